This is an optimization exercise on Yosys and OpenROAD, whose aim is small area, a short achievable clock period and few clock cycles, not a production implementation. RTL that was checked went through simulation tests only; none was proved equivalent to the original. Runs are listed by start time; runs that overlapped did not see each other's results, and the first one shown may already differ from the original design. The series may have gaps, and a smaller design here may also do less where the tests do not look. Only the layout flow was run in runs 2, 3, 5, 8 to 10, 21 and 22; the RTL was not checked for function there. Power and IR drop assume default switching activity.

### flow/config.mk
export PLATFORM = sky130hd
export DESIGN_NAME = Top
export DESIGN_NICKNAME = Top
export VERILOG_FILES = /design/flow/design.v
export SDC_FILE = /design/flow/constraint.sdc
export NUM_CORES = 4
export LEC_CHECK = 0
export ABC_AREA = 1
export CAP_MARGIN = 20
export CORE_MARGIN = 2
export CORE_UTILIZATION = 40
export SLEW_MARGIN = 20
export SYNTH_MEMORY_MAX_BITS = 32768
### flow/constraint.sdc
create_clock -name core_clock -period 10.0 [get_ports {sys_clk}]
set_input_delay 2.0000 -clock core_clock [delete_from_list [all_inputs] [get_ports {sys_clk}]]
set_output_delay 2.0000 -clock core_clock [all_outputs]
set_load 0.01 [all_outputs]
### flow/design.v
module Top(
    input                           sys_clk     ,
    input                           sys_rst_n   ,
    input                           trig        ,
    output  reg                     vld         ,
    input                   [9:0]   data_in     ,
    output  wire    signed  [12:0]  sin_out     ,
    output  wire    signed  [12:0]  cos_out
);
wire [7:0] r = data_in[7:0];
reg  [7:0] w;        
reg        sw;       
reg        s_neg;
reg        c_neg;
reg        busy;
always @(posedge sys_clk) begin
    w     <= r[7] ? (8'd0 - r) : r;
    sw    <= data_in[8] ^ data_in[7];
    s_neg <= data_in[9];
    c_neg <= data_in[9] ^ data_in[8];
end
always @(posedge sys_clk or negedge sys_rst_n) begin
    if (~sys_rst_n) begin
        busy <= 1'b0;
        vld  <= 1'b0;
    end
    else begin
        busy <= trig;
        vld  <= busy;
    end
end
wire [10:0] s_t;
wire [11:0] c_t;
sc_tab tab (.a(w[6:0]), .s(s_t), .c(c_t));
wire [10:0] s_w = w[7] ? 11'd1448 : s_t;
wire [11:0] c_w = w[7] ? 12'd1448 : c_t;
wire        fix = sw && (w == 8'd108);
wire [11:0] s_mag = sw ? c_w : {1'b0, s_w};
wire [11:0] c_mag = sw ? (fix ? 12'd1259 : {1'b0, s_w}) : c_w;
reg [11:0] s_r, c_r;
reg        sn_r, cn_r;
always @(posedge sys_clk) begin
    s_r  <= s_mag;
    c_r  <= c_mag;
    sn_r <= s_neg;
    cn_r <= c_neg;
end
assign sin_out = sn_r ? -{1'b0, s_r} : {1'b0, s_r};
assign cos_out = cn_r ? -{1'b0, c_r} : {1'b0, c_r};
endmodule
module sc_tab(
    input  [6:0] a,
    output [10:0] s,
    output [11:0] c
);
wire new_n31;
wire new_n32;
wire new_n33;
wire new_n34;
wire new_n35;
wire new_n37;
wire new_n38;
wire new_n39;
wire new_n40;
wire new_n41;
wire new_n42;
wire new_n43;
wire new_n45;
wire new_n46;
wire new_n47;
wire new_n48;
wire new_n49;
wire new_n50;
wire new_n51;
wire new_n52;
wire new_n53;
wire new_n54;
wire new_n55;
wire new_n56;
wire new_n57;
wire new_n58;
wire new_n59;
wire new_n60;
wire new_n61;
wire new_n62;
wire new_n63;
wire new_n64;
wire new_n65;
wire new_n66;
wire new_n67;
wire new_n68;
wire new_n69;
wire new_n70;
wire new_n71;
wire new_n72;
wire new_n73;
wire new_n74;
wire new_n75;
wire new_n76;
wire new_n77;
wire new_n78;
wire new_n79;
wire new_n80;
wire new_n81;
wire new_n82;
wire new_n83;
wire new_n84;
wire new_n85;
wire new_n86;
wire new_n87;
wire new_n88;
wire new_n89;
wire new_n90;
wire new_n91;
wire new_n92;
wire new_n93;
wire new_n94;
wire new_n95;
wire new_n96;
wire new_n97;
wire new_n98;
wire new_n100;
wire new_n101;
wire new_n102;
wire new_n103;
wire new_n104;
wire new_n105;
wire new_n106;
wire new_n107;
wire new_n108;
wire new_n109;
wire new_n110;
wire new_n111;
wire new_n112;
wire new_n113;
wire new_n114;
wire new_n116;
wire new_n117;
wire new_n118;
wire new_n119;
wire new_n120;
wire new_n121;
wire new_n122;
wire new_n123;
wire new_n124;
wire new_n125;
wire new_n126;
wire new_n127;
wire new_n128;
wire new_n129;
wire new_n130;
wire new_n131;
wire new_n132;
wire new_n133;
wire new_n134;
wire new_n135;
wire new_n136;
wire new_n137;
wire new_n138;
wire new_n139;
wire new_n140;
wire new_n141;
wire new_n142;
wire new_n143;
wire new_n144;
wire new_n145;
wire new_n146;
wire new_n147;
wire new_n148;
wire new_n149;
wire new_n150;
wire new_n151;
wire new_n152;
wire new_n153;
wire new_n154;
wire new_n155;
wire new_n156;
wire new_n157;
wire new_n158;
wire new_n159;
wire new_n160;
wire new_n161;
wire new_n162;
wire new_n163;
wire new_n164;
wire new_n165;
wire new_n166;
wire new_n167;
wire new_n168;
wire new_n169;
wire new_n170;
wire new_n171;
wire new_n172;
wire new_n173;
wire new_n174;
wire new_n175;
wire new_n176;
wire new_n177;
wire new_n178;
wire new_n179;
wire new_n180;
wire new_n181;
wire new_n182;
wire new_n183;
wire new_n185;
wire new_n187;
wire new_n188;
wire new_n189;
wire new_n190;
wire new_n191;
wire new_n192;
wire new_n193;
wire new_n194;
wire new_n195;
wire new_n196;
wire new_n197;
wire new_n198;
wire new_n199;
wire new_n200;
wire new_n201;
wire new_n202;
wire new_n203;
wire new_n204;
wire new_n205;
wire new_n206;
wire new_n207;
wire new_n208;
wire new_n209;
wire new_n210;
wire new_n211;
wire new_n212;
wire new_n213;
wire new_n214;
wire new_n215;
wire new_n216;
wire new_n217;
wire new_n218;
wire new_n219;
wire new_n220;
wire new_n221;
wire new_n222;
wire new_n223;
wire new_n224;
wire new_n225;
wire new_n226;
wire new_n227;
wire new_n228;
wire new_n229;
wire new_n230;
wire new_n231;
wire new_n232;
wire new_n233;
wire new_n234;
wire new_n235;
wire new_n236;
wire new_n237;
wire new_n238;
wire new_n239;
wire new_n240;
wire new_n241;
wire new_n242;
wire new_n243;
wire new_n244;
wire new_n245;
wire new_n247;
wire new_n248;
wire new_n249;
wire new_n250;
wire new_n251;
wire new_n252;
wire new_n253;
wire new_n254;
wire new_n255;
wire new_n256;
wire new_n257;
wire new_n258;
wire new_n259;
wire new_n260;
wire new_n261;
wire new_n262;
wire new_n263;
wire new_n264;
wire new_n265;
wire new_n266;
wire new_n267;
wire new_n268;
wire new_n269;
wire new_n270;
wire new_n271;
wire new_n272;
wire new_n273;
wire new_n274;
wire new_n275;
wire new_n276;
wire new_n277;
wire new_n278;
wire new_n279;
wire new_n280;
wire new_n281;
wire new_n282;
wire new_n283;
wire new_n284;
wire new_n285;
wire new_n287;
wire new_n288;
wire new_n289;
wire new_n290;
wire new_n291;
wire new_n292;
wire new_n293;
wire new_n294;
wire new_n295;
wire new_n296;
wire new_n297;
wire new_n298;
wire new_n299;
wire new_n300;
wire new_n301;
wire new_n302;
wire new_n303;
wire new_n304;
wire new_n305;
wire new_n306;
wire new_n307;
wire new_n308;
wire new_n309;
wire new_n310;
wire new_n311;
wire new_n312;
wire new_n313;
wire new_n314;
wire new_n315;
wire new_n316;
wire new_n317;
wire new_n318;
wire new_n319;
wire new_n320;
wire new_n321;
wire new_n322;
wire new_n323;
wire new_n324;
wire new_n325;
wire new_n327;
wire new_n328;
wire new_n329;
wire new_n330;
wire new_n331;
wire new_n332;
wire new_n333;
wire new_n334;
wire new_n335;
wire new_n336;
wire new_n337;
wire new_n338;
wire new_n339;
wire new_n340;
wire new_n341;
wire new_n342;
wire new_n343;
wire new_n344;
wire new_n345;
wire new_n346;
wire new_n347;
wire new_n348;
wire new_n349;
wire new_n350;
wire new_n351;
wire new_n352;
wire new_n353;
wire new_n354;
wire new_n355;
wire new_n356;
wire new_n357;
wire new_n358;
wire new_n359;
wire new_n360;
wire new_n361;
wire new_n362;
wire new_n363;
wire new_n364;
wire new_n365;
wire new_n366;
wire new_n367;
wire new_n369;
wire new_n370;
wire new_n371;
wire new_n372;
wire new_n373;
wire new_n374;
wire new_n375;
wire new_n376;
wire new_n377;
wire new_n378;
wire new_n379;
wire new_n380;
wire new_n381;
wire new_n382;
wire new_n383;
wire new_n384;
wire new_n385;
wire new_n386;
wire new_n387;
wire new_n388;
wire new_n389;
wire new_n390;
wire new_n391;
wire new_n392;
wire new_n393;
wire new_n394;
wire new_n395;
wire new_n396;
wire new_n397;
wire new_n398;
wire new_n399;
wire new_n400;
wire new_n401;
wire new_n402;
wire new_n403;
wire new_n405;
wire new_n406;
wire new_n408;
wire new_n409;
wire new_n411;
wire new_n412;
wire new_n413;
wire new_n415;
wire new_n416;
wire new_n417;
wire new_n418;
wire new_n419;
wire new_n420;
wire new_n421;
wire new_n422;
wire new_n423;
wire new_n424;
wire new_n425;
wire new_n426;
wire new_n427;
wire new_n429;
wire new_n430;
wire new_n432;
wire new_n433;
wire new_n434;
wire new_n435;
wire new_n436;
wire new_n437;
wire new_n438;
wire new_n439;
wire new_n440;
wire new_n441;
wire new_n442;
wire new_n443;
wire new_n444;
wire new_n445;
wire new_n446;
wire new_n447;
wire new_n448;
wire new_n449;
wire new_n450;
wire new_n452;
wire new_n453;
wire new_n454;
wire new_n455;
wire new_n456;
wire new_n457;
wire new_n458;
wire new_n459;
wire new_n460;
wire new_n461;
wire new_n462;
wire new_n463;
wire new_n464;
wire new_n465;
wire new_n466;
wire new_n467;
wire new_n468;
wire new_n469;
wire new_n470;
wire new_n471;
wire new_n472;
wire new_n473;
wire new_n474;
wire new_n475;
wire new_n476;
wire new_n478;
wire new_n479;
wire new_n480;
wire new_n481;
wire new_n482;
wire new_n483;
wire new_n484;
wire new_n485;
wire new_n486;
wire new_n487;
wire new_n488;
wire new_n489;
wire new_n490;
wire new_n491;
wire new_n492;
wire new_n493;
wire new_n494;
wire new_n495;
wire new_n496;
wire new_n497;
wire new_n498;
wire new_n499;
wire new_n500;
wire new_n501;
wire new_n502;
wire new_n503;
wire new_n504;
wire new_n505;
wire new_n506;
wire new_n508;
wire new_n509;
wire new_n510;
wire new_n511;
wire new_n512;
wire new_n513;
wire new_n514;
wire new_n515;
wire new_n516;
wire new_n517;
wire new_n518;
wire new_n519;
wire new_n520;
wire new_n521;
wire new_n522;
wire new_n523;
wire new_n524;
wire new_n525;
wire new_n526;
wire new_n527;
wire new_n528;
wire new_n529;
wire new_n530;
wire new_n531;
wire new_n532;
wire new_n533;
wire new_n534;
wire new_n535;
wire new_n536;
wire new_n537;
wire new_n538;
wire new_n540;
wire new_n541;
wire new_n542;
wire new_n543;
wire new_n544;
wire new_n545;
wire new_n546;
wire new_n547;
wire new_n548;
wire new_n549;
wire new_n550;
wire new_n551;
wire new_n552;
wire new_n553;
wire new_n554;
wire new_n555;
wire new_n556;
wire new_n557;
wire new_n558;
wire new_n559;
wire new_n560;
wire new_n561;
wire new_n562;
wire new_n563;
wire new_n564;
wire new_n565;
wire new_n566;
wire new_n567;
wire new_n568;
wire new_n569;
wire new_n570;
wire new_n571;
wire new_n573;
wire new_n574;
wire new_n575;
wire new_n576;
wire new_n577;
wire new_n578;
wire new_n579;
wire new_n580;
wire new_n581;
wire new_n582;
wire new_n583;
wire new_n584;
wire new_n585;
wire new_n586;
wire new_n587;
wire new_n588;
wire new_n589;
wire new_n590;
wire new_n591;
wire new_n592;
wire new_n593;
wire new_n594;
wire new_n595;
wire new_n596;
wire new_n597;
wire new_n598;
wire new_n599;
wire new_n600;
wire new_n601;
wire new_n602;
wire new_n603;
wire new_n604;
wire new_n605;
wire new_n606;
wire new_n607;
wire new_n608;
wire new_n609;
wire new_n610;
assign new_n31 = a[6] & a[5];
assign new_n32 = a[6] & a[4];
assign new_n33 = a[2] & a[1];
assign new_n34 = ~a[3] & ~new_n33;
assign new_n35 = new_n32 & ~new_n34;
assign s[10] = ~(~new_n31 & ~new_n35);
assign new_n37 = ~a[2] & ~a[1];
assign new_n38 = ~a[4] & new_n37;
assign new_n39 = a[5] & ~new_n38;
assign new_n40 = ~a[6] & ~new_n39;
assign new_n41 = ~s[10] & ~new_n40;
assign new_n42 = ~a[4] & ~a[3];
assign new_n43 = ~a[6] & new_n42;
assign s[9] = new_n41 & ~new_n43;
assign new_n45 = ~a[4] & a[1];
assign new_n46 = a[6] & new_n45;
assign new_n47 = a[2] & ~a[1];
assign new_n48 = a[4] & ~a[0];
assign new_n49 = new_n47 & new_n48;
assign new_n50 = ~new_n41 & new_n49;
assign new_n51 = ~a[6] & a[1];
assign new_n52 = a[4] & ~a[2];
assign new_n53 = new_n51 & new_n52;
assign new_n54 = a[6] & ~a[5];
assign new_n55 = new_n47 & new_n54;
assign new_n56 = ~new_n53 & ~new_n55;
assign new_n57 = a[1] & a[0];
assign new_n58 = a[6] & a[2];
assign new_n59 = new_n57 & ~new_n58;
assign new_n60 = a[4] & ~a[3];
assign new_n61 = ~a[5] & a[2];
assign new_n62 = ~new_n60 & new_n61;
assign new_n63 = ~new_n59 & ~new_n62;
assign new_n64 = new_n56 & new_n63;
assign new_n65 = ~new_n50 & new_n64;
assign new_n66 = ~new_n46 & new_n65;
assign new_n67 = ~a[5] & new_n66;
assign new_n68 = a[6] & ~a[4];
assign new_n69 = a[3] & ~a[2];
assign new_n70 = new_n68 & new_n69;
assign new_n71 = ~a[5] & a[4];
assign new_n72 = ~a[6] & new_n71;
assign new_n73 = ~new_n60 & ~new_n72;
assign new_n74 = ~a[6] & ~a[2];
assign new_n75 = ~new_n45 & new_n74;
assign new_n76 = new_n73 & new_n75;
assign new_n77 = a[5] & new_n37;
assign new_n78 = ~a[5] & ~a[3];
assign new_n79 = a[5] & a[3];
assign new_n80 = ~new_n78 & ~new_n79;
assign new_n81 = ~a[4] & new_n80;
assign new_n82 = ~new_n77 & new_n81;
assign new_n83 = ~new_n76 & ~new_n82;
assign new_n84 = ~new_n70 & new_n83;
assign new_n85 = ~a[5] & a[0];
assign new_n86 = new_n51 & new_n85;
assign new_n87 = new_n57 & new_n68;
assign new_n88 = new_n31 & ~new_n87;
assign new_n89 = ~new_n86 & ~new_n88;
assign new_n90 = a[3] & ~new_n65;
assign new_n91 = a[4] & ~new_n90;
assign new_n92 = new_n89 & ~new_n91;
assign new_n93 = ~a[3] & ~new_n89;
assign new_n94 = a[2] & ~new_n93;
assign new_n95 = ~new_n92 & new_n94;
assign new_n96 = new_n84 & ~new_n95;
assign new_n97 = ~new_n67 & ~new_n96;
assign new_n98 = new_n52 & new_n78;
assign s[7] = ~(~new_n97 & ~new_n98);
assign new_n100 = ~a[6] & a[4];
assign new_n101 = ~new_n68 & ~new_n100;
assign new_n102 = ~a[5] & a[3];
assign new_n103 = ~new_n101 & ~new_n102;
assign new_n104 = s[7] & new_n103;
assign new_n105 = a[5] & new_n42;
assign new_n106 = a[5] & ~a[3];
assign new_n107 = ~new_n101 & ~new_n106;
assign new_n108 = ~new_n31 & ~new_n107;
assign new_n109 = ~new_n105 & ~new_n108;
assign new_n110 = ~s[7] & ~new_n109;
assign new_n111 = ~a[6] & a[3];
assign new_n112 = ~a[5] & ~a[4];
assign new_n113 = new_n111 & new_n112;
assign new_n114 = ~new_n110 & ~new_n113;
assign s[8] = ~new_n104 & new_n114;
assign new_n116 = a[3] & ~a[0];
assign new_n117 = ~a[6] & new_n116;
assign new_n118 = ~a[6] & ~a[1];
assign new_n119 = ~new_n106 & new_n118;
assign new_n120 = ~a[4] & ~new_n119;
assign new_n121 = ~new_n117 & new_n120;
assign new_n122 = a[3] & ~new_n57;
assign new_n123 = new_n31 & ~new_n122;
assign new_n124 = ~a[1] & ~a[0];
assign new_n125 = ~a[3] & ~new_n124;
assign new_n126 = ~a[5] & ~new_n125;
assign new_n127 = ~new_n123 & ~new_n126;
assign new_n128 = new_n121 & new_n127;
assign new_n129 = a[6] & new_n125;
assign new_n130 = a[5] & ~new_n111;
assign new_n131 = ~new_n129 & new_n130;
assign new_n132 = a[3] & ~a[1];
assign new_n133 = ~a[6] & a[0];
assign new_n134 = ~new_n132 & new_n133;
assign new_n135 = a[1] & new_n78;
assign new_n136 = a[4] & ~new_n135;
assign new_n137 = ~new_n134 & new_n136;
assign new_n138 = ~new_n131 & new_n137;
assign new_n139 = ~new_n128 & ~new_n138;
assign new_n140 = a[5] & ~a[2];
assign new_n141 = a[1] & new_n140;
assign new_n142 = a[2] & ~a[0];
assign new_n143 = a[5] & ~a[4];
assign new_n144 = a[6] & new_n143;
assign new_n145 = ~new_n142 & new_n144;
assign new_n146 = new_n66 & ~new_n145;
assign new_n147 = ~new_n141 & new_n146;
assign new_n148 = new_n139 & ~new_n141;
assign new_n149 = ~new_n61 & ~new_n139;
assign new_n150 = new_n42 & ~new_n149;
assign new_n151 = ~new_n148 & new_n150;
assign new_n152 = ~new_n147 & ~new_n151;
assign new_n153 = ~a[3] & new_n152;
assign new_n154 = ~a[4] & ~new_n152;
assign new_n155 = ~a[4] & a[2];
assign new_n156 = a[4] & ~new_n58;
assign new_n157 = ~new_n57 & ~new_n156;
assign new_n158 = new_n51 & ~new_n142;
assign new_n159 = ~new_n157 & ~new_n158;
assign new_n160 = ~new_n155 & ~new_n159;
assign new_n161 = ~a[6] & a[5];
assign new_n162 = new_n124 & ~new_n161;
assign new_n163 = ~new_n74 & new_n162;
assign new_n164 = ~a[5] & ~a[2];
assign new_n165 = a[5] & a[2];
assign new_n166 = ~new_n164 & ~new_n165;
assign new_n167 = new_n57 & ~new_n71;
assign new_n168 = ~new_n166 & new_n167;
assign new_n169 = ~new_n163 & ~new_n168;
assign new_n170 = ~new_n160 & new_n169;
assign new_n171 = ~new_n154 & ~new_n170;
assign new_n172 = a[3] & ~new_n171;
assign new_n173 = ~new_n153 & ~new_n172;
assign new_n174 = new_n139 & ~new_n173;
assign new_n175 = a[6] & a[3];
assign new_n176 = ~new_n31 & ~new_n175;
assign new_n177 = a[4] & new_n176;
assign new_n178 = new_n173 & new_n177;
assign new_n179 = ~new_n174 & ~new_n178;
assign new_n180 = a[3] & new_n31;
assign new_n181 = new_n179 & ~new_n180;
assign new_n182 = ~a[2] & ~new_n181;
assign new_n183 = a[2] & ~new_n139;
assign s[6] = ~(~new_n182 & ~new_n183);
assign new_n185 = new_n61 & new_n87;
assign s[5] = ~(new_n173 & ~new_n185);
assign new_n187 = ~a[2] & a[0];
assign new_n188 = ~new_n142 & ~new_n187;
assign new_n189 = a[1] & new_n188;
assign new_n190 = new_n152 & new_n189;
assign new_n191 = ~a[0] & new_n140;
assign new_n192 = new_n58 & new_n85;
assign new_n193 = ~a[1] & ~new_n192;
assign new_n194 = ~new_n191 & new_n193;
assign new_n195 = ~a[3] & ~new_n188;
assign new_n196 = a[4] & ~new_n195;
assign new_n197 = ~new_n194 & new_n196;
assign new_n198 = ~new_n190 & new_n197;
assign new_n199 = a[3] & a[0];
assign new_n200 = ~a[3] & ~a[0];
assign new_n201 = ~new_n199 & ~new_n200;
assign new_n202 = a[6] & ~a[2];
assign new_n203 = a[4] & a[3];
assign new_n204 = ~new_n42 & ~new_n203;
assign new_n205 = new_n202 & ~new_n204;
assign new_n206 = new_n201 & new_n205;
assign new_n207 = ~new_n57 & ~new_n124;
assign new_n208 = a[3] & ~new_n37;
assign new_n209 = new_n207 & new_n208;
assign new_n210 = new_n57 & ~new_n199;
assign new_n211 = ~new_n209 & ~new_n210;
assign new_n212 = new_n31 & ~new_n211;
assign new_n213 = ~a[1] & a[0];
assign new_n214 = a[3] & new_n213;
assign new_n215 = ~new_n142 & ~new_n214;
assign new_n216 = a[3] & a[2];
assign new_n217 = new_n54 & ~new_n216;
assign new_n218 = ~new_n215 & new_n217;
assign new_n219 = ~a[6] & new_n79;
assign new_n220 = new_n37 & new_n219;
assign new_n221 = new_n134 & new_n166;
assign new_n222 = ~new_n220 & ~new_n221;
assign new_n223 = ~new_n218 & new_n222;
assign new_n224 = new_n61 & ~new_n201;
assign new_n225 = new_n57 & new_n224;
assign new_n226 = a[1] & new_n166;
assign new_n227 = ~new_n51 & ~new_n61;
assign new_n228 = ~a[0] & ~new_n227;
assign new_n229 = ~new_n226 & new_n228;
assign new_n230 = ~new_n225 & ~new_n229;
assign new_n231 = new_n223 & new_n230;
assign new_n232 = ~new_n212 & new_n231;
assign new_n233 = ~a[4] & ~new_n232;
assign new_n234 = ~new_n206 & ~new_n233;
assign new_n235 = ~new_n198 & new_n234;
assign new_n236 = a[5] & a[0];
assign new_n237 = ~new_n213 & ~new_n236;
assign new_n238 = ~a[2] & ~new_n42;
assign new_n239 = ~new_n237 & new_n238;
assign new_n240 = new_n162 & ~new_n164;
assign new_n241 = ~new_n239 & ~new_n240;
assign new_n242 = ~new_n175 & ~new_n241;
assign new_n243 = a[1] & new_n142;
assign new_n244 = new_n100 & new_n243;
assign new_n245 = ~new_n242 & ~new_n244;
assign s[4] = ~(new_n235 & new_n245);
assign new_n247 = ~a[6] & ~a[0];
assign new_n248 = ~new_n199 & ~new_n247;
assign new_n249 = new_n112 & ~new_n248;
assign new_n250 = ~a[0] & ~new_n61;
assign new_n251 = a[4] & new_n250;
assign new_n252 = ~new_n175 & ~new_n251;
assign new_n253 = new_n175 & new_n251;
assign new_n254 = ~new_n252 & ~new_n253;
assign new_n255 = ~new_n235 & new_n254;
assign new_n256 = new_n155 & ~new_n176;
assign new_n257 = new_n98 & new_n133;
assign new_n258 = a[1] & ~new_n257;
assign new_n259 = ~new_n256 & new_n258;
assign new_n260 = ~new_n255 & new_n259;
assign new_n261 = ~new_n249 & new_n260;
assign new_n262 = a[6] & ~a[0];
assign new_n263 = ~new_n155 & ~new_n206;
assign new_n264 = new_n262 & ~new_n263;
assign new_n265 = a[0] & ~new_n54;
assign new_n266 = new_n43 & new_n140;
assign new_n267 = ~new_n265 & ~new_n266;
assign new_n268 = ~new_n161 & ~new_n203;
assign new_n269 = ~new_n267 & ~new_n268;
assign new_n270 = ~a[3] & ~new_n156;
assign new_n271 = a[0] & ~new_n270;
assign new_n272 = ~a[0] & new_n101;
assign new_n273 = ~a[5] & ~new_n272;
assign new_n274 = ~new_n271 & new_n273;
assign new_n275 = ~a[1] & ~new_n274;
assign new_n276 = ~new_n269 & new_n275;
assign new_n277 = ~new_n264 & new_n276;
assign new_n278 = ~new_n261 & ~new_n277;
assign new_n279 = ~a[2] & new_n213;
assign new_n280 = a[5] & new_n279;
assign new_n281 = a[5] & ~a[0];
assign new_n282 = ~a[3] & new_n58;
assign new_n283 = ~new_n51 & ~new_n282;
assign new_n284 = new_n281 & ~new_n283;
assign new_n285 = ~new_n280 & ~new_n284;
assign s[3] = ~(~new_n278 & new_n285);
assign new_n287 = ~new_n203 & new_n213;
assign new_n288 = new_n152 & new_n287;
assign new_n289 = ~new_n112 & new_n232;
assign new_n290 = a[3] & new_n187;
assign new_n291 = ~new_n289 & new_n290;
assign new_n292 = ~a[3] & a[2];
assign new_n293 = ~a[5] & ~new_n292;
assign new_n294 = ~new_n207 & new_n293;
assign new_n295 = ~a[3] & ~a[1];
assign new_n296 = ~new_n124 & ~new_n165;
assign new_n297 = ~new_n295 & ~new_n296;
assign new_n298 = ~new_n294 & ~new_n297;
assign new_n299 = a[4] & ~new_n298;
assign new_n300 = ~a[3] & new_n280;
assign new_n301 = ~a[4] & ~a[0];
assign new_n302 = a[6] & ~new_n301;
assign new_n303 = new_n176 & ~new_n302;
assign new_n304 = ~new_n69 & new_n281;
assign new_n305 = ~new_n295 & new_n304;
assign new_n306 = ~new_n243 & ~new_n305;
assign new_n307 = ~new_n303 & new_n306;
assign new_n308 = ~new_n300 & new_n307;
assign new_n309 = ~new_n299 & new_n308;
assign new_n310 = ~new_n291 & new_n309;
assign new_n311 = ~new_n288 & new_n310;
assign new_n312 = a[4] & a[1];
assign new_n313 = a[2] & new_n312;
assign new_n314 = new_n85 & ~new_n313;
assign new_n315 = new_n38 & new_n281;
assign new_n316 = ~new_n314 & ~new_n315;
assign new_n317 = ~a[3] & ~new_n316;
assign new_n318 = ~a[3] & ~new_n39;
assign new_n319 = ~new_n85 & ~new_n281;
assign new_n320 = ~a[4] & a[0];
assign new_n321 = new_n33 & new_n320;
assign new_n322 = ~new_n319 & ~new_n321;
assign new_n323 = ~new_n318 & ~new_n322;
assign new_n324 = ~a[6] & ~new_n323;
assign new_n325 = ~new_n317 & new_n324;
assign s[2] = ~new_n311 & ~new_n325;
assign new_n327 = a[6] & new_n204;
assign new_n328 = ~a[1] & ~new_n327;
assign new_n329 = new_n208 & ~new_n328;
assign new_n330 = ~new_n282 & ~new_n312;
assign new_n331 = ~new_n236 & ~new_n330;
assign new_n332 = a[0] & new_n175;
assign new_n333 = ~a[2] & ~new_n68;
assign new_n334 = ~new_n332 & new_n333;
assign new_n335 = ~new_n331 & ~new_n334;
assign new_n336 = ~new_n329 & new_n335;
assign new_n337 = ~new_n188 & new_n302;
assign new_n338 = a[4] & new_n74;
assign new_n339 = ~new_n337 & ~new_n338;
assign new_n340 = a[3] & ~new_n339;
assign new_n341 = ~a[6] & ~new_n216;
assign new_n342 = new_n188 & new_n341;
assign new_n343 = new_n133 & new_n155;
assign new_n344 = a[1] & ~new_n31;
assign new_n345 = ~new_n42 & new_n344;
assign new_n346 = ~new_n343 & new_n345;
assign new_n347 = ~new_n342 & new_n346;
assign new_n348 = ~new_n340 & new_n347;
assign new_n349 = ~new_n336 & ~new_n348;
assign new_n350 = ~new_n143 & ~new_n349;
assign new_n351 = ~new_n52 & ~new_n68;
assign new_n352 = ~a[0] & ~new_n351;
assign new_n353 = new_n39 & new_n352;
assign new_n354 = ~a[6] & new_n77;
assign new_n355 = ~a[3] & ~new_n354;
assign new_n356 = ~new_n353 & new_n355;
assign new_n357 = ~new_n350 & new_n356;
assign new_n358 = a[5] & a[4];
assign new_n359 = ~new_n349 & ~new_n358;
assign new_n360 = ~new_n33 & new_n207;
assign new_n361 = a[6] & ~new_n47;
assign new_n362 = ~new_n321 & new_n361;
assign new_n363 = ~new_n360 & new_n362;
assign new_n364 = ~new_n343 & ~new_n363;
assign new_n365 = a[5] & ~new_n364;
assign new_n366 = a[3] & ~new_n365;
assign new_n367 = ~new_n359 & new_n366;
assign s[1] = ~new_n357 & ~new_n367;
assign new_n369 = ~new_n54 & ~new_n219;
assign new_n370 = new_n124 & ~new_n369;
assign new_n371 = s[6] & new_n370;
assign new_n372 = ~new_n38 & new_n202;
assign new_n373 = ~new_n312 & ~new_n372;
assign new_n374 = a[3] & ~new_n373;
assign new_n375 = new_n100 & new_n295;
assign new_n376 = ~new_n374 & ~new_n375;
assign new_n377 = a[0] & ~new_n376;
assign new_n378 = a[1] & ~a[0];
assign new_n379 = ~new_n179 & new_n378;
assign new_n380 = ~new_n377 & ~new_n379;
assign new_n381 = ~a[5] & ~new_n380;
assign new_n382 = a[5] & ~new_n173;
assign new_n383 = a[1] & ~new_n199;
assign new_n384 = ~a[6] & ~new_n214;
assign new_n385 = ~new_n383 & new_n384;
assign new_n386 = new_n68 & ~new_n295;
assign new_n387 = ~a[4] & ~new_n386;
assign new_n388 = ~new_n385 & new_n387;
assign new_n389 = ~new_n382 & new_n388;
assign new_n390 = a[6] & ~new_n132;
assign new_n391 = ~new_n312 & new_n390;
assign new_n392 = a[1] & new_n42;
assign new_n393 = ~a[2] & ~new_n60;
assign new_n394 = ~new_n332 & ~new_n393;
assign new_n395 = ~new_n392 & new_n394;
assign new_n396 = ~new_n391 & new_n395;
assign new_n397 = new_n202 & new_n213;
assign new_n398 = a[5] & ~new_n397;
assign new_n399 = ~a[2] & new_n45;
assign new_n400 = new_n398 & ~new_n399;
assign new_n401 = ~new_n396 & new_n400;
assign new_n402 = ~new_n389 & ~new_n401;
assign new_n403 = ~new_n381 & new_n402;
assign s[0] = ~(~new_n371 & new_n403);
assign new_n405 = new_n37 & new_n42;
assign new_n406 = ~a[0] & new_n405;
assign c[11] = new_n249 & new_n406;
assign new_n408 = ~new_n34 & new_n358;
assign new_n409 = a[6] & new_n408;
assign c[9] = ~c[11] & ~new_n409;
assign new_n411 = new_n32 & ~new_n65;
assign new_n412 = ~s[10] & ~new_n411;
assign new_n413 = ~new_n408 & ~new_n412;
assign c[8] = ~c[11] & ~new_n413;
assign new_n415 = a[5] & new_n242;
assign new_n416 = ~a[1] & ~new_n85;
assign new_n417 = new_n216 & ~new_n416;
assign new_n418 = ~new_n34 & ~new_n417;
assign new_n419 = a[6] & ~new_n418;
assign new_n420 = ~c[11] & ~new_n419;
assign new_n421 = ~new_n415 & new_n420;
assign new_n422 = ~new_n41 & ~new_n421;
assign new_n423 = new_n41 & ~new_n42;
assign new_n424 = ~new_n413 & new_n423;
assign new_n425 = ~new_n422 & ~new_n424;
assign new_n426 = ~new_n68 & new_n425;
assign new_n427 = new_n100 & new_n208;
assign c[6] = ~(~new_n425 & ~new_n427);
assign new_n429 = ~new_n43 & ~new_n327;
assign new_n430 = ~c[6] & new_n429;
assign c[7] = ~(~new_n426 & ~new_n430);
assign new_n432 = ~a[1] & ~new_n320;
assign new_n433 = ~new_n84 & new_n432;
assign new_n434 = a[6] & ~new_n77;
assign new_n435 = ~new_n57 & new_n238;
assign new_n436 = new_n80 & ~new_n435;
assign new_n437 = ~new_n434 & ~new_n436;
assign new_n438 = ~new_n433 & new_n437;
assign new_n439 = ~a[5] & new_n204;
assign new_n440 = ~new_n72 & ~new_n439;
assign new_n441 = ~a[4] & ~new_n58;
assign new_n442 = ~new_n33 & ~new_n37;
assign new_n443 = ~new_n207 & new_n442;
assign new_n444 = ~new_n441 & ~new_n443;
assign new_n445 = ~new_n440 & ~new_n444;
assign new_n446 = new_n38 & new_n262;
assign new_n447 = new_n58 & ~new_n112;
assign new_n448 = ~new_n416 & new_n447;
assign new_n449 = ~new_n446 & ~new_n448;
assign new_n450 = ~new_n445 & new_n449;
assign c[5] = ~(~new_n438 & new_n450);
assign new_n452 = new_n132 & new_n217;
assign new_n453 = ~new_n224 & ~new_n452;
assign new_n454 = ~new_n260 & ~new_n453;
assign new_n455 = ~a[6] & new_n83;
assign new_n456 = ~a[3] & ~new_n140;
assign new_n457 = ~new_n455 & new_n456;
assign new_n458 = ~new_n57 & ~new_n166;
assign new_n459 = new_n60 & ~new_n458;
assign new_n460 = new_n132 & new_n191;
assign new_n461 = new_n33 & new_n79;
assign new_n462 = new_n52 & new_n132;
assign new_n463 = ~new_n461 & ~new_n462;
assign new_n464 = a[6] & ~new_n378;
assign new_n465 = new_n52 & new_n102;
assign new_n466 = ~new_n464 & ~new_n465;
assign new_n467 = new_n463 & new_n466;
assign new_n468 = ~new_n460 & new_n467;
assign new_n469 = ~new_n459 & new_n468;
assign new_n470 = ~new_n50 & new_n469;
assign new_n471 = ~new_n457 & new_n470;
assign new_n472 = a[1] & new_n31;
assign new_n473 = ~a[2] & new_n125;
assign new_n474 = ~new_n435 & new_n473;
assign new_n475 = ~new_n472 & ~new_n474;
assign new_n476 = ~new_n471 & new_n475;
assign c[4] = ~(~new_n454 & new_n476);
assign new_n478 = new_n165 & new_n295;
assign new_n479 = ~new_n45 & new_n142;
assign new_n480 = new_n126 & new_n479;
assign new_n481 = ~new_n250 & new_n392;
assign new_n482 = a[6] & ~new_n214;
assign new_n483 = ~new_n61 & ~new_n482;
assign new_n484 = ~new_n481 & ~new_n483;
assign new_n485 = ~new_n480 & new_n484;
assign new_n486 = ~new_n478 & ~new_n485;
assign new_n487 = new_n189 & new_n439;
assign new_n488 = ~new_n38 & new_n236;
assign new_n489 = ~new_n406 & ~new_n488;
assign new_n490 = ~new_n487 & new_n489;
assign new_n491 = ~new_n486 & new_n490;
assign new_n492 = a[1] & ~new_n142;
assign new_n493 = new_n105 & new_n492;
assign new_n494 = new_n47 & new_n79;
assign new_n495 = ~a[6] & ~new_n49;
assign new_n496 = ~new_n494 & new_n495;
assign new_n497 = ~new_n493 & new_n496;
assign new_n498 = ~new_n225 & ~new_n300;
assign new_n499 = a[1] & new_n164;
assign new_n500 = ~new_n200 & ~new_n213;
assign new_n501 = ~new_n499 & new_n500;
assign new_n502 = a[4] & ~new_n501;
assign new_n503 = ~c[11] & ~new_n502;
assign new_n504 = new_n498 & new_n503;
assign new_n505 = new_n497 & new_n504;
assign new_n506 = ~new_n371 & new_n505;
assign c[3] = ~(~new_n491 & ~new_n506);
assign new_n508 = new_n165 & new_n173;
assign new_n509 = new_n112 & new_n152;
assign new_n510 = ~new_n32 & new_n61;
assign new_n511 = ~a[3] & ~new_n510;
assign new_n512 = new_n378 & ~new_n511;
assign new_n513 = ~new_n509 & new_n512;
assign new_n514 = ~new_n78 & new_n393;
assign new_n515 = new_n57 & ~new_n72;
assign new_n516 = ~new_n514 & new_n515;
assign new_n517 = new_n152 & new_n516;
assign new_n518 = ~new_n513 & ~new_n517;
assign new_n519 = ~new_n508 & ~new_n518;
assign new_n520 = ~new_n179 & new_n311;
assign new_n521 = ~a[1] & ~new_n520;
assign new_n522 = new_n54 & ~new_n521;
assign new_n523 = a[3] & new_n166;
assign new_n524 = ~new_n405 & ~new_n523;
assign new_n525 = new_n247 & ~new_n524;
assign new_n526 = new_n111 & new_n188;
assign new_n527 = a[2] & ~new_n111;
assign new_n528 = ~a[1] & ~new_n527;
assign new_n529 = ~new_n526 & new_n528;
assign new_n530 = ~new_n73 & new_n213;
assign new_n531 = ~new_n78 & ~new_n124;
assign new_n532 = ~a[6] & ~a[4];
assign new_n533 = ~new_n531 & new_n532;
assign new_n534 = ~new_n327 & ~new_n533;
assign new_n535 = ~new_n530 & new_n534;
assign new_n536 = ~new_n529 & new_n535;
assign new_n537 = ~new_n525 & ~new_n536;
assign new_n538 = ~new_n522 & new_n537;
assign c[2] = ~(~new_n519 & ~new_n538);
assign new_n540 = ~new_n45 & ~new_n48;
assign new_n541 = new_n146 & ~new_n540;
assign new_n542 = ~new_n71 & ~new_n541;
assign new_n543 = ~a[3] & new_n188;
assign new_n544 = ~new_n542 & new_n543;
assign new_n545 = new_n118 & new_n233;
assign new_n546 = ~a[4] & new_n201;
assign new_n547 = a[4] & a[0];
assign new_n548 = ~new_n140 & new_n547;
assign new_n549 = ~new_n191 & ~new_n548;
assign new_n550 = ~new_n546 & new_n549;
assign new_n551 = a[1] & ~new_n550;
assign new_n552 = ~new_n390 & ~new_n434;
assign new_n553 = ~new_n279 & ~new_n295;
assign new_n554 = ~a[5] & ~new_n553;
assign new_n555 = ~a[1] & ~new_n301;
assign new_n556 = new_n61 & ~new_n555;
assign new_n557 = new_n463 & ~new_n556;
assign new_n558 = ~new_n554 & new_n557;
assign new_n559 = ~new_n552 & new_n558;
assign new_n560 = ~new_n551 & new_n559;
assign new_n561 = ~new_n124 & new_n155;
assign new_n562 = ~new_n53 & ~new_n561;
assign new_n563 = ~new_n54 & ~new_n80;
assign new_n564 = ~new_n562 & new_n563;
assign new_n565 = ~new_n85 & ~new_n165;
assign new_n566 = ~a[1] & ~new_n204;
assign new_n567 = ~new_n565 & new_n566;
assign new_n568 = ~new_n86 & ~new_n567;
assign new_n569 = ~new_n564 & new_n568;
assign new_n570 = ~new_n560 & new_n569;
assign new_n571 = ~new_n545 & new_n570;
assign c[1] = ~(~new_n544 & new_n571);
assign new_n573 = ~new_n117 & new_n198;
assign new_n574 = ~new_n117 & ~new_n215;
assign new_n575 = new_n47 & ~new_n574;
assign new_n576 = ~new_n69 & ~new_n292;
assign new_n577 = new_n57 & ~new_n74;
assign new_n578 = new_n576 & new_n577;
assign new_n579 = ~new_n247 & ~new_n464;
assign new_n580 = ~new_n576 & new_n579;
assign new_n581 = ~new_n578 & ~new_n580;
assign new_n582 = ~new_n575 & new_n581;
assign new_n583 = ~a[4] & ~new_n582;
assign new_n584 = new_n48 & ~new_n74;
assign new_n585 = ~new_n118 & new_n584;
assign new_n586 = new_n576 & new_n585;
assign new_n587 = new_n398 & ~new_n586;
assign new_n588 = ~new_n583 & new_n587;
assign new_n589 = ~new_n573 & new_n588;
assign new_n590 = a[0] & ~new_n175;
assign new_n591 = ~new_n204 & new_n378;
assign new_n592 = new_n175 & new_n591;
assign new_n593 = ~new_n590 & ~new_n592;
assign new_n594 = ~s[6] & ~new_n593;
assign new_n595 = s[6] & new_n332;
assign new_n596 = ~a[0] & ~new_n43;
assign new_n597 = new_n47 & ~new_n596;
assign new_n598 = ~new_n293 & ~new_n510;
assign new_n599 = new_n386 & ~new_n492;
assign new_n600 = ~new_n598 & ~new_n599;
assign new_n601 = new_n38 & new_n116;
assign new_n602 = ~a[3] & ~new_n378;
assign new_n603 = new_n100 & ~new_n602;
assign new_n604 = ~new_n601 & ~new_n603;
assign new_n605 = new_n600 & new_n604;
assign new_n606 = ~new_n597 & new_n605;
assign new_n607 = ~new_n595 & new_n606;
assign new_n608 = ~new_n594 & new_n607;
assign new_n609 = ~new_n589 & ~new_n608;
assign new_n610 = new_n74 & new_n591;
assign c[0] = ~(~new_n609 & ~new_n610);
assign c[10] = ~c[11];
endmodule
### flow/run.sh
#!/bin/bash
# synth_recipe.tcl (not shown) runs the flow's synth.tcl, then flattens the netlist and writes it again
# the make line also repeats each setting of config.mk as NAME=value (left out here)
make -C /OpenROAD-flow-scripts/flow DESIGN_CONFIG=/design/flow/config.mk WORK_HOME=/design/flow/orfs CLKGATE_MAP_FILE= SYNTH_SCRIPT=/design/flow/synth_recipe.tcl finish
==> key figures, run 1 <==
Clock tree
  – Cell at the root of the clock tree: clkbuf_8
  – CTS Hold Bufs: 0
  – CTS clk-pin slew, worst paths: about 80 ps
  – CTS sink count: 39
  – # resized after CTS: 0
  – H-Tree Depth: 2
  – Total CTS buffers: 5
  – CTS tree: built
  – Setup bufs post-CTS: 0
  – Worst-Skew Late Latency: slightly below 300 ps
  – Clk buf depth: 2

Final layout
  – Area added between synthesis and finish: 13.4%
  – Non-Filler Instances: 839
  – Most common library cell in the layout ignoring fill and taps: nand2_1
  – Nets: between 700 and 800
  – Multi-input combinational cell area: around 2900 um2
  – # fillers: ~1100
  – Register area: slightly below 800 um2
  – Most frequent cells in the layout: nand2_1 (133), inv_1 (91), nor2_1 (75)
  – N_diodes: 0
  – Fraction of layout cells with a size suffix above 1: about 6.0%

Route
  – Pre-Repair DR Iteration Count: 5
  – Post-Route WL: ~17000 um
  – Via count: 4975
  – Antenna Violating Nets Remaining: 0
  – DR DRC count: 0
  – Drt via density: ~5.9
  – Violation count after the first detailed-routing iteration: around 640
  – Avg WL per Cell: approximately 21 um

STA
  – Setup TNS: 0 ps
  – Final period util: between 40% and 50%
  – Fmax achieved: approximately 0.24 GHz
  – Slew margin rel.: between 40% and 50%
  – Final-report setup violation count: 0
  – Final min period: between 4000 and 5000 ps
  – Final hold vios: 0
  – Slew Viols, Final: 0
  – Clock Skew: ~5.0 ps
  – Slew @ Worst Pin: between 800 and 900 ps
  – Unrepaired setup endpoints after global routing: no

Worst setup path
  – Worst path arrival time: 2240 ps
  – CP max FO: 3
  – Worst reg-to-reg path cell count: 14
  – CP Cell Sequence: inv_1, ha_1, inv_1, nor3_1, nor3b_1, inv_1, nor2_1, a21oi_1, xor2_1, clkdlybuf4s50_1
  – Setup crit start kind: flop
  – CP dominant cell by count: inv_1
  – Reg2reg start: w[2]
  – Worst R2R Setup Slack: ~6100 ps
  – Crit path capture type: output pin
  – Slowest-stage cell, CP: clkdlybuf4s50_1
  – Crit path required time: about 8000 ps
  – CP peak stage delay: around 550 ps
  – Kind of critical path: flop to output pin
  – Reg2reg end: s_r[5]

Synthesis
  – Net count after synthesis: just over 700
  – Syn. warnings: 1
  – Area leader, netlist: dfxtp_1
  – Largest cells by area after synthesis: dfxtp_1 (17%), nand2_1 (12%), ha_1 (10%)
  – Sequential area share after synthesis: between 10% and 20%
  – Mapped cell area: between 4000 and 5000 um2
  – Number of flops mapped to enable cells by yosys: 0
  – Post-synth cell types: 50
  – Gate Count Post-Synth: between 600 and 700
  – Synth top area share: between 10% and 20%
  – Ys async rst share: a little over 5%
  – Predominant post-synthesis flop cell: dfxtp_1
  – #FFs+latches synth: 39
  – Synthesized area per cell: 6.27 um2

GRT
  – First-pass GRT wire length: 26700 um
  – Gr usage total: between 30% and 40%
  – Vias in the first global route: ~4700
  – Initial antenna violation count: 0
  – GR Overflow Total: 0
  – Largest net degree at the start of global routing: 30

Run status
  – Status: timing/DRC/antenna clean

Die
  – Core Box Area: approximately 10000 um2
  – # rows: 37
  – Die Width: ~110 um
  – Io pins: 40
  – Die area: 11500 um2
  – Die height: roughly 110 um
  – Starting Density: between 40% and 50%

Placed design
  – Hpwl dp: 13000 um
  – RD Place Congestion: approximately 1.1
  – DP Cell Count: 831
  – Number of port buffers: 39

Power
  – Peak supply drop: approximately 99 uV
  – Cell leakage power: around 2.3 nW
  – Power per cell area: between 150 and 200 nW/um2

Min path
  – Cells on Worst Hold Path: 0
  – Worst Hold Launch: c_neg
  – Worst Hold End: cn_r
  – HP Class: flop to flop

Run
  – Max cap viols: 0
layer usage:
layer	wire [um]	GRT usage, %	vias to the layer above
li1	-	-	2311
met1	7140	40.9	2257
met2	7350	46.6	353
met3	2200	9.30	54
met4	614	10.0	0
met5	0	0	-
where the power goes:
group	leakage [nW]	internal (W)	switching (W)
combinational	1.89	0.000190	0.000311
clock	0.0581	0.0000742	0.0000549
sequential	0.334	0.000188	0.0000304
total	2.29	0.000452	0.000396
through the flow:
stage	area [um2]	setup WS, ps	hold slack, ps	util, %	total power [W]
3_3_place_gp	4710	6070	310	45.7	0.000711
4_1_cts	4830	5750	331	46.7	0.000836
5_1_grt	4830	5510	341	46.7	0.000904
2_1_floorplan	4260	6620	310	-	0.000515
6_report	4830	5760	330	46.7	0.000848
3_5_place_dp	4710	6090	313	45.7	0.000706
cells in the mapped netlist, types with 7 or more instances:
cell      instances
a21oi_1          28
a31oi_1           8
buf_2             8
clkbuf_1         14
dfxtp_1          37
ha_1             35
inv_1            91
nand2_1         133
nand2_2           7
nand3_1          42
nand4_1           9
nor2_1           75
nor3_1           15
o211ai_1          8
o21ai_0          57
o22ai_1          10
xor2_1           23
sequential cells by signal, indices dropped and copies added, names as in the netlist:
name and count:
busy 1, c_neg 1, c_r 12, cn_r 1
s_neg 1, s_r 12, sn_r 1, sw 1
vld 1, w 8
how the worst max path moves through the flow:
stage | to | slack [ps] | startpoint | cells past startpoint
global placement | cos_out[10] | 6070 | c_r[0] | 10
global route | cos_out[10] | 5510 | c_r[1] | 10
finish | cos_out[10] | 5760 | c_r[0] | 10
CTS | cos_out[10] | 5750 | c_r[0] | 10
detailed placement | cos_out[10] | 6090 | c_r[0] | 10
floorplan | cos_out[10] | 6620 | c_r[0] | 9
critical path: cells and delay by family, from the launching register on:
kind,cells,cell delay (ps)
XOR/XNOR,1,130
buffers and inverters,4,730
AND/OR/NAND/NOR,3,540
adder cells (fa/ha/maj),1,130
AO/OA/AOI/OAI,1,100
flip-flops,1,330
cells by family (layout without fill, tap and decap cells):
kind of cell,count (synthesis),count (layout),synth area share (%)
and+or+nand+nor,299,299,31.5
adders and majority gates,35,35,10.3
DFF,39,39,18.6
buffers and inverters,129,153,12.5
xor gates and xnor gates,28,28,5.76
AOI/OAI and AO/OA,149,149,21.4
cell type report:
| type | count | share of cell area [%] |
|---|---|---|
| sequential | 39 | 16.4 |
| multi-input combinational | 511 | 60.8 |
| timing repair buffer | 46 | 9.18 |
| inverter | 99 | 7.75 |
| clock buffer | 5 | 1.43 |
| tap | 136 | 3.53 |
| clock inverter | 3 | 0.907 |
Testbench counts, summed over its fixed seeds: cycles 4,800.
==> inputs of run 2 (changes only) <==
--- a/flow/design.v
+++ b/flow/design.v
@@ -38,14 +38,11 @@
 wire [11:0] s_mag = sw ? c_w : {1'b0, s_w};
 wire [11:0] c_mag = sw ? (fix ? 12'd1259 : {1'b0, s_w}) : c_w;
-reg [11:0] s_r, c_r;
-reg        sn_r, cn_r;
+reg [12:0] s_r, c_r;
 always @(posedge sys_clk) begin
-    s_r  <= s_mag;
-    c_r  <= c_mag;
-    sn_r <= s_neg;
-    cn_r <= c_neg;
+    s_r <= s_neg ? -{1'b0, s_mag} : {1'b0, s_mag};
+    c_r <= c_neg ? -{1'b0, c_mag} : {1'b0, c_mag};
 end
-assign sin_out = sn_r ? -{1'b0, s_r} : {1'b0, s_r};
-assign cos_out = cn_r ? -{1'b0, c_r} : {1'b0, c_r};
+assign sin_out = s_r;
+assign cos_out = c_r;
 endmodule
 module sc_tab(
==> run 2 against run 1 <==
  * Still clean
  * Setup slack got worse by 170 ps
  * Critical path depth up 15
  * Synthesized area rose by 9.3%
  * Clock skew about the same
  * Cell count rose by 9.8%
  * Utilization is 0.43 points lower
  * Count of clock-buffer cells in the layout is 1 higher
  * Die area rose by 8.9%
  * Via count rose by 9.8%
  * Synthesized cell count increased by 11%
  * Highest routed layer unchanged
==> key figures, run 2 <==
Run status
  – Status: timing/DRC/antenna clean

Power
  – Power per cell area: between 150 and 200 nW/um2
  – Sw Pwr: 0.000455 W
  – Reg power frac: between 20 and 25%
  – Clock share of power: between 10% and 20%
  – Cell leakage power: roughly 2.6 nW
  – Peak supply drop: between 100 and 150 uV
  – Combinational power share: a little under 60%
  – Net Sw Frac: 46.3%
  – Internal Power: about 0.00053 W

STA
  – Post-layout worst setup margin: ~5600 ps
  – Final period util: 44.2%
  – Unrepaired setup endpoints after global routing: no
  – Setup TNS: 0 ps
  – Slew margin rel.: between 40% and 50%
  – Clock Skew: slightly above 5 ps
  – Fmax achieved: 0.226 GHz
  – Slew Viols, Final: 0
  – Final hold vios: 0
  – Final-report setup violation count: 0
  – Slew @ Worst Pin: between 800 and 900 ps
  – Final min period: approximately 4400 ps

Worst setup path
  – CP max FO: 18
  – Crit path required time: a little over 10000 ps
  – Critical path buffer and inverter count: 2
  – Crit path capture type: flop
  – Kind of critical path: flop to flop
  – CP dominant cell by count: nand2_4
  – Slowest-stage cell, CP: dfxtp_1
  – Crit-path leading delay family: simple AND/OR/NAND/NOR gates
  – Setup crit start kind: flop
  – CP peak stage delay: about 860 ps
  – Worst path arrival time: ~4600 ps

Clock tree
  – # resized after CTS: 0
  – CTS clk-pin slew, worst paths: approximately 60 ps
  – CTS sink count: 39
  – Total CTS buffers: 5
  – Clk buf depth: 2
  – CTS tree: built
  – Setup bufs post-CTS: 0
  – CTS Hold Bufs: 0
  – H-Tree Depth: 2
  – Cell at the root of the clock tree: clkbuf_16
  – Worst-Skew Late Latency: 290 ps

Route
  – DR DRC count: 0
  – Via count: ~5500
  – Violation count after the first detailed-routing iteration: 555
  – Avg WL per Cell: 21.0 um
  – Post-Route WL: 19400 um
  – Drt via density: 5.93
  – Pre-Repair DR Iteration Count: 5
  – Antenna Violating Nets Remaining: 0

Min path
  – HP Class: flop to flop

Synthesis
  – Syn. warnings: 1
  – Synth top area share: ~16%
  – Net count after synthesis: approximately 800
  – Predominant post-synthesis flop cell: dfxtp_1
  – Largest cells by area after synthesis: dfxtp_1 (16%), nand2_1 (15%), ha_1 (9.4%)
  – Most common cell in the netlist: nand2_1
  – Post-synth cell types: 53
  – Mapped cell area: ~4700 um2
  – Commonest cells post-synth: nand2_1 (191), inv_1 (90), nor2_1 (72)
  – Sequential area share after synthesis: 17.0%
  – Synthesized area per cell: about 6 um2
  – Gate Count Post-Synth: about 750
  – Ys async rst share: 5.13%
  – #FFs+latches synth: 39
  – Number of flops mapped to enable cells by yosys: 0
  – Area leader, netlist: dfxtp_1

GRT
  – First-pass GRT wire length: about 30000 um
  – Vias in the first global route: 5210
  – Gr usage total: ~31%
  – GR Overflow Total: 0
  – Initial antenna violation count: 0
  – Largest net degree at the start of global routing: 30

Die
  – Io pins: 40
  – Die height: 112 um
  – Core Box Area: approximately 11000 um2
  – Starting Density: 40.9%
  – # rows: 39
  – Die Width: about 110 um
  – Die area: 12500 um2

Final layout
  – # fillers: 1228
  – Design Area, Final: 5270 um2
  – N_diodes: 0
  – Most common library cell in the layout ignoring fill and taps: nand2_1
  – Area added between synthesis and finish: 13.2%
  – Fraction of layout cells with a size suffix above 1: a little over a tenth
  – Top flop regs: c_r (13), s_r (13), w (8)
  – Most frequent cells in the layout: nand2_1 (191), inv_1 (90), nor2_1 (72)
  – Nets: slightly above 800

Placed design
  – Hpwl dp: approximately 15000 um
  – RD Place Congestion: between 1 and 1.5
  – Placed Area: about 5100 um2
  – Number of port buffers: 39
  – Place WS: about 5800 ps

Run
  – Max cap viols: 0
==> run 2: kinds of logic (layout without fill, tap and decap cells) <==
family | count (synthesis) | after routing | share of synthesized area (%)
buffers and inverters | 131 | 155 | 12.1
AOI/OAI and AO/OA | 136 | 136 | 18.1
DFF | 39 | 39 | 17.0
adders and majority gates | 35 | 35 | 9.42
xor gates and xnor gates | 21 | 21 | 3.95
and+or+nand+nor | 392 | 392 | 39.4
==> run 2: path summary, 6_finish.rpt <==
| kind | startpoint | end | slack [ps] | depth (start not counted) |
|---|---|---|---|---|
| hold / removal | busy | vld | 350 | 0 |
| setup reg to reg | w[0] | s_r[6] | 5580 | 25 |
| hold reg to reg | busy | vld | 350 | 0 |
| setup / recovery | w[0] | s_r[6] | 5580 | 25 |
| min in group asynchronous | sys_rst_n | busy | 1870 | 1 |
| max in group asynchronous | sys_rst_n | vld | 8010 | 1 |
==> run 2: final cells by class <==
class                           instances  area, um2  area share (%)
Inverter                              101        384            7.29
Multi-Input combinational cell        584       3300            62.6
Sequential cell                        39        791            15.0
Clock buffer                            6        139            2.64
Timing Repair Buffer                   46        443            8.41
Clock inverter                          2       35.0           0.665
Tap cell                              143        179            3.40
==> run 2: routing by layer <==
metal	global-route usage (%)	share of wire (%)
met1	43.3	42
met2	46.5	43
met3	6.26	11
met4	11.4	4.0
met5	0	0
==> run 2: power groups by stage <==
| stage | combinational [W] | sequential [W] | clock (W) |
|---|---|---|---|
| final | 0.000581 | 0.000215 | 0.000186 |
| after global routing | 0.000626 | 0.000220 | 0.000197 |
| after CTS | 0.000566 | 0.000216 | 0.000189 |
| after detailed placement | 0.000563 | 0.000219 | 0 |
| after global placement | 0.000570 | 0.000219 | 0 |
| after floorplan | 0.000337 | 0.000239 | 0 |
==> run 2: stage by stage <==
stage / power, W / utilization (%) / cells / hold slack, ps
after floorplan: 0.000575 / - / 754 / 331
after global placement: 0.000789 / 44.8 / 913 / 337
after detailed placement: 0.000783 / 44.8 / 913 / 339
after CTS: 0.000972 / 46.3 / 921 / 352
after global routing: 0.00104 / 46.3 / 921 / 353
final: 0.000983 / 46.3 / 921 / 349
==> inputs of run 3 (changes only) <==
--- a/flow/config.mk
+++ b/flow/config.mk
@@ -6,5 +6,4 @@
 export NUM_CORES = 4
 export LEC_CHECK = 0
-export ABC_AREA = 1
 export CAP_MARGIN = 20
 export CORE_MARGIN = 2
==> run 3 against run 2 <==
  * Still clean on timing, DRC and antenna
  * Sequential cell count did not move
  * Synthesized cell count fell by 16%
  * Die area rose by 0.45%
  * Critical path depth fell by 8
  * Combinational power fell by 0.9%
  * Critical path type unchanged
  * Largest power group unchanged
==> key figures, run 3 <==
GRT
  – Gr usage total: 28.8%
  – Initial antenna violation count: 0
  – First-pass GRT wire length: 28800 um
  – Vias in the first global route: about 5100
  – Largest net degree at the start of global routing: between 50 and 60
  – GR Overflow Total: 0

Synthesis
  – Largest cells by area after synthesis: dfxtp_1 (16%), ha_1 (9.4%), nor2_1 (4.4%)
  – Syn. warnings: 1
  – Area leader, netlist: dfxtp_1
  – Gate Count Post-Synth: around 640
  – Synth top area share: roughly 16%
  – Post-synth cell types: between 80 and 90
  – Commonest cells post-synth: nor2_1 (55), nand2_1 (53), a21oi_1 (38)
  – Mapped cell area: ~4700 um2
  – Net count after synthesis: 683
  – Predominant post-synthesis flop cell: dfxtp_1
  – Most common cell in the netlist: nor2_1
  – Number of flops mapped to enable cells by yosys: 0
  – Synthesized area per cell: roughly 7.4 um2
  – Ys async rst share: 5.13%
  – Sequential area share after synthesis: ~17%
  – #FFs+latches synth: 39

STA
  – Unrepaired setup endpoints after global routing: no
  – Final min period: about 5100 ps
  – Clock Skew: ~6.1 ps
  – Fmax achieved: 0.197 GHz
  – Slew margin rel.: between 30% and 40%
  – Final period util: about half
  – Final hold vios: 0
  – Slew Viols, Final: 0
  – Setup TNS: 0 ps
  – Slew @ Worst Pin: around 900 ps
  – Final-report setup violation count: 0

Final layout
  – Most frequent cells in the layout: nor2_1 (55), nand2_1 (53), clkdlybuf4s50_1 (39)
  – Most common library cell in the layout ignoring fill and taps: nor2_1
  – Fraction of layout cells with a size suffix above 1: 6.82%
  – Top flop regs: c_r (13), s_r (13), w (8)
  – Area added between synthesis and finish: 12.5%
  – Register area: 791 um2
  – Multi-input combinational cell area: 3590 um2
  – N_diodes: 0
  – Nets: roughly 690
  – # fillers: between 1000 and 1500
  – Non-Filler Instances: slightly below 800

Clock tree
  – Worst-Skew Late Latency: around 280 ps
  – # resized after CTS: 0
  – CTS Hold Bufs: 0
  – Total CTS buffers: 5
  – CTS clk-pin slew, worst paths: 60 ps
  – Clk buf depth: 2
  – Setup bufs post-CTS: 0
  – H-Tree Depth: 2
  – CTS tree: built
  – Cell at the root of the clock tree: clkbuf_16
  – CTS sink count: 39

Worst setup path
  – Crit path required time: about 10000 ps
  – Kind of critical path: flop to flop
  – Worst path arrival time: ~5300 ps
  – CP max FO: 38
  – Crit path capture type: flop
  – Setup crit start kind: flop

Die
  – # rows: 39
  – Die Width: approximately 110 um
  – Die area: around 13000 um2
  – Starting Density: 40.9%
  – Core Box Area: 11400 um2
  – Die height: roughly 110 um
  – Io pins: 40

Run status
  – Status: timing/DRC/antenna clean

Min path
  – HP Class: flop to flop

Route
  – Avg WL per Cell: roughly 24 um
  – Antenna Violating Nets Remaining: 0
  – Violation count after the first detailed-routing iteration: a little under 1000
  – Pre-Repair DR Iteration Count: 8
  – DR DRC count: 0
  – Drt via density: around 6.9
  – Via count: 5413
  – Post-Route WL: 18600 um

Power
  – Net Sw Frac: 43.4%
  – Clock share of power: between 15 and 20%
  – Combinational power share: between 50% and 60%
  – Cell leakage power: 2.02 nW
  – Power per cell area: about 180 nW/um2
  – Reg power frac: between 20% and 30%
  – Sw Pwr: about 0.00042 W
  – Peak supply drop: approximately 120 uV
  – Internal Power: ~0.00055 W

Placed design
  – DP Cell Count: 780
  – Number of port buffers: 39
  – RD Place Congestion: ~1.1
  – Hpwl dp: about 13000 um

Run
  – Max cap viols: 0
## run 3: area by class of cell
type / instances / share of cell area (%)
multi-input combinational: 529 / 68.2
sequential: 39 / 15.0
timing repair buffer: 47 / 8.57
tap: 143 / 3.40
clock buffer: 5 / 2.38
inverter: 22 / 1.57
clock inverter: 3 / 0.833
## run 3: worst paths after layout
kind / slack, ps / endpoint / startpoint / cells past startpoint
worst max register to register: 4920 / c_r[10] / w[1] / 17
worst min-delay path: 350 / vld / busy / 0
max in group asynchronous: 8010 / vld / sys_rst_n / 1
worst min register to register: 350 / vld / busy / 0
worst max-delay path: 4920 / c_r[10] / w[1] / 17
min in group asynchronous: 1880 / busy / sys_rst_n / 1
## run 3: kinds of logic (layout without fill, tap and decap cells)
group | count (synthesis) | after routing | synth area share [%]
adders and majority gates | 35 | 35 | 9.37
DFF | 39 | 39 | 16.9
and+or+nand+nor | 243 | 243 | 26.7
muxes | 8 | 8 | 1.77
AOI/OAI and AO/OA | 217 | 217 | 34.1
buffers and inverters | 67 | 77 | 6.32
xor gates and xnor gates | 26 | 26 | 4.87
## run 3: per-stage QoR
stage	setup slack, ps	total power (W)	util (%)	area (um2)	hold slack [ps]
final	4920	0.000967	46.0	5260	354
after global routing	4690	0.00102	46.0	5260	368
after CTS	5080	0.000954	46.0	5260	357
after detailed placement	5060	0.000773	44.6	5090	344
after global placement	5040	0.000779	44.6	5090	340
after floorplan	6000	0.000577	-	4670	331
## run 3: power by group through the flow
stage / sequential, W / clock [W] / combinational [W]
floorplan: 0.000239 / 0 / 0.000338
global placement: 0.000216 / 0 / 0.000563
detailed placement: 0.000217 / 0 / 0.000556
CTS: 0.000214 / 0.000182 / 0.000558
global route: 0.000217 / 0.000189 / 0.000610
finish: 0.000213 / 0.000179 / 0.000576
## run 3: routing by layer
layer  up-vias  track usage (%)  part of all wire [%]
met3       104             6.26                    12
met5         -                0                     0
met2       436             43.2                    42
met1      2483             39.1                    39
li1       2390                -                     -
met4         0             14.1                   6.2
## run 3: critical path, cell delays in order (launching register included)
cell	delay [ps]
dfxtp_1	300
buf_4	370
clkinv_1	540
ha_1	590
nor2b_1	290
a221o_1	350
a2111oi_0	740
o311ai_0	290
o22ai_1	240
a211o_1	200
a22o_1	160
nor2_1	40
inv_1	90
ha_1	130
inv_1	40
or2_1	280
o21ai_1	190
xor2_1	160
==> inputs of run 4 (changes only) <==
--- a/flow/design.v
+++ b/flow/design.v
@@ -38,11 +38,14 @@
 wire [11:0] s_mag = sw ? c_w : {1'b0, s_w};
 wire [11:0] c_mag = sw ? (fix ? 12'd1259 : {1'b0, s_w}) : c_w;
-reg [12:0] s_r, c_r;
+reg [11:0] s_r, c_r;
+reg        sn_r, cn_r;
 always @(posedge sys_clk) begin
-    s_r <= s_neg ? -{1'b0, s_mag} : {1'b0, s_mag};
-    c_r <= c_neg ? -{1'b0, c_mag} : {1'b0, c_mag};
+    s_r  <= s_mag;
+    c_r  <= c_mag;
+    sn_r <= s_neg;
+    cn_r <= c_neg;
 end
-assign sin_out = s_r;
-assign cos_out = c_r;
+assign sin_out = sn_r ? -{1'b0, s_r} : {1'b0, s_r};
+assign cos_out = cn_r ? -{1'b0, c_r} : {1'b0, c_r};
 endmodule
 module sc_tab(
==> flow/flow/run.sh (new file) <==
#!/bin/bash
# The standard layout, with faster port buffers and timing repair aimed 6.5 ns below the clock period.
set -euo pipefail
bash standard.sh "BUFFER_PORTS_ARGS=-buffer_cell sky130_fd_sc_hd__buf_2" SETUP_SLACK_MARGIN=6.5 finish > standard_flow.log 2>&1
==> flow/standard.sh (new file) <==
#!/bin/bash
# synth_recipe.tcl (not shown) runs the flow's synth.tcl, then flattens the netlist and writes it again
# the make line also repeats each setting of config.mk as NAME=value (left out here)
make -C /OpenROAD-flow-scripts/flow DESIGN_CONFIG=/design/flow/config.mk WORK_HOME=/design/flow/orfs CLKGATE_MAP_FILE= SYNTH_SCRIPT=/design/flow/synth_recipe.tcl "${@:-finish}"
--- a/flow/config.mk
+++ b/flow/config.mk
@@ -6,4 +6,5 @@
 export NUM_CORES = 4
 export LEC_CHECK = 0
+export ABC_AREA = 1
 export CAP_MARGIN = 20
 export CORE_MARGIN = 2
removed: flow/run.sh
==> run 4 against run 3 <==
  * Cell area fell by 8.7%
  * Critical endpoint is now cos_out[10]
  * Synthesized area fell by 8.9%
  * Maximum frequency is 36% higher
  * Combinational power down 14%
  * Critical path depth decreased by 7
  * Cell count increased by 7.4%
  * Clock skew grew 3.2 ps
  * First-iteration DRC count decreased by 23%
==> key figures, run 4 <==
Clock tree
  – Clk buf depth: 2
  – H-Tree Depth: 2
  – Total CTS buffers: 5
  – CTS Hold Bufs: 0
  – CTS clk-pin slew, worst paths: ~80 ps
  – CTS sink count: 39
  – Worst-Skew Late Latency: roughly 300 ps
  – CTS tree: built
  – Cell at the root of the clock tree: clkbuf_8

Final layout
  – N_diodes: 0
  – Most frequent cells in the layout: nand2_1 (129), inv_1 (84), nor2_1 (70)
  – Top flop regs: c_r (12), s_r (12), w (8)
  – Area added between synthesis and finish: 12.8%
  – Nets: 757
  – Most common library cell in the layout ignoring fill and taps: nand2_1
  – Fraction of layout cells with a size suffix above 1: approximately 17%
  – Non-Filler Instances: 846

Synthesis
  – Largest cells by area after synthesis: dfxtp_1 (17%), nand2_1 (12%), ha_1 (10%)
  – Post-synth cell types: 50
  – Synthesized area per cell: ~6.3 um2
  – Most common cell in the netlist: nand2_1
  – #FFs+latches synth: 39
  – Commonest cells post-synth: nand2_1 (133), inv_1 (91), nor2_1 (75)
  – Area leader, netlist: dfxtp_1
  – Syn. warnings: 1
  – Synth top area share: between 10% and 20%
  – Sequential area share after synthesis: between 10% and 20%
  – Ys async rst share: 5.13%
  – Number of flops mapped to enable cells by yosys: 0
  – Gate Count Post-Synth: around 680
  – Mapped cell area: around 4300 um2
  – Predominant post-synthesis flop cell: dfxtp_1
  – Net count after synthesis: ~730

Worst setup path
  – CP Cell Sequence: inv_4, ha_4, inv_2, nor3_2, nor3b_2, inv_2, nor2_4, a21oi_2, xor2_1, buf_2
  – Crit path capture type: output pin
  – Worst path arrival time: around 1700 ps
  – Setup crit start kind: flop
  – Reg2reg start: w[5]
  – CP peak stage delay: 370 ps
  – Worst R2R Setup Slack: approximately 6700 ps
  – Reg2reg end: c_r[2]
  – Slowest-stage cell, CP: dfxtp_4
  – Crit path required time: 8000 ps
  – Worst reg-to-reg path cell count: 15
  – Kind of critical path: flop to output pin
  – CP dominant cell by count: inv_2
  – CP max FO: 3

Placed design
  – RD Place Congestion: 1.07
  – Number of port buffers: 39
  – Hpwl dp: roughly 14000 um
  – DP Cell Count: between 800 and 900

Die
  – Die height: around 110 um
  – Die Width: ~110 um
  – Starting Density: 41.2%
  – Io pins: 40
  – Core Box Area: about 10000 um2
  – Die area: between 10000 and 15000 um2
  – # rows: 37

Power
  – Power per cell area: about 170 nW/um2
  – Cell leakage power: around 2.3 nW
  – Peak supply drop: just over 100 uV

Route
  – Violation count after the first detailed-routing iteration: about 740
  – Via count: roughly 5100
  – Antenna Violating Nets Remaining: 0
  – Drt via density: 6.05
  – Avg WL per Cell: around 22 um
  – Post-Route WL: 18600 um
  – DR DRC count: 0
  – Pre-Repair DR Iteration Count: 6

STA
  – Fmax achieved: between 0.2 and 0.3 GHz
  – Final min period: between 3000 and 4000 ps
  – Final-report setup violation count: 0
  – Clock Skew: around 9 ps
  – Slew Viols, Final: 0
  – Slew margin rel.: a little over half
  – Setup TNS: 0 ps
  – Slew @ Worst Pin: between 700 and 800 ps
  – Final hold vios: 0
  – Unrepaired setup endpoints after global routing: yes
  – Final period util: a little under two fifths

GRT
  – GR Overflow Total: 0
  – Largest net degree at the start of global routing: 30
  – Gr usage total: between 30% and 40%
  – First-pass GRT wire length: around 28000 um
  – Vias in the first global route: roughly 5000
  – Initial antenna violation count: 0

Run
  – Max cap viols: 0

Min path
  – Worst Hold End: sn_r
  – Worst Hold Launch: s_neg
  – Cells on Worst Hold Path: 0
  – HP Class: flop to flop

Run status
  – Status: timing/DRC/antenna clean
## run 4: power breakdown
group / total, W / switching, W / internal [W] / leakage (nW)
Clock: 0.000103 / 0.0000537 / 0.0000489 / 0.0422
Combinational: 0.000493 / 0.000327 / 0.000166 / 1.95
Sequential: 0.000232 / 0.0000406 / 0.000191 / 0.335
## run 4: layout make-up
type	count	area, um2
multi-input combinational	511	3060
fill	1070	5520
tap	136	170
sequential	39	805
timing repair buffer	53	304
clock buffer	7	76.3
inverter	99	377
clock inverter	1	5.00
## run 4: kinds of logic after synthesis
group	count (synthesis)	synth area share, %
AND/OR/NAND/NOR	299	31.5
AO/OA/AOI/OAI	149	21.4
buffers and inverters	129	12.5
flip-flops	39	18.6
adder cells (fa/ha/maj)	35	10.3
XOR/XNOR	28	5.76
## run 4: how the worst max path moves through the flow
stage	startpoint	to	cells past startpoint
global route	c_r[0]	cos_out[10]	10
detailed placement	c_r[0]	cos_out[10]	10
CTS	c_r[0]	cos_out[8]	10
floorplan	c_r[0]	cos_out[10]	9
finish	c_r[0]	cos_out[10]	10
global placement	c_r[0]	cos_out[10]	10
## run 4: stage by stage
step / util [%] / worst slack [ps] / hold slack (ps) / total power, W / cell area, um2
detailed placement: 43.8 / 6440 / 312 / 0.000669 / 4520
global placement: 43.8 / 6430 / 311 / 0.000679 / 4520
global route: 46.5 / 6170 / 336 / 0.000877 / 4800
floorplan: - / 6620 / 310 / 0.000515 / 4260
CTS: 45.6 / 6270 / 328 / 0.000789 / 4710
finish: 46.5 / 6270 / 328 / 0.000827 / 4800
## run 4: worst max-delay path, delay by kind of cell (launching register included)
family                   cells  cell delay (ps)
AND/OR/NAND/NOR              3              420
flip-flops                   1              370
buffers and inverters        4              310
XOR/XNOR                     1              160
adder cells (fa/ha/maj)      1              120
AO/OA/AOI/OAI                1               60
## run 4: layer usage
metal  wire length, um  GRT usage, %  share of wire (%)  vias to the layer above
met5                 0             0                  0                        -
met4              1080          16.0                5.8                        0
met3              2210          9.91                 12                       79
met2              7860          49.0                 42                      379
met1              7480          42.6                 40                     2333
li1                  -             -                  -                     2324
## run 4: what timing repair did
action / in CTS / in global routing
buffers inserted: 4 / 3
endpoints found under the setup margin: 13 / 18
gates resized for setup: 29 / 20
pin swaps: 3 / 9
Testbench counts for the RTL of run 4, summed over its fixed seeds: cycles 4,800.
==> inputs of run 5 (changes only) <==
--- a/flow/design.v
+++ b/flow/design.v
@@ -38,14 +38,11 @@
 wire [11:0] s_mag = sw ? c_w : {1'b0, s_w};
 wire [11:0] c_mag = sw ? (fix ? 12'd1259 : {1'b0, s_w}) : c_w;
-reg [11:0] s_r, c_r;
-reg        sn_r, cn_r;
+reg [12:0] s_r, c_r;
 always @(posedge sys_clk) begin
-    s_r  <= s_mag;
-    c_r  <= c_mag;
-    sn_r <= s_neg;
-    cn_r <= c_neg;
+    s_r <= s_neg ? -{1'b0, s_mag} : {1'b0, s_mag};
+    c_r <= c_neg ? -{1'b0, c_mag} : {1'b0, c_mag};
 end
-assign sin_out = sn_r ? -{1'b0, s_r} : {1'b0, s_r};
-assign cos_out = cn_r ? -{1'b0, c_r} : {1'b0, c_r};
+assign sin_out = s_r;
+assign cos_out = c_r;
 endmodule
 module sc_tab(
==> run 5 against run 4 <==
  * Clock skew fell by 4.6 ps
  * Sequential cell count unchanged
  * Hold slack better by 19 ps
  * Clock power increased by 82%
==> key figures, run 5 <==
GRT
  – Vias in the first global route: ~5400
  – Largest net degree at the start of global routing: 30
  – GR Overflow Total: 0
  – Initial antenna violation count: 0
  – Gr usage total: roughly 32%
  – First-pass GRT wire length: approximately 31000 um

STA
  – Final hold vios: 0
  – Fmax achieved: 0.293 GHz
  – Slew @ Worst Pin: approximately 740 ps
  – Slew Viols, Final: 0
  – Setup TNS: 0 ps
  – Unrepaired setup endpoints after global routing: yes
  – Final period util: between 30% and 40%
  – Final hold slack: between 300 and 400 ps
  – Final min period: between 3000 and 4000 ps
  – Clock Skew: between 4 and 5 ps
  – Slew margin rel.: approximately 50%
  – Final-report setup violation count: 0

Clock tree
  – CTS clk-pin slew, worst paths: 60 ps
  – CTS sink count: 39
  – Cell at the root of the clock tree: clkbuf_16
  – Clk buf depth: 2
  – Worst-Skew Late Latency: roughly 280 ps
  – Total CTS buffers: 5
  – H-Tree Depth: 2
  – CTS Hold Bufs: 0
  – CTS tree: built

Final layout
  – Fraction of layout cells with a size suffix above 1: 28.0%
  – Most frequent cells in the layout: nand2_1 (176), inv_1 (83), nor2_1 (65)
  – Nets: 876
  – Most common library cell in the layout ignoring fill and taps: nand2_1
  – Top flop regs: c_r (13), s_r (13), w (8)
  – # fillers: 1153
  – N_diodes: 0
  – Area added between synthesis and finish: 30.5%

Die
  – Die area: 12500 um2
  – Die Width: 112 um
  – Core Box Area: around 11000 um2
  – Io pins: 40
  – Die height: approximately 110 um
  – # rows: 39
  – Starting Density: between 40% and 50%

Synthesis
  – Most common cell in the netlist: nand2_1
  – Predominant post-synthesis flop cell: dfxtp_1
  – Post-synth cell types: between 50 and 60
  – Mapped cell area: around 4700 um2
  – #FFs+latches synth: 39
  – Synth top area share: 15.9%
  – Largest cells by area after synthesis: dfxtp_1 (16%), nand2_1 (15%), ha_1 (9.4%)
  – Area leader, netlist: dfxtp_1
  – Synthesized area per cell: 6.17 um2
  – Net count after synthesis: 802
  – Syn. warnings: 1
  – Ys async rst share: just over 5%
  – Gate Count Post-Synth: 754
  – Sequential area share after synthesis: between 10% and 20%
  – Number of flops mapped to enable cells by yosys: 0
  – Commonest cells post-synth: nand2_1 (191), inv_1 (90), nor2_1 (72)

Worst setup path
  – Crit path capture type: flop
  – Setup crit start kind: flop
  – CP max FO: 6
  – Crit path required time: between 10000 and 15000 ps
  – Worst path arrival time: about 3600 ps
  – Kind of critical path: flop to flop

Power
  – Cell leakage power: a little under 3 nW
  – Overall Power: 0.00107 W
  – Peak supply drop: between 100 and 150 uV
  – Power per cell area: 176 nW/um2

Run status
  – Status: timing/DRC/antenna clean

Route
  – Pre-Repair DR Iteration Count: 8
  – DR DRC count: 0
  – Violation count after the first detailed-routing iteration: roughly 840
  – Avg WL per Cell: 21.5 um
  – Post-Route WL: around 21000 um
  – Antenna Violating Nets Remaining: 0
  – Via count: between 5000 and 6000
  – Drt via density: 6.00

Placed design
  – RD Place Congestion: between 1 and 1.5
  – Hpwl dp: ~15000 um
  – Number of port buffers: 39

Min path
  – HP Class: flop to flop

Run
  – Max cap viols: 0
run 5: changes by cell type after synthesis, sizes merged, moves of 5 or more:
cell   previous run  this run
nor3             15        20
o21ai            62        70
nand3            45        51
nand2           144       224
a21oi            28        19
run 5: kinds of logic (layout without fill, tap and decap cells):
group | after synthesis | after routing | synth area share [%]
and+or+nand+nor | 392 | 392 | 39.4
AOI/OAI and AO/OA | 136 | 136 | 18.1
buffers and inverters | 131 | 206 | 12.1
DFF | 39 | 39 | 17.0
adders and majority gates | 35 | 35 | 9.42
xor gates and xnor gates | 21 | 21 | 3.95
run 5: worst max-delay path, cell delays in order, from the launching register on:
cell and delay (ps):
dfxtp_4 350, buf_12 110, clkinvlp_4 210, ha_4 260
buf_4 150, o21ai_0 230, nand2_1 100, nor2_1 180
a21oi_1 130, nor2_1 230, nand2_1 100, nand2_1 70
nand2_1 70, nand2_1 70, nand2_1 110, nand2_1 90
nand2_1 70, nand2_1 130, inv_1 110, nor3_2 140
inv_2 60, o21ai_4 170, nand2_1 70, nand2_1 50
nand2_1 40
run 5: per-stage QoR:
step                      utilization [%]  cell area, um2  setup WS, ps  instances
final                                53.4            6070          6580        972
after global routing                 53.4            6070          6390        972
after CTS                            47.9            5440          6490        938
after detailed placement             43.1            4900          5900        913
after global placement               43.1            4900          5950        913
after floorplan                         -            4650          6570        754
run 5: what timing repair did:
item | CTS | global route
pin swaps | 3 | 25
resized for setup | 46 | 82
endpoints found under the setup margin | 24 | 22
setup buffers | 14 | 33
cloned | 3 | 1
run 5: report_power, final:
group	switching [W]	total (W)	internal, W
sequential	0.0000161	0.000215	0.000199
clock	0.0000631	0.000187	0.000124
combinational	0.000426	0.000667	0.000241
total	0.000505	0.00107	0.000564
run 5: layer usage:
metal | track usage (%) | up-vias | wire length (um)
li1 | - | 2615 | -
met5 | 0 | - | 0
met3 | 9.47 | 95 | 2780
met2 | 47.6 | 438 | 8680
met4 | 14.2 | 0 | 1220
met1 | 43.6 | 2685 | 8260
run 5: path summary, 6_finish.rpt:
kind / start / endpoint / slack [ps] / cells after the start
max: w[5] / s_r[10] / 6580 / 24
min: busy / vld / 350 / 0
max reg2reg: w[5] / s_r[10] / 6580 / 24
min reg2reg: busy / vld / 350 / 0
max in group asynchronous: sys_rst_n / vld / 8420 / 1
min in group asynchronous: sys_rst_n / busy / 1490 / 1
run 5: layout make-up:
class / instances / area (um2) / share of cell area (%)
clock inverter: 2 / 35.0 / 0.577
multi-input combinational: 584 / 3670 / 60.4
timing repair buffer: 97 / 830 / 13.7
clock buffer: 6 / 139 / 2.29
sequential: 39 / 806 / 13.3
inverter: 101 / 414 / 6.82
tap: 143 / 179 / 2.95
==> inputs of run 6 (changes only) <==
--- a/flow/design.v
+++ b/flow/design.v
@@ -38,11 +38,14 @@
 wire [11:0] s_mag = sw ? c_w : {1'b0, s_w};
 wire [11:0] c_mag = sw ? (fix ? 12'd1259 : {1'b0, s_w}) : c_w;
-reg [12:0] s_r, c_r;
+reg [11:0] s_r, c_r;
+reg        sn_r, cn_r;
 always @(posedge sys_clk) begin
-    s_r <= s_neg ? -{1'b0, s_mag} : {1'b0, s_mag};
-    c_r <= c_neg ? -{1'b0, c_mag} : {1'b0, c_mag};
+    s_r  <= s_mag;
+    c_r  <= c_mag;
+    sn_r <= s_neg;
+    cn_r <= c_neg;
 end
-assign sin_out = s_r;
-assign cos_out = c_r;
+assign sin_out = sn_r ? -{1'b0, s_r} : {1'b0, s_r};
+assign cos_out = cn_r ? -{1'b0, c_r} : {1'b0, c_r};
 endmodule
 module sc_tab(
==> flow/flow/run.sh (replaced) <==
#!/bin/bash
# The standard layout, without adder cells in synthesis, with faster port buffers,
# and with timing repair aimed 6.5 ns below the clock period.
set -euo pipefail
bash standard.sh ADDER_MAP_FILE= "BUFFER_PORTS_ARGS=-buffer_cell sky130_fd_sc_hd__buf_2" SETUP_SLACK_MARGIN=6.5  finish > standard_flow.log 2>&1
==> run 6 against run 5 <==
  * Synthesized cell count down 12%
  * Sequential power increased by 6%
  * Synthesized area down 17%
  * Register-to-register slack better by 120 ps
  * Cell count fell by 13%
  * Combinational power down 32%
  * Critical path depth decreased by 11
==> key figures, run 6 <==
Synthesis
  – Gate Count Post-Synth: 667
  – Post-synth cell types: 40
  – Commonest cells post-synth: nand2_1 (147), nor2_1 (92), inv_1 (72)
  – Area leader, netlist: dfxtp_1
  – Mapped cell area: between 3000 and 4000 um2
  – Synthesized area per cell: between 5 and 6 um2
  – Number of flops mapped to enable cells by yosys: 0
  – Most common cell in the netlist: nand2_1
  – Synth top area share: around 19%
  – Predominant post-synthesis flop cell: dfxtp_1
  – Sequential area share after synthesis: approximately a fifth
  – Largest cells by area after synthesis: dfxtp_1 (19%), nand2_1 (14%), nor2_1 (9.0%)
  – Net count after synthesis: slightly below 700
  – #FFs+latches synth: 39
  – Ys async rst share: 5.13%
  – Syn. warnings: 1

Power
  – Internal Power: approximately 0.00044 W
  – Clock share of power: between 10% and 20%
  – Net Sw Frac: a little under half
  – Cell leakage power: 2.16 nW
  – Combinational power share: 54.3%
  – Sw Pwr: 0.000394 W
  – Overall Power: about 0.00084 W
  – Power per cell area: 184 nW/um2
  – Peak supply drop: around 120 uV
  – Reg power frac: 27.2%

STA
  – Fmax achieved: around 0.24 GHz
  – Final period util: approximately two fifths
  – Slew @ Worst Pin: about 830 ps
  – Final min period: about 4000 ps
  – Final-report setup violation count: 0
  – Final hold vios: 0
  – Setup TNS: 0 ps
  – Post-layout worst setup margin: 5900 ps
  – Slew margin rel.: 43.0%
  – Clock Skew: 12.2 ps
  – Unrepaired setup endpoints after global routing: yes
  – Slew Viols, Final: 0

Route
  – Via count: between 5000 and 6000
  – Antenna Violating Nets Remaining: 0
  – Violation count after the first detailed-routing iteration: between 800 and 900
  – Post-Route WL: about 18000 um
  – DR DRC count: 0
  – Drt via density: 6.18
  – Avg WL per Cell: ~21 um
  – Pre-Repair DR Iteration Count: 6

Clock tree
  – Cell at the root of the clock tree: clkbuf_8
  – H-Tree Depth: 2
  – CTS tree: built
  – CTS sink count: 39
  – Total CTS buffers: 5
  – Worst-Skew Late Latency: between 200 and 300 ps
  – Clk buf depth: 2
  – CTS clk-pin slew, worst paths: about 80 ps

Placed design
  – Hpwl dp: 13000 um
  – RD Place Congestion: around 1.0
  – Placed Area: between 4000 and 5000 um2
  – Number of port buffers: 39
  – Place WS: just over 6000 ps

Worst setup path
  – Crit path required time: roughly 8000 ps
  – Reg2reg end: s_r[4]
  – Worst R2R Setup Slack: around 6700 ps
  – Setup crit start kind: flop
  – Crit path capture type: output pin
  – Reg2reg start: w[3]
  – Worst path arrival time: 2100 ps
  – Kind of critical path: flop to output pin
  – CP max FO: 3
  – Worst reg-to-reg path cell count: 19

GRT
  – GR Overflow Total: 0
  – First-pass GRT wire length: 26600 um
  – Vias in the first global route: 4870
  – Largest net degree at the start of global routing: 26
  – Initial antenna violation count: 0
  – Gr usage total: around 34%

Die
  – Die Width: between 100 and 150 um
  – Die height: between 100 and 150 um
  – # rows: 35
  – Core Box Area: 9280 um2
  – Starting Density: 41.5%
  – Io pins: 40
  – Die area: ~10000 um2

Final layout
  – N_diodes: 0
  – Nets: 724
  – Top flop regs: c_r (12), s_r (12), w (8)
  – Most common library cell in the layout ignoring fill and taps: nand2_1
  – Area added between synthesis and finish: 18.1%
  – Layout Utilization: around half
  – Most frequent cells in the layout: nand2_1 (141), nor2_1 (85), inv_1 (67)
  – Design Area, Final: 4550 um2
  – Fraction of layout cells with a size suffix above 1: ~20%

Min path
  – Cells on Worst Hold Path: 0
  – Worst Hold Launch: c_neg
  – HP Class: flop to flop
  – Worst Hold End: cn_r

Run
  – Max cap viols: 0

Run status
  – Status: timing/DRC/antenna clean
## run 6: changes by cell type in the layout (fill, tap and decap cells not counted), moves of 13 or more
cell	previous run	this run
inv_1	83	67
nand2_1	176	141
a21oi_1	18	32
nand2_4	14	1
nor2_1	65	85
buf_4	43	20
ha_1	19	0
## run 6: power groups by stage
| stage | Sequential [W] | Clock, W | Combinational [W] |
|---|---|---|---|
| after floorplan | 0.000212 | 0 | 0.000273 |
| after global placement | 0.000218 | 0 | 0.000410 |
| after detailed placement | 0.000222 | 0 | 0.000402 |
| after CTS | 0.000222 | 0.000155 | 0.000419 |
| after global routing | 0.000230 | 0.000162 | 0.000483 |
| final | 0.000227 | 0.000155 | 0.000454 |
## run 6: routing by layer
metal	routed length, um	track usage, %	vias up
li1	-	-	2313
met1	6700	43.4	2338
met2	7550	49.5	451
met3	2650	11.6	97
met4	1100	20.1	2
met5	35	2.88	-
## run 6: worst max-delay path by stage
stage	startpoint	end	slack [ps]	depth (start not counted)
after detailed placement	c_r[1]	cos_out[11]	6170	13
after global routing	s_r[0]	sin_out[11]	5760	13
after CTS	c_r[0]	cos_out[11]	5890	13
after global placement	s_r[1]	sin_out[11]	6290	13
after floorplan	c_r[1]	cos_out[11]	6420	12
final	c_r[1]	cos_out[11]	5900	13
## run 6: critical path, cell delays in order, from the launching register on
cell and delay [ps]:
dfxtp_2 340, nor2_2 130, inv_1 60, nor2_2 120
inv_2 60, nor3_2 100, inv_1 80, nor2_2 130
inv_2 60, nor3_4 140, nand2_2 100, o21ai_2 160
xor2_1 170, buf_2 160
## run 6: timing repair
action,in CTS,in global routing
hold buffers,0,0
setup buffers,12,10
pin swaps,13,20
resized for setup,25,25
setup endpoints to repair,18,36
## run 6: area by class of cell
type                       instances  area [um2]
sequential                        39         802
clock inverter                     2        60.1
tap                              129         161
inverter                          81         308
timing repair buffer              68         447
clock buffer                       6        72.6
fill                             976        4730
multi-input combinational        516        2700
## run 6: cell families after synthesis
group                     Yosys count  synth area share (%)
DFF                                39                  20.5
and+or+nand+nor                   335                  37.1
xor gates and xnor gates           28                  6.36
buffers and inverters             112                  12.1
AOI/OAI and AO/OA                 153                  23.9
## run 6: metrics by stage
stage | std cells | hold WS [ps]
after floorplan | 667 | 310
after global placement | 811 | 311
after detailed placement | 811 | 312
after CTS | 831 | 330
after global routing | 841 | 331
final | 841 | 327
Testbench counts for the RTL of run 6, summed over its fixed seeds: cycles 4,800.
==> inputs of run 7 (changes only) <==
==> flow/flow/run.sh (replaced) <==
#!/bin/bash
# The standard layout, without adder cells in synthesis, with faster port buffers,
# and with timing repair aimed 6.0 ns below the clock period.
set -euo pipefail
bash standard.sh ADDER_MAP_FILE= "BUFFER_PORTS_ARGS=-buffer_cell sky130_fd_sc_hd__buf_2" SETUP_SLACK_MARGIN=6.0  finish > standard_flow.log 2>&1
==> run 7 against run 6 <==
  * Still clean
  * Global-route usage fell by 2.2 points
  * Register-to-register slack worse by 250 ps
  * Wire length shrank 7.4%
  * Critical path depth unchanged
  * Sequential cell count unchanged
  * Synthesized cell count stayed put
  * Combinational power shrank 5.1%
  * Non-clock buffer count decreased by 18
  * Utilization decreased by 2.1 points
  * Count of clock-buffer cells in the layout unchanged
==> key figures, run 7 <==
STA
  – Final min period: just over 4000 ps
  – Fmax achieved: approximately 0.25 GHz
  – Unrepaired setup endpoints after global routing: yes
  – Slew Viols, Final: 0
  – Final period util: about two fifths
  – Slew margin rel.: 46.7%
  – Final hold vios: 0
  – Final-report setup violation count: 0
  – Clock Skew: between 6 and 7 ps
  – Setup TNS: 0 ps
  – Slew @ Worst Pin: between 700 and 800 ps

Min path
  – HP Class: flop to flop

Worst setup path
  – CP max FO: 3
  – CP dominant cell by count: inv_2
  – Slowest-stage cell, CP: dfxtp_4
  – Setup crit start kind: flop
  – Worst path arrival time: 2050 ps
  – Crit path capture type: output pin
  – Crit-path leading delay family: simple AND/OR/NAND/NOR gates
  – Crit path required time: approximately 8000 ps
  – CP Cell Sequence: nor2_4, inv_2, nor2_4, inv_2, nor3_2, inv_1, nor2_2, inv_2, nor3_4, nand2_2, o21ai_2, xor2_1, buf_2
  – Critical path buffer and inverter count: 5
  – CP peak stage delay: 360 ps
  – Kind of critical path: flop to output pin
  – Worst R2R Setup Slack: around 6500 ps

Placed design
  – Hpwl dp: roughly 12000 um
  – RD Place Congestion: 1.11
  – DP Cell Count: between 800 and 900
  – Number of port buffers: 39
  – Placed Area: just over 4000 um2

Power
  – Peak supply drop: approximately 85 uV
  – Cell leakage power: about 2.1 nW
  – Power per cell area: roughly 180 nW/um2

Clock tree
  – Clk buf depth: 2
  – CTS clk-pin slew, worst paths: 70 ps
  – CTS sink count: 39
  – CTS Hold Bufs: 0
  – CTS tree: built
  – Worst-Skew Late Latency: 280 ps
  – H-Tree Depth: 2
  – Cell at the root of the clock tree: clkbuf_8
  – Total CTS buffers: 5

Route
  – Via count: between 5000 and 6000
  – Pre-Repair DR Iteration Count: 7
  – DR DRC count: 0
  – Avg WL per Cell: just over 20 um
  – Violation count after the first detailed-routing iteration: approximately 890
  – Post-Route WL: 16700 um
  – Drt via density: approximately 6.2
  – Antenna Violating Nets Remaining: 0

Final layout
  – Nets: between 700 and 800
  – N_diodes: 0
  – Multi-input combinational cell area: roughly 2700 um2
  – Top flop regs: c_r (12), s_r (12), w (8)
  – Most frequent cells in the layout: nand2_1 (144), nor2_1 (85), inv_1 (67)
  – Area added between synthesis and finish: 13.1%
  – Non-Filler Instances: approximately 820
  – # fillers: roughly 1000
  – Most common library cell in the layout ignoring fill and taps: nand2_1
  – Layout Utilization: a little under half
  – Register area: around 800 um2
  – Fraction of layout cells with a size suffix above 1: between 15 and 20%
  – Design Area, Final: about 4400 um2

Synthesis
  – Syn. warnings: 1
  – Ys async rst share: 5.13%
  – Predominant post-synthesis flop cell: dfxtp_1
  – Number of flops mapped to enable cells by yosys: 0
  – #FFs+latches synth: 39
  – Most common cell in the netlist: nand2_1
  – Gate Count Post-Synth: ~670
  – Post-synth cell types: 40
  – Net count after synthesis: roughly 700
  – Mapped cell area: roughly 3900 um2
  – Synth top area share: about a fifth
  – Area leader, netlist: dfxtp_1
  – Sequential area share after synthesis: around a fifth
  – Synthesized area per cell: between 5 and 6 um2
  – Commonest cells post-synth: nand2_1 (147), nor2_1 (92), inv_1 (72)
  – Largest cells by area after synthesis: dfxtp_1 (19%), nand2_1 (14%), nor2_1 (9.0%)

Die
  – Core Box Area: slightly above 9000 um2
  – Die Width: roughly 100 um
  – Io pins: 40
  – Starting Density: 41.5%
  – Die height: a little over 100 um
  – Die area: around 10000 um2
  – # rows: 35

GRT
  – Gr usage total: 31.8%
  – First-pass GRT wire length: 25300 um
  – GR peak layer: met2
  – Grt met1 use: between 40% and 50%
  – GR Overflow Total: 0
  – Vias in the first global route: ~4700
  – Largest net degree at the start of global routing: 26
  – Initial antenna violation count: 0
  – Met3 GRT Util: between 10% and 20%
  – GRT met2 Usage: 46.5%

Run
  – Max cap viols: 0

Run status
  – Status: timing/DRC/antenna clean
## run 7: changes by cell type in the layout (fill, tap and decap cells not counted), sizes merged
cell      delta
buf         -18
clkinvlp     -1
inv          +1
## run 7: worst paths after layout
| kind | start | cells after the start | end |
|---|---|---|---|
| worst max-delay path | c_r[0] | 13 | cos_out[11] |
| min in group asynchronous | sys_rst_n | 1 | busy |
| worst max register to register | w[0] | 15 | s_r[4] |
| max in group asynchronous | sys_rst_n | 1 | vld |
| worst min register to register | c_neg | 0 | cn_r |
| worst min-delay path | c_neg | 0 | cn_r |
## run 7: per-layer routing
layer	wire length [um]	vias to the layer above	part of all wire, %
met1	6230	2255	37
met3	2610	120	16
met2	6790	504	41
met5	0	-	0
met4	1070	0	6.4
li1	-	2263	-
## run 7: metrics by stage
stage	total power [W]	worst slack, ps	hold slack [ps]
finish	0.000802	5950	331
global route	0.000848	5720	342
CTS	0.000769	5930	332
detailed placement	0.000615	6030	314
global placement	0.000621	6080	312
floorplan	0.000483	6250	310
## run 7: what timing repair did
item / CTS / global route
pin swaps: 0 / 9
endpoints found under the setup margin: 8 / 13
resized for setup: 6 / 27
buffers inserted: 1 / 2
## run 7: cell families (layout without fill, tap and decap cells)
family / count (synthesis) / after routing / share of synthesized area [%]
simple gates: 335 / 335 / 37.1
compound gates: 153 / 153 / 23.9
buf+inv: 112 / 139 / 12.1
flops: 39 / 39 / 20.5
xor+xnor: 28 / 28 / 6.36
## run 7: report_power, final
| part | internal [W] | switching, W |
|---|---|---|
| clock network | 0.0000997 | 0.0000504 |
| logic | 0.000137 | 0.000293 |
| registers | 0.000189 | 0.0000327 |
## run 7: layout make-up
type                    count  share of cell area (%)
clock buffers               6                    1.67
clock inverters             2                    1.38
inverters                  81                    6.98
multi-input cells         516                    61.6
flip-flops and latches     39                    18.3
well taps                 129                    3.70
repair buffers             50                    6.46
==> inputs of run 8 (changes only) <==
==> flow/design.v (replaced) <==
module Top(
    input                           sys_clk     ,
    input                           sys_rst_n   ,
    input                           trig        ,
    output  reg                     vld         ,
    input                   [9:0]   data_in     ,
    output  wire    signed  [12:0]  sin_out     ,
    output  wire    signed  [12:0]  cos_out
);
wire [7:0] r = data_in[7:0];
reg  [7:0] w;        
reg        sw;       
reg        s_neg;
reg        c_neg;
reg        busy;
always @(posedge sys_clk) begin
    w     <= r[7] ? (8'd0 - r) : r;
    sw    <= data_in[8] ^ data_in[7];
    s_neg <= data_in[9];
    c_neg <= data_in[9] ^ data_in[8];
end
always @(posedge sys_clk or negedge sys_rst_n) begin
    if (~sys_rst_n) begin
        busy <= 1'b0;
        vld  <= 1'b0;
    end
    else begin
        busy <= trig;
        vld  <= busy;
    end
end
wire [10:0] s_t;
wire [11:0] c_t;
sc_tab tab (.a(w), .s(s_t), .c(c_t));
wire        fix = sw && (w == 8'd108);
wire        w0  = (w == 8'd0);
wire [11:0] s_mag = sw ? c_t : {1'b0, s_t};
wire [11:0] c_mag = sw ? (fix ? 12'd1259 : {1'b0, s_t}) : c_t;
wire        s_n = s_neg & ~(w0 & ~sw);
wire        c_n = c_neg & ~(w0 & sw);
function [11:0] lowzero;
    input [11:0] m;
    reg   [11:0] n;
    reg          a01, a23, a45, a67, a89, p4, p8;
    begin
        n   = ~m;
        a01 = n[0] & n[1];
        a23 = n[2] & n[3];
        a45 = n[4] & n[5];
        a67 = n[6] & n[7];
        a89 = n[8] & n[9];
        p4  = a01 & a23;
        p8  = p4 & (a45 & a67);
        lowzero[0]  = 1'b1;
        lowzero[1]  = n[0];
        lowzero[2]  = a01;
        lowzero[3]  = a01 & n[2];
        lowzero[4]  = p4;
        lowzero[5]  = p4 & n[4];
        lowzero[6]  = p4 & a45;
        lowzero[7]  = p4 & (a45 & n[6]);
        lowzero[8]  = p8;
        lowzero[9]  = p8 & n[8];
        lowzero[10] = p8 & a89;
        lowzero[11] = p8 & (a89 & n[10]);
    end
endfunction
wire [11:0] s_z = lowzero(s_mag);
wire [11:0] c_z = lowzero(c_mag);
reg  [11:0] s_r, c_r;
reg         sn_r, cn_r;
always @(posedge sys_clk) begin
    s_r  <= s_mag ^ ({12{s_n}} & s_z);
    c_r  <= c_mag ^ ({12{c_n}} & c_z);
    sn_r <= s_n;
    cn_r <= c_n;
end
assign sin_out = {sn_r, s_r ^ {12{sn_r}}};
assign cos_out = {cn_r, c_r ^ {12{cn_r}}};
endmodule
module sc_tab(
    input  [7:0] a,
    output [10:0] s,
    output [11:0] c
);
wire new_n32;
wire new_n33;
wire new_n34;
wire new_n35;
wire new_n36;
wire new_n37;
wire new_n38;
wire new_n40;
wire new_n41;
wire new_n42;
wire new_n43;
wire new_n44;
wire new_n45;
wire new_n46;
wire new_n48;
wire new_n49;
wire new_n50;
wire new_n51;
wire new_n52;
wire new_n53;
wire new_n54;
wire new_n55;
wire new_n56;
wire new_n57;
wire new_n58;
wire new_n59;
wire new_n60;
wire new_n61;
wire new_n62;
wire new_n63;
wire new_n64;
wire new_n65;
wire new_n66;
wire new_n67;
wire new_n68;
wire new_n69;
wire new_n70;
wire new_n71;
wire new_n72;
wire new_n73;
wire new_n74;
wire new_n75;
wire new_n76;
wire new_n77;
wire new_n78;
wire new_n79;
wire new_n80;
wire new_n81;
wire new_n82;
wire new_n83;
wire new_n84;
wire new_n85;
wire new_n86;
wire new_n87;
wire new_n88;
wire new_n89;
wire new_n90;
wire new_n91;
wire new_n92;
wire new_n93;
wire new_n94;
wire new_n95;
wire new_n96;
wire new_n97;
wire new_n98;
wire new_n99;
wire new_n100;
wire new_n101;
wire new_n102;
wire new_n103;
wire new_n104;
wire new_n105;
wire new_n106;
wire new_n107;
wire new_n108;
wire new_n109;
wire new_n110;
wire new_n111;
wire new_n112;
wire new_n113;
wire new_n114;
wire new_n115;
wire new_n116;
wire new_n117;
wire new_n118;
wire new_n119;
wire new_n120;
wire new_n121;
wire new_n122;
wire new_n123;
wire new_n124;
wire new_n125;
wire new_n126;
wire new_n127;
wire new_n128;
wire new_n129;
wire new_n130;
wire new_n131;
wire new_n132;
wire new_n133;
wire new_n134;
wire new_n135;
wire new_n136;
wire new_n137;
wire new_n138;
wire new_n139;
wire new_n140;
wire new_n141;
wire new_n142;
wire new_n143;
wire new_n144;
wire new_n145;
wire new_n146;
wire new_n147;
wire new_n148;
wire new_n149;
wire new_n150;
wire new_n151;
wire new_n152;
wire new_n153;
wire new_n154;
wire new_n155;
wire new_n156;
wire new_n157;
wire new_n158;
wire new_n159;
wire new_n160;
wire new_n161;
wire new_n162;
wire new_n163;
wire new_n164;
wire new_n165;
wire new_n166;
wire new_n167;
wire new_n168;
wire new_n169;
wire new_n170;
wire new_n171;
wire new_n172;
wire new_n173;
wire new_n174;
wire new_n175;
wire new_n176;
wire new_n177;
wire new_n178;
wire new_n179;
wire new_n180;
wire new_n181;
wire new_n182;
wire new_n183;
wire new_n184;
wire new_n185;
wire new_n186;
wire new_n187;
wire new_n188;
wire new_n189;
wire new_n190;
wire new_n191;
wire new_n192;
wire new_n193;
wire new_n194;
wire new_n195;
wire new_n196;
wire new_n197;
wire new_n198;
wire new_n200;
wire new_n201;
wire new_n202;
wire new_n203;
wire new_n204;
wire new_n205;
wire new_n207;
wire new_n210;
wire new_n211;
wire new_n213;
wire new_n215;
wire new_n216;
wire new_n217;
wire new_n218;
wire new_n219;
wire new_n220;
wire new_n222;
wire new_n223;
wire new_n224;
wire new_n225;
wire new_n226;
wire new_n227;
wire new_n228;
wire new_n229;
wire new_n230;
wire new_n232;
wire new_n233;
wire new_n234;
wire new_n235;
wire new_n236;
wire new_n237;
wire new_n238;
wire new_n239;
wire new_n240;
wire new_n241;
wire new_n242;
wire new_n243;
wire new_n244;
wire new_n245;
wire new_n246;
wire new_n247;
wire new_n248;
wire new_n249;
wire new_n250;
wire new_n251;
wire new_n252;
wire new_n253;
wire new_n254;
wire new_n255;
wire new_n256;
wire new_n257;
wire new_n258;
wire new_n259;
wire new_n260;
wire new_n261;
wire new_n262;
wire new_n263;
wire new_n265;
wire new_n266;
wire new_n267;
wire new_n268;
wire new_n269;
wire new_n270;
wire new_n271;
wire new_n272;
wire new_n273;
wire new_n274;
wire new_n275;
wire new_n276;
wire new_n277;
wire new_n278;
wire new_n279;
wire new_n280;
wire new_n281;
wire new_n282;
wire new_n283;
wire new_n284;
wire new_n285;
wire new_n286;
wire new_n287;
wire new_n288;
wire new_n289;
wire new_n290;
wire new_n291;
wire new_n292;
wire new_n293;
wire new_n294;
wire new_n295;
wire new_n296;
wire new_n297;
wire new_n299;
wire new_n300;
wire new_n301;
wire new_n302;
wire new_n303;
wire new_n304;
wire new_n305;
wire new_n306;
wire new_n307;
wire new_n308;
wire new_n309;
wire new_n310;
wire new_n311;
wire new_n312;
wire new_n313;
wire new_n314;
wire new_n315;
wire new_n316;
wire new_n317;
wire new_n318;
wire new_n319;
wire new_n320;
wire new_n321;
wire new_n322;
wire new_n323;
wire new_n324;
wire new_n325;
wire new_n326;
wire new_n327;
wire new_n328;
wire new_n329;
wire new_n330;
wire new_n332;
wire new_n333;
wire new_n334;
wire new_n335;
wire new_n336;
wire new_n337;
wire new_n338;
wire new_n339;
wire new_n340;
wire new_n341;
wire new_n342;
wire new_n343;
wire new_n344;
wire new_n345;
wire new_n346;
wire new_n347;
wire new_n348;
wire new_n349;
wire new_n350;
wire new_n351;
wire new_n352;
wire new_n353;
wire new_n354;
wire new_n355;
wire new_n356;
wire new_n357;
wire new_n358;
wire new_n359;
wire new_n360;
wire new_n362;
wire new_n363;
wire new_n364;
wire new_n365;
wire new_n366;
wire new_n367;
wire new_n368;
wire new_n369;
wire new_n370;
wire new_n371;
wire new_n372;
wire new_n373;
wire new_n374;
wire new_n376;
wire new_n377;
wire new_n378;
wire new_n379;
wire new_n380;
wire new_n381;
wire new_n382;
wire new_n383;
wire new_n384;
wire new_n385;
wire new_n386;
wire new_n387;
wire new_n388;
wire new_n389;
wire new_n391;
wire new_n392;
wire new_n393;
wire new_n394;
wire new_n395;
wire new_n396;
wire new_n397;
wire new_n398;
wire new_n399;
wire new_n400;
wire new_n401;
wire new_n402;
wire new_n403;
wire new_n404;
wire new_n405;
wire new_n406;
wire new_n407;
wire new_n408;
wire new_n409;
wire new_n410;
wire new_n411;
wire new_n412;
wire new_n414;
wire new_n415;
wire new_n416;
wire new_n417;
wire new_n418;
wire new_n419;
wire new_n420;
wire new_n421;
wire new_n422;
wire new_n423;
wire new_n424;
wire new_n425;
wire new_n426;
wire new_n427;
wire new_n428;
wire new_n429;
wire new_n430;
wire new_n431;
wire new_n432;
wire new_n433;
wire new_n434;
wire new_n435;
wire new_n436;
wire new_n437;
wire new_n438;
wire new_n439;
wire new_n440;
wire new_n441;
wire new_n443;
wire new_n444;
wire new_n445;
wire new_n446;
wire new_n447;
wire new_n448;
wire new_n449;
wire new_n450;
wire new_n451;
wire new_n452;
wire new_n453;
wire new_n454;
wire new_n455;
wire new_n456;
wire new_n457;
wire new_n458;
wire new_n459;
wire new_n460;
wire new_n461;
wire new_n462;
wire new_n463;
wire new_n464;
wire new_n465;
wire new_n466;
wire new_n467;
wire new_n468;
wire new_n469;
wire new_n470;
wire new_n471;
wire new_n472;
wire new_n473;
wire new_n475;
wire new_n476;
wire new_n477;
wire new_n478;
wire new_n479;
wire new_n480;
wire new_n481;
wire new_n482;
wire new_n483;
wire new_n484;
wire new_n485;
wire new_n486;
wire new_n487;
wire new_n488;
wire new_n489;
wire new_n490;
wire new_n491;
wire new_n492;
wire new_n493;
wire new_n494;
wire new_n495;
wire new_n496;
wire new_n497;
wire new_n498;
wire new_n499;
wire new_n500;
wire new_n501;
wire new_n502;
wire new_n503;
wire new_n504;
wire new_n505;
wire new_n506;
wire new_n507;
wire new_n508;
wire new_n510;
wire new_n511;
wire new_n512;
wire new_n513;
wire new_n514;
wire new_n515;
wire new_n516;
wire new_n517;
wire new_n518;
wire new_n519;
wire new_n520;
wire new_n521;
wire new_n522;
wire new_n523;
wire new_n524;
wire new_n525;
wire new_n526;
wire new_n527;
wire new_n528;
wire new_n529;
wire new_n530;
wire new_n531;
wire new_n532;
wire new_n533;
wire new_n534;
wire new_n535;
wire new_n536;
wire new_n537;
wire new_n538;
wire new_n539;
wire new_n540;
wire new_n541;
wire new_n542;
wire new_n543;
wire new_n544;
wire new_n546;
wire new_n547;
wire new_n548;
wire new_n549;
wire new_n550;
wire new_n551;
wire new_n552;
wire new_n553;
wire new_n554;
wire new_n555;
wire new_n556;
wire new_n557;
wire new_n558;
wire new_n559;
wire new_n560;
wire new_n561;
wire new_n562;
wire new_n563;
wire new_n564;
wire new_n565;
wire new_n566;
wire new_n567;
wire new_n568;
wire new_n569;
wire new_n570;
wire new_n571;
wire new_n572;
wire new_n573;
wire new_n574;
wire new_n575;
assign new_n32 = ~a[3] & ~a[1];
assign new_n33 = a[6] & ~new_n32;
assign new_n34 = ~a[3] & ~a[2];
assign new_n35 = a[4] & ~new_n34;
assign new_n36 = new_n33 & new_n35;
assign new_n37 = a[6] & a[5];
assign new_n38 = ~a[7] & ~new_n37;
assign s[10] = ~(~new_n36 & new_n38);
assign new_n40 = a[5] & a[3];
assign new_n41 = a[5] & a[4];
assign new_n42 = ~new_n40 & ~new_n41;
assign new_n43 = ~a[4] & ~a[1];
assign new_n44 = ~a[2] & new_n43;
assign new_n45 = ~new_n42 & ~new_n44;
assign new_n46 = ~a[6] & ~new_n45;
assign s[9] = ~s[10] & ~new_n46;
assign new_n48 = a[5] & ~a[3];
assign new_n49 = ~a[5] & a[4];
assign new_n50 = ~a[3] & new_n49;
assign new_n51 = ~a[6] & ~a[4];
assign new_n52 = ~a[4] & a[3];
assign new_n53 = a[6] & ~new_n52;
assign new_n54 = ~new_n51 & ~new_n53;
assign new_n55 = a[5] & new_n43;
assign new_n56 = ~new_n54 & ~new_n55;
assign new_n57 = new_n40 & ~new_n56;
assign new_n58 = ~new_n50 & ~new_n57;
assign new_n59 = a[1] & a[0];
assign new_n60 = a[4] & a[3];
assign new_n61 = ~a[3] & ~a[0];
assign new_n62 = a[6] & ~new_n61;
assign new_n63 = ~new_n60 & ~new_n62;
assign new_n64 = ~new_n59 & ~new_n63;
assign new_n65 = a[6] & a[4];
assign new_n66 = ~a[5] & a[3];
assign new_n67 = ~new_n48 & ~new_n66;
assign new_n68 = new_n65 & ~new_n67;
assign new_n69 = a[2] & ~new_n68;
assign new_n70 = a[3] & ~a[1];
assign new_n71 = a[4] & ~new_n70;
assign new_n72 = ~a[4] & new_n66;
assign new_n73 = ~a[0] & new_n72;
assign new_n74 = ~new_n71 & ~new_n73;
assign new_n75 = ~a[6] & ~new_n74;
assign new_n76 = ~a[2] & ~new_n50;
assign new_n77 = ~new_n75 & new_n76;
assign new_n78 = ~a[3] & ~new_n37;
assign new_n79 = new_n43 & ~new_n78;
assign new_n80 = a[3] & new_n37;
assign new_n81 = ~new_n79 & ~new_n80;
assign new_n82 = new_n77 & new_n81;
assign new_n83 = ~new_n69 & ~new_n82;
assign new_n84 = a[3] & ~new_n59;
assign new_n85 = ~new_n67 & ~new_n84;
assign new_n86 = ~a[6] & new_n85;
assign new_n87 = a[4] & ~a[3];
assign new_n88 = ~new_n52 & ~new_n87;
assign new_n89 = new_n37 & new_n88;
assign new_n90 = ~new_n72 & ~new_n89;
assign new_n91 = ~new_n86 & new_n90;
assign new_n92 = ~new_n83 & ~new_n91;
assign new_n93 = new_n64 & ~new_n92;
assign new_n94 = ~a[4] & ~a[3];
assign new_n95 = a[1] & ~new_n94;
assign new_n96 = ~a[0] & ~new_n95;
assign new_n97 = new_n49 & new_n96;
assign new_n98 = ~a[5] & a[1];
assign new_n99 = new_n94 & new_n98;
assign new_n100 = a[2] & ~new_n99;
assign new_n101 = ~new_n97 & new_n100;
assign new_n102 = ~new_n93 & new_n101;
assign new_n103 = ~new_n58 & ~new_n102;
assign new_n104 = ~new_n48 & ~new_n103;
assign new_n105 = a[4] & ~new_n104;
assign new_n106 = ~a[4] & new_n104;
assign new_n107 = ~new_n105 & ~new_n106;
assign new_n108 = ~a[3] & a[2];
assign new_n109 = ~a[6] & ~a[5];
assign new_n110 = new_n94 & new_n109;
assign new_n111 = ~new_n65 & ~new_n110;
assign new_n112 = ~a[2] & ~a[1];
assign new_n113 = ~new_n49 & ~new_n112;
assign new_n114 = ~a[6] & a[5];
assign new_n115 = ~new_n94 & new_n114;
assign new_n116 = ~new_n113 & new_n115;
assign new_n117 = ~a[2] & a[0];
assign new_n118 = a[2] & ~a[0];
assign new_n119 = ~new_n117 & ~new_n118;
assign new_n120 = a[5] & ~a[1];
assign new_n121 = ~new_n37 & ~new_n98;
assign new_n122 = ~new_n120 & new_n121;
assign new_n123 = ~new_n119 & new_n122;
assign new_n124 = ~new_n116 & ~new_n123;
assign new_n125 = new_n111 & ~new_n124;
assign new_n126 = ~a[1] & ~a[0];
assign new_n127 = ~new_n59 & ~new_n126;
assign new_n128 = new_n49 & ~new_n127;
assign new_n129 = a[6] & ~new_n128;
assign new_n130 = new_n83 & ~new_n129;
assign new_n131 = a[1] & ~a[0];
assign new_n132 = a[6] & ~new_n94;
assign new_n133 = ~new_n51 & ~new_n132;
assign new_n134 = ~new_n131 & ~new_n133;
assign new_n135 = new_n65 & new_n108;
assign new_n136 = a[1] & ~new_n51;
assign new_n137 = ~a[0] & new_n136;
assign new_n138 = ~new_n135 & new_n137;
assign new_n139 = ~new_n134 & ~new_n138;
assign new_n140 = ~a[4] & ~a[2];
assign new_n141 = ~a[5] & ~new_n117;
assign new_n142 = ~new_n140 & new_n141;
assign new_n143 = a[4] & ~new_n98;
assign new_n144 = ~new_n127 & new_n143;
assign new_n145 = ~new_n142 & ~new_n144;
assign new_n146 = ~new_n139 & ~new_n145;
assign new_n147 = ~new_n130 & new_n146;
assign new_n148 = ~new_n59 & new_n92;
assign new_n149 = new_n147 & ~new_n148;
assign new_n150 = ~a[6] & ~new_n107;
assign new_n151 = ~new_n33 & new_n117;
assign new_n152 = ~new_n150 & new_n151;
assign new_n153 = ~new_n149 & ~new_n152;
assign new_n154 = ~new_n125 & new_n153;
assign new_n155 = new_n108 & ~new_n154;
assign new_n156 = ~a[2] & ~new_n32;
assign new_n157 = new_n65 & new_n156;
assign new_n158 = new_n37 & new_n156;
assign new_n159 = ~new_n78 & ~new_n118;
assign new_n160 = ~a[1] & ~new_n40;
assign new_n161 = ~new_n159 & new_n160;
assign new_n162 = a[3] & a[1];
assign new_n163 = ~new_n118 & new_n162;
assign new_n164 = new_n111 & ~new_n163;
assign new_n165 = ~new_n161 & new_n164;
assign new_n166 = ~new_n158 & new_n165;
assign new_n167 = ~new_n157 & ~new_n166;
assign new_n168 = ~a[3] & a[0];
assign new_n169 = ~new_n156 & ~new_n168;
assign new_n170 = ~new_n59 & ~new_n162;
assign new_n171 = ~new_n169 & new_n170;
assign new_n172 = new_n147 & new_n171;
assign new_n173 = ~new_n167 & ~new_n172;
assign new_n174 = ~new_n155 & new_n173;
assign new_n175 = ~a[1] & new_n155;
assign new_n176 = ~a[7] & ~new_n175;
assign new_n177 = ~new_n174 & new_n176;
assign new_n178 = a[6] & ~new_n141;
assign new_n179 = new_n59 & ~new_n88;
assign new_n180 = a[3] & a[2];
assign new_n181 = ~new_n126 & new_n180;
assign new_n182 = ~a[4] & new_n181;
assign new_n183 = ~new_n162 & ~new_n182;
assign new_n184 = ~new_n179 & ~new_n183;
assign new_n185 = new_n94 & ~new_n127;
assign new_n186 = ~new_n184 & ~new_n185;
assign new_n187 = new_n178 & ~new_n186;
assign new_n188 = new_n154 & ~new_n187;
assign new_n189 = a[1] & new_n117;
assign new_n190 = new_n188 & new_n189;
assign new_n191 = ~a[5] & ~a[3];
assign new_n192 = ~a[6] & a[4];
assign new_n193 = ~new_n191 & ~new_n192;
assign new_n194 = new_n98 & new_n193;
assign new_n195 = ~new_n64 & new_n194;
assign new_n196 = ~new_n190 & new_n195;
assign new_n197 = new_n190 & ~new_n195;
assign new_n198 = ~new_n196 & ~new_n197;
assign s[5] = ~(new_n177 & new_n198);
assign new_n200 = new_n65 & s[5];
assign new_n201 = ~s[10] & ~new_n200;
assign new_n202 = ~a[2] & new_n126;
assign new_n203 = new_n110 & new_n202;
assign new_n204 = ~a[7] & ~new_n203;
assign new_n205 = a[5] & new_n36;
assign c[9] = new_n204 & ~new_n205;
assign new_n207 = ~new_n201 & c[9];
assign c[11] = new_n201 & ~c[9];
assign c[8] = ~new_n207 & ~c[11];
assign new_n210 = new_n107 & ~c[8];
assign new_n211 = ~a[7] & new_n150;
assign s[8] = ~new_n210 & ~new_n211;
assign new_n213 = ~a[7] & ~new_n92;
assign s[7] = ~(~new_n103 & new_n213);
assign new_n215 = a[1] & new_n83;
assign new_n216 = a[5] & new_n51;
assign new_n217 = ~new_n84 & new_n216;
assign new_n218 = ~new_n215 & ~new_n217;
assign new_n219 = new_n102 & new_n218;
assign new_n220 = ~a[7] & ~new_n82;
assign s[6] = ~new_n219 & new_n220;
assign new_n222 = ~a[5] & ~new_n126;
assign new_n223 = a[4] & a[2];
assign new_n224 = ~new_n140 & ~new_n223;
assign new_n225 = new_n222 & ~new_n224;
assign new_n226 = ~a[4] & a[0];
assign new_n227 = ~a[6] & ~a[2];
assign new_n228 = ~new_n226 & new_n227;
assign new_n229 = new_n225 & new_n228;
assign new_n230 = new_n188 & ~new_n229;
assign s[4] = ~a[7] & ~new_n230;
assign new_n232 = new_n190 & new_n192;
assign new_n233 = ~a[0] & new_n104;
assign new_n234 = ~new_n104 & ~new_n118;
assign new_n235 = new_n37 & ~new_n234;
assign new_n236 = ~new_n233 & new_n235;
assign new_n237 = new_n92 & new_n112;
assign new_n238 = a[6] & a[2];
assign new_n239 = ~a[6] & new_n60;
assign new_n240 = ~a[5] & ~new_n239;
assign new_n241 = ~new_n238 & ~new_n240;
assign new_n242 = new_n59 & ~new_n191;
assign new_n243 = ~new_n241 & new_n242;
assign new_n244 = ~new_n83 & new_n243;
assign new_n245 = ~a[5] & ~new_n51;
assign new_n246 = ~new_n53 & ~new_n245;
assign new_n247 = new_n66 & new_n238;
assign new_n248 = ~new_n246 & ~new_n247;
assign new_n249 = a[1] & ~new_n248;
assign new_n250 = ~a[1] & ~new_n65;
assign new_n251 = new_n245 & new_n250;
assign new_n252 = ~new_n249 & ~new_n251;
assign new_n253 = ~a[0] & ~new_n252;
assign new_n254 = ~a[1] & a[0];
assign new_n255 = ~a[4] & new_n191;
assign new_n256 = ~new_n241 & ~new_n255;
assign new_n257 = new_n254 & ~new_n256;
assign new_n258 = ~a[7] & ~new_n257;
assign new_n259 = ~new_n253 & new_n258;
assign new_n260 = ~new_n244 & new_n259;
assign new_n261 = ~new_n237 & new_n260;
assign new_n262 = ~new_n172 & new_n261;
assign new_n263 = ~new_n236 & new_n262;
assign s[3] = ~(~new_n232 & new_n263);
assign new_n265 = a[2] & a[1];
assign new_n266 = ~new_n255 & ~new_n265;
assign new_n267 = a[4] & new_n59;
assign new_n268 = ~a[6] & ~new_n267;
assign new_n269 = ~new_n130 & ~new_n268;
assign new_n270 = a[2] & ~a[1];
assign new_n271 = new_n40 & new_n270;
assign new_n272 = new_n48 & new_n131;
assign new_n273 = new_n60 & new_n126;
assign new_n274 = ~new_n272 & ~new_n273;
assign new_n275 = ~new_n271 & new_n274;
assign new_n276 = new_n269 & new_n275;
assign new_n277 = new_n266 & new_n276;
assign new_n278 = ~a[6] & ~new_n66;
assign new_n279 = ~new_n277 & ~new_n278;
assign new_n280 = ~new_n237 & ~new_n279;
assign new_n281 = ~a[0] & ~new_n280;
assign new_n282 = ~new_n34 & ~new_n180;
assign new_n283 = ~a[5] & new_n282;
assign new_n284 = new_n266 & new_n283;
assign new_n285 = a[5] & new_n265;
assign new_n286 = a[4] & new_n285;
assign new_n287 = ~a[1] & ~new_n191;
assign new_n288 = ~new_n35 & new_n287;
assign new_n289 = ~new_n286 & ~new_n288;
assign new_n290 = ~new_n284 & new_n289;
assign new_n291 = new_n276 & new_n290;
assign new_n292 = a[3] & new_n109;
assign new_n293 = ~new_n265 & new_n292;
assign new_n294 = a[0] & ~new_n293;
assign new_n295 = ~new_n237 & new_n294;
assign new_n296 = ~new_n291 & new_n295;
assign new_n297 = ~new_n281 & ~new_n296;
assign s[2] = ~a[7] & ~new_n297;
assign new_n299 = a[3] & ~new_n270;
assign new_n300 = ~new_n127 & new_n299;
assign new_n301 = ~new_n218 & new_n300;
assign new_n302 = new_n131 & new_n218;
assign new_n303 = a[4] & ~a[0];
assign new_n304 = new_n238 & ~new_n303;
assign new_n305 = ~a[2] & ~new_n62;
assign new_n306 = ~new_n304 & ~new_n305;
assign new_n307 = ~new_n165 & ~new_n306;
assign new_n308 = new_n193 & ~new_n307;
assign new_n309 = ~new_n70 & new_n308;
assign new_n310 = ~new_n302 & new_n309;
assign new_n311 = ~new_n301 & new_n310;
assign new_n312 = ~new_n140 & ~new_n226;
assign new_n313 = ~new_n303 & new_n312;
assign new_n314 = ~new_n228 & ~new_n313;
assign new_n315 = new_n162 & ~new_n314;
assign new_n316 = new_n269 & ~new_n315;
assign new_n317 = ~a[2] & ~new_n179;
assign new_n318 = ~new_n41 & ~new_n317;
assign new_n319 = ~new_n316 & new_n318;
assign new_n320 = ~a[0] & new_n49;
assign new_n321 = ~new_n113 & ~new_n320;
assign new_n322 = ~a[1] & ~new_n321;
assign new_n323 = a[4] & ~new_n254;
assign new_n324 = ~new_n66 & ~new_n140;
assign new_n325 = ~new_n323 & new_n324;
assign new_n326 = a[6] & ~new_n325;
assign new_n327 = ~new_n322 & new_n326;
assign new_n328 = ~new_n48 & ~new_n327;
assign new_n329 = ~new_n319 & new_n328;
assign new_n330 = ~a[7] & ~new_n329;
assign s[1] = ~new_n311 & new_n330;
assign new_n332 = ~new_n33 & ~new_n65;
assign new_n333 = new_n117 & new_n162;
assign new_n334 = ~new_n332 & ~new_n333;
assign new_n335 = new_n126 & ~new_n224;
assign new_n336 = a[3] & ~new_n117;
assign new_n337 = a[4] & ~new_n168;
assign new_n338 = ~new_n336 & new_n337;
assign new_n339 = ~new_n335 & ~new_n338;
assign new_n340 = new_n334 & new_n339;
assign new_n341 = ~new_n88 & new_n127;
assign new_n342 = ~a[6] & ~new_n99;
assign new_n343 = ~new_n341 & new_n342;
assign new_n344 = ~new_n37 & ~new_n343;
assign new_n345 = ~new_n340 & new_n344;
assign new_n346 = new_n62 & ~new_n119;
assign new_n347 = ~new_n87 & ~new_n140;
assign new_n348 = a[1] & ~new_n347;
assign new_n349 = a[5] & ~new_n348;
assign new_n350 = ~new_n346 & new_n349;
assign new_n351 = ~new_n315 & ~new_n350;
assign new_n352 = ~new_n345 & new_n351;
assign new_n353 = a[3] & ~a[2];
assign new_n354 = new_n114 & ~new_n140;
assign new_n355 = ~new_n353 & new_n354;
assign new_n356 = ~a[4] & a[1];
assign new_n357 = new_n108 & new_n356;
assign new_n358 = ~new_n273 & ~new_n357;
assign new_n359 = new_n355 & new_n358;
assign new_n360 = ~a[7] & ~new_n359;
assign s[0] = ~new_n352 & new_n360;
assign new_n362 = ~a[6] & c[9];
assign new_n363 = new_n201 & ~new_n362;
assign new_n364 = a[4] & ~a[1];
assign new_n365 = ~a[4] & ~new_n282;
assign new_n366 = ~new_n35 & new_n136;
assign new_n367 = ~new_n365 & new_n366;
assign new_n368 = ~new_n364 & ~new_n367;
assign new_n369 = new_n33 & ~new_n368;
assign new_n370 = new_n60 & ~new_n112;
assign new_n371 = ~new_n132 & ~new_n370;
assign new_n372 = ~new_n369 & new_n371;
assign new_n373 = a[5] & c[9];
assign new_n374 = ~new_n372 & new_n373;
assign c[7] = ~new_n363 & ~new_n374;
assign new_n376 = a[4] & ~new_n48;
assign new_n377 = ~new_n112 & new_n376;
assign new_n378 = ~new_n44 & ~new_n377;
assign new_n379 = new_n153 & ~new_n378;
assign new_n380 = a[6] & ~a[5];
assign new_n381 = new_n83 & new_n380;
assign new_n382 = ~new_n115 & ~new_n381;
assign new_n383 = ~new_n379 & ~new_n382;
assign new_n384 = a[1] & new_n180;
assign new_n385 = new_n48 & ~new_n265;
assign new_n386 = ~new_n72 & ~new_n385;
assign new_n387 = ~new_n384 & new_n386;
assign new_n388 = a[6] & ~new_n387;
assign new_n389 = new_n204 & ~new_n388;
assign c[6] = ~new_n383 & new_n389;
assign new_n391 = ~a[3] & ~new_n59;
assign new_n392 = new_n222 & ~new_n391;
assign new_n393 = ~new_n272 & ~new_n392;
assign new_n394 = new_n83 & ~new_n393;
assign new_n395 = ~a[4] & new_n202;
assign new_n396 = ~new_n285 & ~new_n395;
assign new_n397 = a[6] & ~new_n396;
assign new_n398 = ~a[5] & ~new_n53;
assign new_n399 = ~a[6] & a[3];
assign new_n400 = new_n112 & ~new_n399;
assign new_n401 = ~new_n42 & new_n400;
assign new_n402 = ~new_n398 & ~new_n401;
assign new_n403 = new_n44 & new_n61;
assign new_n404 = ~new_n181 & ~new_n403;
assign new_n405 = ~new_n402 & new_n404;
assign new_n406 = ~new_n113 & ~new_n226;
assign new_n407 = new_n399 & ~new_n406;
assign new_n408 = a[2] & new_n50;
assign new_n409 = ~a[7] & ~new_n408;
assign new_n410 = ~new_n407 & new_n409;
assign new_n411 = ~new_n405 & new_n410;
assign new_n412 = ~new_n397 & new_n411;
assign c[5] = ~(~new_n394 & new_n412);
assign new_n414 = a[6] & ~new_n154;
assign new_n415 = new_n191 & ~new_n414;
assign new_n416 = new_n48 & new_n95;
assign new_n417 = ~new_n43 & ~new_n416;
assign new_n418 = ~new_n154 & ~new_n417;
assign new_n419 = ~new_n180 & new_n224;
assign new_n420 = ~new_n65 & ~new_n178;
assign new_n421 = ~new_n419 & new_n420;
assign new_n422 = ~new_n285 & new_n421;
assign new_n423 = a[3] & ~new_n98;
assign new_n424 = ~new_n109 & new_n423;
assign new_n425 = ~a[5] & new_n118;
assign new_n426 = ~new_n37 & ~new_n425;
assign new_n427 = ~new_n424 & new_n426;
assign new_n428 = ~new_n120 & ~new_n427;
assign new_n429 = ~new_n421 & new_n428;
assign new_n430 = ~new_n422 & ~new_n429;
assign new_n431 = ~new_n418 & new_n430;
assign new_n432 = ~new_n415 & new_n431;
assign new_n433 = new_n67 & ~new_n109;
assign new_n434 = new_n202 & new_n433;
assign new_n435 = a[2] & new_n245;
assign new_n436 = a[3] & ~new_n126;
assign new_n437 = ~a[0] & new_n32;
assign new_n438 = ~new_n436 & ~new_n437;
assign new_n439 = new_n435 & new_n438;
assign new_n440 = new_n204 & ~new_n439;
assign new_n441 = ~new_n434 & new_n440;
assign c[4] = ~new_n432 & new_n441;
assign new_n443 = ~new_n44 & ~new_n425;
assign new_n444 = a[6] & new_n88;
assign new_n445 = ~new_n443 & new_n444;
assign new_n446 = new_n92 & new_n335;
assign new_n447 = a[0] & new_n37;
assign new_n448 = ~new_n109 & ~new_n391;
assign new_n449 = ~a[4] & ~new_n242;
assign new_n450 = ~new_n448 & new_n449;
assign new_n451 = ~new_n42 & new_n59;
assign new_n452 = ~new_n68 & ~new_n178;
assign new_n453 = ~new_n451 & new_n452;
assign new_n454 = ~new_n450 & new_n453;
assign new_n455 = ~new_n77 & ~new_n454;
assign new_n456 = ~new_n179 & ~new_n323;
assign new_n457 = ~new_n407 & new_n456;
assign new_n458 = new_n77 & ~new_n457;
assign new_n459 = ~new_n455 & ~new_n458;
assign new_n460 = ~new_n447 & ~new_n459;
assign new_n461 = ~a[2] & new_n96;
assign new_n462 = a[2] & new_n127;
assign new_n463 = ~new_n461 & ~new_n462;
assign new_n464 = new_n326 & ~new_n463;
assign new_n465 = new_n225 & ~new_n326;
assign new_n466 = new_n40 & new_n131;
assign new_n467 = ~new_n465 & ~new_n466;
assign new_n468 = ~new_n464 & new_n467;
assign new_n469 = ~new_n460 & new_n468;
assign new_n470 = ~new_n446 & new_n469;
assign new_n471 = new_n445 & new_n470;
assign new_n472 = ~new_n445 & ~new_n470;
assign new_n473 = ~a[7] & ~new_n472;
assign c[3] = ~(~new_n471 & new_n473);
assign new_n475 = ~a[0] & ~new_n83;
assign new_n476 = a[0] & new_n83;
assign new_n477 = new_n364 & ~new_n476;
assign new_n478 = ~new_n475 & new_n477;
assign new_n479 = ~new_n52 & new_n98;
assign new_n480 = ~new_n424 & ~new_n479;
assign new_n481 = ~new_n65 & ~new_n480;
assign new_n482 = ~new_n37 & ~new_n118;
assign new_n483 = ~new_n147 & new_n482;
assign new_n484 = ~new_n481 & new_n483;
assign new_n485 = new_n478 & new_n484;
assign new_n486 = new_n481 & ~new_n483;
assign new_n487 = new_n308 & new_n437;
assign new_n488 = ~a[4] & ~new_n265;
assign new_n489 = a[0] & ~new_n488;
assign new_n490 = new_n111 & ~new_n489;
assign new_n491 = ~new_n423 & ~new_n490;
assign new_n492 = ~new_n487 & ~new_n491;
assign new_n493 = ~a[5] & ~new_n270;
assign new_n494 = new_n252 & new_n493;
assign new_n495 = ~new_n492 & ~new_n494;
assign new_n496 = ~a[0] & ~new_n71;
assign new_n497 = ~new_n56 & new_n496;
assign new_n498 = ~new_n51 & ~new_n127;
assign new_n499 = ~a[3] & ~new_n226;
assign new_n500 = ~new_n498 & new_n499;
assign new_n501 = ~a[6] & new_n59;
assign new_n502 = ~a[2] & ~new_n242;
assign new_n503 = ~new_n501 & new_n502;
assign new_n504 = ~new_n500 & new_n503;
assign new_n505 = ~new_n497 & new_n504;
assign new_n506 = ~new_n495 & ~new_n505;
assign new_n507 = ~new_n486 & new_n506;
assign new_n508 = ~new_n485 & new_n507;
assign c[2] = ~a[7] & ~new_n508;
assign new_n510 = ~new_n32 & ~new_n270;
assign new_n511 = ~new_n85 & ~new_n423;
assign new_n512 = a[5] & new_n189;
assign new_n513 = a[4] & ~new_n61;
assign new_n514 = ~new_n512 & new_n513;
assign new_n515 = ~new_n511 & new_n514;
assign new_n516 = ~a[5] & new_n126;
assign new_n517 = ~new_n312 & ~new_n333;
assign new_n518 = ~new_n516 & new_n517;
assign new_n519 = ~new_n515 & ~new_n518;
assign new_n520 = new_n510 & ~new_n519;
assign new_n521 = a[2] & a[0];
assign new_n522 = ~a[5] & ~new_n353;
assign new_n523 = ~new_n521 & new_n522;
assign new_n524 = a[6] & ~new_n523;
assign new_n525 = ~a[6] & a[2];
assign new_n526 = ~new_n254 & ~new_n525;
assign new_n527 = ~a[4] & ~new_n526;
assign new_n528 = ~new_n165 & new_n527;
assign new_n529 = ~new_n524 & ~new_n528;
assign new_n530 = ~new_n520 & ~new_n529;
assign new_n531 = new_n34 & new_n131;
assign new_n532 = ~new_n40 & ~new_n501;
assign new_n533 = ~new_n531 & new_n532;
assign new_n534 = ~new_n478 & new_n533;
assign new_n535 = a[1] & new_n88;
assign new_n536 = new_n228 & new_n535;
assign new_n537 = a[5] & ~new_n536;
assign new_n538 = ~new_n60 & ~new_n227;
assign new_n539 = ~new_n43 & new_n510;
assign new_n540 = ~new_n538 & ~new_n539;
assign new_n541 = ~new_n182 & ~new_n540;
assign new_n542 = new_n537 & new_n541;
assign new_n543 = ~new_n534 & ~new_n542;
assign new_n544 = ~new_n530 & ~new_n543;
assign c[1] = ~a[7] & ~new_n544;
assign new_n546 = ~new_n32 & ~new_n173;
assign new_n547 = new_n147 & ~new_n546;
assign new_n548 = new_n132 & ~new_n162;
assign new_n549 = new_n368 & new_n548;
assign new_n550 = ~new_n60 & ~new_n531;
assign new_n551 = ~new_n300 & new_n550;
assign new_n552 = ~a[6] & ~new_n551;
assign new_n553 = new_n94 & new_n117;
assign new_n554 = ~new_n356 & new_n521;
assign new_n555 = ~a[5] & ~new_n554;
assign new_n556 = ~new_n553 & new_n555;
assign new_n557 = ~new_n552 & new_n556;
assign new_n558 = ~new_n549 & new_n557;
assign new_n559 = ~new_n547 & new_n558;
assign new_n560 = ~a[1] & ~new_n51;
assign new_n561 = new_n180 & ~new_n356;
assign new_n562 = ~new_n560 & new_n561;
assign new_n563 = ~new_n369 & ~new_n562;
assign new_n564 = ~a[0] & ~new_n563;
assign new_n565 = ~a[4] & ~new_n34;
assign new_n566 = ~a[6] & ~new_n565;
assign new_n567 = ~new_n94 & new_n270;
assign new_n568 = a[0] & ~new_n567;
assign new_n569 = ~new_n566 & new_n568;
assign new_n570 = ~new_n367 & new_n569;
assign new_n571 = new_n87 & new_n202;
assign new_n572 = new_n537 & ~new_n571;
assign new_n573 = ~new_n570 & new_n572;
assign new_n574 = ~new_n564 & new_n573;
assign new_n575 = ~a[7] & ~new_n574;
assign c[0] = ~new_n559 & new_n575;
assign c[10] = ~c[11];
endmodule
==> flow/flow/run.sh (replaced) <==
#!/bin/bash
# The standard layout (standard.sh), with three changes: synthesis maps no adder
# cells (ADDER_MAP_FILE empty, so ABC maps that logic with the rest), port buffers are
# buf_2 instead of the delay buffer buffer_ports picks by default, and timing repair
# aims for 6.0 ns of setup slack. The clock period and constraints are the standard flow's.
set -euo pipefail
bash standard.sh ADDER_MAP_FILE= "BUFFER_PORTS_ARGS=-buffer_cell sky130_fd_sc_hd__buf_2" SETUP_SLACK_MARGIN=6.0  finish > standard_flow.log 2>&1
==> run 8 against run 7 <==
  * Still clean
  * Synthesized area up 1.2%
  * Synthesized cell count is 6.3% lower
  * Power decreased by 1.4%
  * Largest power group unchanged
==> key figures, run 8 <==
Run status
  – Status: timing/DRC/antenna clean

Synthesis
  – Number of flops mapped to enable cells by yosys: 0
  – Ys async rst share: around 5.1%
  – Predominant post-synthesis flop cell: dfxtp_1
  – Synthesized area per cell: 6.24 um2
  – Largest cells by area after synthesis: dfxtp_1 (19%), nand2_1 (12%), xor2_1 (7.4%)
  – Commonest cells post-synth: nand2_1 (125), nor2_1 (71), inv_1 (53), nand3_1 (53), dfxtp_1 (37)
  – Net count after synthesis: around 640
  – Gate Count Post-Synth: approximately 630
  – Post-synth cell types: 52
  – Sequential area share after synthesis: between 20 and 25%
  – Area leader, netlist: dfxtp_1
  – Most common cell in the netlist: nand2_1
  – #FFs+latches synth: 39
  – Synth top area share: 19.0%
  – Mapped cell area: 3900 um2
  – Syn. warnings: 1

Clock tree
  – CTS tree: built
  – # resized after CTS: 0
  – Cell at the root of the clock tree: clkbuf_8
  – CTS sink count: 39
  – Clk buf depth: 2
  – Total CTS buffers: 5
  – Worst-Skew Late Latency: around 300 ps
  – CTS clk-pin slew, worst paths: approximately 90 ps
  – H-Tree Depth: 2
  – Setup bufs post-CTS: 0
  – CTS Hold Bufs: 0

Route
  – DR DRC count: 0
  – Drt via density: slightly above 6
  – Pre-Repair DR Iteration Count: 8
  – Antenna Violating Nets Remaining: 0
  – Post-Route WL: 15800 um
  – Violation count after the first detailed-routing iteration: between 700 and 800
  – Via count: around 4700
  – Avg WL per Cell: slightly above 20 um

Worst setup path
  – CP peak stage delay: between 800 and 900 ps
  – Worst R2R Setup Slack: ~6300 ps
  – Worst path arrival time: 3910 ps
  – Reg2reg start: w[0]
  – CP dominant cell by count: nand2_1
  – Crit path capture type: flop
  – CP Cell Sequence: nor2_1, inv_1, nand2_1, nand3_1, nand2_1, nand2_1, nand3_1, a21oi_1, o211ai_1, nand3_1, nand2_1, nand2_1, inv_2, nor2_4, nand2_2, a21oi_4, nand3b_1, nand2_1, nand2_1
  – Slowest-stage cell, CP: dfxtp_1
  – Crit path required time: 10190 ps
  – Setup crit start kind: flop
  – Worst reg-to-reg path cell count: 19
  – Kind of critical path: flop to flop
  – Reg2reg end: s_r[6]
  – CP max FO: 16

Die
  – Die Width: a little over 100 um
  – # rows: 36
  – Io pins: 40
  – Starting Density: about two fifths
  – Core Box Area: between 9000 and 10000 um2
  – Die area: between 10000 and 15000 um2
  – Die height: between 100 and 150 um

STA
  – Clock Skew: between 9 and 10 ps
  – Final-report setup violation count: 0
  – Slew Viols, Final: 0
  – Fmax achieved: around 0.27 GHz
  – Final period util: 37.2%
  – Setup TNS: 0 ps
  – Unrepaired setup endpoints after global routing: no
  – Slew @ Worst Pin: ~1000 ps
  – Slew margin rel.: 31.4%
  – Final min period: between 3000 and 4000 ps
  – Final hold vios: 0

Final layout
  – Most common library cell in the layout ignoring fill and taps: nand2_1
  – # fillers: 1086
  – N_diodes: 0
  – Register area: ~800 um2
  – Fraction of layout cells with a size suffix above 1: approximately a fifth
  – Multi-input combinational cell area: between 2000 and 3000 um2
  – Nets: approximately 660
  – Non-Filler Instances: 779
  – Area added between synthesis and finish: 8.28%
  – Design Area, Final: 4220 um2
  – Layout Utilization: between 40% and 50%
  – Top flop regs: c_r (12), s_r (12), w (8)
  – Most frequent cells in the layout: nand2_1 (125), nor2_1 (71), inv_1 (53), nand3_1 (53), buf_2 (39)

GRT
  – Vias in the first global route: roughly 4400
  – First-pass GRT wire length: between 20000 and 25000 um
  – GR Overflow Total: 0
  – Initial antenna violation count: 0
  – Largest net degree at the start of global routing: 29
  – Gr usage total: 30.2%

Placed design
  – RD Place Congestion: 1.03
  – Placed Area: around 4100 um2
  – DP Cell Count: slightly below 800
  – Number of port buffers: 39
  – Hpwl dp: ~12000 um

Min path
  – Cells on Worst Hold Path: 0
  – HP Class: flop to flop
  – Worst Hold End: vld
  – Worst Hold Launch: busy

Power
  – Cell leakage power: 2.00 nW
  – Power per cell area: roughly 190 nW/um2
  – Peak supply drop: between 80 and 90 uV

Run
  – Max cap viols: 0
==> run 8: changes by cell type in the layout (fill, tap and decap cells not counted), sizes merged, moves of 5 or more <==
cell	change
o21ai	-18
o211ai	+6
a21oi	-14
nand2	-10
inv	-9
a211oi	-6
xnor2	-5
nor2	-17
buf	-5
xor2	+15
nor3	+5
nand3	+8
==> run 8: per-stage QoR <==
stage               power [W]  setup WS [ps]  hold WS (ps)
floorplan            0.000515           6920           331
finish               0.000791           6280           359
detailed placement   0.000643           6550           344
global placement     0.000657           6420           341
global route         0.000843           6090           376
CTS                  0.000781           6470           364
==> run 8: power breakdown <==
part | internal, W | leakage [nW] | total (W) | switching [W]
logic | 0.000143 | 1.61 | 0.000441 | 0.000298
clock network | 0.0000752 | 0.0548 | 0.000136 | 0.0000613
registers | 0.000192 | 0.334 | 0.000213 | 0.0000217
total | 0.000410 | 2.00 | 0.000791 | 0.000381
==> run 8: cell families (layout without fill, tap and decap cells) <==
kind of cell,after synthesis,after routing,share of synthesized area [%]
buffers and inverters,104,125,12.2
AND/OR/NAND/NOR,322,322,38.5
AO/OA/AOI/OAI,122,122,20.5
XOR/XNOR,38,38,8.53
flip-flops,39,39,20.3
==> run 8: layout make-up <==
cell class                      count  share of cell area (%)
Multi-Input combinational cell    482                    62.4
Clock inverter                      3                    1.10
Clock buffer                        5                    1.63
Tap cell                          133                    3.94
Sequential cell                    39                    18.7
Inverter                           72                    6.52
Timing Repair Buffer               45                    5.69
==> run 8: metal layers <==
metal,vias up,wire (um),global-route usage (%)
met4,0,1050,15.5
li1,2125,-,-
met3,89,2110,6.58
met5,-,0,0
met2,404,6540,45.3
met1,2107,6070,40.6
==> run 8: how the worst max path moves through the flow <==
stage	from	to	slack (ps)	depth (start not counted)
2_1_floorplan	cn_r	cos_out[10]	6920	2
3_3_place_gp	w[2]	s_r[6]	6420	20
3_5_place_dp	w[2]	s_r[6]	6550	20
4_1_cts	cn_r	cos_out[11]	6470	2
5_1_grt	w[5]	s_r[8]	6090	25
6_report	w[0]	s_r[6]	6280	19
==> run 8: worst max-delay path: cells and delay by family (launching register included) <==
kind	cells	cell delay [ps]
and+or+nand+nor	14	1800
buffers and inverters	2	370
AOI/OAI and AO/OA	3	550
DFF	1	880
==> inputs of run 9 (changes only) <==
==> flow/flow/run.sh (replaced) <==
#!/bin/bash
# The standard layout (standard.sh), with three changes: synthesis maps no adder
# cells (ADDER_MAP_FILE empty, so ABC maps that logic with the rest), port buffers are
# buf_2 instead of the delay buffer buffer_ports picks by default, and timing repair
# aims for 6.6 ns of setup slack. The clock period and constraints are the standard flow's.
set -euo pipefail
bash standard.sh ADDER_MAP_FILE= "BUFFER_PORTS_ARGS=-buffer_cell sky130_fd_sc_hd__buf_2" SETUP_SLACK_MARGIN=6.6  finish > standard_flow.log 2>&1
==> run 9 against run 8 <==
  * Still clean
  * Wire length up 0.95%
  * Die area stayed put
  * Register-to-register slack better by 470 ps
  * Via count is 1.9% higher
  * Power grew 1.8%
  * Synthesized cell count did not move
  * First-iteration DRC count decreased by 0.14%
  * Sequential cell count is the same
  * Maximum frequency increased by 14%
==> key figures, run 9 <==
Die
  – Die Width: 103 um
  – Core Box Area: around 9600 um2
  – # rows: 36
  – Die area: about 11000 um2
  – Starting Density: 40.5%
  – Io pins: 40
  – Die height: roughly 100 um

Power
  – Cell leakage power: roughly 2.0 nW
  – Net Sw Frac: 48.0%
  – Peak supply drop: a little under 90 uV
  – Clock share of power: between 15 and 20%
  – Combinational power share: about 56%
  – Power per cell area: between 150 and 200 nW/um2
  – Sw Pwr: around 0.00039 W
  – Overall Power: 0.000805 W
  – Reg power frac: between 20% and 30%
  – Internal Power: about 0.00042 W

Worst setup path
  – CP Cell Sequence: xor2_1, buf_2
  – Slowest-stage cell, CP: dfxtp_2
  – CP peak stage delay: slightly below 600 ps
  – Worst path arrival time: about 1300 ps
  – Crit path required time: about 8000 ps
  – Kind of critical path: flop to output pin
  – Critical path buffer and inverter count: 1
  – Crit path capture type: output pin
  – CP max FO: 13
  – Setup crit start kind: flop
  – Crit-path leading delay family: flip-flops

Route
  – Post-Route WL: 15900 um
  – Pre-Repair DR Iteration Count: 6
  – Violation count after the first detailed-routing iteration: 734
  – Via count: ~4800
  – DR DRC count: 0
  – Drt via density: approximately 6
  – Antenna Violating Nets Remaining: 0
  – Avg WL per Cell: ~20 um

Final layout
  – Most frequent cells in the layout: nand2_1 (125), nor2_1 (69), nand3_1 (53)
  – Fraction of layout cells with a size suffix above 1: between 20% and 30%
  – Top flop regs: c_r (12), s_r (12), w (8)
  – Most common library cell in the layout ignoring fill and taps: nand2_1
  – Area added between synthesis and finish: 11.8%
  – N_diodes: 0
  – Nets: about 670

Synthesis
  – Number of flops mapped to enable cells by yosys: 0
  – Syn. warnings: 1
  – Area leader, netlist: dfxtp_1
  – Post-synth cell types: 52
  – Synth top area share: 19.0%
  – Synthesized area per cell: a little over 6 um2
  – #FFs+latches synth: 39
  – Predominant post-synthesis flop cell: dfxtp_1
  – Commonest cells post-synth: nand2_1 (125), nor2_1 (71), inv_1 (53), nand3_1 (53), dfxtp_1 (37)
  – Gate Count Post-Synth: about 630
  – Most common cell in the netlist: nand2_1
  – Net count after synthesis: approximately 640
  – Ys async rst share: about 5%
  – Mapped cell area: a little under 4000 um2
  – Largest cells by area after synthesis: dfxtp_1 (19%), nand2_1 (12%), xor2_1 (7.4%)
  – Sequential area share after synthesis: 20.3%

STA
  – Final hold vios: 0
  – Setup TNS: 0 ps
  – Final-report setup violation count: 0
  – Final period util: roughly 33%
  – Final min period: between 3000 and 4000 ps
  – Fmax achieved: between 0.3 and 0.4 GHz
  – Unrepaired setup endpoints after global routing: yes
  – Final hold slack: 359 ps
  – Slew Viols, Final: 0
  – Slew margin rel.: 30.5%
  – Slew @ Worst Pin: between 1000 and 1500 ps
  – Clock Skew: between 10 and 15 ps

Placed design
  – Hpwl dp: between 10000 and 15000 um
  – RD Place Congestion: between 1 and 1.5
  – Number of port buffers: 39

GRT
  – GR Overflow Total: 0
  – Gr usage total: between 30% and 40%
  – Largest net degree at the start of global routing: 29
  – Vias in the first global route: between 4000 and 5000
  – Initial antenna violation count: 0
  – First-pass GRT wire length: approximately 24000 um

Clock tree
  – Cell at the root of the clock tree: clkbuf_8
  – H-Tree Depth: 2
  – CTS tree: built
  – Worst-Skew Late Latency: approximately 300 ps
  – Total CTS buffers: 5
  – CTS clk-pin slew, worst paths: 90 ps
  – CTS sink count: 39
  – Clk buf depth: 2

Run
  – Max cap viols: 0

Run status
  – Status: timing/DRC/antenna clean

Min path
  – HP Class: flop to flop
## run 9: cell count changes in the layout (fill, tap and decap cells not counted), sizes merged
cell | before | now
buf | 45 | 53
inv | 72 | 69
clkinvlp | 1 | 3
clkinv | 1 | 2
## run 9: cell type report
class	instances	area, um2
Inverter	72	300
Sequential cell	39	801
Timing Repair Buffer	53	319
Fill cell	1083	5280
Clock inverter	3	46.3
Clock buffer	5	68.8
Tap cell	133	166
Multi-Input combinational cell	482	2660
## run 9: repair_timing
action	4_1_cts	5_1_grt
resized for setup	5	22
endpoints found under the setup margin	27	12
pin swaps	0	1
hold buffers	0	0
setup buffers	0	8
## run 9: stage by stage
stage	setup WS (ps)	instance area (um2)	std cells	util [%]
finish	6740	4360	787	45.2
CTS	6680	4230	779	43.9
global placement	6420	4110	771	42.6
detailed placement	6550	4110	771	42.6
floorplan	6920	3900	625	-
global route	6560	4360	787	45.2
## run 9: power groups by stage
stage	registers, W	clock network [W]	logic, W
2_1_floorplan	0.000209	0	0.000306
3_3_place_gp	0.000216	0	0.000441
3_5_place_dp	0.000217	0	0.000426
4_1_cts	0.000214	0.000139	0.000428
5_1_grt	0.000218	0.000146	0.000493
6_report	0.000214	0.000137	0.000454
## run 9: path summary, 6_finish.rpt
check	start	to	slack [ps]	depth (start not counted)
max in group asynchronous	sys_rst_n	vld	8440	1
setup / recovery	cn_r	cos_out[11]	6740	2
setup reg to reg	w[2]	s_r[6]	6750	21
min in group asynchronous	sys_rst_n	busy	1470	1
hold / removal	busy	vld	360	0
hold reg to reg	busy	vld	360	0
## run 9: per-layer routing
layer | wire length (um) | vias up | share of wire, % | global-route usage [%]
met2 | 6600 | 418 | 41 | 45.3
met4 | 1070 | 0 | 6.7 | 15.7
li1 | - | 2148 | - | -
met3 | 2130 | 105 | 13 | 6.71
met1 | 6120 | 2143 | 38 | 40.9
met5 | 0 | - | 0 | 0
## run 9: kinds of logic after synthesis
kind of cell,count (synthesis),share of synthesized area (%)
AOI/OAI and AO/OA,122,20.5
DFF,39,20.3
xor gates and xnor gates,38,8.53
buffers and inverters,104,12.2
and+or+nand+nor,322,38.5
==> inputs of run 10 (changes only) <==
==> flow/flow/run.sh (replaced) <==
#!/bin/bash
# The standard layout (standard.sh), with three changes: synthesis maps no adder
# cells (ADDER_MAP_FILE empty, so ABC maps that logic with the rest), port buffers are
# buf_2 instead of the delay buffer buffer_ports picks by default, and timing repair
# aims for 7.4 ns of setup slack. The clock period and constraints are the standard flow's.
set -euo pipefail
bash standard.sh ADDER_MAP_FILE= "BUFFER_PORTS_ARGS=-buffer_cell sky130_fd_sc_hd__buf_2" SETUP_SLACK_MARGIN=7.4  finish > standard_flow.log 2>&1
==> run 10 against run 9 <==
  * First-iteration DRC count up 60%
  * Utilization up 23 points
  * Wire length up 34%
  * Non-clock buffer count up 106
  * Power up 44%
  * Critical path depth up 1
  * Register-to-register slack better by 110 ps
  * Count of clock-buffer cells in the layout unchanged
  * Global-route usage up 6.8 points
  * Critical endpoint is now cos_out[10]
  * Highest routed layer unchanged
==> key figures, run 10 <==
Placed design
  – Number of port buffers: 39
  – Place WS: between 6000 and 7000 ps
  – Placed Area: 4460 um2
  – RD Place Congestion: around 1.1
  – Hpwl dp: roughly 12000 um

Worst setup path
  – Setup crit start kind: flop
  – Reg2reg end: s_r[6]
  – CP peak stage delay: around 400 ps
  – Worst R2R Setup Slack: 6860 ps
  – Reg2reg start: w[5]
  – Worst reg-to-reg path cell count: 25
  – Crit path capture type: output pin
  – CP Cell Sequence: buf_12, xor2_1, buf_2
  – Slowest-stage cell, CP: dfxtp_4
  – Kind of critical path: flop to output pin
  – Worst path arrival time: 1160 ps
  – Crit path required time: 8000 ps
  – CP max FO: 6

Synthesis
  – Most common cell in the netlist: nand2_1
  – Mapped cell area: just under 4000 um2
  – Net count after synthesis: ~640
  – Post-synth cell types: 52
  – Gate Count Post-Synth: between 600 and 700
  – Ys async rst share: between 5 and 6%
  – Number of flops mapped to enable cells by yosys: 0
  – #FFs+latches synth: 39
  – Largest cells by area after synthesis: dfxtp_1 (19%), nand2_1 (12%), xor2_1 (7.4%)
  – Commonest cells post-synth: nand2_1 (125), nor2_1 (71), inv_1 (53), nand3_1 (53), dfxtp_1 (37)
  – Sequential area share after synthesis: 20.3%
  – Synth top area share: a little under a fifth
  – Area leader, netlist: dfxtp_1
  – Predominant post-synthesis flop cell: dfxtp_1
  – Syn. warnings: 1
  – Synthesized area per cell: between 6 and 7 um2

Route
  – Via count: about 5800
  – DR DRC count: 0
  – Violation count after the first detailed-routing iteration: ~1200
  – Pre-Repair DR Iteration Count: 17
  – Drt via density: approximately 6.5
  – Avg WL per Cell: approximately 24 um
  – Post-Route WL: 21300 um
  – Antenna Violating Nets Remaining: 0

Final layout
  – Top flop regs: c_r (12), s_r (12), w (8)
  – Most frequent cells in the layout: nand2_1 (94), buf_4 (85), nor2_1 (52)
  – Fraction of layout cells with a size suffix above 1: approximately half
  – Most common library cell in the layout ignoring fill and taps: nand2_1
  – # fillers: 740
  – N_diodes: 0
  – Area added between synthesis and finish: 67.5%
  – Nets: 773
  – Design Area, Final: between 6000 and 7000 um2

Clock tree
  – H-Tree Depth: 2
  – CTS clk-pin slew, worst paths: roughly 80 ps
  – Cell at the root of the clock tree: clkbuf_8
  – CTS tree: built
  – Total CTS buffers: 5
  – CTS sink count: 39
  – Worst-Skew Late Latency: 290 ps
  – Clk buf depth: 2

STA
  – Slew margin rel.: a little over 50%
  – Unrepaired setup endpoints after global routing: yes
  – Slew @ Worst Pin: about 740 ps
  – Final min period: between 3000 and 4000 ps
  – Final period util: 31.6%
  – Final hold vios: 0
  – Slew Viols, Final: 0
  – Fmax achieved: ~0.32 GHz
  – Clock Skew: ~6.3 ps
  – Final hold slack: about 370 ps
  – Post-layout worst setup margin: around 6800 ps
  – Final-report setup violation count: 0
  – Setup TNS: 0 ps

Die
  – # rows: 36
  – Io pins: 40
  – Starting Density: between 40 and 50%
  – Die height: ~100 um
  – Die Width: roughly 100 um
  – Die area: 10600 um2
  – Core Box Area: 9640 um2

Min path
  – HP Class: flop to flop
  – Worst Hold End: vld
  – Cells on Worst Hold Path: 0
  – Worst Hold Launch: busy

Run
  – Max cap viols: 0

GRT
  – Largest net degree at the start of global routing: 23
  – Initial antenna violation count: 0
  – First-pass GRT wire length: approximately 29000 um
  – GR Overflow Total: 0
  – Vias in the first global route: ~5200
  – Gr usage total: roughly 37%

Power
  – Power per cell area: between 150 and 200 nW/um2
  – Cell leakage power: around 3.0 nW
  – Peak supply drop: around 120 uV

Run status
  – Status: timing/DRC/antenna clean
==> run 10: kinds of logic (layout without fill, tap and decap cells) <==
logic type,after synthesis,count (layout),share of synthesized area [%]
AOI/OAI and AO/OA,122,122,20.5
and+or+nand+nor,322,322,38.5
DFF,39,39,20.3
buffers and inverters,104,240,12.2
xor gates and xnor gates,38,38,8.53
==> run 10: through the flow <==
step	std cells	utilization, %	power (W)
detailed placement	772	46.3	0.000705
floorplan	625	-	0.000574
CTS	857	60.7	0.00101
global placement	772	46.3	0.000714
finish	894	67.8	0.00116
global route	894	67.8	0.00120
==> run 10: worst max-delay path by stage <==
stage | slack, ps | startpoint | cells after the start | endpoint
after detailed placement | 6330 | w[3] | 23 | s_r[5]
after CTS | 6860 | cn_r | 3 | cos_out[10]
after floorplan | 7180 | cn_r | 2 | cos_out[10]
after global routing | 6810 | cn_r | 3 | cos_out[10]
after global placement | 6340 | w[3] | 23 | s_r[5]
final | 6840 | cn_r | 3 | cos_out[10]
==> run 10: timing repair <==
action                                  in CTS  in global routing
resized for setup                          133                 96
setup buffers                               72                 37
hold buffers                                 0                  0
pin swaps                                   45                 56
endpoints found under the setup margin      55                 55
gates cloned                                 5                  0
==> run 10: final cells by class <==
class,count,area [um2],area share [%]
Clock buffer,5,68.8,1.05
Timing Repair inverter,1,8.76,0.134
Sequential cell,39,816,12.5
Inverter,72,328,5.02
Clock inverter,3,67.6,1.03
Multi-Input combinational cell,482,3520,53.9
Timing Repair Buffer,159,1550,23.8
Tap cell,133,166,2.55
==> run 10: where the power goes <==
part | switching [W] | internal [W]
registers | 0.0000502 | 0.000193
clock network | 0.0000581 | 0.0000995
logic | 0.000424 | 0.000334
total | 0.000532 | 0.000626
==> run 10: per-layer routing <==
layer | global-route usage, % | vias up | share of wire [%]
met5 | 0 | - | 0
met4 | 24.3 | 0 | 10
met3 | 14.7 | 246 | 16
met2 | 54.6 | 614 | 41
met1 | 44.8 | 2581 | 33
li1 | - | 2346 | -
==> run 10: worst max-delay path: cells and delay by family (launching register included) <==
kind / cells / cell delay (ps)
xor+xnor: 1 / 150
buf+inv: 2 / 320
flops: 1 / 400
==> inputs of run 11 (changes only) <==
==> flow/design.v (replaced) <==
module Top(
    input                           sys_clk     ,
    input                           sys_rst_n   ,
    input                           trig        ,
    output  reg                     vld         ,
    input                   [9:0]   data_in     ,
    output  wire    signed  [12:0]  sin_out     ,
    output  wire    signed  [12:0]  cos_out
);
wire [7:0] r = data_in[7:0];
reg  [7:0] w;        
reg        sw;       
reg        s_neg;
reg        c_neg;
reg        busy;
always @(posedge sys_clk) begin
    w     <= r[7] ? (8'd0 - r) : r;
    sw    <= data_in[8] ^ data_in[7];
    s_neg <= data_in[9];
    c_neg <= data_in[9] ^ data_in[8];
end
always @(posedge sys_clk or negedge sys_rst_n) begin
    if (~sys_rst_n) begin
        busy <= 1'b0;
        vld  <= 1'b0;
    end
    else begin
        busy <= trig;
        vld  <= busy;
    end
end
wire [10:0] s_t;
wire [11:0] c_t;
sc_tab tab (.a(w), .s(s_t), .c(c_t));
wire        fix = sw && (w == 8'd108);
wire        w0  = (w == 8'd0);
wire [11:0] s_mag = sw ? c_t : {1'b0, s_t};
wire [11:0] c_mag = sw ? (fix ? 12'd1259 : {1'b0, s_t}) : c_t;
wire        s_n = s_neg & ~(w0 & ~sw);
wire        c_n = c_neg & ~(w0 & sw);
function [11:0] lowzero;
    input [11:0] m;
    reg   [11:0] n;
    reg          a01, a23, a45, a67, a89, p4, p8;
    begin
        n   = ~m;
        a01 = n[0] & n[1];
        a23 = n[2] & n[3];
        a45 = n[4] & n[5];
        a67 = n[6] & n[7];
        a89 = n[8] & n[9];
        p4  = a01 & a23;
        p8  = p4 & (a45 & a67);
        lowzero[0]  = 1'b1;
        lowzero[1]  = n[0];
        lowzero[2]  = a01;
        lowzero[3]  = a01 & n[2];
        lowzero[4]  = p4;
        lowzero[5]  = p4 & n[4];
        lowzero[6]  = p4 & a45;
        lowzero[7]  = p4 & (a45 & n[6]);
        lowzero[8]  = p8;
        lowzero[9]  = p8 & n[8];
        lowzero[10] = p8 & a89;
        lowzero[11] = p8 & (a89 & n[10]);
    end
endfunction
wire [11:0] s_z = lowzero(s_mag);
wire [11:0] c_z = lowzero(c_mag);
reg  [12:0] s_r, c_r;
always @(posedge sys_clk) begin
    s_r <= {s_n, s_mag ^ ({12{s_n}} & ~s_z)};
    c_r <= {c_n, c_mag ^ ({12{c_n}} & ~c_z)};
end
assign sin_out = s_r;
assign cos_out = c_r;
endmodule
module sc_tab(
    input  [7:0] a,
    output [10:0] s,
    output [11:0] c
);
wire new_n32;
wire new_n33;
wire new_n34;
wire new_n35;
wire new_n36;
wire new_n37;
wire new_n38;
wire new_n40;
wire new_n41;
wire new_n42;
wire new_n43;
wire new_n44;
wire new_n45;
wire new_n47;
wire new_n48;
wire new_n49;
wire new_n50;
wire new_n51;
wire new_n52;
wire new_n53;
wire new_n54;
wire new_n55;
wire new_n56;
wire new_n57;
wire new_n58;
wire new_n59;
wire new_n60;
wire new_n61;
wire new_n62;
wire new_n63;
wire new_n64;
wire new_n65;
wire new_n66;
wire new_n67;
wire new_n68;
wire new_n69;
wire new_n70;
wire new_n71;
wire new_n72;
wire new_n73;
wire new_n74;
wire new_n75;
wire new_n76;
wire new_n77;
wire new_n78;
wire new_n79;
wire new_n80;
wire new_n81;
wire new_n82;
wire new_n83;
wire new_n84;
wire new_n85;
wire new_n86;
wire new_n87;
wire new_n88;
wire new_n89;
wire new_n90;
wire new_n91;
wire new_n92;
wire new_n93;
wire new_n94;
wire new_n95;
wire new_n96;
wire new_n97;
wire new_n98;
wire new_n99;
wire new_n100;
wire new_n101;
wire new_n102;
wire new_n103;
wire new_n104;
wire new_n105;
wire new_n106;
wire new_n107;
wire new_n108;
wire new_n109;
wire new_n110;
wire new_n111;
wire new_n112;
wire new_n113;
wire new_n114;
wire new_n115;
wire new_n116;
wire new_n117;
wire new_n118;
wire new_n119;
wire new_n120;
wire new_n121;
wire new_n122;
wire new_n123;
wire new_n124;
wire new_n125;
wire new_n126;
wire new_n127;
wire new_n128;
wire new_n129;
wire new_n130;
wire new_n131;
wire new_n132;
wire new_n133;
wire new_n134;
wire new_n135;
wire new_n136;
wire new_n137;
wire new_n138;
wire new_n139;
wire new_n140;
wire new_n141;
wire new_n142;
wire new_n143;
wire new_n144;
wire new_n145;
wire new_n146;
wire new_n147;
wire new_n148;
wire new_n149;
wire new_n150;
wire new_n151;
wire new_n152;
wire new_n153;
wire new_n154;
wire new_n155;
wire new_n156;
wire new_n157;
wire new_n158;
wire new_n159;
wire new_n160;
wire new_n161;
wire new_n162;
wire new_n163;
wire new_n164;
wire new_n165;
wire new_n166;
wire new_n167;
wire new_n168;
wire new_n169;
wire new_n170;
wire new_n171;
wire new_n172;
wire new_n173;
wire new_n174;
wire new_n175;
wire new_n176;
wire new_n177;
wire new_n178;
wire new_n179;
wire new_n180;
wire new_n181;
wire new_n182;
wire new_n183;
wire new_n184;
wire new_n185;
wire new_n186;
wire new_n187;
wire new_n188;
wire new_n189;
wire new_n190;
wire new_n191;
wire new_n192;
wire new_n193;
wire new_n194;
wire new_n195;
wire new_n196;
wire new_n197;
wire new_n198;
wire new_n199;
wire new_n200;
wire new_n201;
wire new_n202;
wire new_n203;
wire new_n205;
wire new_n206;
wire new_n207;
wire new_n208;
wire new_n210;
wire new_n211;
wire new_n212;
wire new_n213;
wire new_n214;
wire new_n215;
wire new_n218;
wire new_n219;
wire new_n221;
wire new_n222;
wire new_n223;
wire new_n225;
wire new_n226;
wire new_n227;
wire new_n228;
wire new_n229;
wire new_n230;
wire new_n232;
wire new_n233;
wire new_n234;
wire new_n235;
wire new_n236;
wire new_n237;
wire new_n238;
wire new_n239;
wire new_n240;
wire new_n241;
wire new_n243;
wire new_n244;
wire new_n245;
wire new_n246;
wire new_n247;
wire new_n248;
wire new_n249;
wire new_n250;
wire new_n251;
wire new_n252;
wire new_n253;
wire new_n254;
wire new_n255;
wire new_n256;
wire new_n257;
wire new_n258;
wire new_n259;
wire new_n260;
wire new_n261;
wire new_n262;
wire new_n263;
wire new_n264;
wire new_n265;
wire new_n266;
wire new_n267;
wire new_n268;
wire new_n269;
wire new_n270;
wire new_n271;
wire new_n272;
wire new_n274;
wire new_n275;
wire new_n276;
wire new_n277;
wire new_n278;
wire new_n279;
wire new_n280;
wire new_n281;
wire new_n282;
wire new_n283;
wire new_n284;
wire new_n285;
wire new_n286;
wire new_n287;
wire new_n288;
wire new_n289;
wire new_n290;
wire new_n291;
wire new_n292;
wire new_n293;
wire new_n294;
wire new_n295;
wire new_n296;
wire new_n297;
wire new_n298;
wire new_n299;
wire new_n300;
wire new_n301;
wire new_n302;
wire new_n303;
wire new_n304;
wire new_n305;
wire new_n306;
wire new_n307;
wire new_n309;
wire new_n310;
wire new_n311;
wire new_n312;
wire new_n313;
wire new_n314;
wire new_n315;
wire new_n316;
wire new_n317;
wire new_n318;
wire new_n319;
wire new_n320;
wire new_n321;
wire new_n322;
wire new_n323;
wire new_n324;
wire new_n325;
wire new_n326;
wire new_n327;
wire new_n328;
wire new_n329;
wire new_n330;
wire new_n331;
wire new_n332;
wire new_n333;
wire new_n334;
wire new_n335;
wire new_n336;
wire new_n337;
wire new_n338;
wire new_n339;
wire new_n340;
wire new_n341;
wire new_n342;
wire new_n344;
wire new_n345;
wire new_n346;
wire new_n347;
wire new_n348;
wire new_n349;
wire new_n350;
wire new_n351;
wire new_n352;
wire new_n353;
wire new_n354;
wire new_n355;
wire new_n356;
wire new_n357;
wire new_n358;
wire new_n359;
wire new_n360;
wire new_n361;
wire new_n362;
wire new_n363;
wire new_n364;
wire new_n365;
wire new_n366;
wire new_n367;
wire new_n368;
wire new_n369;
wire new_n370;
wire new_n371;
wire new_n372;
wire new_n374;
wire new_n375;
wire new_n376;
wire new_n377;
wire new_n378;
wire new_n379;
wire new_n380;
wire new_n381;
wire new_n382;
wire new_n383;
wire new_n384;
wire new_n385;
wire new_n386;
wire new_n387;
wire new_n388;
wire new_n390;
wire new_n391;
wire new_n392;
wire new_n393;
wire new_n394;
wire new_n395;
wire new_n396;
wire new_n397;
wire new_n398;
wire new_n399;
wire new_n400;
wire new_n401;
wire new_n402;
wire new_n403;
wire new_n404;
wire new_n406;
wire new_n407;
wire new_n408;
wire new_n409;
wire new_n410;
wire new_n411;
wire new_n412;
wire new_n413;
wire new_n414;
wire new_n415;
wire new_n416;
wire new_n417;
wire new_n418;
wire new_n419;
wire new_n420;
wire new_n421;
wire new_n422;
wire new_n423;
wire new_n424;
wire new_n425;
wire new_n426;
wire new_n427;
wire new_n428;
wire new_n430;
wire new_n431;
wire new_n432;
wire new_n433;
wire new_n434;
wire new_n435;
wire new_n436;
wire new_n437;
wire new_n438;
wire new_n439;
wire new_n440;
wire new_n441;
wire new_n442;
wire new_n443;
wire new_n444;
wire new_n445;
wire new_n446;
wire new_n447;
wire new_n448;
wire new_n449;
wire new_n450;
wire new_n451;
wire new_n452;
wire new_n453;
wire new_n454;
wire new_n455;
wire new_n456;
wire new_n458;
wire new_n459;
wire new_n460;
wire new_n461;
wire new_n462;
wire new_n463;
wire new_n464;
wire new_n465;
wire new_n466;
wire new_n467;
wire new_n468;
wire new_n469;
wire new_n470;
wire new_n471;
wire new_n472;
wire new_n473;
wire new_n474;
wire new_n475;
wire new_n476;
wire new_n477;
wire new_n478;
wire new_n479;
wire new_n480;
wire new_n481;
wire new_n482;
wire new_n483;
wire new_n484;
wire new_n485;
wire new_n486;
wire new_n487;
wire new_n488;
wire new_n490;
wire new_n491;
wire new_n492;
wire new_n493;
wire new_n494;
wire new_n495;
wire new_n496;
wire new_n497;
wire new_n498;
wire new_n499;
wire new_n500;
wire new_n501;
wire new_n502;
wire new_n503;
wire new_n504;
wire new_n505;
wire new_n506;
wire new_n507;
wire new_n508;
wire new_n509;
wire new_n510;
wire new_n511;
wire new_n512;
wire new_n513;
wire new_n514;
wire new_n515;
wire new_n516;
wire new_n517;
wire new_n518;
wire new_n519;
wire new_n520;
wire new_n521;
wire new_n522;
wire new_n523;
wire new_n525;
wire new_n526;
wire new_n527;
wire new_n528;
wire new_n529;
wire new_n530;
wire new_n531;
wire new_n532;
wire new_n533;
wire new_n534;
wire new_n535;
wire new_n536;
wire new_n537;
wire new_n538;
wire new_n539;
wire new_n540;
wire new_n541;
wire new_n542;
wire new_n543;
wire new_n544;
wire new_n545;
wire new_n546;
wire new_n547;
wire new_n548;
wire new_n549;
wire new_n550;
wire new_n551;
wire new_n552;
wire new_n553;
wire new_n554;
wire new_n555;
wire new_n556;
wire new_n557;
wire new_n558;
wire new_n559;
wire new_n561;
wire new_n562;
wire new_n563;
wire new_n564;
wire new_n565;
wire new_n566;
wire new_n567;
wire new_n568;
wire new_n569;
wire new_n570;
wire new_n571;
wire new_n572;
wire new_n573;
wire new_n574;
wire new_n575;
wire new_n576;
wire new_n577;
wire new_n578;
wire new_n579;
wire new_n580;
wire new_n581;
wire new_n582;
wire new_n583;
wire new_n584;
wire new_n585;
wire new_n586;
wire new_n587;
wire new_n588;
wire new_n589;
wire new_n590;
wire new_n591;
assign new_n32 = ~a[3] & ~a[1];
assign new_n33 = a[6] & ~new_n32;
assign new_n34 = ~a[3] & ~a[2];
assign new_n35 = a[4] & ~new_n34;
assign new_n36 = new_n33 & new_n35;
assign new_n37 = a[6] & a[5];
assign new_n38 = ~a[7] & ~new_n37;
assign s[10] = ~(~new_n36 & new_n38);
assign new_n40 = ~a[4] & ~a[2];
assign new_n41 = ~a[1] & new_n40;
assign new_n42 = ~a[4] & ~a[3];
assign new_n43 = a[5] & ~new_n42;
assign new_n44 = ~new_n41 & new_n43;
assign new_n45 = ~a[6] & ~new_n44;
assign s[9] = ~s[10] & ~new_n45;
assign new_n47 = a[5] & ~a[3];
assign new_n48 = ~a[5] & a[3];
assign new_n49 = ~new_n47 & ~new_n48;
assign new_n50 = a[1] & a[0];
assign new_n51 = a[3] & ~new_n50;
assign new_n52 = ~new_n49 & ~new_n51;
assign new_n53 = ~a[6] & new_n52;
assign new_n54 = ~a[4] & new_n48;
assign new_n55 = a[4] & ~a[3];
assign new_n56 = ~a[4] & a[3];
assign new_n57 = ~new_n55 & ~new_n56;
assign new_n58 = new_n37 & new_n57;
assign new_n59 = ~new_n54 & ~new_n58;
assign new_n60 = ~new_n53 & new_n59;
assign new_n61 = a[4] & a[3];
assign new_n62 = ~a[3] & ~a[0];
assign new_n63 = a[6] & ~new_n62;
assign new_n64 = ~new_n61 & ~new_n63;
assign new_n65 = ~new_n50 & ~new_n64;
assign new_n66 = new_n60 & new_n65;
assign new_n67 = ~a[5] & a[4];
assign new_n68 = ~a[3] & new_n67;
assign new_n69 = ~a[2] & ~new_n68;
assign new_n70 = a[3] & ~a[1];
assign new_n71 = a[4] & ~new_n70;
assign new_n72 = ~a[4] & ~a[0];
assign new_n73 = new_n48 & new_n72;
assign new_n74 = ~new_n71 & ~new_n73;
assign new_n75 = ~a[6] & ~new_n74;
assign new_n76 = new_n69 & ~new_n75;
assign new_n77 = ~a[3] & ~new_n37;
assign new_n78 = ~a[4] & ~a[1];
assign new_n79 = a[3] & new_n37;
assign new_n80 = ~new_n78 & ~new_n79;
assign new_n81 = ~new_n77 & ~new_n80;
assign new_n82 = new_n76 & ~new_n81;
assign new_n83 = a[6] & a[4];
assign new_n84 = ~new_n49 & new_n83;
assign new_n85 = a[2] & ~new_n84;
assign new_n86 = new_n65 & ~new_n85;
assign new_n87 = ~new_n82 & new_n86;
assign new_n88 = ~new_n66 & ~new_n87;
assign new_n89 = ~a[5] & a[1];
assign new_n90 = new_n42 & new_n89;
assign new_n91 = a[1] & ~new_n42;
assign new_n92 = ~a[0] & ~new_n91;
assign new_n93 = new_n67 & new_n92;
assign new_n94 = ~new_n90 & ~new_n93;
assign new_n95 = a[2] & new_n94;
assign new_n96 = ~new_n47 & new_n95;
assign new_n97 = new_n88 & new_n96;
assign new_n98 = a[5] & a[3];
assign new_n99 = ~a[6] & ~a[4];
assign new_n100 = a[6] & ~new_n56;
assign new_n101 = ~new_n99 & ~new_n100;
assign new_n102 = a[5] & new_n78;
assign new_n103 = ~new_n101 & ~new_n102;
assign new_n104 = new_n98 & ~new_n103;
assign new_n105 = ~new_n68 & ~new_n104;
assign new_n106 = ~new_n47 & new_n105;
assign new_n107 = ~new_n97 & ~new_n106;
assign new_n108 = a[4] & new_n107;
assign new_n109 = ~a[4] & ~new_n107;
assign new_n110 = ~new_n108 & ~new_n109;
assign new_n111 = ~a[6] & a[4];
assign new_n112 = new_n107 & new_n111;
assign new_n113 = new_n99 & ~new_n107;
assign new_n114 = ~new_n112 & ~new_n113;
assign new_n115 = ~a[2] & a[0];
assign new_n116 = ~new_n33 & new_n115;
assign new_n117 = new_n114 & new_n116;
assign new_n118 = ~a[5] & ~a[3];
assign new_n119 = new_n99 & new_n118;
assign new_n120 = ~new_n83 & ~new_n119;
assign new_n121 = a[5] & ~a[1];
assign new_n122 = a[2] & ~a[0];
assign new_n123 = ~new_n115 & ~new_n122;
assign new_n124 = ~new_n37 & ~new_n89;
assign new_n125 = ~new_n123 & new_n124;
assign new_n126 = ~new_n121 & new_n125;
assign new_n127 = ~a[2] & ~a[1];
assign new_n128 = ~new_n67 & ~new_n127;
assign new_n129 = ~a[6] & new_n43;
assign new_n130 = ~new_n128 & new_n129;
assign new_n131 = ~new_n126 & ~new_n130;
assign new_n132 = new_n120 & ~new_n131;
assign new_n133 = ~new_n82 & ~new_n85;
assign new_n134 = ~a[1] & ~a[0];
assign new_n135 = ~new_n50 & ~new_n134;
assign new_n136 = new_n67 & ~new_n135;
assign new_n137 = a[6] & ~new_n136;
assign new_n138 = new_n133 & ~new_n137;
assign new_n139 = a[4] & ~new_n89;
assign new_n140 = ~new_n135 & new_n139;
assign new_n141 = ~a[5] & ~new_n115;
assign new_n142 = ~new_n40 & new_n141;
assign new_n143 = ~new_n140 & ~new_n142;
assign new_n144 = a[1] & ~a[0];
assign new_n145 = a[6] & ~new_n42;
assign new_n146 = ~new_n99 & ~new_n145;
assign new_n147 = ~new_n144 & ~new_n146;
assign new_n148 = a[6] & a[2];
assign new_n149 = new_n55 & new_n148;
assign new_n150 = ~new_n99 & new_n144;
assign new_n151 = ~new_n149 & new_n150;
assign new_n152 = ~new_n147 & ~new_n151;
assign new_n153 = ~new_n143 & ~new_n152;
assign new_n154 = ~new_n138 & new_n153;
assign new_n155 = ~new_n60 & ~new_n133;
assign new_n156 = ~new_n50 & new_n155;
assign new_n157 = new_n154 & ~new_n156;
assign new_n158 = ~new_n132 & ~new_n157;
assign new_n159 = ~new_n117 & new_n158;
assign new_n160 = a[6] & ~new_n141;
assign new_n161 = new_n50 & ~new_n57;
assign new_n162 = a[3] & a[1];
assign new_n163 = a[3] & a[2];
assign new_n164 = ~new_n134 & new_n163;
assign new_n165 = ~a[4] & new_n164;
assign new_n166 = ~new_n162 & ~new_n165;
assign new_n167 = ~new_n161 & ~new_n166;
assign new_n168 = new_n42 & ~new_n135;
assign new_n169 = ~new_n167 & ~new_n168;
assign new_n170 = new_n160 & ~new_n169;
assign new_n171 = ~a[2] & new_n50;
assign new_n172 = ~new_n170 & new_n171;
assign new_n173 = new_n159 & new_n172;
assign new_n174 = ~a[5] & ~new_n111;
assign new_n175 = new_n162 & new_n174;
assign new_n176 = ~new_n65 & new_n175;
assign new_n177 = new_n173 & ~new_n176;
assign new_n178 = ~new_n173 & new_n176;
assign new_n179 = ~new_n177 & ~new_n178;
assign new_n180 = ~new_n122 & new_n162;
assign new_n181 = new_n120 & ~new_n180;
assign new_n182 = ~new_n98 & new_n122;
assign new_n183 = ~new_n77 & ~new_n182;
assign new_n184 = ~a[1] & ~new_n183;
assign new_n185 = new_n181 & ~new_n184;
assign new_n186 = ~a[2] & ~new_n32;
assign new_n187 = new_n37 & new_n186;
assign new_n188 = new_n185 & ~new_n187;
assign new_n189 = new_n83 & new_n186;
assign new_n190 = ~new_n188 & ~new_n189;
assign new_n191 = ~new_n162 & new_n186;
assign new_n192 = ~a[3] & a[0];
assign new_n193 = ~new_n191 & ~new_n192;
assign new_n194 = ~new_n50 & ~new_n193;
assign new_n195 = new_n154 & new_n194;
assign new_n196 = ~new_n190 & ~new_n195;
assign new_n197 = ~a[3] & a[2];
assign new_n198 = ~new_n159 & new_n197;
assign new_n199 = new_n196 & ~new_n198;
assign new_n200 = ~a[1] & new_n197;
assign new_n201 = ~new_n159 & new_n200;
assign new_n202 = ~a[7] & ~new_n201;
assign new_n203 = ~new_n199 & new_n202;
assign s[5] = ~(new_n179 & new_n203);
assign new_n205 = ~a[2] & new_n134;
assign new_n206 = new_n119 & new_n205;
assign new_n207 = ~a[7] & ~new_n206;
assign new_n208 = a[5] & new_n36;
assign c[9] = new_n207 & ~new_n208;
assign new_n210 = new_n83 & c[9];
assign new_n211 = s[5] & new_n210;
assign new_n212 = s[10] & c[9];
assign new_n213 = ~new_n211 & ~new_n212;
assign new_n214 = new_n83 & s[5];
assign new_n215 = ~s[10] & ~c[9];
assign c[11] = ~new_n214 & new_n215;
assign c[8] = new_n213 & ~c[11];
assign new_n218 = new_n110 & ~c[8];
assign new_n219 = ~a[7] & ~new_n114;
assign s[8] = ~new_n218 & ~new_n219;
assign new_n221 = new_n88 & new_n95;
assign new_n222 = ~new_n105 & ~new_n221;
assign new_n223 = ~a[7] & ~new_n222;
assign s[7] = ~(~new_n155 & new_n223);
assign new_n225 = a[5] & new_n99;
assign new_n226 = ~new_n51 & new_n225;
assign new_n227 = a[1] & new_n133;
assign new_n228 = ~new_n226 & ~new_n227;
assign new_n229 = new_n221 & new_n228;
assign new_n230 = ~a[7] & ~new_n229;
assign s[6] = ~new_n82 & new_n230;
assign new_n232 = ~a[5] & ~new_n134;
assign new_n233 = a[4] & a[2];
assign new_n234 = ~new_n40 & ~new_n233;
assign new_n235 = new_n232 & ~new_n234;
assign new_n236 = ~a[4] & a[0];
assign new_n237 = ~a[6] & ~a[2];
assign new_n238 = ~new_n236 & new_n237;
assign new_n239 = new_n235 & new_n238;
assign new_n240 = ~new_n170 & ~new_n239;
assign new_n241 = new_n159 & new_n240;
assign s[4] = ~a[7] & ~new_n241;
assign new_n243 = ~a[1] & a[0];
assign new_n244 = ~new_n118 & ~new_n148;
assign new_n245 = ~new_n174 & new_n244;
assign new_n246 = ~a[5] & new_n42;
assign new_n247 = ~new_n245 & ~new_n246;
assign new_n248 = new_n243 & ~new_n247;
assign new_n249 = new_n127 & new_n155;
assign new_n250 = ~a[5] & ~new_n99;
assign new_n251 = ~new_n100 & ~new_n250;
assign new_n252 = new_n48 & new_n148;
assign new_n253 = ~new_n251 & ~new_n252;
assign new_n254 = a[1] & ~new_n253;
assign new_n255 = ~a[1] & ~new_n83;
assign new_n256 = new_n250 & new_n255;
assign new_n257 = ~new_n254 & ~new_n256;
assign new_n258 = ~a[0] & ~new_n257;
assign new_n259 = ~a[7] & ~new_n258;
assign new_n260 = new_n50 & ~new_n118;
assign new_n261 = ~new_n245 & new_n260;
assign new_n262 = ~new_n133 & new_n261;
assign new_n263 = new_n259 & ~new_n262;
assign new_n264 = ~new_n249 & new_n263;
assign new_n265 = ~new_n248 & new_n264;
assign new_n266 = ~new_n195 & new_n265;
assign new_n267 = new_n107 & new_n122;
assign new_n268 = a[0] & ~new_n107;
assign new_n269 = ~new_n267 & ~new_n268;
assign new_n270 = new_n37 & ~new_n269;
assign new_n271 = new_n266 & ~new_n270;
assign new_n272 = new_n111 & new_n173;
assign s[3] = ~(new_n271 & ~new_n272);
assign new_n274 = a[2] & a[1];
assign new_n275 = ~new_n246 & ~new_n274;
assign new_n276 = a[4] & new_n50;
assign new_n277 = ~a[6] & ~new_n276;
assign new_n278 = ~new_n138 & ~new_n277;
assign new_n279 = new_n61 & new_n134;
assign new_n280 = new_n47 & new_n144;
assign new_n281 = a[2] & ~a[1];
assign new_n282 = new_n98 & new_n281;
assign new_n283 = ~new_n280 & ~new_n282;
assign new_n284 = ~new_n279 & new_n283;
assign new_n285 = new_n278 & new_n284;
assign new_n286 = new_n275 & new_n285;
assign new_n287 = ~a[6] & ~new_n48;
assign new_n288 = ~new_n286 & ~new_n287;
assign new_n289 = ~new_n249 & ~new_n288;
assign new_n290 = ~a[0] & ~new_n289;
assign new_n291 = ~new_n34 & ~new_n163;
assign new_n292 = ~a[5] & new_n291;
assign new_n293 = new_n275 & new_n292;
assign new_n294 = ~a[1] & ~new_n118;
assign new_n295 = ~new_n35 & new_n294;
assign new_n296 = a[5] & new_n274;
assign new_n297 = a[4] & new_n296;
assign new_n298 = ~new_n295 & ~new_n297;
assign new_n299 = ~new_n293 & new_n298;
assign new_n300 = new_n285 & new_n299;
assign new_n301 = ~a[6] & ~a[5];
assign new_n302 = ~new_n274 & new_n301;
assign new_n303 = a[3] & new_n302;
assign new_n304 = a[0] & ~new_n303;
assign new_n305 = ~new_n249 & new_n304;
assign new_n306 = ~new_n300 & new_n305;
assign new_n307 = ~new_n290 & ~new_n306;
assign s[2] = ~a[7] & ~new_n307;
assign new_n309 = ~a[0] & new_n67;
assign new_n310 = ~new_n128 & ~new_n309;
assign new_n311 = ~a[1] & ~new_n310;
assign new_n312 = a[4] & ~new_n243;
assign new_n313 = ~new_n40 & ~new_n48;
assign new_n314 = ~new_n312 & new_n313;
assign new_n315 = a[6] & ~new_n314;
assign new_n316 = ~new_n311 & new_n315;
assign new_n317 = ~new_n47 & ~new_n316;
assign new_n318 = a[4] & ~a[0];
assign new_n319 = ~a[4] & ~new_n122;
assign new_n320 = ~new_n318 & ~new_n319;
assign new_n321 = ~new_n238 & ~new_n320;
assign new_n322 = new_n162 & ~new_n321;
assign new_n323 = new_n278 & ~new_n322;
assign new_n324 = a[5] & a[4];
assign new_n325 = ~a[2] & ~new_n161;
assign new_n326 = ~new_n324 & ~new_n325;
assign new_n327 = ~new_n323 & new_n326;
assign new_n328 = new_n317 & ~new_n327;
assign new_n329 = ~new_n111 & ~new_n118;
assign new_n330 = new_n148 & ~new_n318;
assign new_n331 = ~a[2] & ~new_n63;
assign new_n332 = ~new_n330 & ~new_n331;
assign new_n333 = ~new_n185 & ~new_n332;
assign new_n334 = new_n329 & ~new_n333;
assign new_n335 = ~new_n70 & new_n334;
assign new_n336 = a[3] & ~new_n281;
assign new_n337 = ~new_n135 & new_n336;
assign new_n338 = ~new_n228 & new_n337;
assign new_n339 = new_n335 & ~new_n338;
assign new_n340 = new_n144 & new_n228;
assign new_n341 = new_n339 & ~new_n340;
assign new_n342 = ~new_n328 & ~new_n341;
assign s[1] = ~a[7] & new_n342;
assign new_n344 = new_n63 & ~new_n123;
assign new_n345 = ~new_n40 & ~new_n55;
assign new_n346 = a[1] & ~new_n345;
assign new_n347 = ~new_n344 & ~new_n346;
assign new_n348 = a[5] & new_n347;
assign new_n349 = ~new_n322 & ~new_n348;
assign new_n350 = new_n115 & new_n162;
assign new_n351 = a[4] & new_n62;
assign new_n352 = ~new_n350 & ~new_n351;
assign new_n353 = new_n61 & new_n115;
assign new_n354 = new_n352 & ~new_n353;
assign new_n355 = new_n134 & ~new_n234;
assign new_n356 = ~new_n33 & ~new_n83;
assign new_n357 = ~new_n355 & ~new_n356;
assign new_n358 = new_n354 & new_n357;
assign new_n359 = ~new_n57 & new_n135;
assign new_n360 = ~a[6] & ~new_n90;
assign new_n361 = ~new_n359 & new_n360;
assign new_n362 = ~new_n37 & ~new_n361;
assign new_n363 = ~new_n358 & new_n362;
assign new_n364 = new_n349 & ~new_n363;
assign new_n365 = new_n42 & new_n274;
assign new_n366 = ~new_n279 & ~new_n365;
assign new_n367 = a[3] & ~a[2];
assign new_n368 = ~a[6] & a[5];
assign new_n369 = ~new_n40 & new_n368;
assign new_n370 = ~new_n367 & new_n369;
assign new_n371 = new_n366 & new_n370;
assign new_n372 = ~a[7] & ~new_n371;
assign s[0] = ~new_n364 & new_n372;
assign new_n374 = ~s[10] & ~new_n214;
assign new_n375 = ~a[6] & c[9];
assign new_n376 = new_n374 & ~new_n375;
assign new_n377 = a[4] & ~a[1];
assign new_n378 = a[1] & ~new_n99;
assign new_n379 = ~new_n35 & new_n378;
assign new_n380 = ~a[4] & ~new_n291;
assign new_n381 = new_n379 & ~new_n380;
assign new_n382 = ~new_n377 & ~new_n381;
assign new_n383 = new_n33 & ~new_n382;
assign new_n384 = new_n61 & ~new_n127;
assign new_n385 = ~new_n145 & ~new_n384;
assign new_n386 = ~new_n383 & new_n385;
assign new_n387 = a[5] & c[9];
assign new_n388 = ~new_n386 & new_n387;
assign c[7] = ~new_n376 & ~new_n388;
assign new_n390 = a[6] & ~a[5];
assign new_n391 = new_n133 & new_n390;
assign new_n392 = ~new_n129 & ~new_n391;
assign new_n393 = ~new_n47 & ~new_n127;
assign new_n394 = a[4] & new_n393;
assign new_n395 = ~new_n41 & ~new_n394;
assign new_n396 = ~new_n157 & ~new_n395;
assign new_n397 = ~new_n117 & new_n396;
assign new_n398 = ~new_n392 & ~new_n397;
assign new_n399 = new_n47 & ~new_n274;
assign new_n400 = a[2] & new_n162;
assign new_n401 = ~new_n54 & ~new_n400;
assign new_n402 = ~new_n399 & new_n401;
assign new_n403 = a[6] & ~new_n402;
assign new_n404 = new_n207 & ~new_n403;
assign c[6] = ~new_n398 & new_n404;
assign new_n406 = ~a[6] & a[3];
assign new_n407 = new_n127 & ~new_n406;
assign new_n408 = new_n43 & new_n407;
assign new_n409 = ~new_n54 & ~new_n301;
assign new_n410 = ~new_n408 & new_n409;
assign new_n411 = ~new_n164 & ~new_n410;
assign new_n412 = ~a[1] & new_n62;
assign new_n413 = new_n40 & new_n412;
assign new_n414 = new_n411 & ~new_n413;
assign new_n415 = ~new_n128 & ~new_n236;
assign new_n416 = new_n406 & ~new_n415;
assign new_n417 = a[2] & new_n68;
assign new_n418 = ~a[7] & ~new_n417;
assign new_n419 = ~new_n416 & new_n418;
assign new_n420 = ~new_n414 & new_n419;
assign new_n421 = ~a[3] & ~new_n50;
assign new_n422 = new_n232 & ~new_n421;
assign new_n423 = ~new_n280 & ~new_n422;
assign new_n424 = new_n133 & ~new_n423;
assign new_n425 = new_n420 & ~new_n424;
assign new_n426 = ~a[0] & new_n41;
assign new_n427 = ~new_n296 & ~new_n426;
assign new_n428 = a[6] & ~new_n427;
assign c[5] = ~(new_n425 & ~new_n428);
assign new_n430 = a[3] & ~new_n134;
assign new_n431 = a[2] & ~new_n430;
assign new_n432 = new_n250 & ~new_n412;
assign new_n433 = new_n431 & new_n432;
assign new_n434 = new_n207 & ~new_n433;
assign new_n435 = new_n49 & new_n205;
assign new_n436 = ~new_n301 & new_n435;
assign new_n437 = new_n434 & ~new_n436;
assign new_n438 = a[6] & ~new_n159;
assign new_n439 = new_n118 & ~new_n438;
assign new_n440 = new_n47 & new_n91;
assign new_n441 = ~new_n78 & ~new_n440;
assign new_n442 = ~new_n159 & ~new_n441;
assign new_n443 = ~new_n163 & new_n234;
assign new_n444 = ~new_n83 & ~new_n443;
assign new_n445 = ~new_n160 & new_n444;
assign new_n446 = a[3] & ~new_n89;
assign new_n447 = ~new_n301 & new_n446;
assign new_n448 = ~a[5] & new_n122;
assign new_n449 = ~new_n37 & ~new_n448;
assign new_n450 = ~new_n447 & new_n449;
assign new_n451 = ~new_n121 & ~new_n450;
assign new_n452 = ~new_n445 & new_n451;
assign new_n453 = ~new_n296 & new_n445;
assign new_n454 = ~new_n452 & ~new_n453;
assign new_n455 = ~new_n442 & new_n454;
assign new_n456 = ~new_n439 & new_n455;
assign c[4] = new_n437 & ~new_n456;
assign new_n458 = a[6] & new_n57;
assign new_n459 = ~new_n41 & ~new_n448;
assign new_n460 = new_n458 & ~new_n459;
assign new_n461 = new_n43 & new_n50;
assign new_n462 = ~new_n301 & ~new_n421;
assign new_n463 = ~a[4] & ~new_n260;
assign new_n464 = ~new_n462 & new_n463;
assign new_n465 = ~new_n84 & ~new_n160;
assign new_n466 = ~new_n464 & new_n465;
assign new_n467 = ~new_n461 & new_n466;
assign new_n468 = ~new_n76 & new_n467;
assign new_n469 = ~new_n161 & ~new_n312;
assign new_n470 = ~new_n416 & new_n469;
assign new_n471 = new_n76 & new_n470;
assign new_n472 = ~new_n468 & ~new_n471;
assign new_n473 = a[0] & new_n37;
assign new_n474 = new_n472 & ~new_n473;
assign new_n475 = new_n235 & ~new_n315;
assign new_n476 = new_n98 & new_n144;
assign new_n477 = ~new_n475 & ~new_n476;
assign new_n478 = a[2] & new_n135;
assign new_n479 = ~a[2] & new_n92;
assign new_n480 = ~new_n478 & ~new_n479;
assign new_n481 = new_n315 & ~new_n480;
assign new_n482 = new_n477 & ~new_n481;
assign new_n483 = new_n155 & new_n355;
assign new_n484 = new_n482 & ~new_n483;
assign new_n485 = ~new_n474 & new_n484;
assign new_n486 = new_n460 & new_n485;
assign new_n487 = ~a[7] & ~new_n486;
assign new_n488 = ~new_n460 & ~new_n485;
assign c[3] = ~(new_n487 & ~new_n488);
assign new_n490 = ~a[4] & ~new_n274;
assign new_n491 = a[0] & ~new_n490;
assign new_n492 = new_n120 & ~new_n491;
assign new_n493 = ~new_n446 & ~new_n492;
assign new_n494 = new_n334 & new_n412;
assign new_n495 = ~new_n493 & ~new_n494;
assign new_n496 = ~a[5] & ~new_n281;
assign new_n497 = new_n257 & new_n496;
assign new_n498 = ~new_n495 & ~new_n497;
assign new_n499 = ~new_n56 & new_n89;
assign new_n500 = ~new_n447 & ~new_n499;
assign new_n501 = ~new_n83 & ~new_n500;
assign new_n502 = a[0] & ~new_n133;
assign new_n503 = ~a[0] & new_n133;
assign new_n504 = ~new_n502 & ~new_n503;
assign new_n505 = new_n377 & ~new_n504;
assign new_n506 = ~new_n37 & ~new_n122;
assign new_n507 = ~new_n154 & new_n506;
assign new_n508 = new_n505 & new_n507;
assign new_n509 = ~new_n501 & new_n508;
assign new_n510 = ~a[3] & ~new_n236;
assign new_n511 = ~new_n99 & ~new_n135;
assign new_n512 = new_n510 & ~new_n511;
assign new_n513 = ~a[6] & new_n50;
assign new_n514 = ~new_n260 & ~new_n513;
assign new_n515 = ~a[2] & new_n514;
assign new_n516 = ~new_n512 & new_n515;
assign new_n517 = ~a[0] & ~new_n71;
assign new_n518 = ~new_n103 & new_n517;
assign new_n519 = new_n516 & ~new_n518;
assign new_n520 = new_n501 & ~new_n507;
assign new_n521 = ~new_n519 & ~new_n520;
assign new_n522 = ~new_n509 & new_n521;
assign new_n523 = ~new_n498 & new_n522;
assign c[2] = ~a[7] & ~new_n523;
assign new_n525 = a[2] & a[0];
assign new_n526 = ~new_n367 & ~new_n525;
assign new_n527 = ~a[5] & new_n526;
assign new_n528 = a[6] & ~new_n527;
assign new_n529 = ~a[6] & a[2];
assign new_n530 = ~new_n243 & ~new_n529;
assign new_n531 = ~a[4] & ~new_n530;
assign new_n532 = ~new_n185 & new_n531;
assign new_n533 = ~new_n528 & ~new_n532;
assign new_n534 = a[4] & ~new_n62;
assign new_n535 = a[5] & new_n171;
assign new_n536 = new_n534 & ~new_n535;
assign new_n537 = ~new_n52 & ~new_n446;
assign new_n538 = new_n536 & ~new_n537;
assign new_n539 = ~a[5] & new_n134;
assign new_n540 = new_n319 & ~new_n350;
assign new_n541 = ~new_n539 & new_n540;
assign new_n542 = ~new_n538 & ~new_n541;
assign new_n543 = ~a[1] & ~new_n367;
assign new_n544 = ~new_n542 & ~new_n543;
assign new_n545 = ~new_n533 & ~new_n544;
assign new_n546 = new_n34 & new_n144;
assign new_n547 = ~new_n513 & ~new_n546;
assign new_n548 = ~new_n98 & new_n547;
assign new_n549 = ~new_n505 & new_n548;
assign new_n550 = new_n57 & new_n238;
assign new_n551 = a[1] & new_n550;
assign new_n552 = a[5] & ~new_n551;
assign new_n553 = ~new_n78 & ~new_n543;
assign new_n554 = ~new_n61 & ~new_n237;
assign new_n555 = ~new_n553 & ~new_n554;
assign new_n556 = ~new_n165 & ~new_n555;
assign new_n557 = new_n552 & new_n556;
assign new_n558 = ~new_n549 & ~new_n557;
assign new_n559 = ~new_n545 & ~new_n558;
assign c[1] = ~a[7] & ~new_n559;
assign new_n561 = ~a[1] & ~new_n99;
assign new_n562 = ~a[4] & a[1];
assign new_n563 = new_n163 & ~new_n562;
assign new_n564 = ~new_n561 & new_n563;
assign new_n565 = ~new_n383 & ~new_n564;
assign new_n566 = ~a[0] & ~new_n565;
assign new_n567 = ~a[4] & ~new_n34;
assign new_n568 = ~a[6] & ~new_n567;
assign new_n569 = ~new_n42 & new_n281;
assign new_n570 = a[0] & ~new_n569;
assign new_n571 = ~new_n568 & new_n570;
assign new_n572 = ~new_n381 & new_n571;
assign new_n573 = new_n55 & new_n205;
assign new_n574 = ~new_n572 & ~new_n573;
assign new_n575 = new_n552 & new_n574;
assign new_n576 = ~new_n566 & new_n575;
assign new_n577 = ~a[7] & ~new_n576;
assign new_n578 = ~new_n32 & ~new_n196;
assign new_n579 = new_n154 & ~new_n578;
assign new_n580 = ~new_n61 & ~new_n546;
assign new_n581 = ~new_n337 & new_n580;
assign new_n582 = ~a[6] & ~new_n581;
assign new_n583 = new_n42 & new_n115;
assign new_n584 = new_n525 & ~new_n562;
assign new_n585 = ~new_n583 & ~new_n584;
assign new_n586 = ~a[5] & new_n585;
assign new_n587 = ~new_n582 & new_n586;
assign new_n588 = new_n145 & ~new_n162;
assign new_n589 = new_n382 & new_n588;
assign new_n590 = new_n587 & ~new_n589;
assign new_n591 = ~new_n579 & new_n590;
assign c[0] = new_n577 & ~new_n591;
assign c[10] = ~c[11];
endmodule
==> flow/flow/run.sh (replaced) <==
#!/bin/bash
# The standard layout (standard.sh), with three changes: synthesis maps no adder
# cells (ADDER_MAP_FILE empty, so ABC maps that logic with the rest), port buffers are
# buf_2 instead of the delay buffer buffer_ports picks by default, and timing repair
# aims for 6.8 ns of setup slack. The clock period and constraints are the standard flow's.
set -euo pipefail
bash standard.sh ADDER_MAP_FILE= "BUFFER_PORTS_ARGS=-buffer_cell sky130_fd_sc_hd__buf_2" SETUP_SLACK_MARGIN=6.8  finish > standard_flow.log 2>&1
==> run 11 against run 10 <==
  * Clock power decreased by 15%
  * Count of clock-buffer cells in the layout unchanged
  * Die area decreased by 3.1%
  * Combinational power decreased by 43%
  * Critical path type is now flop to flop
  * Largest power group unchanged
  * Still clean on timing, DRC and antenna
  * Hold slack improved by 1.1 ps
  * Non-clock buffer count decreased by 111
  * Setup slack improved by 170 ps
  * Critical endpoint is now c_r[5]
  * Critical path depth increased by 18
  * Highest routed layer unchanged
==> key figures, run 11 <==
STA
  – Final hold vios: 0
  – Slew Viols, Final: 0
  – Final hold slack: 369 ps
  – Final-report setup violation count: 0
  – Final period util: 30.0%
  – Final min period: 3000 ps
  – Clock Skew: between 7 and 8 ps
  – Unrepaired setup endpoints after global routing: no
  – Fmax achieved: 0.334 GHz
  – Setup TNS: 0 ps
  – Slew margin rel.: 40.7%
  – Slew @ Worst Pin: around 900 ps

Final layout
  – N_diodes: 0
  – Most frequent cells in the layout: nand2_1 (197), nor2_1 (77), nand3_1 (65)
  – # fillers: 977
  – Most common library cell in the layout ignoring fill and taps: nand2_1
  – Area added between synthesis and finish: 11.4%
  – Top flop regs: c_r (13), s_r (13), w (8)
  – Fraction of layout cells with a size suffix above 1: 15.8%
  – Design Area, Final: 4210 um2
  – Nets: 710

Synthesis
  – #FFs+latches synth: 39
  – Largest cells by area after synthesis: nand2_1 (20%), dfxtp_1 (20%), nand3_1 (8.6%)
  – Post-synth cell types: approximately 50
  – Commonest cells post-synth: nand2_1 (200), nor2_1 (78), nand3_1 (65)
  – Predominant post-synthesis flop cell: dfxtp_1
  – Mapped cell area: 3770 um2
  – Net count after synthesis: 680
  – Ys async rst share: just over 5%
  – Number of flops mapped to enable cells by yosys: 0
  – Synthesized area per cell: ~5.7 um2
  – Most common cell in the netlist: nand2_1
  – Gate Count Post-Synth: approximately 670
  – Synth top area share: roughly a fifth
  – Syn. warnings: 1
  – Area leader, netlist: nand2_1
  – Sequential area share after synthesis: about a fifth

Power
  – Overall Power: approximately 0.0008 W
  – Cell leakage power: roughly 2.1 nW
  – Reg power frac: 27.9%
  – Sw Pwr: roughly 0.00038 W
  – Combinational power share: 55.2%
  – Clock share of power: about 17%
  – Internal Power: just over 0.0004 W
  – Peak supply drop: roughly 88 uV
  – Power per cell area: around 190 nW/um2
  – Net Sw Frac: roughly 48%

Route
  – Post-Route WL: around 15000 um
  – Drt via density: between 6 and 7
  – Avg WL per Cell: between 15 and 20 um
  – Via count: 4985
  – Antenna Violating Nets Remaining: 0
  – Violation count after the first detailed-routing iteration: between 800 and 900
  – Pre-Repair DR Iteration Count: 8
  – DR DRC count: 0

Placed design
  – Placed Area: between 3000 and 4000 um2
  – RD Place Congestion: about 1.2
  – Number of port buffers: 39
  – Hpwl dp: ~12000 um

Run status
  – Status: timing/DRC/antenna clean

Clock tree
  – Clk buf depth: 2
  – H-Tree Depth: 2
  – Cell at the root of the clock tree: clkbuf_8
  – CTS tree: built
  – CTS sink count: 39
  – Worst-Skew Late Latency: 300 ps
  – Total CTS buffers: 5
  – CTS clk-pin slew, worst paths: ~80 ps

Min path
  – Worst Hold Launch: busy
  – Worst Hold End: vld
  – Cells on Worst Hold Path: 0
  – HP Class: flop to flop

Die
  – # rows: 35
  – Io pins: 40
  – Die height: 101 um
  – Starting Density: 41.0%
  – Die Width: about 100 um
  – Core Box Area: around 9200 um2
  – Die area: 10200 um2

GRT
  – Gr usage total: between 30% and 40%
  – Vias in the first global route: about 4500
  – GR Overflow Total: 0
  – Largest net degree at the start of global routing: 27
  – Initial antenna violation count: 0
  – First-pass GRT wire length: roughly 24000 um

Worst setup path
  – Crit path required time: roughly 10000 ps
  – Crit path capture type: flop
  – Kind of critical path: flop to flop
  – Reg2reg start: w[3]
  – CP max FO: 10
  – Worst path arrival time: 3190 ps
  – Worst R2R Setup Slack: approximately 7000 ps
  – Setup crit start kind: flop
  – Worst reg-to-reg path cell count: 21
  – Reg2reg end: c_r[5]

Run
  – Max cap viols: 0
[run 11: cell count changes after synthesis, sizes merged, moves of 4 or more]
cell | before | now
buf | 25 | 21
xor2 | 33 | 14
o221ai | 5 | 1
nor2 | 79 | 85
a21oi | 21 | 26
nand2 | 153 | 211
nand3 | 60 | 68
nand4 | 5 | 9
a31oi | 8 | 2
inv | 71 | 78
o21ai | 45 | 52
nor3 | 20 | 16
[run 11: area by class of cell]
type,count,area (um2),share of cell area [%]
Multi-Input combinational cell,522,2550,60.7
Timing Repair inverter,1,5.00,0.119
Tap cell,111,139,3.30
Clock buffer,5,68.8,1.64
Clock inverter,3,43.8,1.04
Timing Repair Buffer,48,274,6.51
Inverter,80,314,7.47
Sequential cell,39,810,19.2
[run 11: per-stage QoR]
step,instances,worst slack [ps],utilization [%]
2_1_floorplan,667,7150,-
3_3_place_gp,793,6450,43.2
3_5_place_dp,793,6530,43.2
4_1_cts,801,6880,44.5
5_1_grt,809,6800,45.7
6_report,809,7000,45.7
[run 11: worst max-delay path, cell delays in order, from the launching register on]
cell and delay (ps):
dfxtp_4 380, buf_4 190, nor2_1 370, nand2_1 140, nand2_1 190, a21oi_1 60, nand2_1 110, nand2_1 80
nand3_1 80, nand2_1 40, o21ai_0 120, nand2_1 100, nor2_1 120, nand2_1 130, nand3_1 100, nand2_1 90
nor2_1 160, nand2_1 100, nor2_1 130, nor2_1 60, nand2_1 70, nand2_1 50
[run 11: worst max-delay path by stage]
stage / from / end / slack (ps) / cells after the start
finish: w[3] / c_r[5] / 7000 / 21
CTS: w[3] / s_r[6] / 6880 / 17
floorplan: data_in[1] / w[5] / 7150 / 8
global route: w[4] / c_r[6] / 6800 / 20
global placement: w[4] / c_r[5] / 6450 / 15
detailed placement: w[4] / c_r[6] / 6530 / 22
[run 11: cell families (layout without fill, tap and decap cells)]
group | count (synthesis) | count (layout) | share of synthesized area [%]
and+or+nand+nor | 393 | 393 | 45.0
buffers and inverters | 106 | 137 | 12.1
xor gates and xnor gates | 22 | 22 | 5.10
DFF | 39 | 39 | 20.9
AOI/OAI and AO/OA | 107 | 107 | 16.9
[run 11: power groups by stage]
stage | Combinational [W] | Sequential (W) | Clock (W)
6_report | 0.000435 | 0.000219 | 0.000134
3_5_place_dp | 0.000403 | 0.000225 | 0
5_1_grt | 0.000471 | 0.000224 | 0.000144
2_1_floorplan | 0.000271 | 0.000233 | 0
4_1_cts | 0.000405 | 0.000222 | 0.000138
3_3_place_gp | 0.000413 | 0.000225 | 0
[run 11: per-layer routing]
layer,GRT usage (%),vias up,routed length (um)
met5,0,-,0
met4,19.5,0,1330
met3,8.90,143,2210
met2,45.4,486,6130
met1,39.2,2133,5780
li1,-,2223,-
[run 11: repair_timing]
| action | CTS | global route |
|---|---|---|
| cloned | 0 | 1 |
| setup buffers | 0 | 7 |
| gates resized for setup | 6 | 21 |
| endpoints found under the setup margin | 14 | 12 |
| hold buffers | 0 | 0 |
Testbench counts for the RTL of run 11, summed over its fixed seeds: cycles 4,800.
==> inputs of run 12 (changes only) <==
==> flow/design.v (replaced) <==
module Top(
    input                           sys_clk     ,
    input                           sys_rst_n   ,
    input                           trig        ,
    output  reg                     vld         ,
    input                   [9:0]   data_in     ,
    output  wire    signed  [12:0]  sin_out     ,
    output  wire    signed  [12:0]  cos_out
);
wire [7:0] r = data_in[7:0];
reg  [7:0] w;        
reg        sw;       
reg        s_neg;
reg        c_neg;
reg        busy;
always @(posedge sys_clk) begin
    w     <= r[7] ? (8'd0 - r) : r;
    sw    <= data_in[8] ^ data_in[7];
    s_neg <= data_in[9];
    c_neg <= data_in[9] ^ data_in[8];
end
always @(posedge sys_clk or negedge sys_rst_n) begin
    if (~sys_rst_n) begin
        busy <= 1'b0;
        vld  <= 1'b0;
    end
    else begin
        busy <= trig;
        vld  <= busy;
    end
end
wire [10:0] s_t;
wire [11:0] c_t;
sc_tab tab (.a(w), .s(s_t), .c(c_t));
wire        fix = sw && (w == 8'd108);
wire        w0  = (w == 8'd0);
wire [11:0] s_mag = sw ? c_t : {1'b0, s_t};
wire [11:0] c_mag = sw ? (fix ? 12'd1259 : {1'b0, s_t}) : c_t;
wire        s_n = s_neg & ~(w0 & ~sw);
wire        c_n = c_neg & ~(w0 & sw);
function [11:0] lowzero;
    input [11:0] m;
    reg   [11:0] n;
    reg          a01, a23, a45, a67, a89, p4, p8;
    begin
        n   = ~m;
        a01 = n[0] & n[1];
        a23 = n[2] & n[3];
        a45 = n[4] & n[5];
        a67 = n[6] & n[7];
        a89 = n[8] & n[9];
        p4  = a01 & a23;
        p8  = p4 & (a45 & a67);
        lowzero[0]  = 1'b1;
        lowzero[1]  = n[0];
        lowzero[2]  = a01;
        lowzero[3]  = a01 & n[2];
        lowzero[4]  = p4;
        lowzero[5]  = p4 & n[4];
        lowzero[6]  = p4 & a45;
        lowzero[7]  = p4 & (a45 & n[6]);
        lowzero[8]  = p8;
        lowzero[9]  = p8 & n[8];
        lowzero[10] = p8 & a89;
        lowzero[11] = p8 & (a89 & n[10]);
    end
endfunction
wire [11:0] s_z = lowzero(s_mag);
wire [11:0] c_z = lowzero(c_mag);
reg  [12:0] s_r, c_r;
always @(posedge sys_clk) begin
    s_r <= {s_n, s_mag ^ ({12{s_n}} & ~s_z)};
    c_r <= {c_n, c_mag ^ ({12{c_n}} & ~c_z)};
end
assign sin_out = s_r;
assign cos_out = c_r;
endmodule
module sc_tab(
    input  [7:0] a,
    output [10:0] s,
    output [11:0] c
);
wire new_n32;
wire new_n33;
wire new_n34;
wire new_n35;
wire new_n36;
wire new_n37;
wire new_n39;
wire new_n40;
wire new_n41;
wire new_n42;
wire new_n43;
wire new_n44;
wire new_n45;
wire new_n47;
wire new_n48;
wire new_n49;
wire new_n50;
wire new_n51;
wire new_n52;
wire new_n53;
wire new_n54;
wire new_n55;
wire new_n56;
wire new_n57;
wire new_n58;
wire new_n59;
wire new_n60;
wire new_n61;
wire new_n62;
wire new_n63;
wire new_n64;
wire new_n65;
wire new_n66;
wire new_n67;
wire new_n68;
wire new_n69;
wire new_n70;
wire new_n71;
wire new_n72;
wire new_n73;
wire new_n74;
wire new_n75;
wire new_n76;
wire new_n77;
wire new_n78;
wire new_n79;
wire new_n80;
wire new_n81;
wire new_n82;
wire new_n83;
wire new_n84;
wire new_n85;
wire new_n86;
wire new_n87;
wire new_n88;
wire new_n89;
wire new_n90;
wire new_n91;
wire new_n92;
wire new_n93;
wire new_n94;
wire new_n95;
wire new_n96;
wire new_n97;
wire new_n98;
wire new_n99;
wire new_n100;
wire new_n101;
wire new_n102;
wire new_n103;
wire new_n104;
wire new_n106;
wire new_n107;
wire new_n108;
wire new_n109;
wire new_n110;
wire new_n111;
wire new_n113;
wire new_n114;
wire new_n115;
wire new_n116;
wire new_n117;
wire new_n118;
wire new_n119;
wire new_n120;
wire new_n121;
wire new_n122;
wire new_n123;
wire new_n124;
wire new_n125;
wire new_n126;
wire new_n127;
wire new_n128;
wire new_n129;
wire new_n130;
wire new_n131;
wire new_n132;
wire new_n133;
wire new_n134;
wire new_n135;
wire new_n136;
wire new_n137;
wire new_n138;
wire new_n139;
wire new_n140;
wire new_n141;
wire new_n142;
wire new_n143;
wire new_n144;
wire new_n145;
wire new_n146;
wire new_n147;
wire new_n148;
wire new_n149;
wire new_n150;
wire new_n151;
wire new_n152;
wire new_n153;
wire new_n154;
wire new_n155;
wire new_n156;
wire new_n157;
wire new_n158;
wire new_n159;
wire new_n160;
wire new_n161;
wire new_n162;
wire new_n163;
wire new_n164;
wire new_n165;
wire new_n166;
wire new_n167;
wire new_n168;
wire new_n169;
wire new_n170;
wire new_n171;
wire new_n172;
wire new_n173;
wire new_n175;
wire new_n176;
wire new_n177;
wire new_n178;
wire new_n179;
wire new_n180;
wire new_n181;
wire new_n182;
wire new_n183;
wire new_n184;
wire new_n185;
wire new_n186;
wire new_n187;
wire new_n188;
wire new_n189;
wire new_n190;
wire new_n191;
wire new_n192;
wire new_n193;
wire new_n194;
wire new_n195;
wire new_n196;
wire new_n197;
wire new_n198;
wire new_n199;
wire new_n200;
wire new_n201;
wire new_n202;
wire new_n203;
wire new_n204;
wire new_n205;
wire new_n206;
wire new_n207;
wire new_n208;
wire new_n209;
wire new_n210;
wire new_n211;
wire new_n212;
wire new_n213;
wire new_n214;
wire new_n215;
wire new_n216;
wire new_n217;
wire new_n218;
wire new_n219;
wire new_n220;
wire new_n221;
wire new_n222;
wire new_n223;
wire new_n224;
wire new_n225;
wire new_n226;
wire new_n227;
wire new_n228;
wire new_n229;
wire new_n230;
wire new_n231;
wire new_n232;
wire new_n233;
wire new_n234;
wire new_n235;
wire new_n236;
wire new_n237;
wire new_n238;
wire new_n240;
wire new_n241;
wire new_n242;
wire new_n243;
wire new_n244;
wire new_n246;
wire new_n247;
wire new_n248;
wire new_n249;
wire new_n250;
wire new_n251;
wire new_n252;
wire new_n253;
wire new_n254;
wire new_n255;
wire new_n256;
wire new_n257;
wire new_n258;
wire new_n259;
wire new_n260;
wire new_n261;
wire new_n262;
wire new_n263;
wire new_n264;
wire new_n265;
wire new_n266;
wire new_n267;
wire new_n268;
wire new_n269;
wire new_n270;
wire new_n271;
wire new_n272;
wire new_n273;
wire new_n274;
wire new_n275;
wire new_n276;
wire new_n277;
wire new_n278;
wire new_n279;
wire new_n281;
wire new_n282;
wire new_n283;
wire new_n284;
wire new_n285;
wire new_n286;
wire new_n287;
wire new_n288;
wire new_n289;
wire new_n290;
wire new_n291;
wire new_n292;
wire new_n293;
wire new_n294;
wire new_n295;
wire new_n296;
wire new_n297;
wire new_n298;
wire new_n299;
wire new_n300;
wire new_n301;
wire new_n302;
wire new_n303;
wire new_n304;
wire new_n305;
wire new_n306;
wire new_n307;
wire new_n308;
wire new_n309;
wire new_n311;
wire new_n312;
wire new_n313;
wire new_n314;
wire new_n315;
wire new_n316;
wire new_n317;
wire new_n318;
wire new_n319;
wire new_n320;
wire new_n321;
wire new_n322;
wire new_n323;
wire new_n324;
wire new_n325;
wire new_n326;
wire new_n327;
wire new_n328;
wire new_n329;
wire new_n330;
wire new_n331;
wire new_n332;
wire new_n333;
wire new_n334;
wire new_n335;
wire new_n336;
wire new_n337;
wire new_n338;
wire new_n339;
wire new_n340;
wire new_n341;
wire new_n342;
wire new_n344;
wire new_n345;
wire new_n346;
wire new_n347;
wire new_n348;
wire new_n349;
wire new_n350;
wire new_n351;
wire new_n352;
wire new_n353;
wire new_n354;
wire new_n355;
wire new_n356;
wire new_n357;
wire new_n358;
wire new_n359;
wire new_n360;
wire new_n361;
wire new_n362;
wire new_n363;
wire new_n364;
wire new_n365;
wire new_n366;
wire new_n367;
wire new_n368;
wire new_n369;
wire new_n370;
wire new_n371;
wire new_n372;
wire new_n374;
wire new_n375;
wire new_n377;
wire new_n379;
wire new_n380;
wire new_n382;
wire new_n383;
wire new_n384;
wire new_n385;
wire new_n386;
wire new_n387;
wire new_n388;
wire new_n390;
wire new_n391;
wire new_n392;
wire new_n393;
wire new_n394;
wire new_n395;
wire new_n396;
wire new_n397;
wire new_n398;
wire new_n399;
wire new_n400;
wire new_n401;
wire new_n402;
wire new_n403;
wire new_n404;
wire new_n405;
wire new_n407;
wire new_n408;
wire new_n409;
wire new_n410;
wire new_n411;
wire new_n412;
wire new_n413;
wire new_n414;
wire new_n415;
wire new_n416;
wire new_n417;
wire new_n418;
wire new_n420;
wire new_n421;
wire new_n422;
wire new_n423;
wire new_n424;
wire new_n425;
wire new_n426;
wire new_n427;
wire new_n428;
wire new_n429;
wire new_n430;
wire new_n431;
wire new_n432;
wire new_n433;
wire new_n434;
wire new_n435;
wire new_n436;
wire new_n437;
wire new_n438;
wire new_n439;
wire new_n440;
wire new_n441;
wire new_n442;
wire new_n444;
wire new_n445;
wire new_n446;
wire new_n447;
wire new_n448;
wire new_n449;
wire new_n450;
wire new_n451;
wire new_n452;
wire new_n453;
wire new_n454;
wire new_n455;
wire new_n456;
wire new_n457;
wire new_n458;
wire new_n459;
wire new_n460;
wire new_n461;
wire new_n462;
wire new_n463;
wire new_n464;
wire new_n465;
wire new_n466;
wire new_n467;
wire new_n468;
wire new_n470;
wire new_n471;
wire new_n472;
wire new_n473;
wire new_n474;
wire new_n475;
wire new_n476;
wire new_n477;
wire new_n478;
wire new_n479;
wire new_n480;
wire new_n481;
wire new_n482;
wire new_n483;
wire new_n484;
wire new_n485;
wire new_n486;
wire new_n487;
wire new_n488;
wire new_n489;
wire new_n490;
wire new_n491;
wire new_n492;
wire new_n493;
wire new_n494;
wire new_n496;
wire new_n497;
wire new_n498;
wire new_n499;
wire new_n500;
wire new_n501;
wire new_n502;
wire new_n503;
wire new_n504;
wire new_n505;
wire new_n506;
wire new_n507;
wire new_n508;
wire new_n509;
wire new_n510;
wire new_n511;
wire new_n512;
wire new_n513;
wire new_n514;
wire new_n515;
wire new_n516;
wire new_n517;
wire new_n518;
wire new_n519;
wire new_n520;
wire new_n521;
wire new_n522;
wire new_n523;
wire new_n524;
wire new_n525;
wire new_n526;
wire new_n527;
wire new_n529;
wire new_n530;
wire new_n531;
wire new_n532;
wire new_n533;
wire new_n534;
wire new_n535;
wire new_n536;
wire new_n537;
wire new_n538;
wire new_n539;
wire new_n540;
wire new_n541;
wire new_n542;
wire new_n543;
wire new_n544;
wire new_n545;
wire new_n546;
wire new_n547;
wire new_n548;
wire new_n549;
wire new_n550;
wire new_n551;
wire new_n552;
wire new_n553;
wire new_n554;
wire new_n555;
wire new_n556;
wire new_n557;
wire new_n558;
wire new_n559;
wire new_n560;
assign new_n32 = a[2] & a[1];
assign new_n33 = ~a[3] & ~new_n32;
assign new_n34 = a[6] & a[4];
assign new_n35 = ~new_n33 & new_n34;
assign new_n36 = ~a[7] & ~new_n35;
assign new_n37 = a[6] & a[5];
assign s[10] = ~(new_n36 & ~new_n37);
assign new_n39 = ~a[4] & ~a[3];
assign new_n40 = ~a[2] & ~a[1];
assign new_n41 = ~a[4] & new_n40;
assign new_n42 = ~a[6] & a[5];
assign new_n43 = ~new_n41 & new_n42;
assign new_n44 = ~new_n39 & new_n43;
assign new_n45 = ~a[6] & ~new_n44;
assign s[9] = ~s[10] & ~new_n45;
assign new_n47 = ~a[5] & a[4];
assign new_n48 = a[1] & a[0];
assign new_n49 = ~a[4] & ~new_n48;
assign new_n50 = a[6] & a[3];
assign new_n51 = new_n49 & new_n50;
assign new_n52 = ~a[6] & new_n48;
assign new_n53 = ~a[4] & a[3];
assign new_n54 = new_n52 & new_n53;
assign new_n55 = ~a[6] & new_n39;
assign new_n56 = ~new_n54 & ~new_n55;
assign new_n57 = ~new_n51 & new_n56;
assign new_n58 = a[5] & ~new_n57;
assign new_n59 = a[4] & a[3];
assign new_n60 = ~new_n52 & new_n59;
assign new_n61 = ~a[5] & ~a[1];
assign new_n62 = new_n39 & ~new_n61;
assign new_n63 = ~new_n60 & ~new_n62;
assign new_n64 = ~new_n37 & ~new_n63;
assign new_n65 = ~a[1] & ~a[0];
assign new_n66 = new_n47 & new_n65;
assign new_n67 = a[5] & ~a[4];
assign new_n68 = ~a[3] & ~new_n67;
assign new_n69 = ~a[5] & a[1];
assign new_n70 = a[6] & ~new_n65;
assign new_n71 = ~new_n69 & new_n70;
assign new_n72 = new_n68 & new_n71;
assign new_n73 = ~new_n66 & ~new_n72;
assign new_n74 = ~new_n64 & new_n73;
assign new_n75 = ~new_n58 & new_n74;
assign new_n76 = a[2] & new_n75;
assign new_n77 = a[6] & ~a[4];
assign new_n78 = a[5] & a[3];
assign new_n79 = ~a[6] & ~a[5];
assign new_n80 = a[1] & ~new_n79;
assign new_n81 = ~new_n78 & ~new_n80;
assign new_n82 = new_n77 & ~new_n81;
assign new_n83 = a[4] & ~a[3];
assign new_n84 = ~a[5] & new_n83;
assign new_n85 = ~a[4] & a[1];
assign new_n86 = a[3] & new_n42;
assign new_n87 = ~new_n85 & new_n86;
assign new_n88 = ~new_n84 & ~new_n87;
assign new_n89 = ~new_n82 & new_n88;
assign new_n90 = ~new_n76 & ~new_n89;
assign new_n91 = ~new_n42 & new_n68;
assign new_n92 = ~new_n34 & new_n78;
assign new_n93 = ~new_n91 & ~new_n92;
assign new_n94 = new_n76 & new_n93;
assign new_n95 = ~new_n90 & ~new_n94;
assign new_n96 = new_n47 & new_n95;
assign new_n97 = a[3] & new_n95;
assign new_n98 = new_n67 & ~new_n97;
assign new_n99 = ~new_n96 & ~new_n98;
assign new_n100 = ~a[6] & ~new_n99;
assign new_n101 = new_n59 & new_n76;
assign new_n102 = ~a[6] & ~new_n101;
assign new_n103 = new_n99 & ~new_n102;
assign new_n104 = ~a[7] & ~new_n103;
assign s[8] = ~(~new_n100 & new_n104);
assign new_n106 = ~new_n55 & new_n95;
assign new_n107 = ~a[5] & ~a[4];
assign new_n108 = new_n48 & new_n107;
assign new_n109 = new_n106 & ~new_n108;
assign new_n110 = ~a[3] & new_n107;
assign new_n111 = ~new_n109 & ~new_n110;
assign s[7] = ~(~a[7] & ~new_n111);
assign new_n113 = ~a[6] & ~a[3];
assign new_n114 = ~a[1] & a[0];
assign new_n115 = ~a[4] & a[2];
assign new_n116 = a[4] & ~a[2];
assign new_n117 = ~new_n115 & ~new_n116;
assign new_n118 = new_n114 & ~new_n117;
assign new_n119 = ~a[2] & ~a[0];
assign new_n120 = ~new_n32 & ~new_n40;
assign new_n121 = ~new_n119 & new_n120;
assign new_n122 = new_n107 & ~new_n121;
assign new_n123 = a[2] & ~a[0];
assign new_n124 = ~a[6] & a[1];
assign new_n125 = ~new_n107 & ~new_n124;
assign new_n126 = ~new_n123 & ~new_n125;
assign new_n127 = a[6] & ~a[1];
assign new_n128 = new_n61 & new_n123;
assign new_n129 = ~new_n127 & ~new_n128;
assign new_n130 = ~new_n126 & new_n129;
assign new_n131 = ~new_n122 & ~new_n130;
assign new_n132 = ~new_n118 & new_n131;
assign new_n133 = new_n50 & new_n123;
assign new_n134 = ~a[2] & a[0];
assign new_n135 = a[6] & a[1];
assign new_n136 = ~new_n47 & new_n135;
assign new_n137 = ~new_n134 & new_n136;
assign new_n138 = ~new_n133 & ~new_n137;
assign new_n139 = ~new_n132 & new_n138;
assign new_n140 = ~new_n113 & ~new_n139;
assign new_n141 = a[1] & ~a[0];
assign new_n142 = ~new_n114 & ~new_n141;
assign new_n143 = a[6] & new_n142;
assign new_n144 = ~new_n40 & ~new_n143;
assign new_n145 = ~a[3] & ~new_n144;
assign new_n146 = a[6] & ~new_n123;
assign new_n147 = ~new_n32 & ~new_n146;
assign new_n148 = ~a[5] & ~new_n48;
assign new_n149 = ~new_n134 & new_n148;
assign new_n150 = ~new_n147 & new_n149;
assign new_n151 = ~new_n145 & ~new_n150;
assign new_n152 = new_n131 & new_n151;
assign new_n153 = ~a[3] & ~new_n152;
assign new_n154 = ~new_n140 & ~new_n153;
assign new_n155 = a[3] & a[2];
assign new_n156 = ~a[3] & ~a[2];
assign new_n157 = ~new_n155 & ~new_n156;
assign new_n158 = a[5] & ~a[1];
assign new_n159 = ~new_n69 & ~new_n158;
assign new_n160 = new_n77 & ~new_n159;
assign new_n161 = ~new_n157 & new_n160;
assign new_n162 = ~a[7] & ~new_n161;
assign new_n163 = ~new_n154 & new_n162;
assign new_n164 = new_n75 & ~new_n163;
assign new_n165 = ~a[6] & a[4];
assign new_n166 = ~a[5] & a[3];
assign new_n167 = ~new_n47 & ~new_n50;
assign new_n168 = ~new_n166 & ~new_n167;
assign new_n169 = ~new_n165 & ~new_n168;
assign new_n170 = new_n163 & ~new_n169;
assign new_n171 = ~a[2] & ~new_n170;
assign new_n172 = ~new_n164 & new_n171;
assign new_n173 = ~a[7] & ~new_n76;
assign s[6] = ~new_n172 & new_n173;
assign new_n175 = ~a[6] & new_n40;
assign new_n176 = ~a[4] & new_n142;
assign new_n177 = a[4] & ~a[1];
assign new_n178 = ~new_n119 & new_n177;
assign new_n179 = a[6] & ~new_n178;
assign new_n180 = ~new_n176 & new_n179;
assign new_n181 = ~new_n175 & ~new_n180;
assign new_n182 = new_n78 & ~new_n181;
assign new_n183 = a[1] & new_n134;
assign new_n184 = new_n151 & ~new_n183;
assign new_n185 = ~new_n182 & new_n184;
assign new_n186 = new_n77 & new_n134;
assign new_n187 = ~new_n55 & ~new_n107;
assign new_n188 = ~new_n186 & new_n187;
assign new_n189 = ~new_n185 & new_n188;
assign new_n190 = ~a[3] & a[0];
assign new_n191 = ~a[2] & ~new_n79;
assign new_n192 = new_n190 & new_n191;
assign new_n193 = ~a[3] & ~a[0];
assign new_n194 = ~a[2] & ~new_n166;
assign new_n195 = ~new_n193 & new_n194;
assign new_n196 = ~new_n37 & ~new_n195;
assign new_n197 = ~new_n123 & ~new_n134;
assign new_n198 = ~new_n158 & ~new_n197;
assign new_n199 = new_n196 & new_n198;
assign new_n200 = ~new_n192 & ~new_n199;
assign new_n201 = ~new_n189 & ~new_n200;
assign new_n202 = a[2] & a[0];
assign new_n203 = a[4] & new_n202;
assign new_n204 = a[3] & a[0];
assign new_n205 = a[6] & ~new_n204;
assign new_n206 = new_n165 & ~new_n190;
assign new_n207 = a[6] & a[2];
assign new_n208 = a[4] & ~new_n207;
assign new_n209 = new_n190 & ~new_n208;
assign new_n210 = ~new_n206 & ~new_n209;
assign new_n211 = ~new_n205 & new_n210;
assign new_n212 = ~new_n133 & ~new_n211;
assign new_n213 = ~new_n203 & ~new_n212;
assign new_n214 = ~new_n47 & ~new_n69;
assign new_n215 = new_n213 & ~new_n214;
assign new_n216 = new_n201 & ~new_n215;
assign new_n217 = ~new_n32 & ~new_n110;
assign new_n218 = ~a[0] & ~new_n217;
assign new_n219 = ~a[5] & ~new_n115;
assign new_n220 = ~a[6] & ~new_n219;
assign new_n221 = new_n116 & new_n142;
assign new_n222 = ~a[5] & new_n221;
assign new_n223 = ~new_n220 & ~new_n222;
assign new_n224 = ~new_n218 & new_n223;
assign new_n225 = ~a[6] & a[2];
assign new_n226 = ~a[5] & ~a[3];
assign new_n227 = ~new_n225 & new_n226;
assign new_n228 = ~new_n224 & new_n227;
assign new_n229 = new_n189 & ~new_n228;
assign new_n230 = ~new_n216 & ~new_n229;
assign new_n231 = a[2] & ~a[1];
assign new_n232 = new_n68 & new_n231;
assign new_n233 = ~new_n230 & new_n232;
assign new_n234 = a[5] & a[1];
assign new_n235 = ~new_n48 & ~new_n234;
assign new_n236 = new_n205 & ~new_n235;
assign new_n237 = ~new_n117 & new_n236;
assign new_n238 = new_n163 & ~new_n237;
assign s[5] = ~(~new_n233 & new_n238);
assign new_n240 = ~new_n53 & ~new_n83;
assign new_n241 = ~a[1] & ~new_n240;
assign new_n242 = new_n107 & ~new_n241;
assign new_n243 = new_n184 & new_n242;
assign new_n244 = new_n230 & ~new_n243;
assign s[4] = ~a[7] & ~new_n244;
assign new_n246 = ~new_n53 & ~new_n114;
assign new_n247 = ~new_n204 & new_n246;
assign new_n248 = ~a[4] & ~new_n119;
assign new_n249 = ~a[2] & a[1];
assign new_n250 = ~new_n248 & new_n249;
assign new_n251 = ~new_n247 & new_n250;
assign new_n252 = ~new_n221 & ~new_n251;
assign new_n253 = new_n50 & ~new_n252;
assign new_n254 = ~a[0] & new_n77;
assign new_n255 = new_n210 & ~new_n254;
assign new_n256 = new_n61 & new_n255;
assign new_n257 = ~a[3] & new_n41;
assign new_n258 = ~new_n141 & ~new_n257;
assign new_n259 = ~a[6] & ~new_n258;
assign new_n260 = a[4] & new_n204;
assign new_n261 = ~new_n85 & ~new_n260;
assign new_n262 = new_n207 & ~new_n261;
assign new_n263 = a[6] & ~new_n59;
assign new_n264 = new_n123 & new_n263;
assign new_n265 = new_n114 & ~new_n207;
assign new_n266 = a[5] & ~new_n265;
assign new_n267 = ~new_n264 & new_n266;
assign new_n268 = ~new_n262 & new_n267;
assign new_n269 = ~new_n259 & new_n268;
assign new_n270 = ~new_n256 & ~new_n269;
assign new_n271 = ~new_n253 & ~new_n270;
assign new_n272 = ~new_n207 & ~new_n236;
assign new_n273 = new_n47 & ~new_n272;
assign new_n274 = a[6] & ~new_n107;
assign new_n275 = new_n33 & new_n274;
assign new_n276 = ~new_n273 & new_n275;
assign new_n277 = new_n69 & ~new_n276;
assign new_n278 = ~new_n213 & new_n277;
assign new_n279 = ~new_n271 & ~new_n278;
assign s[3] = ~(~a[7] & ~new_n279);
assign new_n281 = a[4] & ~new_n156;
assign new_n282 = ~new_n226 & new_n281;
assign new_n283 = new_n226 & ~new_n281;
assign new_n284 = new_n114 & ~new_n283;
assign new_n285 = ~new_n282 & new_n284;
assign new_n286 = a[6] & ~new_n285;
assign new_n287 = ~new_n32 & ~new_n286;
assign new_n288 = a[3] & ~new_n114;
assign new_n289 = ~new_n234 & ~new_n288;
assign new_n290 = a[4] & ~new_n249;
assign new_n291 = ~new_n289 & new_n290;
assign new_n292 = ~new_n78 & ~new_n234;
assign new_n293 = ~new_n193 & ~new_n231;
assign new_n294 = ~new_n292 & ~new_n293;
assign new_n295 = new_n134 & new_n166;
assign new_n296 = ~new_n294 & ~new_n295;
assign new_n297 = ~new_n291 & new_n296;
assign new_n298 = new_n224 & new_n297;
assign new_n299 = ~new_n287 & new_n298;
assign new_n300 = new_n155 & new_n242;
assign new_n301 = ~a[6] & ~new_n300;
assign new_n302 = a[5] & ~a[3];
assign new_n303 = new_n41 & new_n302;
assign new_n304 = ~new_n166 & ~new_n303;
assign new_n305 = ~a[0] & ~new_n304;
assign new_n306 = a[0] & new_n304;
assign new_n307 = ~new_n305 & ~new_n306;
assign new_n308 = new_n301 & new_n307;
assign new_n309 = ~a[7] & ~new_n308;
assign s[2] = ~new_n299 & new_n309;
assign new_n311 = a[1] & new_n119;
assign new_n312 = ~new_n175 & ~new_n178;
assign new_n313 = ~new_n311 & new_n312;
assign new_n314 = a[3] & ~new_n313;
assign new_n315 = new_n162 & ~new_n314;
assign new_n316 = ~new_n40 & new_n240;
assign new_n317 = new_n42 & ~new_n316;
assign new_n318 = ~a[4] & ~a[0];
assign new_n319 = ~a[3] & ~new_n197;
assign new_n320 = ~new_n115 & ~new_n319;
assign new_n321 = ~new_n318 & ~new_n320;
assign new_n322 = new_n37 & ~new_n321;
assign new_n323 = ~new_n317 & ~new_n322;
assign new_n324 = new_n315 & ~new_n323;
assign new_n325 = new_n48 & new_n210;
assign new_n326 = ~a[6] & ~new_n325;
assign new_n327 = a[6] & new_n213;
assign new_n328 = new_n59 & ~new_n135;
assign new_n329 = ~new_n327 & ~new_n328;
assign new_n330 = ~new_n114 & ~new_n329;
assign new_n331 = ~new_n326 & ~new_n330;
assign new_n332 = ~a[2] & ~new_n331;
assign new_n333 = ~new_n138 & new_n315;
assign new_n334 = new_n225 & new_n325;
assign new_n335 = new_n231 & new_n263;
assign new_n336 = ~a[7] & ~a[5];
assign new_n337 = new_n83 & new_n127;
assign new_n338 = new_n336 & ~new_n337;
assign new_n339 = ~new_n335 & new_n338;
assign new_n340 = ~new_n334 & new_n339;
assign new_n341 = ~new_n333 & new_n340;
assign new_n342 = ~new_n332 & new_n341;
assign s[1] = ~(~new_n324 & ~new_n342);
assign new_n344 = new_n65 & ~new_n155;
assign new_n345 = new_n263 & new_n344;
assign new_n346 = ~new_n127 & ~new_n142;
assign new_n347 = ~new_n47 & ~new_n79;
assign new_n348 = ~new_n123 & new_n347;
assign new_n349 = ~new_n240 & ~new_n348;
assign new_n350 = ~new_n346 & new_n349;
assign new_n351 = new_n68 & ~new_n281;
assign new_n352 = ~new_n148 & ~new_n351;
assign new_n353 = ~new_n122 & new_n352;
assign new_n354 = ~new_n349 & ~new_n353;
assign new_n355 = ~new_n350 & ~new_n354;
assign new_n356 = ~new_n124 & ~new_n127;
assign new_n357 = new_n240 & ~new_n356;
assign new_n358 = ~new_n189 & new_n357;
assign new_n359 = ~new_n355 & ~new_n358;
assign new_n360 = new_n207 & ~new_n247;
assign new_n361 = a[1] & ~new_n155;
assign new_n362 = ~new_n117 & new_n361;
assign new_n363 = ~a[6] & a[3];
assign new_n364 = ~new_n40 & ~new_n363;
assign new_n365 = ~a[0] & ~new_n32;
assign new_n366 = ~new_n364 & new_n365;
assign new_n367 = a[5] & ~new_n175;
assign new_n368 = ~new_n366 & new_n367;
assign new_n369 = ~new_n362 & new_n368;
assign new_n370 = ~new_n360 & new_n369;
assign new_n371 = ~new_n359 & ~new_n370;
assign new_n372 = ~new_n345 & ~new_n371;
assign s[0] = ~a[7] & ~new_n372;
assign new_n374 = new_n68 & new_n175;
assign new_n375 = new_n318 & new_n374;
assign c[11] = ~a[7] & new_n375;
assign new_n377 = ~new_n36 & ~new_n336;
assign c[9] = ~new_n375 & ~new_n377;
assign new_n379 = ~s[10] & ~new_n375;
assign new_n380 = ~new_n273 & new_n379;
assign c[8] = ~(~new_n377 & ~new_n380);
assign new_n382 = new_n33 & new_n67;
assign new_n383 = a[6] & ~new_n382;
assign new_n384 = a[5] & ~new_n40;
assign new_n385 = new_n59 & new_n384;
assign new_n386 = ~new_n375 & ~new_n385;
assign new_n387 = ~new_n383 & new_n386;
assign new_n388 = new_n36 & ~new_n273;
assign c[7] = ~(~new_n387 & new_n388);
assign new_n390 = ~a[2] & new_n158;
assign new_n391 = ~new_n48 & new_n116;
assign new_n392 = new_n302 & ~new_n391;
assign new_n393 = ~a[0] & new_n41;
assign new_n394 = ~a[6] & ~new_n393;
assign new_n395 = ~new_n392 & new_n394;
assign new_n396 = new_n390 & new_n395;
assign new_n397 = ~a[7] & ~new_n375;
assign new_n398 = new_n43 & ~new_n240;
assign new_n399 = ~new_n32 & ~new_n107;
assign new_n400 = ~new_n202 & new_n399;
assign new_n401 = new_n50 & ~new_n158;
assign new_n402 = ~new_n400 & new_n401;
assign new_n403 = ~new_n398 & ~new_n402;
assign new_n404 = new_n397 & new_n403;
assign new_n405 = ~new_n276 & new_n404;
assign c[6] = ~new_n396 & new_n405;
assign new_n407 = a[6] & ~new_n120;
assign new_n408 = new_n214 & new_n407;
assign new_n409 = ~new_n273 & ~new_n408;
assign new_n410 = ~new_n201 & ~new_n409;
assign new_n411 = ~a[5] & ~new_n202;
assign new_n412 = ~new_n32 & new_n411;
assign new_n413 = new_n59 & ~new_n384;
assign new_n414 = ~new_n412 & new_n413;
assign new_n415 = new_n395 & ~new_n414;
assign new_n416 = new_n53 & new_n412;
assign new_n417 = ~a[7] & ~new_n416;
assign new_n418 = ~new_n415 & new_n417;
assign c[5] = ~(~new_n410 & new_n418);
assign new_n420 = ~new_n49 & new_n191;
assign new_n421 = a[2] & ~new_n166;
assign new_n422 = ~new_n65 & ~new_n421;
assign new_n423 = new_n223 & ~new_n422;
assign new_n424 = ~new_n420 & ~new_n423;
assign new_n425 = new_n61 & ~new_n202;
assign new_n426 = new_n157 & new_n425;
assign new_n427 = ~new_n424 & new_n426;
assign new_n428 = a[1] & ~new_n196;
assign new_n429 = ~a[4] & new_n157;
assign new_n430 = new_n158 & ~new_n429;
assign new_n431 = ~new_n115 & new_n193;
assign new_n432 = ~new_n430 & ~new_n431;
assign new_n433 = ~a[6] & new_n134;
assign new_n434 = a[5] & ~new_n433;
assign new_n435 = new_n432 & new_n434;
assign new_n436 = a[3] & ~a[2];
assign new_n437 = ~new_n143 & ~new_n436;
assign new_n438 = a[4] & ~new_n437;
assign new_n439 = ~new_n435 & ~new_n438;
assign new_n440 = new_n424 & new_n439;
assign new_n441 = ~new_n428 & ~new_n440;
assign new_n442 = ~new_n427 & new_n441;
assign c[4] = ~a[7] & ~new_n442;
assign new_n444 = ~new_n207 & ~new_n390;
assign new_n445 = ~a[0] & ~new_n444;
assign new_n446 = new_n80 & ~new_n363;
assign new_n447 = ~new_n255 & new_n446;
assign new_n448 = ~new_n445 & ~new_n447;
assign new_n449 = new_n165 & new_n411;
assign new_n450 = ~a[2] & new_n127;
assign new_n451 = a[3] & new_n450;
assign new_n452 = ~new_n37 & ~new_n451;
assign new_n453 = ~new_n449 & new_n452;
assign new_n454 = ~new_n300 & new_n453;
assign new_n455 = new_n432 & new_n454;
assign new_n456 = ~new_n448 & new_n455;
assign new_n457 = new_n47 & new_n120;
assign new_n458 = a[6] & new_n257;
assign new_n459 = ~new_n457 & ~new_n458;
assign new_n460 = ~a[0] & ~new_n42;
assign new_n461 = ~new_n344 & ~new_n460;
assign new_n462 = ~new_n374 & ~new_n461;
assign new_n463 = new_n459 & new_n462;
assign new_n464 = a[6] & a[0];
assign new_n465 = ~new_n459 & new_n464;
assign new_n466 = ~new_n463 & ~new_n465;
assign new_n467 = ~new_n455 & new_n466;
assign new_n468 = ~new_n456 & ~new_n467;
assign c[3] = ~(~a[7] & ~new_n468);
assign new_n470 = a[0] & new_n177;
assign new_n471 = ~new_n318 & ~new_n470;
assign new_n472 = ~a[6] & ~new_n471;
assign new_n473 = new_n106 & new_n472;
assign new_n474 = ~new_n110 & ~new_n158;
assign new_n475 = ~new_n197 & ~new_n474;
assign new_n476 = new_n59 & new_n141;
assign new_n477 = ~new_n475 & ~new_n476;
assign new_n478 = ~new_n76 & ~new_n477;
assign new_n479 = ~new_n151 & new_n165;
assign new_n480 = ~new_n37 & ~new_n335;
assign new_n481 = ~new_n316 & ~new_n480;
assign new_n482 = ~new_n224 & new_n450;
assign new_n483 = ~new_n481 & ~new_n482;
assign new_n484 = ~new_n479 & new_n483;
assign new_n485 = ~new_n131 & ~new_n421;
assign new_n486 = ~new_n302 & ~new_n436;
assign new_n487 = ~new_n485 & new_n486;
assign new_n488 = ~new_n83 & new_n120;
assign new_n489 = a[0] & ~new_n488;
assign new_n490 = ~new_n487 & new_n489;
assign new_n491 = ~new_n243 & ~new_n490;
assign new_n492 = new_n484 & new_n491;
assign new_n493 = ~new_n478 & new_n492;
assign new_n494 = ~new_n473 & new_n493;
assign c[2] = ~a[7] & ~new_n494;
assign new_n496 = a[5] & ~new_n201;
assign new_n497 = new_n201 & new_n255;
assign new_n498 = ~new_n127 & ~new_n190;
assign new_n499 = new_n240 & ~new_n498;
assign new_n500 = ~new_n240 & new_n498;
assign new_n501 = new_n197 & ~new_n500;
assign new_n502 = ~new_n499 & new_n501;
assign new_n503 = ~new_n497 & ~new_n502;
assign new_n504 = ~new_n496 & new_n503;
assign new_n505 = new_n205 & new_n292;
assign new_n506 = ~new_n121 & ~new_n264;
assign new_n507 = ~new_n505 & new_n506;
assign new_n508 = ~new_n317 & ~new_n507;
assign new_n509 = ~new_n504 & new_n508;
assign new_n510 = ~a[6] & new_n311;
assign new_n511 = ~new_n106 & new_n510;
assign new_n512 = a[0] & ~new_n241;
assign new_n513 = ~a[3] & new_n85;
assign new_n514 = ~new_n512 & ~new_n513;
assign new_n515 = new_n81 & ~new_n514;
assign new_n516 = new_n116 & ~new_n124;
assign new_n517 = new_n193 & new_n516;
assign new_n518 = ~new_n114 & new_n120;
assign new_n519 = ~a[4] & new_n127;
assign new_n520 = a[3] & ~new_n165;
assign new_n521 = ~new_n519 & new_n520;
assign new_n522 = new_n67 & new_n521;
assign new_n523 = ~new_n518 & new_n522;
assign new_n524 = ~new_n517 & ~new_n523;
assign new_n525 = ~new_n515 & new_n524;
assign new_n526 = ~new_n511 & new_n525;
assign new_n527 = ~new_n509 & new_n526;
assign c[1] = ~a[7] & ~new_n527;
assign new_n529 = ~new_n85 & new_n119;
assign new_n530 = ~new_n177 & new_n529;
assign new_n531 = new_n521 & ~new_n530;
assign new_n532 = ~a[3] & ~new_n510;
assign new_n533 = ~new_n32 & ~new_n207;
assign new_n534 = new_n248 & new_n533;
assign new_n535 = a[4] & ~new_n533;
assign new_n536 = ~new_n534 & ~new_n535;
assign new_n537 = new_n532 & new_n536;
assign new_n538 = ~new_n531 & ~new_n537;
assign new_n539 = ~new_n202 & ~new_n262;
assign new_n540 = ~new_n176 & ~new_n539;
assign new_n541 = ~a[6] & ~new_n141;
assign new_n542 = ~new_n50 & ~new_n83;
assign new_n543 = ~new_n541 & new_n542;
assign new_n544 = a[5] & ~new_n543;
assign new_n545 = ~new_n540 & ~new_n544;
assign new_n546 = ~new_n538 & new_n545;
assign new_n547 = ~new_n48 & new_n53;
assign new_n548 = ~new_n207 & new_n547;
assign new_n549 = ~new_n197 & new_n548;
assign new_n550 = ~new_n114 & new_n207;
assign new_n551 = ~new_n264 & new_n550;
assign new_n552 = new_n544 & ~new_n551;
assign new_n553 = ~new_n549 & new_n552;
assign new_n554 = ~new_n209 & ~new_n450;
assign new_n555 = ~new_n117 & ~new_n554;
assign new_n556 = ~new_n251 & ~new_n517;
assign new_n557 = ~new_n555 & new_n556;
assign new_n558 = new_n553 & new_n557;
assign new_n559 = ~new_n546 & ~new_n558;
assign new_n560 = ~new_n54 & ~new_n559;
assign c[0] = ~a[7] & ~new_n560;
assign c[10] = ~c[11];
endmodule
==> flow/flow/run.sh (replaced) <==
#!/bin/bash
# The standard layout (standard.sh), with three changes: synthesis maps no adder
# cells (ADDER_MAP_FILE empty, so ABC maps that logic with the rest), port buffers are
# buf_2 instead of the delay buffer buffer_ports picks by default, and timing repair
# aims for 7.3 ns of setup slack. The clock period and constraints are the standard flow's.
set -euo pipefail
bash standard.sh ADDER_MAP_FILE= "BUFFER_PORTS_ARGS=-buffer_cell sky130_fd_sc_hd__buf_2" SETUP_SLACK_MARGIN=7.3  finish > standard_flow.log 2>&1
--- a/flow/config.mk
+++ b/flow/config.mk
@@ -10,4 +10,6 @@
 export CORE_MARGIN = 2
 export CORE_UTILIZATION = 40
+export CTS_CLUSTER_DIAMETER = 500
+export CTS_CLUSTER_SIZE = 60
 export SLEW_MARGIN = 20
 export SYNTH_MEMORY_MAX_BITS = 32768
==> run 12 against run 11 <==
  * Clock power about the same
  * Count of clock-buffer cells in the layout unchanged
  * Still clean
  * Sequential cell count unchanged
  * Global-route usage decreased by 2.1 points
  * Utilization increased by 2.5 points
  * Setup slack improved by 210 ps
  * Cell area increased by 11%
  * Synthesized area increased by 5.8%
  * Combinational power increased by 12%
  * Cell count increased by 4.4%
  * Power increased by 6.2%
==> key figures, run 12 <==
Run status
  – Status: timing/DRC/antenna clean

Die
  – Io pins: 40
  – Starting Density: 41.1%
  – Die area: approximately 11000 um2
  – # rows: 36
  – Core Box Area: slightly below 10000 um2
  – Die height: 104 um
  – Die Width: around 100 um

Power
  – Peak supply drop: about 96 uV
  – Internal Power: around 0.00044 W
  – Power per cell area: ~180 nW/um2
  – Clock share of power: between 10% and 20%
  – Combinational power share: roughly three fifths
  – Cell leakage power: approximately 2.4 nW
  – Reg power frac: 25.3%
  – Sw Pwr: around 0.0004 W
  – Net Sw Frac: a little under half

Worst setup path
  – Setup crit start kind: flop
  – Critical path buffer and inverter count: 1
  – Slowest-stage cell, CP: dfrtp_1
  – Crit path required time: roughly 8000 ps
  – Crit-path leading delay family: flip-flops
  – CP peak stage delay: roughly 360 ps
  – Worst path arrival time: between 700 and 800 ps
  – Crit path capture type: output pin
  – Kind of critical path: flop to output pin
  – CP max FO: 1
  – CP Cell Sequence: buf_2

Clock tree
  – Cell at the root of the clock tree: clkbuf_8
  – Worst-Skew Late Latency: 290 ps
  – Total CTS buffers: 5
  – CTS tree: built
  – CTS sink count: 39
  – Clk buf depth: 2
  – CTS clk-pin slew, worst paths: 80 ps
  – H-Tree Depth: 2

STA
  – Final min period: 2790 ps
  – Fmax achieved: 0.359 GHz
  – Slew @ Worst Pin: 713 ps
  – Final-report setup violation count: 0
  – Unrepaired setup endpoints after global routing: yes
  – Clock Skew: between 6 and 7 ps
  – Slew Viols, Final: 0
  – Slew margin rel.: around 52%
  – Final hold vios: 0
  – Setup TNS: 0 ps
  – Final period util: between 20% and 30%

Final layout
  – Area added between synthesis and finish: 17.4%
  – Fraction of layout cells with a size suffix above 1: roughly a quarter
  – N_diodes: 0
  – Most common library cell in the layout ignoring fill and taps: nand2_1
  – Design Area, Final: approximately 4700 um2
  – Top flop regs: c_r (13), s_r (13), w (8)
  – Nets: between 700 and 800
  – Most frequent cells in the layout: nand2_1 (201), nand3_1 (60), inv_1 (59)

GRT
  – Vias in the first global route: ~4500
  – Gr usage total: about 29%
  – First-pass GRT wire length: between 20000 and 25000 um
  – GR Overflow Total: 0
  – Initial antenna violation count: 0
  – Largest net degree at the start of global routing: 28

Synthesis
  – Syn. warnings: 1
  – Area leader, netlist: nand2_1
  – Gate Count Post-Synth: between 600 and 700
  – Predominant post-synthesis flop cell: dfxtp_1
  – Largest cells by area after synthesis: nand2_1 (19%), dfxtp_1 (19%), nand3_1 (7.5%)
  – Ys async rst share: 5.13%
  – Net count after synthesis: ~690
  – Most common cell in the netlist: nand2_1
  – Synth top area share: about a fifth
  – Mapped cell area: around 4000 um2
  – Synthesized area per cell: between 5 and 6 um2
  – Post-synth cell types: 46
  – Sequential area share after synthesis: between 10% and 20%
  – Number of flops mapped to enable cells by yosys: 0
  – Commonest cells post-synth: nand2_1 (206), inv_1 (61), nand3_1 (60)
  – #FFs+latches synth: 39

Route
  – Violation count after the first detailed-routing iteration: approximately 540
  – Via count: between 4000 and 5000
  – Drt via density: a little under 6
  – Post-Route WL: between 15000 and 20000 um
  – Pre-Repair DR Iteration Count: 7
  – Avg WL per Cell: 18.7 um
  – DR DRC count: 0
  – Antenna Violating Nets Remaining: 0

Min path
  – HP Class: flop to flop

Placed design
  – RD Place Congestion: about 1.1
  – Placed Area: 4200 um2
  – Hpwl dp: roughly 12000 um
  – Number of port buffers: 39

Run
  – Max cap viols: 0
[run 12: cell types whose count changed after synthesis, moves of 4 or more]
cell,change
nor2_2,+5
nand2_1,+6
nand2_4,+7
nor2_1,-27
nand2_2,+13
nand3_1,-5
buf_6,+9
nand4_1,+9
xor2_1,-4
nor3_1,-10
[run 12: metal layers]
layer | share of wire, % | global-route usage, % | up-vias
met5 | 0 | 0 | -
met4 | 6.2 | 14.9 | 0
met3 | 13 | 8.40 | 84
met2 | 42 | 43.0 | 386
met1 | 39 | 37.0 | 2174
li1 | - | - | 2279
[run 12: cell type report]
type | instances | area [um2]
clock buffers | 5 | 68.8
clock inverters | 3 | 46.3
fillers | 1055 | 5040
inverters | 82 | 342
multi-input cells | 526 | 2790
flip-flops and latches | 39 | 805
well taps | 133 | 166
repair buffers | 57 | 473
[run 12: kinds of logic (layout without fill, tap and decap cells)]
logic type,count (synthesis),after routing,share of synthesized area (%)
AO/OA/AOI/OAI,112,112,16.9
XOR/XNOR,16,16,3.51
buffers and inverters,110,147,13.3
flip-flops,39,39,19.8
AND/OR/NAND/NOR,397,398,46.5
[run 12: through the flow]
step / cells / setup slack, ps / power (W) / util, % / hold slack, ps
2_1_floorplan: 674 / 7200 / 0.000522 / - / 331
3_3_place_gp: 824 / 7000 / 0.000654 / 43.1 / 340
3_5_place_dp: 824 / 6950 / 0.000645 / 43.1 / 342
4_1_cts: 832 / 7200 / 0.000785 / 44.7 / 364
5_1_grt: 845 / 7170 / 0.000890 / 48.2 / 385
6_report: 845 / 7210 / 0.000836 / 48.2 / 364
[run 12: repair_timing]
item | in CTS | in global routing
gates resized for setup | 11 | 62
cloned | 0 | 1
pin swaps | 0 | 10
endpoints found under the setup margin | 45 | 46
hold buffers | 0 | 0
buffers inserted | 0 | 12
[run 12: power by group through the flow]
stage	Combinational [W]	Clock, W	Sequential (W)
CTS	0.000438	0.000139	0.000208
floorplan	0.000295	0	0.000228
finish	0.000488	0.000137	0.000212
global route	0.000526	0.000148	0.000216
detailed placement	0.000434	0	0.000211
global placement	0.000444	0	0.000210
[run 12: worst paths after layout]
check                           startpoint  endpoint  slack [ps]  cells after the start
min in group asynchronous        sys_rst_n       vld        1470                      1
worst min register to register        busy       vld         360                      0
worst min-delay path                  busy       vld         360                      0
max in group asynchronous        sys_rst_n      busy        8430                      1
worst max register to register        w[4]    s_r[6]        7390                     17
worst max-delay path                   vld       vld        7210                      1
Testbench counts for the RTL of run 12, summed over its fixed seeds: cycles 4,800.
==> inputs of run 13 (changes only) <==
==> flow/flow/run.sh (replaced) <==
#!/bin/bash
# The standard layout (standard.sh), with three changes: synthesis maps no adder
# cells (ADDER_MAP_FILE empty, so ABC maps that logic with the rest), port buffers are
# buf_2 instead of the delay buffer buffer_ports picks by default, and timing repair
# aims for 7.2 ns of setup slack. The clock period and constraints are the standard flow's.
set -euo pipefail
bash standard.sh ADDER_MAP_FILE= "BUFFER_PORTS_ARGS=-buffer_cell sky130_fd_sc_hd__buf_2" SETUP_SLACK_MARGIN=7.2  finish > standard_flow.log 2>&1
--- a/flow/config.mk
+++ b/flow/config.mk
@@ -10,6 +10,4 @@
 export CORE_MARGIN = 2
 export CORE_UTILIZATION = 40
-export CTS_CLUSTER_DIAMETER = 500
-export CTS_CLUSTER_SIZE = 60
 export SLEW_MARGIN = 20
 export SYNTH_MEMORY_MAX_BITS = 32768
==> run 13 against run 12 <==
  * Count of clock-buffer cells in the layout stayed put
  * Wire length decreased by 0.90%
  * Sequential share of layout area grew 0.65 points
  * Still clean
  * Power decreased by 3.6%
  * Sequential power is essentially flat
  * Critical path type unchanged
  * Synthesized area did not move
  * Combinational power down 5.7%
  * Synthesized cell count is the same
  * Highest routed layer unchanged
==> key figures, run 13 <==
Worst setup path
  – Crit path required time: roughly 8000 ps
  – Reg2reg start: w[1]
  – Setup crit start kind: flop
  – CP max FO: 1
  – CP Cell Sequence: buf_2
  – Kind of critical path: flop to output pin
  – Critical path buffer and inverter count: 1
  – CP peak stage delay: roughly 360 ps
  – Slowest-stage cell, CP: dfrtp_1
  – Critical path startpoint: vld
  – Worst path arrival time: roughly 800 ps
  – Crit-path leading delay family: flip-flops
  – Crit path capture type: output pin

Power
  – Power per cell area: around 180 nW/um2
  – Reg power frac: 26.0%
  – Sw Pwr: about 0.0004 W
  – Net Sw Frac: between 40% and 50%
  – Peak supply drop: 84.7 uV
  – Cell leakage power: 2.28 nW
  – Combinational power share: between 50 and 60%
  – Overall Power: ~0.0008 W
  – Internal Power: between 0.0004 and 0.0005 W
  – Clock share of power: ~17%

STA
  – Slew Viols, Final: 0
  – Final-report setup violation count: 0
  – Final min period: around 2800 ps
  – Setup TNS: 0 ps
  – Post-layout worst setup margin: between 7000 and 8000 ps
  – Unrepaired setup endpoints after global routing: yes
  – Clock Skew: slightly below 5 ps
  – Final hold vios: 0
  – Slew @ Worst Pin: 730 ps
  – Slew margin rel.: between 50% and 60%
  – Final period util: about 28%
  – Fmax achieved: ~0.36 GHz

Final layout
  – Most common library cell in the layout ignoring fill and taps: nand2_1
  – N_diodes: 0
  – Area added between synthesis and finish: 12.4%
  – Register area: approximately 800 um2
  – Fraction of layout cells with a size suffix above 1: 22.6%
  – Non-Filler Instances: 841
  – Nets: 720
  – Top flop regs: c_r (13), s_r (13), w (8)
  – Most frequent cells in the layout: nand2_1 (204), nand3_1 (60), inv_1 (58)
  – # fillers: 1091
  – Multi-input combinational cell area: 2720 um2
  – Layout Utilization: around 46%

Clock tree
  – Worst-Skew Late Latency: ~300 ps
  – CTS clk-pin slew, worst paths: 80 ps
  – CTS Hold Bufs: 0
  – Cell at the root of the clock tree: clkbuf_8
  – CTS tree: built
  – CTS sink count: 39
  – Total CTS buffers: 5
  – H-Tree Depth: 2
  – Clk buf depth: 2

Die
  – # rows: 36
  – Core Box Area: between 9000 and 10000 um2
  – Die Width: between 100 and 150 um
  – Io pins: 40
  – Starting Density: between 40% and 50%
  – Die area: between 10000 and 15000 um2
  – Die height: 104 um

Synthesis
  – Sequential area share after synthesis: between 10% and 20%
  – Synthesized area per cell: about 5.9 um2
  – Mapped cell area: between 3000 and 4000 um2
  – #FFs+latches synth: 39
  – Complex-gate fraction of the synthesized area: 16.9%
  – Post-Synth Simple-Gate Area: a little under half
  – Area leader, netlist: nand2_1
  – Ys async rst share: under 10%
  – Xor/xnor cell area share of the yosys netlist: 3.51%
  – Predominant post-synthesis flop cell: dfxtp_1
  – Net count after synthesis: 687
  – Largest family of logic cells by synthesized area: simple AND/OR/NAND/NOR gates
  – Adder-cell share of the synthesized area: 0%
  – Number of flops mapped to enable cells by yosys: 0
  – Synth top area share: 19.4%
  – Gate Count Post-Synth: 674
  – Mux cell area share after synthesis: 0%
  – Most common cell in the netlist: nand2_1
  – Commonest cells post-synth: nand2_1 (206), inv_1 (61), nand3_1 (60)
  – Syn. warnings: 1
  – Largest cells by area after synthesis: nand2_1 (19%), dfxtp_1 (19%), nand3_1 (7.5%)
  – Post-synth cell types: 46

Route
  – Antenna Violating Nets Remaining: 0
  – Drt via density: 5.80
  – Via count: a little under 5000
  – Pre-Repair DR Iteration Count: 6
  – Avg WL per Cell: about 19 um
  – Violation count after the first detailed-routing iteration: between 500 and 600
  – Post-Route WL: 15600 um
  – DR DRC count: 0

Run status
  – Status: timing/DRC/antenna clean

Placed design
  – Place WS: ~6900 ps
  – Number of port buffers: 39
  – DP Cell Count: between 800 and 900
  – RD Place Congestion: between 1 and 1.5
  – Hpwl dp: roughly 12000 um

Min path
  – HP Class: flop to flop
  – Worst Hold Launch: busy

GRT
  – Vias in the first global route: between 4000 and 5000
  – First-pass GRT wire length: 24800 um
  – Largest net degree at the start of global routing: 28
  – GR Overflow Total: 0
  – Gr usage total: just under 30%
  – Initial antenna violation count: 0

Run
  – Max cap viols: 0
## run 13: changes by cell type in the layout (fill, tap and decap cells not counted), moves of 2 or more
cell and delta:
buf_2 +7, buf_12 -5, buf_6 -5, dfxtp_1 +4, dfxtp_2 -4, inv_6 -3
nand2_1 +3, a21oi_2 +2, a21oi_4 -2, inv_2 +2, nand2_4 -2, nor2_4 -2
o21ai_2 -2
## run 13: what timing repair did
| item | in CTS | in global routing |
|---|---|---|
| setup buffers | 0 | 9 |
| gates cloned | 0 | 1 |
| endpoints found under the hold margin | 0 | 0 |
| setup endpoints to repair | 15 | 20 |
| pin swaps | 0 | 6 |
| resized for setup | 6 | 32 |
## run 13: power groups by stage
| stage | clock network [W] | logic (W) | registers (W) |
|---|---|---|---|
| 2_1_floorplan | 0 | 0.000295 | 0.000228 |
| 3_3_place_gp | 0 | 0.000441 | 0.000212 |
| 3_5_place_dp | 0 | 0.000431 | 0.000212 |
| 4_1_cts | 0.000141 | 0.000434 | 0.000209 |
| 5_1_grt | 0.000148 | 0.000501 | 0.000213 |
| 6_report | 0.000137 | 0.000460 | 0.000209 |
## run 13: per-layer routing
| metal | part of all wire [%] | vias to the layer above | routed length, um | global-route usage (%) |
|---|---|---|---|---|
| met2 | 44 | 341 | 6800 | 44.6 |
| met3 | 13 | 75 | 2050 | 9.90 |
| met4 | 4.8 | 0 | 758 | 13.2 |
| met5 | 0 | - | 0 | 0 |
| met1 | 39 | 2194 | 6020 | 36.5 |
| li1 | - | 2269 | - | - |
## run 13: cell families (layout without fill, tap and decap cells)
group | after synthesis | after routing
compound gates | 112 | 112
xor+xnor | 16 | 16
buf+inv | 110 | 144
flops | 39 | 39
simple gates | 397 | 397
## run 13: final cells by class
type | instances | share of cell area (%)
repair buffers | 53 | 7.50
repair inverters | 1 | 0.111
inverters | 82 | 7.66
clock inverters | 3 | 1.03
multi-input cells | 525 | 60.6
well taps | 133 | 3.71
clock buffers | 5 | 1.53
flip-flops and latches | 39 | 17.8
## run 13: worst paths after layout
path,depth (start not counted),slack [ps],to
worst max register to register,20,7330,s_r[3]
worst min-delay path,0,360,vld
worst min register to register,0,360,vld
worst max-delay path,1,7200,vld
min in group asynchronous,1,1460,vld
max in group asynchronous,1,8450,busy
## run 13: stage by stage
step,instance area [um2],hold slack (ps)
after global placement,4190,337
final,4490,357
after floorplan,4000,331
after detailed placement,4190,346
after CTS,4320,361
after global routing,4490,364
==> inputs of run 14 (changes only) <==
--- a/flow/flow/run.sh
+++ b/flow/flow/run.sh
@@ -5,3 +5,3 @@
 # aims for 7.2 ns of setup slack. The clock period and constraints are the standard flow's.
 set -euo pipefail
-bash standard.sh ADDER_MAP_FILE= "BUFFER_PORTS_ARGS=-buffer_cell sky130_fd_sc_hd__buf_2" SETUP_SLACK_MARGIN=7.2  finish > standard_flow.log 2>&1
+bash standard.sh ADDER_MAP_FILE= "BUFFER_PORTS_ARGS=-buffer_cell sky130_fd_sc_hd__buf_2" SETUP_SLACK_MARGIN=7.2 "CTS_ARGS=-root_buf sky130_fd_sc_hd__clkbuf_16 -buf_list sky130_fd_sc_hd__clkbuf_16 -repair_clock_nets" finish > standard_flow.log 2>&1
==> run 14 against run 13 <==
  * Register-to-register slack is essentially flat
  * Critical path depth unchanged
  * Synthesized cell count did not move
  * Setup slack better by 29 ps
  * Sequential share of layout area shrank 0.11 points
  * Via count fell by 0.84%
  * Utilization grew 0.21 points
  * Highest routed layer unchanged
  * Clock power grew 35%
  * First-iteration DRC count is 13% higher
  * Clock skew fell by 1.3 ps
  * Die area unchanged
  * Critical endpoint unchanged
==> key figures, run 14 <==
STA
  – Final hold slack: roughly 350 ps
  – Slew @ Worst Pin: 744 ps
  – Final period util: 27.7%
  – Fmax achieved: 0.361 GHz
  – Slew Viols, Final: 0
  – Slew margin rel.: between 50% and 60%
  – Final min period: approximately 2800 ps
  – Final-report setup violation count: 0
  – Final hold vios: 0
  – Setup TNS: 0 ps
  – Unrepaired setup endpoints after global routing: yes
  – Clock Skew: around 3.6 ps
  – Post-layout worst setup margin: 7230 ps

Final layout
  – Most frequent cells in the layout: nand2_1 (202), nand3_1 (60), inv_1 (58)
  – Most common library cell in the layout ignoring fill and taps: nand2_1
  – N_diodes: 0
  – Fraction of layout cells with a size suffix above 1: around 22%
  – Top flop regs: c_r (13), s_r (13), w (8)
  – Area added between synthesis and finish: 12.9%
  – Nets: between 700 and 800
  – Non-Filler Instances: around 840

Synthesis
  – Synthesized area per cell: roughly 5.9 um2
  – Synth top area share: about a fifth
  – Predominant post-synthesis flop cell: dfxtp_1
  – #FFs+latches synth: 39
  – Mapped cell area: around 4000 um2
  – Ys async rst share: under 10%
  – Commonest cells post-synth: nand2_1 (206), inv_1 (61), nand3_1 (60)
  – Area leader, netlist: nand2_1
  – Largest cells by area after synthesis: nand2_1 (19%), dfxtp_1 (19%), nand3_1 (7.5%)
  – Sequential area share after synthesis: between 10% and 20%
  – Most common cell in the netlist: nand2_1
  – Net count after synthesis: ~690
  – Number of flops mapped to enable cells by yosys: 0
  – Post-synth cell types: 46
  – Syn. warnings: 1
  – Gate Count Post-Synth: between 600 and 700

Power
  – Overall Power: 0.000851 W
  – Cell leakage power: about 2.3 nW
  – Peak supply drop: 103 uV
  – Power per cell area: 189 nW/um2

Route
  – DR WL met3: between 2000 and 2500 um
  – Top layer in use: met4
  – Routed wl met2: roughly 6700 um
  – Antenna Violating Nets Remaining: 0
  – Drt via density: roughly 5.8
  – Violation count after the first detailed-routing iteration: about 630
  – Avg WL per Cell: ~19 um
  – Met1 wire length: between 6000 and 7000 um
  – Pre-Repair DR Iteration Count: 6
  – DR DRC count: 0
  – Post-Route WL: around 16000 um
  – Via count: 4838

Worst setup path
  – Slowest-stage cell, CP: dfrtp_1
  – CP Cell Sequence: buf_2
  – Kind of critical path: flop to output pin
  – Worst reg-to-reg path cell count: 22
  – CP peak stage delay: 350 ps
  – Crit path capture type: output pin
  – Crit-path leading delay family: flip-flops
  – Reg2reg end: c_r[3]
  – Worst setup path endpoint: vld
  – Crit path required time: roughly 8000 ps
  – Setup crit start kind: flop
  – CP Depth: 1
  – Worst R2R Setup Slack: 7330 ps
  – Critical path startpoint: vld
  – Critical path buffer and inverter count: 1
  – Worst path arrival time: about 770 ps
  – CP max FO: 1
  – Reg2reg start: w[1]

Placed design
  – Hpwl dp: approximately 12000 um
  – Place WS: slightly below 7000 ps
  – Number of port buffers: 39
  – RD Place Congestion: 1.11
  – DP Cell Count: between 800 and 900

Die
  – Starting Density: around 41%
  – Core Box Area: slightly below 10000 um2
  – Die area: 10800 um2
  – Io pins: 40
  – Die height: 104 um
  – # rows: 36
  – Die Width: 104 um

Run
  – Max cap viols: 0

GRT
  – First-pass GRT wire length: roughly 25000 um
  – GR Overflow Total: 0
  – Gr usage total: between 20% and 30%
  – Vias in the first global route: around 4700
  – Largest net degree at the start of global routing: 28
  – Initial antenna violation count: 0

Clock tree
  – CTS clk-pin slew, worst paths: 60 ps
  – Clk buf depth: 2
  – H-Tree Depth: 2
  – Worst-Skew Late Latency: 280 ps
  – Cell at the root of the clock tree: clkbuf_16
  – CTS tree: built
  – CTS Hold Bufs: 0
  – CTS sink count: 39
  – Total CTS buffers: 5

Min path
  – HP Class: flop to flop
  – Cells on Worst Hold Path: 0

Run status
  – Status: timing/DRC/antenna clean
[run 14: cell count changes in the layout (fill, tap and decap cells not counted), sizes merged]
cell / delta
clkinv: +1
buf: -5
clkinvlp: -2
[run 14: stage by stage]
stage	util (%)	area, um2
floorplan	-	4000
global placement	43.1	4190
detailed placement	43.1	4190
CTS	44.9	4370
global route	46.3	4510
finish	46.3	4510
[run 14: cells by family (layout without fill, tap and decap cells)]
logic type | count (synthesis) | count (layout) | share of synthesized area (%)
compound gates | 112 | 112 | 16.9
xor+xnor | 16 | 16 | 3.51
buf+inv | 110 | 138 | 13.3
flops | 39 | 39 | 19.8
simple gates | 397 | 397 | 46.5
[run 14: worst reg2reg max path, stage by stage (launching register included)]
cell	delay (ps)
dfxtp_1	350
buf_12	200
inv_6	100
nand2_4	160
nand2_1	170
nor2_1	120
o21ai_1	70
nand2_1	150
nand2_1	110
nand2_2	110
nand2_1	130
nand2_1	100
nand3_1	100
nand2_1	90
nand2_2	80
nand2_2	80
nand2_2	80
nand2_4	90
nand2_1	60
nand2_2	80
nand2_1	50
nand2_1	50
nand2_1	40
[run 14: timing repair]
| action | 4_1_cts | 5_1_grt |
|---|---|---|
| setup endpoints to repair | 14 | 17 |
| gates resized for setup | 6 | 35 |
| pin swaps | 0 | 6 |
| buffers inserted | 0 | 4 |
[run 14: cell type report]
| type | count | area [um2] |
|---|---|---|
| inverters | 82 | 344 |
| well taps | 133 | 166 |
| clock inverters | 3 | 46.3 |
| repair buffers | 48 | 302 |
| multi-input cells | 525 | 2730 |
| fillers | 1097 | 5220 |
| flip-flops and latches | 39 | 798 |
| clock buffers | 5 | 125 |
[run 14: layer usage]
metal,global-route usage [%],vias up
met5,0,-
met4,14.3,0
met3,9.77,77
met2,44.3,342
met1,36.6,2158
li1,-,2261
[run 14: report_power, final]
part           switching (W)  internal [W]  leakage [nW]
clock network      0.0000662      0.000118        0.0804
logic               0.000313      0.000144          1.87
registers          0.0000145      0.000195         0.336
[run 14: worst min-delay path by stage]
stage | from | end | slack, ps
after floorplan | busy | vld | 330
after global routing | busy | vld | 360
after global placement | busy | vld | 340
after CTS | busy | vld | 350
final | busy | vld | 350
after detailed placement | busy | vld | 350
==> inputs of run 15 (changes only) <==
==> flow/flow/run.sh (replaced) <==
#!/bin/bash
# The standard layout (standard.sh), with three changes: synthesis maps no adder
# cells (ADDER_MAP_FILE empty, so ABC maps that logic with the rest), port buffers are
# buf_2 instead of the delay buffer buffer_ports picks by default, and timing repair
# aims for 7.1 ns of setup slack. The clock period and constraints are the standard flow's.
set -euo pipefail
bash standard.sh ADDER_MAP_FILE= "BUFFER_PORTS_ARGS=-buffer_cell sky130_fd_sc_hd__buf_2" SETUP_SLACK_MARGIN=7.1  finish > standard_flow.log 2>&1
==> run 15 against run 14 <==
  * Sequential share of layout area grew 0.38 points
  * First-iteration DRC count grew 2.1%
  * Synthesized cell count is the same
  * Critical path depth is the same
  * Sequential power is essentially flat
  * Combinational power is essentially flat
  * Die area is the same
  * Setup slack lost 26 ps
  * Largest power group unchanged
  * Highest routed layer unchanged
==> key figures, run 15 <==
Die
  – # rows: 36
  – Core Box Area: ~9700 um2
  – Die Width: 104 um
  – Die height: just over 100 um
  – Die area: 10800 um2
  – Starting Density: 41.1%
  – Io pins: 40

Worst setup path
  – Critical path buffer and inverter count: 1
  – Setup crit start kind: flop
  – CP Cell Sequence: buf_2
  – CP max FO: 1
  – Worst R2R Setup Slack: 7250 ps
  – Crit path capture type: output pin
  – Worst path arrival time: between 700 and 800 ps
  – Kind of critical path: flop to output pin
  – Crit path required time: roughly 8000 ps
  – Worst reg-to-reg path cell count: 17
  – Reg2reg start: w[6]
  – CP Depth: 1
  – Slowest-stage cell, CP: dfrtp_1
  – CP peak stage delay: about 360 ps
  – Reg2reg end: c_r[5]
  – Crit-path leading delay family: flip-flops

Route
  – Pre-Repair DR Iteration Count: 5
  – DR DRC count: 0
  – Post-Route WL: around 16000 um
  – Violation count after the first detailed-routing iteration: 641
  – Via count: slightly below 5000
  – Drt via density: 5.81
  – Antenna Violating Nets Remaining: 0
  – Avg WL per Cell: about 19 um

Run
  – Max cap viols: 0

Final layout
  – Top flop regs: c_r (13), s_r (13), w (8)
  – Area added between synthesis and finish: 10.6%
  – Most frequent cells in the layout: nand2_1 (205), inv_1 (61), nand3_1 (60)
  – Fraction of layout cells with a size suffix above 1: about a fifth
  – Most common library cell in the layout ignoring fill and taps: nand2_1
  – Non-Filler Instances: between 800 and 900
  – Nets: 718
  – Design Area, Final: about 4400 um2
  – N_diodes: 0
  – Layout Utilization: 45.4%

STA
  – Unrepaired setup endpoints after global routing: yes
  – Final period util: 27.9%
  – Slew margin rel.: a little under half
  – Final min period: 2790 ps
  – Setup TNS: 0 ps
  – Final-report setup violation count: 0
  – Final hold vios: 0
  – Slew Viols, Final: 0
  – Slew @ Worst Pin: 797 ps
  – Clock Skew: roughly 8.7 ps
  – Fmax achieved: around 0.36 GHz

Placed design
  – RD Place Congestion: about 1.1
  – Number of port buffers: 39
  – DP Cell Count: 823
  – Placed Area: 4180 um2
  – Hpwl dp: 12000 um

Synthesis
  – Ys async rst share: 5.13%
  – Mapped cell area: about 4000 um2
  – Synth top area share: about a fifth
  – Most common cell in the netlist: nand2_1
  – Area leader, netlist: nand2_1
  – Predominant post-synthesis flop cell: dfxtp_1
  – Net count after synthesis: 687
  – Synthesized area per cell: ~6 um2
  – Gate Count Post-Synth: around 670
  – Post-synth cell types: 46
  – Largest cells by area after synthesis: nand2_1 (19%), dfxtp_1 (19%), nand3_1 (7.5%)
  – Number of flops mapped to enable cells by yosys: 0
  – Commonest cells post-synth: nand2_1 (206), inv_1 (61), nand3_1 (60)
  – Syn. warnings: 1
  – Sequential area share after synthesis: 19.8%
  – #FFs+latches synth: 39

GRT
  – Largest net degree at the start of global routing: 28
  – First-pass GRT wire length: roughly 24000 um
  – Gr usage total: approximately 28%
  – Initial antenna violation count: 0
  – GR Overflow Total: 0
  – Vias in the first global route: ~4500

Clock tree
  – CTS sink count: 39
  – H-Tree Depth: 2
  – Cell at the root of the clock tree: clkbuf_8
  – CTS tree: built
  – Clk buf depth: 2
  – Total CTS buffers: 5
  – CTS clk-pin slew, worst paths: 80 ps
  – Worst-Skew Late Latency: 300 ps

Min path
  – Worst Hold Launch: busy
  – Cells on Worst Hold Path: 0
  – Worst Hold End: vld
  – HP Class: flop to flop

Power
  – Cell leakage power: ~2.3 nW
  – Overall Power: about 0.00080 W
  – Peak supply drop: 79.3 uV
  – Power per cell area: around 180 nW/um2

Run status
  – Status: timing/DRC/antenna clean
run 15: cell types whose count changed in the layout (fill, tap and decap cells not counted), sizes merged:
cell      change
buf           +3
clkinv        -2
clkinvlp      +2
inv           +1
run 15: repair_timing:
action / CTS / global route
pin swaps: 0 / 0
setup buffers: 0 / 7
hold endpoints to repair: 0 / 0
gates cloned: 0 / 1
resized for setup: 3 / 16
hold buffers: 0 / 0
setup endpoints to repair: 14 / 15
run 15: how the worst max path moves through the flow:
stage	start	end	slack, ps
final	vld	vld	7210
after CTS	w[6]	s_r[5]	7120
after global placement	w[1]	s_r[3]	6790
after floorplan	data_in[1]	w[5]	7150
after detailed placement	w[1]	s_r[4]	6810
after global routing	w[6]	s_r[6]	7080
run 15: logic make-up (layout without fill, tap and decap cells):
group / count (synthesis) / in the layout / share of synthesized area (%)
xor+xnor: 16 / 16 / 3.51
buf+inv: 110 / 142 / 13.3
flops: 39 / 39 / 19.8
simple gates: 397 / 397 / 46.5
compound gates: 112 / 112 / 16.9
run 15: layout make-up:
type                            count  area [um2]
Tap cell                          133         166
Fill cell                        1084        5310
Inverter                           82         334
Timing Repair Buffer               51         305
Multi-Input combinational cell    525        2700
Clock inverter                      3        46.3
Sequential cell                    39         800
Clock buffer                        5        68.8
Timing Repair inverter              1        5.00
run 15: metal layers:
layer  up-vias  global-route usage (%)  part of all wire, %
met5         -                       0                    0
met4         0                    14.9                  5.6
met3        92                    9.02                   13
met2       331                    43.1                   43
met1      2188                    35.8                   39
li1       2264                       -                    -
run 15: stage by stage:
step	hold slack (ps)	setup slack, ps
6_report	358	7210
5_1_grt	364	7080
4_1_cts	360	7120
3_5_place_dp	340	6810
3_3_place_gp	339	6790
2_1_floorplan	331	7150
run 15: where the power goes:
part / switching (W) / leakage [nW] / internal (W)
logic: 0.000312 / 1.87 / 0.000143
registers: 0.0000152 / 0.336 / 0.000195
clock network: 0.0000615 / 0.0548 / 0.0000752
==> inputs of run 16 (changes only) <==
==> flow/flow/run.sh (replaced) <==
#!/bin/bash
# The standard layout (standard.sh) with one added step and three settings:
#  - after the standard synthesis, the combinational logic between the standard
#    synthesis's flip-flops is mapped again by ABC for area (remap.script); the
#    flip-flops, their names and cell types are left as they are;
#  - synthesis maps no adder cells (ADDER_MAP_FILE empty);
#  - port buffers are buf_2 instead of the delay buffer buffer_ports picks;
#  - timing repair aims for SETUP_SLACK_MARGIN ns of setup slack.
# The clock period and constraints are the standard flow's. Each tool's output goes to a log here.
set -euo pipefail
W=$(pwd)
R=$W/orfs/results/$FLOW_PLATFORM/Top/base
P=$FLOW_HOME/platforms/$FLOW_PLATFORM
LIB=$P/lib/sky130_fd_sc_hd__tt_025C_1v80.lib
VARS=(ADDER_MAP_FILE= "BUFFER_PORTS_ARGS=-buffer_cell sky130_fd_sc_hd__buf_2" SETUP_SLACK_MARGIN=7.2)

bash standard.sh "${VARS[@]}" synth > synth.log 2>&1

cp "$R/1_2_yosys.v" "$W/standard_1_2_yosys.v"
python3 flow/split_lib.py "$LIB" "$P/config.mk" remap_comb.lib remap_seq.lib remap_dont_use.txt > split_lib.log 2>&1
cat > remap.ys <<EOT
read_liberty -lib remap_seq.lib
read_liberty -ignore_miss_func remap_comb.lib
read_verilog -defer $W/standard_1_2_yosys.v
hierarchy -top $FLOW_TOP
flatten
rename -hide w:*.*
opt_clean -purge
abc -liberty $LIB $(cat remap_dont_use.txt) -script $W/flow/remap.script
opt_clean -purge
hilomap -singleton -hicell sky130_fd_sc_hd__conb_1 HI -locell sky130_fd_sc_hd__conb_1 LO
splitnets
opt_clean -purge
insbuf -buf sky130_fd_sc_hd__buf_4 A X
stat -liberty $LIB
write_verilog -noattr -nohex -nodec $R/1_2_yosys.v
EOT
yosys -l remap.log -q remap.ys > /dev/null 2>&1
rm -f "$R/1_synth.odb" "$R/1_synth.sdc"

bash standard.sh "${VARS[@]}" finish > layout.log 2>&1
rm -f remap_comb.lib remap_seq.lib
==> flow/flow/remap.script (new file) <==
strash
dch
map -B 0.9
topo
stime -c
buffer -c
upsize -c -D 1800
dnsize -c -D 1800
==> flow/flow/split_lib.py (new file) <==
# split_lib.py LIB PLATFORM_CONFIG COMB_OUT SEQ_OUT DONTUSE_OUT
# Splits a Liberty file into its combinational cells (with functions) and the rest
# (flip-flops, latches, cells without a function), and writes the platform's
# DONT_USE_CELLS as yosys abc -dont_use arguments.
import re, sys
lib, cfg, comb_out, seq_out, du_out = sys.argv[1:6]
src = open(lib).read()
starts = [(m.start(), m.group(1)) for m in
          re.finditer(r'\n\s*cell\s*\(\s*"?([A-Za-z0-9_]+)"?\s*\)\s*\{', src)]
def block_end(pos):
    j = src.index('{', pos); depth = 0
    while True:
        c = src[j]
        if c == '{': depth += 1
        elif c == '}':
            depth -= 1
            if depth == 0: return j + 1
        j += 1
header = src[:starts[0][0]]
comb, seq = [], []
for pos, name in starts:
    body = src[pos:block_end(pos)]
    is_seq = re.search(r'\n\s*(ff|latch|statetable)\s*\(', body) is not None
    (seq if (is_seq or 'function' not in body) else comb).append(body)
open(comb_out, 'w').write(header + ''.join(comb) + '\n}\n')
open(seq_out, 'w').write(header + ''.join(seq) + '\n}\n')
# DONT_USE_CELLS += \ name name \ ... up to the first line not ending in a backslash
lines = open(cfg).read().split('\n')
du = []
for i, l in enumerate(lines):
    if re.match(r'\s*export\s+DONT_USE_CELLS\s*\+?=', l):
        j = i
        while True:
            du += re.findall(r'sky130_fd_sc_hd__[A-Za-z0-9_]+', lines[j])
            if not lines[j].rstrip().endswith('\\'): break
            j += 1
open(du_out, 'w').write(' '.join('-dont_use ' + c for c in du) + '\n')
print(len(comb), 'combinational cells,', len(seq), 'others,', len(du), 'dont_use')
==> run 16 against run 15 <==
  * Setup slack improved by 13 ps
  * Count of clock-buffer cells in the layout grew 1
  * Utilization up 7.9 points
  * Non-clock buffer count rose by 24
  * Die area fell by 10%
  * Via count up 7.7%
  * Largest power group unchanged
  * Sequential cell count is the same
  * Sequential share of layout area is 0.70 points lower
  * Combinational power rose by 8.1%
  * Hold slack got worse by 0.64 ps
  * Synthesized area is 11% lower
==> key figures, run 16 <==
Clock tree
  – Total CTS buffers: 5
  – Worst-Skew Late Latency: 290 ps
  – CTS sink count: 39
  – Cell at the root of the clock tree: clkbuf_8
  – Clk buf depth: 2
  – H-Tree Depth: 2
  – CTS Hold Bufs: 0
  – CTS clk-pin slew, worst paths: 80 ps
  – CTS tree: built

Worst setup path
  – Critical path buffer and inverter count: 1
  – Crit path required time: 8000 ps
  – CP Cell Sequence: buf_2
  – Worst path arrival time: between 700 and 800 ps
  – Crit path capture type: output pin
  – Kind of critical path: flop to output pin
  – Slowest-stage cell, CP: dfrtp_1
  – Setup crit start kind: flop
  – CP max FO: 1
  – Crit-path leading delay family: flip-flops
  – CP peak stage delay: around 360 ps

STA
  – Final period util: about 28%
  – Setup TNS: 0 ps
  – Unrepaired setup endpoints after global routing: yes
  – Slew @ Worst Pin: about 640 ps
  – Slew margin rel.: 57.0%
  – Clock Skew: between 9 and 10 ps
  – Slew Viols, Final: 0
  – Final hold slack: ~360 ps
  – Final hold vios: 0
  – Final min period: roughly 2800 ps
  – Final-report setup violation count: 0
  – Fmax achieved: between 0.3 and 0.4 GHz

Die
  – Io pins: 40
  – Core Box Area: around 8700 um2
  – Die Width: 98.4 um
  – # rows: 34
  – Die area: around 9700 um2
  – Die height: a little under 100 um
  – Starting Density: roughly 41%

Synthesis
  – Synthesized area per cell: between 5 and 6 um2
  – Mapped cell area: ~3600 um2
  – Gate Count Post-Synth: 660
  – Syn. warnings: 1
  – Net count after synthesis: roughly 670

Min path
  – HP Class: flop to flop

Power
  – Sw Pwr: slightly below 0.0004 W
  – Peak supply drop: about 95 uV
  – Cell leakage power: roughly 2.4 nW
  – Power per cell area: roughly 180 nW/um2
  – Combinational power share: approximately 57%
  – Clock share of power: 18.0%
  – Internal Power: roughly 0.00046 W
  – Reg power frac: about a quarter
  – Net Sw Frac: 46.5%

GRT
  – Largest net degree at the start of global routing: 28
  – GR peak layer: met2
  – Vias in the first global route: between 4000 and 5000
  – First-pass GRT wire length: between 20000 and 30000 um
  – Met3 GRT Util: 7.02%
  – Grt met1 use: 44.9%
  – Gr usage total: between 30% and 40%
  – GR Overflow Total: 0
  – GRT met2 Usage: about half
  – Initial antenna violation count: 0

Final layout
  – Most common library cell in the layout ignoring fill and taps: nand2_1
  – Top flop regs: c_r (13), s_r (13), w (8)
  – Nets: around 750
  – # fillers: roughly 900
  – Non-Filler Instances: about 840
  – Design Area, Final: approximately 4600 um2
  – N_diodes: 0
  – Multi-input combinational cell area: 2650 um2
  – Register area: approximately 800 um2
  – Area added between synthesis and finish: 29.7%
  – Fraction of layout cells with a size suffix above 1: approximately 20%
  – Most frequent cells in the layout: nand2_1 (208), inv_1 (72), nor2_1 (59), nand3_1 (59), o21ai_0 (45)

Placed design
  – Hpwl dp: 12200 um
  – RD Place Congestion: ~1.1
  – Number of port buffers: 39
  – DP Cell Count: 803
  – Placed Area: just under 4000 um2

Route
  – Drt via density: between 6 and 7
  – Via count: about 5300
  – Violation count after the first detailed-routing iteration: 723
  – Pre-Repair DR Iteration Count: 6
  – Post-Route WL: 16600 um
  – DR DRC count: 0
  – Avg WL per Cell: a little under 20 um
  – Antenna Violating Nets Remaining: 0

Run status
  – Status: timing/DRC/antenna clean

Run
  – Max cap viols: 0
run 16: power groups by stage:
stage          Sequential [W]  Clock, W  Combinational [W]
2_1_floorplan        0.000237         0           0.000237
3_3_place_gp         0.000211         0           0.000408
3_5_place_dp         0.000211         0           0.000402
4_1_cts              0.000208  0.000157           0.000419
5_1_grt              0.000213  0.000163           0.000526
6_report             0.000209  0.000154           0.000492
run 16: worst reg2reg max path: cells and delay by family (launching register included):
family                 cells  cell delay, ps
flip-flops                 1             360
AND/OR/NAND/NOR           14            1390
buffers and inverters      4             730
AO/OA/AOI/OAI              1             220
run 16: path summary, 6_finish.rpt:
check	startpoint	endpoint	slack, ps	depth (start not counted)
worst max-delay path	vld	vld	7220	1
worst min-delay path	busy	vld	360	0
worst max register to register	w[4]	s_r[6]	7260	19
worst min register to register	busy	vld	360	0
max in group asynchronous	sys_rst_n	busy	8430	1
min in group asynchronous	sys_rst_n	vld	1480	1
run 16: layer usage:
metal	vias to the layer above	routed length (um)
met5	-	0
met4	0	1120
met3	118	2190
met2	470	6980
met1	2341	6300
li1	2321	-
run 16: stage by stage:
| step | power, W | setup WS (ps) | utilization (%) |
|---|---|---|---|
| 2_1_floorplan | 0.000474 | 7320 | - |
| 3_3_place_gp | 0.000619 | 6340 | 44.9 |
| 3_5_place_dp | 0.000613 | 6490 | 44.9 |
| 4_1_cts | 0.000784 | 7200 | 48.4 |
| 5_1_grt | 0.000903 | 7160 | 53.3 |
| 6_report | 0.000855 | 7220 | 53.3 |
run 16: repair_timing:
| item | 4_1_cts | 5_1_grt |
|---|---|---|
| endpoints found under the setup margin | 23 | 16 |
| setup buffers | 9 | 21 |
| cloned | 0 | 1 |
| pin swaps | 1 | 13 |
| gates resized for setup | 32 | 79 |
| hold endpoints to repair | 0 | 0 |
run 16: area by class of cell:
cell class | count | area share (%)
well taps | 108 | 2.92
clock inverters | 2 | 1.30
inverters | 82 | 7.35
flip-flops and latches | 39 | 17.4
repair buffers | 75 | 12.2
clock buffers | 6 | 1.57
multi-input cells | 530 | 57.3
==> inputs of run 17 (changes only) <==
==> flow/flow/remap.script (replaced) <==
strash
dch
map -B 0.9
topo
stime -c
buffer -c
upsize -c -D 1600
dnsize -c -D 1600
==> run 17 against run 16 <==
  * Combinational power decreased by 6.5%
  * Synthesized area increased by 1.4%
  * Register-to-register slack gained 30 ps
  * Highest routed layer unchanged
  * Cell count down 1.3%
  * Setup slack got worse by 4.1 ps
  * Critical endpoint unchanged
  * Sequential power increased by 2%
  * Count of clock-buffer cells in the layout is the same
  * Cell area down 4.6%
  * Via count decreased by 2.2%
  * Synthesized cell count is the same
  * Maximum frequency down 0.15%
  * Sequential share of layout area is 1.1 points higher
==> key figures, run 17 <==
Final layout
  – Top flop regs: c_r (13), s_r (13), w (8)
  – N_diodes: 0
  – Most common library cell in the layout ignoring fill and taps: nand2_1
  – # fillers: about 940
  – Nets: approximately 740
  – Register area: 815 um2
  – Area added between synthesis and finish: 22.1%
  – Fraction of layout cells with a size suffix above 1: between 15 and 20%
  – Most frequent cells in the layout: nand2_1 (220), inv_1 (73), nor2_1 (64)
  – Design Area, Final: ~4400 um2
  – Multi-input combinational cell area: around 2600 um2

STA
  – Fmax achieved: about 0.36 GHz
  – Final-report setup violation count: 0
  – Final min period: around 2800 ps
  – Final hold slack: about 350 ps
  – Slew margin rel.: between 50% and 60%
  – Final period util: between 20% and 30%
  – Unrepaired setup endpoints after global routing: yes
  – Slew Viols, Final: 0
  – Clock Skew: 6.14 ps
  – Setup TNS: 0 ps
  – Post-layout worst setup margin: 7210 ps
  – Slew @ Worst Pin: approximately 660 ps
  – Final hold vios: 0

Worst setup path
  – Crit path capture type: output pin
  – Worst reg-to-reg path cell count: 19
  – Critical path startpoint: vld
  – Crit path required time: approximately 8000 ps
  – CP max FO: 1
  – CP Cell Sequence: buf_2
  – Setup crit start kind: flop
  – CP peak stage delay: about 360 ps
  – Critical path buffer and inverter count: 1
  – Reg2reg start: w[5]
  – Kind of critical path: flop to output pin
  – Worst path arrival time: 790 ps
  – Crit-path leading delay family: flip-flops
  – Reg2reg end: s_r[3]
  – Slowest-stage cell, CP: dfrtp_1
  – Worst R2R Setup Slack: 7290 ps

Min path
  – Worst Hold End: vld
  – Cells on Worst Hold Path: 0
  – HP Class: flop to flop
  – Worst Hold Launch: busy

Clock tree
  – Total CTS buffers: 5
  – H-Tree Depth: 2
  – CTS Hold Bufs: 0
  – Cell at the root of the clock tree: clkbuf_8
  – Worst-Skew Late Latency: approximately 290 ps
  – CTS clk-pin slew, worst paths: around 70 ps
  – CTS sink count: 39
  – CTS tree: built
  – Clk buf depth: 2

GRT
  – Initial antenna violation count: 0
  – GR Overflow Total: 0
  – Gr usage total: between 30% and 40%
  – Vias in the first global route: 4648
  – Largest net degree at the start of global routing: 26
  – First-pass GRT wire length: roughly 24000 um

Synthesis
  – Gate Count Post-Synth: 660
  – Synthesized area per cell: ~5.5 um2
  – Net count after synthesis: ~670
  – Mapped cell area: 3620 um2
  – Syn. warnings: 1

Power
  – Peak supply drop: 89.2 uV
  – Power per cell area: 187 nW/um2
  – Overall Power: 0.000827 W
  – Cell leakage power: about 2.4 nW

Route
  – Violation count after the first detailed-routing iteration: a little over 800
  – Post-Route WL: around 16000 um
  – Antenna Violating Nets Remaining: 0
  – Avg WL per Cell: a little under 20 um
  – Drt via density: ~6.2
  – Via count: 5137
  – Pre-Repair DR Iteration Count: 6
  – DR DRC count: 0

Placed design
  – Hpwl dp: around 12000 um
  – RD Place Congestion: around 1.1
  – Place WS: roughly 6700 ps
  – Number of port buffers: 39
  – Placed Area: approximately 3900 um2

Die
  – Core Box Area: 8760 um2
  – # rows: 34
  – Die height: ~99 um
  – Starting Density: 41.3%
  – Io pins: 40
  – Die area: about 9800 um2
  – Die Width: 99.1 um

Run
  – Max cap viols: 0

Run status
  – Status: timing/DRC/antenna clean
## run 17: metrics by stage
step	util, %	instances
2_1_floorplan	-	660
6_report	50.4	831
3_5_place_dp	44.8	801
5_1_grt	50.4	831
4_1_cts	47.1	813
3_3_place_gp	44.8	801
## run 17: worst max path at each step
stage | end | slack (ps) | cells after the start
floorplan | w[5] | 7320 | 6
global placement | c_r[3] | 6500 | 19
detailed placement | c_r[2] | 6700 | 18
CTS | s_r[3] | 7200 | 20
global route | vld | 7180 | 1
finish | vld | 7210 | 1
## run 17: where the power goes
| part | leakage, nW | total, W | internal (W) | switching, W |
|---|---|---|---|---|
| combinational | 1.96 | 0.000460 | 0.000145 | 0.000316 |
| sequential | 0.337 | 0.000213 | 0.000195 | 0.0000184 |
| clock | 0.0654 | 0.000154 | 0.0000997 | 0.0000542 |
## run 17: layout make-up
cell class / instances / share of cell area (%)
Inverter: 82 / 7.56
Multi-Input combinational cell: 531 / 58.5
Clock inverter: 2 / 1.36
Tap cell: 108 / 3.06
Clock buffer: 6 / 1.64
Sequential cell: 39 / 18.4
Timing Repair Buffer: 63 / 9.41
## run 17: repair_timing
action	4_1_cts	5_1_grt
pin swaps	0	3
buffers inserted	4	16
cloned	0	2
hold endpoints to repair	0	0
endpoints found under the setup margin	22	17
gates resized for setup	17	43
## run 17: routing by layer
layer	up-vias	part of all wire, %	track usage, %
li1	2303	-	-
met3	131	16	11.9
met2	472	38	43.9
met4	0	7.9	19.1
met5	-	0	0
met1	2231	37	40.9
==> inputs of run 18 (changes only) <==
==> flow/flow/remap.script (replaced) <==
strash
dch
map -B 0.9
topo
stime -c
buffer -c
upsize -c -D 1400
dnsize -c -D 1400
==> run 18 against run 17 <==
  * Register-to-register slack improved by 40 ps
  * Synthesized area is 10% higher
  * Maximum frequency is 0.36% lower
  * Synthesized cell count stayed put
  * Global-route usage fell by 1.7 points
  * Non-clock buffer count is 17 lower
  * Highest routed layer unchanged
  * Combinational power grew 1%
  * Still clean
  * Wire length decreased by 1.7%
  * Clock skew grew 2.6 ps
  * Hold slack better by 2.5 ps
==> key figures, run 18 <==
Clock tree
  – CTS tree: built
  – Clk buf depth: 2
  – H-Tree Depth: 2
  – Total CTS buffers: 5
  – Worst-Skew Late Latency: roughly 300 ps
  – CTS sink count: 39
  – CTS clk-pin slew, worst paths: around 90 ps
  – Cell at the root of the clock tree: clkbuf_8
  – CTS Hold Bufs: 0

Final layout
  – Non-Filler Instances: 838
  – Top flop regs: c_r (13), s_r (13), w (8)
  – Area added between synthesis and finish: 13.3%
  – N_diodes: 0
  – Fraction of layout cells with a size suffix above 1: 20.0%
  – Nets: 717
  – # fillers: 1054
  – Most frequent cells in the layout: nand2_1 (204), inv_1 (65), nor2_1 (58)
  – Most common library cell in the layout ignoring fill and taps: nand2_1

Die
  – Io pins: 40
  – Die height: 104 um
  – Die Width: approximately 100 um
  – Core Box Area: between 9000 and 10000 um2
  – Die area: roughly 11000 um2
  – Starting Density: about 40%
  – # rows: 36

Route
  – Drt via density: just under 6
  – Pre-Repair DR Iteration Count: 5
  – Avg WL per Cell: about 19 um
  – Antenna Violating Nets Remaining: 0
  – DR DRC count: 0
  – Post-Route WL: between 15000 and 20000 um
  – Via count: just under 5000
  – Violation count after the first detailed-routing iteration: roughly 570

Worst setup path
  – CP max FO: 1
  – Worst path arrival time: 800 ps
  – Critical path buffer and inverter count: 1
  – Setup crit start kind: flop
  – CP peak stage delay: between 300 and 400 ps
  – CP Cell Sequence: buf_6
  – Kind of critical path: flop to output pin
  – Slowest-stage cell, CP: dfrtp_1
  – Crit-path leading delay family: flip-flops
  – Crit path capture type: output pin
  – Crit path required time: roughly 8000 ps

Synthesis
  – Net count after synthesis: about 670
  – Mapped cell area: between 3000 and 4000 um2
  – Syn. warnings: 1
  – Synthesized area per cell: approximately 6 um2
  – Gate Count Post-Synth: 660

STA
  – Slew @ Worst Pin: a little over 700 ps
  – Unrepaired setup endpoints after global routing: yes
  – Final period util: around 28%
  – Slew margin rel.: a little over half
  – Clock Skew: just under 9 ps
  – Final min period: between 2000 and 3000 ps
  – Fmax achieved: about 0.36 GHz
  – Final hold vios: 0
  – Slew Viols, Final: 0
  – Final-report setup violation count: 0
  – Setup TNS: 0 ps

GRT
  – Initial antenna violation count: 0
  – GR Overflow Total: 0
  – First-pass GRT wire length: 25100 um
  – Largest net degree at the start of global routing: 28
  – Gr usage total: approximately 30%
  – Vias in the first global route: 4680

Placed design
  – DP Cell Count: around 830
  – Number of port buffers: 39
  – RD Place Congestion: 1.09
  – Hpwl dp: ~12000 um

Min path
  – HP Class: flop to flop

Power
  – Cell leakage power: 2.36 nW
  – Power per cell area: about 180 nW/um2
  – Peak supply drop: about 100 uV

Run
  – Max cap viols: 0

Run status
  – Status: timing/DRC/antenna clean
## run 18: layout make-up
cell class	count	area [um2]	share of cell area (%)
Multi-Input combinational cell	530	2770	61.3
Timing Repair Buffer	46	293	6.48
Clock buffer	5	68.8	1.52
Clock inverter	3	43.8	0.970
Sequential cell	39	801	17.7
Tap cell	133	166	3.69
Inverter	82	373	8.26
## run 18: repair_timing
item | 4_1_cts | 5_1_grt
resized for setup | 4 | 20
pin swaps | 0 | 1
setup buffers | 0 | 2
endpoints found under the setup margin | 15 | 16
## run 18: worst paths after layout
kind / endpoint / start / depth (start not counted) / slack [ps]
setup / recovery: vld / vld / 1 / 7200
hold / removal: vld / busy / 0 / 360
setup reg to reg: c_r[5] / w[4] / 15 / 7330
hold reg to reg: vld / busy / 0 / 360
max in group asynchronous: busy / sys_rst_n / 1 / 8450
min in group asynchronous: vld / sys_rst_n / 1 / 1460
## run 18: metrics by stage
stage | utilization (%) | power (W) | hold WS [ps] | setup slack [ps] | cell area, um2
3_5_place_dp | 44.4 | 0.000659 | 345 | 7000 | 4320
4_1_cts | 45.6 | 0.000794 | 360 | 7210 | 4440
6_report | 46.4 | 0.000814 | 356 | 7200 | 4520
5_1_grt | 46.4 | 0.000863 | 372 | 7180 | 4520
3_3_place_gp | 44.4 | 0.000668 | 340 | 7010 | 4320
2_1_floorplan | - | 0.000526 | 331 | 7320 | 3990
## run 18: where the power goes
part / switching [W] / leakage, nW / internal (W)
sequential: 0.0000185 / 0.336 / 0.000194
combinational: 0.000320 / 1.96 / 0.000146
clock: 0.0000607 / 0.0581 / 0.0000744
## run 18: metal layers
metal / track usage, % / up-vias / part of all wire [%]
li1: - / 2260 / -
met1: 38.5 / 2238 / 40
met2: 45.0 / 360 / 42
met3: 8.37 / 91 / 12
met4: 15.2 / 0 / 6.6
met5: 0 / - / 0
==> inputs of run 19 (changes only) <==
==> flow/flow/remap.script (replaced) <==
strash
dch
map -B 0.9
topo
stime -c
buffer -c
upsize -c -D 1500
dnsize -c -D 1500
==> run 19 against run 18 <==
  * Die area decreased by 7.0%
  * Register-to-register slack barely moved
  * Clock skew fell by 1.4 ps
  * Power decreased by 5.9%
  * Still clean on timing, DRC and antenna
  * Count of clock-buffer cells in the layout stayed put
  * Combinational power shrank 4%
  * Sequential share of layout area increased by 1.2 points
  * Clock power is 21% lower
==> key figures, run 19 <==
Route
  – DR DRC count: 0
  – Pre-Repair DR Iteration Count: 7
  – Met1 wire length: 6310 um
  – Routed wl met2: about 6500 um
  – Via count: 5022
  – Antenna Violating Nets Remaining: 0
  – Drt via density: ~6.1
  – Violation count after the first detailed-routing iteration: roughly 800
  – Post-Route WL: between 15000 and 20000 um
  – Avg WL per Cell: approximately 20 um
  – Top layer in use: met4
  – DR WL met3: ~2100 um

STA
  – Unrepaired setup endpoints after global routing: yes
  – Slew @ Worst Pin: between 600 and 700 ps
  – Setup TNS: 0 ps
  – Final hold vios: 0
  – Slew margin rel.: a little under three fifths
  – Clock Skew: 7.39 ps
  – Slew Viols, Final: 0
  – Final min period: 2790 ps
  – Final-report setup violation count: 0
  – Fmax achieved: roughly 0.36 GHz
  – Final period util: about 28%

Final layout
  – Most common library cell in the layout ignoring fill and taps: nand2_1
  – Area added between synthesis and finish: 15.4%
  – Fraction of layout cells with a size suffix above 1: 15.6%
  – Top flop regs: c_r (13), s_r (13), w (8)
  – Most frequent cells in the layout: nand2_1 (219), inv_1 (70), nor2_1 (63)
  – Nets: about 720
  – Non-Filler Instances: ~820
  – N_diodes: 0

Die
  – Die area: ~10000 um2
  – Io pins: 40
  – Die height: approximately 100 um
  – Core Box Area: roughly 9100 um2
  – Starting Density: 40.5%
  – # rows: 35
  – Die Width: about 100 um

Worst setup path
  – CP Cell Sequence: buf_2
  – Kind of critical path: flop to output pin
  – Setup crit start kind: flop
  – Slowest-stage cell, CP: dfrtp_1
  – CP max FO: 1
  – Crit path required time: 8000 ps
  – Crit path capture type: output pin
  – Critical path buffer and inverter count: 1
  – Crit-path leading delay family: flip-flops
  – CP peak stage delay: roughly 360 ps
  – Worst path arrival time: just under 800 ps

Synthesis
  – Mapped cell area: ~3700 um2
  – Net count after synthesis: a little under 700
  – Syn. warnings: 1
  – Gate Count Post-Synth: 660
  – Synthesized area per cell: around 5.6 um2

Min path
  – HP Class: flop to flop

Clock tree
  – Worst-Skew Late Latency: about 300 ps
  – CTS clk-pin slew, worst paths: 80 ps
  – Clk buf depth: 2
  – CTS sink count: 39
  – Total CTS buffers: 5
  – H-Tree Depth: 2
  – Cell at the root of the clock tree: clkbuf_8
  – CTS tree: built

GRT
  – GR Overflow Total: 0
  – Initial antenna violation count: 0
  – First-pass GRT wire length: around 25000 um
  – Gr usage total: 32.4%
  – Largest net degree at the start of global routing: 28
  – Vias in the first global route: about 4600

Run status
  – Status: timing/DRC/antenna clean

Power
  – Cell leakage power: between 2 and 2.5 nW
  – Peak supply drop: roughly 90 uV
  – Power per cell area: between 150 and 200 nW/um2

Placed design
  – DP Cell Count: 805
  – Number of port buffers: 39
  – Hpwl dp: roughly 12000 um
  – RD Place Congestion: 1.05

Run
  – Max cap viols: 0
## run 19: layout make-up
class / instances / area (um2)
Multi-Input combinational cell: 531 / 2570
Sequential cell: 39 / 806
Tap cell: 111 / 139
Timing Repair Buffer: 50 / 314
Clock buffer: 5 / 68.8
Inverter: 82 / 347
Fill cell: 1011 / 4840
Clock inverter: 3 / 15.0
## run 19: power by group
part	switching, W	internal [W]
logic	0.000310	0.000138
registers	0.0000168	0.000194
clock network	0.0000586	0.0000478
total	0.000386	0.000380
## run 19: worst reg2reg max path, delay by kind of cell (launching register included)
kind            cells  cell delay, ps
compound gates      1             500
buf+inv             4             530
flops               1             350
simple gates       11            1190
## run 19: through the flow
stage	total power (W)	cell area [um2]	worst slack (ps)	utilization [%]	hold slack, ps
after global routing	0.000815	4260	7180	46.8	365
after detailed placement	0.000628	4010	6900	44.0	346
after CTS	0.000736	4100	7200	45.0	364
final	0.000766	4260	7210	46.8	361
after global placement	0.000635	4010	6770	44.0	335
after floorplan	0.000491	3690	7320	-	331
## run 19: metal layers
| metal | global-route usage, % | vias to the layer above |
|---|---|---|
| met5 | 0 | - |
| met4 | 18.0 | 0 |
| met3 | 7.38 | 120 |
| met2 | 47.8 | 425 |
| met1 | 43.5 | 2211 |
| li1 | - | 2266 |
## run 19: final timing paths
| kind | startpoint | end | slack (ps) | depth (start not counted) |
|---|---|---|---|---|
| worst max-delay path | vld | vld | 7210 | 1 |
| worst min-delay path | busy | vld | 360 | 0 |
| worst max register to register | w[2] | s_r[5] | 7330 | 16 |
| worst min register to register | busy | vld | 360 | 0 |
| max in group asynchronous | sys_rst_n | busy | 8440 | 1 |
| min in group asynchronous | sys_rst_n | busy | 1470 | 1 |
## run 19: repair_timing
action                                 CTS  global route
gates cloned                             0             1
hold buffers                             0             0
endpoints found under the hold margin    0             0
pin swaps                                0             2
setup endpoints to repair               16            17
buffers inserted                         0             7
gates resized for setup                  7            29
==> inputs of run 20 (changes only) <==
==> flow/flow/remap.script (replaced) <==
strash
dch
map -B 0.9
topo
stime -c
buffer -c
upsize -c -D 1700
dnsize -c -D 1700
==> run 20 against run 19 <==
  * Still clean on timing, DRC and antenna
  * Maximum frequency increased by 0.39%
  * Setup slack improved by 11 ps
  * Die area shrank 3.0%
  * Hold slack lost 6.4 ps
  * Sequential share of layout area shrank 0.40 points
  * Utilization rose by 3.0 points
  * Power is 5.6% higher
  * Clock skew up 3.6 ps
==> key figures, run 20 <==
GRT
  – Vias in the first global route: ~4500
  – Largest net degree at the start of global routing: 28
  – GR Overflow Total: 0
  – Gr usage total: between 30% and 40%
  – Initial antenna violation count: 0
  – First-pass GRT wire length: 23600 um

Final layout
  – Most common library cell in the layout ignoring fill and taps: nand2_1
  – Nets: about 730
  – # fillers: between 900 and 1000
  – Layout Utilization: 49.8%
  – Area added between synthesis and finish: 21.3%
  – Fraction of layout cells with a size suffix above 1: 15.5%
  – Non-Filler Instances: roughly 820
  – Top flop regs: c_r (13), s_r (13), w (8)
  – Register area: ~800 um2
  – N_diodes: 0
  – Multi-input combinational cell area: ~2600 um2
  – Most frequent cells in the layout: nand2_1 (218), inv_1 (72), nor2_1 (63)

Min path
  – Cells on Worst Hold Path: 0
  – HP Class: flop to flop

Worst setup path
  – Reg2reg start: w[5]
  – Worst R2R Setup Slack: 7390 ps
  – CP Depth: 1
  – Worst reg-to-reg path cell count: 23
  – Worst setup path endpoint: vld
  – Reg2reg end: s_r[3]
  – CP peak stage delay: about 360 ps
  – Setup crit start kind: flop
  – CP Cell Sequence: buf_2
  – Critical path buffer and inverter count: 1
  – Kind of critical path: flop to output pin
  – CP max FO: 1
  – Crit path required time: 8000 ps
  – Worst path arrival time: ~780 ps
  – Critical path startpoint: vld
  – Crit path capture type: output pin
  – Crit-path leading delay family: flip-flops
  – Slowest-stage cell, CP: dfrtp_1

Placed design
  – RD Place Congestion: approximately 1.1
  – Number of port buffers: 39
  – Hpwl dp: around 12000 um
  – DP Cell Count: 802
  – Place WS: approximately 6300 ps

Clock tree
  – Total CTS buffers: 5
  – CTS sink count: 39
  – H-Tree Depth: 2
  – Worst-Skew Late Latency: between 200 and 300 ps
  – Cell at the root of the clock tree: clkbuf_8
  – CTS tree: built
  – CTS Hold Bufs: 0
  – CTS clk-pin slew, worst paths: ~80 ps
  – Clk buf depth: 2

Route
  – Avg WL per Cell: ~19 um
  – DR DRC count: 0
  – Antenna Violating Nets Remaining: 0
  – Pre-Repair DR Iteration Count: 6
  – Violation count after the first detailed-routing iteration: a little over 700
  – Post-Route WL: 15500 um
  – Via count: around 5000
  – Drt via density: approximately 6.1

STA
  – Slew Viols, Final: 0
  – Unrepaired setup endpoints after global routing: yes
  – Slew margin rel.: between 50% and 60%
  – Fmax achieved: approximately 0.36 GHz
  – Final period util: 27.8%
  – Slew @ Worst Pin: 629 ps
  – Final hold vios: 0
  – Post-layout worst setup margin: roughly 7200 ps
  – Setup TNS: 0 ps
  – Clock Skew: ~11 ps
  – Final min period: around 2800 ps
  – Final-report setup violation count: 0

Die
  – Io pins: 40
  – Starting Density: between 40 and 50%
  – Die height: just under 100 um
  – Die area: approximately 9700 um2
  – Die Width: just under 100 um
  – Core Box Area: slightly below 9000 um2
  – # rows: 34

Run status
  – Status: timing/DRC/antenna clean

Run
  – Max cap viols: 0

Power
  – Cell leakage power: ~2.3 nW
  – Peak supply drop: about 130 uV
  – Power per cell area: roughly 190 nW/um2

Synthesis
  – Mapped cell area: between 3000 and 4000 um2
  – Syn. warnings: 1
  – Gate Count Post-Synth: 660
  – Net count after synthesis: approximately 670
  – Synthesized area per cell: roughly 5.4 um2
[run 20: changes by cell type in the layout (fill, tap and decap cells not counted), sizes merged]
cell | before | now
inv | 81 | 80
nor2 | 76 | 75
clkbuf | 5 | 7
clkinv | 3 | 1
bufinv | 0 | 2
buf | 50 | 56
[run 20: layout make-up]
| class | count | share of cell area, % |
|---|---|---|
| Multi-Input combinational cell | 530 | 58.9 |
| Sequential cell | 39 | 18.5 |
| Timing Repair Buffer | 57 | 8.64 |
| Inverter | 82 | 7.81 |
| Tap cell | 108 | 3.11 |
| Clock buffer | 6 | 1.67 |
| Clock inverter | 2 | 1.38 |
[run 20: how the worst min path moves through the flow]
stage / startpoint / end / slack (ps)
after detailed placement: busy / vld / 340
after global routing: busy / vld / 360
final: busy / vld / 350
after global placement: busy / vld / 340
after CTS: busy / vld / 360
after floorplan: busy / vld / 330
[run 20: routing by layer]
metal / vias to the layer above / global-route usage, % / wire, um
li1: 2281 / - / -
met1: 2212 / 41.8 / 6030
met2: 424 / 45.5 / 6450
met3: 82 / 8.51 / 2190
met4: 0 / 13.3 / 803
met5: - / 0 / 0
[run 20: what timing repair did]
| action | in CTS | in global routing |
|---|---|---|
| setup endpoints to repair | 26 | 17 |
| pin swaps | 0 | 3 |
| buffers inserted | 1 | 13 |
| resized for setup | 22 | 51 |
[run 20: per-stage QoR]
stage	hold slack, ps	power, W	instance area [um2]
3_5_place_dp	341	0.000607	3900
2_1_floorplan	331	0.000477	3580
4_1_cts	359	0.000767	4100
3_3_place_gp	337	0.000615	3900
6_report	355	0.000809	4340
5_1_grt	362	0.000859	4340
[run 20: where the power goes]
group / internal [W] / switching [W] / total, W
Combinational: 0.000142 / 0.000300 / 0.000442
Clock: 0.0000998 / 0.0000558 / 0.000156
Sequential: 0.000194 / 0.0000172 / 0.000212
Total: 0.000436 / 0.000373 / 0.000809
==> inputs of run 21 (changes only) <==
--- a/flow/design.v
+++ b/flow/design.v
@@ -11,12 +11,12 @@
 reg  [7:0] w;        
 reg        sw;       
-reg        s_neg;
-reg        c_neg;
+reg        s_n;      
+reg        c_n;      
 reg        busy;
 always @(posedge sys_clk) begin
     w     <= r[7] ? (8'd0 - r) : r;
     sw    <= data_in[8] ^ data_in[7];
-    s_neg <= data_in[9];
-    c_neg <= data_in[9] ^ data_in[8];
+    s_n   <= data_in[9] & ~(r == 8'd0 & ~data_in[8]);
+    c_n   <= (data_in[9] ^ data_in[8]) & ~(r == 8'd0 & data_in[8]);
 end
 always @(posedge sys_clk or negedge sys_rst_n) begin
@@ -34,9 +34,6 @@
 sc_tab tab (.a(w), .s(s_t), .c(c_t));
 wire        fix = sw && (w == 8'd108);
-wire        w0  = (w == 8'd0);
 wire [11:0] s_mag = sw ? c_t : {1'b0, s_t};
 wire [11:0] c_mag = sw ? (fix ? 12'd1259 : {1'b0, s_t}) : c_t;
-wire        s_n = s_neg & ~(w0 & ~sw);
-wire        c_n = c_neg & ~(w0 & sw);
 function [11:0] lowzero;
     input [11:0] m;
==> flow/flow/remap.script (replaced) <==
strash
dch
map -B 0.9
topo
stime -c
buffer -c
upsize -c -D 1500
dnsize -c -D 1500
==> run 21 against run 20 <==
  * Global-route usage is 0.48 points lower
  * Non-clock buffer count increased by 4
  * Sequential power up 2%
  * Critical endpoint unchanged
  * Wire length rose by 0.14%
  * Register-to-register slack worse by 80 ps
  * Clock skew down 8.5 ps
  * Setup slack better by 1.1 ps
  * Critical path depth unchanged
  * Count of clock-buffer cells in the layout unchanged
==> key figures, run 21 <==
Run status
  – Status: timing/DRC/antenna clean

STA
  – Final-report setup violation count: 0
  – Unrepaired setup endpoints after global routing: yes
  – Final min period: between 2000 and 3000 ps
  – Clock Skew: 2.44 ps
  – Slew margin rel.: between 50% and 60%
  – Setup TNS: 0 ps
  – Slew Viols, Final: 0
  – Slew @ Worst Pin: ~600 ps
  – Final hold vios: 0
  – Fmax achieved: ~0.36 GHz
  – Final period util: between 20 and 30%

Clock tree
  – H-Tree Depth: 2
  – CTS Hold Bufs: 0
  – Worst-Skew Late Latency: about 290 ps
  – Cell at the root of the clock tree: clkbuf_8
  – CTS tree: built
  – Total CTS buffers: 5
  – Clk buf depth: 2
  – CTS sink count: 39
  – CTS clk-pin slew, worst paths: 80 ps

Synthesis
  – Synthesized area per cell: approximately 5.6 um2
  – Gate Count Post-Synth: 653
  – Syn. warnings: 1
  – Mapped cell area: around 3700 um2
  – Net count after synthesis: roughly 670

Worst setup path
  – Reg2reg end: s_r[5]
  – CP peak stage delay: about 360 ps
  – Worst R2R Setup Slack: between 7000 and 8000 ps
  – Critical path startpoint: vld
  – Crit path required time: roughly 8000 ps
  – Critical path buffer and inverter count: 1
  – Crit path capture type: output pin
  – CP max FO: 1
  – Slowest-stage cell, CP: dfrtp_1
  – Worst setup path endpoint: vld
  – Reg2reg start: w[6]
  – Setup crit start kind: flop
  – CP Cell Sequence: buf_2
  – Kind of critical path: flop to output pin
  – Worst reg-to-reg path cell count: 14
  – Crit-path leading delay family: flip-flops
  – CP Depth: 1
  – Worst path arrival time: between 700 and 800 ps

Route
  – Post-Route WL: around 15000 um
  – Violation count after the first detailed-routing iteration: roughly 740
  – DR DRC count: 0
  – Pre-Repair DR Iteration Count: 8
  – Drt via density: between 6 and 7
  – Via count: 4994
  – Antenna Violating Nets Remaining: 0
  – Avg WL per Cell: 18.8 um

GRT
  – Largest net degree at the start of global routing: 29
  – Gr usage total: ~30%
  – Vias in the first global route: approximately 4500
  – GR Overflow Total: 0
  – Initial antenna violation count: 1
  – First-pass GRT wire length: 23300 um

Placed design
  – Hpwl dp: between 10000 and 15000 um
  – Placed Area: 3950 um2
  – RD Place Congestion: between 1 and 1.5
  – Number of port buffers: 39

Die
  – # rows: 34
  – Die height: approximately 100 um
  – Core Box Area: 8810 um2
  – Die area: between 9000 and 10000 um2
  – Die Width: between 90 and 100 um
  – Starting Density: between 40% and 50%
  – Io pins: 40

Final layout
  – N_diodes: 0
  – Top flop regs: c_r (13), s_r (13), w (8)
  – # fillers: around 900
  – Area added between synthesis and finish: 21.5%
  – Design Area, Final: between 4000 and 5000 um2
  – Most common library cell in the layout ignoring fill and taps: nand2_1
  – Fraction of layout cells with a size suffix above 1: between 10% and 20%
  – Most frequent cells in the layout: nand2_1 (218), inv_1 (61), nand3_1 (60)
  – Nets: around 730

Power
  – Peak supply drop: between 80 and 90 uV
  – Power per cell area: 181 nW/um2
  – Cell leakage power: around 2.3 nW
  – Overall Power: approximately 0.00080 W

Min path
  – HP Class: flop to flop

Run
  – Max cap viols: 0
[run 21: area by class of cell]
type / instances / area (um2) / area share, %
timing repair buffer: 61 / 427 / 9.61
tap: 108 / 135 / 3.04
multi-input combinational: 529 / 2620 / 59.1
inverter: 76 / 314 / 7.07
clock buffer: 6 / 82.6 / 1.86
clock inverter: 2 / 35.0 / 0.789
timing repair inverter: 2 / 10.0 / 0.225
sequential: 39 / 815 / 18.3
[run 21: metrics by stage]
step | util (%) | worst slack (ps) | std cells | hold slack [ps]
2_1_floorplan | - | 7050 | 653 | 331
3_3_place_gp | 44.9 | 6670 | 793 | 337
3_5_place_dp | 44.9 | 6770 | 793 | 343
4_1_cts | 46.9 | 7190 | 804 | 361
5_1_grt | 50.4 | 7060 | 823 | 366
6_report | 50.4 | 7220 | 823 | 358
[run 21: how the worst min path moves through the flow]
stage	startpoint	end	slack [ps]	cells after the start
3_3_place_gp	busy	vld	340	0
5_1_grt	busy	vld	370	0
6_report	busy	vld	360	0
3_5_place_dp	busy	vld	340	0
4_1_cts	busy	vld	360	0
2_1_floorplan	busy	vld	330	0
[run 21: routing by layer]
metal  track usage [%]  part of all wire (%)
met1              39.1                    37
met2              43.4                    41
met3              10.4                    14
met4              17.7                   7.3
met5                 0                     0
[run 21: report_power, final]
part           switching (W)  internal (W)  total [W]
sequential         0.0000218      0.000195   0.000217
clock              0.0000578     0.0000808   0.000139
combinational       0.000300      0.000147   0.000447
total               0.000380      0.000423   0.000803
[run 21: what timing repair did]
| item | in CTS | in global routing |
|---|---|---|
| pin swaps | 0 | 2 |
| cloned | 1 | 2 |
| endpoints found under the hold margin | 0 | 0 |
| setup endpoints to repair | 18 | 20 |
| gates resized for setup | 22 | 45 |
| buffers inserted | 2 | 17 |
==> inputs of run 22 (changes only) <==
--- a/flow/flow/run.sh
+++ b/flow/flow/run.sh
@@ -13,5 +13,5 @@
 P=$FLOW_HOME/platforms/$FLOW_PLATFORM
 LIB=$P/lib/sky130_fd_sc_hd__tt_025C_1v80.lib
-VARS=(ADDER_MAP_FILE= "BUFFER_PORTS_ARGS=-buffer_cell sky130_fd_sc_hd__buf_2" SETUP_SLACK_MARGIN=7.2)
+VARS=(ADDER_MAP_FILE= "BUFFER_PORTS_ARGS=-buffer_cell sky130_fd_sc_hd__buf_2" SETUP_SLACK_MARGIN=7.12)
 
 bash standard.sh "${VARS[@]}" synth > synth.log 2>&1
==> run 22 against run 21 <==
  * Cell count is 0.36% lower
  * Highest routed layer unchanged
  * Still clean
  * Hold slack is essentially flat
  * Combinational power decreased by 2%
  * Critical endpoint is now s_n
  * Count of clock-buffer cells in the layout stayed put
  * Via count decreased by 0.26%
  * Setup slack lost 120 ps
  * Power down 1.3%
  * Cell area shrank 2.0%
  * Sequential power about the same
  * Utilization decreased by 0.99 points
  * Sequential share of layout area is 0.28 points higher
  * Clock power barely moved
==> key figures, run 22 <==
Run status
  – Status: timing/DRC/antenna clean

Die
  – Die Width: ~100 um
  – Starting Density: 41.5%
  – Die area: about 10000 um2
  – Core Box Area: 8810 um2
  – # rows: 34
  – Die height: ~100 um
  – Io pins: 40

Final layout
  – Fraction of layout cells with a size suffix above 1: a little under a fifth
  – Layout Utilization: between 40% and 50%
  – Top flop regs: c_r (13), s_r (13), w (8)
  – Nets: ~720
  – Area added between synthesis and finish: 19.1%
  – Most common library cell in the layout ignoring fill and taps: nand2_1
  – Most frequent cells in the layout: nand2_1 (222), inv_1 (61), nand3_1 (60)

STA
  – Slew margin rel.: between 50% and 60%
  – Clock Skew: between 4 and 5 ps
  – Final-report setup violation count: 0
  – Setup TNS: 0 ps
  – Final hold vios: 0
  – Unrepaired setup endpoints after global routing: yes
  – Fmax achieved: between 0.3 and 0.4 GHz
  – Slew Viols, Final: 0
  – Final period util: 29.0%
  – Final min period: 2900 ps
  – Slew @ Worst Pin: roughly 630 ps

GRT
  – Vias in the first global route: around 4400
  – Gr usage total: 30.1%
  – First-pass GRT wire length: 23200 um
  – GR Overflow Total: 0
  – Initial antenna violation count: 1
  – Largest net degree at the start of global routing: 29

Worst setup path
  – Worst path arrival time: roughly 3100 ps
  – Crit path capture type: flop
  – CP Cell Sequence: buf_8, nor2_4, nand2_2, nor2_2, inv_1, nor2_1, inv_1, nor2_2, inv_2, nor3_2, inv_1, nor2_1, nor2_1
  – Setup crit start kind: input port
  – Crit path required time: around 10000 ps
  – CP max FO: 2
  – Kind of critical path: input port to flop
  – Slowest-stage cell, CP: nor2_2
  – CP peak stage delay: about 140 ps

Synthesis
  – Net count after synthesis: roughly 670
  – Syn. warnings: 1
  – Gate Count Post-Synth: around 650
  – Synthesized area per cell: 5.60 um2
  – Mapped cell area: about 3700 um2

Power
  – Net Sw Frac: 47.2%
  – Power per cell area: about 180 nW/um2
  – Cell leakage power: between 2 and 2.5 nW
  – Clock share of power: between 10% and 20%
  – Sw Pwr: about 0.00037 W
  – Reg power frac: 27.3%
  – Internal Power: ~0.00042 W
  – Combinational power share: between 50% and 60%
  – Peak supply drop: 86.9 uV

Route
  – Post-Route WL: around 15000 um
  – Drt via density: approximately 6.1
  – Antenna Violating Nets Remaining: 0
  – Pre-Repair DR Iteration Count: 8
  – Violation count after the first detailed-routing iteration: 831
  – DR DRC count: 0
  – Avg WL per Cell: between 15 and 20 um
  – Via count: 4981

Clock tree
  – CTS clk-pin slew, worst paths: approximately 80 ps
  – CTS tree: built
  – Total CTS buffers: 5
  – CTS Hold Bufs: 0
  – Worst-Skew Late Latency: slightly below 300 ps
  – Cell at the root of the clock tree: clkbuf_8
  – CTS sink count: 39
  – Clk buf depth: 2
  – H-Tree Depth: 2

Placed design
  – Hpwl dp: 11100 um
  – Number of port buffers: 39
  – RD Place Congestion: about 1.2

Min path
  – HP Class: flop to flop

Run
  – Max cap viols: 0
-- run 22: cell type report --
| cell class | count | area, um2 |
|---|---|---|
| clock buffers | 6 | 82.6 |
| clock inverters | 2 | 35.0 |
| multi-input cells | 529 | 2590 |
| well taps | 108 | 135 |
| repair buffers | 57 | 375 |
| inverters | 76 | 314 |
| flip-flops and latches | 39 | 811 |
| diodes | 1 | 2.50 |
| repair inverters | 2 | 10.0 |
| fillers | 934 | 4450 |
-- run 22: critical path, delay by kind of cell --
family / cells / cell delay (ps)
buffers and inverters: 5 / 330
AND/OR/NAND/NOR: 8 / 760
-- run 22: per-layer routing --
metal | global-route usage, % | wire length, um | vias to the layer above
li1 | - | - | 2258
met1 | 39.0 | 5710 | 2149
met2 | 42.9 | 6130 | 449
met3 | 10.6 | 2230 | 125
met4 | 17.3 | 1140 | 0
met5 | 0 | 0 | -
-- run 22: stage by stage --
step / std cells / instance area [um2] / hold WS, ps / setup slack, ps / power [W]
CTS: 802 / 4090 / 361 / 7130 / 0.000756
global route: 819 / 4350 / 366 / 6930 / 0.000846
global placement: 793 / 3950 / 337 / 6670 / 0.000624
detailed placement: 793 / 3950 / 343 / 6770 / 0.000614
floorplan: 653 / 3660 / 331 / 7050 / 0.000487
finish: 820 / 4350 / 358 / 7100 / 0.000793
-- run 22: path summary, 6_finish.rpt --
path                       startpoint     end  slack [ps]  depth (start not counted)
max                        data_in[0]     s_n        7100                         13
min                              busy     vld         360                          0
max reg2reg                      w[6]  s_r[6]        7290                         14
min reg2reg                      busy     vld         360                          0
max in group asynchronous   sys_rst_n     vld        8430                          1
min in group asynchronous   sys_rst_n    busy        1480                          1
-- run 22: power groups by stage --
stage	Combinational [W]	Sequential, W	Clock, W
after floorplan	0.000246	0.000242	0
after global placement	0.000401	0.000223	0
after detailed placement	0.000392	0.000222	0
after CTS	0.000396	0.000219	0.000141
after global routing	0.000475	0.000221	0.000150
final	0.000438	0.000216	0.000138
-- run 22: timing repair --
item	4_1_cts	5_1_grt
gates resized for setup	10	44
cloned	1	1
pin swaps	0	8
setup endpoints to repair	18	17
buffers inserted	0	16
==> inputs of run 23 (changes only) <==
--- a/flow/design.v
+++ b/flow/design.v
@@ -11,12 +11,12 @@
 reg  [7:0] w;        
 reg        sw;       
-reg        s_n;      
-reg        c_n;      
+reg        s_neg;
+reg        c_neg;
 reg        busy;
 always @(posedge sys_clk) begin
     w     <= r[7] ? (8'd0 - r) : r;
     sw    <= data_in[8] ^ data_in[7];
-    s_n   <= data_in[9] & ~(r == 8'd0 & ~data_in[8]);
-    c_n   <= (data_in[9] ^ data_in[8]) & ~(r == 8'd0 & data_in[8]);
+    s_neg <= data_in[9];
+    c_neg <= data_in[9] ^ data_in[8];
 end
 always @(posedge sys_clk or negedge sys_rst_n) begin
@@ -34,6 +34,9 @@
 sc_tab tab (.a(w), .s(s_t), .c(c_t));
 wire        fix = sw && (w == 8'd108);
+wire        w0  = (w == 8'd0);
 wire [11:0] s_mag = sw ? c_t : {1'b0, s_t};
 wire [11:0] c_mag = sw ? (fix ? 12'd1259 : {1'b0, s_t}) : c_t;
+wire        s_n = s_neg & ~(w0 & ~sw);
+wire        c_n = c_neg & ~(w0 & sw);
 function [11:0] lowzero;
     input [11:0] m;
==> run 23 against run 22 <==
  * Largest power group unchanged
  * Largest cell class unchanged
  * Critical endpoint is now vld
  * Clock skew grew 2.8 ps
  * Non-clock buffer count shrank 14
  * Critical path type is now flop to output pin
  * Clock power shrank 23%
  * Utilization shrank 4.0 points
==> key figures, run 23 <==
Route
  – Via count: about 5000
  – Violation count after the first detailed-routing iteration: about 850
  – Pre-Repair DR Iteration Count: 8
  – DR DRC count: 0
  – Drt via density: around 6.1
  – Post-Route WL: 16000 um
  – Antenna Violating Nets Remaining: 0
  – Avg WL per Cell: just under 20 um

Clock tree
  – H-Tree Depth: 2
  – Cell at the root of the clock tree: clkbuf_8
  – CTS tree: built
  – CTS Hold Bufs: 0
  – CTS clk-pin slew, worst paths: 80 ps
  – Total CTS buffers: 5
  – CTS sink count: 39
  – Clk buf depth: 2
  – Worst-Skew Late Latency: ~300 ps
  – Setup bufs post-CTS: 0

Die
  – Io pins: 40
  – Die Width: between 100 and 150 um
  – # rows: 35
  – Die height: between 100 and 150 um
  – Starting Density: around two fifths
  – Core Box Area: roughly 9000 um2
  – Die area: roughly 10000 um2

Final layout
  – # fillers: just over 1000
  – Multi-input combinational cell area: between 2000 and 3000 um2
  – Area added between synthesis and finish: 12.2%
  – Nets: roughly 700
  – Most frequent cells in the layout: nand2_1 (221), inv_1 (71), nor2_1 (64)
  – Design Area, Final: between 4000 and 5000 um2
  – Fraction of layout cells with a size suffix above 1: about 14%
  – Register area: 806 um2
  – N_diodes: 0
  – Most common library cell in the layout ignoring fill and taps: nand2_1
  – Top flop regs: c_r (13), s_r (13), w (8)

Power
  – Net Sw Frac: between 50% and 60%
  – Reg power frac: about 28%
  – Internal Power: 0.000373 W
  – Combinational power share: about 58%
  – Clock share of power: 14.0%
  – Power per cell area: 182 nW/um2
  – Cell leakage power: roughly 2.2 nW
  – Peak supply drop: 92.0 uV
  – Sw Pwr: around 0.00038 W

GRT
  – Largest net degree at the start of global routing: 28
  – Gr usage total: 32.4%
  – First-pass GRT wire length: roughly 25000 um
  – Initial antenna violation count: 0
  – Vias in the first global route: 4676
  – GR Overflow Total: 0

Synthesis
  – Synthesized area per cell: 5.60 um2
  – Gate Count Post-Synth: 660
  – Net count after synthesis: 673
  – Syn. warnings: 1
  – Mapped cell area: 3690 um2

Worst setup path
  – Crit path capture type: output pin
  – Crit-path leading delay family: flip-flops
  – CP peak stage delay: roughly 360 ps
  – CP max FO: 1
  – Setup crit start kind: flop
  – Worst path arrival time: between 700 and 800 ps
  – CP Cell Sequence: buf_2
  – Critical path buffer and inverter count: 1
  – Crit path required time: 8000 ps
  – Slowest-stage cell, CP: dfrtp_1
  – Kind of critical path: flop to output pin

STA
  – Final-report setup violation count: 0
  – Final min period: roughly 2800 ps
  – Final period util: roughly 28%
  – Final hold vios: 0
  – Setup TNS: 0 ps
  – Slew Viols, Final: 0
  – Clock Skew: 7.44 ps
  – Slew @ Worst Pin: approximately 660 ps
  – Fmax achieved: between 0.3 and 0.4 GHz
  – Slew margin rel.: a little under three fifths
  – Unrepaired setup endpoints after global routing: no

Run
  – Max cap viols: 0

Placed design
  – Number of port buffers: 39
  – Placed Area: around 4000 um2
  – Hpwl dp: between 10000 and 15000 um
  – RD Place Congestion: 1.05

Min path
  – HP Class: flop to flop

Run status
  – Status: timing/DRC/antenna clean
-- run 23: worst paths after layout --
| path | cells past startpoint | start | slack (ps) | endpoint |
|---|---|---|---|---|
| max | 1 | vld | 7210 | vld |
| min reg2reg | 0 | busy | 360 | vld |
| max reg2reg | 20 | w[4] | 7290 | s_r[3] |
| min in group asynchronous | 1 | sys_rst_n | 1470 | busy |
| min | 0 | busy | 360 | vld |
| max in group asynchronous | 1 | sys_rst_n | 8430 | busy |
-- run 23: layout make-up --
type / instances / share of cell area, %
clock buffer: 5 / 1.66
clock inverter: 3 / 0.362
inverter: 82 / 8.30
multi-input combinational: 530 / 61.1
sequential: 39 / 19.4
tap: 111 / 3.35
timing repair buffer: 43 / 5.80
-- run 23: what timing repair did --
action                                 4_1_cts  5_1_grt
resized for setup                            4       19
endpoints found under the hold margin        0        0
setup endpoints to repair                   13       16
gates cloned                                 0        0
-- run 23: per-stage QoR --
stage,worst slack (ps),hold WS (ps),instances,util (%),power [W]
after floorplan,7320,331,660,-,0.000491
after global placement,6770,335,805,44.0,0.000635
after detailed placement,6900,346,805,44.0,0.000628
after CTS,7120,364,813,45.0,0.000735
after global routing,7120,365,813,45.5,0.000804
final,7210,361,813,45.5,0.000754
-- run 23: power groups by stage --
stage	clock, W	combinational [W]	sequential [W]
finish	0.000106	0.000435	0.000213
global route	0.000115	0.000473	0.000216
CTS	0.000109	0.000414	0.000212
detailed placement	0	0.000412	0.000216
global placement	0	0.000421	0.000214
floorplan	0	0.000251	0.000240
-- run 23: layer usage --
layer	share of wire [%]	vias to the layer above	GRT usage, %
li1	-	2258	-
met1	40	2223	42.3
met2	41	390	47.7
met3	12	109	8.91
met4	6.7	0	19.0
met5	0	-	0
Testbench counts for the RTL of run 23, summed over its fixed seeds: cycles 4,800.
==> inputs of run 24 (changes only) <==
--- a/flow/flow/run.sh
+++ b/flow/flow/run.sh
@@ -13,5 +13,5 @@
 P=$FLOW_HOME/platforms/$FLOW_PLATFORM
 LIB=$P/lib/sky130_fd_sc_hd__tt_025C_1v80.lib
-VARS=(ADDER_MAP_FILE= "BUFFER_PORTS_ARGS=-buffer_cell sky130_fd_sc_hd__buf_2" SETUP_SLACK_MARGIN=7.12)
+VARS=(ADDER_MAP_FILE= "BUFFER_PORTS_ARGS=-buffer_cell sky130_fd_sc_hd__buf_2" SETUP_SLACK_MARGIN=7.12 "CTS_ARGS=-root_buf sky130_fd_sc_hd__clkbuf_16 -buf_list sky130_fd_sc_hd__clkbuf_16 -sink_clustering_size 50 -sink_clustering_max_diameter 500 -repair_clock_nets -dont_use_dummy_load")
 
 bash standard.sh "${VARS[@]}" synth > synth.log 2>&1
==> run 24 against run 23 <==
  * Still clean on timing, DRC and antenna
  * Synthesized area unchanged
  * Count of clock-buffer cells in the layout unchanged
  * Register-to-register slack about the same
  * Power up 5.1%
  * Cell count down 0.37%
  * Clock skew up 4.0 ps
  * Maximum frequency up 0.67%
  * First-iteration DRC count down 15%
  * Global-route usage up 0.20 points
  * Clock power up 37%
  * Hold slack worse by 4.8 ps
  * Utilization up 0.41 points
==> key figures, run 24 <==
Worst setup path
  – Crit path required time: around 8000 ps
  – Setup crit start kind: flop
  – CP Cell Sequence: buf_2
  – Worst R2R Setup Slack: between 7000 and 8000 ps
  – Critical path buffer and inverter count: 1
  – Worst reg-to-reg path cell count: 15
  – Slowest-stage cell, CP: dfrtp_1
  – CP max FO: 1
  – Crit path capture type: output pin
  – Reg2reg start: w[2]
  – Crit-path leading delay family: flip-flops
  – Kind of critical path: flop to output pin
  – CP peak stage delay: 350 ps
  – Worst path arrival time: about 770 ps
  – Reg2reg end: s_r[5]

Final layout
  – Design Area, Final: roughly 4200 um2
  – Area added between synthesis and finish: 13.2%
  – Top flop regs: c_r (13), s_r (13), w (8)
  – Most common library cell in the layout ignoring fill and taps: nand2_1
  – Most frequent cells in the layout: nand2_1 (220), inv_1 (71), nor2_1 (65)
  – Fraction of layout cells with a size suffix above 1: between 10% and 20%
  – Register area: ~800 um2
  – Non-Filler Instances: between 800 and 900
  – N_diodes: 0
  – Nets: just over 700
  – # fillers: 1024
  – Multi-input combinational cell area: around 2500 um2

Clock tree
  – CTS clk-pin slew, worst paths: approximately 60 ps
  – Cell at the root of the clock tree: clkbuf_16
  – H-Tree Depth: 2
  – Total CTS buffers: 5
  – CTS sink count: 39
  – Clk buf depth: 2
  – CTS tree: built
  – Worst-Skew Late Latency: slightly below 300 ps

Min path
  – Cells on Worst Hold Path: 0
  – HP Class: flop to flop
  – Worst Hold End: vld
  – Worst Hold Launch: busy

Die
  – Core Box Area: between 9000 and 10000 um2
  – Die Width: between 100 and 150 um
  – Io pins: 40
  – # rows: 35
  – Starting Density: 40.5%
  – Die area: 10000 um2
  – Die height: 100 um

STA
  – Final-report setup violation count: 0
  – Clock Skew: 11.5 ps
  – Slew @ Worst Pin: 636 ps
  – Final period util: between 20% and 30%
  – Final min period: approximately 2800 ps
  – Final hold vios: 0
  – Setup TNS: 0 ps
  – Unrepaired setup endpoints after global routing: no
  – Post-layout worst setup margin: 7230 ps
  – Slew Viols, Final: 0
  – Final hold slack: approximately 360 ps
  – Slew margin rel.: between 50% and 60%
  – Fmax achieved: 0.361 GHz

Placed design
  – DP Cell Count: about 800
  – Hpwl dp: roughly 12000 um
  – Placed Area: ~4000 um2
  – RD Place Congestion: about 1.0
  – Place WS: 6900 ps
  – Number of port buffers: 39

Synthesis
  – Mapped cell area: about 3700 um2
  – Synthesized area per cell: around 5.6 um2
  – Net count after synthesis: about 670
  – Gate Count Post-Synth: 660
  – Syn. warnings: 1

GRT
  – Largest net degree at the start of global routing: 28
  – Initial antenna violation count: 0
  – Gr usage total: between 30% and 40%
  – First-pass GRT wire length: ~25000 um
  – GR Overflow Total: 0
  – Vias in the first global route: 4639

Route
  – Avg WL per Cell: approximately 20 um
  – DR DRC count: 0
  – Violation count after the first detailed-routing iteration: just over 700
  – Via count: 5004
  – Drt via density: 6.18
  – Pre-Repair DR Iteration Count: 6
  – Post-Route WL: about 16000 um
  – Antenna Violating Nets Remaining: 0

Power
  – Cell leakage power: ~2.2 nW
  – Combinational power share: 54.8%
  – Net Sw Frac: 47.8%
  – Sw Pwr: ~0.00038 W
  – Reg power frac: a little over a quarter
  – Clock share of power: between 10% and 20%
  – Power per cell area: between 150 and 200 nW/um2
  – Peak supply drop: just over 90 uV
  – Internal Power: a little over 0.0004 W

Run
  – Max cap viols: 0

Run status
  – Status: timing/DRC/antenna clean
[run 24: worst max path at each step]
stage	start	end	slack (ps)	cells after the start
CTS	w[4]	c_r[5]	7130	15
detailed placement	w[3]	c_r[5]	6900	16
floorplan	data_in[1]	w[5]	7320	6
finish	vld	vld	7230	1
global placement	w[3]	c_r[6]	6770	16
global route	w[3]	c_r[5]	7130	16
[run 24: cell type report]
cell class / count / share of cell area (%)
Timing Repair Buffer: 43 / 5.66
Tap cell: 111 / 3.32
Inverter: 82 / 8.23
Multi-Input combinational cell: 530 / 60.5
Sequential cell: 39 / 19.3
Clock buffer: 5 / 2.99
[run 24: what timing repair did]
| item | in CTS | in global routing |
|---|---|---|
| setup endpoints to repair | 13 | 16 |
| setup buffers | 0 | 0 |
| hold buffers | 0 | 0 |
| resized for setup | 4 | 18 |
| pin swaps | 0 | 0 |
[run 24: through the flow]
stage	power, W	utilization [%]
2_1_floorplan	0.000491	-
3_3_place_gp	0.000635	44.0
3_5_place_dp	0.000628	44.0
4_1_cts	0.000775	45.4
5_1_grt	0.000843	45.9
6_report	0.000792	45.9
[run 24: routing by layer]
| layer | GRT usage [%] | part of all wire (%) | vias to the layer above |
|---|---|---|---|
| met5 | 0 | 0 | - |
| met1 | 42.9 | 39 | 2218 |
| met4 | 18.5 | 7.2 | 0 |
| li1 | - | - | 2249 |
| met2 | 47.8 | 41 | 420 |
| met3 | 8.98 | 13 | 117 |
[run 24: power groups by stage]
stage                     logic, W  clock network [W]  registers, W
after global placement    0.000421                  0      0.000214
final                     0.000434           0.000145      0.000213
after floorplan           0.000251                  0      0.000240
after CTS                 0.000414           0.000148      0.000213
after global routing      0.000473           0.000153      0.000217
after detailed placement  0.000412                  0      0.000216
==> inputs of run 25 (changes only) <==
--- a/flow/flow/run.sh
+++ b/flow/flow/run.sh
@@ -13,5 +13,5 @@
 P=$FLOW_HOME/platforms/$FLOW_PLATFORM
 LIB=$P/lib/sky130_fd_sc_hd__tt_025C_1v80.lib
-VARS=(ADDER_MAP_FILE= "BUFFER_PORTS_ARGS=-buffer_cell sky130_fd_sc_hd__buf_2" SETUP_SLACK_MARGIN=7.12 "CTS_ARGS=-root_buf sky130_fd_sc_hd__clkbuf_16 -buf_list sky130_fd_sc_hd__clkbuf_16 -sink_clustering_size 50 -sink_clustering_max_diameter 500 -repair_clock_nets -dont_use_dummy_load")
+VARS=(ADDER_MAP_FILE= "BUFFER_PORTS_ARGS=-buffer_cell sky130_fd_sc_hd__buf_2" SETUP_SLACK_MARGIN=7.12)
 
 bash standard.sh "${VARS[@]}" synth > synth.log 2>&1
==> flow/flow/remap.script (replaced) <==
strash
dch
map -B 0.9
topo
stime -c
buffer -c
upsize -c -D 1600
dnsize -c -D 1600
==> run 25 against run 24 <==
  * Synthesized cell count is the same
  * Clock power grew 6%
  * Highest routed layer unchanged
  * Sequential power is essentially flat
  * Critical path depth is the same
  * Register-to-register slack lost 70 ps
  * Still clean
  * Setup slack lost 14 ps
  * Synthesized area shrank 2.1%
  * Sequential share of layout area shrank 0.45 points
  * Clock skew shrank 4.9 ps
  * Combinational power grew 3%
  * Cell count grew 2.3%
==> key figures, run 25 <==
Route
  – Avg WL per Cell: ~20 um
  – Pre-Repair DR Iteration Count: 10
  – Via count: a little over 5000
  – Drt via density: about 6
  – Violation count after the first detailed-routing iteration: around 850
  – Post-Route WL: roughly 16000 um
  – Antenna Violating Nets Remaining: 0
  – DR DRC count: 0

Die
  – Io pins: 40
  – # rows: 34
  – Starting Density: around two fifths
  – Die area: around 9800 um2
  – Die Width: 99.1 um
  – Core Box Area: 8760 um2
  – Die height: 99.1 um

Clock tree
  – Cell at the root of the clock tree: clkbuf_8
  – H-Tree Depth: 2
  – Total CTS buffers: 5
  – CTS sink count: 39
  – CTS tree: built
  – CTS clk-pin slew, worst paths: about 70 ps
  – Clk buf depth: 2
  – Worst-Skew Late Latency: 290 ps

Placed design
  – Hpwl dp: approximately 12000 um
  – DP Cell Count: 801
  – Number of port buffers: 39
  – RD Place Congestion: around 1.1

STA
  – Fmax achieved: 0.359 GHz
  – Final hold slack: around 350 ps
  – Final hold vios: 0
  – Final period util: 27.9%
  – Setup TNS: 0 ps
  – Clock Skew: 6.59 ps
  – Final-report setup violation count: 0
  – Slew margin rel.: around 55%
  – Final min period: between 2000 and 3000 ps
  – Unrepaired setup endpoints after global routing: yes
  – Slew @ Worst Pin: ~670 ps
  – Slew Viols, Final: 0

Power
  – Peak supply drop: 90.9 uV
  – Clock share of power: 18.9%
  – Power per cell area: about 190 nW/um2
  – Cell leakage power: 2.33 nW
  – Net Sw Frac: between 40% and 50%
  – Reg power frac: a little over a quarter
  – Combinational power share: between 50% and 60%
  – Sw Pwr: 0.000382 W
  – Internal Power: approximately 0.00043 W

Run status
  – Status: timing/DRC/antenna clean

Worst setup path
  – Worst reg-to-reg path cell count: 19
  – Setup crit start kind: flop
  – CP Cell Sequence: buf_2
  – Crit-path leading delay family: flip-flops
  – Slowest-stage cell, CP: dfrtp_1
  – CP Depth: 1
  – Crit path capture type: output pin
  – Kind of critical path: flop to output pin
  – Critical path buffer and inverter count: 1
  – Crit path required time: approximately 8000 ps
  – CP max FO: 1
  – CP peak stage delay: 360 ps
  – Worst path arrival time: about 790 ps

GRT
  – Gr usage total: between 30% and 40%
  – Vias in the first global route: 4662
  – First-pass GRT wire length: between 20000 and 25000 um
  – Largest net degree at the start of global routing: 26
  – GR Overflow Total: 0
  – Initial antenna violation count: 0

Final layout
  – Top flop regs: c_r (13), s_r (13), w (8)
  – Non-Filler Instances: about 830
  – Area added between synthesis and finish: 19.1%
  – Nets: about 730
  – Fraction of layout cells with a size suffix above 1: 15.1%
  – # fillers: 945
  – N_diodes: 0
  – Most frequent cells in the layout: nand2_1 (225), inv_1 (73), nor2_1 (65)
  – Most common library cell in the layout ignoring fill and taps: nand2_1

Synthesis
  – Net count after synthesis: ~670
  – Syn. warnings: 1
  – Synthesized area per cell: around 5.5 um2
  – Gate Count Post-Synth: 660
  – Mapped cell area: ~3600 um2

Min path
  – Cells on Worst Hold Path: 0
  – HP Class: flop to flop

Run
  – Max cap viols: 0
-- run 25: cell type report --
| cell class | instances | area [um2] | area share (%) |
|---|---|---|---|
| clock buffer | 6 | 72.6 | 1.68 |
| clock inverter | 2 | 60.1 | 1.39 |
| inverter | 82 | 320 | 7.44 |
| multi-input combinational | 531 | 2540 | 59.0 |
| sequential | 39 | 811 | 18.8 |
| tap | 108 | 135 | 3.14 |
| timing repair buffer | 61 | 368 | 8.54 |
-- run 25: what timing repair did --
item / in CTS / in global routing
gates resized for setup: 10 / 28
buffers inserted: 4 / 15
cloned: 0 / 1
pin swaps: 0 / 1
endpoints found under the setup margin: 18 / 16
hold buffers: 0 / 0
-- run 25: stage by stage --
stage,total power (W),area (um2),setup slack (ps),utilization (%)
2_1_floorplan,0.000482,3620,7320,-
4_1_cts,0.000777,4110,7120,46.8
3_3_place_gp,0.000625,3920,6500,44.8
5_1_grt,0.000861,4310,7100,49.2
6_report,0.000815,4310,7210,49.2
3_5_place_dp,0.000617,3920,6700,44.8
-- run 25: path summary, 6_finish.rpt --
kind	from	end	slack, ps
min	busy	vld	350
max in group asynchronous	sys_rst_n	busy	8430
max reg2reg	w[5]	s_r[3]	7220
min in group asynchronous	sys_rst_n	vld	1470
min reg2reg	busy	vld	350
max	vld	vld	7210
-- run 25: power by group through the flow --
stage | registers [W] | clock network (W) | logic, W
2_1_floorplan | 0.000238 | 0 | 0.000244
3_3_place_gp | 0.000219 | 0 | 0.000405
3_5_place_dp | 0.000219 | 0 | 0.000398
4_1_cts | 0.000217 | 0.000157 | 0.000403
5_1_grt | 0.000215 | 0.000163 | 0.000483
6_report | 0.000212 | 0.000154 | 0.000449
-- run 25: per-layer routing --
metal	share of wire (%)	routed length, um	vias to the layer above	global-route usage [%]
li1	-	-	2288	-
met2	39	6350	464	43.6
met5	0	0	-	0
met4	7.5	1210	0	19.6
met1	38	6140	2251	40.7
met3	15	2480	111	12.2
==> inputs of run 26 (changes only) <==
==> flow/flow/remap.script (replaced) <==
strash
dch
map -B 0.9
topo
stime -c
buffer -c
upsize -c -D 1700
dnsize -c -D 1700
==> run 26 against run 25 <==
  * Still clean on timing, DRC and antenna
  * Cell count decreased by 1.8%
  * Wire length down 6.7%
  * Non-clock buffer count fell by 14
  * First-iteration DRC count is 18% lower
  * Setup slack improved by 3.8 ps
  * Die area is 1.0% lower
  * Count of clock-buffer cells in the layout stayed put
  * Sequential share of layout area is 0.23 points higher
  * Synthesized area down 1.0%
  * Clock skew up 3.5 ps
  * Combinational power is 5.6% lower
  * Critical path type unchanged
  * Critical endpoint unchanged
==> key figures, run 26 <==
Clock tree
  – Clk buf depth: 2
  – CTS Hold Bufs: 0
  – CTS clk-pin slew, worst paths: 80 ps
  – H-Tree Depth: 2
  – Worst-Skew Late Latency: 290 ps
  – CTS tree: built
  – Cell at the root of the clock tree: clkbuf_8
  – Total CTS buffers: 5
  – CTS sink count: 39

Worst setup path
  – CP max FO: 1
  – CP peak stage delay: about 360 ps
  – Setup crit start kind: flop
  – Reg2reg start: w[4]
  – Worst path arrival time: 780 ps
  – Kind of critical path: flop to output pin
  – Critical path buffer and inverter count: 1
  – CP Cell Sequence: buf_2
  – Worst R2R Setup Slack: ~7300 ps
  – Slowest-stage cell, CP: dfrtp_1
  – Crit path required time: 8000 ps
  – Worst reg-to-reg path cell count: 20
  – Reg2reg end: s_r[3]
  – Crit path capture type: output pin
  – Crit-path leading delay family: flip-flops

Min path
  – Worst Hold End: vld
  – Cells on Worst Hold Path: 0
  – Worst Hold Launch: busy
  – HP Class: flop to flop

Route
  – Post-Route WL: 15100 um
  – Pre-Repair DR Iteration Count: 10
  – Drt via density: a little over 6
  – DR DRC count: 0
  – Avg WL per Cell: 18.5 um
  – Violation count after the first detailed-routing iteration: around 700
  – Via count: roughly 5000
  – Antenna Violating Nets Remaining: 0

Final layout
  – N_diodes: 0
  – Top flop regs: c_r (13), s_r (13), w (8)
  – Area added between synthesis and finish: 17.8%
  – Fraction of layout cells with a size suffix above 1: between 10% and 20%
  – Nets: roughly 700
  – Design Area, Final: between 4000 and 5000 um2
  – Most frequent cells in the layout: nand2_1 (222), inv_1 (73), nor2_1 (66)
  – # fillers: approximately 930
  – Most common library cell in the layout ignoring fill and taps: nand2_1

Synthesis
  – Synthesized area per cell: 5.42 um2
  – Syn. warnings: 1
  – Net count after synthesis: just under 700
  – Gate Count Post-Synth: 660
  – Mapped cell area: 3580 um2

STA
  – Clock Skew: 10.1 ps
  – Setup TNS: 0 ps
  – Slew margin rel.: 58.3%
  – Fmax achieved: ~0.36 GHz
  – Final period util: ~28%
  – Unrepaired setup endpoints after global routing: yes
  – Final min period: between 2000 and 3000 ps
  – Final hold vios: 0
  – Slew @ Worst Pin: 625 ps
  – Slew Viols, Final: 0
  – Final-report setup violation count: 0

GRT
  – First-pass GRT wire length: ~24000 um
  – GR peak layer: met2
  – Met3 GRT Util: ~8.4%
  – GRT met2 Usage: 45.6%
  – Gr usage total: a little under a third
  – Grt met1 use: between 40% and 50%
  – Largest net degree at the start of global routing: 28
  – Vias in the first global route: between 4000 and 5000
  – Initial antenna violation count: 0
  – GR Overflow Total: 0

Power
  – Peak supply drop: 134 uV
  – Power per cell area: 188 nW/um2
  – Cell leakage power: roughly 2.3 nW

Die
  – Io pins: 40
  – Die Width: between 90 and 100 um
  – Starting Density: approximately two fifths
  – Die height: roughly 99 um
  – Die area: ~10000 um2
  – Core Box Area: just under 9000 um2
  – # rows: 34

Placed design
  – Number of port buffers: 39
  – RD Place Congestion: around 1.1
  – Hpwl dp: around 12000 um
  – Placed Area: just under 4000 um2

Run
  – Max cap viols: 0

Run status
  – Status: timing/DRC/antenna clean
==> run 26: what timing repair did <==
| action | CTS | global route |
|---|---|---|
| endpoints found under the setup margin | 26 | 14 |
| resized for setup | 14 | 44 |
| endpoints found under the hold margin | 0 | 0 |
| buffers inserted | 1 | 3 |
==> run 26: metrics by stage <==
stage | total power (W) | hold WS [ps] | setup slack (ps) | util, % | std cells
4_1_cts | 0.000765 | 359 | 7120 | 46.7 | 811
2_1_floorplan | 0.000477 | 331 | 7320 | - | 660
3_3_place_gp | 0.000615 | 337 | 6320 | 44.7 | 802
6_report | 0.000793 | 355 | 7220 | 48.4 | 814
5_1_grt | 0.000844 | 362 | 7070 | 48.4 | 814
3_5_place_dp | 0.000607 | 341 | 6300 | 44.7 | 802
==> run 26: routing by layer <==
layer	wire [um]	vias up
met5	0	-
met4	831	0
met2	6310	398
li1	-	2270
met3	1960	86
met1	5990	2220
==> run 26: final cells by class <==
type	count	area (um2)	area share, %
multi-input combinational	530	2520	59.9
sequential	39	803	19.1
inverter	82	337	7.98
timing repair buffer	47	284	6.74
tap	108	135	3.20
clock buffer	6	72.6	1.72
clock inverter	2	60.1	1.42
==> run 26: how the worst max path moves through the flow <==
stage,endpoint,slack [ps],start,depth (start not counted)
global route,s_r[3],7070,w[2],22
CTS,s_r[5],7120,w[3],15
global placement,s_r[3],6320,w[6],19
detailed placement,s_r[3],6300,w[6],19
floorplan,w[5],7320,data_in[1],6
finish,vld,7220,vld,1
==> run 26: worst register-to-register path: stages (launching register included) <==
cell and delay, ps:
dfxtp_1 350, buf_12 190, inv_4 130, nor2_4 210
inv_1 130, nand2_1 110, nand2_1 120, o21ai_1 190
nand2_1 120, o22ai_1 110, o21ai_0 170, nand2_1 120
nand2_1 70, inv_1 70, nand2_1 60, nand2_2 130
nand2_1 60, nand2_1 110, nand2_1 70, nand2_1 60
nand2_1 40
==> run 26: where the power goes <==
| part | total (W) | internal, W | switching [W] |
|---|---|---|---|
| Combinational | 0.000424 | 0.000133 | 0.000292 |
| Clock | 0.000156 | 0.0000998 | 0.0000560 |
| Sequential | 0.000213 | 0.000194 | 0.0000186 |

==> port drivers added, routing unchanged <==
The results above use ideal ports. As a check the final layouts listed here were re-extracted and re-timed, cells and wires unchanged. Step 1 (the two cells are an assumption about what drives the block):
set clk [get_ports {sys_clk}]
set_driving_cell -lib_cell sky130_fd_sc_hd__clkbuf_16 $clk
set_driving_cell -lib_cell sky130_fd_sc_hd__buf_2 [delete_from_list [all_inputs] $clk]
Step 2 adds t to the input delays and takes it off the output delays; t is the mean of the earliest and latest rising clock arrival at the registers after step 1. Input paths then give back, and output paths get back, about the clock's delay inside the block. a / b / c = no drivers / after step 1 / after step 2; a / b = the first two.
run | t (ns) | setup slack, ns | worst hold slack (ns) | worst slew at a driven data input, ns
run 1 | 0.309 | 5.759 / 5.733 / 6.043 | 0.330 / 0.330 / 0.330 | 0.04
run 2 | 0.317 | 5.584 / 5.584 / 5.584 | 0.349 / 0.349 / 0.349 | 0.04
run 3 | 0.316 | 4.916 / 4.916 / 4.916 | 0.354 / 0.354 / 0.354 | 0.03
run 4 | 0.321 | 6.269 / 6.241 / 6.562 | 0.328 / 0.328 / 0.328 | 0.04
run 5 | 0.319 | 6.585 / 6.585 / 6.585 | 0.347 / 0.347 / 0.347 | 0.04
run 6 | 0.315 | 5.898 / 5.871 / 6.185 | 0.327 / 0.327 / 0.327 | 0.04
run 7 | 0.306 | 5.945 / 5.919 / 6.225 | 0.331 / 0.331 / 0.331 | 0.03
run 8 | 0.319 | 6.280 / 6.280 / 6.280 | 0.359 / 0.359 / 0.359 | 0.03
run 9 | 0.320 | 6.741 / 6.715 / 6.748 | 0.359 / 0.359 / 0.359 | 0.03
run 10 | 0.318 | 6.837 / 6.807 / 6.860 | 0.368 / 0.368 / 0.368 | 0.05
run 11 | 0.327 | 7.004 / 7.004 / 6.918 | 0.369 / 0.369 / 0.369 | 0.03
run 12 | 0.319 | 7.212 / 7.182 / 6.943 | 0.364 / 0.364 / 0.364 | 0.05
run 13 | 0.338 | 7.202 / 7.166 / 6.996 | 0.357 / 0.357 / 0.357 | 0.03
run 14 | 0.323 | 7.231 / 7.191 / 6.987 | 0.352 / 0.352 / 0.352 | 0.03
run 15 | 0.326 | 7.206 / 7.175 / 6.975 | 0.358 / 0.358 / 0.358 | 0.03
run 16 | 0.315 | 7.218 / 7.188 / 7.051 | 0.357 / 0.357 / 0.357 | 0.03
run 17 | 0.320 | 7.214 / 7.185 / 7.084 | 0.354 / 0.354 / 0.354 | 0.03
run 18 | 0.324 | 7.204 / 7.174 / 7.113 | 0.356 / 0.356 / 0.356 | 0.04
run 19 | 0.329 | 7.207 / 7.175 / 7.095 | 0.361 / 0.361 / 0.361 | 0.03
run 20 | 0.315 | 7.218 / 7.191 / 7.024 | 0.355 / 0.355 / 0.355 | 0.03
run 21 | 0.319 | 7.219 / 7.189 / 6.893 | 0.358 / 0.358 / 0.358 | 0.05
run 22 | 0.319 | 7.097 / 7.086 / 6.768 | 0.358 / 0.358 / 0.358 | 0.05
run 23 | 0.325 | 7.210 / 7.179 / 7.093 | 0.361 / 0.361 / 0.361 | 0.03
run 24 | 0.318 | 7.229 / 7.192 / 7.086 | 0.356 / 0.356 / 0.356 | 0.03
run 25 | 0.321 | 7.214 / 7.184 / 7.084 | 0.354 / 0.354 / 0.354 | 0.03
run 26 | 0.314 | 7.218 / 7.192 / 7.025 | 0.355 / 0.355 / 0.355 | 0.03
After both steps every run listed still meets setup and hold. For run 22, which loses most, drivers alone change the setup slack by -0.011 ns; drivers and shift together by -0.329 ns.
